Context: an optimization exercise on an open-source flow, tuned for small area, a short achievable clock period and few clock cycles. The choices shown serve that exercise and are no tape-out recipe. RTL that was checked went through simulation tests only; none was proved equivalent to the original. Order is by start time. A run may have started before the one above it ended, and the first run may already hold edits. Not every run is shown, and edits may drop behaviour that the tests do not exercise. The RTL of runs 3 to 8 and 12 to 19 was laid out without a check of its function.

## design/flow/run.sh

```bash
#!/bin/bash
# synth_recipe.tcl (not shown) runs the flow's synth.tcl, then flattens the netlist and writes it again
# the make line also repeats each setting of config.mk as NAME=value (left out here)
make -C /OpenROAD-flow-scripts/flow DESIGN_CONFIG=/design/flow/config.mk WORK_HOME=/design/flow/orfs CLKGATE_MAP_FILE= SYNTH_SCRIPT=/design/flow/synth_recipe.tcl finish
```

## design/flow/config.mk

```make
export PLATFORM = sky130hd
export DESIGN_NAME = posit_top
export DESIGN_NICKNAME = posit_top
export VERILOG_FILES = /design/flow/design.v
export SDC_FILE = /design/flow/constraint.sdc
export NUM_CORES = 4
export LEC_CHECK = 0
export CAP_MARGIN = 20
export CORE_MARGIN = 2
export CORE_UTILIZATION = 40
export SLEW_MARGIN = 20
```

## design/flow/constraint.sdc

```tcl
create_clock -name core_clock -period 10.5 [get_ports {clk}]
set_input_delay 2.1000 -clock core_clock [delete_from_list [all_inputs] [get_ports {clk}]]
set_output_delay 2.1000 -clock core_clock [all_outputs]
set_load 0.01 [all_outputs]
```

## design/flow/design.v

```verilog
module CLZ #(
  parameter width = 8,
  localparam index_width = $clog2(width)
  )(  
  input [width - 1 : 0] in,
  output reg [index_width : 0] index
);
integer i;
always @* begin
  index = width;
  for (i = 0; i < width; i = i + 1) begin
    if (in[i] == 1'b1) begin
      index = i;
    end
  end
end
endmodule
module divider#(
  parameter width = 25
)(
  input clk,
  input reset,
  input en,
  input [width - 1 : 0] num, den,
  output reg [width - 1 : 0] q, r,
  output reg done
);
integer count;
reg [width - 1 : 0] d;
wire [width : 0] s;
assign s = {1'b0, r} - {1'b0, d};
always @(posedge clk or posedge reset) begin
  if(reset) begin
    d <= 0;
    q <= 0;
    r <= 0;
    done <= 0;
    count <= 0;
  end else if(!en) begin
    d <= 0;
    q <= 0;
    r <= 0;
    done <= 0;
    count <= 0;
  end else begin
    if (count == 0) begin
      r <= num;
      q <= 0;
      d <= den;
      count <= count + 1;
    end else if (count < width) begin
      if (r == 0) begin
        done <= 1;
        count <= width;
      end else if (s[width]) begin
        r <= {r[width - 2 : 0], q[width - 1]};
        q <= q << 1;
        count <= count + 1;
      end else begin
        r <= {s[width - 1 : 0], q[width - 1]};
        q <= {q[width - 2 : 0], 1'b1};
        count <= count + 1;
      end
    end else begin
      done <= 1;
    end
  end
end
endmodule
module posit_extraction #(
  parameter posit_width = 8,   
  parameter es = 1,            
  localparam frac_width = posit_width - es - 3,  
  localparam regime_width = $clog2(posit_width) + 1   
  )(
  input clk,
  input reset,
  input en,
  input [posit_width - 1 : 0] posit,
  output reg sign,
  output reg [regime_width - 1 : 0] regime,
  output reg [es - 1 : 0] exponent,
  output reg [frac_width - 1 : 0] fraction,
  output reg [posit_width - 1 : 0] abs_posit,
  output reg zero,
  output reg exception_flag
);
wire [posit_width - 2 : 0] twos_comp;  
wire [posit_width - 2 : 0] abs_regime;
wire [regime_width - 1: 0] index;
wire [regime_width - 2 : 0] zero_count;
wire [posit_width - 4 : 0] temp;
wire temp_sign, zero_temp, exception_temp;
assign zero_temp = ~|posit;
assign temp_sign = posit[posit_width - 1];
assign exception_temp = posit[posit_width - 1] & ~(|posit[posit_width - 2 : 0]);  
assign twos_comp = ({(posit_width){posit[posit_width - 1]}} ^ posit[posit_width - 1 : 0]) + posit[posit_width - 1];
assign abs_regime = {(posit_width - 1){twos_comp[posit_width - 2]}} ^ twos_comp[posit_width - 2 : 0];
assign zero_count = posit_width - index - 2;
assign temp = twos_comp[posit_width - 4 : 0] << (zero_count - 1);
CLZ #(posit_width - 1) count_leading_bit (
  .in(abs_regime),
  .index(index)
);
always @(posedge clk or posedge reset) begin
  if (reset) begin
    sign <= 0;
    regime <= 0;
    exponent <= 0;
    fraction <= 0;
    abs_posit <= 0;
    zero <= 0;
    exception_flag <= 0;
  end else if (!en) begin
    sign <= 0;
    regime <= 0;
    exponent <= 0;
    fraction <= 0;
    abs_posit <= 0;
    zero <= 0;
    exception_flag <= 0;
  end else if (en) begin
    sign <= temp_sign;
    regime <= (twos_comp[posit_width - 2]) ? zero_count - 1 : -zero_count;  
    exponent <= temp[posit_width - 4 : frac_width];
    fraction <= temp[frac_width - 1 : 0];
    abs_posit <= twos_comp;
    zero <= zero_temp;
    exception_flag <= exception_temp;
  end
end
endmodule
module posit_scalar #(
  parameter posit_width = 8,   
  parameter es = 1,            
  localparam regime_width = $clog2(posit_width) + 1,   
  localparam frac_width = posit_width - es - 3,  
  localparam scale_width = es + regime_width,  
  localparam signed [scale_width-1:0] max_sf = (1 << es) * (posit_width - 2)  
  )(
  input clk,
  input reset,   
  input en,     
  input [1:0] opcode,  
  input a_zero_in, b_zero_in,
  input a_sign, b_sign,
  input [regime_width - 1 : 0] a_regime, b_regime,
  input [es - 1 : 0] a_exponent, b_exponent,
  input [frac_width - 1 : 0] a_fraction, b_fraction,
  input [posit_width - 1 : 0] a_abs, b_abs,
  input a_exception, b_exception,
  output reg greater_sign, smaller_sign,
  output reg [frac_width - 1 : 0] greater_fraction, smaller_fraction,
  output reg [scale_width - 1 : 0] shift, greater_sf,
  output reg a_zero_out, b_zero_out,
  output reg greater_is_a,
  output reg exception_flag
);
wire a_greater_b;
wire a_b_sf_same;
wire a_b_frac_same;
wire a_b_sign_dif;
wire sum_zero;
wire signed [scale_width - 1 : 0] ZERO_SF;
wire [scale_width - 1 : 0] a_sf, b_sf, a_abs_sf, b_abs_sf;
wire [scale_width * 2 : 0] mul_result_sf, div_result_sf;
wire a_zero_temp, b_zero_temp;
function [scale_width - 1 : 0] MaxMin_sf (input [scale_width * 2 : 0] in); 
    begin
        MaxMin_sf = ($signed(in) >  max_sf) ? max_sf :
                  ($signed(in) < -max_sf) ? -max_sf : in;
    end 
endfunction
assign a_zero_temp = a_zero_in;
assign b_zero_temp = b_zero_in;
assign a_greater_b = (a_abs > b_abs) ? 1'b1 : 1'b0;  
assign a_sf = (a_regime << es) + a_exponent;  
assign b_sf = (b_regime << es) + b_exponent;
assign mul_result_sf = $signed(a_sf) + $signed(b_sf);
assign div_result_sf = $signed(a_sf) - $signed(b_sf);
assign a_b_sf_same = (a_sf == b_sf) ? 1'b1 : 1'b0;
assign a_b_frac_same = (a_fraction == b_fraction) ? 1'b1 : 1'b0;
assign a_b_sign_dif = (a_sign != b_sign) ? 1'b1 : 1'b0;
assign sum_zero = (a_b_sf_same & a_b_frac_same & a_b_sign_dif & (opcode != 2'b01) ) || 
                    (a_b_sf_same & a_b_frac_same & (opcode == 2'b01) & (a_sign == b_sign));
assign ZERO_SF = -(((posit_width - 1) << es) + 1);
assign a_abs_sf = ({(scale_width){a_sf[scale_width - 1]}} ^ a_sf[scale_width - 1: 0]) + a_sf[scale_width - 1];
assign b_abs_sf = ({(scale_width){b_sf[scale_width - 1]}} ^ b_sf[scale_width - 1: 0]) + b_sf[scale_width - 1];
always @(posedge clk or posedge reset) begin
  if (reset) begin
    greater_fraction <= 0;
    smaller_fraction <= 0;
    shift <= 0;
    greater_sf <= 0;
    greater_sign <= 0;
    smaller_sign <= 0;
    a_zero_out <= 0;
    b_zero_out <= 0;
    exception_flag <= 0;
    greater_is_a <= 0;
  end
  else if (en) begin
    a_zero_out <= a_zero_temp;
    b_zero_out <= b_zero_temp;
    exception_flag <= a_exception | b_exception; 
    greater_is_a <= a_greater_b;
      if (opcode[1]) begin
          if (opcode[0]) begin   
                greater_sf <= MaxMin_sf(div_result_sf);
          end
          else begin   
              greater_sf <= MaxMin_sf(mul_result_sf);
          end
          greater_sign <= a_sign;
          smaller_sign <= b_sign;
          greater_fraction <= a_fraction;
          smaller_fraction <= b_fraction;
      end
      else begin
          if (sum_zero) begin
              greater_fraction <= 0;
              smaller_fraction <= 0;
              greater_sign <= 0;
              smaller_sign <= 0;
              greater_sf <= ZERO_SF;
          end
          else if (a_greater_b) begin  
              greater_fraction <= a_fraction;
              smaller_fraction <= b_fraction;
              greater_sign <= a_sign;
              smaller_sign <= b_sign;
              greater_sf <= a_sf;
              if (!a_sf[scale_width - 1] & !b_sf[scale_width - 1]) begin     
                  shift <= a_sf - b_sf;   
              end
              else if (!a_sf[scale_width - 1] & b_sf[scale_width - 1]) begin   
                  shift <= a_abs_sf + b_abs_sf; 
              end
              else begin
                  shift <= b_abs_sf - a_abs_sf;  
              end
          end
          else begin   
              greater_sign <= b_sign;
              smaller_sign <= a_sign;
              greater_fraction <= b_fraction;
              smaller_fraction <= a_fraction;
              greater_sf <= b_sf;
              if(!a_sf[scale_width - 1] & !b_sf[scale_width - 1]) begin  
                shift <= b_sf - a_sf;
              end
              else if (a_sf[scale_width - 1] & !b_sf[scale_width - 1]) begin  
                shift <= a_abs_sf + b_abs_sf;
              end
              else begin
                shift <= a_abs_sf - b_abs_sf;  
              end          
          end
      end
    end
  end
endmodule
module posit_arithmetic_operator #(
  parameter posit_width = 8,   
  parameter es = 1,            
  localparam regime_width = $clog2(posit_width) + 1,   
  localparam frac_width = posit_width - es - 3,  
  localparam scale_width = es + regime_width,  
  localparam long_width = posit_width * 2,  
  localparam d_width = posit_width - es,  
  localparam index_width = $clog2(long_width+1)
  )(
  input clk,
  input reset,
  input en,    
  input [1:0] opcode,  
  input a_zero_in, b_zero_in,
  input greater_sign, smaller_sign,
  input [frac_width - 1 : 0] greater_fraction, smaller_fraction,
  input [scale_width - 1: 0] shift, greater_sf,
  input greater_is_a,
  input exception,
  output reg [posit_width - 1 : 0] result_frac,
  output reg result_sign,
  output reg [scale_width - 1 : 0] result_sf,
  output hold,
  output reg zero,
  output reg exception_flag
);
wire add_sign;
wire [long_width - 1 : 0] add_long_gr, add_long_sm, add_long_result, long_result;
wire [posit_width - 1 : 0] mul_a, mul_b;
wire [long_width - 1 : 0] mul_long_result;
wire [d_width - 1 : 0] div_n, div_d, div_q, div_r;
wire lt_flag, div_en, div_done;
wire [index_width - 1 : 0] index;
wire [scale_width - 1 : 0] temp_result_sf0, temp_result_sf1, temp_result_sf2;
wire a_zero_temp, b_zero_temp, smaller_frac_zero, greater_frac_zero;
assign a_zero_temp = a_zero_in;
assign b_zero_temp = b_zero_in;
assign smaller_frac_zero = ~|smaller_fraction;
assign greater_frac_zero = ~|greater_fraction;
assign add_sign = smaller_sign ^ opcode[0];  
assign add_long_gr = {2'b01, greater_fraction, {(long_width - frac_width - 2){1'b0}}};    
assign add_long_sm = {2'b01, smaller_fraction, {(long_width - frac_width - 2){1'b0}}} >> shift;  
assign add_long_result = (greater_sign == add_sign) ? add_long_gr + add_long_sm : add_long_gr - add_long_sm;
assign mul_a = {1'b1, greater_fraction, {(posit_width - frac_width - 1){1'b0}}};
assign mul_b = {1'b1, smaller_fraction, {(posit_width - frac_width - 1){1'b0}}};
assign mul_long_result = mul_a * mul_b;
assign lt_flag = greater_is_a ? (((greater_fraction < smaller_fraction) && (&opcode[1:0])) ? 1'b1 : 1'b0) : 1'b0;  
assign div_n = {1'b1, greater_fraction, 2'b0};
assign div_d = (lt_flag) ? {2'b01, smaller_fraction, 1'b0} : {1'b1, smaller_fraction, 2'b0};
assign div_en = en && opcode[1] && opcode[0] && !div_done;
assign hold = en && (opcode == 2'b11) && !div_done;
divider #(d_width) div (
  .clk(clk),
  .reset(reset),
  .en(div_en),
  .num(div_n),
  .den(div_d),
  .q(div_q),
  .r(div_r),
  .done(div_done)
);
assign long_result = (!opcode[1]) ? add_long_result : (!opcode[0]) ? mul_long_result : {div_q, {(long_width - d_width){1'b0}}};
CLZ #(long_width) count_leading_bit (
  .in(long_result),
  .index(index)  
);
assign temp_result_sf0 = greater_sf + 1 - lt_flag;
assign temp_result_sf1 = greater_sf - lt_flag;
assign temp_result_sf2 = (&opcode) ? greater_sf - lt_flag : greater_sf - (long_width - index - 2) - lt_flag;
always @(posedge clk or posedge reset) begin
  if (reset) begin
    result_frac <= 0;
    result_sign <= 0;
    result_sf <= 0;
    exception_flag <= 0;
    zero <= 0;
  end else if (en) begin
    exception_flag <= exception;
    zero <= 0; 
    result_sign <=
                    opcode[1] ? (greater_sign ^ smaller_sign):                                  
                   (opcode==2'b01 && greater_sign==smaller_sign) ? 
                        (greater_is_a ? greater_sign : ~greater_sign):                        
                   (opcode==2'b01 && greater_sign!=smaller_sign) ?
                        (greater_is_a ? greater_sign : smaller_sign):                        
                        greater_sign;                                                        
    if(a_zero_temp | b_zero_temp) begin
        if(opcode[1]) begin
            result_frac <= 0;
            result_sign <= 0;
            result_sf <= 0;
            zero <= a_zero_temp | b_zero_temp;
        end 
        else begin
            result_frac <= {1'b0, greater_fraction, {(posit_width - frac_width-1){1'b0}}};
            result_sign <= (a_zero_temp && opcode == 2'b01) ? ~greater_sign : greater_sign;
            result_sf <= greater_sf;
        end 
    end
    else if (index == (long_width - 1)) begin  
      result_frac[posit_width - 1 : 1] <= long_result[long_width - 1 : (long_width - posit_width + 1)];
      result_frac[0] <= |long_result[(long_width - posit_width) : 0];
      result_sf <= temp_result_sf0;  
    end
    else if (index == (long_width - 2)) begin  
      result_frac[posit_width - 1 : 1] <= long_result[long_width - 2 : (long_width - posit_width)];
      result_frac[0] <= |long_result[(long_width -  posit_width - 1) : 0];
      result_sf <= temp_result_sf1;
    end
    else begin  
      result_frac <= long_result[(index < posit_width - 1 ? (posit_width - 1) : index) -: posit_width];
      result_frac[0] <= |(long_result << (posit_width + (long_width - index)));
      result_sf <= temp_result_sf2;   
    end
  end
end
endmodule
module posit_encoder#(
  parameter posit_width = 8,
  parameter es = 1,
  localparam frac_width = posit_width - es - 3,  
  localparam regime_width = $clog2(posit_width) + 1,   
  localparam scale_width = es + regime_width,  
  localparam long_width = 2 * posit_width,  
  localparam signed [scale_width-1:0] max_sf = (1 << es) * (posit_width - 2),  
  localparam [posit_width-1:0] NaR = {1'b1, {(posit_width - 1){1'b0}}}  
)(
  input clk,
  input reset,
  input en,
  input sign,
  input [posit_width - 1 : 0] frac,
  input [scale_width - 1 : 0] sf,
  input exception,
  input zero_in,
  output reg [posit_width - 1 : 0] ans,
  output reg zero,
  output reg ready,
  output reg exception_flag
);
wire [scale_width - 1 : 0] abs_sf;
wire [es - 1 : 0] exp;
wire [regime_width - 1 : 0] regime, reg_shift;
wire [1:0] reg_pre;
wire [long_width - 1 : 0] temp_long_ans, temp_shift;
wire sticky, guard, round, nom;
wire [posit_width - 1 : 0] temp_ans;
assign abs_sf = ({(scale_width){sf[scale_width - 1]}} ^ sf[scale_width - 1 : 0]) + sf[scale_width - 1];
assign exp = (sf[scale_width - 1]) ? sf[es - 1 : 0] : abs_sf[es - 1 : 0];  
assign regime = (sf[scale_width - 1]) ? ~(sf >> es) + 1'b1 : abs_sf >> es; 
assign reg_pre = (sf[scale_width - 1]) ? 2'b01 : 2'b10; 
assign temp_long_ans[long_width - 1 : 0] = {reg_pre, exp, frac[posit_width - 2 : 0], {(posit_width-es-1){1'b0}}}; 
assign temp_shift = (sf[scale_width - 1]) ? $signed(temp_long_ans) >>> (regime - 1) : $signed(temp_long_ans) >>> regime;  
assign guard = temp_shift[posit_width];
assign round = temp_shift[posit_width - 1]; 
assign sticky = |temp_shift[posit_width - 2 : 0];
assign nom = guard & (round | sticky);
assign temp_ans = {1'b0, temp_shift[long_width-1:posit_width+1]};  
always @(posedge clk or posedge reset) begin
  if (reset) begin
    ans <= 0;
    zero <= 0;
    ready <= 0;
    exception_flag <= 0;
  end else if (en) begin
    ans <= ({(posit_width){sign}} ^ temp_ans) + sign;
    zero <= ~|temp_ans;
    ready <= 1'b1;
    if(exception) begin
      ans <= NaR;
    end else if (zero_in) begin
      ans <= 0;
    end
    exception_flag <= exception;
  end else begin
    ready <= 0;
  end
end
endmodule
module posit_top#(
  parameter posit_width = 16,  
  parameter es = 1,  
  localparam regime_width = $clog2(posit_width) + 1,  
  localparam frac_width = posit_width - es - 3,  
  localparam scale_width = es + regime_width  
)(
  input clk, 
  input reset,
  input start,
  input [1:0] opcode,  
  input [posit_width - 1 : 0] a, b,
  output done, zero,
  output [posit_width - 1 : 0] result
);
reg ctrl_extrac, ctrl_scalar, ctrl_op, ctrl_enc;
wire a_zero_extrac, b_zero_extrac, a_zero_scalar, b_zero_scalar, zero_arith;
wire a_sign, b_sign;
wire [regime_width - 1 : 0] a_regime, b_regime;
wire [es - 1 : 0] a_exponent, b_exponent;
wire [frac_width - 1 : 0] a_fraction, b_fraction;
wire [posit_width - 1 : 0] a_abs, b_abs;
wire a_exception, b_exception, exception_flag_s, exception_flag_arith, greater_is_a;
wire greater_sign, smaller_sign;
wire [frac_width - 1 : 0] greater_fraction, smaller_fraction;
wire [scale_width - 1 : 0] shift, greater_sf;
wire hold;
wire exception_flag;
wire [posit_width - 1 : 0] result_frac;
wire result_sign;
wire [scale_width - 1 : 0] result_sf;
posit_extraction #(.posit_width(posit_width), .es(es)) a_posit_extraction_inst (
  .clk(clk),
  .reset(reset),
  .en(ctrl_extrac),
  .posit(a),
  .sign(a_sign),
  .regime(a_regime),
  .exponent(a_exponent),
  .fraction(a_fraction),
  .abs_posit(a_abs),
  .zero(a_zero_extrac),
  .exception_flag(a_exception)
);
posit_extraction #(.posit_width(posit_width), .es(es)) b_posit_extraction_inst (
  .clk(clk),
  .reset(reset),
  .en(ctrl_extrac),
  .posit(b),
  .sign(b_sign),
  .regime(b_regime),
  .exponent(b_exponent),
  .fraction(b_fraction),
  .abs_posit(b_abs),
  .zero(b_zero_extrac),
  .exception_flag(b_exception)
);
posit_scalar #( .posit_width(posit_width), .es(es)) posit_scalar_inst (
  .clk(clk),
  .reset(reset),
  .en(ctrl_scalar),
  .opcode(opcode),
  .a_sign(a_sign),
  .b_sign(b_sign),
  .a_regime(a_regime),
  .b_regime(b_regime),
  .a_exponent(a_exponent),
  .b_exponent(b_exponent),
  .a_fraction(a_fraction),
  .b_fraction(b_fraction),
  .a_abs(a_abs),
  .b_abs(b_abs),
  .a_zero_in(a_zero_extrac),
  .b_zero_in(b_zero_extrac),
  .a_exception(a_exception),
  .b_exception(b_exception),
  .greater_sign(greater_sign),
  .smaller_sign(smaller_sign),
  .greater_fraction(greater_fraction),
  .smaller_fraction(smaller_fraction),
  .shift(shift),
  .greater_sf(greater_sf),
  .a_zero_out(a_zero_scalar),
  .b_zero_out(b_zero_scalar),
  .greater_is_a(greater_is_a),
  .exception_flag(exception_flag_s) 
);
posit_arithmetic_operator #(
  .posit_width(posit_width),
  .es(es)
) posit_arithmetic_operator_inst (
  .clk(clk),
  .reset(reset),
  .en(ctrl_op),
  .opcode(opcode),  
  .a_zero_in(a_zero_scalar),
  .b_zero_in(b_zero_scalar),
  .greater_sign(greater_sign),
  .smaller_sign(smaller_sign),
  .greater_fraction(greater_fraction),
  .smaller_fraction(smaller_fraction),
  .shift(shift),
  .greater_sf(greater_sf),
  .greater_is_a(greater_is_a),
  .exception(exception_flag_s),
  .result_frac(result_frac),
  .result_sign(result_sign),
  .result_sf(result_sf),
  .hold(hold),
  .zero(zero_arith),
  .exception_flag(exception_flag_arith)
);
posit_encoder #( .posit_width(posit_width), .es(es)) posit_encoder_inst (
  .clk(clk),
  .reset(reset),
  .en(ctrl_enc),
  .sign(result_sign),
  .frac(result_frac),
  .sf(result_sf),
  .exception(exception_flag_arith),
  .zero_in(zero_arith),
  .ans(result),
  .zero(zero),
  .ready(done),
  .exception_flag(exception_flag)
);
reg start_temp;
always @(posedge clk or posedge reset) begin
  if (reset) begin
    ctrl_extrac <= 0;
    ctrl_scalar <= 0;
    ctrl_op <= 0;
    ctrl_enc <= 0;
    start_temp <= 0;
  end else begin
  start_temp <= start;
    if (start) begin  
      ctrl_extrac <= start;
    end else begin
      ctrl_extrac <= 0;
    end
    if (ctrl_extrac) begin
        ctrl_scalar <= ctrl_extrac;
    end else begin
        ctrl_scalar <= 0;
    end
    if (opcode == 2'b11 && ctrl_op == 1 && hold) begin
      ctrl_enc <= 0;
    end else begin
      ctrl_op <= ctrl_scalar;
      ctrl_enc <= ctrl_op;
    end
  end
end
endmodule
```

==> results of run 1 <==
-- critical path: cells and delay by family (launching register included) --
| family | cells | cell delay [ns] |
|---|---|---|
| AO/OA/AOI/OAI | 14 | 2.91 |
| buffers and inverters | 7 | 1.17 |
| adder cells (fa/ha/maj) | 8 | 3.35 |
| AND/OR/NAND/NOR | 8 | 1.70 |
| flip-flops | 1 | 0.57 |
-- placed cells by master (no fill, tap or decap), types with 38 or more instances in the layout --
cell | netlist | layout
nor2_1 | 351 | 350
xnor2_1 | 142 | 140
ha_1 | 222 | 221
o21ai_0 | 186 | 184
a211oi_1 | 44 | 42
nor3_1 | 87 | 86
buf_4 | 4 | 89
clkdlybuf4s50_1 | 0 | 53
fa_1 | 132 | 132
a22oi_1 | 39 | 39
dfrtp_1 | 234 | 228
a31oi_1 | 46 | 46
nand4_1 | 40 | 40
mux2i_1 | 105 | 104
and2_1 | 113 | 113
nand3_1 | 92 | 92
inv_1 | 302 | 300
nand2b_1 | 48 | 48
a21o_1 | 53 | 53
xor2_1 | 80 | 80
nand2_1 | 340 | 340
nor2b_1 | 38 | 38
o211ai_1 | 42 | 42
a21oi_1 | 241 | 238
-- per-layer routing --
layer / vias up / track usage / part of all wire / wire length [µm]
li1: 13210 / - / - / -
met1: 13560 / 0.3543 / 0.45 / 44230
met2: 1031 / 0.4078 / 0.46 / 44840
met3: 165 / 0.02938 / 0.064 / 6252
met4: 0 / 0.06611 / 0.029 / 2799
met5: - / 0 / 0 / 0
-- cells by family after synthesis --
family,synth area share
mux,0.06483
compound gates,0.2153
xor+xnor,0.06542
fa+ha+maj,0.1816
buf+inv,0.06708
simple gates,0.2110
flops,0.1947
-- per-stage QoR --
step	hold slack, ns	setup slack [ns]	instance area, µm²	util	cells
after CTS	0.5285	0.2370	32720	0.4395	4709
after global routing	0.5549	0.001591	32780	0.4404	4709
after floorplan	0.3920	0.2398	30070	-	3746
after detailed placement	0.5191	0.3098	31720	0.4261	4658
final	0.5281	0.5703	32790	0.4404	4710
after global placement	0.5173	0.5439	31710	0.4259	4657
-- how the worst max path moves through the flow --
stage,startpoint,end,slack [ns],cells past startpoint
floorplan,posit_scalar_inst.smaller_fraction[6],posit_arithmetic_operator_inst.result_frac[4],0.24,40
global placement,posit_scalar_inst.smaller_fraction[1],posit_arithmetic_operator_inst.result_frac[8],0.54,37
detailed placement,posit_scalar_inst.smaller_fraction[1],posit_arithmetic_operator_inst.result_frac[5],0.31,37
CTS,posit_scalar_inst.smaller_fraction[1],posit_arithmetic_operator_inst.result_frac[8],0.24,37
global route,posit_scalar_inst.greater_fraction[1],posit_arithmetic_operator_inst.result_frac[14],0.002,39
finish,posit_scalar_inst.greater_fraction[6],posit_arithmetic_operator_inst.result_frac[14],0.57,37
-- final cells by class --
class	instances	area (µm²)	share of cell area
Multi-Input combinational cell	2997	22270	0.6793
Antenna cell	1	2.502	0.00007633
Tap cell	969	1212	0.03698
Clock buffer	33	749.5	0.02286
Inverter	310	1177	0.03591
Sequential cell	234	5863	0.1788
Timing Repair Buffer	148	1264	0.03855
Clock inverter	18	246.5	0.007518
==> metrics.csv, run 1 <==
stage;metric;value;unit
status;status;complete, no violations;
placement;RePlAce Congestion;1.014;
sta;worst slew pin tran;1.035;ns
logic_synthesis;post-synthesis sequential area ratio;0.1947;
logic_synthesis;dominant cell type by area after synthesis;dfrtp_1;
worst_setup_path;Worst path most repeated cell;fa_1;
global_routing;GRT Total Usage;0.2514;
sta;Setup TNS;0;ns
sta;# setup viols final;0;
logic_synthesis;Post-synth EDFFs;0;
worst_setup_path;slowest stage cell, crit path;dfrtp_1;
logic_synthesis;post-synthesis cell area;0.03007;mm²
job;max-cap viol count;0;
sta;Max Slew Vio Count;0;
sta;Worst Clk Skew;0.06135;ns
cells_and_area;Area growth syn-to-layout;9.038;%
worst_setup_path;CP Data Required Time;10.95;ns
routing;drt pass-1 iters;7;
floorplan;initial core utilization;0.4039;
logic_synthesis;synthesized netlist cell count;3746;
logic_synthesis;Async SR Flop Fraction;1.000;
worst_setup_path;reg2reg setup slack;0.57;ns
worst_setup_path;Reg2Reg Depth;37;
worst_setup_path;Critical Path Source Type;register;
hold_path;WHS Path Cells;2;
placement;dpl hpwl;75730;µm
global_routing;first-pass GRT wire length;156700;µm
logic_synthesis;Synth top cells by count;nor2_1 (351), nand2_1 (340), inv_1 (302), a21oi_1 (241), dfrtp_1 (234);
routing;Final ANT Viol Nets;0;
placement;port bufs;54;
routing;Routed WL per cell;20.83;µm
worst_setup_path;CP Max Fanout;25;
clocking;Max clock buf depth;3;
cells_and_area;max reg flops;32;
sta;relative slew slack;0.3049;
floorplan;core area;0.07445;mm²
global_routing;number of global-route vias before repair;26970;
routing;# DRC;0;
cells_and_area;share of layout cells above drive strength 1;0.07460;
clocking;H-tree Lvls;1;
worst_setup_path;crit path DAT;10.38;ns
logic_synthesis;Synth cell types;126;
worst_setup_path;r2r endpoint;posit_arithmetic_operator_inst.result_frac[14];
clocking;CTS tree;done;
worst_setup_path;CP Capture Type;register;
hold_path;Hold Path End;posit_encoder_inst.ans[2];
logic_synthesis;top-area cell type share of the netlist area;0.1947;
clocking;hold buffers post-CTS;0;
hold_path;worst hold path class;register to register;
logic_synthesis;most common cell in the netlist;nor2_1;
clocking;CTS resizes;0;
sta;final hold vios;0;
global_routing;antenna violations before repair;3;
routing;DR vias/cell;5.939;
sta;RSZ-0062 raised after global routing;false;
clocking;Clock Latency Late Sink;0.62;ns
floorplan;Die Y;278.2;µm
cells_and_area;nets;4110;
worst_setup_path;r2r startpoint;posit_scalar_inst.greater_fraction[6];
global_routing;largest net degree at the start of global routing;97;
clocking;root buffer cell;clkbuf_16;
sta;Tmin final;9.930;ns
sta;final critical-path share of the clock period;0.9457;
routing;DRT iter0 DRCs;2598;
hold_path;min-delay src;posit_encoder_inst.ans[2];
routing;final WL;98120;µm
logic_synthesis;Syn. warnings;8;
routing;Vias;27970;
sta;Fmax;100.7;MHz
clocking;number of setup buffers added after CTS;0;
floorplan;FP Rows;100;
cells_and_area;fillers;7483;
logic_synthesis;top cells by area, synth;dfrtp_1 (19%), ha_1 (9.2%), fa_1 (8.8%), nor2_1 (4.4%), nand2_1 (4.2%);
logic_synthesis;average size of a mapped cell;8.027;µm²
logic_synthesis;ys flop type;dfrtp_1;
logic_synthesis;register bit total from synthesis;234;
worst_setup_path;CP Class;register to register;
logic_synthesis;syn_nets;4137;
clocking;CTS buffer count;28;
worst_setup_path;Max stage delay on crit path;0.57;ns
clocking;clock sink total;234;
floorplan;die width;278.2;µm
clocking;Reg clk slew, reported paths;0.06;ns
floorplan;# IOs;55;
floorplan;Die ar.;0.07738;mm²
global_routing;gr ovfl total;0;
Testbench counts, summed over its fixed seeds: cycles 232,117.
Power of run 1 is not shown: default switching activity piles up to over one toggle a cycle in this logic, so the estimate is an artifact.
==> run 2: changes to the inputs <==
==> design/flow/design.v (replaced) <==
module CLZ #(
  parameter W = 14
)(
  input [W - 1 : 0] in,
  output [4:0] lz
);
wire [15:0] x = {in, {(16 - W){1'b0}}};
wire [7:0] v1;
wire [7:0] c1;
wire [3:0] v2;
wire [1:0] c2 [0:3];
wire [1:0] v3;
wire [2:0] c3 [0:1];
genvar g;
generate
  for (g = 0; g < 8; g = g + 1) begin : l1
    assign v1[g] = x[2 * g + 1] | x[2 * g];
    assign c1[g] = ~x[2 * g + 1];
  end
  for (g = 0; g < 4; g = g + 1) begin : l2
    assign v2[g] = v1[2 * g + 1] | v1[2 * g];
    assign c2[g] = v1[2 * g + 1] ? {1'b0, c1[2 * g + 1]} : {1'b1, c1[2 * g]};
  end
  for (g = 0; g < 2; g = g + 1) begin : l3
    assign v3[g] = v2[2 * g + 1] | v2[2 * g];
    assign c3[g] = v2[2 * g + 1] ? {1'b0, c2[2 * g + 1]} : {1'b1, c2[2 * g]};
  end
endgenerate
wire any = v3[1] | v3[0];
wire [3:0] c4 = v3[1] ? {1'b0, c3[1]} : {1'b1, c3[0]};
assign lz = any ? {1'b0, c4} : W;
endmodule
module CTZ12 (
  input [11:0] in,
  output [3:0] tz
);
wire [4:0] c;
CLZ #(12) z (.in({in[0], in[1], in[2], in[3], in[4], in[5], in[6], in[7], in[8], in[9], in[10], in[11]}), .lz(c));
assign tz = c[3:0];
endmodule
module pfx_or #(
  parameter W = 16
)(
  input [W - 1 : 0] in,
  output [W - 1 : 0] out
);
localparam L = $clog2(W);
wire [W - 1 : 0] O [0 : L];
assign O[0] = in;
genvar l, i;
generate
  for (l = 0; l < L; l = l + 1) begin : lev
    for (i = 0; i < W; i = i + 1) begin : bt
      if ((i >> l) & 1) begin
        localparam integer j = ((i >> l) << l) - 1;
        assign O[l + 1][i] = O[l][i] | O[l][j];
      end else begin
        assign O[l + 1][i] = O[l][i];
      end
    end
  end
endgenerate
assign out = O[L];
endmodule
module padd #(
  parameter W = 16
)(
  input [W - 1 : 0] a, b,
  input cin,
  output [W - 1 : 0] s,
  output cout
);
localparam L = $clog2(W + 1);
wire [W : 0] G [0 : L];
wire [W : 0] P [0 : L];
assign G[0] = {a & b, cin};
assign P[0] = {a ^ b, 1'b0};
genvar l, i;
generate
  for (l = 0; l < L; l = l + 1) begin : lev
    for (i = 0; i <= W; i = i + 1) begin : bt
      if ((i >> l) & 1) begin
        localparam integer j = ((i >> l) << l) - 1;
        assign G[l + 1][i] = G[l][i] | (P[l][i] & G[l][j]);
        assign P[l + 1][i] = P[l][i] & P[l][j];
      end else begin
        assign G[l + 1][i] = G[l][i];
        assign P[l + 1][i] = P[l][i];
      end
    end
  end
endgenerate
assign s = P[0][W : 1] ^ G[L][W - 1 : 0];
assign cout = G[L][W];
endmodule
module pgt #(
  parameter W = 15
)(
  input [W - 1 : 0] a, b,
  output gt
);
localparam L = $clog2(W);
wire [W - 1 : 0] G [0 : L];
wire [W - 1 : 0] E [0 : L];
assign G[0] = a & ~b;
assign E[0] = ~(a ^ b);
genvar l, i;
generate
  for (l = 0; l < L; l = l + 1) begin : lev
    for (i = 0; i < W; i = i + 1) begin : bt
      if ((i >> l) & 1) begin
        localparam integer j = ((i >> l) << l) - 1;
        assign G[l + 1][i] = G[l][i] | (E[l][i] & G[l][j]);
        assign E[l + 1][i] = E[l][i] & E[l][j];
      end else begin
        assign G[l + 1][i] = G[l][i];
        assign E[l + 1][i] = E[l][i];
      end
    end
  end
endgenerate
assign gt = G[L][W - 1];
endmodule
module dstep (
  input [14:0] r, d,
  output [14:0] r_out,
  output qb
);
wire [14:0] g0 = ~r & d;
wire [14:0] p0 = ~(r ^ d);
wire [14:0] G [0:4];
wire [14:0] P [0:4];
assign G[0] = g0;
assign P[0] = p0;
genvar l, i;
generate
  for (l = 0; l < 4; l = l + 1) begin : lev
    for (i = 0; i < 15; i = i + 1) begin : bt
      if ((i >> l) & 1) begin
        localparam integer j = ((i >> l) << l) - 1;
        assign G[l+1][i] = G[l][i] | (P[l][i] & G[l][j]);
        assign P[l+1][i] = P[l][i] & P[l][j];
      end else begin
        assign G[l+1][i] = G[l][i];
        assign P[l+1][i] = P[l][i];
      end
    end
  end
endgenerate
wire [14:0] bin = {G[4][13:0], 1'b0};
wire lt = G[4][14];         
assign qb = ~lt;
wire [14:0] t = (d ^ bin) & {15{~lt}};
wire [14:0] rn = r ^ t;
assign r_out = {rn[13:0], 1'b0};
endmodule
module divider #(
  parameter STEPS = 1
)(
  input [14:0] r_in,
  input [13:0] q_in,
  input [14:0] d,
  output [14:0] r_out,
  output [13:0] q_out
);
wire [14:0] r [0 : STEPS];
wire [13:0] q [0 : STEPS];
assign r[0] = r_in;
assign q[0] = q_in;
genvar i;
generate
  for (i = 0; i < STEPS; i = i + 1) begin : step
    wire qb;
    dstep st (.r(r[i]), .d(d), .r_out(r[i + 1]), .qb(qb));
    assign q[i + 1] = {q[i][12:0], qb};
  end
endgenerate
assign r_out = r[STEPS];
assign q_out = q[STEPS];
endmodule
module posit_extraction (
  input [15:0] x,
  output [14:0] t,
  output [5:0] sf,
  output [11:0] f,
  output [3:0] tz,
  output zero,
  output nar
);
wire s = x[15];
wire [14:0] any_le;
pfx_or #(15) po (.in(x[14:0]), .out(any_le));
wire [14:0] lower_any = {any_le[13:0], 1'b0};
assign t = x[14:0] ^ ({15{s}} & lower_any);
assign zero = ~|x;
assign nar = s & ~lower_any[14] & ~x[14];
wire r0 = t[14];
wire [4:0] lz;
CLZ #(14) clz (.in(t[13:0] ^ {14{r0}}), .lz(lz));
wire [12:0] tmp = t[12:0] << lz[3:0];
assign f = tmp[11:0];
assign sf = {r0 ? {1'b0, lz[3:0]} : ~{1'b0, lz[3:0]}, tmp[12]};
CTZ12 ctz (.in(f), .tz(tz));
endmodule
module posit_scalar (
  input [5:0] a_sf, b_sf,
  output [5:0] mul_sf, div_sf
);
wire signed [6:0] ms = $signed(a_sf) + $signed(b_sf);
wire signed [6:0] ds = $signed(a_sf) - $signed(b_sf);
assign mul_sf = (ms > 7'sd28) ? 6'd28 : (ms < -7'sd28) ? -6'sd28 : ms[5:0];
assign div_sf = (ds > 7'sd28) ? 6'd28 : (ds < -7'sd28) ? -6'sd28 : ds[5:0];
endmodule
module posit_arithmetic_operator (
  input [1:0] opcode,
  input [15:0] a, b,
  input [13:0] div_q,          
  output [14:0] div_n, div_d,  
  output [15:0] ans,
  output zero_flag
);
wire [14:0] ta, tb;
wire [5:0] sfa, sfb;
wire [11:0] fa, fb;
wire [3:0] tza, tzb;
wire za, zb, na, nb;
posit_extraction ea (.x(a), .t(ta), .sf(sfa), .f(fa), .tz(tza), .zero(za), .nar(na));
posit_extraction eb (.x(b), .t(tb), .sf(sfb), .f(fb), .tz(tzb), .zero(zb), .nar(nb));
wire sa = a[15];
wire sb = b[15];
wire a_gt_b;
pgt #(15) cmp (.a(ta), .b(tb), .gt(a_gt_b));
wire eff_sub = sa ^ sb ^ opcode[0];
wire sum_zero = (ta == tb) & eff_sub;
wire [5:0] sfg = a_gt_b ? sfa : sfb;
wire [11:0] fg = a_gt_b ? fa : fb;
wire [11:0] fs = a_gt_b ? fb : fa;
wire [3:0] tzs = a_gt_b ? tzb : tza;
wire [5:0] d_ab = sfa - sfb;
wire [5:0] d_ba = sfb - sfa;
wire [5:0] shift = a_gt_b ? d_ab : d_ba;
wire [14:0] sm_full = {2'b01, fs, 1'b0};
wire [14:0] S = (shift[5:4] != 2'b00) ? 15'd0 : (sm_full >> shift[3:0]);
wire sticky = (shift >= {2'b00, tzs} + 6'd2) & (shift <= 6'd30);
wire [14:0] G = {2'b01, fg, 1'b0};
wire [14:0] V;
padd #(15) addsub (.a(G), .b(S ^ {15{eff_sub}}), .cin(eff_sub & ~sticky), .s(V), .cout());
wire [4:0] lzv;
CLZ #(15) clzv (.in(V), .lz(lzv));
wire [14:0] Vn = V << lzv[3:0];
wire [11:0] f_as = Vn[13:2];
wire [5:0] sf_as = sfg + 6'd1 - {2'b0, lzv[3:0]};
wire [25:0] P;
mul13 mul (.a(fa), .b(fb), .p(P));
wire [5:0] mul_sf, div_sf;
posit_scalar scal (.a_sf(sfa), .b_sf(sfb), .mul_sf(mul_sf), .div_sf(div_sf));
wire [11:0] f_m = P[25] ? P[24:13] : P[23:12];
wire [5:0] sf_m = mul_sf + {5'b0, P[25]};
wire fb_gt_fa;
pgt #(12) cmpf (.a(fb), .b(fa), .gt(fb_gt_fa));
wire lt = a_gt_b & fb_gt_fa;
assign div_n = {1'b1, fa, 2'b0};
assign div_d = lt ? {2'b01, fb, 1'b0} : {1'b1, fb, 2'b0};
wire [4:0] lzq;
CLZ #(14) clzq (.in(div_q), .lz(lzq));
wire [13:0] qn = div_q << lzq[3:0];
wire [11:0] f_d = qn[12:1];
wire [5:0] sf_d = div_sf - {5'b0, lt};
reg [11:0] f_r;
reg [5:0] sf_r;
reg s_r;
always @* begin
  case (opcode)
    2'b10: begin f_r = f_m; sf_r = sf_m; s_r = sa ^ sb; end
    2'b11: begin f_r = f_d; sf_r = sf_d; s_r = sa ^ sb; end
    default: begin
      if (za | zb) begin f_r = fg; sf_r = sfg; end
      else begin f_r = f_as; sf_r = sf_as; end
      s_r = a_gt_b ? sa : (sb ^ opcode[0]);
    end
  endcase
end
wire [15:0] enc_ans;
wire enc_tz;
posit_encoder enc (.sign(s_r), .sf(sf_r), .f(f_r), .ans(enc_ans), .tz(enc_tz));
wire muldiv_zero = opcode[1] & (za | zb);
wire add_zero = ~opcode[1] & sum_zero;
assign ans = (na | nb) ? 16'h8000 : (muldiv_zero | add_zero) ? 16'h0000 : enc_ans;
assign zero_flag = add_zero | (~muldiv_zero & enc_tz);
endmodule
module mul13 (input [11:0] a, input [11:0] b, output [25:0] p);
wire s1;
wire c2;
assign s1 = (a[0]&b[9]) ^ (a[1]&b[8]);
assign c2 = (a[0]&b[9]) & (a[1]&b[8]);
wire s3;
wire c4;
assign s3 = (a[0]&b[10]) ^ (a[1]&b[9]) ^ (a[2]&b[8]);
assign c4 = ((a[0]&b[10]) & (a[1]&b[9])) | ((a[0]&b[10]) & (a[2]&b[8])) | ((a[1]&b[9]) & (a[2]&b[8]));
wire s5;
wire c6;
assign s5 = (a[3]&b[7]) ^ (a[4]&b[6]);
assign c6 = (a[3]&b[7]) & (a[4]&b[6]);
wire s7;
wire c8;
assign s7 = (a[0]&b[11]) ^ (a[1]&b[10]) ^ (a[2]&b[9]);
assign c8 = ((a[0]&b[11]) & (a[1]&b[10])) | ((a[0]&b[11]) & (a[2]&b[9])) | ((a[1]&b[10]) & (a[2]&b[9]));
wire s9;
wire c10;
assign s9 = (a[3]&b[8]) ^ (a[4]&b[7]) ^ (a[5]&b[6]);
assign c10 = ((a[3]&b[8]) & (a[4]&b[7])) | ((a[3]&b[8]) & (a[5]&b[6])) | ((a[4]&b[7]) & (a[5]&b[6]));
wire s11;
wire c12;
assign s11 = (a[6]&b[5]) ^ (a[7]&b[4]);
assign c12 = (a[6]&b[5]) & (a[7]&b[4]);
wire s13;
wire c14;
assign s13 = (a[1]&b[11]) ^ (a[2]&b[10]) ^ (a[3]&b[9]);
assign c14 = ((a[1]&b[11]) & (a[2]&b[10])) | ((a[1]&b[11]) & (a[3]&b[9])) | ((a[2]&b[10]) & (a[3]&b[9]));
wire s15;
wire c16;
assign s15 = (a[4]&b[8]) ^ (a[5]&b[7]) ^ (a[6]&b[6]);
assign c16 = ((a[4]&b[8]) & (a[5]&b[7])) | ((a[4]&b[8]) & (a[6]&b[6])) | ((a[5]&b[7]) & (a[6]&b[6]));
wire s17;
wire c18;
assign s17 = (a[7]&b[5]) ^ (a[8]&b[4]) ^ (a[9]&b[3]);
assign c18 = ((a[7]&b[5]) & (a[8]&b[4])) | ((a[7]&b[5]) & (a[9]&b[3])) | ((a[8]&b[4]) & (a[9]&b[3]));
wire s19;
wire c20;
assign s19 = (a[10]&b[2]) ^ (a[11]&b[1]);
assign c20 = (a[10]&b[2]) & (a[11]&b[1]);
wire s21;
wire c22;
assign s21 = (a[2]&b[11]) ^ (a[3]&b[10]) ^ (a[4]&b[9]);
assign c22 = ((a[2]&b[11]) & (a[3]&b[10])) | ((a[2]&b[11]) & (a[4]&b[9])) | ((a[3]&b[10]) & (a[4]&b[9]));
wire s23;
wire c24;
assign s23 = (a[5]&b[8]) ^ (a[6]&b[7]) ^ (a[7]&b[6]);
assign c24 = ((a[5]&b[8]) & (a[6]&b[7])) | ((a[5]&b[8]) & (a[7]&b[6])) | ((a[6]&b[7]) & (a[7]&b[6]));
wire s25;
wire c26;
assign s25 = (a[8]&b[5]) ^ (a[9]&b[4]) ^ (a[10]&b[3]);
assign c26 = ((a[8]&b[5]) & (a[9]&b[4])) | ((a[8]&b[5]) & (a[10]&b[3])) | ((a[9]&b[4]) & (a[10]&b[3]));
wire s27;
wire c28;
assign s27 = (a[11]&b[2]) ^ a[1];
assign c28 = (a[11]&b[2]) & a[1];
wire s29;
wire c30;
assign s29 = (a[3]&b[11]) ^ (a[4]&b[10]) ^ (a[5]&b[9]);
assign c30 = ((a[3]&b[11]) & (a[4]&b[10])) | ((a[3]&b[11]) & (a[5]&b[9])) | ((a[4]&b[10]) & (a[5]&b[9]));
wire s31;
wire c32;
assign s31 = (a[6]&b[8]) ^ (a[7]&b[7]) ^ (a[8]&b[6]);
assign c32 = ((a[6]&b[8]) & (a[7]&b[7])) | ((a[6]&b[8]) & (a[8]&b[6])) | ((a[7]&b[7]) & (a[8]&b[6]));
wire s33;
wire c34;
assign s33 = (a[9]&b[5]) ^ (a[10]&b[4]) ^ (a[11]&b[3]);
assign c34 = ((a[9]&b[5]) & (a[10]&b[4])) | ((a[9]&b[5]) & (a[11]&b[3])) | ((a[10]&b[4]) & (a[11]&b[3]));
wire s35;
wire c36;
assign s35 = (a[4]&b[11]) ^ (a[5]&b[10]) ^ (a[6]&b[9]);
assign c36 = ((a[4]&b[11]) & (a[5]&b[10])) | ((a[4]&b[11]) & (a[6]&b[9])) | ((a[5]&b[10]) & (a[6]&b[9]));
wire s37;
wire c38;
assign s37 = (a[7]&b[8]) ^ (a[8]&b[7]) ^ (a[9]&b[6]);
assign c38 = ((a[7]&b[8]) & (a[8]&b[7])) | ((a[7]&b[8]) & (a[9]&b[6])) | ((a[8]&b[7]) & (a[9]&b[6]));
wire s39;
wire c40;
assign s39 = (a[5]&b[11]) ^ (a[6]&b[10]) ^ (a[7]&b[9]);
assign c40 = ((a[5]&b[11]) & (a[6]&b[10])) | ((a[5]&b[11]) & (a[7]&b[9])) | ((a[6]&b[10]) & (a[7]&b[9]));
wire s41;
wire c42;
assign s41 = (a[0]&b[6]) ^ (a[1]&b[5]);
assign c42 = (a[0]&b[6]) & (a[1]&b[5]);
wire s43;
wire c44;
assign s43 = (a[0]&b[7]) ^ (a[1]&b[6]) ^ (a[2]&b[5]);
assign c44 = ((a[0]&b[7]) & (a[1]&b[6])) | ((a[0]&b[7]) & (a[2]&b[5])) | ((a[1]&b[6]) & (a[2]&b[5]));
wire s45;
wire c46;
assign s45 = (a[3]&b[4]) ^ (a[4]&b[3]);
assign c46 = (a[3]&b[4]) & (a[4]&b[3]);
wire s47;
wire c48;
assign s47 = (a[0]&b[8]) ^ (a[1]&b[7]) ^ (a[2]&b[6]);
assign c48 = ((a[0]&b[8]) & (a[1]&b[7])) | ((a[0]&b[8]) & (a[2]&b[6])) | ((a[1]&b[7]) & (a[2]&b[6]));
wire s49;
wire c50;
assign s49 = (a[3]&b[5]) ^ (a[4]&b[4]) ^ (a[5]&b[3]);
assign c50 = ((a[3]&b[5]) & (a[4]&b[4])) | ((a[3]&b[5]) & (a[5]&b[3])) | ((a[4]&b[4]) & (a[5]&b[3]));
wire s51;
wire c52;
assign s51 = (a[6]&b[2]) ^ (a[7]&b[1]);
assign c52 = (a[6]&b[2]) & (a[7]&b[1]);
wire s53;
wire c54;
assign s53 = (a[2]&b[7]) ^ (a[3]&b[6]) ^ (a[4]&b[5]);
assign c54 = ((a[2]&b[7]) & (a[3]&b[6])) | ((a[2]&b[7]) & (a[4]&b[5])) | ((a[3]&b[6]) & (a[4]&b[5]));
wire s55;
wire c56;
assign s55 = (a[5]&b[4]) ^ (a[6]&b[3]) ^ (a[7]&b[2]);
assign c56 = ((a[5]&b[4]) & (a[6]&b[3])) | ((a[5]&b[4]) & (a[7]&b[2])) | ((a[6]&b[3]) & (a[7]&b[2]));
wire s57;
wire c58;
assign s57 = (a[8]&b[1]) ^ (a[9]&b[0]) ^ s1;
assign c58 = ((a[8]&b[1]) & (a[9]&b[0])) | ((a[8]&b[1]) & s1) | ((a[9]&b[0]) & s1);
wire s59;
wire c60;
assign s59 = (a[5]&b[5]) ^ (a[6]&b[4]) ^ (a[7]&b[3]);
assign c60 = ((a[5]&b[5]) & (a[6]&b[4])) | ((a[5]&b[5]) & (a[7]&b[3])) | ((a[6]&b[4]) & (a[7]&b[3]));
wire s61;
wire c62;
assign s61 = (a[8]&b[2]) ^ (a[9]&b[1]) ^ (a[10]&b[0]);
assign c62 = ((a[8]&b[2]) & (a[9]&b[1])) | ((a[8]&b[2]) & (a[10]&b[0])) | ((a[9]&b[1]) & (a[10]&b[0]));
wire s63;
wire c64;
assign s63 = s3 ^ s5 ^ c2;
assign c64 = (s3 & s5) | (s3 & c2) | (s5 & c2);
wire s65;
wire c66;
assign s65 = (a[8]&b[3]) ^ (a[9]&b[2]) ^ (a[10]&b[1]);
assign c66 = ((a[8]&b[3]) & (a[9]&b[2])) | ((a[8]&b[3]) & (a[10]&b[1])) | ((a[9]&b[2]) & (a[10]&b[1]));
wire s67;
wire c68;
assign s67 = (a[11]&b[0]) ^ s7 ^ s9;
assign c68 = ((a[11]&b[0]) & s7) | ((a[11]&b[0]) & s9) | (s7 & s9);
wire s69;
wire c70;
assign s69 = s11 ^ c4 ^ c6;
assign c70 = (s11 & c4) | (s11 & c6) | (c4 & c6);
wire s71;
wire c72;
assign s71 = a[0] ^ b[0] ^ s13;
assign c72 = (a[0] & b[0]) | (a[0] & s13) | (b[0] & s13);
wire s73;
wire c74;
assign s73 = s15 ^ s17 ^ s19;
assign c74 = (s15 & s17) | (s15 & s19) | (s17 & s19);
wire s75;
wire c76;
assign s75 = c8 ^ c10 ^ c12;
assign c76 = (c8 & c10) | (c8 & c12) | (c10 & c12);
wire s77;
wire c78;
assign s77 = b[1] ^ s21 ^ s23;
assign c78 = (b[1] & s21) | (b[1] & s23) | (s21 & s23);
wire s79;
wire c80;
assign s79 = s25 ^ s27 ^ c14;
assign c80 = (s25 & s27) | (s25 & c14) | (s27 & c14);
wire s81;
wire c82;
assign s81 = c16 ^ c18 ^ c20;
assign c82 = (c16 & c18) | (c16 & c20) | (c18 & c20);
wire s83;
wire c84;
assign s83 = a[2] ^ b[2] ^ s29;
assign c84 = (a[2] & b[2]) | (a[2] & s29) | (b[2] & s29);
wire s85;
wire c86;
assign s85 = s31 ^ s33 ^ c22;
assign c86 = (s31 & s33) | (s31 & c22) | (s33 & c22);
wire s87;
wire c88;
assign s87 = c24 ^ c26 ^ c28;
assign c88 = (c24 & c26) | (c24 & c28) | (c26 & c28);
wire s89;
wire c90;
assign s89 = (a[10]&b[5]) ^ (a[11]&b[4]) ^ a[3];
assign c90 = ((a[10]&b[5]) & (a[11]&b[4])) | ((a[10]&b[5]) & a[3]) | ((a[11]&b[4]) & a[3]);
wire s91;
wire c92;
assign s91 = b[3] ^ s35 ^ s37;
assign c92 = (b[3] & s35) | (b[3] & s37) | (s35 & s37);
wire s93;
wire c94;
assign s93 = c30 ^ c32 ^ c34;
assign c94 = (c30 & c32) | (c30 & c34) | (c32 & c34);
wire s95;
wire c96;
assign s95 = (a[8]&b[8]) ^ (a[9]&b[7]) ^ (a[10]&b[6]);
assign c96 = ((a[8]&b[8]) & (a[9]&b[7])) | ((a[8]&b[8]) & (a[10]&b[6])) | ((a[9]&b[7]) & (a[10]&b[6]));
wire s97;
wire c98;
assign s97 = (a[11]&b[5]) ^ a[4] ^ b[4];
assign c98 = ((a[11]&b[5]) & a[4]) | ((a[11]&b[5]) & b[4]) | (a[4] & b[4]);
wire s99;
wire c100;
assign s99 = s39 ^ c36 ^ c38;
assign c100 = (s39 & c36) | (s39 & c38) | (c36 & c38);
wire s101;
wire c102;
assign s101 = (a[6]&b[11]) ^ (a[7]&b[10]) ^ (a[8]&b[9]);
assign c102 = ((a[6]&b[11]) & (a[7]&b[10])) | ((a[6]&b[11]) & (a[8]&b[9])) | ((a[7]&b[10]) & (a[8]&b[9]));
wire s103;
wire c104;
assign s103 = (a[9]&b[8]) ^ (a[10]&b[7]) ^ (a[11]&b[6]);
assign c104 = ((a[9]&b[8]) & (a[10]&b[7])) | ((a[9]&b[8]) & (a[11]&b[6])) | ((a[10]&b[7]) & (a[11]&b[6]));
wire s105;
wire c106;
assign s105 = a[5] ^ b[5] ^ c40;
assign c106 = (a[5] & b[5]) | (a[5] & c40) | (b[5] & c40);
wire s107;
wire c108;
assign s107 = (a[7]&b[11]) ^ (a[8]&b[10]) ^ (a[9]&b[9]);
assign c108 = ((a[7]&b[11]) & (a[8]&b[10])) | ((a[7]&b[11]) & (a[9]&b[9])) | ((a[8]&b[10]) & (a[9]&b[9]));
wire s109;
wire c110;
assign s109 = (a[10]&b[8]) ^ (a[11]&b[7]) ^ a[6];
assign c110 = ((a[10]&b[8]) & (a[11]&b[7])) | ((a[10]&b[8]) & a[6]) | ((a[11]&b[7]) & a[6]);
wire s111;
wire c112;
assign s111 = (a[8]&b[11]) ^ (a[9]&b[10]) ^ (a[10]&b[9]);
assign c112 = ((a[8]&b[11]) & (a[9]&b[10])) | ((a[8]&b[11]) & (a[10]&b[9])) | ((a[9]&b[10]) & (a[10]&b[9]));
wire s113;
wire c114;
assign s113 = (a[0]&b[4]) ^ (a[1]&b[3]);
assign c114 = (a[0]&b[4]) & (a[1]&b[3]);
wire s115;
wire c116;
assign s115 = (a[0]&b[5]) ^ (a[1]&b[4]) ^ (a[2]&b[3]);
assign c116 = ((a[0]&b[5]) & (a[1]&b[4])) | ((a[0]&b[5]) & (a[2]&b[3])) | ((a[1]&b[4]) & (a[2]&b[3]));
wire s117;
wire c118;
assign s117 = (a[3]&b[2]) ^ (a[4]&b[1]);
assign c118 = (a[3]&b[2]) & (a[4]&b[1]);
wire s119;
wire c120;
assign s119 = (a[2]&b[4]) ^ (a[3]&b[3]) ^ (a[4]&b[2]);
assign c120 = ((a[2]&b[4]) & (a[3]&b[3])) | ((a[2]&b[4]) & (a[4]&b[2])) | ((a[3]&b[3]) & (a[4]&b[2]));
wire s121;
wire c122;
assign s121 = (a[5]&b[1]) ^ (a[6]&b[0]) ^ s41;
assign c122 = ((a[5]&b[1]) & (a[6]&b[0])) | ((a[5]&b[1]) & s41) | ((a[6]&b[0]) & s41);
wire s123;
wire c124;
assign s123 = (a[5]&b[2]) ^ (a[6]&b[1]) ^ (a[7]&b[0]);
assign c124 = ((a[5]&b[2]) & (a[6]&b[1])) | ((a[5]&b[2]) & (a[7]&b[0])) | ((a[6]&b[1]) & (a[7]&b[0]));
wire s125;
wire c126;
assign s125 = s43 ^ s45 ^ c42;
assign c126 = (s43 & s45) | (s43 & c42) | (s45 & c42);
wire s127;
wire c128;
assign s127 = (a[8]&b[0]) ^ s47 ^ s49;
assign c128 = ((a[8]&b[0]) & s47) | ((a[8]&b[0]) & s49) | (s47 & s49);
wire s129;
wire c130;
assign s129 = s51 ^ c44 ^ c46;
assign c130 = (s51 & c44) | (s51 & c46) | (c44 & c46);
wire s131;
wire c132;
assign s131 = s53 ^ s55 ^ s57;
assign c132 = (s53 & s55) | (s53 & s57) | (s55 & s57);
wire s133;
wire c134;
assign s133 = c48 ^ c50 ^ c52;
assign c134 = (c48 & c50) | (c48 & c52) | (c50 & c52);
wire s135;
wire c136;
assign s135 = s59 ^ s61 ^ s63;
assign c136 = (s59 & s61) | (s59 & s63) | (s61 & s63);
wire s137;
wire c138;
assign s137 = c54 ^ c56 ^ c58;
assign c138 = (c54 & c56) | (c54 & c58) | (c56 & c58);
wire s139;
wire c140;
assign s139 = s65 ^ s67 ^ s69;
assign c140 = (s65 & s67) | (s65 & s69) | (s67 & s69);
wire s141;
wire c142;
assign s141 = c60 ^ c62 ^ c64;
assign c142 = (c60 & c62) | (c60 & c64) | (c62 & c64);
wire s143;
wire c144;
assign s143 = s71 ^ s73 ^ s75;
assign c144 = (s71 & s73) | (s71 & s75) | (s73 & s75);
wire s145;
wire c146;
assign s145 = c66 ^ c68 ^ c70;
assign c146 = (c66 & c68) | (c66 & c70) | (c68 & c70);
wire s147;
wire c148;
assign s147 = s77 ^ s79 ^ s81;
assign c148 = (s77 & s79) | (s77 & s81) | (s79 & s81);
wire s149;
wire c150;
assign s149 = c72 ^ c74 ^ c76;
assign c150 = (c72 & c74) | (c72 & c76) | (c74 & c76);
wire s151;
wire c152;
assign s151 = s83 ^ s85 ^ s87;
assign c152 = (s83 & s85) | (s83 & s87) | (s85 & s87);
wire s153;
wire c154;
assign s153 = c78 ^ c80 ^ c82;
assign c154 = (c78 & c80) | (c78 & c82) | (c80 & c82);
wire s155;
wire c156;
assign s155 = s89 ^ s91 ^ s93;
assign c156 = (s89 & s91) | (s89 & s93) | (s91 & s93);
wire s157;
wire c158;
assign s157 = c84 ^ c86 ^ c88;
assign c158 = (c84 & c86) | (c84 & c88) | (c86 & c88);
wire s159;
wire c160;
assign s159 = s95 ^ s97 ^ s99;
assign c160 = (s95 & s97) | (s95 & s99) | (s97 & s99);
wire s161;
wire c162;
assign s161 = c90 ^ c92 ^ c94;
assign c162 = (c90 & c92) | (c90 & c94) | (c92 & c94);
wire s163;
wire c164;
assign s163 = s101 ^ s103 ^ s105;
assign c164 = (s101 & s103) | (s101 & s105) | (s103 & s105);
wire s165;
wire c166;
assign s165 = c96 ^ c98 ^ c100;
assign c166 = (c96 & c98) | (c96 & c100) | (c98 & c100);
wire s167;
wire c168;
assign s167 = b[6] ^ s107 ^ s109;
assign c168 = (b[6] & s107) | (b[6] & s109) | (s107 & s109);
wire s169;
wire c170;
assign s169 = c102 ^ c104 ^ c106;
assign c170 = (c102 & c104) | (c102 & c106) | (c104 & c106);
wire s171;
wire c172;
assign s171 = (a[11]&b[8]) ^ a[7] ^ b[7];
assign c172 = ((a[11]&b[8]) & a[7]) | ((a[11]&b[8]) & b[7]) | (a[7] & b[7]);
wire s173;
wire c174;
assign s173 = s111 ^ c108 ^ c110;
assign c174 = (s111 & c108) | (s111 & c110) | (c108 & c110);
wire s175;
wire c176;
assign s175 = (a[9]&b[11]) ^ (a[10]&b[10]) ^ (a[11]&b[9]);
assign c176 = ((a[9]&b[11]) & (a[10]&b[10])) | ((a[9]&b[11]) & (a[11]&b[9])) | ((a[10]&b[10]) & (a[11]&b[9]));
wire s177;
wire c178;
assign s177 = a[8] ^ b[8] ^ c112;
assign c178 = (a[8] & b[8]) | (a[8] & c112) | (b[8] & c112);
wire s179;
wire c180;
assign s179 = (a[10]&b[11]) ^ (a[11]&b[10]) ^ a[9];
assign c180 = ((a[10]&b[11]) & (a[11]&b[10])) | ((a[10]&b[11]) & a[9]) | ((a[11]&b[10]) & a[9]);
wire s181;
wire c182;
assign s181 = (a[0]&b[3]) ^ (a[1]&b[2]);
assign c182 = (a[0]&b[3]) & (a[1]&b[2]);
wire s183;
wire c184;
assign s183 = (a[2]&b[2]) ^ (a[3]&b[1]) ^ (a[4]&b[0]);
assign c184 = ((a[2]&b[2]) & (a[3]&b[1])) | ((a[2]&b[2]) & (a[4]&b[0])) | ((a[3]&b[1]) & (a[4]&b[0]));
wire s185;
wire c186;
assign s185 = (a[5]&b[0]) ^ s115 ^ s117;
assign c186 = ((a[5]&b[0]) & s115) | ((a[5]&b[0]) & s117) | (s115 & s117);
wire s187;
wire c188;
assign s187 = s119 ^ s121 ^ c116;
assign c188 = (s119 & s121) | (s119 & c116) | (s121 & c116);
wire s189;
wire c190;
assign s189 = s123 ^ s125 ^ c120;
assign c190 = (s123 & s125) | (s123 & c120) | (s125 & c120);
wire s191;
wire c192;
assign s191 = s127 ^ s129 ^ c124;
assign c192 = (s127 & s129) | (s127 & c124) | (s129 & c124);
wire s193;
wire c194;
assign s193 = s131 ^ s133 ^ c128;
assign c194 = (s131 & s133) | (s131 & c128) | (s133 & c128);
wire s195;
wire c196;
assign s195 = s135 ^ s137 ^ c132;
assign c196 = (s135 & s137) | (s135 & c132) | (s137 & c132);
wire s197;
wire c198;
assign s197 = s139 ^ s141 ^ c136;
assign c198 = (s139 & s141) | (s139 & c136) | (s141 & c136);
wire s199;
wire c200;
assign s199 = s143 ^ s145 ^ c140;
assign c200 = (s143 & s145) | (s143 & c140) | (s145 & c140);
wire s201;
wire c202;
assign s201 = s147 ^ s149 ^ c144;
assign c202 = (s147 & s149) | (s147 & c144) | (s149 & c144);
wire s203;
wire c204;
assign s203 = s151 ^ s153 ^ c148;
assign c204 = (s151 & s153) | (s151 & c148) | (s153 & c148);
wire s205;
wire c206;
assign s205 = s155 ^ s157 ^ c152;
assign c206 = (s155 & s157) | (s155 & c152) | (s157 & c152);
wire s207;
wire c208;
assign s207 = s159 ^ s161 ^ c156;
assign c208 = (s159 & s161) | (s159 & c156) | (s161 & c156);
wire s209;
wire c210;
assign s209 = s163 ^ s165 ^ c160;
assign c210 = (s163 & s165) | (s163 & c160) | (s165 & c160);
wire s211;
wire c212;
assign s211 = s167 ^ s169 ^ c164;
assign c212 = (s167 & s169) | (s167 & c164) | (s169 & c164);
wire s213;
wire c214;
assign s213 = s171 ^ s173 ^ c168;
assign c214 = (s171 & s173) | (s171 & c168) | (s173 & c168);
wire s215;
wire c216;
assign s215 = s175 ^ s177 ^ c172;
assign c216 = (s175 & s177) | (s175 & c172) | (s177 & c172);
wire s217;
wire c218;
assign s217 = b[9] ^ s179 ^ c176;
assign c218 = (b[9] & s179) | (b[9] & c176) | (s179 & c176);
wire s219;
wire c220;
assign s219 = (a[11]&b[11]) ^ a[10] ^ b[10];
assign c220 = ((a[11]&b[11]) & a[10]) | ((a[11]&b[11]) & b[10]) | (a[10] & b[10]);
wire s221;
wire c222;
assign s221 = (a[0]&b[2]) ^ (a[1]&b[1]);
assign c222 = (a[0]&b[2]) & (a[1]&b[1]);
wire s223;
wire c224;
assign s223 = (a[2]&b[1]) ^ (a[3]&b[0]) ^ s181;
assign c224 = ((a[2]&b[1]) & (a[3]&b[0])) | ((a[2]&b[1]) & s181) | ((a[3]&b[0]) & s181);
wire s225;
wire c226;
assign s225 = s113 ^ s183 ^ c182;
assign c226 = (s113 & s183) | (s113 & c182) | (s183 & c182);
wire s227;
wire c228;
assign s227 = c114 ^ s185 ^ c184;
assign c228 = (c114 & s185) | (c114 & c184) | (s185 & c184);
wire s229;
wire c230;
assign s229 = c118 ^ s187 ^ c186;
assign c230 = (c118 & s187) | (c118 & c186) | (s187 & c186);
wire s231;
wire c232;
assign s231 = c122 ^ s189 ^ c188;
assign c232 = (c122 & s189) | (c122 & c188) | (s189 & c188);
wire s233;
wire c234;
assign s233 = c126 ^ s191 ^ c190;
assign c234 = (c126 & s191) | (c126 & c190) | (s191 & c190);
wire s235;
wire c236;
assign s235 = c130 ^ s193 ^ c192;
assign c236 = (c130 & s193) | (c130 & c192) | (s193 & c192);
wire s237;
wire c238;
assign s237 = c134 ^ s195 ^ c194;
assign c238 = (c134 & s195) | (c134 & c194) | (s195 & c194);
wire s239;
wire c240;
assign s239 = c138 ^ s197 ^ c196;
assign c240 = (c138 & s197) | (c138 & c196) | (s197 & c196);
wire s241;
wire c242;
assign s241 = c142 ^ s199 ^ c198;
assign c242 = (c142 & s199) | (c142 & c198) | (s199 & c198);
wire s243;
wire c244;
assign s243 = c146 ^ s201 ^ c200;
assign c244 = (c146 & s201) | (c146 & c200) | (s201 & c200);
wire s245;
wire c246;
assign s245 = c150 ^ s203 ^ c202;
assign c246 = (c150 & s203) | (c150 & c202) | (s203 & c202);
wire s247;
wire c248;
assign s247 = c154 ^ s205 ^ c204;
assign c248 = (c154 & s205) | (c154 & c204) | (s205 & c204);
wire s249;
wire c250;
assign s249 = c158 ^ s207 ^ c206;
assign c250 = (c158 & s207) | (c158 & c206) | (s207 & c206);
wire s251;
wire c252;
assign s251 = c162 ^ s209 ^ c208;
assign c252 = (c162 & s209) | (c162 & c208) | (s209 & c208);
wire s253;
wire c254;
assign s253 = c166 ^ s211 ^ c210;
assign c254 = (c166 & s211) | (c166 & c210) | (s211 & c210);
wire s255;
wire c256;
assign s255 = c170 ^ s213 ^ c212;
assign c256 = (c170 & s213) | (c170 & c212) | (s213 & c212);
wire s257;
wire c258;
assign s257 = c174 ^ s215 ^ c214;
assign c258 = (c174 & s215) | (c174 & c214) | (s215 & c214);
wire s259;
wire c260;
assign s259 = c178 ^ s217 ^ c216;
assign c260 = (c178 & s217) | (c178 & c216) | (s217 & c216);
wire s261;
wire c262;
assign s261 = c180 ^ s219 ^ c218;
assign c262 = (c180 & s219) | (c180 & c218) | (s219 & c218);
wire s263;
wire c264;
assign s263 = a[11] ^ b[11] ^ c220;
assign c264 = (a[11] & b[11]) | (a[11] & c220) | (b[11] & c220);
wire [25:0] r0 = {1'b0, 1'b1, s263, s261, s259, s257, s255, s253, s251, s249, s247, s245, s243, s241, s239, s237, s235, s233, s231, s229, s227, s225, s223, (a[2]&b[0]), (a[0]&b[1]), (a[0]&b[0])};
wire [25:0] r1 = {1'b0, c264, c262, c260, c258, c256, c254, c252, c250, c248, c246, c244, c242, c240, c238, c236, c234, c232, c230, c228, c226, c224, c222, s221, (a[1]&b[0]), 1'b0};
padd #(26) cpa (.a(r0), .b(r1), .cin(1'b0), .s(p), .cout());
endmodule
module posit_encoder (
  input sign,
  input [5:0] sf,
  input [11:0] f,
  output [15:0] ans,
  output tz
);
wire neg = sf[5];
wire [3:0] sh = sf[4:1] ^ {4{neg}};
wire [14:0] w = {~neg, neg, sf[0], f};
wire [29:0] wx = {{15{~neg}}, w} >> sh;
wire [15:0] t = {1'b0, wx[14:0]};
assign tz = ~|t;
wire [15:0] any_le;
pfx_or #(16) po (.in(t), .out(any_le));
wire [15:0] lower_any = {any_le[14:0], 1'b0};
assign ans = t ^ ({16{sign}} & lower_any);
endmodule
module posit_top#(
  parameter posit_width = 16,  
  parameter es = 1  
)(
  input clk,
  input reset,
  input start,
  input [1:0] opcode,  
  input [posit_width - 1 : 0] a, b,
  output reg done,
  output reg zero,
  output reg [posit_width - 1 : 0] result
);
wire [14:0] div_n, div_d;
wire [15:0] ans;
wire zero_flag;
reg busy1, busy2, busy3;
reg [14:0] r_reg, d_reg;
reg [13:0] q_reg;
wire [14:0] r4, r5;
wire [13:0] q4, q5;
divider #(.STEPS(4)) div_b4 (.r_in(r_reg), .q_in(q_reg), .d(d_reg), .r_out(r4), .q_out(q4));
divider #(.STEPS(1)) div_b1 (.r_in(r4), .q_in(q4), .d(d_reg), .r_out(r5), .q_out(q5));
posit_arithmetic_operator core (
  .opcode(opcode), .a(a), .b(b), .div_q(q4),
  .div_n(div_n), .div_d(div_d), .ans(ans), .zero_flag(zero_flag)
);
wire start_div = start & opcode[1] & opcode[0];
always @(posedge clk or posedge reset) begin
  if (reset) begin
    done <= 1'b0;
    busy1 <= 1'b0;
    busy2 <= 1'b0;
    busy3 <= 1'b0;
  end else begin
    done <= (start & ~start_div) | busy3;
    busy1 <= start_div;
    busy2 <= busy1;
    busy3 <= busy2;
  end
end
always @(posedge clk) begin
  result <= ans;
  zero <= zero_flag;
  r_reg <= (busy1 | busy2) ? r5 : div_n;
  q_reg <= (busy1 | busy2) ? q5 : 14'd0;
  d_reg <= div_d;
end
endmodule
--- a/design/flow/config.mk
+++ b/design/flow/config.mk
@@ -6,4 +6,5 @@
 export NUM_CORES = 4
 export LEC_CHECK = 0
+export ABC_AREA = 1
 export CAP_MARGIN = 20
 export CORE_MARGIN = 2
==> run 2 against run 1 <==
Compared with the run above:
- now fails the layout checks on negative setup slack
- clock-buffer cell count down 22
- highest routed layer is now met5
- hold slack worse by 0.13 ns
- routed wire length is 15% lower
- non-clock buffer count rose by 902
- clock skew shrank 0.043 ns
- design area down 6.4%
- setup slack got worse by 3.0 ns
- register-to-register slack lost 3.0 ns
- synthesized cell count decreased by 19%
- via count shrank 11%
- largest cell class unchanged
- global-route usage up 6.7 points
- critical path depth rose by 42
==> metrics.csv, run 2 <==
stage;metric;value;unit
status;status;finished with violations;
status;layout check faults;negative setup slack;
sta;final critical-path share of the clock period;1.235;
routing;DR vias/cell;5.365;
floorplan;# IOs;55;
routing;# DRC;0;
logic_synthesis;Synth top cells by count;nand2_1 (772), inv_1 (428), nor2_1 (311), nand3_1 (288), ha_1 (185);
sta;final hold vios;0;
routing;Vias;24840;
sta;worst slew pin tran;0.9974;ns
global_routing;number of global-route vias before repair;24440;
routing;drt pass-1 iters;7;
global_routing;GRT Total Usage;0.3181;
placement;placed cell areas;0.02497;mm²
placement;port bufs;54;
clocking;root buffer cell;clkbuf_16;
cells_and_area;commonest non-fill, non-tap cell in the layout;buf_4;
sta;relative slew slack;0.3334;
logic_synthesis;register bit total from synthesis;58;
sta;RSZ-0062 raised after global routing;true;
logic_synthesis;post-synthesis cell area;0.01866;mm²
worst_setup_path;CP Data Required Time;10.72;ns
logic_synthesis;top cells by area, synth;nand2_1 (16%), fa_1 (14%), ha_1 (12%), inv_1 (8.6%), nand3_1 (7.7%);
hold_path;worst hold path class;register to register;
floorplan;Die ar.;0.04840;mm²
logic_synthesis;most common cell in the netlist;nand2_1;
worst_setup_path;crit path DAT;13.19;ns
placement;DP Worst Slack;-2.299;ns
clocking;Reg clk slew, reported paths;0.07;ns
routing;DRT iter0 DRCs;2168;
floorplan;FP Rows;79;
worst_setup_path;CP Capture Type;register;
clocking;clock sink total;58;
worst_setup_path;Max stage delay on crit path;0.71;ns
sta;fin worst setup slack;-2.470;ns
cells_and_area;max reg flops;16;
logic_synthesis;top-area cell type share of the netlist area;0.1553;
cells_and_area;commonest non-fill, non-tap cells in the layout;buf_4 (923), nand2_1 (655), inv_1 (363);
sta;Tmin final;12.97;ns
worst_setup_path;slowest stage cell, crit path;xor2_1;
routing;Routed WL per cell;17.95;µm
cells_and_area;fillers;3761;
logic_synthesis;Async SR Flop Fraction;0.06897;
cells_and_area;fin area;0.03070;mm²
clocking;hold buffers post-CTS;0;
sta;# setup viols final;31;
clocking;CTS buffer count;9;
worst_setup_path;Critical Path Source Type;register;
sta;Setup TNS;-56.06;ns
clocking;H-tree Lvls;3;
floorplan;core area;0.04626;mm²
clocking;Max clock buf depth;2;
worst_setup_path;CP Max Fanout;4;
cells_and_area;share of layout cells above drive strength 1;0.4260;
logic_synthesis;average size of a mapped cell;6.139;µm²
routing;Final ANT Viol Nets;0;
routing;final WL;83090;µm
cells_and_area;Area growth syn-to-layout;64.51;%
global_routing;gr ovfl total;0;
logic_synthesis;synthesized netlist cell count;3040;
cells_and_area;nets;4366;
global_routing;first-pass GRT wire length;122800;µm
clocking;CTS tree;done;
sta;Max Slew Vio Count;0;
logic_synthesis;ys flop type;dfxtp_1;
logic_synthesis;Post-synth EDFFs;0;
placement;dpl hpwl;54280;µm
placement;RePlAce Congestion;0.9452;
floorplan;die width;220;µm
logic_synthesis;Syn. warnings;14;
logic_synthesis;Synth cell types;62;
clocking;Clock Latency Late Sink;0.36;ns
logic_synthesis;post-synthesis sequential area ratio;0.06329;
sta;Worst Clk Skew;0.01823;ns
global_routing;largest net degree at the start of global routing;34;
sta;Fmax;77.10;MHz
floorplan;initial core utilization;0.4034;
logic_synthesis;dominant cell type by area after synthesis;nand2_1;
logic_synthesis;syn_nets;3390;
global_routing;antenna violations before repair;3;
job;max-cap viol count;0;
floorplan;Die Y;220;µm
worst_setup_path;CP Class;register to register;
[run 2: repair_timing]
item / 4_1_cts / 5_1_grt
pin swaps: 262 / 186
setup endpoints to repair: 31 / 31
cloned: 11 / 2
setup buffers: 292 / 65
gates resized for setup: 590 / 240
[run 2: cell type report]
class	instances	area, µm²	area share
Inverter	453	1745	0.05685
Timing Repair Buffer	1050	8351	0.2720
Multi-Input combinational cell	2443	18340	0.5974
Clock buffer	11	264.0	0.008599
Tap cell	607	759.5	0.02474
Sequential cell	58	1185	0.03859
Timing Repair inverter	1	16.27	0.0005298
Clock inverter	5	36.28	0.001182
Antenna cell	2	5.005	0.0001630
[run 2: final timing paths]
kind / slack (ns) / startpoint / cells past startpoint / endpoint
max: -2.47 / r_reg[2] / 79 / r_reg[7]
min: 0.40 / busy2 / 0 / busy3
max reg2reg: -2.47 / r_reg[2] / 79 / r_reg[7]
min reg2reg: 0.40 / busy2 / 0 / busy3
max in group asynchronous: 8.41 / reset / 2 / busy1
min in group asynchronous: 1.93 / reset / 2 / busy2
[run 2: logic make-up (layout without fill, tap and decap cells)]
group           count (synthesis)  after routing  synth area share
simple gates                 1519           1528            0.3495
other cells                     1              3         0.0002009
buf+inv                       548           1520            0.1171
fa+ha+maj                     313            313            0.2613
compound gates                453            453            0.1366
mux                             4              4          0.002145
xor+xnor                      144            144           0.06979
flops                          58             58           0.06329
[run 2: critical path, delay by kind of cell, from the launching register on]
| kind | cells | cell delay (ns) |
|---|---|---|
| compound gates | 29 | 4.72 |
| xor+xnor | 4 | 1.51 |
| fa+ha+maj | 5 | 1.32 |
| buf+inv | 25 | 2.44 |
| flops | 1 | 0.32 |
| simple gates | 16 | 2.47 |
[run 2: metal layers]
layer  wire [µm]  share of wire  global-route usage  vias to the layer above
met5          69        0.00083                   0                        -
met4        5493          0.066              0.1644                        4
met3        6515          0.078             0.04596                      387
met2       38420           0.46              0.5468                     1134
met1       32600           0.39              0.3849                    11620
li1            -              -                   -                    11690
[run 2: metrics by stage]
stage,utilization,hold slack (ns),cells
finish,0.6637,0.3961,4630
global route,0.6636,0.4104,4629
CTS,0.6322,0.4018,4572
detailed placement,0.5398,0.3895,4256
global placement,0.5398,0.3809,4256
floorplan,-,0.3543,3040
Testbench counts for the RTL of run 2, summed over its fixed seeds: cycles 46,265.
Power of run 2 is left out for the same reason.
==> run 3: changes to the inputs <==
--- a/design/flow/design.v
+++ b/design/flow/design.v
@@ -236,19 +236,36 @@
 wire [11:0] fg = a_gt_b ? fa : fb;
 wire [11:0] fs = a_gt_b ? fb : fa;
-wire [3:0] tzs = a_gt_b ? tzb : tza;
-wire [5:0] d_ab = sfa - sfb;
-wire [5:0] d_ba = sfb - sfa;
+wire [5:0] d_ab, d_ba;
+padd #(6) sub_ab (.a(sfa), .b(~sfb), .cin(1'b1), .s(d_ab), .cout());
+padd #(6) sub_ba (.a(sfb), .b(~sfa), .cin(1'b1), .s(d_ba), .cout());
 wire [5:0] shift = a_gt_b ? d_ab : d_ba;
-wire [14:0] sm_full = {2'b01, fs, 1'b0};
-wire [14:0] S = (shift[5:4] != 2'b00) ? 15'd0 : (sm_full >> shift[3:0]);
-wire sticky = (shift >= {2'b00, tzs} + 6'd2) & (shift <= 6'd30);
 wire [14:0] G = {2'b01, fg, 1'b0};
+wire [14:0] S_full = {2'b01, fs, 1'b0};
+wire [5:0] sfg_p1, sfg_m1;
+padd #(6) inc_g (.a(sfg), .b(6'd1), .cin(1'b0), .s(sfg_p1), .cout());
+padd #(6) dec_g (.a(sfg), .b(6'h3f), .cin(1'b0), .s(sfg_m1), .cout());
+wire [14:0] S = (shift[5:4] != 2'b00) ? 15'd0 : (S_full >> shift[3:0]);
+wire [11:0] po_a, po_b;
+pfx_or #(12) poa (.in(fa), .out(po_a));
+pfx_or #(12) pob (.in(fb), .out(po_b));
+wire [11:0] po_s = a_gt_b ? po_b : po_a;
+wire [15:0] sticky_tab = {2'b11, po_s, 2'b00};
+wire sticky = shift[5] ? 1'b0 : shift[4] ? (shift[3:0] != 4'hf) : sticky_tab[shift[3:0]];
 wire [14:0] V;
 padd #(15) addsub (.a(G), .b(S ^ {15{eff_sub}}), .cin(eff_sub & ~sticky), .s(V), .cout());
-wire [4:0] lzv;
-CLZ #(15) clzv (.in(V), .lz(lzv));
-wire [14:0] Vn = V << lzv[3:0];
-wire [11:0] f_as = Vn[13:2];
-wire [5:0] sf_as = sfg + 6'd1 - {2'b0, lzv[3:0]};
+wire [11:0] f_far = V[14] ? V[13:2] : V[13] ? V[12:1] : V[11:0];
+wire [5:0] sf_far = V[14] ? sfg_p1 : V[13] ? sfg : sfg_m1;
+wire [14:0] Sn = shift[0] ? {1'b0, S_full[14:1]} : S_full;
+wire [14:0] Vn;
+padd #(15) subn (.a(G), .b(~Sn), .cin(1'b1), .s(Vn), .cout());
+wire [4:0] lzn;
+CLZ #(15) clzn (.in(Vn), .lz(lzn));
+wire [14:0] Vnn = Vn << lzn[3:0];
+wire [11:0] f_near = Vnn[13:2];
+wire [5:0] sf_near;
+padd #(6) sfn (.a(sfg_p1), .b(~{2'b0, lzn[3:0]}), .cin(1'b1), .s(sf_near), .cout());
+wire near = eff_sub & (shift[5:1] == 5'd0);
+wire [11:0] f_as = near ? f_near : f_far;
+wire [5:0] sf_as = near ? sf_near : sf_far;
 wire [25:0] P;
 mul13 mul (.a(fa), .b(fb), .p(P));
==> design/flow/flow/run.sh (new file) <==
#!/bin/bash
# Layout flow: the standard layout (standard.sh), with one synthesis
# setting changed: ADDER_MAP_FILE is left empty, so Yosys does not extract
# full/half adders into sky130 fa/ha cells and ABC maps the arithmetic into
# ordinary gates (faster carry paths). Everything else, including the
# registers the synthesis makes, is the standard flow's.
set -euo pipefail
cd "$(dirname "$0")/.."
sed 's/CLKGATE_MAP_FILE= /CLKGATE_MAP_FILE= ADDER_MAP_FILE= /' standard.sh > standard_noadder.sh
grep -q 'ADDER_MAP_FILE= ' standard_noadder.sh
bash standard_noadder.sh > flow_orfs.log 2>&1 || { tail -50 flow_orfs.log; exit 1; }
test -f out/final.def
==> design/flow/standard.sh (new file) <==
#!/bin/bash
# synth_recipe.tcl (not shown) runs the flow's synth.tcl, then flattens the netlist and writes it again
# the make line also repeats each setting of config.mk as NAME=value (left out here)
make -C /OpenROAD-flow-scripts/flow DESIGN_CONFIG=/design/flow/config.mk WORK_HOME=/design/flow/orfs CLKGATE_MAP_FILE= SYNTH_SCRIPT=/design/flow/synth_recipe.tcl "${@:-finish}"
removed: design/flow/run.sh
==> run 3 against run 2 <==
Compared with the run above:
- the run now finishes clean
- final cell count grew 31%
- die area grew 30%
- sequential share of layout area grew 0.44 points
- register-to-register slack gained 3.4 ns
- fmax grew 30%
- hold slack gained 0.0059 ns
- utilization shrank 21 points
- synthesized cell count grew 69%
==> metrics.csv, run 3 <==
stage;metric;value;unit
clocking;CTS buffer count;9;
logic_synthesis;post-synthesis sequential area ratio;0.04845;
worst_setup_path;Critical path buffers and inverters;10;
worst_setup_path;crit path DAT;10.21;ns
global_routing;first-pass GRT wire length;152700;µm
global_routing;GRT Total Usage;0.3002;
clocking;Max clock buf depth;2;
sta;Fmax;100.5;MHz
sta;worst slew pin tran;0.8967;ns
logic_synthesis;xor/xnor cell area share of the yosys netlist;0.04199;
logic_synthesis;mux cell area share after synthesis;0;
logic_synthesis;Post-synth EDFFs;0;
logic_synthesis;largest family of logic cells by synthesized area;simple AND/OR/NAND/NOR gates;
sta;final critical-path share of the clock period;0.9476;
cells_and_area;max reg flops;16;
clocking;clock sink total;58;
cells_and_area;Area growth syn-to-layout;12.66;%
sta;Tmin final;9.950;ns
worst_setup_path;reg2reg setup slack;0.88;ns
worst_setup_path;CP Data Required Time;10.76;ns
logic_synthesis;top-area cell type share of the netlist area;0.3395;
sta;Worst Clk Skew;0.01591;ns
logic_synthesis;post-synthesis cell area;0.02438;mm²
logic_synthesis;Async SR Flop Fraction;0.06897;
floorplan;core area;0.06036;mm²
hold_path;min-delay src;busy1;
cells_and_area;commonest non-fill, non-tap cell in the layout;nand2_1;
global_routing;gr ovfl total;0;
worst_setup_path;slowest stage cell, crit path;clkdlybuf4s50_1;
placement;dpl hpwl;80260;µm
global_routing;number of global-route vias before repair;28710;
floorplan;die width;250.9;µm
routing;Routed WL per cell;16.09;µm
hold_path;worst hold path class;register to register;
logic_synthesis;Syn. warnings;16;
status;status;complete, no violations;
placement;RePlAce Congestion;1.056;
sta;# setup viols final;0;
routing;Vias;32940;
floorplan;initial core utilization;0.4039;
sta;relative slew slack;0.3959;
cells_and_area;share of layout cells above drive strength 1;0.1071;
sta;RSZ-0062 raised after global routing;true;
worst_setup_path;CP delay by family, top;simple AND/OR/NAND/NOR gates;
clocking;Reg clk slew, reported paths;0.06;ns
worst_setup_path;CP Max Fanout;13;
logic_synthesis;ys flop type;dfxtp_1;
clocking;CTS tree;done;
logic_synthesis;synthesized netlist cell count;5147;
worst_setup_path;CP Capture Type;register;
cells_and_area;nets;5297;
logic_synthesis;Synth Area in Simple Gates;0.6816;
global_routing;largest net degree at the start of global routing;31;
placement;port bufs;54;
logic_synthesis;syn_nets;5184;
worst_setup_path;Max stage delay on crit path;0.47;ns
worst_setup_path;r2r startpoint;d_reg[4];
logic_synthesis;Synth Area in Adders;0.0008213;
logic_synthesis;top cells by area, synth;nand2_1 (34%), nand3_1 (20%), inv_1 (7.7%), nor2_1 (5.1%), dfxtp_1 (4.4%);
clocking;root buffer cell;clkbuf_16;
routing;Final ANT Viol Nets;0;
global_routing;antenna violations before repair;2;
logic_synthesis;register bit total from synthesis;58;
routing;# DRC;0;
floorplan;FP Rows;90;
cells_and_area;commonest non-fill, non-tap cells in the layout;nand2_1 (2188), nand3_1 (945), inv_1 (501);
worst_setup_path;Critical Path Source Type;input port;
routing;DR vias/cell;5.446;
job;max-cap viol count;0;
clocking;H-tree Lvls;3;
floorplan;Die Y;250.9;µm
routing;final WL;97310;µm
logic_synthesis;Synth top cells by count;nand2_1 (2205), nand3_1 (963), inv_1 (503), nor2_1 (331), o21ai_0 (136);
sta;Max Slew Vio Count;0;
logic_synthesis;most common cell in the netlist;nand2_1;
worst_setup_path;CP Class;input port to register;
logic_synthesis;compound-cell area share of the yosys netlist;0.09948;
logic_synthesis;average size of a mapped cell;4.736;µm²
cells_and_area;final core utilization;0.4550;
floorplan;Die ar.;0.06293;mm²
logic_synthesis;dominant cell type by area after synthesis;nand2_1;
floorplan;# IOs;55;
clocking;Clock Latency Late Sink;0.38;ns
routing;drt pass-1 iters;7;
routing;DRT iter0 DRCs;3613;
worst_setup_path;Crit. Startpoint;a[5];
sta;final hold vios;0;
logic_synthesis;Synth cell types;68;
-- run 3: changes by cell type in the layout (fill, tap and decap cells not counted), moves of 35 or more --
| cell | delta |
|---|---|
| nor2_1 | +54 |
| nand4_1 | +57 |
| fa_1 | -112 |
| ha_1 | -159 |
| inv_1 | +138 |
| buf_4 | -736 |
| nand2_2 | -35 |
| nand2_1 | +1533 |
| nand3_1 | +747 |
| nand3_2 | -49 |
| buf_6 | -52 |
-- run 3: stage by stage --
stage / TNS [ns] / std cells / hold slack, ns / setup WS [ns] / instance area, µm²
floorplan: 0 / 5147 / 0.3543 / 2.269 / 24380
global placement: -3.209 / 6008 / 0.3613 / -0.2970 / 26330
detailed placement: -2.222 / 6008 / 0.3866 / -0.2387 / 26330
CTS: 0 / 6024 / 0.3980 / 0.1164 / 26680
global route: -0.03270 / 6047 / 0.4080 / -0.02154 / 27460
finish: 0 / 6048 / 0.4020 / 0.5498 / 27460
-- run 3: routing by layer --
metal / track usage / share of wire / vias up
met5: 0 / 0.00013 / -
met4: 0.1194 / 0.042 / 2
met3: 0.03810 / 0.081 / 184
met2: 0.4834 / 0.43 / 1267
met1: 0.4056 / 0.44 / 14720
li1: - / - / 16760
-- run 3: final timing paths --
path	to	depth (start not counted)
setup / recovery	result[12]	59
hold / removal	busy2	0
setup reg to reg	result[12]	56
hold reg to reg	busy2	0
max in group asynchronous	busy2	2
min in group asynchronous	done	2
-- run 3: logic make-up after synthesis --
group | after synthesis
and+or+nand+nor | 3816
buffers and inverters | 729
DFF | 58
xor gates and xnor gates | 111
adders and majority gates | 2
AOI/OAI and AO/OA | 431
-- run 3: repair_timing --
item / CTS / global route
hold buffers: 0 / 0
endpoints found under the setup margin: 0 / 16
gates resized for setup: 0 / 146
setup buffers: 0 / 22
-- run 3: cell type report --
| type | instances | area, µm² |
|---|---|---|
| inverters | 577 | 2193 |
| diodes | 1 | 2.502 |
| fillers | 6814 | 32900 |
| repair buffers | 253 | 2132 |
| clock buffers | 9 | 225.2 |
| repair inverters | 1 | 7.507 |
| flip-flops and latches | 58 | 1181 |
| multi-input cells | 4360 | 20620 |
| clock inverters | 7 | 125.1 |
| well taps | 782 | 978.4 |
Power of run 3 is left out for the same reason.
==> run 4: changes to the inputs <==
--- a/design/flow/config.mk
+++ b/design/flow/config.mk
@@ -10,3 +10,4 @@
 export CORE_MARGIN = 2
 export CORE_UTILIZATION = 40
+export SETUP_SLACK_MARGIN = 2
 export SLEW_MARGIN = 20
==> run 4 against run 3 <==
Compared with the run above:
- clock skew is 0.0020 ns lower
- area after synthesis stayed put
- first-iteration DRC count is 7.2% higher
- largest cell class unchanged
==> metrics.csv, run 4 <==
stage;metric;value;unit
placement;port bufs;54;
clocking;Reg clk slew, reported paths;0.06;ns
logic_synthesis;Synth Area in Simple Gates;0.6816;
sta;worst slew pin tran;0.9158;ns
cells_and_area;diode count;0;
job;max-cap viol count;0;
worst_setup_path;CP Data Required Time;10.80;ns
logic_synthesis;Post-synth EDFFs;0;
logic_synthesis;dominant cell type by area after synthesis;nand2_1;
logic_synthesis;compound-cell area share of the yosys netlist;0.09948;
worst_setup_path;r2r startpoint;d_reg[1];
worst_setup_path;CP Capture Type;register;
clocking;CTS buffer count;9;
logic_synthesis;Synth top cells by count;nand2_1 (2205), nand3_1 (963), inv_1 (503), nor2_1 (331), o21ai_0 (136);
worst_setup_path;crit path DAT;9.43;ns
worst_setup_path;CP Max Fanout;8;
hold_path;min-delay src;busy1;
sta;final critical-path share of the clock period;0.8697;
global_routing;gr ovfl total;0;
sta;final hold vios;0;
worst_setup_path;CP Class;input port to register;
sta;# setup viols final;0;
floorplan;Die ar.;0.06293;mm²
logic_synthesis;ys flop type;dfxtp_1;
cells_and_area;commonest non-fill, non-tap cells in the layout;nand2_1 (1819), nand3_1 (720), inv_1 (473);
sta;Tmin final;9.132;ns
cells_and_area;non-filler cells, final;6343;
floorplan;core area;0.06036;mm²
worst_setup_path;CP delay by family, top;simple AND/OR/NAND/NOR gates;
logic_synthesis;xor/xnor cell area share of the yosys netlist;0.04199;
floorplan;die width;250.9;µm
routing;Routed WL per cell;17.54;µm
clocking;clock sink total;58;
logic_synthesis;mux cell area share after synthesis;0;
routing;# DRC;0;
sta;Hold Slack;0.4008;ns
logic_synthesis;largest family of logic cells by synthesized area;simple AND/OR/NAND/NOR gates;
global_routing;number of global-route vias before repair;31500;
sta;relative slew slack;0.3830;
placement;RePlAce Congestion;1.056;
floorplan;initial core utilization;0.4039;
floorplan;Die Y;250.9;µm
hold_path;worst hold path class;register to register;
routing;drt pass-1 iters;7;
worst_setup_path;Max stage delay on crit path;0.29;ns
cells_and_area;nets;5593;
worst_setup_path;Critical path buffers and inverters;11;
logic_synthesis;register bit total from synthesis;58;
worst_setup_path;Worst path most repeated cell;nand2_2;
cells_and_area;max reg flops;16;
logic_synthesis;Async SR Flop Fraction;0.06897;
routing;DRT iter0 DRCs;3874;
clocking;CTS tree;done;
sta;Worst Clk Skew;0.01395;ns
sta;Fmax;109.5;MHz
clocking;Clock Latency Late Sink;0.38;ns
logic_synthesis;most common cell in the netlist;nand2_1;
logic_synthesis;Synth cell types;68;
cells_and_area;Area growth syn-to-layout;44.24;%
logic_synthesis;post-synthesis cell area;0.02438;mm²
logic_synthesis;top cells by area, synth;nand2_1 (34%), nand3_1 (20%), inv_1 (7.7%), nor2_1 (5.1%), dfxtp_1 (4.4%);
floorplan;FP Rows;90;
global_routing;GRT Total Usage;0.3238;
cells_and_area;commonest non-fill, non-tap cell in the layout;nand2_1;
global_routing;first-pass GRT wire length;165000;µm
floorplan;# IOs;55;
worst_setup_path;Critical Path Source Type;input port;
global_routing;antenna violations before repair;0;
logic_synthesis;post-synthesis sequential area ratio;0.04845;
logic_synthesis;average size of a mapped cell;4.736;µm²
sta;Setup TNS;0;ns
clocking;root buffer cell;clkbuf_16;
global_routing;largest net degree at the start of global routing;30;
logic_synthesis;synthesized netlist cell count;5147;
cells_and_area;share of layout cells above drive strength 1;0.3039;
clocking;hold buffers post-CTS;0;
worst_setup_path;reg2reg setup slack;2.51;ns
status;status;complete, no violations;
worst_setup_path;Crit. Startpoint;a[9];
logic_synthesis;Synth Area in Adders;0.0008213;
routing;Final ANT Viol Nets;0;
routing;final WL;111300;µm
logic_synthesis;top-area cell type share of the netlist area;0.3395;
logic_synthesis;syn_nets;5184;
logic_synthesis;Syn. warnings;16;
placement;dpl hpwl;80260;µm
placement;cell total after placement;6008;
worst_setup_path;slowest stage cell, crit path;dlygate4sd2_1;
sta;RSZ-0062 raised after global routing;true;
routing;Vias;36100;
sta;Max Slew Vio Count;0;
routing;DR vias/cell;5.691;
clocking;H-tree Lvls;3;
clocking;Max clock buf depth;2;
[run 4: changes by cell type in the layout (fill, tap and decap cells not counted), sizes merged, moves of 2 or more]
cell,change
clkdlybuf4s50,-32
buf,+277
bufbuf,+3
clkinvlp,+4
clkinv,-2
dlymetal6s2s,+2
nand2,+12
clkbuf,+11
clkdlybuf4s15,+5
dlygate4sd2,+15
[run 4: kinds of logic (layout without fill, tap and decap cells)]
family | Yosys count | in the layout
AOI/OAI and AO/OA | 431 | 431
and+or+nand+nor | 3816 | 3830
DFF | 58 | 58
xor gates and xnor gates | 111 | 111
buffers and inverters | 729 | 1129
adders and majority gates | 2 | 2
[run 4: layout make-up]
class                      instances  area [µm²]
sequential                        58        1196
clock inverter                     7       125.1
clock buffer                       9       225.2
tap                              782       978.4
timing repair inverter             2       11.26
timing repair buffer             534        5070
fill                            5852       25200
multi-input combinational       4374       25260
inverter                         577        2296
[run 4: worst paths after layout]
check                        end  depth (start not counted)
max in group asynchronous  busy2                          2
min                        busy2                          0
min in group asynchronous   done                          2
max                         zero                         63
min reg2reg                busy2                          0
max reg2reg                 zero                         60
[run 4: per-layer routing]
metal | vias to the layer above | part of all wire | global-route usage
li1 | 17410 | - | -
met1 | 16330 | 0.40 | 0.4164
met2 | 1894 | 0.44 | 0.5213
met3 | 457 | 0.10 | 0.05467
met4 | 0 | 0.062 | 0.1638
met5 | - | 0 | 0
[run 4: what timing repair did]
action	CTS	global route
gates resized for setup	843	639
setup buffers	187	104
setup endpoints to repair	30	30
gates cloned	22	6
pin swaps	203	239
[run 4: per-stage QoR]
stage	area, µm²	worst slack, ns	util
floorplan	24380	2.269	-
global placement	26330	-0.2970	0.4362
detailed placement	26330	-0.2387	0.4362
CTS	31790	1.680	0.5267
global route	35160	0.8920	0.5825
finish	35160	1.368	0.5825
[run 4: worst reg2reg max path: cells and delay by family (launching register included)]
kind / cells / cell delay [ns]
flip-flops: 1 / 0.41
buffers and inverters: 7 / 1.01
AO/OA/AOI/OAI: 6 / 1.14
AND/OR/NAND/NOR: 47 / 5.36
Power of run 4 is left out for the same reason.
==> run 5: changes to the inputs <==
--- a/design/flow/config.mk
+++ b/design/flow/config.mk
@@ -10,4 +10,4 @@
 export CORE_MARGIN = 2
 export CORE_UTILIZATION = 40
-export SETUP_SLACK_MARGIN = 2
+export SETUP_SLACK_MARGIN = 3
 export SLEW_MARGIN = 20
==> run 5 against run 4 <==
Compared with the run above:
- critical path type unchanged
- routed wire length rose by 5.0%
- final cell count rose by 1.7%
- critical endpoint is now result[14]
- highest routed layer unchanged
- die area did not move
- design area rose by 6.7%
- global-route usage rose by 0.71 points
==> metrics.csv, run 5 <==
stage;metric;value;unit
sta;Setup TNS;0;ns
worst_setup_path;reg2reg setup slack;2.67;ns
sta;Max Slew Vio Count;0;
logic_synthesis;Syn. warnings;16;
logic_synthesis;synthesized netlist cell count;5147;
clocking;root buffer cell;clkbuf_16;
cells_and_area;max reg flops;16;
floorplan;Die ar.;0.06293;mm²
routing;Routed WL per cell;18.13;µm
logic_synthesis;post-synthesis cell area;0.02438;mm²
cells_and_area;commonest non-fill, non-tap cell in the layout;nand2_1;
logic_synthesis;Synth top cells by count;nand2_1 (2205), nand3_1 (963), inv_1 (503), nor2_1 (331), o21ai_0 (136);
worst_setup_path;r2r startpoint;d_reg[10];
routing;drt pass-1 iters;8;
floorplan;die width;250.9;µm
logic_synthesis;top cells by area, synth;nand2_1 (34%), nand3_1 (20%), inv_1 (7.7%), nor2_1 (5.1%), dfxtp_1 (4.4%);
job;max-cap viol count;0;
clocking;CTS buffer count;9;
logic_synthesis;syn_nets;5184;
placement;port bufs;54;
logic_synthesis;register bit total from synthesis;58;
global_routing;largest net degree at the start of global routing;29;
cells_and_area;share of layout cells above drive strength 1;0.3644;
placement;DP Worst Slack;-0.07261;ns
clocking;Max clock buf depth;2;
sta;relative slew slack;0.3686;
worst_setup_path;CP Capture Type;register;
global_routing;GRT Total Usage;0.3309;
routing;Final ANT Viol Nets;0;
routing;DRT iter0 DRCs;3637;
logic_synthesis;Post-synth EDFFs;0;
clocking;hold buffers post-CTS;0;
logic_synthesis;Synth cell types;68;
sta;final critical-path share of the clock period;0.8656;
sta;RSZ-0062 raised after global routing;true;
sta;fin worst setup slack;1.411;ns
global_routing;number of global-route vias before repair;31620;
sta;worst slew pin tran;0.9460;ns
worst_setup_path;slowest stage cell, crit path;nand3b_1;
floorplan;FP Rows;90;
worst_setup_path;crit path DAT;9.31;ns
placement;RePlAce Congestion;1.029;
cells_and_area;nets;5700;
logic_synthesis;top-area cell type share of the netlist area;0.3395;
cells_and_area;diode count;0;
logic_synthesis;most common cell in the netlist;nand2_1;
sta;Fmax;110.0;MHz
worst_setup_path;CP Max Fanout;8;
global_routing;first-pass GRT wire length;169000;µm
placement;dpl hpwl;82570;µm
cells_and_area;commonest non-fill, non-tap cells in the layout;nand2_1 (1696), nand3_1 (651), inv_1 (461);
clocking;clock sink total;58;
worst_setup_path;CP Data Required Time;10.72;ns
routing;Vias;36660;
sta;# setup viols final;0;
floorplan;core area;0.06036;mm²
floorplan;# IOs;55;
worst_setup_path;Reg2Reg Depth;56;
worst_setup_path;r2r endpoint;result[14];
clocking;CTS tree;done;
routing;# DRC;0;
logic_synthesis;ys flop type;dfxtp_1;
cells_and_area;Area growth syn-to-layout;53.85;%
global_routing;antenna violations before repair;0;
sta;Hold Slack;0.3717;ns
floorplan;Die Y;250.9;µm
worst_setup_path;Max stage delay on crit path;0.22;ns
worst_setup_path;CP Class;input port to register;
hold_path;worst hold path class;register to register;
routing;final WL;116900;µm
clocking;Clock Latency Late Sink;0.33;ns
logic_synthesis;average size of a mapped cell;4.736;µm²
logic_synthesis;post-synthesis sequential area ratio;0.04845;
sta;Tmin final;9.089;ns
sta;Worst Clk Skew;0.007933;ns
hold_path;WHS Path Cells;0;
routing;DR vias/cell;5.684;
worst_setup_path;Critical Path Source Type;input port;
logic_synthesis;dominant cell type by area after synthesis;nand2_1;
logic_synthesis;Async SR Flop Fraction;0.06897;
cells_and_area;final core utilization;0.6213;
global_routing;gr ovfl total;0;
floorplan;initial core utilization;0.4039;
clocking;Reg clk slew, reported paths;0.05;ns
status;status;complete, no violations;
clocking;H-tree Lvls;3;
hold_path;Hold Path End;busy2;
hold_path;min-delay src;busy1;
sta;final hold vios;0;
## run 5: cell count changes in the layout (fill, tap and decap cells not counted), moves of 14 or more
cell	change
nand3_4	+31
nor2_4	+17
nand2_1	-123
o21ai_0	-15
buf_6	+26
nand3_2	+37
buf_4	+78
nand3_1	-69
nand2_4	+42
nand2_2	+82
buf_2	+14
## run 5: logic make-up after synthesis
| logic type | count (synthesis) | synth area share |
|---|---|---|
| xor gates and xnor gates | 111 | 0.04199 |
| AOI/OAI and AO/OA | 431 | 0.09948 |
| DFF | 58 | 0.04846 |
| adders and majority gates | 2 | 0.0008213 |
| and+or+nand+nor | 3816 | 0.6816 |
| buffers and inverters | 729 | 0.1277 |
## run 5: cell type report
| class | instances | area, µm² |
|---|---|---|
| sequential | 58 | 1241 |
| timing repair buffer | 641 | 6035 |
| clock inverter | 5 | 78.83 |
| clock buffer | 10 | 239.0 |
| multi-input combinational | 4373 | 26600 |
| tap | 782 | 978.4 |
| fill | 5601 | 22860 |
| timing repair inverter | 3 | 20.02 |
| inverter | 577 | 2313 |
## run 5: worst max path at each step
stage,from,end,slack [ns]
5_1_grt,a[9],result[9],1.05
6_report,a[5],result[14],1.41
3_5_place_dp,b[15],zero,-0.07
2_1_floorplan,a[0],result[14],2.33
4_1_cts,a[1],result[14],1.86
3_3_place_gp,b[15],zero,-0.01
## run 5: critical path, delay by kind of cell
family          cells  cell delay, ns
compound gates      2            0.27
buf+inv            12            1.58
simple gates       49            5.33
## run 5: repair_timing
item	4_1_cts	5_1_grt
gates cloned	23	15
buffers inserted	196	176
pin swaps	257	324
endpoints found under the hold margin	0	0
endpoints found under the setup margin	30	30
resized for setup	949	993
## run 5: layer usage
| metal | wire length (µm) | up-vias | global-route usage |
|---|---|---|---|
| li1 | - | 17610 | - |
| met1 | 47790 | 16820 | 0.4451 |
| met2 | 52310 | 1767 | 0.5317 |
| met3 | 10610 | 456 | 0.04773 |
| met4 | 6181 | 0 | 0.1304 |
| met5 | 0 | - | 0 |
## run 5: per-stage QoR
stage | cell area [µm²] | std cells
after global placement | 26600 | 6024
final | 37500 | 6449
after global routing | 37500 | 6449
after detailed placement | 26600 | 6024
after CTS | 31990 | 6258
after floorplan | 24550 | 5147
Power of run 5 is left out for the same reason.
==> run 6: changes to the inputs <==
==> design/flow/design.v (replaced) <==
module CLZ #(
  parameter W = 14
)(
  input [W - 1 : 0] in,
  output [4:0] lz
);
wire [15:0] x = {in, {(16 - W){1'b0}}};
wire [7:0] v1;
wire [7:0] c1;
wire [3:0] v2;
wire [1:0] c2 [0:3];
wire [1:0] v3;
wire [2:0] c3 [0:1];
genvar g;
generate
  for (g = 0; g < 8; g = g + 1) begin : l1
    assign v1[g] = x[2 * g + 1] | x[2 * g];
    assign c1[g] = ~x[2 * g + 1];
  end
  for (g = 0; g < 4; g = g + 1) begin : l2
    assign v2[g] = v1[2 * g + 1] | v1[2 * g];
    assign c2[g] = v1[2 * g + 1] ? {1'b0, c1[2 * g + 1]} : {1'b1, c1[2 * g]};
  end
  for (g = 0; g < 2; g = g + 1) begin : l3
    assign v3[g] = v2[2 * g + 1] | v2[2 * g];
    assign c3[g] = v2[2 * g + 1] ? {1'b0, c2[2 * g + 1]} : {1'b1, c2[2 * g]};
  end
endgenerate
wire any = v3[1] | v3[0];
wire [3:0] c4 = v3[1] ? {1'b0, c3[1]} : {1'b1, c3[0]};
assign lz = any ? {1'b0, c4} : W;
endmodule
module pfx_or #(
  parameter W = 16
)(
  input [W - 1 : 0] in,
  output [W - 1 : 0] out
);
localparam L = $clog2(W);
wire [W - 1 : 0] O [0 : L];
assign O[0] = in;
genvar l, i;
generate
  for (l = 0; l < L; l = l + 1) begin : lev
    for (i = 0; i < W; i = i + 1) begin : bt
      if ((i >> l) & 1) begin
        localparam integer j = ((i >> l) << l) - 1;
        assign O[l + 1][i] = O[l][i] | O[l][j];
      end else begin
        assign O[l + 1][i] = O[l][i];
      end
    end
  end
endgenerate
assign out = O[L];
endmodule
module padd #(
  parameter W = 16
)(
  input [W - 1 : 0] a, b,
  input cin,
  output [W - 1 : 0] s,
  output cout
);
localparam L = $clog2(W + 1);
wire [W : 0] G [0 : L];
wire [W : 0] P [0 : L];
assign G[0] = {a & b, cin};
assign P[0] = {a ^ b, 1'b0};
genvar l, i;
generate
  for (l = 0; l < L; l = l + 1) begin : lev
    for (i = 0; i <= W; i = i + 1) begin : bt
      if ((i >> l) & 1) begin
        localparam integer j = ((i >> l) << l) - 1;
        assign G[l + 1][i] = G[l][i] | (P[l][i] & G[l][j]);
        assign P[l + 1][i] = P[l][i] & P[l][j];
      end else begin
        assign G[l + 1][i] = G[l][i];
        assign P[l + 1][i] = P[l][i];
      end
    end
  end
endgenerate
assign s = P[0][W : 1] ^ G[L][W - 1 : 0];
assign cout = G[L][W];
endmodule
module pgt #(
  parameter W = 15
)(
  input [W - 1 : 0] a, b,
  output gt,
  output eq
);
localparam L = $clog2(W);
wire [W - 1 : 0] G [0 : L];
wire [W - 1 : 0] E [0 : L];
assign G[0] = a & ~b;
assign E[0] = ~(a ^ b);
genvar l, i;
generate
  for (l = 0; l < L; l = l + 1) begin : lev
    for (i = 0; i < W; i = i + 1) begin : bt
      if ((i >> l) & 1) begin
        localparam integer j = ((i >> l) << l) - 1;
        assign G[l + 1][i] = G[l][i] | (E[l][i] & G[l][j]);
        assign E[l + 1][i] = E[l][i] & E[l][j];
      end else begin
        assign G[l + 1][i] = G[l][i];
        assign E[l + 1][i] = E[l][i];
      end
    end
  end
endgenerate
assign gt = G[L][W - 1];
assign eq = E[L][W - 1];
endmodule
module dstep (
  input [14:0] r, d,
  output [14:0] r_out,
  output qb
);
wire [14:0] g0 = ~r & d;
wire [14:0] p0 = ~(r ^ d);
wire [14:0] G [0:4];
wire [14:0] P [0:4];
assign G[0] = g0;
assign P[0] = p0;
genvar l, i;
generate
  for (l = 0; l < 4; l = l + 1) begin : lev
    for (i = 0; i < 15; i = i + 1) begin : bt
      if ((i >> l) & 1) begin
        localparam integer j = ((i >> l) << l) - 1;
        assign G[l+1][i] = G[l][i] | (P[l][i] & G[l][j]);
        assign P[l+1][i] = P[l][i] & P[l][j];
      end else begin
        assign G[l+1][i] = G[l][i];
        assign P[l+1][i] = P[l][i];
      end
    end
  end
endgenerate
wire [14:0] bin = {G[4][13:0], 1'b0};
wire lt = G[4][14];         
assign qb = ~lt;
wire [14:0] t = (d ^ bin) & {15{~lt}};
wire [14:0] rn = r ^ t;
assign r_out = {rn[13:0], 1'b0};
endmodule
module divider #(
  parameter STEPS = 1
)(
  input [14:0] r_in,
  input [13:0] q_in,
  input [14:0] d,
  output [14:0] r_out,
  output [13:0] q_out
);
wire [14:0] r [0 : STEPS];
wire [13:0] q [0 : STEPS];
assign r[0] = r_in;
assign q[0] = q_in;
genvar i;
generate
  for (i = 0; i < STEPS; i = i + 1) begin : step
    wire qb;
    dstep st (.r(r[i]), .d(d), .r_out(r[i + 1]), .qb(qb));
    assign q[i + 1] = {q[i][12:0], qb};
  end
endgenerate
assign r_out = r[STEPS];
assign q_out = q[STEPS];
endmodule
module posit_extraction (
  input [15:0] x,
  output [14:0] t,
  output [5:0] sf,
  output [11:0] f,
  output zero,
  output nar
);
wire s = x[15];
wire [14:0] any_le;
pfx_or #(15) po (.in(x[14:0]), .out(any_le));
wire [14:0] lower_any = {any_le[13:0], 1'b0};
assign t = x[14:0] ^ ({15{s}} & lower_any);
assign zero = ~|x;
assign nar = s & ~lower_any[14] & ~x[14];
wire r0 = t[14];
wire [4:0] lz;
CLZ #(14) clz (.in(t[13:0] ^ {14{r0}}), .lz(lz));
wire [12:0] tmp = t[12:0] << lz[3:0];
assign f = tmp[11:0];
assign sf = {r0 ? {1'b0, lz[3:0]} : ~{1'b0, lz[3:0]}, tmp[12]};
endmodule
module posit_scalar (
  input div,
  input [5:0] a_sf, b_sf,
  output [5:0] md_sf
);
wire [5:0] bx = div ? ~b_sf : b_sf;
wire [6:0] msu = {a_sf[5], a_sf} + {bx[5], bx} + {6'd0, div};
wire signed [6:0] ms = msu;
assign md_sf = (ms > 7'sd28) ? 6'd28 : (ms < -7'sd28) ? -6'sd28 : ms[5:0];
endmodule
module posit_arithmetic_operator (
  input [1:0] opcode,
  input [15:0] a, b,
  input [13:0] div_q,          
  output [14:0] div_n, div_d,  
  output enc_sign,             
  output [5:0] enc_sf,
  output [11:0] enc_f,
  output nar,                  
  output force_zero,           
  output zero_flag
);
wire [14:0] ta, tb;
wire [5:0] sfa, sfb;
wire [11:0] fa, fb;
wire za, zb, na, nb;
posit_extraction ea (.x(a), .t(ta), .sf(sfa), .f(fa), .zero(za), .nar(na));
posit_extraction eb (.x(b), .t(tb), .sf(sfb), .f(fb), .zero(zb), .nar(nb));
wire sa = a[15];
wire sb = b[15];
wire a_gt_b, a_eq_b;
pgt #(15) cmp (.a(ta), .b(tb), .gt(a_gt_b), .eq(a_eq_b));
wire eff_sub = sa ^ sb ^ opcode[0];
wire sum_zero = a_eq_b & eff_sub;
wire [5:0] sfg = a_gt_b ? sfa : sfb;
wire [11:0] fg = a_gt_b ? fa : fb;
wire [11:0] fs = a_gt_b ? fb : fa;
wire [5:0] d_ab = sfa - sfb;
wire [5:0] d_ba = sfb - sfa;
wire [5:0] shift = a_gt_b ? d_ab : d_ba;
wire [14:0] G = {2'b01, fg, 1'b0};
wire [14:0] S_full = {2'b01, fs, 1'b0};
wire [5:0] sfg_p1 = sfg + 6'd1;
wire [5:0] sfg_m1 = sfg - 6'd1;
wire [14:0] S = (shift[5:4] != 2'b00) ? 15'd0 : (S_full >> shift[3:0]);
wire [11:0] po_a, po_b;
pfx_or #(12) poa (.in(fa), .out(po_a));
pfx_or #(12) pob (.in(fb), .out(po_b));
wire [11:0] po_s = a_gt_b ? po_b : po_a;
wire [15:0] sticky_tab = {2'b11, po_s, 2'b00};
wire sticky = shift[5] ? 1'b0 : shift[4] ? (shift[3:0] != 4'hf) : sticky_tab[shift[3:0]];
wire [14:0] V;
padd #(15) addsub (.a(G), .b(S ^ {15{eff_sub}}), .cin(eff_sub & ~sticky), .s(V), .cout());
wire [11:0] f_far = V[14] ? V[13:2] : V[13] ? V[12:1] : V[11:0];
wire [5:0] sf_far = V[14] ? sfg_p1 : V[13] ? sfg : sfg_m1;
wire [4:0] lzn;
CLZ #(15) clzn (.in(V), .lz(lzn));
wire [14:0] Vnn = V << lzn[3:0];
wire [11:0] f_near = Vnn[13:2];
wire [5:0] sf_near = sfg_p1 - {2'b0, lzn[3:0]};
wire near = eff_sub & (shift[5:1] == 5'd0);
wire [11:0] f_as = near ? f_near : f_far;
wire [5:0] sf_as = near ? sf_near : sf_far;
wire [25:0] P;
mul13 mul (.a(fa), .b(fb), .p(P));
wire [5:0] md_sf;
posit_scalar scal (.div(opcode[0]), .a_sf(sfa), .b_sf(sfb), .md_sf(md_sf));
wire [11:0] f_m = P[25] ? P[24:13] : P[23:12];
wire [5:0] sf_m = md_sf + {5'b0, P[25]};
wire fb_gt_fa;
pgt #(12) cmpf (.a(fb), .b(fa), .gt(fb_gt_fa), .eq());
wire lt = a_gt_b & fb_gt_fa;
assign div_n = {1'b1, fa, 2'b0};
assign div_d = lt ? {2'b01, fb, 1'b0} : {1'b1, fb, 2'b0};
wire [4:0] lzh;
CLZ #(10) clzq (.in(div_q[13:4]), .lz(lzh));
wire [13:0] qn_h = div_q << lzh[3:0];
wire [2:0] qn_l = div_q[3] ? div_q[2:0] : div_q[2] ? {div_q[1:0], 1'b0} : div_q[1] ? {div_q[0], 2'b0} : 3'b0;
wire [11:0] f_d = (div_q[13:4] != 10'd0) ? qn_h[12:1] : {qn_l, 9'b0};
wire [5:0] sf_d = md_sf - {5'b0, lt};
reg [11:0] f_r;
reg [5:0] sf_r;
reg s_r;
always @* begin
  case (opcode)
    2'b10: begin f_r = f_m; sf_r = sf_m; s_r = sa ^ sb; end
    2'b11: begin f_r = f_d; sf_r = sf_d; s_r = sa ^ sb; end
    default: begin
      if (za | zb) begin f_r = fg; sf_r = sfg; end
      else begin f_r = f_as; sf_r = sf_as; end
      s_r = a_gt_b ? sa : (sb ^ opcode[0]);
    end
  endcase
end
wire enc_tz = sf_r[5] & (sf_r[4:2] == 3'b000);
wire muldiv_zero = opcode[1] & (za | zb);
wire add_zero = ~opcode[1] & sum_zero;
assign enc_sign = s_r;
assign enc_sf = sf_r;
assign enc_f = f_r;
assign nar = na | nb;
assign force_zero = muldiv_zero | add_zero;
assign zero_flag = add_zero | (~muldiv_zero & enc_tz);
endmodule
module mul13 (input [11:0] a, input [11:0] b, output [25:0] p);
wire neg0 = b[1] & ~(b[0] & 1'b0);
wire one0 = b[0] ^ 1'b0;
wire two0 = (b[1] & ~b[0] & ~1'b0) | (~b[1] & b[0] & 1'b0);
wire pp0_0 = ((one0 & a[0]) | (two0 & 1'b0)) ^ neg0;
wire pp0_1 = ((one0 & a[1]) | (two0 & a[0])) ^ neg0;
wire pp0_2 = ((one0 & a[2]) | (two0 & a[1])) ^ neg0;
wire pp0_3 = ((one0 & a[3]) | (two0 & a[2])) ^ neg0;
wire pp0_4 = ((one0 & a[4]) | (two0 & a[3])) ^ neg0;
wire pp0_5 = ((one0 & a[5]) | (two0 & a[4])) ^ neg0;
wire pp0_6 = ((one0 & a[6]) | (two0 & a[5])) ^ neg0;
wire pp0_7 = ((one0 & a[7]) | (two0 & a[6])) ^ neg0;
wire pp0_8 = ((one0 & a[8]) | (two0 & a[7])) ^ neg0;
wire pp0_9 = ((one0 & a[9]) | (two0 & a[8])) ^ neg0;
wire pp0_10 = ((one0 & a[10]) | (two0 & a[9])) ^ neg0;
wire pp0_11 = ((one0 & a[11]) | (two0 & a[10])) ^ neg0;
wire pp0_12 = ((one0 & 1'b1) | (two0 & a[11])) ^ neg0;
wire pp0_13 = ((one0 & 1'b0) | (two0 & 1'b1)) ^ neg0;
wire neg1 = b[3] & ~(b[2] & b[1]);
wire one1 = b[2] ^ b[1];
wire two1 = (b[3] & ~b[2] & ~b[1]) | (~b[3] & b[2] & b[1]);
wire pp1_0 = ((one1 & a[0]) | (two1 & 1'b0)) ^ neg1;
wire pp1_1 = ((one1 & a[1]) | (two1 & a[0])) ^ neg1;
wire pp1_2 = ((one1 & a[2]) | (two1 & a[1])) ^ neg1;
wire pp1_3 = ((one1 & a[3]) | (two1 & a[2])) ^ neg1;
wire pp1_4 = ((one1 & a[4]) | (two1 & a[3])) ^ neg1;
wire pp1_5 = ((one1 & a[5]) | (two1 & a[4])) ^ neg1;
wire pp1_6 = ((one1 & a[6]) | (two1 & a[5])) ^ neg1;
wire pp1_7 = ((one1 & a[7]) | (two1 & a[6])) ^ neg1;
wire pp1_8 = ((one1 & a[8]) | (two1 & a[7])) ^ neg1;
wire pp1_9 = ((one1 & a[9]) | (two1 & a[8])) ^ neg1;
wire pp1_10 = ((one1 & a[10]) | (two1 & a[9])) ^ neg1;
wire pp1_11 = ((one1 & a[11]) | (two1 & a[10])) ^ neg1;
wire pp1_12 = ((one1 & 1'b1) | (two1 & a[11])) ^ neg1;
wire pp1_13 = ((one1 & 1'b0) | (two1 & 1'b1)) ^ neg1;
wire neg2 = b[5] & ~(b[4] & b[3]);
wire one2 = b[4] ^ b[3];
wire two2 = (b[5] & ~b[4] & ~b[3]) | (~b[5] & b[4] & b[3]);
wire pp2_0 = ((one2 & a[0]) | (two2 & 1'b0)) ^ neg2;
wire pp2_1 = ((one2 & a[1]) | (two2 & a[0])) ^ neg2;
wire pp2_2 = ((one2 & a[2]) | (two2 & a[1])) ^ neg2;
wire pp2_3 = ((one2 & a[3]) | (two2 & a[2])) ^ neg2;
wire pp2_4 = ((one2 & a[4]) | (two2 & a[3])) ^ neg2;
wire pp2_5 = ((one2 & a[5]) | (two2 & a[4])) ^ neg2;
wire pp2_6 = ((one2 & a[6]) | (two2 & a[5])) ^ neg2;
wire pp2_7 = ((one2 & a[7]) | (two2 & a[6])) ^ neg2;
wire pp2_8 = ((one2 & a[8]) | (two2 & a[7])) ^ neg2;
wire pp2_9 = ((one2 & a[9]) | (two2 & a[8])) ^ neg2;
wire pp2_10 = ((one2 & a[10]) | (two2 & a[9])) ^ neg2;
wire pp2_11 = ((one2 & a[11]) | (two2 & a[10])) ^ neg2;
wire pp2_12 = ((one2 & 1'b1) | (two2 & a[11])) ^ neg2;
wire pp2_13 = ((one2 & 1'b0) | (two2 & 1'b1)) ^ neg2;
wire neg3 = b[7] & ~(b[6] & b[5]);
wire one3 = b[6] ^ b[5];
wire two3 = (b[7] & ~b[6] & ~b[5]) | (~b[7] & b[6] & b[5]);
wire pp3_0 = ((one3 & a[0]) | (two3 & 1'b0)) ^ neg3;
wire pp3_1 = ((one3 & a[1]) | (two3 & a[0])) ^ neg3;
wire pp3_2 = ((one3 & a[2]) | (two3 & a[1])) ^ neg3;
wire pp3_3 = ((one3 & a[3]) | (two3 & a[2])) ^ neg3;
wire pp3_4 = ((one3 & a[4]) | (two3 & a[3])) ^ neg3;
wire pp3_5 = ((one3 & a[5]) | (two3 & a[4])) ^ neg3;
wire pp3_6 = ((one3 & a[6]) | (two3 & a[5])) ^ neg3;
wire pp3_7 = ((one3 & a[7]) | (two3 & a[6])) ^ neg3;
wire pp3_8 = ((one3 & a[8]) | (two3 & a[7])) ^ neg3;
wire pp3_9 = ((one3 & a[9]) | (two3 & a[8])) ^ neg3;
wire pp3_10 = ((one3 & a[10]) | (two3 & a[9])) ^ neg3;
wire pp3_11 = ((one3 & a[11]) | (two3 & a[10])) ^ neg3;
wire pp3_12 = ((one3 & 1'b1) | (two3 & a[11])) ^ neg3;
wire pp3_13 = ((one3 & 1'b0) | (two3 & 1'b1)) ^ neg3;
wire neg4 = b[9] & ~(b[8] & b[7]);
wire one4 = b[8] ^ b[7];
wire two4 = (b[9] & ~b[8] & ~b[7]) | (~b[9] & b[8] & b[7]);
wire pp4_0 = ((one4 & a[0]) | (two4 & 1'b0)) ^ neg4;
wire pp4_1 = ((one4 & a[1]) | (two4 & a[0])) ^ neg4;
wire pp4_2 = ((one4 & a[2]) | (two4 & a[1])) ^ neg4;
wire pp4_3 = ((one4 & a[3]) | (two4 & a[2])) ^ neg4;
wire pp4_4 = ((one4 & a[4]) | (two4 & a[3])) ^ neg4;
wire pp4_5 = ((one4 & a[5]) | (two4 & a[4])) ^ neg4;
wire pp4_6 = ((one4 & a[6]) | (two4 & a[5])) ^ neg4;
wire pp4_7 = ((one4 & a[7]) | (two4 & a[6])) ^ neg4;
wire pp4_8 = ((one4 & a[8]) | (two4 & a[7])) ^ neg4;
wire pp4_9 = ((one4 & a[9]) | (two4 & a[8])) ^ neg4;
wire pp4_10 = ((one4 & a[10]) | (two4 & a[9])) ^ neg4;
wire pp4_11 = ((one4 & a[11]) | (two4 & a[10])) ^ neg4;
wire pp4_12 = ((one4 & 1'b1) | (two4 & a[11])) ^ neg4;
wire pp4_13 = ((one4 & 1'b0) | (two4 & 1'b1)) ^ neg4;
wire neg5 = b[11] & ~(b[10] & b[9]);
wire one5 = b[10] ^ b[9];
wire two5 = (b[11] & ~b[10] & ~b[9]) | (~b[11] & b[10] & b[9]);
wire pp5_0 = ((one5 & a[0]) | (two5 & 1'b0)) ^ neg5;
wire pp5_1 = ((one5 & a[1]) | (two5 & a[0])) ^ neg5;
wire pp5_2 = ((one5 & a[2]) | (two5 & a[1])) ^ neg5;
wire pp5_3 = ((one5 & a[3]) | (two5 & a[2])) ^ neg5;
wire pp5_4 = ((one5 & a[4]) | (two5 & a[3])) ^ neg5;
wire pp5_5 = ((one5 & a[5]) | (two5 & a[4])) ^ neg5;
wire pp5_6 = ((one5 & a[6]) | (two5 & a[5])) ^ neg5;
wire pp5_7 = ((one5 & a[7]) | (two5 & a[6])) ^ neg5;
wire pp5_8 = ((one5 & a[8]) | (two5 & a[7])) ^ neg5;
wire pp5_9 = ((one5 & a[9]) | (two5 & a[8])) ^ neg5;
wire pp5_10 = ((one5 & a[10]) | (two5 & a[9])) ^ neg5;
wire pp5_11 = ((one5 & a[11]) | (two5 & a[10])) ^ neg5;
wire pp5_12 = ((one5 & 1'b1) | (two5 & a[11])) ^ neg5;
wire pp5_13 = ((one5 & 1'b0) | (two5 & 1'b1)) ^ neg5;
wire neg6 = 1'b0 & ~(1'b1 & b[11]);
wire one6 = 1'b1 ^ b[11];
wire two6 = (1'b0 & ~1'b1 & ~b[11]) | (~1'b0 & 1'b1 & b[11]);
wire pp6_0 = ((one6 & a[0]) | (two6 & 1'b0)) ^ neg6;
wire pp6_1 = ((one6 & a[1]) | (two6 & a[0])) ^ neg6;
wire pp6_2 = ((one6 & a[2]) | (two6 & a[1])) ^ neg6;
wire pp6_3 = ((one6 & a[3]) | (two6 & a[2])) ^ neg6;
wire pp6_4 = ((one6 & a[4]) | (two6 & a[3])) ^ neg6;
wire pp6_5 = ((one6 & a[5]) | (two6 & a[4])) ^ neg6;
wire pp6_6 = ((one6 & a[6]) | (two6 & a[5])) ^ neg6;
wire pp6_7 = ((one6 & a[7]) | (two6 & a[6])) ^ neg6;
wire pp6_8 = ((one6 & a[8]) | (two6 & a[7])) ^ neg6;
wire pp6_9 = ((one6 & a[9]) | (two6 & a[8])) ^ neg6;
wire pp6_10 = ((one6 & a[10]) | (two6 & a[9])) ^ neg6;
wire pp6_11 = ((one6 & a[11]) | (two6 & a[10])) ^ neg6;
wire pp6_12 = ((one6 & 1'b1) | (two6 & a[11])) ^ neg6;
wire pp6_13 = ((one6 & 1'b0) | (two6 & 1'b1)) ^ neg6;
wire s1;
wire c2;
assign s1 = pp0_10 ^ pp1_8;
assign c2 = pp0_10 & pp1_8;
wire s3;
wire c4;
assign s3 = pp0_11 ^ pp1_9;
assign c4 = pp0_11 & pp1_9;
wire s5;
wire c6;
assign s5 = pp0_12 ^ pp1_10 ^ pp2_8;
assign c6 = (pp0_12 & pp1_10) | (pp0_12 & pp2_8) | (pp1_10 & pp2_8);
wire s7;
wire c8;
assign s7 = pp3_6 ^ pp4_4;
assign c8 = pp3_6 & pp4_4;
wire s9;
wire c10;
assign s9 = pp0_13 ^ pp1_11 ^ pp2_9;
assign c10 = (pp0_13 & pp1_11) | (pp0_13 & pp2_9) | (pp1_11 & pp2_9);
wire s11;
wire c12;
assign s11 = pp3_7 ^ pp4_5;
assign c12 = pp3_7 & pp4_5;
wire s13;
wire c14;
assign s13 = ~neg0 ^ pp1_12 ^ pp2_10;
assign c14 = (~neg0 & pp1_12) | (~neg0 & pp2_10) | (pp1_12 & pp2_10);
wire s15;
wire c16;
assign s15 = pp3_8 ^ pp4_6 ^ pp5_4;
assign c16 = (pp3_8 & pp4_6) | (pp3_8 & pp5_4) | (pp4_6 & pp5_4);
wire s17;
wire c18;
assign s17 = pp1_13 ^ pp2_11 ^ pp3_9;
assign c18 = (pp1_13 & pp2_11) | (pp1_13 & pp3_9) | (pp2_11 & pp3_9);
wire s19;
wire c20;
assign s19 = pp4_7 ^ pp5_5;
assign c20 = pp4_7 & pp5_5;
wire s21;
wire c22;
assign s21 = ~neg1 ^ pp2_12 ^ pp3_10;
assign c22 = (~neg1 & pp2_12) | (~neg1 & pp3_10) | (pp2_12 & pp3_10);
wire s23;
wire c24;
assign s23 = pp2_13 ^ pp3_11;
assign c24 = pp2_13 & pp3_11;
wire s25;
wire c26;
assign s25 = pp0_6 ^ pp1_4;
assign c26 = pp0_6 & pp1_4;
wire s27;
wire c28;
assign s27 = pp0_7 ^ pp1_5;
assign c28 = pp0_7 & pp1_5;
wire s29;
wire c30;
assign s29 = pp0_8 ^ pp1_6 ^ pp2_4;
assign c30 = (pp0_8 & pp1_6) | (pp0_8 & pp2_4) | (pp1_6 & pp2_4);
wire s31;
wire c32;
assign s31 = pp3_2 ^ pp4_0;
assign c32 = pp3_2 & pp4_0;
wire s33;
wire c34;
assign s33 = pp0_9 ^ pp1_7 ^ pp2_5;
assign c34 = (pp0_9 & pp1_7) | (pp0_9 & pp2_5) | (pp1_7 & pp2_5);
wire s35;
wire c36;
assign s35 = pp3_3 ^ pp4_1;
assign c36 = pp3_3 & pp4_1;
wire s37;
wire c38;
assign s37 = pp2_6 ^ pp3_4 ^ pp4_2;
assign c38 = (pp2_6 & pp3_4) | (pp2_6 & pp4_2) | (pp3_4 & pp4_2);
wire s39;
wire c40;
assign s39 = pp5_0 ^ neg5 ^ s1;
assign c40 = (pp5_0 & neg5) | (pp5_0 & s1) | (neg5 & s1);
wire s41;
wire c42;
assign s41 = pp2_7 ^ pp3_5 ^ pp4_3;
assign c42 = (pp2_7 & pp3_5) | (pp2_7 & pp4_3) | (pp3_5 & pp4_3);
wire s43;
wire c44;
assign s43 = pp5_1 ^ s3 ^ c2;
assign c44 = (pp5_1 & s3) | (pp5_1 & c2) | (s3 & c2);
wire s45;
wire c46;
assign s45 = pp5_2 ^ pp6_0 ^ neg6;
assign c46 = (pp5_2 & pp6_0) | (pp5_2 & neg6) | (pp6_0 & neg6);
wire s47;
wire c48;
assign s47 = s5 ^ s7 ^ c4;
assign c48 = (s5 & s7) | (s5 & c4) | (s7 & c4);
wire s49;
wire c50;
assign s49 = pp5_3 ^ pp6_1 ^ s9;
assign c50 = (pp5_3 & pp6_1) | (pp5_3 & s9) | (pp6_1 & s9);
wire s51;
wire c52;
assign s51 = s11 ^ c6 ^ c8;
assign c52 = (s11 & c6) | (s11 & c8) | (c6 & c8);
wire s53;
wire c54;
assign s53 = pp6_2 ^ 1'b1 ^ s13;
assign c54 = (pp6_2 & 1'b1) | (pp6_2 & s13) | (1'b1 & s13);
wire s55;
wire c56;
assign s55 = s15 ^ c10 ^ c12;
assign c56 = (s15 & c10) | (s15 & c12) | (c10 & c12);
wire s57;
wire c58;
assign s57 = pp6_3 ^ 1'b1 ^ s17;
assign c58 = (pp6_3 & 1'b1) | (pp6_3 & s17) | (1'b1 & s17);
wire s59;
wire c60;
assign s59 = s19 ^ c14 ^ c16;
assign c60 = (s19 & c14) | (s19 & c16) | (c14 & c16);
wire s61;
wire c62;
assign s61 = pp4_8 ^ pp5_6 ^ pp6_4;
assign c62 = (pp4_8 & pp5_6) | (pp4_8 & pp6_4) | (pp5_6 & pp6_4);
wire s63;
wire c64;
assign s63 = s21 ^ c18 ^ c20;
assign c64 = (s21 & c18) | (s21 & c20) | (c18 & c20);
wire s65;
wire c66;
assign s65 = pp4_9 ^ pp5_7 ^ pp6_5;
assign c66 = (pp4_9 & pp5_7) | (pp4_9 & pp6_5) | (pp5_7 & pp6_5);
wire s67;
wire c68;
assign s67 = 1'b1 ^ s23 ^ c22;
assign c68 = (1'b1 & s23) | (1'b1 & c22) | (s23 & c22);
wire s69;
wire c70;
assign s69 = ~neg2 ^ pp3_12 ^ pp4_10;
assign c70 = (~neg2 & pp3_12) | (~neg2 & pp4_10) | (pp3_12 & pp4_10);
wire s71;
wire c72;
assign s71 = pp5_8 ^ pp6_6 ^ c24;
assign c72 = (pp5_8 & pp6_6) | (pp5_8 & c24) | (pp6_6 & c24);
wire s73;
wire c74;
assign s73 = pp3_13 ^ pp4_11 ^ pp5_9;
assign c74 = (pp3_13 & pp4_11) | (pp3_13 & pp5_9) | (pp4_11 & pp5_9);
wire s75;
wire c76;
assign s75 = pp6_7 ^ 1'b1;
assign c76 = pp6_7 & 1'b1;
wire s77;
wire c78;
assign s77 = ~neg3 ^ pp4_12 ^ pp5_10;
assign c78 = (~neg3 & pp4_12) | (~neg3 & pp5_10) | (pp4_12 & pp5_10);
wire s79;
wire c80;
assign s79 = pp4_13 ^ pp5_11;
assign c80 = pp4_13 & pp5_11;
wire s81;
wire c82;
assign s81 = pp0_4 ^ pp1_2;
assign c82 = pp0_4 & pp1_2;
wire s83;
wire c84;
assign s83 = pp0_5 ^ pp1_3;
assign c84 = pp0_5 & pp1_3;
wire s85;
wire c86;
assign s85 = pp2_2 ^ pp3_0 ^ neg3;
assign c86 = (pp2_2 & pp3_0) | (pp2_2 & neg3) | (pp3_0 & neg3);
wire s87;
wire c88;
assign s87 = pp2_3 ^ pp3_1 ^ s27;
assign c88 = (pp2_3 & pp3_1) | (pp2_3 & s27) | (pp3_1 & s27);
wire s89;
wire c90;
assign s89 = neg4 ^ s29 ^ s31;
assign c90 = (neg4 & s29) | (neg4 & s31) | (s29 & s31);
wire s91;
wire c92;
assign s91 = s33 ^ s35 ^ c30;
assign c92 = (s33 & s35) | (s33 & c30) | (s35 & c30);
wire s93;
wire c94;
assign s93 = s37 ^ s39 ^ c34;
assign c94 = (s37 & s39) | (s37 & c34) | (s39 & c34);
wire s95;
wire c96;
assign s95 = s41 ^ s43 ^ c38;
assign c96 = (s41 & s43) | (s41 & c38) | (s43 & c38);
wire s97;
wire c98;
assign s97 = s45 ^ s47 ^ c42;
assign c98 = (s45 & s47) | (s45 & c42) | (s47 & c42);
wire s99;
wire c100;
assign s99 = s49 ^ s51 ^ c46;
assign c100 = (s49 & s51) | (s49 & c46) | (s51 & c46);
wire s101;
wire c102;
assign s101 = s53 ^ s55 ^ c50;
assign c102 = (s53 & s55) | (s53 & c50) | (s55 & c50);
wire s103;
wire c104;
assign s103 = s57 ^ s59 ^ c54;
assign c104 = (s57 & s59) | (s57 & c54) | (s59 & c54);
wire s105;
wire c106;
assign s105 = s61 ^ s63 ^ c58;
assign c106 = (s61 & s63) | (s61 & c58) | (s63 & c58);
wire s107;
wire c108;
assign s107 = s65 ^ s67 ^ c62;
assign c108 = (s65 & s67) | (s65 & c62) | (s67 & c62);
wire s109;
wire c110;
assign s109 = s69 ^ s71 ^ c66;
assign c110 = (s69 & s71) | (s69 & c66) | (s71 & c66);
wire s111;
wire c112;
assign s111 = s73 ^ s75 ^ c70;
assign c112 = (s73 & s75) | (s73 & c70) | (s75 & c70);
wire s113;
wire c114;
assign s113 = pp6_8 ^ s77 ^ c74;
assign c114 = (pp6_8 & s77) | (pp6_8 & c74) | (s77 & c74);
wire s115;
wire c116;
assign s115 = pp6_9 ^ 1'b1 ^ s79;
assign c116 = (pp6_9 & 1'b1) | (pp6_9 & s79) | (1'b1 & s79);
wire s117;
wire c118;
assign s117 = ~neg4 ^ pp5_12 ^ pp6_10;
assign c118 = (~neg4 & pp5_12) | (~neg4 & pp6_10) | (pp5_12 & pp6_10);
wire s119;
wire c120;
assign s119 = pp5_13 ^ pp6_11;
assign c120 = pp5_13 & pp6_11;
wire s121;
wire c122;
assign s121 = pp0_2 ^ pp1_0;
assign c122 = pp0_2 & pp1_0;
wire s123;
wire c124;
assign s123 = pp0_3 ^ pp1_1;
assign c124 = pp0_3 & pp1_1;
wire s125;
wire c126;
assign s125 = pp2_0 ^ neg2 ^ s81;
assign c126 = (pp2_0 & neg2) | (pp2_0 & s81) | (neg2 & s81);
wire s127;
wire c128;
assign s127 = pp2_1 ^ s83 ^ c82;
assign c128 = (pp2_1 & s83) | (pp2_1 & c82) | (s83 & c82);
wire s129;
wire c130;
assign s129 = s25 ^ s85 ^ c84;
assign c130 = (s25 & s85) | (s25 & c84) | (s85 & c84);
wire s131;
wire c132;
assign s131 = c26 ^ s87 ^ c86;
assign c132 = (c26 & s87) | (c26 & c86) | (s87 & c86);
wire s133;
wire c134;
assign s133 = c28 ^ s89 ^ c88;
assign c134 = (c28 & s89) | (c28 & c88) | (s89 & c88);
wire s135;
wire c136;
assign s135 = c32 ^ s91 ^ c90;
assign c136 = (c32 & s91) | (c32 & c90) | (s91 & c90);
wire s137;
wire c138;
assign s137 = c36 ^ s93 ^ c92;
assign c138 = (c36 & s93) | (c36 & c92) | (s93 & c92);
wire s139;
wire c140;
assign s139 = c40 ^ s95 ^ c94;
assign c140 = (c40 & s95) | (c40 & c94) | (s95 & c94);
wire s141;
wire c142;
assign s141 = c44 ^ s97 ^ c96;
assign c142 = (c44 & s97) | (c44 & c96) | (s97 & c96);
wire s143;
wire c144;
assign s143 = c48 ^ s99 ^ c98;
assign c144 = (c48 & s99) | (c48 & c98) | (s99 & c98);
wire s145;
wire c146;
assign s145 = c52 ^ s101 ^ c100;
assign c146 = (c52 & s101) | (c52 & c100) | (s101 & c100);
wire s147;
wire c148;
assign s147 = c56 ^ s103 ^ c102;
assign c148 = (c56 & s103) | (c56 & c102) | (s103 & c102);
wire s149;
wire c150;
assign s149 = c60 ^ s105 ^ c104;
assign c150 = (c60 & s105) | (c60 & c104) | (s105 & c104);
wire s151;
wire c152;
assign s151 = c64 ^ s107 ^ c106;
assign c152 = (c64 & s107) | (c64 & c106) | (s107 & c106);
wire s153;
wire c154;
assign s153 = c68 ^ s109 ^ c108;
assign c154 = (c68 & s109) | (c68 & c108) | (s109 & c108);
wire s155;
wire c156;
assign s155 = c72 ^ s111 ^ c110;
assign c156 = (c72 & s111) | (c72 & c110) | (s111 & c110);
wire s157;
wire c158;
assign s157 = c76 ^ s113 ^ c112;
assign c158 = (c76 & s113) | (c76 & c112) | (s113 & c112);
wire s159;
wire c160;
assign s159 = c78 ^ s115 ^ c114;
assign c160 = (c78 & s115) | (c78 & c114) | (s115 & c114);
wire s161;
wire c162;
assign s161 = c80 ^ s117 ^ c116;
assign c162 = (c80 & s117) | (c80 & c116) | (s117 & c116);
wire s163;
wire c164;
assign s163 = 1'b1 ^ s119 ^ c118;
assign c164 = (1'b1 & s119) | (1'b1 & c118) | (s119 & c118);
wire s165;
wire c166;
assign s165 = ~neg5 ^ pp6_12 ^ c120;
assign c166 = (~neg5 & pp6_12) | (~neg5 & c120) | (pp6_12 & c120);
wire s167;
wire c168;
assign s167 = pp6_13 ^ 1'b1;
assign c168 = pp6_13 & 1'b1;
wire [25:0] r0 = {s167, s165, s163, s161, s159, s157, s155, s153, s151, s149, s147, s145, s143, s141, s139, s137, s135, s133, s131, s129, s127, s125, s123, neg1, pp0_1, pp0_0};
wire [25:0] r1 = {c166, c164, c162, c160, c158, c156, c154, c152, c150, c148, c146, c144, c142, c140, c138, c136, c134, c132, c130, c128, c126, c124, c122, s121, 1'b0, neg0};
padd #(26) cpa (.a(r0), .b(r1), .cin(1'b0), .s(p), .cout());
endmodule
module posit_encoder (
  input sign,
  input [5:0] sf,
  input [11:0] f,
  output [15:0] ans
);
wire neg = sf[5];
wire [3:0] sh = sf[4:1] ^ {4{neg}};
wire [14:0] w = {~neg, neg, sf[0], f};
wire [29:0] wx = {{15{~neg}}, w} >> sh;
wire [15:0] t = {1'b0, wx[14:0]};
wire [15:0] any_le;
pfx_or #(16) po (.in(t), .out(any_le));
wire [15:0] lower_any = {any_le[14:0], 1'b0};
assign ans = t ^ ({16{sign}} & lower_any);
endmodule
module posit_top#(
  parameter posit_width = 16,  
  parameter es = 1  
)(
  input clk,
  input reset,
  input start,
  input [1:0] opcode,  
  input [posit_width - 1 : 0] a, b,
  output reg done,
  output reg zero,
  output [posit_width - 1 : 0] result
);
wire [14:0] div_n, div_d;
wire enc_sign, nar, force_zero, zero_flag;
wire [5:0] enc_sf;
wire [11:0] enc_f;
reg busy1, busy2, busy3;
reg sign_reg, nar_reg, fz_reg;
reg [5:0] sf_reg;
reg [11:0] f_reg;
wire [15:0] enc_ans;
posit_encoder enc (.sign(sign_reg), .sf(sf_reg), .f(f_reg), .ans(enc_ans));
assign result = nar_reg ? 16'h8000 : fz_reg ? 16'h0000 : enc_ans;
reg [14:0] r_reg, d_reg;
reg [13:0] q_reg;
wire [14:0] r4, r5;
wire [13:0] q4, q5;
divider #(.STEPS(4)) div_b4 (.r_in(r_reg), .q_in(q_reg), .d(d_reg), .r_out(r4), .q_out(q4));
divider #(.STEPS(1)) div_b1 (.r_in(r4), .q_in(q4), .d(d_reg), .r_out(r5), .q_out(q5));
posit_arithmetic_operator core (
  .opcode(opcode), .a(a), .b(b), .div_q(q4),
  .div_n(div_n), .div_d(div_d),
  .enc_sign(enc_sign), .enc_sf(enc_sf), .enc_f(enc_f),
  .nar(nar), .force_zero(force_zero), .zero_flag(zero_flag)
);
wire start_div = start & opcode[1] & opcode[0];
always @(posedge clk or posedge reset) begin
  if (reset) begin
    done <= 1'b0;
    busy1 <= 1'b0;
    busy2 <= 1'b0;
    busy3 <= 1'b0;
  end else begin
    done <= (start & ~start_div) | busy3;
    busy1 <= start_div;
    busy2 <= busy1;
    busy3 <= busy2;
  end
end
always @(posedge clk) begin
  sign_reg <= enc_sign;
  sf_reg <= enc_sf;
  f_reg <= enc_f;
  nar_reg <= nar;
  fz_reg <= force_zero;
  zero <= zero_flag;
  r_reg <= (busy1 | busy2) ? r5 : div_n;
  q_reg <= (busy1 | busy2) ? q5 : 14'd0;
  d_reg <= div_d;
end
endmodule
--- a/design/flow/config.mk
+++ b/design/flow/config.mk
@@ -10,4 +10,3 @@
 export CORE_MARGIN = 2
 export CORE_UTILIZATION = 40
-export SETUP_SLACK_MARGIN = 3
 export SLEW_MARGIN = 20
==> run 6 against run 5 <==
Compared with the run above:
- routed wire length is 32% lower
- sequential share of layout area increased by 2.1 points
- synthesized cell count shrank 11%
- critical path depth down 8
- final cell count fell by 17%
- flip-flop and latch count rose by 5
- design area down 36%
- first-iteration DRC count decreased by 24%
- still clean
- global-route usage shrank 6.0 points
- die area shrank 8.3%
==> metrics.csv, run 6 <==
stage;metric;value;unit
global_routing;gr ovfl total;0;
routing;DR vias/cell;5.327;
worst_setup_path;CP Class;input port to register;
placement;dpl hpwl;64650;µm
floorplan;Die Y;240.2;µm
sta;RSZ-0062 raised after global routing;false;
logic_synthesis;most common cell in the netlist;nand2_1;
logic_synthesis;Syn. warnings;15;
routing;Final ANT Viol Nets;0;
job;max-cap viol count;0;
sta;final hold vios;0;
routing;final WL;79010;µm
hold_path;worst hold path class;register to register;
logic_synthesis;syn_nets;4632;
clocking;clock sink total;63;
sta;# setup viols final;0;
clocking;CTS tree;done;
logic_synthesis;register bit total from synthesis;63;
logic_synthesis;dominant cell type by area after synthesis;nand2_1;
routing;Routed WL per cell;14.76;µm
cells_and_area;commonest non-fill, non-tap cells in the layout;nand2_1 (1888), nand3_1 (787), inv_1 (481);
floorplan;initial core utilization;0.4051;
cells_and_area;FF+latch area;0.001281;mm²
clocking;number of setup buffers added after CTS;0;
clocking;Reg clk slew, reported paths;0.06;ns
routing;Vias;28510;
status;status;complete, no violations;
cells_and_area;commonest non-fill, non-tap cell in the layout;nand2_1;
clocking;Max clock buf depth;2;
worst_setup_path;CP Capture Type;register;
worst_setup_path;Max stage delay on crit path;0.61;ns
global_routing;antenna violations before repair;5;
cells_and_area;fillers;6347;
sta;Fmax;103.7;MHz
logic_synthesis;post-synthesis sequential area ratio;0.05741;
floorplan;core area;0.05509;mm²
logic_synthesis;top-area cell type share of the netlist area;0.3175;
logic_synthesis;post-synthesis cell area;0.02232;mm²
sta;fin worst setup slack;0.8593;ns
global_routing;first-pass GRT wire length;127800;µm
routing;# DRC;0;
cells_and_area;Area growth syn-to-layout;6.806;%
placement;DP Worst Slack;0.6663;ns
logic_synthesis;average size of a mapped cell;4.857;µm²
placement;RePlAce Congestion;0.9842;
logic_synthesis;synthesized netlist cell count;4595;
floorplan;FP Rows;86;
floorplan;# IOs;55;
logic_synthesis;Post-synth EDFFs;0;
cells_and_area;nets;4635;
sta;Tmin final;9.641;ns
cells_and_area;area of the multi-input gates;0.01818;mm²
sta;Max Slew Vio Count;0;
worst_setup_path;Worst path most repeated cell;nand2_1;
sta;relative slew slack;0.2923;
placement;port bufs;54;
cells_and_area;max reg flops;14;
global_routing;largest net degree at the start of global routing;49;
logic_synthesis;ys flop type;dfxtp_1;
clocking;root buffer cell;clkbuf_16;
logic_synthesis;Synth top cells by count;nand2_1 (1888), nand3_1 (787), inv_1 (481), nor2_1 (265), o21ai_0 (174);
logic_synthesis;Synth cell types;73;
global_routing;GRT Total Usage;0.2709;
clocking;H-tree Lvls;3;
worst_setup_path;crit path DAT;9.85;ns
global_routing;number of global-route vias before repair;25520;
clocking;hold buffers post-CTS;0;
sta;Worst Clk Skew;0.01064;ns
sta;Setup TNS;0;ns
worst_setup_path;CP Data Required Time;10.71;ns
clocking;CTS resizes;0;
sta;final critical-path share of the clock period;0.9182;
clocking;Clock Latency Late Sink;0.34;ns
routing;DRT iter0 DRCs;2750;
routing;drt pass-1 iters;7;
clocking;CTS buffer count;9;
sta;worst slew pin tran;1.051;ns
worst_setup_path;CP Max Fanout;21;
floorplan;die width;240.2;µm
worst_setup_path;slowest stage cell, crit path;clkinv_1;
worst_setup_path;reg2reg setup slack;1.28;ns
floorplan;Die ar.;0.05770;mm²
logic_synthesis;Async SR Flop Fraction;0.06349;
logic_synthesis;top cells by area, synth;nand2_1 (32%), nand3_1 (18%), inv_1 (8.1%), dfxtp_1 (5.3%), nor2_1 (4.5%);
cells_and_area;share of layout cells above drive strength 1;0.07148;
worst_setup_path;Critical Path Source Type;input port;
## run 6: final cells by class
cell class              instances  share of cell area
diodes                          1           0.0001050
clock buffers                  12             0.01034
clock inverters                 4           0.0009448
inverters                     547             0.08650
multi-input cells            3848              0.7628
flip-flops and latches         63             0.05375
well taps                     748             0.03926
repair buffers                129             0.04630
## run 6: cell families after synthesis
kind of cell | Yosys count | synth area share
adder cells (fa/ha/maj) | 1 | 0.0005045
AND/OR/NAND/NOR | 3249 | 0.6397
flip-flops | 63 | 0.05741
buffers and inverters | 684 | 0.1279
AO/OA/AOI/OAI | 476 | 0.1246
XOR/XNOR | 120 | 0.04905
multiplexers | 2 | 0.0008970
## run 6: path summary, 6_finish.rpt
path                            from        to  cells past startpoint
setup / recovery                a[0]      zero                     55
hold / removal                 busy1     busy2                      0
setup reg to reg           d_reg[10]  r_reg[7]                     53
hold reg to reg                busy1     busy2                      0
max in group asynchronous      reset      done                      2
min in group asynchronous      reset     busy1                      2
## run 6: routing by layer
metal	wire, µm	track usage	share of wire
met5	25	0	0.00032
met4	4242	0.1355	0.054
met3	5065	0.02388	0.064
met2	35520	0.4623	0.45
met1	34150	0.3404	0.43
## run 6: stage by stage
stage / hold WS [ns] / std cells / cell area [µm²] / utilization
2_1_floorplan: 0.3543 / 4595 / 22320 / -
3_5_place_dp: 0.3640 / 5335 / 23570 / 0.4277
6_report: 0.3814 / 5352 / 23840 / 0.4327
5_1_grt: 0.3887 / 5351 / 23830 / 0.4326
4_1_cts: 0.3816 / 5351 / 23830 / 0.4326
3_3_place_gp: 0.3593 / 5335 / 23570 / 0.4277
## run 6: critical path: cells and delay by family
kind	cells	cell delay, ns
compound gates	2	0.56
buf+inv	6	1.55
simple gates	47	5.58
Power of run 6 is left out for the same reason.
==> run 7: changes to the inputs <==
--- a/design/flow/config.mk
+++ b/design/flow/config.mk
@@ -10,3 +10,5 @@
 export CORE_MARGIN = 2
 export CORE_UTILIZATION = 40
+export SETUP_SLACK_MARGIN = 1.5
 export SLEW_MARGIN = 20
+export TNS_END_PERCENT = 5
==> run 7 against run 6 <==
Compared with the run above:
- critical path type unchanged
- sequential share of layout area shrank 0.45 points
- synthesized cell count stayed put
- via count increased by 2.6%
- area after synthesis stayed put
- largest cell class unchanged
- highest routed layer unchanged
==> metrics.csv, run 7 <==
stage;metric;value;unit
sta;Hold Slack;0.3813;ns
clocking;Reg clk slew, reported paths;0.06;ns
clocking;Max clock buf depth;2;
job;max-cap viol count;0;
sta;Worst Clk Skew;0.01170;ns
cells_and_area;diode count;0;
cells_and_area;share of layout cells above drive strength 1;0.1321;
logic_synthesis;Synth cell types;73;
sta;worst slew pin tran;1.100;ns
routing;DR vias/cell;5.352;
worst_setup_path;CP Data Required Time;10.72;ns
logic_synthesis;post-synthesis sequential area ratio;0.05741;
logic_synthesis;synthesized netlist cell count;4595;
clocking;Clock Latency Late Sink;0.34;ns
logic_synthesis;top-area cell type share of the netlist area;0.3175;
logic_synthesis;average size of a mapped cell;4.857;µm²
logic_synthesis;register bit total from synthesis;63;
routing;# DRC;0;
routing;drt pass-1 iters;6;
cells_and_area;nets;4748;
clocking;root buffer cell;clkbuf_16;
placement;RePlAce Congestion;0.9842;
routing;Routed WL per cell;15.01;µm
worst_setup_path;Reg2Reg Depth;51;
worst_setup_path;slowest stage cell, crit path;clkdlybuf4s50_1;
cells_and_area;final core utilization;0.4728;
sta;Tmin final;8.613;ns
sta;Setup TNS;0;ns
worst_setup_path;CP Max Fanout;13;
global_routing;GRT Total Usage;0.2726;
global_routing;antenna violations before repair;4;
floorplan;Die Y;240.2;µm
floorplan;core area;0.05509;mm²
routing;DRT iter0 DRCs;2608;
cells_and_area;max reg flops;14;
logic_synthesis;syn_nets;4632;
cells_and_area;commonest non-fill, non-tap cell in the layout;nand2_1;
logic_synthesis;top cells by area, synth;nand2_1 (32%), nand3_1 (18%), inv_1 (8.1%), dfxtp_1 (5.3%), nor2_1 (4.5%);
floorplan;# IOs;55;
sta;Max Slew Vio Count;0;
routing;Vias;29240;
worst_setup_path;Max stage delay on crit path;0.45;ns
placement;DP Worst Slack;0.6663;ns
logic_synthesis;dominant cell type by area after synthesis;nand2_1;
cells_and_area;fillers;6147;
logic_synthesis;Synth top cells by count;nand2_1 (1888), nand3_1 (787), inv_1 (481), nor2_1 (265), o21ai_0 (174);
global_routing;number of global-route vias before repair;25680;
floorplan;die width;240.2;µm
sta;Fmax;116.1;MHz
clocking;H-tree Lvls;3;
routing;Final ANT Viol Nets;0;
worst_setup_path;Critical Path Source Type;input port;
cells_and_area;commonest non-fill, non-tap cells in the layout;nand2_1 (1822), nand3_1 (750), inv_1 (480);
floorplan;initial core utilization;0.4051;
worst_setup_path;CP Capture Type;register;
sta;# setup viols final;0;
worst_setup_path;crit path DAT;8.83;ns
cells_and_area;Area growth syn-to-layout;16.72;%
clocking;CTS buffer count;9;
logic_synthesis;Async SR Flop Fraction;0.06349;
logic_synthesis;Syn. warnings;15;
logic_synthesis;ys flop type;dfxtp_1;
clocking;CTS tree;done;
hold_path;worst hold path class;register to register;
global_routing;first-pass GRT wire length;128600;µm
placement;dpl hpwl;64650;µm
logic_synthesis;post-synthesis cell area;0.02232;mm²
global_routing;largest net degree at the start of global routing;49;
sta;fin worst setup slack;1.887;ns
clocking;clock sink total;63;
sta;relative slew slack;0.2589;
logic_synthesis;most common cell in the netlist;nand2_1;
worst_setup_path;CP Class;input port to register;
sta;RSZ-0062 raised after global routing;true;
floorplan;Die ar.;0.05770;mm²
hold_path;WHS Path Cells;0;
sta;final hold vios;0;
floorplan;FP Rows;86;
worst_setup_path;Worst path most repeated cell;nand2_1;
placement;port bufs;54;
global_routing;gr ovfl total;0;
routing;final WL;82040;µm
logic_synthesis;Post-synth EDFFs;0;
sta;final critical-path share of the clock period;0.8202;
status;status;complete, no violations;
## run 7: changes by cell type in the layout (fill, tap and decap cells not counted), sizes merged
cell,change
clkinvlp,+1
clkdlybuf4s50,-20
clkbuf,+3
dlygate4sd2,+1
diode,-1
nand2,+6
inv,+3
nor2,+1
buf,+104
clkinv,-4
dlymetal6s2s,+18
## run 7: final cells by class
type / instances / area, µm² / area share
clock inverters: 4 / 22.52 / 0.0008646
multi-input cells: 3855 / 19340 / 0.7425
well taps: 748 / 935.9 / 0.03593
clock buffers: 12 / 246.5 / 0.009463
repair buffers: 235 / 2122 / 0.08146
inverters: 547 / 2096 / 0.08046
flip-flops and latches: 63 / 1284 / 0.04928
## run 7: per-layer routing
layer,up-vias,share of wire,GRT usage
met3,250,0.062,0.02377
met1,12940,0.43,0.3418
met4,2,0.057,0.1372
met5,-,0.00012,0
met2,996,0.45,0.4660
li1,15060,-,-
## run 7: timing repair
item / CTS / global route
gates resized for setup: 29 / 297
setup buffers: 20 / 85
setup endpoints to repair: 29 / 33
pin swaps: 8 / 75
hold buffers: 0 / 0
cloned: 1 / 7
## run 7: cells by family (layout without fill, tap and decap cells)
logic type,after synthesis,in the layout,synth area share
xor gates and xnor gates,120,120,0.04905
buffers and inverters,684,798,0.1279
and+or+nand+nor,3249,3256,0.6397
muxes,2,2,0.0008970
AOI/OAI and AO/OA,476,476,0.1246
DFF,63,63,0.05741
adders and majority gates,1,1,0.0005045
## run 7: critical path: cells and delay by family
family / cells / cell delay, ns
buf+inv: 6 / 1.09
simple gates: 42 / 4.30
compound gates: 7 / 1.29
## run 7: path summary, 6_finish.rpt
kind | start | endpoint | slack [ns]
max | b[6] | f_reg[8] | 1.89
min | busy1 | busy2 | 0.38
max reg2reg | d_reg[10] | r_reg[10] | 2.33
min reg2reg | busy1 | busy2 | 0.38
max in group asynchronous | reset | done | 8.41
min in group asynchronous | reset | busy1 | 1.94
## run 7: stage by stage
step	instances	cell area, µm²
detailed placement	5335	23570
floorplan	4595	22320
global placement	5335	23570
global route	5464	26050
CTS	5372	24110
finish	5464	26050
Power of run 7 is left out for the same reason.
==> run 8: changes to the inputs <==
--- a/design/flow/config.mk
+++ b/design/flow/config.mk
@@ -10,5 +10,5 @@
 export CORE_MARGIN = 2
 export CORE_UTILIZATION = 40
-export SETUP_SLACK_MARGIN = 1.5
+export SETUP_SLACK_MARGIN = 2.5
 export SLEW_MARGIN = 20
 export TNS_END_PERCENT = 5
==> run 8 against run 7 <==
Compared with the run above:
- final cell count up 2.7%
- clock-buffer cell count did not move
- routed wire length rose by 8.7%
- setup slack gained 0.42 ns
- register-to-register slack improved by 0.56 ns
- first-iteration DRC count rose by 18%
- flip-flop and latch count did not move
- via count is 6.3% higher
- critical endpoint unchanged
- die area did not move
==> metrics.csv, run 8 <==
stage;metric;value;unit
cells_and_area;non-filler cells, final;5613;
logic_synthesis;post-synthesis cell area;0.02232;mm²
routing;final WL;89170;µm
placement;cell total after placement;5335;
worst_setup_path;slowest stage cell, crit path;a21oi_4;
logic_synthesis;register bit total from synthesis;63;
sta;fin worst setup slack;2.306;ns
logic_synthesis;dominant cell type by area after synthesis;nand2_1;
cells_and_area;share of layout cells above drive strength 1;0.2333;
global_routing;number of global-route vias before repair;26600;
cells_and_area;max reg flops;14;
floorplan;initial core utilization;0.4051;
worst_setup_path;CP Class;input port to register;
routing;Final ANT Viol Nets;0;
clocking;root buffer cell;clkbuf_16;
routing;Routed WL per cell;15.89;µm
clocking;CTS tree;done;
logic_synthesis;top cells by area, synth;nand2_1 (32%), nand3_1 (18%), inv_1 (8.1%), dfxtp_1 (5.3%), nor2_1 (4.5%);
floorplan;die width;240.2;µm
job;max-cap viol count;0;
logic_synthesis;synthesized netlist cell count;4595;
worst_setup_path;Worst path most repeated cell;nand2_2;
logic_synthesis;Post-synth EDFFs;0;
placement;dpl hpwl;64650;µm
worst_setup_path;Critical Path Source Type;input port;
clocking;Max clock buf depth;2;
cells_and_area;area of the multi-input gates;0.02139;mm²
clocking;Reg clk slew, reported paths;0.06;ns
sta;# setup viols final;0;
cells_and_area;fillers;5638;
routing;drt pass-1 iters;6;
logic_synthesis;top-area cell type share of the netlist area;0.3175;
floorplan;core area;0.05509;mm²
sta;Worst Clk Skew;0.01038;ns
worst_setup_path;crit path DAT;8.41;ns
logic_synthesis;Syn. warnings;15;
clocking;Clock Latency Late Sink;0.34;ns
floorplan;Die ar.;0.05770;mm²
routing;# DRC;0;
cells_and_area;commonest non-fill, non-tap cells in the layout;nand2_1 (1678), nand3_1 (642), inv_1 (459);
logic_synthesis;ys flop type;dfxtp_1;
global_routing;largest net degree at the start of global routing;49;
routing;DRT iter0 DRCs;3084;
logic_synthesis;post-synthesis sequential area ratio;0.05741;
hold_path;worst hold path class;register to register;
worst_setup_path;CP Data Required Time;10.72;ns
sta;Max Slew Vio Count;0;
clocking;H-tree Lvls;3;
worst_setup_path;reg2reg setup slack;2.89;ns
placement;port bufs;54;
cells_and_area;nets;4896;
sta;worst slew pin tran;1.059;ns
status;status;complete, no violations;
global_routing;GRT Total Usage;0.2795;
routing;Vias;31100;
global_routing;gr ovfl total;0;
cells_and_area;commonest non-fill, non-tap cell in the layout;nand2_1;
sta;Tmin final;8.194;ns
placement;DP Worst Slack;0.6663;ns
clocking;CTS buffer count;9;
sta;Fmax;122.0;MHz
sta;Setup TNS;0;ns
global_routing;first-pass GRT wire length;132100;µm
logic_synthesis;Synth top cells by count;nand2_1 (1888), nand3_1 (787), inv_1 (481), nor2_1 (265), o21ai_0 (174);
sta;final critical-path share of the clock period;0.7804;
worst_setup_path;CP Max Fanout;7;
logic_synthesis;syn_nets;4632;
global_routing;antenna violations before repair;3;
clocking;clock sink total;63;
cells_and_area;Area growth syn-to-layout;32.07;%
cells_and_area;FF+latch area;0.001291;mm²
logic_synthesis;average size of a mapped cell;4.857;µm²
sta;relative slew slack;0.2867;
routing;DR vias/cell;5.540;
worst_setup_path;CP Capture Type;register;
worst_setup_path;Max stage delay on crit path;0.23;ns
logic_synthesis;Synth cell types;73;
sta;final hold vios;0;
logic_synthesis;most common cell in the netlist;nand2_1;
floorplan;# IOs;55;
floorplan;Die Y;240.2;µm
floorplan;FP Rows;86;
placement;RePlAce Congestion;0.9842;
sta;RSZ-0062 raised after global routing;true;
logic_synthesis;Async SR Flop Fraction;0.06349;
run 8: cell counts after synthesis:
No cell type changed its count.
run 8: layer usage:
metal  vias up  GRT usage  part of all wire
met5         -          0                 0
met4         0     0.1496             0.067
met3       406    0.02181             0.074
met2      1458     0.4784              0.46
met1     13830     0.3484              0.40
li1      15400          -                 -
run 8: final timing paths:
path | to | depth (start not counted) | start
setup / recovery | f_reg[8] | 54 | a[1]
hold / removal | busy2 | 0 | busy1
setup reg to reg | r_reg[10] | 54 | d_reg[1]
hold reg to reg | busy2 | 0 | busy1
max in group asynchronous | done | 2 | reset
min in group asynchronous | busy1 | 2 | reset
run 8: what timing repair did:
item | CTS | global route
setup buffers | 90 | 156
setup endpoints to repair | 33 | 36
gates cloned | 5 | 10
gates resized for setup | 274 | 666
pin swaps | 73 | 231
hold buffers | 0 | 0
run 8: worst max-delay path, delay by kind of cell:
kind | cells | cell delay [ns]
and+or+nand+nor | 39 | 4.13
buffers and inverters | 7 | 0.90
AOI/OAI and AO/OA | 8 | 1.20
run 8: area by class of cell:
cell class	instances	share of cell area
Antenna cell	1	0.00008490
Sequential cell	63	0.04381
Tap cell	748	0.03175
Clock inverter	4	0.0007641
Inverter	547	0.07301
Timing Repair Buffer	380	0.1166
Multi-Input combinational cell	3858	0.7256
Clock buffer	12	0.008363
run 8: logic make-up (layout without fill, tap and decap cells):
group,count (synthesis),count (layout),share of synthesized area
adder cells (fa/ha/maj),1,1,0.0005045
AND/OR/NAND/NOR,3249,3259,0.6397
buffers and inverters,684,943,0.1279
multiplexers,2,2,0.0008970
XOR/XNOR,120,120,0.04905
flip-flops,63,63,0.05741
other,0,1,0
AO/OA/AOI/OAI,476,476,0.1246
run 8: stage by stage:
step                hold slack (ns)  instance area [µm²]    util
floorplan                    0.3543                22320       -
global placement             0.3593                23570  0.4277
detailed placement           0.3640                23570  0.4277
CTS                          0.3816                25670  0.4660
global route                 0.3887                29470  0.5350
finish                       0.3813                29470  0.5350
Power of run 8 is left out for the same reason.
==> run 9: changes to the inputs <==
--- a/design/flow/design.v
+++ b/design/flow/design.v
@@ -212,8 +212,8 @@
   output enc_sign,             
   output [5:0] enc_sf,
-  output [11:0] enc_f,
+  output [13:0] enc_m,
   output nar,                  
-  output force_zero,           
-  output zero_flag
+  output muldiv_zero,          
+  output add_zero              
 );
 wire [14:0] ta, tb;
@@ -237,6 +237,6 @@
 wire [14:0] G = {2'b01, fg, 1'b0};
 wire [14:0] S_full = {2'b01, fs, 1'b0};
-wire [5:0] sfg_p1 = sfg + 6'd1;
 wire [5:0] sfg_m1 = sfg - 6'd1;
+wire [5:0] sfg_m2 = sfg - 6'd2;
 wire [14:0] S = (shift[5:4] != 2'b00) ? 15'd0 : (S_full >> shift[3:0]);
 wire [11:0] po_a, po_b;
@@ -249,10 +249,10 @@
 padd #(15) addsub (.a(G), .b(S ^ {15{eff_sub}}), .cin(eff_sub & ~sticky), .s(V), .cout());
 wire [11:0] f_far = V[14] ? V[13:2] : V[13] ? V[12:1] : V[11:0];
-wire [5:0] sf_far = V[14] ? sfg_p1 : V[13] ? sfg : sfg_m1;
+wire [5:0] sf_far = V[14] ? sfg : V[13] ? sfg_m1 : sfg_m2;
 wire [4:0] lzn;
 CLZ #(15) clzn (.in(V), .lz(lzn));
 wire [14:0] Vnn = V << lzn[3:0];
 wire [11:0] f_near = Vnn[13:2];
-wire [5:0] sf_near = sfg_p1 - {2'b0, lzn[3:0]};
+wire [5:0] sf_near = sfg - {2'b0, lzn[3:0]};
 wire near = eff_sub & (shift[5:1] == 5'd0);
 wire [11:0] f_as = near ? f_near : f_far;
@@ -262,6 +262,4 @@
 wire [5:0] md_sf;
 posit_scalar scal (.div(opcode[0]), .a_sf(sfa), .b_sf(sfb), .md_sf(md_sf));
-wire [11:0] f_m = P[25] ? P[24:13] : P[23:12];
-wire [5:0] sf_m = md_sf + {5'b0, P[25]};
 wire fb_gt_fa;
 pgt #(12) cmpf (.a(fb), .b(fa), .gt(fb_gt_fa), .eq());
@@ -274,28 +272,25 @@
 wire [2:0] qn_l = div_q[3] ? div_q[2:0] : div_q[2] ? {div_q[1:0], 1'b0} : div_q[1] ? {div_q[0], 2'b0} : 3'b0;
 wire [11:0] f_d = (div_q[13:4] != 10'd0) ? qn_h[12:1] : {qn_l, 9'b0};
-wire [5:0] sf_d = md_sf - {5'b0, lt};
-reg [11:0] f_r;
+wire [5:0] sf_d = md_sf - {5'b0, lt} - 6'd1;
+reg [13:0] m_r;
 reg [5:0] sf_r;
 reg s_r;
 always @* begin
   case (opcode)
-    2'b10: begin f_r = f_m; sf_r = sf_m; s_r = sa ^ sb; end
-    2'b11: begin f_r = f_d; sf_r = sf_d; s_r = sa ^ sb; end
+    2'b10: begin m_r = P[25:12]; sf_r = md_sf; s_r = sa ^ sb; end
+    2'b11: begin m_r = {1'b1, f_d, 1'b0}; sf_r = sf_d; s_r = sa ^ sb; end
     default: begin
-      if (za | zb) begin f_r = fg; sf_r = sfg; end
-      else begin f_r = f_as; sf_r = sf_as; end
+      if (za | zb) begin m_r = {1'b1, fg, 1'b0}; sf_r = sfg_m1; end
+      else begin m_r = {1'b1, f_as, 1'b0}; sf_r = sf_as; end
       s_r = a_gt_b ? sa : (sb ^ opcode[0]);
     end
   endcase
 end
-wire enc_tz = sf_r[5] & (sf_r[4:2] == 3'b000);
-wire muldiv_zero = opcode[1] & (za | zb);
-wire add_zero = ~opcode[1] & sum_zero;
 assign enc_sign = s_r;
 assign enc_sf = sf_r;
-assign enc_f = f_r;
+assign enc_m = m_r;
 assign nar = na | nb;
-assign force_zero = muldiv_zero | add_zero;
-assign zero_flag = add_zero | (~muldiv_zero & enc_tz);
+assign muldiv_zero = opcode[1] & (za | zb);
+assign add_zero = ~opcode[1] & sum_zero;
 endmodule
 module mul13 (input [11:0] a, input [11:0] b, output [25:0] p);
@@ -785,20 +780,23 @@
   input [posit_width - 1 : 0] a, b,
   output reg done,
-  output reg zero,
+  output zero,
   output [posit_width - 1 : 0] result
 );
 wire [14:0] div_n, div_d;
-wire enc_sign, nar, force_zero, zero_flag;
+wire enc_sign, nar, muldiv_zero, add_zero;
 wire [5:0] enc_sf;
-wire [11:0] enc_f;
+wire [13:0] enc_m;
 reg busy1, busy2, busy3;
-reg sign_reg, nar_reg, fz_reg;
-reg [5:0] sf_reg;
-reg [11:0] f_reg;
-wire [15:0] enc_ans;
-posit_encoder enc (.sign(sign_reg), .sf(sf_reg), .f(f_reg), .ans(enc_ans));
-assign result = nar_reg ? 16'h8000 : fz_reg ? 16'h0000 : enc_ans;
 reg [14:0] r_reg, d_reg;
 reg [13:0] q_reg;
+reg sign_reg, nar_reg, mdz_reg, addz_reg;
+reg [5:0] sf_reg;
+reg [13:0] m_reg;
+wire [5:0] sf_out = sf_reg + {5'd0, m_reg[13]};
+wire [11:0] f_out = m_reg[13] ? m_reg[12:1] : m_reg[11:0];
+wire [15:0] enc_ans;
+posit_encoder enc (.sign(sign_reg), .sf(sf_out), .f(f_out), .ans(enc_ans));
+assign result = nar_reg ? 16'h8000 : (mdz_reg | addz_reg) ? 16'h0000 : enc_ans;
+assign zero = addz_reg | (~mdz_reg & sf_out[5] & (sf_out[4:2] == 3'b000));
 wire [14:0] r4, r5;
 wire [13:0] q4, q5;
@@ -808,6 +806,6 @@
   .opcode(opcode), .a(a), .b(b), .div_q(q4),
   .div_n(div_n), .div_d(div_d),
-  .enc_sign(enc_sign), .enc_sf(enc_sf), .enc_f(enc_f),
-  .nar(nar), .force_zero(force_zero), .zero_flag(zero_flag)
+  .enc_sign(enc_sign), .enc_sf(enc_sf), .enc_m(enc_m),
+  .nar(nar), .muldiv_zero(muldiv_zero), .add_zero(add_zero)
 );
 wire start_div = start & opcode[1] & opcode[0];
@@ -828,8 +826,8 @@
   sign_reg <= enc_sign;
   sf_reg <= enc_sf;
-  f_reg <= enc_f;
+  m_reg <= enc_m;
   nar_reg <= nar;
-  fz_reg <= force_zero;
-  zero <= zero_flag;
+  mdz_reg <= muldiv_zero;
+  addz_reg <= add_zero;
   r_reg <= (busy1 | busy2) ? r5 : div_n;
   q_reg <= (busy1 | busy2) ? q5 : 14'd0;
--- a/design/flow/config.mk
+++ b/design/flow/config.mk
@@ -10,5 +10,5 @@
 export CORE_MARGIN = 2
 export CORE_UTILIZATION = 40
-export SETUP_SLACK_MARGIN = 2.5
+export SETUP_SLACK_MARGIN = 1.5
 export SLEW_MARGIN = 20
 export TNS_END_PERCENT = 5
==> run 9 against run 8 <==
Compared with the run above:
- sequential share of layout area grew 1.0 points
- non-clock buffer count shrank 224
- critical path type unchanged
- clock-buffer cell count up 1
- hold slack lost 0.0067 ns
- final cell count fell by 6.1%
- flip-flop and latch count up 2
- highest routed layer is now met5
- first-iteration DRC count is 21% lower
- critical path depth is 14 lower
- largest cell class unchanged
==> metrics.csv, run 9 <==
stage;metric;value;unit
cells_and_area;fin area;0.02452;mm²
sta;Max Slew Vio Count;0;
routing;# DRC;0;
routing;wl on met1;34610;µm
logic_synthesis;Post-synth EDFFs;0;
cells_and_area;nets;4556;
floorplan;initial core utilization;0.4060;
logic_synthesis;most common cell in the netlist;nand2_1;
floorplan;Die ar.;0.05794;mm²
routing;wire length on met2;36480;µm
global_routing;gr ovfl total;0;
placement;placed cell areas;0.02335;mm²
placement;dpl hpwl;63650;µm
routing;DRT iter0 DRCs;2439;
sta;final hold vios;0;
hold_path;worst hold path class;register to register;
logic_synthesis;Async SR Flop Fraction;0.06154;
logic_synthesis;dominant cell type by area after synthesis;nand2_1;
cells_and_area;Area growth syn-to-layout;9.424;%
sta;Fmax;115.0;MHz
clocking;CTS tree;done;
status;status;complete, no violations;
routing;DR vias/cell;5.324;
placement;port bufs;54;
routing;Final ANT Viol Nets;0;
routing;highest routed metal layer;met5;
logic_synthesis;Synth top cells by count;nand2_1 (1805), nand3_1 (656), inv_1 (463), nor2_1 (270), o21ai_0 (182);
sta;Worst Clk Skew;0.007419;ns
sta;relative slew slack;0.2659;
logic_synthesis;top cells by area, synth;nand2_1 (30%), nand3_1 (15%), inv_1 (7.8%), dfxtp_1 (5.4%), nor2_1 (4.5%);
logic_synthesis;synthesized netlist cell count;4482;
sta;# setup viols final;0;
worst_setup_path;CP Class;input port to register;
floorplan;Die Y;240.7;µm
logic_synthesis;syn_nets;4519;
worst_setup_path;CP Max Fanout;15;
global_routing;number of global-route vias before repair;24710;
floorplan;# IOs;55;
logic_synthesis;Syn. warnings;15;
sta;worst slew pin tran;1.090;ns
global_routing;largest net degree at the start of global routing;44;
worst_setup_path;crit path DAT;8.91;ns
global_routing;antenna violations before repair;3;
worst_setup_path;CP Capture Type;register;
cells_and_area;commonest non-fill, non-tap cells in the layout;nand2_1 (1789), nand3_1 (653), inv_1 (458);
cells_and_area;final core utilization;0.4443;
worst_setup_path;Max stage delay on crit path;0.60;ns
global_routing;GRT Total Usage;0.2640;
clocking;H-tree Lvls;3;
routing;drt pass-1 iters;8;
cells_and_area;share of layout cells above drive strength 1;0.1054;
routing;final WL;79120;µm
floorplan;die width;240.7;µm
clocking;clock sink total;65;
floorplan;FP Rows;86;
routing;Vias;28070;
clocking;Clock Latency Late Sink;0.33;ns
logic_synthesis;ys flop type;dfxtp_1;
logic_synthesis;post-synthesis cell area;0.02241;mm²
clocking;Reg clk slew, reported paths;0.06;ns
clocking;Max clock buf depth;2;
job;max-cap viol count;0;
sta;Hold Slack;0.3745;ns
routing;met3 wire length;4497;µm
clocking;hold buffers post-CTS;0;
sta;RSZ-0062 raised after global routing;true;
worst_setup_path;CP Data Required Time;10.72;ns
logic_synthesis;average size of a mapped cell;5.000;µm²
global_routing;first-pass GRT wire length;125200;µm
clocking;CTS buffer count;9;
logic_synthesis;register bit total from synthesis;65;
logic_synthesis;Synth cell types;70;
cells_and_area;commonest non-fill, non-tap cell in the layout;nand2_1;
floorplan;core area;0.05520;mm²
sta;final critical-path share of the clock period;0.8284;
sta;Tmin final;8.698;ns
worst_setup_path;Critical Path Source Type;input port;
worst_setup_path;slowest stage cell, crit path;o21ai_0;
worst_setup_path;CP delay by family, top;simple AND/OR/NAND/NOR gates;
worst_setup_path;Critical path buffers and inverters;7;
placement;RePlAce Congestion;0.9989;
clocking;root buffer cell;clkbuf_16;
worst_setup_path;reg2reg setup slack;2.40;ns
sta;Setup TNS;0;ns
worst_setup_path;Worst path most repeated cell;nand2_1;
logic_synthesis;post-synthesis sequential area ratio;0.05895;
logic_synthesis;top-area cell type share of the netlist area;0.3023;
routing;Routed WL per cell;15.01;µm
[run 9: path summary, 6_finish.rpt]
check,from,end,cells after the start
min in group asynchronous,reset,done,2
max in group asynchronous,reset,busy2,2
setup / recovery,a[3],m_reg[10],40
hold reg to reg,busy2,busy3,0
hold / removal,busy2,busy3,0
setup reg to reg,d_reg[5],r_reg[7],45
[run 9: cell type report]
class	instances	area, µm²
clock inverter	3	40.04
tap	748	935.9
inverter	539	2054
multi-input combinational	3748	18560
antenna	1	2.502
sequential	65	1321
timing repair buffer	156	1348
fill	6258	30680
clock buffer	13	260.3
[run 9: timing repair]
action,4_1_cts,5_1_grt
setup buffers,4,55
cloned,0,4
hold endpoints to repair,0,0
setup endpoints to repair,19,35
resized for setup,12,81
pin swaps,1,20
[run 9: stage by stage]
stage / instances / worst slack, ns
floorplan: 4482 / 3.286
global placement: 5193 / 0.6114
detailed placement: 5193 / 0.5022
CTS: 5213 / 1.502
global route: 5272 / 1.263
finish: 5273 / 1.802
[run 9: metal layers]
| metal | GRT usage | vias to the layer above |
|---|---|---|
| li1 | - | 14520 |
| met1 | 0.3357 | 12460 |
| met2 | 0.4570 | 886 |
| met3 | 0.02173 | 203 |
| met4 | 0.1116 | 2 |
| met5 | 0 | - |
[run 9: worst reg2reg max path, delay by kind of cell, from the launching register on]
family                    cells  cell delay [ns]
and+or+nand+nor              34             5.27
AOI/OAI and AO/OA             8             1.69
DFF                           1             0.51
buffers and inverters         2             0.36
xor gates and xnor gates      1             0.20
[run 9: kinds of logic (layout without fill, tap and decap cells)]
family          after synthesis  count (layout)  synth area share
compound gates              499             500            0.1315
xor+xnor                    140             140           0.05985
buf+inv                     673             711            0.1294
flops                        65              65           0.05896
mux                           7               7          0.003182
other cells                   0               1                 0
simple gates               3098            3101            0.6171
Testbench counts for the RTL of run 9, summed over its fixed seeds: cycles 46,265.
Power of run 9 is left out for the same reason.
==> run 10: changes to the inputs <==
--- a/design/flow/config.mk
+++ b/design/flow/config.mk
@@ -10,5 +10,5 @@
 export CORE_MARGIN = 2
 export CORE_UTILIZATION = 40
-export SETUP_SLACK_MARGIN = 1.5
+export SETUP_SLACK_MARGIN = 1
 export SLEW_MARGIN = 20
 export TNS_END_PERCENT = 5
==> run 10 against run 9 <==
Compared with the run above:
- still clean on timing, DRC and antenna
- via count shrank 1.2%
- area after synthesis is the same
- clock-buffer cell count is the same
- clock skew is essentially flat
- flip-flop and latch count is the same
- fmax shrank 2.4%
- setup slack lost 0.22 ns
- highest routed layer unchanged
==> metrics.csv, run 10 <==
stage;metric;value;unit
status;status;complete, no violations;
logic_synthesis;Post-synth EDFFs;0;
worst_setup_path;CP Data Required Time;10.72;ns
worst_setup_path;crit path DAT;9.13;ns
placement;cell total after placement;5193;
worst_setup_path;Worst path most repeated cell;nand2_1;
logic_synthesis;post-synthesis cell area;0.02241;mm²
cells_and_area;area of the multi-input gates;0.01837;mm²
global_routing;first-pass GRT wire length;125100;µm
worst_setup_path;CP Capture Type;register;
sta;Fmax;112.2;MHz
worst_setup_path;reg2reg setup slack;2.18;ns
sta;Tmin final;8.916;ns
cells_and_area;non-filler cells, final;5225;
cells_and_area;commonest non-fill, non-tap cell in the layout;nand2_1;
placement;RePlAce Congestion;0.9989;
sta;Hold Slack;0.3746;ns
logic_synthesis;Synth cell types;70;
logic_synthesis;top cells by area, synth;nand2_1 (30%), nand3_1 (15%), inv_1 (7.8%), dfxtp_1 (5.4%), nor2_1 (4.5%);
worst_setup_path;Critical Path Source Type;input port;
logic_synthesis;synthesized netlist cell count;4482;
logic_synthesis;post-synthesis sequential area ratio;0.05895;
logic_synthesis;average size of a mapped cell;5.000;µm²
sta;Max Slew Vio Count;0;
clocking;CTS buffer count;9;
logic_synthesis;dominant cell type by area after synthesis;nand2_1;
worst_setup_path;CP Class;input port to register;
worst_setup_path;Reg2Reg Depth;45;
cells_and_area;fillers;6306;
clocking;Max clock buf depth;2;
sta;# setup viols final;0;
placement;dpl hpwl;63650;µm
routing;Routed WL per cell;14.97;µm
sta;Worst Clk Skew;0.007400;ns
floorplan;FP Rows;86;
sta;relative slew slack;0.2765;
worst_setup_path;CP Max Fanout;15;
sta;worst slew pin tran;1.085;ns
routing;Final ANT Viol Nets;0;
sta;Setup TNS;0;ns
placement;port bufs;54;
logic_synthesis;top-area cell type share of the netlist area;0.3023;
routing;DRT iter0 DRCs;2431;
job;max-cap viol count;0;
sta;final critical-path share of the clock period;0.8491;
global_routing;antenna violations before repair;3;
logic_synthesis;Synth top cells by count;nand2_1 (1805), nand3_1 (656), inv_1 (463), nor2_1 (270), o21ai_0 (182);
routing;final WL;78210;µm
sta;RSZ-0062 raised after global routing;true;
cells_and_area;share of layout cells above drive strength 1;0.08914;
global_routing;GRT Total Usage;0.2638;
logic_synthesis;syn_nets;4519;
sta;final hold vios;0;
floorplan;Die Y;240.7;µm
routing;DR vias/cell;5.307;
global_routing;number of global-route vias before repair;24690;
floorplan;Die ar.;0.05794;mm²
clocking;clock sink total;65;
worst_setup_path;r2r startpoint;d_reg[10];
worst_setup_path;Crit. Startpoint;a[3];
hold_path;min-delay src;busy2;
routing;# DRC;0;
hold_path;WHS Path Cells;0;
clocking;CTS tree;done;
worst_setup_path;Max stage delay on crit path;0.58;ns
logic_synthesis;most common cell in the netlist;nand2_1;
clocking;Reg clk slew, reported paths;0.06;ns
hold_path;Hold Path End;busy3;
cells_and_area;Area growth syn-to-layout;6.928;%
logic_synthesis;register bit total from synthesis;65;
routing;Vias;27730;
hold_path;worst hold path class;register to register;
logic_synthesis;Async SR Flop Fraction;0.06154;
logic_synthesis;Syn. warnings;15;
floorplan;# IOs;55;
clocking;Clock Latency Late Sink;0.33;ns
cells_and_area;nets;4508;
routing;drt pass-1 iters;6;
worst_setup_path;slowest stage cell, crit path;o21ai_0;
cells_and_area;commonest non-fill, non-tap cells in the layout;nand2_1 (1798), nand3_1 (654), inv_1 (463);
worst_setup_path;r2r endpoint;r_reg[7];
global_routing;gr ovfl total;0;
floorplan;die width;240.7;µm
floorplan;core area;0.05520;mm²
floorplan;initial core utilization;0.4060;
clocking;hold buffers post-CTS;0;
cells_and_area;FF+latch area;0.001321;mm²
clocking;root buffer cell;clkbuf_16;
clocking;H-tree Lvls;3;
logic_synthesis;ys flop type;dfxtp_1;
global_routing;largest net degree at the start of global routing;44;
## run 10: cell count changes in the layout (fill, tap and decap cells not counted), moves of 5 or more
cell     delta
buf_4      -43
nand2_2     -5
nor2_2      -5
inv_1       +5
nor2_1      +7
nand2_1     +9
## run 10: cells by family (layout without fill, tap and decap cells)
logic type	count (synthesis)	count (layout)	synth area share
other	0	1	0
muxes	7	7	0.003182
and+or+nand+nor	3098	3100	0.6171
xor gates and xnor gates	140	140	0.05985
AOI/OAI and AO/OA	499	499	0.1315
DFF	65	65	0.05896
buffers and inverters	673	665	0.1294
## run 10: critical path: cells and delay by family
kind	cells	cell delay, ns
AND/OR/NAND/NOR	27	3.69
AO/OA/AOI/OAI	7	1.76
buffers and inverters	8	1.57
## run 10: repair_timing
item	in CTS	in global routing
pin swaps	1	7
buffers inserted	4	9
endpoints found under the setup margin	17	19
cloned	0	2
resized for setup	4	34
## run 10: metrics by stage
stage	area [µm²]	worst slack (ns)	utilization
2_1_floorplan	22410	3.286	-
3_3_place_gp	23350	0.6114	0.4229
3_5_place_dp	23350	0.5022	0.4229
4_1_cts	23690	1.149	0.4292
5_1_grt	23960	0.9658	0.4341
6_report	23960	1.584	0.4341
## run 10: final cells by class
type / count / area share
flip-flops and latches: 65 / 0.05514
well taps: 748 / 0.03905
multi-input cells: 3746 / 0.7665
repair buffers: 110 / 0.04161
clock buffers: 13 / 0.01086
clock inverters: 3 / 0.001671
diodes: 1 / 0.0001044
inverters: 539 / 0.08505
## run 10: worst max path at each step
stage / endpoint / cells past startpoint / slack [ns]
finish: m_reg[10] / 42 / 1.58
global route: sf_reg[5] / 55 / 0.97
CTS: m_reg[7] / 52 / 1.15
detailed placement: m_reg[7] / 46 / 0.50
global placement: m_reg[3] / 50 / 0.61
floorplan: m_reg[11] / 57 / 3.29
## run 10: routing by layer
layer  track usage  part of all wire  vias to the layer above
li1              -                 -                    14420
met2        0.4573              0.46                      801
met4        0.1097             0.041                        2
met3       0.02127             0.054                      169
met5             0           0.00017                        -
met1        0.3358              0.44                    12340
Power of run 10 is left out for the same reason.
==> run 11: changes to the inputs <==
--- a/design/flow/config.mk
+++ b/design/flow/config.mk
@@ -10,5 +10,6 @@
 export CORE_MARGIN = 2
 export CORE_UTILIZATION = 40
-export SETUP_SLACK_MARGIN = 1
+export GPL_TIMING_DRIVEN = 0
+export SETUP_SLACK_MARGIN = 1.5
 export SLEW_MARGIN = 20
 export TNS_END_PERCENT = 5
==> run 11 against run 10 <==
Compared with the run above:
- sequential share of layout area fell by 0.21 points
- setup slack better by 0.33 ns
- register-to-register slack improved by 1.1 ns
- clock skew decreased by 0.00097 ns
- fmax rose by 3.9%
- via count up 1.7%
- critical endpoint is now m_reg[6]
==> metrics.csv, run 11 <==
stage;metric;value;unit
cells_and_area;share of layout cells above drive strength 1;0.1153;
clocking;CTS buffer count;9;
worst_setup_path;slowest stage cell, crit path;clkdlybuf4s50_1;
logic_synthesis;top cells by area, synth;nand2_1 (30%), nand3_1 (15%), inv_1 (7.8%), dfxtp_1 (5.4%), nor2_1 (4.5%);
clocking;H-tree Lvls;3;
routing;DR vias/cell;5.291;
cells_and_area;Area growth syn-to-layout;11.11;%
status;status;complete, no violations;
cells_and_area;commonest non-fill, non-tap cell in the layout;nand2_1;
logic_synthesis;Post-synth EDFFs;0;
global_routing;first-pass GRT wire length;129100;µm
sta;Tmin final;8.581;ns
routing;Vias;28190;
logic_synthesis;ys flop type;dfxtp_1;
worst_setup_path;r2r startpoint;d_reg[14];
job;max-cap viol count;0;
floorplan;# IOs;55;
global_routing;largest net degree at the start of global routing;12;
logic_synthesis;Synth cell types;70;
floorplan;die width;240.7;µm
hold_path;Hold Path End;busy2;
worst_setup_path;reg2reg setup slack;3.27;ns
clocking;CTS tree;done;
logic_synthesis;xor/xnor cell area share of the yosys netlist;0.05985;
floorplan;Die Y;240.7;µm
clocking;clock sink total;65;
sta;fin worst setup slack;1.919;ns
worst_setup_path;CP delay by family, top;simple AND/OR/NAND/NOR gates;
placement;dpl hpwl;66750;µm
sta;worst slew pin tran;1.009;ns
placement;RePlAce Congestion;1.006;
worst_setup_path;Max stage delay on crit path;0.54;ns
sta;Hold Slack;0.3740;ns
logic_synthesis;Synth Area in Simple Gates;0.6171;
routing;DRT iter0 DRCs;2265;
logic_synthesis;mux cell area share after synthesis;0.003182;
logic_synthesis;register bit total from synthesis;65;
logic_synthesis;synthesized netlist cell count;4482;
sta;RSZ-0062 raised after global routing;true;
logic_synthesis;syn_nets;4519;
worst_setup_path;r2r endpoint;r_reg[10];
worst_setup_path;Worst path most repeated cell;nand3_1;
worst_setup_path;crit path DAT;8.86;ns
floorplan;FP Rows;86;
logic_synthesis;average size of a mapped cell;5.000;µm²
sta;Max Slew Vio Count;0;
sta;final critical-path share of the clock period;0.8172;
logic_synthesis;compound-cell area share of the yosys netlist;0.1315;
sta;Worst Clk Skew;0.006435;ns
placement;DP Worst Slack;1.029;ns
clocking;root buffer cell;clkbuf_16;
hold_path;WHS Path Cells;0;
routing;final WL;80530;µm
logic_synthesis;largest family of logic cells by synthesized area;simple AND/OR/NAND/NOR gates;
sta;final hold vios;0;
logic_synthesis;dominant cell type by area after synthesis;nand2_1;
placement;port bufs;51;
sta;relative slew slack;0.3205;
routing;drt pass-1 iters;7;
sta;Setup TNS;0;ns
cells_and_area;commonest non-fill, non-tap cells in the layout;nand2_1 (1778), nand3_1 (648), inv_1 (458);
floorplan;initial core utilization;0.4060;
routing;Routed WL per cell;15.11;µm
hold_path;worst hold path class;register to register;
logic_synthesis;most common cell in the netlist;nand2_1;
logic_synthesis;Syn. warnings;15;
global_routing;number of global-route vias before repair;25280;
worst_setup_path;CP Class;input port to register;
logic_synthesis;top-area cell type share of the netlist area;0.3023;
global_routing;GRT Total Usage;0.2739;
logic_synthesis;Async SR Flop Fraction;0.06154;
logic_synthesis;post-synthesis cell area;0.02241;mm²
clocking;Clock Latency Late Sink;0.34;ns
worst_setup_path;CP Data Required Time;10.78;ns
worst_setup_path;Critical Path Source Type;input port;
logic_synthesis;post-synthesis sequential area ratio;0.05895;
worst_setup_path;Critical path buffers and inverters;7;
cells_and_area;nets;4612;
routing;# DRC;0;
sta;# setup viols final;0;
clocking;Max clock buf depth;2;
global_routing;gr ovfl total;0;
floorplan;core area;0.05520;mm²
hold_path;min-delay src;busy1;
worst_setup_path;Reg2Reg Depth;51;
routing;Final ANT Viol Nets;0;
global_routing;antenna violations before repair;3;
worst_setup_path;CP Max Fanout;10;
logic_synthesis;Synth Area in Adders;0;
worst_setup_path;CP Capture Type;register;
floorplan;Die ar.;0.05794;mm²
logic_synthesis;Synth top cells by count;nand2_1 (1805), nand3_1 (656), inv_1 (463), nor2_1 (270), o21ai_0 (182);
clocking;hold buffers post-CTS;0;
clocking;Reg clk slew, reported paths;0.06;ns
sta;Fmax;116.5;MHz
[run 11: repair_timing]
| item | CTS | global route |
|---|---|---|
| endpoints found under the setup margin | 5 | 23 |
| resized for setup | 4 | 145 |
| pin swaps | 0 | 24 |
| setup buffers | 0 | 31 |
| gates cloned | 0 | 0 |
[run 11: layout make-up]
cell class	count	area (µm²)
Sequential cell	65	1321
Buffer	134	907.1
Tap cell	748	935.9
Multi-Input combinational cell	3744	18640
Inverter	539	2054
Antenna cell	1	2.502
Clock inverter	4	27.53
Clock buffer	11	252.7
Timing Repair Buffer	82	759.5
Fill cell	6207	30300
[run 11: cell families (layout without fill, tap and decap cells)]
logic type	after synthesis	in the layout
and+or+nand+nor	3098	3098
buffers and inverters	673	770
AOI/OAI and AO/OA	499	499
xor gates and xnor gates	140	140
DFF	65	65
muxes	7	7
other	0	1
[run 11: worst max-delay path by stage]
stage	startpoint	to	cells past startpoint
after global placement	b[0]	m_reg[5]	50
after CTS	a[3]	m_reg[6]	49
after floorplan	a[0]	m_reg[11]	57
after detailed placement	b[0]	m_reg[5]	40
after global routing	b[8]	m_reg[7]	57
final	a[15]	m_reg[6]	44
[run 11: stage by stage]
step	utilization	area, µm²	std cells
detailed placement	0.4322	23860	5281
CTS	0.4374	24150	5296
global route	0.4511	24900	5327
floorplan	-	22410	4482
finish	0.4511	24900	5328
global placement	0.4322	23860	5281
[run 11: per-layer routing]
metal  vias to the layer above  track usage  share of wire
li1                      14610            -              -
met2                       910       0.4671           0.45
met4                         4       0.1414          0.057
met5                         -            0        0.00032
met1                     12450       0.3456           0.43
met3                       222      0.02059          0.059
Power of run 11 is left out for the same reason.
==> run 12: changes to the inputs <==
--- a/design/flow/design.v
+++ b/design/flow/design.v
@@ -250,8 +250,13 @@
 wire [11:0] f_far = V[14] ? V[13:2] : V[13] ? V[12:1] : V[11:0];
 wire [5:0] sf_far = V[14] ? sfg : V[13] ? sfg_m1 : sfg_m2;
+wire [14:0] Sn = (sfa[0] ^ sfb[0]) ? {1'b0, S_full[14:1]} : S_full;
+wire [14:0] Vn;
+padd #(15) subn (.a(G), .b(~Sn), .cin(1'b1), .s(Vn), .cout());
+wire [14:0] nx = opcode[1] ? {div_q, 1'b0} : Vn;
 wire [4:0] lzn;
-CLZ #(15) clzn (.in(V), .lz(lzn));
-wire [14:0] Vnn = V << lzn[3:0];
-wire [11:0] f_near = Vnn[13:2];
+CLZ #(15) clzn (.in(nx), .lz(lzn));
+wire [14:0] nxn = nx << lzn[3:0];
+wire [11:0] f_norm = nxn[13:2];
+wire [11:0] f_near = f_norm;
 wire [5:0] sf_near = sfg - {2'b0, lzn[3:0]};
 wire near = eff_sub & (shift[5:1] == 5'd0);
@@ -267,9 +272,5 @@
 assign div_n = {1'b1, fa, 2'b0};
 assign div_d = lt ? {2'b01, fb, 1'b0} : {1'b1, fb, 2'b0};
-wire [4:0] lzh;
-CLZ #(10) clzq (.in(div_q[13:4]), .lz(lzh));
-wire [13:0] qn_h = div_q << lzh[3:0];
-wire [2:0] qn_l = div_q[3] ? div_q[2:0] : div_q[2] ? {div_q[1:0], 1'b0} : div_q[1] ? {div_q[0], 2'b0} : 3'b0;
-wire [11:0] f_d = (div_q[13:4] != 10'd0) ? qn_h[12:1] : {qn_l, 9'b0};
+wire [11:0] f_d = f_norm;
 wire [5:0] sf_d = md_sf - {5'b0, lt} - 6'd1;
 reg [13:0] m_r;
@@ -765,7 +766,12 @@
 wire [29:0] wx = {{15{~neg}}, w} >> sh;
 wire [15:0] t = {1'b0, wx[14:0]};
-wire [15:0] any_le;
-pfx_or #(16) po (.in(t), .out(any_le));
-wire [15:0] lower_any = {any_le[14:0], 1'b0};
+wire [15:0] lower_any;
+genvar i;
+generate
+  for (i = 0; i < 16; i = i + 1) begin : neg_b
+    if (i == 0) assign lower_any[i] = 1'b0;
+    else assign lower_any[i] = lower_any[i - 1] | t[i - 1];
+  end
+endgenerate
 assign ans = t ^ ({16{sign}} & lower_any);
 endmodule
--- a/design/flow/config.mk
+++ b/design/flow/config.mk
@@ -10,5 +10,4 @@
 export CORE_MARGIN = 2
 export CORE_UTILIZATION = 40
-export GPL_TIMING_DRIVEN = 0
 export SETUP_SLACK_MARGIN = 1.5
 export SLEW_MARGIN = 20
==> run 12 against run 11 <==
Compared with the run above:
- still clean on timing, DRC and antenna
- critical path depth up 8
- register-to-register slack worse by 1.2 ns
- die area up 0.65%
- first-iteration DRC count up 15%
- flip-flop and latch count unchanged
- area after synthesis up 0.66%
- largest cell class unchanged
==> metrics.csv, run 12 <==
stage;metric;value;unit
status;status;complete, no violations;
sta;RSZ-0062 raised after global routing;true;
clocking;Reg clk slew, reported paths;0.06;ns
hold_path;WHS Path Cells;0;
clocking;Clock Latency Late Sink;0.35;ns
cells_and_area;area of the multi-input gates;0.01895;mm²
logic_synthesis;Synth top cells by count;nand2_1 (1970), nand3_1 (653), inv_1 (488), nor2_1 (266), o21ai_0 (155);
clocking;CTS buffer count;9;
hold_path;Hold Path End;busy2;
sta;Setup TNS;0;ns
logic_synthesis;synthesized netlist cell count;4609;
cells_and_area;fillers;6261;
global_routing;largest net degree at the start of global routing;42;
routing;DR vias/cell;5.321;
global_routing;antenna violations before repair;3;
placement;port bufs;54;
global_routing;first-pass GRT wire length;128700;µm
worst_setup_path;CP Max Fanout;15;
floorplan;die width;241.5;µm
routing;Routed WL per cell;15.00;µm
logic_synthesis;post-synthesis sequential area ratio;0.05857;
cells_and_area;commonest non-fill, non-tap cell in the layout;nand2_1;
global_routing;GRT Total Usage;0.2705;
sta;final hold vios;0;
worst_setup_path;reg2reg setup slack;2.09;ns
placement;cell total after placement;5339;
worst_setup_path;r2r endpoint;r_reg[2];
logic_synthesis;Post-synth EDFFs;0;
cells_and_area;nets;4704;
floorplan;# IOs;55;
hold_path;min-delay src;busy1;
sta;# setup viols final;0;
logic_synthesis;ys flop type;dfxtp_1;
sta;Max Slew Vio Count;0;
global_routing;number of global-route vias before repair;25520;
routing;# DRC;0;
routing;Final ANT Viol Nets;0;
clocking;H-tree Lvls;3;
global_routing;met1 usage;0.3684;
placement;dpl hpwl;64830;µm
placement;placed cell areas;0.02369;mm²
worst_setup_path;crit path DAT;8.83;ns
floorplan;FP Rows;87;
sta;relative slew slack;0.2461;
cells_and_area;final core utilization;0.4505;
floorplan;initial core utilization;0.4024;
floorplan;Die Y;241.5;µm
sta;Tmin final;8.537;ns
clocking;root buffer cell;clkbuf_16;
logic_synthesis;Syn. warnings;13;
logic_synthesis;average size of a mapped cell;4.895;µm²
worst_setup_path;Worst path most repeated cell;nand2_1;
logic_synthesis;post-synthesis cell area;0.02256;mm²
worst_setup_path;r2r startpoint;d_reg[12];
placement;RePlAce Congestion;1.007;
worst_setup_path;CP Class;input port to register;
worst_setup_path;CP Data Required Time;10.79;ns
worst_setup_path;Critical Path Source Type;input port;
logic_synthesis;top cells by area, synth;nand2_1 (33%), nand3_1 (14%), inv_1 (8.1%), dfxtp_1 (5.4%), nor2_1 (4.4%);
hold_path;worst hold path class;register to register;
routing;drt pass-1 iters;7;
global_routing;met2 usage;0.4412;
global_routing;met3 Use GR;0.03441;
job;max-cap viol count;0;
sta;final critical-path share of the clock period;0.8130;
clocking;CTS tree;done;
logic_synthesis;register bit total from synthesis;65;
clocking;Max clock buf depth;2;
cells_and_area;non-filler cells, final;5429;
floorplan;Die ar.;0.05832;mm²
worst_setup_path;CP Capture Type;register;
routing;DRT iter0 DRCs;2597;
sta;Fmax;117.1;MHz
logic_synthesis;Synth cell types;68;
logic_synthesis;dominant cell type by area after synthesis;nand2_1;
worst_setup_path;slowest stage cell, crit path;clkdlybuf4s50_1;
sta;worst slew pin tran;1.122;ns
routing;Vias;28890;
cells_and_area;FF+latch area;0.001326;mm²
worst_setup_path;Crit. Startpoint;a[1];
cells_and_area;Area growth syn-to-layout;11.94;%
routing;final WL;81410;µm
cells_and_area;commonest non-fill, non-tap cells in the layout;nand2_1 (1940), nand3_1 (645), inv_1 (487);
cells_and_area;fin area;0.02525;mm²
global_routing;gr ovfl total;0;
logic_synthesis;most common cell in the netlist;nand2_1;
global_routing;busiest grt layer;met2;
cells_and_area;share of layout cells above drive strength 1;0.1124;
logic_synthesis;Async SR Flop Fraction;0.06154;
logic_synthesis;top-area cell type share of the netlist area;0.3278;
worst_setup_path;Reg2Reg Depth;49;
floorplan;core area;0.05606;mm²
sta;Worst Clk Skew;0.006747;ns
worst_setup_path;Max stage delay on crit path;0.46;ns
logic_synthesis;syn_nets;4646;
clocking;clock sink total;65;
[run 12: logic make-up (layout without fill, tap and decap cells)]
group / Yosys count / in the layout / synth area share
AOI/OAI and AO/OA: 470 / 471 / 0.1215
buffers and inverters: 711 / 767 / 0.1308
xor gates and xnor gates: 133 / 133 / 0.05851
and+or+nand+nor: 3214 / 3220 / 0.6235
other: 0 / 1 / 0
muxes: 15 / 15 / 0.006655
adders and majority gates: 1 / 1 / 0.0004437
DFF: 65 / 65 / 0.05857
[run 12: worst max-delay path, delay by kind of cell]
family	cells	cell delay, ns
xor gates and xnor gates	3	0.66
buffers and inverters	10	1.57
and+or+nand+nor	39	4.47
[run 12: how the worst max path moves through the flow]
stage | endpoint | slack [ns]
after floorplan | m_reg[10] | 3.30
after global placement | m_reg[6] | 0.52
after detailed placement | m_reg[6] | 0.41
after CTS | m_reg[6] | 1.31
after global routing | m_reg[4] | 1.33
final | m_reg[9] | 1.96
[run 12: layout make-up]
cell class / instances / area share
multi-input combinational: 3840 / 0.7504
inverter: 578 / 0.08779
timing repair buffer: 173 / 0.05871
sequential: 65 / 0.05252
tap: 756 / 0.03746
clock buffer: 10 / 0.009463
clock inverter: 6 / 0.003567
antenna: 1 / 0.00009909
[run 12: stage by stage]
step                worst slack [ns]  hold WS, ns
floorplan                      3.301       0.3543
global placement              0.5210       0.3605
detailed placement            0.4127       0.3649
CTS                            1.309       0.3768
global route                   1.327       0.3828
finish                         1.963       0.3739
[run 12: layer usage]
layer,vias to the layer above,routed length (µm)
met5,-,11
met4,2,2511
met3,154,6295
met2,1052,35820
met1,12810,36780
li1,14870,-
[run 12: repair_timing]
| item | in CTS | in global routing |
|---|---|---|
| endpoints found under the setup margin | 22 | 40 |
| setup buffers | 2 | 64 |
| resized for setup | 19 | 155 |
| pin swaps | 2 | 33 |
| hold buffers | 0 | 0 |
| gates cloned | 0 | 7 |
Power of run 12 is left out for the same reason.
==> run 13: changes to the inputs <==
--- a/design/flow/config.mk
+++ b/design/flow/config.mk
@@ -9,5 +9,5 @@
 export CAP_MARGIN = 20
 export CORE_MARGIN = 2
-export CORE_UTILIZATION = 40
+export CORE_UTILIZATION = 55
 export SETUP_SLACK_MARGIN = 1.5
 export SLEW_MARGIN = 20
==> run 13 against run 12 <==
Compared with the run above:
- area after synthesis unchanged
- non-clock buffer count shrank 17
- clock-buffer cell count fell by 1
- setup slack got worse by 0.11 ns
- global-route usage rose by 8.9 points
- via count about the same
- first-iteration DRC count up 1.2%
- design area is 2.8% lower
- flip-flop and latch count stayed put
- highest routed layer is now met4
==> metrics.csv, run 13 <==
stage;metric;value;unit
worst_setup_path;crit path DAT;8.88;ns
floorplan;Die Y;206.5;µm
clocking;CTS buffer count;9;
floorplan;Die ar.;0.04265;mm²
sta;worst slew pin tran;1.078;ns
logic_synthesis;ys flop type;dfxtp_1;
routing;DR vias/cell;5.574;
worst_setup_path;Critical path buffers and inverters;9;
cells_and_area;Area growth syn-to-layout;8.835;%
worst_setup_path;Critical Path Source Type;input port;
routing;Vias;28890;
sta;Worst Clk Skew;0.01079;ns
global_routing;gr ovfl total;0;
sta;final hold vios;0;
logic_synthesis;dominant cell type by area after synthesis;nand2_1;
clocking;root buffer cell;clkbuf_16;
floorplan;# IOs;55;
logic_synthesis;Synth cell types;68;
worst_setup_path;CP Capture Type;register;
logic_synthesis;Syn. warnings;13;
logic_synthesis;top-area cell type share of the netlist area;0.3278;
hold_path;min-delay src;busy1;
logic_synthesis;post-synthesis cell area;0.02256;mm²
hold_path;worst hold path class;register to register;
sta;Max Slew Vio Count;0;
logic_synthesis;most common cell in the netlist;nand2_1;
routing;Final ANT Viol Nets;0;
logic_synthesis;average size of a mapped cell;4.895;µm²
logic_synthesis;post-synthesis sequential area ratio;0.05857;
global_routing;largest net degree at the start of global routing;42;
routing;met3 wire length;6611;µm
placement;cell total after placement;5114;
cells_and_area;commonest non-fill, non-tap cells in the layout;nand2_1 (1946), nand3_1 (647), inv_1 (482);
floorplan;core area;0.04065;mm²
worst_setup_path;r2r endpoint;r_reg[13];
placement;dpl hpwl;62320;µm
logic_synthesis;register bit total from synthesis;65;
sta;RSZ-0062 raised after global routing;true;
routing;DRT iter0 DRCs;2628;
logic_synthesis;Post-synth EDFFs;0;
cells_and_area;nets;4683;
placement;RePlAce Congestion;1.032;
hold_path;WHS Path Cells;0;
cells_and_area;diode count;0;
sta;Fmax;115.7;MHz
routing;drt pass-1 iters;6;
clocking;clock sink total;65;
logic_synthesis;syn_nets;4646;
sta;final critical-path share of the clock period;0.8232;
worst_setup_path;CP Class;input port to register;
clocking;H-tree Lvls;3;
sta;Hold Slack;0.3819;ns
clocking;Clock Latency Late Sink;0.36;ns
global_routing;number of global-route vias before repair;24870;
logic_synthesis;Async SR Flop Fraction;0.06154;
floorplan;die width;206.5;µm
cells_and_area;non-filler cells, final;5183;
routing;wl on met1;34680;µm
sta;Tmin final;8.643;ns
job;max-cap viol count;0;
status;status;complete, no violations;
routing;highest routed metal layer;met4;
clocking;CTS tree;done;
routing;final WL;78440;µm
placement;port bufs;54;
worst_setup_path;slowest stage cell, crit path;clkdlybuf4s50_1;
clocking;Max clock buf depth;2;
worst_setup_path;CP delay by family, top;simple AND/OR/NAND/NOR gates;
logic_synthesis;top cells by area, synth;nand2_1 (33%), nand3_1 (14%), inv_1 (8.1%), dfxtp_1 (5.4%), nor2_1 (4.4%);
logic_synthesis;Synth top cells by count;nand2_1 (1970), nand3_1 (653), inv_1 (488), nor2_1 (266), o21ai_0 (155);
worst_setup_path;Max stage delay on crit path;0.46;ns
global_routing;GRT Total Usage;0.3596;
worst_setup_path;r2r startpoint;d_reg[7];
logic_synthesis;synthesized netlist cell count;4609;
routing;wire length on met2;34390;µm
floorplan;FP Rows;74;
global_routing;antenna violations before repair;3;
worst_setup_path;CP Max Fanout;17;
worst_setup_path;Reg2Reg Depth;49;
sta;relative slew slack;0.2736;
sta;Setup TNS;0;ns
floorplan;initial core utilization;0.5550;
worst_setup_path;Worst path most repeated cell;nand2_1;
worst_setup_path;CP Data Required Time;10.74;ns
routing;Routed WL per cell;15.13;µm
global_routing;first-pass GRT wire length;125000;µm
worst_setup_path;reg2reg setup slack;2.14;ns
sta;# setup viols final;0;
cells_and_area;share of layout cells above drive strength 1;0.1004;
cells_and_area;commonest non-fill, non-tap cell in the layout;nand2_1;
routing;# DRC;0;
clocking;Reg clk slew, reported paths;0.06;ns
hold_path;Hold Path End;busy2;
-- run 13: kinds of logic after synthesis --
logic type	Yosys count	share of synthesized area
AND/OR/NAND/NOR	3214	0.6235
buffers and inverters	711	0.1308
AO/OA/AOI/OAI	470	0.1215
XOR/XNOR	133	0.05851
flip-flops	65	0.05857
multiplexers	15	0.006655
adder cells (fa/ha/maj)	1	0.0004437
-- run 13: worst max path at each step --
| stage | endpoint | depth (start not counted) | from |
|---|---|---|---|
| after floorplan | m_reg[10] | 53 | a[9] |
| after global placement | sf_reg[5] | 49 | b[0] |
| after detailed placement | m_reg[6] | 51 | b[0] |
| after CTS | m_reg[9] | 53 | b[0] |
| after global routing | m_reg[11] | 54 | b[1] |
| final | sf_reg[0] | 47 | a[1] |
-- run 13: what timing repair did --
action	in CTS	in global routing
gates cloned	0	3
hold buffers	0	0
setup endpoints to repair	24	40
buffers inserted	0	50
gates resized for setup	13	102
pin swaps	0	21
-- run 13: area by class of cell --
| class | instances | area, µm² |
|---|---|---|
| tap | 532 | 665.6 |
| inverter | 578 | 2215 |
| fill | 4486 | 16090 |
| clock inverter | 7 | 101.3 |
| sequential | 65 | 1325 |
| clock buffer | 9 | 225.2 |
| multi-input combinational | 3836 | 18700 |
| timing repair buffer | 156 | 1326 |
-- run 13: worst register-to-register path, delay by kind of cell (launching register included) --
family | cells | cell delay, ns
AND/OR/NAND/NOR | 43 | 6.20
AO/OA/AOI/OAI | 4 | 1.02
flip-flops | 1 | 0.60
buffers and inverters | 2 | 0.43
-- run 13: per-layer routing --
metal,global-route usage,up-vias
met5,0,-
met4,0.1283,0
met3,0.04207,207
met2,0.5902,1145
met1,0.4847,12740
li1,-,14800
-- run 13: through the flow --
step	utilization	cell area [µm²]	setup slack, ns
floorplan	-	22560	3.301
detailed placement	0.5755	23390	0.6077
global placement	0.5755	23390	0.6059
finish	0.6041	24550	1.857
global route	0.6041	24550	1.287
CTS	0.5846	23760	1.412
Power of run 13 is left out for the same reason.
==> run 14: changes to the inputs <==
==> design/flow/flow/run.sh (replaced) <==
#!/bin/bash
# Layout flow: the standard layout (standard.sh) with two settings
# changed on its make command line:
#  - ADDER_MAP_FILE is left empty, so Yosys does not extract full/half adders
#    into sky130 fa/ha cells and ABC maps the arithmetic into ordinary gates
#    (faster carry paths);
#  - BUFFER_PORTS_ARGS makes the port buffers (every input and output port
#    still gets one) sky130_fd_sc_hd__buf_4 cells instead of the default
#    delay cells.
# Everything else, including the registers the synthesis makes, is the
# standard flow's. The ORFS output goes to flow_orfs.log.
set -euo pipefail
cd "$(dirname "$0")/.."
sed "s/CLKGATE_MAP_FILE= /CLKGATE_MAP_FILE= ADDER_MAP_FILE= 'BUFFER_PORTS_ARGS=-buffer_cell sky130_fd_sc_hd__buf_4' /" standard.sh > standard_own.sh
grep -q 'ADDER_MAP_FILE= ' standard_own.sh
bash standard_own.sh > flow_orfs.log 2>&1 || { tail -50 flow_orfs.log; exit 1; }
test -f out/final.def
--- a/design/flow/config.mk
+++ b/design/flow/config.mk
@@ -10,5 +10,5 @@
 export CORE_MARGIN = 2
 export CORE_UTILIZATION = 55
-export SETUP_SLACK_MARGIN = 1.5
+export SETUP_SLACK_MARGIN = 2.5
 export SLEW_MARGIN = 20
 export TNS_END_PERCENT = 5
==> run 14 against run 13 <==
Compared with the run above:
- design area grew 17%
- via count grew 7.6%
- still clean on timing, DRC and antenna
- area after synthesis stayed put
- largest cell class unchanged
- final cell count is 3.7% higher
- flip-flop and latch count did not move
- fmax up 8.7%
- clock-buffer cell count unchanged
- utilization grew 10 points
- hold slack gained 0.00099 ns
- non-clock buffer count increased by 171
- critical path type unchanged
- global-route usage grew 0.94 points
- die area unchanged
==> metrics.csv, run 14 <==
stage;metric;value;unit
cells_and_area;commonest non-fill, non-tap cell in the layout;nand2_1;
floorplan;Die Y;206.5;µm
clocking;H-tree Lvls;3;
logic_synthesis;syn_nets;4646;
worst_setup_path;slowest stage cell, crit path;xor2_2;
cells_and_area;nets;4876;
logic_synthesis;post-synthesis sequential area ratio;0.05857;
routing;drt pass-1 iters;9;
sta;Hold Slack;0.3829;ns
cells_and_area;Area growth syn-to-layout;27.43;%
worst_setup_path;r2r startpoint;d_reg[7];
sta;Max Slew Vio Count;0;
logic_synthesis;synthesized netlist cell count;4609;
floorplan;# IOs;55;
logic_synthesis;most common cell in the netlist;nand2_1;
sta;RSZ-0062 raised after global routing;true;
placement;RePlAce Congestion;1.050;
routing;Final ANT Viol Nets;0;
routing;Vias;31090;
floorplan;Die ar.;0.04265;mm²
floorplan;FP Rows;74;
clocking;Max clock buf depth;2;
logic_synthesis;dominant cell type by area after synthesis;nand2_1;
status;status;complete, no violations;
clocking;CTS buffer count;9;
worst_setup_path;crit path DAT;8.20;ns
sta;Tmin final;7.954;ns
worst_setup_path;CP Data Required Time;10.75;ns
logic_synthesis;top cells by area, synth;nand2_1 (33%), nand3_1 (14%), inv_1 (8.1%), dfxtp_1 (5.4%), nor2_1 (4.4%);
sta;final hold vios;0;
worst_setup_path;Critical Path Source Type;input port;
logic_synthesis;top-area cell type share of the netlist area;0.3278;
logic_synthesis;register bit total from synthesis;65;
worst_setup_path;CP Capture Type;register;
logic_synthesis;Async SR Flop Fraction;0.06154;
global_routing;largest net degree at the start of global routing;42;
global_routing;gr ovfl total;0;
logic_synthesis;Synth top cells by count;nand2_1 (1970), nand3_1 (653), inv_1 (488), nor2_1 (266), o21ai_0 (155);
global_routing;GRT Total Usage;0.3690;
sta;# setup viols final;0;
placement;port bufs;54;
worst_setup_path;CP Max Fanout;12;
worst_setup_path;Critical path buffers and inverters;6;
global_routing;antenna violations before repair;4;
routing;Routed WL per cell;16.56;µm
logic_synthesis;Syn. warnings;13;
logic_synthesis;Synth cell types;68;
routing;# DRC;0;
placement;dpl hpwl;62450;µm
clocking;CTS tree;done;
worst_setup_path;CP Class;input port to register;
sta;Worst Clk Skew;0.006368;ns
clocking;Reg clk slew, reported paths;0.06;ns
worst_setup_path;CP delay by family, top;simple AND/OR/NAND/NOR gates;
routing;DR vias/cell;5.784;
logic_synthesis;Post-synth EDFFs;0;
cells_and_area;commonest non-fill, non-tap cells in the layout;nand2_1 (1783), nand3_1 (574), inv_1 (462);
sta;final critical-path share of the clock period;0.7576;
logic_synthesis;ys flop type;dfxtp_1;
logic_synthesis;post-synthesis cell area;0.02256;mm²
worst_setup_path;Max stage delay on crit path;0.35;ns
global_routing;number of global-route vias before repair;25180;
worst_setup_path;Worst path most repeated cell;nand2_1;
sta;relative slew slack;0.4178;
clocking;root buffer cell;clkbuf_16;
floorplan;die width;206.5;µm
routing;final WL;89030;µm
hold_path;min-delay src;busy1;
floorplan;initial core utilization;0.5550;
clocking;clock sink total;65;
routing;DRT iter0 DRCs;3403;
worst_setup_path;Crit. Startpoint;a[0];
logic_synthesis;average size of a mapped cell;4.895;µm²
global_routing;first-pass GRT wire length;127500;µm
sta;Setup TNS;0;ns
cells_and_area;diode count;0;
floorplan;core area;0.04065;mm²
sta;Fmax;125.7;MHz
job;max-cap viol count;0;
clocking;Clock Latency Late Sink;0.36;ns
sta;worst slew pin tran;0.8641;ns
cells_and_area;share of layout cells above drive strength 1;0.2287;
hold_path;worst hold path class;register to register;
==> run 14: worst register-to-register path, delay by kind of cell (launching register included) <==
family          cells  cell delay (ns)
simple gates       43             5.54
buf+inv             8             0.99
flops               1             0.45
compound gates      3             0.40
==> run 14: layout make-up <==
class	instances	area (µm²)
clock buffers	9	225.2
clock inverters	7	100.1
fillers	3759	11900
inverters	578	2370
multi-input cells	3858	21200
flip-flops and latches	65	1348
well taps	532	665.6
repair buffers	327	2835
==> run 14: path summary, 6_finish.rpt <==
kind                            end  slack [ns]  cells past startpoint
hold reg to reg               busy2        0.38                      0
setup reg to reg           r_reg[4]        3.02                     54
max in group asynchronous     busy1        8.73                      2
min in group asynchronous     busy2        1.62                      2
setup / recovery           m_reg[7]        2.55                     51
hold / removal                busy2        0.38                      0
==> run 14: routing by layer <==
layer / vias up / global-route usage / wire length, µm
li1: 15250 / - / -
met5: - / 0 / 37
met2: 1690 / 0.5926 / 38910
met4: 6 / 0.1263 / 4323
met3: 353 / 0.05510 / 9580
met1: 13790 / 0.5024 / 36180
==> run 14: kinds of logic (layout without fill, tap and decap cells) <==
family / Yosys count / after routing / share of synthesized area
AO/OA/AOI/OAI: 470 / 471 / 0.1215
XOR/XNOR: 133 / 133 / 0.05851
adder cells (fa/ha/maj): 1 / 1 / 0.0004437
buffers and inverters: 711 / 921 / 0.1308
flip-flops: 65 / 65 / 0.05857
multiplexers: 15 / 15 / 0.006655
AND/OR/NAND/NOR: 3214 / 3238 / 0.6235
==> run 14: timing repair <==
action / in CTS / in global routing
hold buffers: 0 / 0
cloned: 6 / 24
resized for setup: 140 / 646
setup buffers: 39 / 198
pin swaps: 23 / 204
endpoints found under the setup margin: 42 / 40
==> run 14: through the flow <==
| step | util | instance area, µm² | setup slack [ns] | instances |
|---|---|---|---|---|
| final | 0.7073 | 28750 | 2.546 | 5376 |
| after global routing | 0.7073 | 28750 | 2.122 | 5376 |
| after CTS | 0.5998 | 24380 | 2.443 | 5154 |
| after detailed placement | 0.5683 | 23100 | 0.7457 | 5093 |
| after global placement | 0.5683 | 23100 | 0.7490 | 5093 |
| after floorplan | - | 22560 | 3.301 | 4609 |
Power of run 14 is left out for the same reason.
==> run 15: changes to the inputs <==
==> design/flow/flow/run.sh (replaced) <==
#!/bin/bash
# Layout flow: the standard layout (standard.sh), with one synthesis
# setting changed: ADDER_MAP_FILE is left empty, so Yosys does not extract
# full/half adders into sky130 fa/ha cells and ABC maps the arithmetic into
# ordinary gates (faster carry paths). Everything else, including the
# registers the synthesis makes, is the standard flow's.
set -euo pipefail
cd "$(dirname "$0")/.."
sed 's/CLKGATE_MAP_FILE= /CLKGATE_MAP_FILE= ADDER_MAP_FILE= /' standard.sh > standard_noadder.sh
grep -q 'ADDER_MAP_FILE= ' standard_noadder.sh
bash standard_noadder.sh > flow_orfs.log 2>&1 || { tail -50 flow_orfs.log; exit 1; }
test -f out/final.def
==> run 15 against run 14 <==
Compared with the run above:
- register-to-register slack is essentially flat
- clock skew rose by 0.0034 ns
- die area stayed put
- via count fell by 2.1%
- largest cell class unchanged
- highest routed layer is now met4
==> metrics.csv, run 15 <==
stage;metric;value;unit
status;status;complete, no violations;
worst_setup_path;CP Class;input port to register;
cells_and_area;nets;4843;
sta;relative slew slack;0.2929;
worst_setup_path;CP Max Fanout;18;
cells_and_area;Area growth syn-to-layout;22.33;%
logic_synthesis;most common cell in the netlist;nand2_1;
floorplan;# IOs;55;
sta;final hold vios;0;
logic_synthesis;top-area cell type share of the netlist area;0.3278;
worst_setup_path;CP Capture Type;register;
clocking;Max clock buf depth;2;
logic_synthesis;ys flop type;dfxtp_1;
cells_and_area;commonest non-fill, non-tap cells in the layout;nand2_1 (1840), nand3_1 (591), inv_1 (470);
sta;worst slew pin tran;1.057;ns
sta;Tmin final;8.218;ns
sta;Max Slew Vio Count;0;
worst_setup_path;CP Data Required Time;10.74;ns
clocking;CTS buffer count;9;
routing;Routed WL per cell;15.80;µm
clocking;clock sink total;65;
routing;Final ANT Viol Nets;0;
cells_and_area;FF+latch area;0.001354;mm²
global_routing;antenna violations before repair;4;
floorplan;Die ar.;0.04265;mm²
sta;Worst Clk Skew;0.009813;ns
sta;Fmax;121.7;MHz
logic_synthesis;dominant cell type by area after synthesis;nand2_1;
logic_synthesis;register bit total from synthesis;65;
clocking;CTS tree;done;
global_routing;GRT Total Usage;0.3677;
logic_synthesis;post-synthesis cell area;0.02256;mm²
job;max-cap viol count;0;
logic_synthesis;synthesized netlist cell count;4609;
sta;final critical-path share of the clock period;0.7827;
clocking;Reg clk slew, reported paths;0.06;ns
worst_setup_path;slowest stage cell, crit path;clkdlybuf4s50_1;
clocking;H-tree Lvls;3;
routing;DR vias/cell;5.694;
logic_synthesis;Synth cell types;68;
routing;DRT iter0 DRCs;3147;
placement;cell total after placement;5114;
floorplan;initial core utilization;0.5550;
logic_synthesis;average size of a mapped cell;4.895;µm²
routing;final WL;84470;µm
sta;# setup viols final;0;
cells_and_area;share of layout cells above drive strength 1;0.1879;
global_routing;gr ovfl total;0;
worst_setup_path;crit path DAT;8.46;ns
logic_synthesis;Synth top cells by count;nand2_1 (1970), nand3_1 (653), inv_1 (488), nor2_1 (266), o21ai_0 (155);
cells_and_area;commonest non-fill, non-tap cell in the layout;nand2_1;
routing;Vias;30440;
logic_synthesis;syn_nets;4646;
worst_setup_path;Worst path most repeated cell;nand2_1;
clocking;root buffer cell;clkbuf_16;
placement;dpl hpwl;62320;µm
logic_synthesis;top cells by area, synth;nand2_1 (33%), nand3_1 (14%), inv_1 (8.1%), dfxtp_1 (5.4%), nor2_1 (4.4%);
cells_and_area;fillers;4012;
floorplan;die width;206.5;µm
sta;RSZ-0062 raised after global routing;true;
clocking;Clock Latency Late Sink;0.36;ns
worst_setup_path;Max stage delay on crit path;0.41;ns
floorplan;FP Rows;74;
worst_setup_path;Critical path buffers and inverters;8;
routing;# DRC;0;
logic_synthesis;post-synthesis sequential area ratio;0.05857;
floorplan;Die Y;206.5;µm
hold_path;worst hold path class;register to register;
floorplan;core area;0.04065;mm²
placement;port bufs;54;
global_routing;largest net degree at the start of global routing;42;
logic_synthesis;Async SR Flop Fraction;0.06154;
routing;drt pass-1 iters;9;
worst_setup_path;CP delay by family, top;simple AND/OR/NAND/NOR gates;
cells_and_area;area of the multi-input gates;0.02022;mm²
logic_synthesis;Syn. warnings;13;
placement;RePlAce Congestion;1.032;
sta;Setup TNS;0;ns
global_routing;number of global-route vias before repair;25460;
worst_setup_path;Critical Path Source Type;input port;
cells_and_area;non-filler cells, final;5345;
global_routing;first-pass GRT wire length;127700;µm
logic_synthesis;Post-synth EDFFs;0;
worst_setup_path;reg2reg setup slack;3.02;ns
[run 15: changes by cell type in the layout (fill, tap and decap cells not counted), sizes merged, moves of 4 or more]
cell	change
dlymetal6s2s	+7
nand2	-5
buf	-79
inv	+8
clkinv	-7
dlygate4sd2	+4
clkdlybuf4s50	+42
[run 15: worst reg2reg max path, delay by kind of cell (launching register included)]
| kind | cells | cell delay (ns) |
|---|---|---|
| compound gates | 3 | 0.27 |
| flops | 1 | 0.46 |
| buf+inv | 9 | 1.20 |
| simple gates | 46 | 5.49 |
[run 15: repair_timing]
action	4_1_cts	5_1_grt
gates cloned	5	15
hold buffers	0	0
resized for setup	156	417
endpoints found under the setup margin	51	41
buffers inserted	55	138
pin swaps	33	130
[run 15: routing by layer]
metal  GRT usage  vias up  part of all wire
met1      0.4892    13610              0.42
met2      0.6030     1369              0.44
met4      0.1337        0             0.044
met3     0.05275      298             0.095
met5           0        -                 0
li1            -    15160                 -
[run 15: cell families after synthesis]
logic type | synth area share
buf+inv | 0.1308
xor+xnor | 0.05851
simple gates | 0.6235
compound gates | 0.1215
fa+ha+maj | 0.0004437
flops | 0.05857
mux | 0.006655
[run 15: cell type report]
type                    count  share of cell area
inverters                 578             0.08369
diodes                      2           0.0001813
repair buffers            300             0.09834
flip-flops and latches     65             0.04905
well taps                 532             0.02412
clock inverters             7            0.003672
multi-input cells        3851              0.7325
clock buffers               9            0.008161
repair inverters            1           0.0002720
[run 15: worst paths after layout]
check                           from   endpoint  cells past startpoint
max                             a[9]  sf_reg[1]                     52
min                            busy1      busy2                      0
max reg2reg                d_reg[10]   r_reg[5]                     58
min reg2reg                    busy1      busy2                      0
max in group asynchronous      reset      busy3                      2
min in group asynchronous      reset      busy2                      2
[run 15: metrics by stage]
stage               setup WS, ns  hold slack [ns]  instance area, µm²    util
floorplan                  3.301           0.3543               22560       -
global placement          0.6059           0.3727               23390  0.5755
detailed placement        0.6077           0.3768               23390  0.5755
CTS                        2.341           0.3897               24770  0.6093
global route               1.803           0.3936               27590  0.6788
finish                     2.282           0.3827               27600  0.6790
Power of run 15 is left out for the same reason.
==> run 16: changes to the inputs <==
--- a/design/flow/design.v
+++ b/design/flow/design.v
@@ -250,8 +250,5 @@
 wire [11:0] f_far = V[14] ? V[13:2] : V[13] ? V[12:1] : V[11:0];
 wire [5:0] sf_far = V[14] ? sfg : V[13] ? sfg_m1 : sfg_m2;
-wire [14:0] Sn = (sfa[0] ^ sfb[0]) ? {1'b0, S_full[14:1]} : S_full;
-wire [14:0] Vn;
-padd #(15) subn (.a(G), .b(~Sn), .cin(1'b1), .s(Vn), .cout());
-wire [14:0] nx = opcode[1] ? {div_q, 1'b0} : Vn;
+wire [14:0] nx = opcode[1] ? {div_q, 1'b0} : V;
 wire [4:0] lzn;
 CLZ #(15) clzn (.in(nx), .lz(lzn));
--- a/design/flow/config.mk
+++ b/design/flow/config.mk
@@ -10,5 +10,5 @@
 export CORE_MARGIN = 2
 export CORE_UTILIZATION = 55
-export SETUP_SLACK_MARGIN = 2.5
+export SETUP_SLACK_MARGIN = 1.5
 export SLEW_MARGIN = 20
 export TNS_END_PERCENT = 5
==> run 16 against run 15 <==
Compared with the run above:
- still clean
- synthesized cell count decreased by 5.0%
- first-iteration DRC count decreased by 2.8%
- area after synthesis decreased by 4.6%
- fmax decreased by 5.8%
- largest cell class unchanged
==> metrics.csv, run 16 <==
stage;metric;value;unit
worst_setup_path;CP Class;input port to register;
sta;relative slew slack;0.2745;
floorplan;Die ar.;0.04073;mm²
logic_synthesis;post-synthesis sequential area ratio;0.06140;
cells_and_area;Area growth syn-to-layout;13.72;%
cells_and_area;commonest non-fill, non-tap cells in the layout;nand2_1 (1724), nand3_1 (639), inv_1 (467);
logic_synthesis;Synth top cells by count;nand2_1 (1782), nand3_1 (647), inv_1 (477), nor2_1 (293), o21ai_0 (146);
logic_synthesis;Post-synth EDFFs;0;
routing;DRT iter0 DRCs;3059;
logic_synthesis;synthesized netlist cell count;4377;
worst_setup_path;Critical path buffers and inverters;5;
clocking;Max clock buf depth;2;
sta;RSZ-0062 raised after global routing;true;
logic_synthesis;syn_nets;4414;
logic_synthesis;most common cell in the netlist;nand2_1;
sta;# setup viols final;0;
clocking;hold buffers post-CTS;0;
worst_setup_path;Worst path most repeated cell;nand2_1;
placement;dpl hpwl;59730;µm
floorplan;FP Rows;72;
hold_path;worst hold path class;register to register;
placement;cell total after placement;4880;
global_routing;busiest grt layer;met2;
worst_setup_path;Critical Path Source Type;input port;
global_routing;number of global-route vias before repair;23920;
worst_setup_path;CP Capture Type;register;
worst_setup_path;CP Max Fanout;12;
clocking;root buffer cell;clkbuf_16;
logic_synthesis;average size of a mapped cell;4.917;µm²
cells_and_area;nets;4521;
worst_setup_path;slowest stage cell, crit path;o21ai_0;
logic_synthesis;register bit total from synthesis;65;
clocking;Clock Latency Late Sink;0.35;ns
worst_setup_path;CP delay by family, top;simple AND/OR/NAND/NOR gates;
status;status;complete, no violations;
floorplan;core area;0.03865;mm²
clocking;clock sink total;65;
hold_path;min-delay src;busy2;
global_routing;largest net degree at the start of global routing;45;
hold_path;WHS Path Cells;0;
sta;Setup TNS;0;ns
worst_setup_path;r2r endpoint;r_reg[3];
logic_synthesis;Synth cell types;66;
logic_synthesis;post-synthesis cell area;0.02152;mm²
routing;final WL;77380;µm
logic_synthesis;top-area cell type share of the netlist area;0.3108;
sta;final hold vios;0;
routing;Vias;28330;
global_routing;GRT Total Usage;0.3581;
clocking;CTS tree;done;
global_routing;first-pass GRT wire length;120800;µm
job;max-cap viol count;0;
sta;final critical-path share of the clock period;0.8311;
clocking;Reg clk slew, reported paths;0.06;ns
placement;port bufs;54;
clocking;CTS buffer count;9;
worst_setup_path;r2r startpoint;d_reg[10];
cells_and_area;non-filler cells, final;5011;
cells_and_area;fillers;4095;
logic_synthesis;Syn. warnings;13;
worst_setup_path;Reg2Reg Depth;53;
global_routing;gr ovfl total;0;
logic_synthesis;dominant cell type by area after synthesis;nand2_1;
global_routing;met1 usage;0.4896;
routing;Routed WL per cell;15.44;µm
logic_synthesis;Async SR Flop Fraction;0.06154;
cells_and_area;commonest non-fill, non-tap cell in the layout;nand2_1;
floorplan;die width;201.8;µm
worst_setup_path;CP Data Required Time;10.70;ns
logic_synthesis;top cells by area, synth;nand2_1 (31%), nand3_1 (15%), inv_1 (8.3%), dfxtp_1 (5.7%), nor2_1 (5.1%);
sta;Tmin final;8.727;ns
floorplan;initial core utilization;0.5569;
global_routing;antenna violations before repair;5;
routing;# DRC;0;
sta;Fmax;114.6;MHz
sta;Worst Clk Skew;0.008623;ns
cells_and_area;fin area;0.02447;mm²
placement;RePlAce Congestion;1.018;
routing;drt pass-1 iters;6;
placement;placed cell areas;0.02243;mm²
floorplan;# IOs;55;
global_routing;met2 usage;0.5770;
floorplan;Die Y;201.8;µm
worst_setup_path;reg2reg setup slack;2.44;ns
routing;Final ANT Viol Nets;0;
global_routing;met3 Use GR;0.04886;
worst_setup_path;crit path DAT;8.93;ns
clocking;H-tree Lvls;3;
routing;DR vias/cell;5.653;
hold_path;Hold Path End;busy3;
logic_synthesis;ys flop type;dfxtp_1;
worst_setup_path;Max stage delay on crit path;0.51;ns
cells_and_area;share of layout cells above drive strength 1;0.1227;
sta;worst slew pin tran;1.077;ns
sta;Max Slew Vio Count;0;
cells_and_area;final core utilization;0.6332;
[run 16: cell types whose count changed in the layout (fill, tap and decap cells not counted), sizes merged, moves of 22 or more]
cell   change
nand2    -205
buf       -72
inv       -55
o21ai     -52
or2       +23
o22ai     +22
[run 16: worst max path at each step]
| stage | slack, ns | start | cells after the start | to |
|---|---|---|---|---|
| 2_1_floorplan | 3.02 | b[4] | 49 | m_reg[12] |
| 3_3_place_gp | 0.72 | a[0] | 59 | m_reg[2] |
| 3_5_place_dp | 0.62 | a[0] | 59 | m_reg[2] |
| 4_1_cts | 1.28 | b[5] | 61 | sf_reg[4] |
| 5_1_grt | 1.23 | b[4] | 60 | m_reg[6] |
| 6_report | 1.77 | b[4] | 52 | sf_reg[5] |
[run 16: through the flow]
stage	setup slack, ns	hold slack [ns]
final	1.773	0.3723
after global routing	1.227	0.3927
after CTS	1.280	0.3752
after floorplan	3.018	0.3543
after detailed placement	0.6241	0.3631
after global placement	0.7217	0.3580
[run 16: per-layer routing]
metal	wire length [µm]	part of all wire
met2	33960	0.44
met5	0	0
met3	7313	0.095
met1	33340	0.43
met4	2764	0.036
[run 16: worst register-to-register path, delay by kind of cell (launching register included)]
family	cells	cell delay, ns
buffers and inverters	7	0.96
flip-flops	1	0.31
AO/OA/AOI/OAI	3	0.28
AND/OR/NAND/NOR	43	6.39
[run 16: what timing repair did]
| item | CTS | global route |
|---|---|---|
| cloned | 0 | 12 |
| setup endpoints to repair | 29 | 40 |
| resized for setup | 10 | 229 |
| pin swaps | 0 | 52 |
| buffers inserted | 0 | 99 |
[run 16: layout make-up]
cell class | instances | area (µm²) | share of cell area
clock inverters | 7 | 75.07 | 0.003068
multi-input cells | 3660 | 18170 | 0.7424
repair buffers | 229 | 2019 | 0.08252
diodes | 4 | 10.01 | 0.0004090
inverters | 518 | 1988 | 0.08124
clock buffers | 9 | 225.2 | 0.009203
repair inverters | 1 | 7.507 | 0.0003068
well taps | 518 | 648.1 | 0.02648
flip-flops and latches | 65 | 1330 | 0.05435
[run 16: cell families after synthesis]
group                    Yosys count  share of synthesized area
AND/OR/NAND/NOR                 3023                     0.6112
multiplexers                      14                   0.006511
adder cells (fa/ha/maj)            1                  0.0004651
XOR/XNOR                         154                    0.06517
buffers and inverters            662                     0.1303
AO/OA/AOI/OAI                    458                     0.1250
flip-flops                        65                    0.06140
Power of run 16 is left out for the same reason.
==> run 17: changes to the inputs <==
--- a/design/flow/config.mk
+++ b/design/flow/config.mk
@@ -10,5 +10,5 @@
 export CORE_MARGIN = 2
 export CORE_UTILIZATION = 55
-export SETUP_SLACK_MARGIN = 1.5
+export SETUP_SLACK_MARGIN = 1.0
 export SLEW_MARGIN = 20
 export TNS_END_PERCENT = 5
==> run 17 against run 16 <==
Compared with the run above:
- still clean on timing, DRC and antenna
- die area did not move
- sequential share of layout area rose by 0.28 points
- flip-flop and latch count did not move
- fmax fell by 3.1%
- via count fell by 2.7%
- non-clock buffer count fell by 79
- synthesized cell count did not move
- routed wire length fell by 3.4%
- critical path type unchanged
- critical endpoint unchanged
==> metrics.csv, run 17 <==
stage;metric;value;unit
status;status;complete, no violations;
logic_synthesis;post-synthesis cell area;0.02152;mm²
routing;DR vias/cell;5.598;
cells_and_area;Area growth syn-to-layout;7.808;%
sta;# setup viols final;0;
logic_synthesis;top cells by area, synth;nand2_1 (31%), nand3_1 (15%), inv_1 (8.3%), dfxtp_1 (5.7%), nor2_1 (5.1%);
sta;Setup TNS;0;ns
logic_synthesis;Async SR Flop Fraction;0.06154;
logic_synthesis;average size of a mapped cell;4.917;µm²
sta;Max Slew Vio Count;0;
logic_synthesis;top-area cell type share of the netlist area;0.3108;
routing;drt pass-1 iters;8;
logic_synthesis;register bit total from synthesis;65;
cells_and_area;commonest non-fill, non-tap cell in the layout;nand2_1;
sta;Worst Clk Skew;0.008703;ns
placement;dpl hpwl;59730;µm
sta;relative slew slack;0.2362;
global_routing;first-pass GRT wire length;120800;µm
floorplan;# IOs;55;
sta;Fmax;111.0;MHz
worst_setup_path;CP Data Required Time;10.70;ns
logic_synthesis;Synth cell types;66;
floorplan;Die Y;201.8;µm
cells_and_area;share of layout cells above drive strength 1;0.08360;
clocking;H-tree Lvls;3;
clocking;Clock Latency Late Sink;0.35;ns
routing;Final ANT Viol Nets;0;
floorplan;Die ar.;0.04073;mm²
sta;RSZ-0062 raised after global routing;true;
clocking;CTS tree;done;
sta;Tmin final;9.009;ns
logic_synthesis;ys flop type;dfxtp_1;
logic_synthesis;most common cell in the netlist;nand2_1;
routing;Vias;27560;
cells_and_area;commonest non-fill, non-tap cells in the layout;nand2_1 (1771), nand3_1 (647), inv_1 (473);
global_routing;gr ovfl total;0;
floorplan;FP Rows;72;
routing;DRT iter0 DRCs;2740;
cells_and_area;nets;4434;
routing;Routed WL per cell;15.18;µm
logic_synthesis;Syn. warnings;13;
clocking;hold buffers post-CTS;0;
logic_synthesis;dominant cell type by area after synthesis;nand2_1;
placement;port bufs;54;
clocking;Max clock buf depth;2;
sta;final hold vios;0;
logic_synthesis;Post-synth EDFFs;0;
placement;RePlAce Congestion;1.018;
worst_setup_path;CP Capture Type;register;
hold_path;WHS Path Cells;0;
routing;final WL;74720;µm
global_routing;largest net degree at the start of global routing;45;
sta;final critical-path share of the clock period;0.8580;
worst_setup_path;CP Class;input port to register;
hold_path;worst hold path class;register to register;
worst_setup_path;Reg2Reg Depth;50;
global_routing;antenna violations before repair;5;
logic_synthesis;synthesized netlist cell count;4377;
clocking;CTS buffer count;9;
job;max-cap viol count;0;
logic_synthesis;Synth top cells by count;nand2_1 (1782), nand3_1 (647), inv_1 (477), nor2_1 (293), o21ai_0 (146);
clocking;root buffer cell;clkbuf_16;
floorplan;initial core utilization;0.5569;
global_routing;number of global-route vias before repair;23910;
logic_synthesis;syn_nets;4414;
floorplan;die width;201.8;µm
routing;# DRC;0;
worst_setup_path;slowest stage cell, crit path;clkdlybuf4s50_1;
worst_setup_path;Worst path most repeated cell;nand2_1;
worst_setup_path;Max stage delay on crit path;0.49;ns
floorplan;core area;0.03865;mm²
worst_setup_path;crit path DAT;9.21;ns
worst_setup_path;CP Max Fanout;17;
sta;worst slew pin tran;1.134;ns
clocking;clock sink total;65;
worst_setup_path;Critical Path Source Type;input port;
global_routing;GRT Total Usage;0.3580;
logic_synthesis;post-synthesis sequential area ratio;0.06140;
clocking;Reg clk slew, reported paths;0.06;ns
run 17: cell type report:
class / instances / area, µm²
Tap cell: 518 / 648.1
Inverter: 518 / 1964
Sequential cell: 65 / 1325
Timing Repair inverter: 1 / 7.507
Multi-Input combinational cell: 3652 / 17640
Timing Repair Buffer: 150 / 1306
Clock buffer: 9 / 225.2
Clock inverter: 7 / 75.07
Fill cell: 4262 / 15450
Antenna cell: 2 / 5.005
run 17: kinds of logic (layout without fill, tap and decap cells):
kind of cell | count (synthesis) | count (layout) | share of synthesized area
adders and majority gates | 1 | 1 | 0.0004651
other | 0 | 2 | 0
AOI/OAI and AO/OA | 458 | 458 | 0.1250
xor gates and xnor gates | 154 | 154 | 0.06517
and+or+nand+nor | 3023 | 3025 | 0.6112
DFF | 65 | 65 | 0.06140
muxes | 14 | 14 | 0.006511
buffers and inverters | 662 | 685 | 0.1303
run 17: through the flow:
step	util	instances	hold WS, ns	worst slack, ns	area [µm²]
after floorplan	-	4377	0.3543	3.018	21520
after global placement	0.5805	4880	0.3580	0.7217	22430
after detailed placement	0.5805	4880	0.3631	0.6241	22430
after CTS	0.5883	4896	0.3752	1.004	22740
after global routing	0.6002	4920	0.3927	0.8378	23200
final	0.6003	4922	0.3730	1.491	23200
run 17: timing repair:
item | CTS | global route
pin swaps | 0 | 5
gates cloned | 0 | 3
gates resized for setup | 1 | 70
buffers inserted | 0 | 21
setup endpoints to repair | 1 | 39
run 17: worst max-delay path, delay by kind of cell:
| kind | cells | cell delay (ns) |
|---|---|---|
| simple gates | 54 | 5.78 |
| buf+inv | 5 | 1.01 |
| compound gates | 1 | 0.28 |
run 17: final timing paths:
check / from / slack [ns] / endpoint
setup / recovery: a[2] / 1.49 / sf_reg[5]
hold / removal: busy2 / 0.37 / busy3
setup reg to reg: d_reg[9] / 1.93 / r_reg[3]
hold reg to reg: busy2 / 0.37 / busy3
max in group asynchronous: reset / 8.42 / done
min in group asynchronous: reset / 1.93 / busy3
run 17: layer usage:
metal / vias up / part of all wire / track usage
met5: - / 0.00012 / 0
met4: 2 / 0.034 / 0.1218
met3: 181 / 0.086 / 0.04918
met2: 1107 / 0.43 / 0.5765
met1: 12170 / 0.45 / 0.4895
li1: 14100 / - / -
Power of run 17 is left out for the same reason.
==> run 18: changes to the inputs <==
--- a/design/flow/design.v
+++ b/design/flow/design.v
@@ -239,11 +239,11 @@
 wire [5:0] sfg_m1 = sfg - 6'd1;
 wire [5:0] sfg_m2 = sfg - 6'd2;
-wire [14:0] S = (shift[5:4] != 2'b00) ? 15'd0 : (S_full >> shift[3:0]);
-wire [11:0] po_a, po_b;
-pfx_or #(12) poa (.in(fa), .out(po_a));
-pfx_or #(12) pob (.in(fb), .out(po_b));
-wire [11:0] po_s = a_gt_b ? po_b : po_a;
-wire [15:0] sticky_tab = {2'b11, po_s, 2'b00};
-wire sticky = shift[5] ? 1'b0 : shift[4] ? (shift[3:0] != 4'hf) : sticky_tab[shift[3:0]];
+wire [14:0] s1 = shift[0] ? {1'b0, S_full[14:1]} : S_full;
+wire [14:0] s2 = shift[1] ? {2'b0, s1[14:2]} : s1;
+wire [14:0] s4 = shift[2] ? {4'b0, s2[14:4]} : s2;
+wire [14:0] s8 = shift[3] ? {8'b0, s4[14:8]} : s4;
+wire out_any = (shift[1] & |s1[1:0]) | (shift[2] & |s2[3:0]) | (shift[3] & |s4[7:0]);
+wire [14:0] S = (shift[5:4] != 2'b00) ? 15'd0 : s8;
+wire sticky = shift[5] ? 1'b0 : shift[4] ? (shift[3:0] != 4'hf) : out_any;
 wire [14:0] V;
 padd #(15) addsub (.a(G), .b(S ^ {15{eff_sub}}), .cin(eff_sub & ~sticky), .s(V), .cout());
--- a/design/flow/config.mk
+++ b/design/flow/config.mk
@@ -10,5 +10,5 @@
 export CORE_MARGIN = 2
 export CORE_UTILIZATION = 55
-export SETUP_SLACK_MARGIN = 1.0
+export SETUP_SLACK_MARGIN = 1.25
 export SLEW_MARGIN = 20
 export TNS_END_PERCENT = 5
==> run 18 against run 17 <==
Compared with the run above:
- still clean on timing, DRC and antenna
- die area fell by 1.6%
- clock-buffer cell count unchanged
- global-route usage decreased by 0.73 points
- clock skew increased by 0.0043 ns
- hold slack improved by 0.0049 ns
- design area increased by 1.7%
- utilization grew 2.5 points
- routed wire length decreased by 2.6%
- register-to-register slack worse by 0.07 ns
- flip-flop and latch count did not move
- via count fell by 1.2%
- synthesized cell count fell by 2.5%
==> metrics.csv, run 18 <==
stage;metric;value;unit
logic_synthesis;largest family of logic cells by synthesized area;simple AND/OR/NAND/NOR gates;
clocking;clock sink total;65;
worst_setup_path;Worst path most repeated cell;nand2_1;
logic_synthesis;most common cell in the netlist;nand2_1;
worst_setup_path;slowest stage cell, crit path;clkdlybuf4s50_1;
placement;port bufs;54;
worst_setup_path;crit path DAT;9.07;ns
placement;dpl hpwl;57790;µm
logic_synthesis;top-area cell type share of the netlist area;0.2962;
logic_synthesis;Synth top cells by count;nand2_1 (1670), nand3_1 (633), inv_1 (455), nor2_1 (271), o21ai_0 (168);
placement;RePlAce Congestion;1.026;
hold_path;worst hold path class;register to register;
sta;Hold Slack;0.3778;ns
sta;relative slew slack;0.3938;
worst_setup_path;reg2reg setup slack;1.86;ns
sta;Setup TNS;0;ns
cells_and_area;fin area;0.02361;mm²
global_routing;number of global-route vias before repair;23870;
worst_setup_path;Reg2Reg Depth;52;
global_routing;largest net degree at the start of global routing;46;
floorplan;initial core utilization;0.5606;
floorplan;Die Y;200.2;µm
clocking;Clock Latency Late Sink;0.35;ns
routing;drt pass-1 iters;8;
sta;Tmin final;8.835;ns
logic_synthesis;Async SR Flop Fraction;0.06154;
clocking;CTS tree;done;
cells_and_area;nets;4375;
job;max-cap viol count;0;
routing;Vias;27220;
placement;placed cell areas;0.02210;mm²
logic_synthesis;syn_nets;4303;
logic_synthesis;Syn. warnings;12;
worst_setup_path;CP delay by family, top;simple AND/OR/NAND/NOR gates;
cells_and_area;commonest non-fill, non-tap cell in the layout;nand2_1;
floorplan;# IOs;55;
cells_and_area;Area growth syn-to-layout;11.52;%
cells_and_area;commonest non-fill, non-tap cells in the layout;nand2_1 (1639), nand3_1 (631), inv_1 (452);
clocking;H-tree Lvls;3;
floorplan;Die ar.;0.04007;mm²
sta;final critical-path share of the clock period;0.8414;
logic_synthesis;Post-synth EDFFs;0;
logic_synthesis;synthesized netlist cell count;4266;
worst_setup_path;CP Data Required Time;10.74;ns
sta;final hold vios;0;
sta;worst slew pin tran;0.8999;ns
worst_setup_path;CP Capture Type;register;
cells_and_area;share of layout cells above drive strength 1;0.1152;
routing;DRT iter0 DRCs;2692;
logic_synthesis;xor/xnor cell area share of the yosys netlist;0.06561;
worst_setup_path;Critical path buffers and inverters;6;
global_routing;antenna violations before repair;1;
worst_setup_path;Critical Path Source Type;input port;
clocking;Max clock buf depth;2;
sta;Fmax;113.2;MHz
floorplan;die width;200.2;µm
sta;# setup viols final;0;
worst_setup_path;Max stage delay on crit path;0.48;ns
logic_synthesis;top cells by area, synth;nand2_1 (30%), nand3_1 (15%), inv_1 (8.1%), dfxtp_1 (5.8%), xor2_1 (5.5%);
clocking;Reg clk slew, reported paths;0.06;ns
global_routing;gr ovfl total;0;
logic_synthesis;Synth Area in Simple Gates;0.6093;
sta;RSZ-0062 raised after global routing;true;
routing;DR vias/cell;5.609;
worst_setup_path;CP Max Fanout;16;
sta;Worst Clk Skew;0.01298;ns
global_routing;first-pass GRT wire length;118800;µm
worst_setup_path;r2r endpoint;r_reg[2];
cells_and_area;diode count;0;
logic_synthesis;register bit total from synthesis;65;
logic_synthesis;post-synthesis cell area;0.02117;mm²
logic_synthesis;Synth cell types;66;
clocking;CTS buffer count;9;
worst_setup_path;CP Class;input port to register;
logic_synthesis;Synth Area in Adders;0;
logic_synthesis;mux cell area share after synthesis;0.007093;
logic_synthesis;dominant cell type by area after synthesis;nand2_1;
floorplan;core area;0.03776;mm²
logic_synthesis;post-synthesis sequential area ratio;0.06242;
clocking;root buffer cell;clkbuf_16;
routing;final WL;72740;µm
hold_path;Hold Path End;busy3;
routing;Final ANT Viol Nets;0;
logic_synthesis;compound-cell area share of the yosys netlist;0.1288;
hold_path;WHS Path Cells;0;
logic_synthesis;average size of a mapped cell;4.962;µm²
floorplan;FP Rows;71;
routing;# DRC;0;
hold_path;min-delay src;busy2;
worst_setup_path;r2r startpoint;d_reg[10];
status;status;complete, no violations;
logic_synthesis;ys flop type;dfxtp_1;
sta;Max Slew Vio Count;0;
global_routing;GRT Total Usage;0.3507;
routing;Routed WL per cell;14.99;µm
==> run 18: changes by cell type in the layout (fill, tap and decap cells not counted), moves of 9 or more <==
| cell | delta |
|---|---|
| nand2_1 | -132 |
| nand2_2 | +32 |
| buf_4 | +32 |
| nor2_1 | -31 |
| nand2_4 | +9 |
| nor2_2 | +16 |
| o21ai_0 | +19 |
| o21ai_2 | +9 |
| nand3_1 | -16 |
| o211ai_1 | -9 |
| inv_1 | -21 |
==> run 18: per-stage QoR <==
step / setup WS [ns] / utilization / std cells
floorplan: 3.030 / - / 4266
global placement: 0.6600 / 0.5854 / 4764
detailed placement: 0.6655 / 0.5854 / 4764
CTS: 1.273 / 0.5935 / 4782
global route: 1.160 / 0.6252 / 4853
finish: 1.665 / 0.6252 / 4853
==> run 18: logic make-up after synthesis <==
group,count (synthesis)
AOI/OAI and AO/OA,469
xor gates and xnor gates,156
buffers and inverters,645
DFF,65
muxes,15
and+or+nand+nor,2916
==> run 18: how the worst max path moves through the flow <==
stage	slack [ns]	cells after the start	end	start
CTS	1.27	56	m_reg[9]	b[5]
floorplan	3.03	55	m_reg[10]	b[4]
finish	1.67	52	m_reg[9]	b[4]
global placement	0.66	51	m_reg[4]	b[4]
detailed placement	0.67	47	m_reg[12]	b[5]
global route	1.16	56	m_reg[12]	b[4]
==> run 18: worst reg2reg max path, delay by kind of cell, from the launching register on <==
family | cells | cell delay [ns]
AND/OR/NAND/NOR | 40 | 5.63
AO/OA/AOI/OAI | 6 | 1.35
buffers and inverters | 6 | 1.04
flip-flops | 1 | 0.57
==> run 18: area by class of cell <==
class,instances,area (µm²)
Fill cell,4079,14150
Timing Repair Buffer,186,1630
Clock buffer,9,225.2
Sequential cell,65,1329
Clock inverter,6,45.04
Timing Repair inverter,2,10.01
Multi-Input combinational cell,3560,17740
Inverter,514,1987
Tap cell,511,639.4
==> run 18: per-layer routing <==
metal	track usage	vias up	wire, µm
li1	-	13880	-
met1	0.4819	11990	32660
met2	0.5699	1154	31680
met3	0.03498	194	5731
met4	0.1213	2	2657
met5	0	-	10
==> run 18: repair_timing <==
item | 4_1_cts | 5_1_grt
pin swaps | 1 | 32
setup endpoints to repair | 16 | 38
buffers inserted | 3 | 65
gates resized for setup | 7 | 162
cloned | 0 | 6
hold buffers | 0 | 0
Power of run 18 is left out for the same reason.
==> run 19: changes to the inputs <==
--- a/design/flow/config.mk
+++ b/design/flow/config.mk
@@ -9,6 +9,6 @@
 export CAP_MARGIN = 20
 export CORE_MARGIN = 2
-export CORE_UTILIZATION = 55
-export SETUP_SLACK_MARGIN = 1.25
+export CORE_UTILIZATION = 65
+export SETUP_SLACK_MARGIN = 1.0
 export SLEW_MARGIN = 20
 export TNS_END_PERCENT = 5
==> run 19 against run 18 <==
Compared with the run above:
- still clean on timing, DRC and antenna
- via count grew 0.34%
- clock skew is essentially flat
- clock-buffer cell count is the same
- register-to-register slack lost 0.09 ns
- sequential share of layout area grew 0.16 points
- synthesized cell count is the same
- routed wire length shrank 3.5%
- critical path type unchanged
- critical endpoint is now sf_reg[2]
- largest cell class unchanged
- highest routed layer unchanged
==> metrics.csv, run 19 <==
stage;metric;value;unit
global_routing;largest net degree at the start of global routing;43;
sta;Fmax;109.9;MHz
global_routing;GRT Total Usage;0.4037;
floorplan;die width;184.5;µm
global_routing;first-pass GRT wire length;113300;µm
logic_synthesis;Syn. warnings;12;
placement;port bufs;54;
sta;Hold Slack;0.3789;ns
logic_synthesis;synthesized netlist cell count;4266;
logic_synthesis;post-synthesis cell area;0.02117;mm²
routing;final WL;70220;µm
logic_synthesis;Synth Area in Simple Gates;0.6093;
cells_and_area;final core utilization;0.7072;
logic_synthesis;Synth Area in Adders;0;
routing;Routed WL per cell;14.85;µm
cells_and_area;area of the multi-input gates;0.01750;mm²
logic_synthesis;ys flop type;dfxtp_1;
clocking;clock sink total;65;
logic_synthesis;Synth top cells by count;nand2_1 (1670), nand3_1 (633), inv_1 (455), nor2_1 (271), o21ai_0 (168);
clocking;Reg clk slew, reported paths;0.06;ns
routing;Vias;27310;
logic_synthesis;compound-cell area share of the yosys netlist;0.1288;
global_routing;gr ovfl total;0;
routing;DRT iter0 DRCs;3125;
worst_setup_path;Critical Path Source Type;input port;
logic_synthesis;most common cell in the netlist;nand2_1;
cells_and_area;diode count;0;
sta;# setup viols final;0;
routing;Final ANT Viol Nets;0;
worst_setup_path;Worst path most repeated cell;nand2_1;
routing;DR vias/cell;5.774;
logic_synthesis;Post-synth EDFFs;0;
floorplan;initial core utilization;0.6555;
logic_synthesis;mux cell area share after synthesis;0.007093;
worst_setup_path;CP Capture Type;register;
routing;# DRC;0;
floorplan;# IOs;55;
floorplan;Die ar.;0.03402;mm²
sta;relative slew slack;0.1986;
logic_synthesis;largest family of logic cells by synthesized area;simple AND/OR/NAND/NOR gates;
routing;drt pass-1 iters;8;
job;max-cap viol count;0;
sta;final critical-path share of the clock period;0.8666;
cells_and_area;commonest non-fill, non-tap cells in the layout;nand2_1 (1659), nand3_1 (631), inv_1 (451);
logic_synthesis;top-area cell type share of the netlist area;0.2962;
clocking;H-tree Lvls;3;
placement;dpl hpwl;55580;µm
sta;RSZ-0062 raised after global routing;true;
sta;final hold vios;0;
clocking;Clock Latency Late Sink;0.35;ns
global_routing;number of global-route vias before repair;23570;
sta;Tmin final;9.100;ns
logic_synthesis;post-synthesis sequential area ratio;0.06242;
worst_setup_path;crit path DAT;9.31;ns
sta;Setup TNS;0;ns
floorplan;core area;0.03229;mm²
floorplan;FP Rows;66;
clocking;hold buffers post-CTS;0;
clocking;root buffer cell;clkbuf_16;
sta;Worst Clk Skew;0.01319;ns
clocking;Max clock buf depth;2;
logic_synthesis;register bit total from synthesis;65;
worst_setup_path;CP Data Required Time;10.71;ns
sta;Max Slew Vio Count;0;
worst_setup_path;CP Max Fanout;19;
cells_and_area;fillers;3184;
logic_synthesis;syn_nets;4303;
cells_and_area;commonest non-fill, non-tap cell in the layout;nand2_1;
cells_and_area;FF+latch area;0.001323;mm²
cells_and_area;share of layout cells above drive strength 1;0.09258;
placement;RePlAce Congestion;1.040;
cells_and_area;nets;4321;
global_routing;antenna violations before repair;1;
clocking;CTS tree;done;
logic_synthesis;dominant cell type by area after synthesis;nand2_1;
logic_synthesis;top cells by area, synth;nand2_1 (30%), nand3_1 (15%), inv_1 (8.1%), dfxtp_1 (5.8%), xor2_1 (5.5%);
status;status;complete, no violations;
cells_and_area;Area growth syn-to-layout;7.874;%
clocking;CTS buffer count;9;
logic_synthesis;Synth cell types;66;
floorplan;Die Y;184.5;µm
logic_synthesis;Async SR Flop Fraction;0.06154;
logic_synthesis;xor/xnor cell area share of the yosys netlist;0.06561;
worst_setup_path;Max stage delay on crit path;0.52;ns
hold_path;worst hold path class;register to register;
logic_synthesis;average size of a mapped cell;4.962;µm²
worst_setup_path;CP Class;input port to register;
sta;worst slew pin tran;1.190;ns
worst_setup_path;slowest stage cell, crit path;clkdlybuf4s50_1;
-- run 19: cell counts after synthesis --
Identical to the previous run, type by type.
-- run 19: final cells by class --
class	count	area share
flip-flops and latches	65	0.05792
repair buffers	137	0.05293
multi-input cells	3556	0.7665
inverters	514	0.08642
repair inverters	1	0.0002192
well taps	442	0.02422
clock buffers	9	0.009864
clock inverters	6	0.001973
-- run 19: logic make-up (layout without fill, tap and decap cells) --
logic type / after synthesis / in the layout
simple gates: 2916 / 2916
buf+inv: 645 / 667
compound gates: 469 / 469
xor+xnor: 156 / 156
flops: 65 / 65
mux: 15 / 15
-- run 19: what timing repair did --
action                                  4_1_cts  5_1_grt
pin swaps                                     1       13
gates cloned                                  0        1
endpoints found under the setup margin       10       37
setup buffers                                 1       28
gates resized for setup                       4       77
-- run 19: worst max-delay path, delay by kind of cell --
| kind | cells | cell delay [ns] |
|---|---|---|
| xor gates and xnor gates | 1 | 0.38 |
| AOI/OAI and AO/OA | 9 | 1.51 |
| and+or+nand+nor | 36 | 4.38 |
| buffers and inverters | 4 | 0.93 |
-- run 19: metal layers --
layer | wire length (µm) | vias to the layer above | global-route usage | share of wire
met3 | 6849 | 269 | 0.04900 | 0.098
met4 | 3210 | 2 | 0.1728 | 0.046
li1 | - | 13760 | - | -
met2 | 30020 | 1406 | 0.6531 | 0.43
met1 | 30130 | 11880 | 0.5396 | 0.43
met5 | 16 | - | 0 | 0.00023
-- run 19: path summary, 6_finish.rpt --
path / end / from / cells after the start / slack (ns)
max: sf_reg[2] / a[0] / 50 / 1.40
min in group asynchronous: done / reset / 2 / 1.93
min: busy3 / busy2 / 0 / 0.38
max reg2reg: r_reg[6] / d_reg[10] / 50 / 1.77
max in group asynchronous: busy1 / reset / 2 / 8.41
min reg2reg: busy3 / busy2 / 0 / 0.38
-- run 19: through the flow --
step	cells	worst slack, ns	cell area (µm²)
after global placement	4685	0.5874	21940
after detailed placement	4685	0.5235	21940
final	4730	1.400	22830
after floorplan	4266	3.030	21170
after CTS	4701	1.062	22220
after global routing	4730	0.7688	22830
Power of run 19 is left out for the same reason.
==> run 20: changes to the inputs <==
==> design/flow/design.v: back to that of run 9 <==
--- a/design/flow/config.mk
+++ b/design/flow/config.mk
@@ -9,6 +9,6 @@
 export CAP_MARGIN = 20
 export CORE_MARGIN = 2
-export CORE_UTILIZATION = 65
-export SETUP_SLACK_MARGIN = 1.0
+export CORE_UTILIZATION = 55
+export SETUP_SLACK_MARGIN = 1.5
 export SLEW_MARGIN = 20
 export TNS_END_PERCENT = 5
==> run 20 against run 19 <==
Compared with the run above:
- still clean on timing, DRC and antenna
- clock skew decreased by 0.0025 ns
- routed wire length increased by 10%
- via count increased by 4.1%
- design area increased by 6.4%
- hold slack improved by 0.0011 ns
- fmax increased by 6.9%
==> metrics.csv, run 20 <==
stage;metric;value;unit
status;status;complete, no violations;
logic_synthesis;top cells by area, synth;nand2_1 (30%), nand3_1 (15%), inv_1 (7.8%), dfxtp_1 (5.4%), nor2_1 (4.5%);
cells_and_area;fillers;4403;
global_routing;largest net degree at the start of global routing;33;
sta;Tmin final;8.509;ns
placement;port bufs;54;
cells_and_area;commonest non-fill, non-tap cell in the layout;nand2_1;
routing;DRT iter0 DRCs;2926;
sta;fin worst setup slack;1.991;ns
clocking;root buffer cell;clkbuf_16;
worst_setup_path;CP Max Fanout;29;
clocking;CTS buffer count;9;
worst_setup_path;Reg2Reg Depth;47;
worst_setup_path;reg2reg setup slack;2.22;ns
hold_path;min-delay src;busy2;
routing;DR vias/cell;5.633;
logic_synthesis;post-synthesis sequential area ratio;0.05895;
logic_synthesis;Synth top cells by count;nand2_1 (1805), nand3_1 (656), inv_1 (463), nor2_1 (270), o21ai_0 (182);
logic_synthesis;average size of a mapped cell;5.000;µm²
logic_synthesis;top-area cell type share of the netlist area;0.3023;
cells_and_area;area of the multi-input gates;0.01864;mm²
logic_synthesis;post-synthesis cell area;0.02241;mm²
logic_synthesis;register bit total from synthesis;65;
routing;Vias;28440;
job;max-cap viol count;0;
logic_synthesis;Synth cell types;70;
sta;Fmax;117.5;MHz
hold_path;Hold Path End;busy3;
cells_and_area;nets;4554;
worst_setup_path;CP Class;input port to register;
sta;Setup TNS;0;ns
routing;drt pass-1 iters;9;
sta;final hold vios;0;
global_routing;number of global-route vias before repair;24550;
worst_setup_path;r2r endpoint;r_reg[5];
clocking;Max clock buf depth;2;
floorplan;Die ar.;0.04238;mm²
sta;Worst Clk Skew;0.01072;ns
clocking;Reg clk slew, reported paths;0.06;ns
cells_and_area;commonest non-fill, non-tap cells in the layout;nand2_1 (1782), nand3_1 (648), inv_1 (460);
hold_path;WHS Path Cells;0;
worst_setup_path;CP Capture Type;register;
placement;RePlAce Congestion;1.009;
worst_setup_path;Critical Path Source Type;input port;
logic_synthesis;Post-synth EDFFs;0;
clocking;H-tree Lvls;3;
floorplan;die width;205.9;µm
logic_synthesis;syn_nets;4519;
floorplan;FP Rows;73;
global_routing;met1 usage;0.4728;
routing;# DRC;0;
logic_synthesis;Syn. warnings;15;
worst_setup_path;r2r startpoint;d_reg[10];
sta;worst slew pin tran;1.163;ns
floorplan;core area;0.04001;mm²
global_routing;first-pass GRT wire length;123300;µm
global_routing;gr ovfl total;0;
clocking;CTS tree;done;
global_routing;antenna violations before repair;4;
sta;Max Slew Vio Count;0;
floorplan;initial core utilization;0.5602;
sta;relative slew slack;0.2163;
routing;Final ANT Viol Nets;0;
clocking;hold buffers post-CTS;0;
clocking;clock sink total;65;
worst_setup_path;CP Data Required Time;10.74;ns
logic_synthesis;Async SR Flop Fraction;0.06154;
sta;# setup viols final;0;
cells_and_area;FF+latch area;0.001326;mm²
worst_setup_path;crit path DAT;8.75;ns
floorplan;# IOs;55;
cells_and_area;Area growth syn-to-layout;8.452;%
cells_and_area;share of layout cells above drive strength 1;0.1081;
floorplan;Die Y;205.9;µm
hold_path;worst hold path class;register to register;
placement;DP Worst Slack;0.7404;ns
global_routing;busiest grt layer;met2;
worst_setup_path;Worst path most repeated cell;nand2_1;
sta;RSZ-0062 raised after global routing;true;
logic_synthesis;dominant cell type by area after synthesis;nand2_1;
logic_synthesis;ys flop type;dfxtp_1;
global_routing;GRT Total Usage;0.3562;
logic_synthesis;most common cell in the netlist;nand2_1;
worst_setup_path;slowest stage cell, crit path;clkdlybuf4s50_1;
sta;final critical-path share of the clock period;0.8104;
logic_synthesis;synthesized netlist cell count;4482;
global_routing;met3 Use GR;0.04115;
placement;dpl hpwl;61470;µm
routing;final WL;77390;µm
clocking;Clock Latency Late Sink;0.35;ns
worst_setup_path;Max stage delay on crit path;0.48;ns
routing;Routed WL per cell;15.33;µm
global_routing;met2 usage;0.6020;
## run 20: cell types whose count changed in the layout (fill, tap and decap cells not counted), moves of 10 or more
cell	change
or2_2	-14
nand2_1	+123
nand3_1	+17
inv_2	+30
nand2_2	+21
buf_4	+15
xor2_1	-15
nand3_2	+19
o21ai_1	+10
o21ai_0	+13
nand2_4	+11
## run 20: logic make-up after synthesis
kind of cell           after synthesis  synth area share
flip-flops                          65           0.05896
buffers and inverters              673            0.1294
XOR/XNOR                           140           0.05985
AND/OR/NAND/NOR                   3098            0.6171
multiplexers                         7          0.003182
AO/OA/AOI/OAI                      499            0.1315
## run 20: worst max-delay path by stage
stage               slack (ns)  startpoint         to  cells past startpoint
detailed placement        0.74        b[0]   m_reg[3]                     44
CTS                       1.51        a[0]  sf_reg[1]                     50
floorplan                 3.29        a[0]  m_reg[11]                     57
global route              1.40        b[1]  m_reg[11]                     51
global placement          0.75       b[15]   m_reg[3]                     39
finish                    1.99        b[1]  m_reg[10]                     51
## run 20: critical path: cells and delay by family
kind            cells  cell delay, ns
simple gates       42            4.54
buf+inv             6            1.53
compound gates      3            0.53
## run 20: area by class of cell
| type | instances | area share |
|---|---|---|
| Multi-Input combinational cell | 3752 | 0.7669 |
| Inverter | 539 | 0.08432 |
| Sequential cell | 65 | 0.05457 |
| Timing Repair Buffer | 150 | 0.05374 |
| Tap cell | 525 | 0.02703 |
| Clock buffer | 11 | 0.009987 |
| Clock inverter | 5 | 0.003243 |
| Antenna cell | 2 | 0.0002059 |
## run 20: metal layers
metal	part of all wire	up-vias	routed length, µm
met1	0.44	12670	34280
met4	0.031	4	2416
met3	0.074	180	5756
li1	-	14510	-
met5	0.00034	-	26
met2	0.45	1080	34910
## run 20: through the flow
stage               cell area (µm²)    util  hold WS [ns]  cells
finish                        24310  0.6076        0.3800   5049
global route                  24300  0.6074        0.3834   5047
CTS                           23430  0.5858        0.3808   4985
detailed placement            23040  0.5758        0.3682   4966
global placement              23040  0.5758        0.3584   4966
floorplan                     22410       -        0.3543   4482
## run 20: what timing repair did
action,CTS,global route
endpoints found under the setup margin,18,39
hold endpoints to repair,0,0
setup buffers,3,54
pin swaps,1,28
gates cloned,0,8
resized for setup,10,90
Testbench counts for the RTL of run 20, summed over its fixed seeds: cycles 46,265.
Power of run 20 is left out for the same reason.
==> run 21: changes to the inputs <==
--- a/design/flow/config.mk
+++ b/design/flow/config.mk
@@ -10,5 +10,5 @@
 export CORE_MARGIN = 2
 export CORE_UTILIZATION = 55
-export SETUP_SLACK_MARGIN = 1.5
+export SETUP_SLACK_MARGIN = 1.25
 export SLEW_MARGIN = 20
-export TNS_END_PERCENT = 5
+export TNS_END_PERCENT = 0
==> run 21 against run 20 <==
Compared with the run above:
- via count down 1.6%
- routed wire length down 1.7%
- sequential share of layout area up 0.13 points
- clock skew down 0.0021 ns
- register-to-register slack worse by 0.21 ns
- die area unchanged
- final cell count down 0.89%
- still clean on timing, DRC and antenna
- fmax down 2.6%
- non-clock buffer count down 36
- flip-flop and latch count unchanged
- setup slack worse by 0.23 ns
- global-route usage about the same
==> metrics.csv, run 21 <==
stage;metric;value;unit
cells_and_area;fillers;4475;
logic_synthesis;Synth top cells by count;nand2_1 (1805), nand3_1 (656), inv_1 (463), nor2_1 (270), o21ai_0 (182);
routing;DRT iter0 DRCs;2856;
sta;Max Slew Vio Count;0;
routing;# DRC;0;
placement;dpl hpwl;61470;µm
logic_synthesis;top-area cell type share of the netlist area;0.3023;
worst_setup_path;slowest stage cell, crit path;clkdlybuf4s50_1;
global_routing;gr ovfl total;0;
cells_and_area;commonest non-fill, non-tap cells in the layout;nand2_1 (1797), nand3_1 (654), inv_1 (462);
clocking;CTS tree;done;
worst_setup_path;crit path DAT;8.97;ns
cells_and_area;commonest non-fill, non-tap cell in the layout;nand2_1;
job;max-cap viol count;0;
sta;Tmin final;8.738;ns
sta;RSZ-0062 raised after global routing;true;
worst_setup_path;CP Class;input port to register;
clocking;Max clock buf depth;2;
routing;DR vias/cell;5.592;
routing;Final ANT Viol Nets;0;
routing;drt pass-1 iters;6;
clocking;Reg clk slew, reported paths;0.06;ns
worst_setup_path;CP delay by family, top;simple AND/OR/NAND/NOR gates;
placement;RePlAce Congestion;1.009;
worst_setup_path;Critical Path Source Type;input port;
logic_synthesis;most common cell in the netlist;nand2_1;
sta;Fmax;114.4;MHz
logic_synthesis;top cells by area, synth;nand2_1 (30%), nand3_1 (15%), inv_1 (7.8%), dfxtp_1 (5.4%), nor2_1 (4.5%);
logic_synthesis;Async SR Flop Fraction;0.06154;
clocking;hold buffers post-CTS;0;
status;status;complete, no violations;
clocking;root buffer cell;clkbuf_16;
routing;final WL;76090;µm
logic_synthesis;post-synthesis cell area;0.02241;mm²
global_routing;antenna violations before repair;0;
cells_and_area;share of layout cells above drive strength 1;0.09176;
logic_synthesis;average size of a mapped cell;5.000;µm²
cells_and_area;nets;4511;
worst_setup_path;Worst path most repeated cell;nand2_1;
hold_path;worst hold path class;register to register;
clocking;H-tree Lvls;3;
worst_setup_path;CP Max Fanout;19;
clocking;clock sink total;65;
clocking;CTS buffer count;9;
logic_synthesis;synthesized netlist cell count;4482;
worst_setup_path;Critical path buffers and inverters;5;
floorplan;Die Y;205.9;µm
floorplan;FP Rows;73;
cells_and_area;diode count;0;
logic_synthesis;ys flop type;dfxtp_1;
worst_setup_path;CP Data Required Time;10.74;ns
clocking;Clock Latency Late Sink;0.35;ns
floorplan;core area;0.04001;mm²
sta;final critical-path share of the clock period;0.8322;
sta;# setup viols final;0;
routing;Vias;27980;
placement;port bufs;54;
logic_synthesis;register bit total from synthesis;65;
sta;worst slew pin tran;1.091;ns
floorplan;# IOs;55;
floorplan;Die ar.;0.04238;mm²
logic_synthesis;dominant cell type by area after synthesis;nand2_1;
global_routing;first-pass GRT wire length;123200;µm
logic_synthesis;Synth cell types;70;
floorplan;initial core utilization;0.5602;
routing;Routed WL per cell;15.21;µm
worst_setup_path;CP Capture Type;register;
worst_setup_path;reg2reg setup slack;2.01;ns
hold_path;min-delay src;busy2;
worst_setup_path;Crit. Startpoint;a[2];
cells_and_area;Area growth syn-to-layout;5.923;%
logic_synthesis;post-synthesis sequential area ratio;0.05895;
worst_setup_path;r2r startpoint;d_reg[10];
logic_synthesis;syn_nets;4519;
sta;relative slew slack;0.2647;
sta;Worst Clk Skew;0.008619;ns
placement;DP Worst Slack;0.7404;ns
sta;fin worst setup slack;1.762;ns
global_routing;GRT Total Usage;0.3559;
global_routing;number of global-route vias before repair;24510;
logic_synthesis;Syn. warnings;15;
logic_synthesis;Post-synth EDFFs;0;
floorplan;die width;205.9;µm
worst_setup_path;Max stage delay on crit path;0.47;ns
sta;final hold vios;0;
sta;Setup TNS;0;ns
global_routing;largest net degree at the start of global routing;33;
==> run 21: final timing paths <==
| path | cells past startpoint | endpoint |
|---|---|---|
| worst min register to register | 0 | busy3 |
| worst max-delay path | 54 | sf_reg[5] |
| worst max register to register | 47 | r_reg[5] |
| max in group asynchronous | 2 | busy2 |
| min in group asynchronous | 2 | done |
| worst min-delay path | 0 | busy3 |
==> run 21: area by class of cell <==
type / instances / area [µm²] / area share
multi-input combinational: 3745 / 18380 / 0.7742
inverter: 539 / 2043 / 0.08607
sequential: 65 / 1325 / 0.05582
timing repair buffer: 114 / 1013 / 0.04269
tap: 525 / 656.9 / 0.02767
clock buffer: 11 / 242.7 / 0.01023
clock inverter: 5 / 78.83 / 0.003321
==> run 21: logic make-up after synthesis <==
group,synth area share
AO/OA/AOI/OAI,0.1315
XOR/XNOR,0.05985
flip-flops,0.05896
buffers and inverters,0.1294
AND/OR/NAND/NOR,0.6171
multiplexers,0.003182
==> run 21: metal layers <==
metal	vias up	routed length [µm]	GRT usage	share of wire
met5	-	0	0	0
met4	0	2235	0.1087	0.029
met3	148	5980	0.03847	0.079
met2	1005	34190	0.6027	0.45
met1	12420	33680	0.4738	0.44
li1	14410	-	-	-
==> run 21: stage by stage <==
stage	hold slack, ns	std cells	utilization	instance area (µm²)
floorplan	0.3543	4482	-	22410
global placement	0.3584	4966	0.5758	23040
detailed placement	0.3682	4966	0.5758	23040
CTS	0.3808	4982	0.5839	23360
global route	0.3831	5004	0.5934	23740
finish	0.3794	5004	0.5934	23740
==> run 21: worst reg2reg max path, delay by kind of cell, from the launching register on <==
| kind | cells | cell delay, ns |
|---|---|---|
| flip-flops | 1 | 0.48 |
| buffers and inverters | 1 | 0.45 |
| XOR/XNOR | 1 | 0.20 |
| AO/OA/AOI/OAI | 7 | 1.44 |
| AND/OR/NAND/NOR | 38 | 5.79 |
==> run 21: repair_timing <==
item,4_1_cts,5_1_grt
pin swaps,0,11
endpoints found under the hold margin,0,0
endpoints found under the setup margin,11,37
setup buffers,0,21
gates cloned,0,1
gates resized for setup,2,46
Power of run 21 is left out for the same reason.
==> run 22: changes to the inputs <==
==> design/flow/flow/run.sh (replaced) <==
#!/bin/bash
# Layout flow: the standard layout (standard.sh) with two settings
# changed on its make command line:
#  - ADDER_MAP_FILE is left empty, so Yosys does not extract full/half adders
#    into sky130 fa/ha cells and ABC maps the arithmetic into ordinary gates
#    (faster carry paths);
#  - BUFFER_PORTS_ARGS makes the port buffers (every input and output port
#    still gets one) sky130_fd_sc_hd__buf_4 cells instead of the default
#    delay cells.
# Everything else, including the registers the synthesis makes, is the
# standard flow's. The ORFS output goes to flow_orfs.log.
set -euo pipefail
cd "$(dirname "$0")/.."
sed "s/CLKGATE_MAP_FILE= /CLKGATE_MAP_FILE= ADDER_MAP_FILE= 'BUFFER_PORTS_ARGS=-buffer_cell sky130_fd_sc_hd__buf_4' /" standard.sh > standard_own.sh
grep -q 'ADDER_MAP_FILE= ' standard_own.sh
bash standard_own.sh > flow_orfs.log 2>&1 || { tail -50 flow_orfs.log; exit 1; }
test -f out/final.def
==> run 22 against run 21 <==
Compared with the run above:
- utilization decreased by 1.1 points
- still clean on timing, DRC and antenna
- global-route usage decreased by 0.42 points
- register-to-register slack improved by 0.09 ns
==> metrics.csv, run 22 <==
stage;metric;value;unit
status;status;complete, no violations;
logic_synthesis;top-area cell type share of the netlist area;0.3023;
cells_and_area;commonest non-fill, non-tap cell in the layout;nand2_1;
sta;final critical-path share of the clock period;0.8189;
logic_synthesis;Post-synth EDFFs;0;
placement;placed cell areas;0.02280;mm²
sta;final hold vios;0;
clocking;Max clock buf depth;2;
clocking;CTS tree;done;
cells_and_area;Area growth syn-to-layout;3.880;%
floorplan;# IOs;55;
logic_synthesis;register bit total from synthesis;65;
sta;RSZ-0062 raised after global routing;true;
worst_setup_path;CP Class;input port to register;
logic_synthesis;Async SR Flop Fraction;0.06154;
placement;RePlAce Congestion;1.033;
worst_setup_path;slowest stage cell, crit path;o21ai_4;
global_routing;antenna violations before repair;2;
routing;# DRC;0;
logic_synthesis;synthesized netlist cell count;4482;
global_routing;number of global-route vias before repair;24850;
logic_synthesis;syn_nets;4519;
floorplan;Die ar.;0.04238;mm²
logic_synthesis;average size of a mapped cell;5.000;µm²
sta;Setup TNS;0;ns
logic_synthesis;dominant cell type by area after synthesis;nand2_1;
floorplan;FP Rows;73;
floorplan;initial core utilization;0.5602;
worst_setup_path;Critical path buffers and inverters;1;
sta;Worst Clk Skew;0.005646;ns
clocking;root buffer cell;clkbuf_16;
logic_synthesis;post-synthesis cell area;0.02241;mm²
cells_and_area;fin area;0.02328;mm²
sta;relative slew slack;0.3004;
floorplan;core area;0.04001;mm²
worst_setup_path;Worst path most repeated cell;nand2_1;
sta;worst slew pin tran;1.038;ns
job;max-cap viol count;0;
sta;# setup viols final;0;
routing;Final ANT Viol Nets;0;
clocking;Reg clk slew, reported paths;0.06;ns
worst_setup_path;CP Capture Type;register;
global_routing;gr ovfl total;0;
routing;drt pass-1 iters;9;
cells_and_area;nets;4483;
placement;dpl hpwl;60710;µm
sta;Tmin final;8.598;ns
routing;Routed WL per cell;15.05;µm
logic_synthesis;ys flop type;dfxtp_1;
logic_synthesis;top cells by area, synth;nand2_1 (30%), nand3_1 (15%), inv_1 (7.8%), dfxtp_1 (5.4%), nor2_1 (4.5%);
placement;port bufs;54;
placement;DP Worst Slack;0.8458;ns
floorplan;Die Y;205.9;µm
global_routing;largest net degree at the start of global routing;44;
logic_synthesis;post-synthesis sequential area ratio;0.05895;
floorplan;die width;205.9;µm
worst_setup_path;crit path DAT;8.88;ns
cells_and_area;commonest non-fill, non-tap cells in the layout;nand2_1 (1795), nand3_1 (655), inv_1 (462);
worst_setup_path;Max stage delay on crit path;0.48;ns
clocking;H-tree Lvls;3;
clocking;Clock Latency Late Sink;0.34;ns
clocking;clock sink total;65;
logic_synthesis;Syn. warnings;15;
sta;Fmax;116.3;MHz
sta;Max Slew Vio Count;0;
worst_setup_path;CP Max Fanout;20;
worst_setup_path;CP Data Required Time;10.78;ns
global_routing;first-pass GRT wire length;121800;µm
sta;fin worst setup slack;1.902;ns
hold_path;worst hold path class;register to register;
routing;Vias;27710;
routing;final WL;74900;µm
cells_and_area;share of layout cells above drive strength 1;0.09728;
worst_setup_path;Critical Path Source Type;input port;
logic_synthesis;Synth top cells by count;nand2_1 (1805), nand3_1 (656), inv_1 (463), nor2_1 (270), o21ai_0 (182);
worst_setup_path;CP delay by family, top;simple AND/OR/NAND/NOR gates;
routing;DRT iter0 DRCs;2703;
clocking;CTS buffer count;9;
global_routing;GRT Total Usage;0.3517;
logic_synthesis;most common cell in the netlist;nand2_1;
logic_synthesis;Synth cell types;70;
routing;DR vias/cell;5.567;
==> run 22: cell counts after synthesis <==
Identical to the previous run, type by type.
==> run 22: cell type report <==
| type | count | area, µm² |
|---|---|---|
| antenna | 2 | 5.005 |
| inverter | 539 | 2047 |
| timing repair buffer | 86 | 645.6 |
| clock inverter | 5 | 55.05 |
| multi-input combinational | 3745 | 18310 |
| clock buffer | 11 | 242.7 |
| fill | 4525 | 16720 |
| sequential | 65 | 1323 |
| tap | 525 | 656.9 |
==> run 22: path summary, 6_finish.rpt <==
check | startpoint | to | slack [ns] | depth (start not counted)
worst max-delay path | a[2] | m_reg[2] | 1.90 | 52
worst min-delay path | busy1 | busy2 | 0.38 | 0
worst max register to register | d_reg[10] | r_reg[7] | 2.10 | 48
worst min register to register | busy1 | busy2 | 0.38 | 0
max in group asynchronous | reset | busy3 | 8.71 | 2
min in group asynchronous | reset | busy1 | 1.64 | 2
==> run 22: timing repair <==
action | CTS | global route
setup endpoints to repair | 8 | 34
hold buffers | 0 | 0
setup buffers | 0 | 7
cloned | 0 | 1
pin swaps | 0 | 3
resized for setup | 1 | 27
==> run 22: cell families (layout without fill, tap and decap cells) <==
logic type | after synthesis | in the layout | share of synthesized area
and+or+nand+nor | 3098 | 3098 | 0.6171
buffers and inverters | 673 | 641 | 0.1294
AOI/OAI and AO/OA | 499 | 500 | 0.1315
xor gates and xnor gates | 140 | 140 | 0.05985
DFF | 65 | 65 | 0.05896
muxes | 7 | 7 | 0.003182
other | 0 | 2 | 0
==> run 22: layer usage <==
metal  track usage  vias to the layer above  wire (µm)
met5             0                        -         11
met2        0.6083                      985      33760
met1        0.4532                    12180      32750
li1              -                    14370          -
met3       0.02870                      177       5347
met4        0.1357                        2       3024
==> run 22: worst reg2reg max path, delay by kind of cell, from the launching register on <==
family | cells | cell delay, ns
AOI/OAI and AO/OA | 7 | 1.48
buffers and inverters | 3 | 0.48
DFF | 1 | 0.45
and+or+nand+nor | 38 | 5.85
==> run 22: stage by stage <==
stage               utilization  hold slack [ns]  std cells
global route             0.5818           0.3822       4976
floorplan                     -           0.3543       4482
global placement         0.5698           0.3605       4952
CTS                      0.5773           0.3769       4968
finish                   0.5819           0.3760       4978
detailed placement       0.5698           0.3643       4952
Power of run 22 is left out for the same reason.
==> run 23: changes to the inputs <==
--- a/design/flow/design.v
+++ b/design/flow/design.v
@@ -212,5 +212,5 @@
   output enc_sign,             
   output [5:0] enc_sf,
-  output [13:0] enc_m,
+  output [14:0] enc_x,
   output nar,                  
   output muldiv_zero,          
@@ -237,25 +237,13 @@
 wire [14:0] G = {2'b01, fg, 1'b0};
 wire [14:0] S_full = {2'b01, fs, 1'b0};
-wire [5:0] sfg_m1 = sfg - 6'd1;
-wire [5:0] sfg_m2 = sfg - 6'd2;
-wire [14:0] S = (shift[5:4] != 2'b00) ? 15'd0 : (S_full >> shift[3:0]);
-wire [11:0] po_a, po_b;
-pfx_or #(12) poa (.in(fa), .out(po_a));
-pfx_or #(12) pob (.in(fb), .out(po_b));
-wire [11:0] po_s = a_gt_b ? po_b : po_a;
-wire [15:0] sticky_tab = {2'b11, po_s, 2'b00};
-wire sticky = shift[5] ? 1'b0 : shift[4] ? (shift[3:0] != 4'hf) : sticky_tab[shift[3:0]];
+wire [14:0] s1 = shift[0] ? {1'b0, S_full[14:1]} : S_full;
+wire [14:0] s2 = shift[1] ? {2'b0, s1[14:2]} : s1;
+wire [14:0] s4 = shift[2] ? {4'b0, s2[14:4]} : s2;
+wire [14:0] s8 = shift[3] ? {8'b0, s4[14:8]} : s4;
+wire out_any = (shift[1] & |s1[1:0]) | (shift[2] & |s2[3:0]) | (shift[3] & |s4[7:0]);
+wire [14:0] S = (shift[5:4] != 2'b00) ? 15'd0 : s8;
+wire sticky = shift[5] ? 1'b0 : shift[4] ? (shift[3:0] != 4'hf) : out_any;
 wire [14:0] V;
 padd #(15) addsub (.a(G), .b(S ^ {15{eff_sub}}), .cin(eff_sub & ~sticky), .s(V), .cout());
-wire [11:0] f_far = V[14] ? V[13:2] : V[13] ? V[12:1] : V[11:0];
-wire [5:0] sf_far = V[14] ? sfg : V[13] ? sfg_m1 : sfg_m2;
-wire [4:0] lzn;
-CLZ #(15) clzn (.in(V), .lz(lzn));
-wire [14:0] Vnn = V << lzn[3:0];
-wire [11:0] f_near = Vnn[13:2];
-wire [5:0] sf_near = sfg - {2'b0, lzn[3:0]};
-wire near = eff_sub & (shift[5:1] == 5'd0);
-wire [11:0] f_as = near ? f_near : f_far;
-wire [5:0] sf_as = near ? sf_near : sf_far;
 wire [25:0] P;
 mul13 mul (.a(fa), .b(fb), .p(P));
@@ -267,20 +255,15 @@
 assign div_n = {1'b1, fa, 2'b0};
 assign div_d = lt ? {2'b01, fb, 1'b0} : {1'b1, fb, 2'b0};
-wire [4:0] lzh;
-CLZ #(10) clzq (.in(div_q[13:4]), .lz(lzh));
-wire [13:0] qn_h = div_q << lzh[3:0];
-wire [2:0] qn_l = div_q[3] ? div_q[2:0] : div_q[2] ? {div_q[1:0], 1'b0} : div_q[1] ? {div_q[0], 2'b0} : 3'b0;
-wire [11:0] f_d = (div_q[13:4] != 10'd0) ? qn_h[12:1] : {qn_l, 9'b0};
-wire [5:0] sf_d = md_sf - {5'b0, lt} - 6'd1;
-reg [13:0] m_r;
+wire [5:0] sf_d = md_sf - {5'b0, lt};
+reg [14:0] x_r;
 reg [5:0] sf_r;
 reg s_r;
 always @* begin
   case (opcode)
-    2'b10: begin m_r = P[25:12]; sf_r = md_sf; s_r = sa ^ sb; end
-    2'b11: begin m_r = {1'b1, f_d, 1'b0}; sf_r = sf_d; s_r = sa ^ sb; end
+    2'b10: begin x_r = P[25:11]; sf_r = md_sf; s_r = sa ^ sb; end
+    2'b11: begin x_r = {div_q, 1'b0}; sf_r = sf_d; s_r = sa ^ sb; end
     default: begin
-      if (za | zb) begin m_r = {1'b1, fg, 1'b0}; sf_r = sfg_m1; end
-      else begin m_r = {1'b1, f_as, 1'b0}; sf_r = sf_as; end
+      x_r = (za | zb) ? G : V;
+      sf_r = sfg;
       s_r = a_gt_b ? sa : (sb ^ opcode[0]);
     end
@@ -289,5 +272,5 @@
 assign enc_sign = s_r;
 assign enc_sf = sf_r;
-assign enc_m = m_r;
+assign enc_x = x_r;
 assign nar = na | nb;
 assign muldiv_zero = opcode[1] & (za | zb);
@@ -786,13 +769,16 @@
 wire enc_sign, nar, muldiv_zero, add_zero;
 wire [5:0] enc_sf;
-wire [13:0] enc_m;
+wire [14:0] enc_x;
 reg busy1, busy2, busy3;
 reg [14:0] r_reg, d_reg;
 reg [13:0] q_reg;
-reg sign_reg, nar_reg, mdz_reg, addz_reg;
+reg sign_reg, nar_reg, mdz_reg, addz_reg, div_reg;
 reg [5:0] sf_reg;
-reg [13:0] m_reg;
-wire [5:0] sf_out = sf_reg + {5'd0, m_reg[13]};
-wire [11:0] f_out = m_reg[13] ? m_reg[12:1] : m_reg[11:0];
+reg [14:0] x_reg;
+wire [4:0] lz_out;
+CLZ #(15) clz_out (.in(x_reg), .lz(lz_out));
+wire [14:0] xn = x_reg << lz_out[3:0];
+wire [11:0] f_out = xn[13:2];
+wire [5:0] sf_out = div_reg ? sf_reg : sf_reg + 6'd1 - {2'b0, lz_out[3:0]};
 wire [15:0] enc_ans;
 posit_encoder enc (.sign(sign_reg), .sf(sf_out), .f(f_out), .ans(enc_ans));
@@ -806,5 +792,5 @@
   .opcode(opcode), .a(a), .b(b), .div_q(q4),
   .div_n(div_n), .div_d(div_d),
-  .enc_sign(enc_sign), .enc_sf(enc_sf), .enc_m(enc_m),
+  .enc_sign(enc_sign), .enc_sf(enc_sf), .enc_x(enc_x),
   .nar(nar), .muldiv_zero(muldiv_zero), .add_zero(add_zero)
 );
@@ -826,5 +812,6 @@
   sign_reg <= enc_sign;
   sf_reg <= enc_sf;
-  m_reg <= enc_m;
+  x_reg <= enc_x;
+  div_reg <= opcode[1] & opcode[0];
   nar_reg <= nar;
   mdz_reg <= muldiv_zero;
==> design/flow/flow/run.sh (replaced) <==
#!/bin/bash
# Layout flow: the standard layout (standard.sh), with one synthesis
# setting changed: ADDER_MAP_FILE is left empty, so Yosys does not extract
# full/half adders into sky130 fa/ha cells and ABC maps the arithmetic into
# ordinary gates (faster carry paths). Everything else, including the
# registers the synthesis makes, is the standard flow's.
set -euo pipefail
cd "$(dirname "$0")/.."
sed 's/CLKGATE_MAP_FILE= /CLKGATE_MAP_FILE= ADDER_MAP_FILE= /' standard.sh > standard_noadder.sh
grep -q 'ADDER_MAP_FILE= ' standard_noadder.sh
bash standard_noadder.sh > flow_orfs.log 2>&1 || { tail -50 flow_orfs.log; exit 1; }
test -f out/final.def
==> run 23 against run 22 <==
Compared with the run above:
- fmax is 2.9% lower
- via count decreased by 6.9%
- clock-buffer cell count fell by 2
- still clean on timing, DRC and antenna
- die area decreased by 9.6%
- critical endpoint is now x_reg[4]
- final cell count decreased by 6.1%
- first-iteration DRC count decreased by 17%
- routed wire length is 8.9% lower
- hold slack lost 0.0031 ns
- non-clock buffer count is 33 higher
==> metrics.csv, run 23 <==
stage;metric;value;unit
routing;DR vias/cell;5.525;
logic_synthesis;syn_nets;4222;
cells_and_area;diode count;0;
logic_synthesis;Async SR Flop Fraction;0.05970;
logic_synthesis;synthesized netlist cell count;4185;
sta;Fmax;112.9;MHz
sta;RSZ-0062 raised after global routing;true;
placement;port bufs;54;
placement;placed cell areas;0.02101;mm²
cells_and_area;area of the multi-input gates;0.01648;mm²
global_routing;number of global-route vias before repair;22420;
routing;Vias;25810;
worst_setup_path;Worst path most repeated cell;nand2_1;
clocking;hold buffers post-CTS;0;
logic_synthesis;register bit total from synthesis;67;
logic_synthesis;most common cell in the netlist;nand2_1;
routing;DRT iter0 DRCs;2241;
sta;Setup TNS;0;ns
sta;final critical-path share of the clock period;0.8433;
global_routing;antenna violations before repair;0;
hold_path;worst hold path class;register to register;
logic_synthesis;dominant cell type by area after synthesis;nand2_1;
logic_synthesis;ys flop type;dfxtp_1;
logic_synthesis;post-synthesis sequential area ratio;0.06732;
clocking;H-tree Lvls;3;
logic_synthesis;Synth top cells by count;nand2_1 (1789), nand3_1 (579), inv_1 (471), nor2_1 (246), o21ai_0 (227);
global_routing;largest net degree at the start of global routing;52;
global_routing;first-pass GRT wire length;110800;µm
floorplan;core area;0.03643;mm²
logic_synthesis;average size of a mapped cell;4.832;µm²
routing;# DRC;0;
cells_and_area;commonest non-fill, non-tap cell in the layout;nand2_1;
logic_synthesis;post-synthesis cell area;0.02022;mm²
logic_synthesis;top-area cell type share of the netlist area;0.3321;
logic_synthesis;Synth cell types;73;
job;max-cap viol count;0;
cells_and_area;fin area;0.02178;mm²
global_routing;GRT Total Usage;0.3492;
worst_setup_path;CP Class;input port to register;
floorplan;FP Rows;70;
clocking;Clock Latency Late Sink;0.35;ns
clocking;CTS buffer count;9;
placement;RePlAce Congestion;1.035;
placement;DP Worst Slack;0.6980;ns
worst_setup_path;CP Max Fanout;51;
sta;Max Slew Vio Count;0;
logic_synthesis;Post-synth EDFFs;0;
floorplan;die width;195.7;µm
placement;dpl hpwl;54380;µm
sta;# setup viols final;0;
cells_and_area;fillers;4023;
sta;relative slew slack;0.4862;
clocking;Max clock buf depth;2;
clocking;CTS tree;done;
status;status;complete, no violations;
sta;final hold vios;0;
routing;Final ANT Viol Nets;0;
worst_setup_path;CP Capture Type;register;
cells_and_area;Area growth syn-to-layout;7.691;%
logic_synthesis;Syn. warnings;13;
sta;fin worst setup slack;1.646;ns
clocking;clock sink total;67;
clocking;root buffer cell;clkbuf_16;
sta;Worst Clk Skew;0.01192;ns
floorplan;Die Y;195.7;µm
worst_setup_path;crit path DAT;9.05;ns
sta;worst slew pin tran;0.7626;ns
floorplan;# IOs;55;
cells_and_area;share of layout cells above drive strength 1;0.07303;
worst_setup_path;Critical Path Source Type;input port;
routing;Routed WL per cell;14.60;µm
logic_synthesis;top cells by area, synth;nand2_1 (33%), nand3_1 (14%), inv_1 (8.7%), dfxtp_1 (6.2%), o21ai_0 (5.6%);
cells_and_area;final core utilization;0.5977;
floorplan;Die ar.;0.03832;mm²
routing;drt pass-1 iters;7;
worst_setup_path;Max stage delay on crit path;0.60;ns
routing;final WL;68220;µm
global_routing;gr ovfl total;0;
cells_and_area;max reg flops;15;
worst_setup_path;slowest stage cell, crit path;or4_1;
worst_setup_path;CP Data Required Time;10.70;ns
cells_and_area;nets;4236;
floorplan;initial core utilization;0.5550;
cells_and_area;FF+latch area;0.001363;mm²
clocking;Reg clk slew, reported paths;0.05;ns
cells_and_area;commonest non-fill, non-tap cells in the layout;nand2_1 (1773), nand3_1 (577), inv_1 (463);
sta;Tmin final;8.854;ns
run 23: changes by cell type after synthesis, sizes merged, moves of 12 or more:
cell,before,now
a21oi,117,91
buf,85,73
nand2,1904,1829
nand3,701,594
nor2,319,276
o21ai,233,278
o22ai,62,19
or2,38,26
xor2,121,87
run 23: timing repair:
action | in CTS | in global routing
pin swaps | 1 | 7
setup endpoints to repair | 18 | 41
setup buffers | 1 | 23
gates resized for setup | 8 | 73
gates cloned | 0 | 2
run 23: worst paths after layout:
kind	end	startpoint	slack, ns	cells after the start
max in group asynchronous	busy1	reset	8.40	2
hold reg to reg	busy3	busy2	0.37	0
setup reg to reg	r_reg[8]	d_reg[10]	1.83	49
min in group asynchronous	done	reset	1.95	2
setup / recovery	x_reg[4]	a[0]	1.65	38
hold / removal	busy3	busy2	0.37	0
run 23: critical path: cells and delay by family:
family,cells,cell delay [ns]
buffers and inverters,6,1.46
and+or+nand+nor,23,3.64
AOI/OAI and AO/OA,9,1.84
run 23: metal layers:
layer  global-route usage  vias up  share of wire
met3              0.04985      130          0.079
met4               0.1091        0          0.030
li1                     -    13460              -
met2               0.5874      922           0.45
met5                    0        -              0
met1               0.4614    11300           0.45
run 23: stage by stage:
stage | instances | hold WS [ns]
after floorplan | 4185 | 0.3543
after global placement | 4630 | 0.3598
after detailed placement | 4630 | 0.3630
after CTS | 4647 | 0.3754
after global routing | 4672 | 0.3975
final | 4672 | 0.3729
run 23: cell type report:
type	count	area share
Multi-Input combinational cell	3476	0.7566
Inverter	525	0.09250
Sequential cell	67	0.06257
Timing Repair Buffer	119	0.04734
Tap cell	468	0.02689
Clock buffer	9	0.01034
Clock inverter	7	0.003505
Timing Repair inverter	1	0.0002298
run 23: logic make-up (layout without fill, tap and decap cells):
kind of cell | count (synthesis) | count (layout) | synth area share
DFF | 67 | 67 | 0.06732
xor gates and xnor gates | 106 | 106 | 0.04907
and+or+nand+nor | 2880 | 2881 | 0.6126
buffers and inverters | 643 | 661 | 0.1298
muxes | 1 | 1 | 0.0004950
AOI/OAI and AO/OA | 488 | 488 | 0.1407
Testbench counts for the RTL of run 23, summed over its fixed seeds: cycles 46,265.
Power of run 23 is left out for the same reason.
==> run 24: changes to the inputs <==
--- a/design/flow/config.mk
+++ b/design/flow/config.mk
@@ -10,5 +10,5 @@
 export CORE_MARGIN = 2
 export CORE_UTILIZATION = 55
-export SETUP_SLACK_MARGIN = 1.25
+export SETUP_SLACK_MARGIN = 1.5
 export SLEW_MARGIN = 20
-export TNS_END_PERCENT = 0
+export TNS_END_PERCENT = 5
==> run 24 against run 23 <==
Compared with the run above:
- still clean on timing, DRC and antenna
- setup slack improved by 0.34 ns
- non-clock buffer count rose by 30
- global-route usage about the same
- routed wire length increased by 2.0%
- clock skew barely moved
- utilization is 1.3 points higher
- critical endpoint unchanged
- largest cell class unchanged
==> metrics.csv, run 24 <==
stage;metric;value;unit
status;status;complete, no violations;
floorplan;# IOs;55;
routing;DR vias/cell;5.546;
global_routing;largest net degree at the start of global routing;52;
global_routing;gr ovfl total;0;
placement;dpl hpwl;54380;µm
cells_and_area;Area growth syn-to-layout;10.08;%
clocking;H-tree Lvls;3;
global_routing;GRT Total Usage;0.3496;
worst_setup_path;Max stage delay on crit path;0.59;ns
cells_and_area;nets;4272;
worst_setup_path;crit path DAT;8.72;ns
hold_path;worst hold path class;register to register;
routing;Final ANT Viol Nets;0;
logic_synthesis;synthesized netlist cell count;4185;
logic_synthesis;top cells by area, synth;nand2_1 (33%), nand3_1 (14%), inv_1 (8.7%), dfxtp_1 (6.2%), o21ai_0 (5.6%);
worst_setup_path;CP Max Fanout;51;
floorplan;initial core utilization;0.5550;
logic_synthesis;dominant cell type by area after synthesis;nand2_1;
routing;Vias;26110;
worst_setup_path;CP Data Required Time;10.70;ns
sta;Worst Clk Skew;0.01195;ns
clocking;Max clock buf depth;2;
worst_setup_path;slowest stage cell, crit path;or4_1;
routing;drt pass-1 iters;7;
logic_synthesis;Async SR Flop Fraction;0.05970;
clocking;Reg clk slew, reported paths;0.06;ns
sta;Setup TNS;0;ns
sta;final critical-path share of the clock period;0.8113;
global_routing;number of global-route vias before repair;22450;
floorplan;Die ar.;0.03832;mm²
logic_synthesis;Syn. warnings;13;
floorplan;core area;0.03643;mm²
logic_synthesis;register bit total from synthesis;67;
global_routing;antenna violations before repair;0;
cells_and_area;commonest non-fill, non-tap cell in the layout;nand2_1;
routing;DRT iter0 DRCs;2360;
sta;relative slew slack;0.4834;
routing;highest routed metal layer;met4;
logic_synthesis;syn_nets;4222;
floorplan;Die Y;195.7;µm
routing;# DRC;0;
sta;# setup viols final;0;
sta;worst slew pin tran;0.7669;ns
sta;Fmax;117.4;MHz
cells_and_area;diode count;0;
logic_synthesis;post-synthesis cell area;0.02022;mm²
cells_and_area;share of layout cells above drive strength 1;0.08750;
routing;Routed WL per cell;14.78;µm
clocking;hold buffers post-CTS;0;
logic_synthesis;top-area cell type share of the netlist area;0.3321;
placement;port bufs;54;
floorplan;FP Rows;70;
worst_setup_path;CP Class;input port to register;
floorplan;die width;195.7;µm
logic_synthesis;Post-synth EDFFs;0;
worst_setup_path;Worst path most repeated cell;nand2_1;
worst_setup_path;CP Capture Type;register;
routing;wire length on met2;31050;µm
logic_synthesis;most common cell in the netlist;nand2_1;
clocking;clock sink total;67;
clocking;root buffer cell;clkbuf_16;
routing;wl on met1;30640;µm
routing;met3 wire length;5713;µm
logic_synthesis;average size of a mapped cell;4.832;µm²
worst_setup_path;CP delay by family, top;simple AND/OR/NAND/NOR gates;
cells_and_area;commonest non-fill, non-tap cells in the layout;nand2_1 (1770), nand3_1 (574), inv_1 (459);
logic_synthesis;Synth top cells by count;nand2_1 (1789), nand3_1 (579), inv_1 (471), nor2_1 (246), o21ai_0 (227);
routing;final WL;69560;µm
logic_synthesis;Synth cell types;73;
sta;RSZ-0062 raised after global routing;true;
global_routing;first-pass GRT wire length;111000;µm
clocking;Clock Latency Late Sink;0.35;ns
clocking;CTS buffer count;9;
worst_setup_path;Critical path buffers and inverters;7;
clocking;CTS tree;done;
cells_and_area;max reg flops;15;
logic_synthesis;post-synthesis sequential area ratio;0.06732;
placement;RePlAce Congestion;1.035;
sta;Tmin final;8.518;ns
sta;Max Slew Vio Count;0;
worst_setup_path;Critical Path Source Type;input port;
job;max-cap viol count;0;
cells_and_area;fillers;3961;
sta;final hold vios;0;
logic_synthesis;ys flop type;dfxtp_1;
## run 24: cell counts after synthesis
Identical to the previous run, type by type.
## run 24: final cells by class
| type | count | area (µm²) | area share |
|---|---|---|---|
| Tap cell | 468 | 585.6 | 0.02631 |
| Clock inverter | 7 | 76.32 | 0.003429 |
| Multi-Input combinational cell | 3479 | 16700 | 0.7504 |
| Timing Repair Buffer | 149 | 1259 | 0.05655 |
| Sequential cell | 67 | 1364 | 0.06127 |
| Clock buffer | 9 | 225.2 | 0.01012 |
| Timing Repair inverter | 4 | 20.02 | 0.0008993 |
| Inverter | 525 | 2027 | 0.09106 |
## run 24: routing by layer
layer / track usage / vias up
met5: 0 / -
met4: 0.1100 / 0
met3: 0.04470 / 148
met2: 0.5889 / 1019
met1: 0.4641 / 11430
li1: - / 13520
## run 24: cell families (layout without fill, tap and decap cells)
family | after synthesis | in the layout | synth area share
muxes | 1 | 1 | 0.0004950
AOI/OAI and AO/OA | 488 | 489 | 0.1407
and+or+nand+nor | 2880 | 2883 | 0.6126
DFF | 67 | 67 | 0.06732
xor gates and xnor gates | 106 | 106 | 0.04907
buffers and inverters | 643 | 694 | 0.1298
## run 24: stage by stage
stage	util	worst slack (ns)	instance area (µm²)	std cells	hold WS, ns
floorplan	-	3.031	20220	4185	0.3543
global placement	0.5765	0.8024	21010	4630	0.3598
detailed placement	0.5765	0.6980	21010	4630	0.3630
CTS	0.5871	1.454	21390	4650	0.3754
global route	0.6110	1.256	22260	4708	0.3975
finish	0.6110	1.982	22260	4708	0.3730
## run 24: path summary, 6_finish.rpt
path	from	slack [ns]	endpoint	cells past startpoint
worst max-delay path	a[0]	1.98	x_reg[4]	39
worst min-delay path	busy2	0.37	busy3	0
worst max register to register	d_reg[8]	1.99	r_reg[8]	46
worst min register to register	busy2	0.37	busy3	0
max in group asynchronous	reset	8.40	busy1	2
min in group asynchronous	reset	1.95	done	2
## run 24: what timing repair did
action | 4_1_cts | 5_1_grt
gates resized for setup | 18 | 121
buffers inserted | 4 | 50
pin swaps | 1 | 18
cloned | 0 | 8
endpoints found under the setup margin | 22 | 42
Power of run 24 is left out for the same reason.
==> run 25: changes to the inputs <==
==> design/flow/flow/run.sh (replaced) <==
#!/bin/bash
# Layout flow: the standard layout (standard.sh) with two settings
# changed on its make command line:
#  - ADDER_MAP_FILE is left empty, so Yosys does not extract full/half adders
#    into sky130 fa/ha cells and ABC maps the arithmetic into ordinary gates
#    (faster carry paths);
#  - BUFFER_PORTS_ARGS makes the port buffers (every input and output port
#    still gets one) sky130_fd_sc_hd__buf_4 cells instead of the default
#    delay cells.
# Everything else, including the registers the synthesis makes, is the
# standard flow's. The ORFS output goes to flow_orfs.log.
set -euo pipefail
cd "$(dirname "$0")/.."
sed "s/CLKGATE_MAP_FILE= /CLKGATE_MAP_FILE= ADDER_MAP_FILE= 'BUFFER_PORTS_ARGS=-buffer_cell sky130_fd_sc_hd__buf_4' /" standard.sh > standard_own.sh
grep -q 'ADDER_MAP_FILE= ' standard_own.sh
bash standard_own.sh > flow_orfs.log 2>&1 || { tail -50 flow_orfs.log; exit 1; }
test -f out/final.def
==> run 25 against run 24 <==
Compared with the run above:
- sequential share of layout area rose by 0.15 points
- area after synthesis unchanged
- first-iteration DRC count is 0.51% lower
- register-to-register slack got worse by 0.09 ns
- routed wire length decreased by 1.5%
- hold slack improved by 0.0031 ns
- critical endpoint is now r_reg[8]
- global-route usage about the same
- utilization shrank 1.6 points
- die area did not move
- clock skew hardly changed
- still clean
- non-clock buffer count is 37 lower
- design area shrank 2.6%
==> metrics.csv, run 25 <==
stage;metric;value;unit
sta;Max Slew Vio Count;0;
clocking;root buffer cell;clkbuf_16;
global_routing;largest net degree at the start of global routing;52;
routing;Vias;25750;
routing;DRT iter0 DRCs;2348;
global_routing;number of global-route vias before repair;22260;
worst_setup_path;CP Data Required Time;10.68;ns
sta;Fmax;116.3;MHz
floorplan;die width;195.7;µm
worst_setup_path;r2r endpoint;r_reg[8];
cells_and_area;nets;4233;
cells_and_area;commonest non-fill, non-tap cells in the layout;nand2_1 (1767), nand3_1 (577), inv_1 (460);
placement;placed cell areas;0.02076;mm²
floorplan;# IOs;55;
clocking;Max clock buf depth;2;
worst_setup_path;Max stage delay on crit path;0.60;ns
global_routing;gr ovfl total;0;
sta;worst slew pin tran;1.167;ns
floorplan;initial core utilization;0.5550;
hold_path;worst hold path class;register to register;
job;max-cap viol count;0;
logic_synthesis;top-area cell type share of the netlist area;0.3321;
sta;final hold vios;0;
clocking;hold buffers post-CTS;0;
logic_synthesis;top cells by area, synth;nand2_1 (33%), nand3_1 (14%), inv_1 (8.7%), dfxtp_1 (6.2%), o21ai_0 (5.6%);
worst_setup_path;Critical Path Source Type;register;
clocking;CTS buffer count;9;
clocking;clock sink total;67;
sta;relative slew slack;0.2139;
logic_synthesis;post-synthesis cell area;0.02022;mm²
routing;Final ANT Viol Nets;0;
floorplan;core area;0.03643;mm²
routing;Routed WL per cell;14.67;µm
logic_synthesis;post-synthesis sequential area ratio;0.06732;
logic_synthesis;Post-synth EDFFs;0;
cells_and_area;FF+latch area;0.001361;mm²
logic_synthesis;average size of a mapped cell;4.832;µm²
global_routing;antenna violations before repair;4;
sta;Hold Slack;0.3761;ns
hold_path;Hold Path End;busy2;
worst_setup_path;CP Class;register to register;
hold_path;WHS Path Cells;0;
worst_setup_path;slowest stage cell, crit path;dfxtp_1;
logic_synthesis;Synth cell types;73;
sta;Tmin final;8.596;ns
logic_synthesis;most common cell in the netlist;nand2_1;
sta;final critical-path share of the clock period;0.8187;
routing;final WL;68510;µm
clocking;H-tree Lvls;3;
floorplan;Die Y;195.7;µm
logic_synthesis;register bit total from synthesis;67;
placement;DP Worst Slack;0.8356;ns
logic_synthesis;syn_nets;4222;
cells_and_area;Area growth syn-to-layout;7.252;%
cells_and_area;share of layout cells above drive strength 1;0.08641;
routing;drt pass-1 iters;7;
worst_setup_path;crit path DAT;8.77;ns
worst_setup_path;reg2reg setup slack;1.90;ns
cells_and_area;fillers;4016;
routing;# DRC;0;
logic_synthesis;ys flop type;dfxtp_1;
worst_setup_path;Worst path most repeated cell;nand2_1;
logic_synthesis;Async SR Flop Fraction;0.05970;
sta;RSZ-0062 raised after global routing;true;
sta;fin worst setup slack;1.904;ns
floorplan;Die ar.;0.03832;mm²
cells_and_area;fin area;0.02169;mm²
global_routing;first-pass GRT wire length;111400;µm
worst_setup_path;CP Capture Type;register;
routing;DR vias/cell;5.512;
cells_and_area;area of the multi-input gates;0.01653;mm²
placement;port bufs;54;
clocking;CTS tree;done;
worst_setup_path;Reg2Reg Depth;46;
cells_and_area;commonest non-fill, non-tap cell in the layout;nand2_1;
cells_and_area;max reg flops;15;
sta;Setup TNS;0;ns
global_routing;GRT Total Usage;0.3491;
logic_synthesis;dominant cell type by area after synthesis;nand2_1;
status;status;complete, no violations;
sta;Worst Clk Skew;0.01151;ns
worst_setup_path;r2r startpoint;d_reg[9];
clocking;Reg clk slew, reported paths;0.06;ns
hold_path;min-delay src;busy1;
worst_setup_path;CP Max Fanout;16;
logic_synthesis;Syn. warnings;13;
logic_synthesis;Synth top cells by count;nand2_1 (1789), nand3_1 (579), inv_1 (471), nor2_1 (246), o21ai_0 (227);
floorplan;FP Rows;70;
sta;# setup viols final;0;
logic_synthesis;synthesized netlist cell count;4185;
clocking;Clock Latency Late Sink;0.35;ns
placement;RePlAce Congestion;0.9798;
placement;dpl hpwl;54260;µm
-- run 25: cell types whose count changed in the layout (fill, tap and decap cells not counted), moves of 4 or more --
| cell | delta |
|---|---|
| xor2_1 | +6 |
| nor2_1 | +6 |
| o21ai_1 | -6 |
| o21ai_0 | +8 |
| a21oi_1 | +5 |
| buf_4 | +16 |
| xor2_2 | -6 |
| nand2_2 | +4 |
| nor2_2 | -4 |
| clkdlybuf4s50_1 | -51 |
-- run 25: per-stage QoR --
step,instances,util
global placement,4615,0.5697
detailed placement,4615,0.5697
finish,4671,0.5953
floorplan,4185,-
global route,4669,0.5951
CTS,4632,0.5791
-- run 25: how the worst max path moves through the flow --
stage                    from    endpoint  slack [ns]
CTS                 x_reg[13]  result[14]        1.46
finish               d_reg[9]    r_reg[8]        1.90
floorplan           x_reg[14]  result[14]        3.03
detailed placement       b[0]    x_reg[4]        0.84
global placement         b[0]   x_reg[12]        0.97
global route             b[0]   x_reg[12]        1.45
-- run 25: routing by layer --
metal / vias up / wire length, µm / global-route usage
met4: 0 / 2115 / 0.1083
met5: - / 0 / 0
met1: 11240 / 31140 / 0.4731
met2: 917 / 30090 / 0.5833
met3: 139 / 5157 / 0.03610
li1: 13450 / - / -
-- run 25: area by class of cell --
cell class / instances / share of cell area
repair inverters: 3 / 0.0009230
multi-input cells: 3478 / 0.7623
clock buffers: 11 / 0.01119
flip-flops and latches: 67 / 0.06277
clock inverters: 5 / 0.002827
diodes: 2 / 0.0002308
repair buffers: 112 / 0.03952
inverters: 525 / 0.09328
well taps: 468 / 0.02700
-- run 25: cells by family after synthesis --
logic type	share of synthesized area
AND/OR/NAND/NOR	0.6126
buffers and inverters	0.1298
AO/OA/AOI/OAI	0.1407
XOR/XNOR	0.04907
flip-flops	0.06732
multiplexers	0.0004950
-- run 25: worst max-delay path, delay by kind of cell, from the launching register on --
kind / cells / cell delay [ns]
flip-flops: 1 / 0.60
buffers and inverters: 2 / 0.40
XOR/XNOR: 1 / 0.18
AND/OR/NAND/NOR: 41 / 6.90
AO/OA/AOI/OAI: 2 / 0.27
-- run 25: timing repair --
action / in CTS / in global routing
setup endpoints to repair: 18 / 39
gates cloned: 1 / 5
gates resized for setup: 10 / 82
pin swaps: 0 / 6
setup buffers: 0 / 32
Power of run 25 is left out for the same reason.
==> run 26: changes to the inputs <==
--- a/design/flow/config.mk
+++ b/design/flow/config.mk
@@ -10,5 +10,5 @@
 export CORE_MARGIN = 2
 export CORE_UTILIZATION = 55
-export SETUP_SLACK_MARGIN = 1.5
+export SETUP_SLACK_MARGIN = 2.0
 export SLEW_MARGIN = 20
 export TNS_END_PERCENT = 5
==> run 26 against run 25 <==
Compared with the run above:
- flip-flop and latch count unchanged
- still clean
- fmax increased by 6.8%
- clock-buffer cell count unchanged
- critical endpoint is now r_reg[13]
- sequential share of layout area decreased by 0.28 points
- via count increased by 2.3%
- utilization increased by 3.1 points
==> metrics.csv, run 26 <==
stage;metric;value;unit
status;status;complete, no violations;
hold_path;WHS Path Cells;0;
hold_path;Hold Path End;busy2;
routing;DRT iter0 DRCs;2577;
sta;Tmin final;8.049;ns
floorplan;initial core utilization;0.5550;
worst_setup_path;Max stage delay on crit path;0.37;ns
global_routing;first-pass GRT wire length;111900;µm
sta;Fmax;124.2;MHz
logic_synthesis;xor/xnor cell area share of the yosys netlist;0.04907;
floorplan;core area;0.03643;mm²
placement;RePlAce Congestion;0.9798;
logic_synthesis;ys flop type;dfxtp_1;
logic_synthesis;largest family of logic cells by synthesized area;simple AND/OR/NAND/NOR gates;
floorplan;# IOs;55;
floorplan;Die ar.;0.03832;mm²
clocking;Reg clk slew, reported paths;0.06;ns
logic_synthesis;mux cell area share after synthesis;0.0004950;
clocking;CTS tree;done;
placement;placed cell areas;0.02076;mm²
worst_setup_path;CP Data Required Time;10.73;ns
global_routing;number of global-route vias before repair;22330;
worst_setup_path;CP Class;register to register;
cells_and_area;share of layout cells above drive strength 1;0.1204;
routing;# DRC;0;
logic_synthesis;Syn. warnings;13;
logic_synthesis;post-synthesis sequential area ratio;0.06732;
clocking;CTS buffer count;9;
logic_synthesis;most common cell in the netlist;nand2_1;
routing;Routed WL per cell;14.93;µm
job;max-cap viol count;0;
routing;final WL;71010;µm
global_routing;largest net degree at the start of global routing;52;
logic_synthesis;syn_nets;4222;
sta;# setup viols final;0;
floorplan;die width;195.7;µm
logic_synthesis;dominant cell type by area after synthesis;nand2_1;
cells_and_area;commonest non-fill, non-tap cells in the layout;nand2_1 (1750), nand3_1 (568), inv_1 (454);
routing;Vias;26330;
clocking;Clock Latency Late Sink;0.35;ns
sta;relative slew slack;0.2953;
sta;final critical-path share of the clock period;0.7666;
logic_synthesis;Synth Area in Adders;0;
worst_setup_path;crit path DAT;8.28;ns
routing;drt pass-1 iters;7;
floorplan;FP Rows;70;
logic_synthesis;Async SR Flop Fraction;0.05970;
logic_synthesis;Post-synth EDFFs;0;
placement;cell total after placement;4615;
worst_setup_path;r2r endpoint;r_reg[13];
sta;final hold vios;0;
cells_and_area;fin area;0.02284;mm²
routing;Final ANT Viol Nets;0;
hold_path;min-delay src;busy1;
worst_setup_path;CP Capture Type;register;
routing;DR vias/cell;5.538;
hold_path;worst hold path class;register to register;
worst_setup_path;reg2reg setup slack;2.45;ns
worst_setup_path;Worst path most repeated cell;nand2_1;
floorplan;Die Y;195.7;µm
clocking;root buffer cell;clkbuf_16;
clocking;hold buffers post-CTS;0;
sta;Max Slew Vio Count;0;
cells_and_area;commonest non-fill, non-tap cell in the layout;nand2_1;
global_routing;antenna violations before repair;4;
logic_synthesis;register bit total from synthesis;67;
worst_setup_path;slowest stage cell, crit path;nor2_2;
logic_synthesis;Synth top cells by count;nand2_1 (1789), nand3_1 (579), inv_1 (471), nor2_1 (246), o21ai_0 (227);
worst_setup_path;Reg2Reg Depth;46;
clocking;H-tree Lvls;3;
logic_synthesis;top-area cell type share of the netlist area;0.3321;
sta;RSZ-0062 raised after global routing;true;
placement;port bufs;54;
logic_synthesis;top cells by area, synth;nand2_1 (33%), nand3_1 (14%), inv_1 (8.7%), dfxtp_1 (6.2%), o21ai_0 (5.6%);
worst_setup_path;r2r startpoint;d_reg[10];
logic_synthesis;Synth cell types;73;
clocking;Max clock buf depth;2;
sta;Worst Clk Skew;0.01207;ns
worst_setup_path;Critical Path Source Type;register;
placement;dpl hpwl;54260;µm
logic_synthesis;post-synthesis cell area;0.02022;mm²
global_routing;GRT Total Usage;0.3512;
logic_synthesis;average size of a mapped cell;4.832;µm²
cells_and_area;max reg flops;15;
cells_and_area;non-filler cells, final;4755;
global_routing;gr ovfl total;0;
sta;Setup TNS;0;ns
logic_synthesis;compound-cell area share of the yosys netlist;0.1407;
sta;Hold Slack;0.3761;ns
cells_and_area;Area growth syn-to-layout;12.93;%
logic_synthesis;synthesized netlist cell count;4185;
logic_synthesis;Synth Area in Simple Gates;0.6126;
sta;worst slew pin tran;1.046;ns
clocking;clock sink total;67;
cells_and_area;nets;4318;
worst_setup_path;CP Max Fanout;14;
## run 26: worst max path at each step
stage / start / to / slack, ns / cells past startpoint
2_1_floorplan: x_reg[14] / result[14] / 3.03 / 41
3_3_place_gp: b[0] / x_reg[12] / 0.97 / 49
3_5_place_dp: b[0] / x_reg[4] / 0.84 / 49
4_1_cts: d_reg[5] / r_reg[8] / 1.96 / 46
5_1_grt: b[0] / x_reg[4] / 1.93 / 52
6_report: d_reg[10] / r_reg[13] / 2.45 / 46
## run 26: layer usage
layer	global-route usage	up-vias	wire length (µm)
met1	0.4788	11550	31780
met2	0.5899	989	31300
met4	0.1030	0	2458
li1	-	13620	-
met3	0.03129	181	5474
met5	0	-	0
## run 26: metrics by stage
| step | setup WS [ns] | util |
|---|---|---|
| after global placement | 0.9691 | 0.5697 |
| after detailed placement | 0.8356 | 0.5697 |
| after global routing | 1.927 | 0.6267 |
| after floorplan | 3.031 | - |
| after CTS | 1.961 | 0.5842 |
| final | 2.451 | 0.6268 |
## run 26: what timing repair did
action | CTS | global route
pin swaps | 4 | 32
resized for setup | 34 | 176
cloned | 2 | 14
buffers inserted | 13 | 94
setup endpoints to repair | 36 | 42
## run 26: layout make-up
cell class | instances | area (µm²)
clock buffer | 11 | 242.7
timing repair inverter | 6 | 35.03
sequential | 67 | 1370
timing repair buffer | 188 | 1508
tap | 468 | 585.6
fill | 3919 | 13600
antenna | 1 | 2.502
clock inverter | 5 | 61.31
inverter | 525 | 2059
multi-input combinational | 3484 | 16970
## run 26: worst max-delay path, delay by kind of cell, from the launching register on
kind	cells	cell delay, ns
AO/OA/AOI/OAI	2	0.24
XOR/XNOR	1	0.17
buffers and inverters	4	0.70
flip-flops	1	0.31
AND/OR/NAND/NOR	39	6.49
## run 26: cell families (layout without fill, tap and decap cells)
logic type | after synthesis | count (layout)
AO/OA/AOI/OAI | 488 | 490
XOR/XNOR | 106 | 106
buffers and inverters | 643 | 735
flip-flops | 67 | 67
multiplexers | 1 | 1
other | 0 | 1
AND/OR/NAND/NOR | 2880 | 2887
Power of run 26 is left out for the same reason.
==> run 27: changes to the inputs <==
--- a/design/flow/config.mk
+++ b/design/flow/config.mk
@@ -10,5 +10,5 @@
 export CORE_MARGIN = 2
 export CORE_UTILIZATION = 55
-export SETUP_SLACK_MARGIN = 2.0
+export SETUP_SLACK_MARGIN = 2.5
 export SLEW_MARGIN = 20
 export TNS_END_PERCENT = 5
==> run 27 against run 26 <==
Compared with the run above:
- register-to-register slack better by 0.56 ns
- utilization is 6.3 points higher
- first-iteration DRC count increased by 8.0%
- sequential share of layout area decreased by 0.54 points
- largest cell class unchanged
- highest routed layer unchanged
==> metrics.csv, run 27 <==
stage;metric;value;unit
status;status;complete, no violations;
routing;Vias;27550;
global_routing;number of global-route vias before repair;22780;
global_routing;largest net degree at the start of global routing;52;
routing;final WL;75950;µm
worst_setup_path;Critical Path Source Type;input port;
clocking;root buffer cell;clkbuf_16;
sta;Fmax;127.9;MHz
cells_and_area;share of layout cells above drive strength 1;0.1985;
sta;worst slew pin tran;1.214;ns
floorplan;Die Y;195.7;µm
routing;DR vias/cell;5.647;
floorplan;core area;0.03643;mm²
logic_synthesis;Syn. warnings;13;
placement;dpl hpwl;54260;µm
floorplan;FP Rows;70;
cells_and_area;final core utilization;0.6898;
sta;final critical-path share of the clock period;0.7445;
job;max-cap viol count;0;
logic_synthesis;average size of a mapped cell;4.832;µm²
logic_synthesis;Post-synth EDFFs;0;
logic_synthesis;top-area cell type share of the netlist area;0.3321;
logic_synthesis;Synth top cells by count;nand2_1 (1789), nand3_1 (579), inv_1 (471), nor2_1 (246), o21ai_0 (227);
routing;DRT iter0 DRCs;2782;
routing;drt pass-1 iters;7;
worst_setup_path;CP Class;input port to register;
clocking;Clock Latency Late Sink;0.35;ns
sta;relative slew slack;0.1823;
sta;Worst Clk Skew;0.01111;ns
worst_setup_path;Reg2Reg Depth;50;
hold_path;worst hold path class;register to register;
clocking;CTS buffer count;9;
global_routing;antenna violations before repair;3;
hold_path;WHS Path Cells;0;
global_routing;first-pass GRT wire length;114400;µm
logic_synthesis;post-synthesis cell area;0.02022;mm²
sta;# setup viols final;0;
logic_synthesis;ys flop type;dfxtp_1;
routing;Final ANT Viol Nets;0;
worst_setup_path;crit path DAT;7.99;ns
cells_and_area;Area growth syn-to-layout;24.28;%
worst_setup_path;CP Capture Type;register;
worst_setup_path;slowest stage cell, crit path;a21oi_1;
logic_synthesis;post-synthesis sequential area ratio;0.06732;
routing;# DRC;0;
clocking;Max clock buf depth;2;
sta;RSZ-0062 raised after global routing;true;
placement;RePlAce Congestion;0.9798;
clocking;Reg clk slew, reported paths;0.05;ns
routing;Routed WL per cell;15.57;µm
cells_and_area;nets;4439;
cells_and_area;commonest non-fill, non-tap cells in the layout;nand2_1 (1650), nand3_1 (520), inv_1 (431);
global_routing;gr ovfl total;0;
floorplan;initial core utilization;0.5550;
worst_setup_path;Worst path most repeated cell;nand2_1;
cells_and_area;commonest non-fill, non-tap cell in the layout;nand2_1;
worst_setup_path;Max stage delay on crit path;0.29;ns
logic_synthesis;Async SR Flop Fraction;0.05970;
sta;Tmin final;7.818;ns
floorplan;die width;195.7;µm
logic_synthesis;syn_nets;4222;
worst_setup_path;CP Data Required Time;10.67;ns
logic_synthesis;register bit total from synthesis;67;
sta;final hold vios;0;
sta;Max Slew Vio Count;0;
clocking;hold buffers post-CTS;0;
logic_synthesis;top cells by area, synth;nand2_1 (33%), nand3_1 (14%), inv_1 (8.7%), dfxtp_1 (6.2%), o21ai_0 (5.6%);
worst_setup_path;reg2reg setup slack;3.01;ns
sta;Setup TNS;0;ns
global_routing;GRT Total Usage;0.3601;
logic_synthesis;most common cell in the netlist;nand2_1;
logic_synthesis;Synth cell types;73;
floorplan;# IOs;55;
clocking;clock sink total;67;
placement;port bufs;54;
cells_and_area;max reg flops;15;
logic_synthesis;synthesized netlist cell count;4185;
clocking;CTS tree;done;
logic_synthesis;dominant cell type by area after synthesis;nand2_1;
worst_setup_path;CP Max Fanout;8;
floorplan;Die ar.;0.03832;mm²
clocking;H-tree Lvls;3;
## run 27: layer usage
layer | up-vias | part of all wire | global-route usage
met3 | 250 | 0.093 | 0.04813
met1 | 12120 | 0.42 | 0.4819
met5 | - | 0 | 0
met2 | 1306 | 0.44 | 0.5999
li1 | 13880 | - | -
met4 | 0 | 0.040 | 0.1142
## run 27: kinds of logic after synthesis
kind of cell,Yosys count,synth area share
compound gates,488,0.1407
xor+xnor,106,0.04907
buf+inv,643,0.1298
flops,67,0.06732
mux,1,0.0004950
simple gates,2880,0.6126
## run 27: layout make-up
class	instances	area, µm²
multi-input cells	3489	18200
fillers	3546	11300
repair buffers	304	2510
inverters	525	2111
flip-flops and latches	67	1373
well taps	468	585.6
clock buffers	11	242.7
clock inverters	5	61.31
repair inverters	6	37.54
diodes	4	10.01
## run 27: metrics by stage
| stage | setup slack [ns] | instance area (µm²) | hold WS, ns | std cells |
|---|---|---|---|---|
| 2_1_floorplan | 3.031 | 20220 | 0.3543 | 4185 |
| 3_3_place_gp | 0.9691 | 20760 | 0.3561 | 4615 |
| 3_5_place_dp | 0.8356 | 20760 | 0.3625 | 4615 |
| 4_1_cts | 2.467 | 21820 | 0.3751 | 4680 |
| 5_1_grt | 2.255 | 25120 | 0.3908 | 4875 |
| 6_report | 2.682 | 25130 | 0.3760 | 4879 |
## run 27: repair_timing
item / in CTS / in global routing
gates cloned: 10 / 11
gates resized for setup: 116 / 488
pin swaps: 13 / 137
hold endpoints to repair: 0 / 0
setup buffers: 39 / 184
setup endpoints to repair: 46 / 42
## run 27: path summary, 6_finish.rpt
kind,endpoint,from
worst max-delay path,x_reg[1],b[0]
max in group asynchronous,busy1,reset
min in group asynchronous,busy2,reset
worst min register to register,busy2,busy1
worst min-delay path,busy2,busy1
worst max register to register,r_reg[8],d_reg[11]
## run 27: critical path: cells and delay by family
kind / cells / cell delay (ns)
AOI/OAI and AO/OA: 4 / 0.82
and+or+nand+nor: 34 / 3.64
buffers and inverters: 11 / 1.41
Power of run 27 is left out for the same reason.
==> run 28: changes to the inputs <==
--- a/design/flow/config.mk
+++ b/design/flow/config.mk
@@ -10,5 +10,5 @@
 export CORE_MARGIN = 2
 export CORE_UTILIZATION = 55
-export SETUP_SLACK_MARGIN = 2.5
+export SETUP_SLACK_MARGIN = 2.0
 export SLEW_MARGIN = 20
-export TNS_END_PERCENT = 5
+export TNS_END_PERCENT = 0
==> run 28 against run 27 <==
Compared with the run above:
- critical path depth is 3 lower
- global-route usage is 0.89 points lower
- die area stayed put
==> metrics.csv, run 28 <==
stage;metric;value;unit
logic_synthesis;synthesized netlist cell count;4185;
logic_synthesis;Post-synth EDFFs;0;
logic_synthesis;top cells by area, synth;nand2_1 (33%), nand3_1 (14%), inv_1 (8.7%), dfxtp_1 (6.2%), o21ai_0 (5.6%);
logic_synthesis;Async SR Flop Fraction;0.05970;
sta;Max Slew Vio Count;0;
worst_setup_path;Critical Path Source Type;register;
routing;DR vias/cell;5.544;
sta;Setup TNS;0;ns
logic_synthesis;top-area cell type share of the netlist area;0.3321;
routing;final WL;70970;µm
clocking;H-tree Lvls;3;
worst_setup_path;Max stage delay on crit path;0.37;ns
routing;# DRC;0;
worst_setup_path;Reg2Reg Depth;46;
worst_setup_path;CP Capture Type;register;
global_routing;number of global-route vias before repair;22330;
worst_setup_path;Worst path most repeated cell;nand2_1;
sta;# setup viols final;0;
placement;placed cell areas;0.02076;mm²
cells_and_area;commonest non-fill, non-tap cells in the layout;nand2_1 (1750), nand3_1 (568), inv_1 (454);
floorplan;core area;0.03643;mm²
logic_synthesis;syn_nets;4222;
worst_setup_path;CP Max Fanout;14;
global_routing;first-pass GRT wire length;111900;µm
clocking;Reg clk slew, reported paths;0.06;ns
sta;Hold Slack;0.3762;ns
routing;Routed WL per cell;14.93;µm
placement;dpl hpwl;54260;µm
sta;Tmin final;8.064;ns
clocking;Clock Latency Late Sink;0.35;ns
worst_setup_path;CP endpoint;r_reg[13];
clocking;CTS tree;done;
logic_synthesis;average size of a mapped cell;4.832;µm²
logic_synthesis;most common cell in the netlist;nand2_1;
placement;port bufs;54;
cells_and_area;max reg flops;15;
logic_synthesis;register bit total from synthesis;67;
cells_and_area;Area growth syn-to-layout;12.85;%
sta;final critical-path share of the clock period;0.7680;
logic_synthesis;post-synthesis sequential area ratio;0.06732;
global_routing;antenna violations before repair;4;
cells_and_area;nets;4316;
logic_synthesis;Synth top cells by count;nand2_1 (1789), nand3_1 (579), inv_1 (471), nor2_1 (246), o21ai_0 (227);
floorplan;Die ar.;0.03832;mm²
sta;Worst Clk Skew;0.01189;ns
logic_synthesis;post-synthesis cell area;0.02022;mm²
sta;worst slew pin tran;1.085;ns
routing;DRT iter0 DRCs;2536;
status;status;complete, no violations;
clocking;hold buffers post-CTS;0;
global_routing;largest net degree at the start of global routing;52;
logic_synthesis;Syn. warnings;13;
logic_synthesis;ys flop type;dfxtp_1;
cells_and_area;share of layout cells above drive strength 1;0.1197;
sta;RSZ-0062 raised after global routing;true;
global_routing;GRT Total Usage;0.3512;
sta;Fmax;124.0;MHz
sta;final hold vios;0;
cells_and_area;commonest non-fill, non-tap cell in the layout;nand2_1;
floorplan;Die Y;195.7;µm
floorplan;initial core utilization;0.5550;
routing;Vias;26350;
worst_setup_path;CP Data Required Time;10.73;ns
hold_path;worst hold path class;register to register;
floorplan;die width;195.7;µm
global_routing;gr ovfl total;0;
worst_setup_path;CP Class;register to register;
sta;fin worst setup slack;2.436;ns
clocking;Max clock buf depth;2;
worst_setup_path;r2r startpoint;d_reg[10];
clocking;CTS buffer count;9;
routing;drt pass-1 iters;6;
worst_setup_path;reg2reg setup slack;2.44;ns
clocking;clock sink total;67;
placement;RePlAce Congestion;0.9798;
sta;relative slew slack;0.2690;
worst_setup_path;crit path DAT;8.30;ns
floorplan;# IOs;55;
logic_synthesis;dominant cell type by area after synthesis;nand2_1;
worst_setup_path;r2r endpoint;r_reg[13];
clocking;root buffer cell;clkbuf_16;
placement;DP Worst Slack;0.8356;ns
logic_synthesis;Synth cell types;73;
job;max-cap viol count;0;
worst_setup_path;slowest stage cell, crit path;nor2_2;
cells_and_area;fin area;0.02282;mm²
floorplan;FP Rows;70;
worst_setup_path;Crit. Startpoint;d_reg[10];
routing;Final ANT Viol Nets;0;
==> run 28: changes by cell type in the layout (fill, tap and decap cells not counted), sizes merged <==
cell	change
buf	-117
inv	+11
clkinv	-6
clkinvlp	-6
nand2	-5
diode	-3
nor2	-1
o21ai	+1
==> run 28: metal layers <==
metal | GRT usage | up-vias | part of all wire
met5 | 0 | - | 0
met4 | 0.1030 | 0 | 0.032
met3 | 0.03129 | 165 | 0.079
met2 | 0.5899 | 1008 | 0.44
met1 | 0.4788 | 11560 | 0.45
li1 | - | 13620 | -
==> run 28: worst max-delay path, delay by kind of cell (launching register included) <==
family | cells | cell delay, ns
AOI/OAI and AO/OA | 2 | 0.24
xor gates and xnor gates | 1 | 0.17
buffers and inverters | 4 | 0.69
DFF | 1 | 0.31
and+or+nand+nor | 39 | 6.47
==> run 28: how the worst min path moves through the flow <==
stage	depth (start not counted)	startpoint	endpoint
6_report	0	busy1	busy2
3_3_place_gp	0	busy1	busy2
5_1_grt	0	busy1	busy2
2_1_floorplan	0	busy2	busy3
3_5_place_dp	0	busy1	busy2
4_1_cts	0	busy1	busy2
==> run 28: what timing repair did <==
| action | in CTS | in global routing |
|---|---|---|
| gates resized for setup | 34 | 175 |
| gates cloned | 2 | 13 |
| buffers inserted | 13 | 93 |
| pin swaps | 4 | 31 |
| setup endpoints to repair | 36 | 42 |
==> run 28: area by class of cell <==
class,instances,area [µm²]
Inverter,525,2059
Antenna cell,1,2.502
Clock buffer,11,242.7
Sequential cell,67,1370
Timing Repair Buffer,187,1500
Timing Repair inverter,5,30.03
Tap cell,468,585.6
Clock inverter,5,61.31
Multi-Input combinational cell,3484,16970
Fill cell,3925,13620
==> run 28: kinds of logic (layout without fill, tap and decap cells) <==
| family | Yosys count | after routing | share of synthesized area |
|---|---|---|---|
| other | 0 | 1 | 0 |
| xor gates and xnor gates | 106 | 106 | 0.04907 |
| AOI/OAI and AO/OA | 488 | 490 | 0.1407 |
| buffers and inverters | 643 | 733 | 0.1298 |
| muxes | 1 | 1 | 0.0004950 |
| and+or+nand+nor | 2880 | 2887 | 0.6126 |
| DFF | 67 | 67 | 0.06732 |
==> run 28: metrics by stage <==
stage / instances / util
2_1_floorplan: 4185 / -
5_1_grt: 4752 / 0.6262
6_report: 4753 / 0.6263
3_3_place_gp: 4615 / 0.5697
4_1_cts: 4646 / 0.5842
3_5_place_dp: 4615 / 0.5697
Power of run 28 is left out for the same reason.
==> run 29: changes to the inputs <==
--- a/design/flow/config.mk
+++ b/design/flow/config.mk
@@ -9,6 +9,6 @@
 export CAP_MARGIN = 20
 export CORE_MARGIN = 2
-export CORE_UTILIZATION = 55
+export CORE_UTILIZATION = 62
 export SETUP_SLACK_MARGIN = 2.0
 export SLEW_MARGIN = 20
-export TNS_END_PERCENT = 0
+export TNS_END_PERCENT = 5
==> run 29 against run 28 <==
Compared with the run above:
- setup slack worse by 0.015 ns
- hold slack better by 0.0033 ns
- sequential share of layout area is essentially flat
- die area shrank 11%
- flip-flop and latch count unchanged
- area after synthesis unchanged
- final cell count fell by 0.53%
- first-iteration DRC count rose by 31%
- critical endpoint is now x_reg[4]
- highest routed layer is now met5
==> metrics.csv, run 29 <==
stage;metric;value;unit
clocking;clock sink total;67;
cells_and_area;final core utilization;0.7069;
logic_synthesis;ys flop type;dfxtp_1;
clocking;root buffer cell;clkbuf_16;
routing;DRT iter0 DRCs;3316;
routing;drt pass-1 iters;6;
floorplan;FP Rows;66;
routing;highest routed metal layer;met5;
placement;RePlAce Congestion;1.043;
sta;worst slew pin tran;0.9610;ns
cells_and_area;share of layout cells above drive strength 1;0.1200;
worst_setup_path;Critical Path Source Type;input port;
routing;met3 wire length;8225;µm
logic_synthesis;Async SR Flop Fraction;0.05970;
worst_setup_path;CP Max Fanout;51;
worst_setup_path;crit path DAT;8.27;ns
sta;relative slew slack;0.3526;
placement;placed cell areas;0.02073;mm²
worst_setup_path;Worst path most repeated cell;nand2_1;
cells_and_area;nets;4316;
logic_synthesis;post-synthesis sequential area ratio;0.06732;
floorplan;die width;184.6;µm
logic_synthesis;Syn. warnings;13;
logic_synthesis;dominant cell type by area after synthesis;nand2_1;
routing;final WL;71520;µm
routing;Routed WL per cell;15.13;µm
routing;wl on met1;29360;µm
logic_synthesis;Synth cell types;73;
floorplan;Die Y;184.6;µm
clocking;CTS buffer count;9;
worst_setup_path;CP Data Required Time;10.69;ns
routing;Vias;27140;
logic_synthesis;syn_nets;4222;
placement;port bufs;54;
global_routing;gr ovfl total;0;
cells_and_area;commonest non-fill, non-tap cells in the layout;nand2_1 (1752), nand3_1 (574), inv_1 (452);
clocking;hold buffers post-CTS;0;
floorplan;# IOs;55;
logic_synthesis;top cells by area, synth;nand2_1 (33%), nand3_1 (14%), inv_1 (8.7%), dfxtp_1 (6.2%), o21ai_0 (5.6%);
job;max-cap viol count;0;
global_routing;first-pass GRT wire length;108900;µm
clocking;Max clock buf depth;2;
sta;Tmin final;8.079;ns
clocking;H-tree Lvls;3;
logic_synthesis;top-area cell type share of the netlist area;0.3321;
worst_setup_path;Max stage delay on crit path;0.58;ns
routing;DR vias/cell;5.740;
cells_and_area;fin area;0.02283;mm²
global_routing;number of global-route vias before repair;22340;
logic_synthesis;Post-synth EDFFs;0;
logic_synthesis;synthesized netlist cell count;4185;
routing;Final ANT Viol Nets;0;
global_routing;antenna violations before repair;5;
placement;dpl hpwl;53380;µm
global_routing;largest net degree at the start of global routing;52;
routing;wire length on met2;30270;µm
cells_and_area;Area growth syn-to-layout;12.88;%
sta;final hold vios;0;
clocking;CTS tree;done;
global_routing;GRT Total Usage;0.3913;
clocking;Clock Latency Late Sink;0.35;ns
sta;Fmax;123.8;MHz
sta;Max Slew Vio Count;0;
routing;# DRC;0;
sta;final critical-path share of the clock period;0.7694;
sta;Worst Clk Skew;0.01567;ns
logic_synthesis;post-synthesis cell area;0.02022;mm²
clocking;Reg clk slew, reported paths;0.06;ns
sta;Setup TNS;0;ns
sta;RSZ-0062 raised after global routing;true;
cells_and_area;commonest non-fill, non-tap cell in the layout;nand2_1;
logic_synthesis;most common cell in the netlist;nand2_1;
logic_synthesis;Synth top cells by count;nand2_1 (1789), nand3_1 (579), inv_1 (471), nor2_1 (246), o21ai_0 (227);
logic_synthesis;average size of a mapped cell;4.832;µm²
sta;# setup viols final;0;
floorplan;core area;0.03229;mm²
hold_path;worst hold path class;register to register;
floorplan;initial core utilization;0.6263;
logic_synthesis;register bit total from synthesis;67;
worst_setup_path;slowest stage cell, crit path;or4_1;
worst_setup_path;CP Class;input port to register;
floorplan;Die ar.;0.03408;mm²
worst_setup_path;CP Capture Type;register;
worst_setup_path;reg2reg setup slack;2.49;ns
sta;Hold Slack;0.3795;ns
status;status;complete, no violations;
cells_and_area;max reg flops;15;
[run 29: metal layers]
metal  GRT usage  vias to the layer above
met3     0.07133                      297
met4      0.1667                        4
li1            -                    13640
met2      0.6227                     1470
met1      0.5168                    11730
met5           0                        -
[run 29: through the flow]
step                setup WS (ns)  cells
floorplan                   3.031   4185
global placement           0.9218   4590
detailed placement         0.8280   4590
CTS                         1.974   4610
global route                1.812   4726
finish                      2.421   4728
[run 29: worst paths after layout]
| kind | start | end | cells after the start |
|---|---|---|---|
| max | b[0] | x_reg[4] | 39 |
| min | busy1 | busy2 | 0 |
| max reg2reg | d_reg[10] | r_reg[12] | 49 |
| min reg2reg | busy1 | busy2 | 0 |
| max in group asynchronous | reset | busy1 | 2 |
| min in group asynchronous | reset | busy2 | 2 |
[run 29: kinds of logic after synthesis]
family | synth area share
multiplexers | 0.0004950
XOR/XNOR | 0.04907
flip-flops | 0.06732
AO/OA/AOI/OAI | 0.1407
AND/OR/NAND/NOR | 0.6126
buffers and inverters | 0.1298
[run 29: layout make-up]
| cell class | instances | area (µm²) |
|---|---|---|
| antenna | 2 | 5.005 |
| clock buffer | 11 | 232.7 |
| clock inverter | 5 | 78.83 |
| fill | 3189 | 9463 |
| inverter | 525 | 2066 |
| multi-input combinational | 3488 | 17050 |
| sequential | 67 | 1366 |
| tap | 442 | 553.0 |
| timing repair buffer | 182 | 1440 |
| timing repair inverter | 6 | 35.03 |
[run 29: critical path: cells and delay by family]
| kind | cells | cell delay, ns |
|---|---|---|
| buf+inv | 4 | 0.88 |
| simple gates | 26 | 3.36 |
| compound gates | 9 | 1.92 |
[run 29: what timing repair did]
action                     4_1_cts  5_1_grt
gates cloned                     2       17
gates resized for setup         31      185
setup buffers                    2       99
setup endpoints to repair       35       43
pin swaps                        1       41
Power of run 29 is left out for the same reason.
==> run 30: changes to the inputs <==
--- a/design/flow/config.mk
+++ b/design/flow/config.mk
@@ -9,6 +9,6 @@
 export CAP_MARGIN = 20
 export CORE_MARGIN = 2
-export CORE_UTILIZATION = 62
-export SETUP_SLACK_MARGIN = 2.0
+export CORE_UTILIZATION = 55
+export SETUP_SLACK_MARGIN = 2.25
 export SLEW_MARGIN = 20
 export TNS_END_PERCENT = 5
==> run 30 against run 29 <==
Compared with the run above:
- fmax up 2.3%
- first-iteration DRC count shrank 26%
- area after synthesis is the same
- critical endpoint is now result[14]
- highest routed layer unchanged
==> metrics.csv, run 30 <==
stage;metric;value;unit
logic_synthesis;Async SR Flop Fraction;0.05970;
cells_and_area;nets;4354;
job;max-cap viol count;0;
floorplan;initial core utilization;0.5550;
logic_synthesis;top cells by area, synth;nand2_1 (33%), nand3_1 (14%), inv_1 (8.7%), dfxtp_1 (6.2%), o21ai_0 (5.6%);
routing;DR vias/cell;5.608;
sta;worst slew pin tran;1.129;ns
placement;RePlAce Congestion;0.9798;
logic_synthesis;top-area cell type share of the netlist area;0.3321;
sta;# setup viols final;0;
worst_setup_path;CP Capture Type;primary output;
floorplan;Die Y;195.7;µm
floorplan;Die ar.;0.03832;mm²
status;status;complete, no violations;
logic_synthesis;syn_nets;4222;
routing;met3 wire length;6522;µm
global_routing;antenna violations before repair;4;
worst_setup_path;crit path DAT;5.80;ns
worst_setup_path;Worst path most repeated cell;inv_1;
worst_setup_path;Critical path buffers and inverters;9;
routing;Routed WL per cell;15.20;µm
worst_setup_path;CP Max Fanout;10;
routing;# DRC;0;
sta;relative slew slack;0.2397;
worst_setup_path;CP delay by family, top;simple AND/OR/NAND/NOR gates;
sta;Tmin final;7.896;ns
logic_synthesis;Synth cell types;73;
clocking;Reg clk slew, reported paths;0.05;ns
cells_and_area;commonest non-fill, non-tap cells in the layout;nand2_1 (1719), nand3_1 (556), inv_1 (449);
logic_synthesis;Synth top cells by count;nand2_1 (1789), nand3_1 (579), inv_1 (471), nor2_1 (246), o21ai_0 (227);
logic_synthesis;post-synthesis cell area;0.02022;mm²
placement;dpl hpwl;54260;µm
sta;Max Slew Vio Count;0;
floorplan;core area;0.03643;mm²
logic_synthesis;post-synthesis sequential area ratio;0.06732;
worst_setup_path;Critical Path Source Type;register;
clocking;CTS tree;done;
floorplan;FP Rows;70;
global_routing;largest net degree at the start of global routing;52;
sta;Setup TNS;0;ns
logic_synthesis;Syn. warnings;13;
routing;Final ANT Viol Nets;0;
clocking;CTS buffer count;9;
routing;wl on met1;31450;µm
routing;drt pass-1 iters;6;
worst_setup_path;Max stage delay on crit path;0.33;ns
logic_synthesis;most common cell in the netlist;nand2_1;
sta;Fmax;126.6;MHz
logic_synthesis;synthesized netlist cell count;4185;
worst_setup_path;slowest stage cell, crit path;dfxtp_1;
routing;final WL;72820;µm
routing;DRT iter0 DRCs;2470;
worst_setup_path;CP Class;register to primary output;
global_routing;first-pass GRT wire length;113900;µm
sta;final critical-path share of the clock period;0.7520;
hold_path;worst hold path class;register to register;
floorplan;# IOs;55;
logic_synthesis;dominant cell type by area after synthesis;nand2_1;
routing;wire length on met2;32130;µm
worst_setup_path;CP Data Required Time;8.40;ns
logic_synthesis;Post-synth EDFFs;0;
clocking;root buffer cell;clkbuf_16;
routing;Vias;26870;
logic_synthesis;register bit total from synthesis;67;
global_routing;gr ovfl total;0;
sta;final hold vios;0;
cells_and_area;share of layout cells above drive strength 1;0.1439;
clocking;clock sink total;67;
global_routing;number of global-route vias before repair;22650;
cells_and_area;fillers;3782;
cells_and_area;Area growth syn-to-layout;16.53;%
placement;port bufs;54;
clocking;H-tree Lvls;3;
clocking;Max clock buf depth;2;
routing;highest routed metal layer;met5;
global_routing;GRT Total Usage;0.3577;
cells_and_area;commonest non-fill, non-tap cell in the layout;nand2_1;
logic_synthesis;average size of a mapped cell;4.832;µm²
sta;RSZ-0062 raised after global routing;true;
logic_synthesis;ys flop type;dfxtp_1;
cells_and_area;max reg flops;15;
clocking;Clock Latency Late Sink;0.35;ns
floorplan;die width;195.7;µm
clocking;hold buffers post-CTS;0;
sta;Worst Clk Skew;0.01262;ns
[run 30: cells by family (layout without fill, tap and decap cells)]
logic type / count (synthesis) / in the layout / share of synthesized area
AND/OR/NAND/NOR: 2880 / 2893 / 0.6126
buffers and inverters: 643 / 763 / 0.1298
AO/OA/AOI/OAI: 488 / 492 / 0.1407
multiplexers: 1 / 1 / 0.0004950
XOR/XNOR: 106 / 106 / 0.04907
other: 0 / 1 / 0
flip-flops: 67 / 67 / 0.06732
[run 30: metrics by stage]
stage | std cells | hold WS, ns | setup slack [ns] | utilization | cell area, µm²
6_report | 4791 | 0.3744 | 2.604 | 0.6468 | 23570
5_1_grt | 4790 | 0.3908 | 2.067 | 0.6467 | 23560
4_1_cts | 4661 | 0.3751 | 2.242 | 0.5901 | 21500
3_5_place_dp | 4615 | 0.3625 | 0.8356 | 0.5697 | 20760
3_3_place_gp | 4615 | 0.3561 | 0.9691 | 0.5697 | 20760
2_1_floorplan | 4185 | 0.3543 | 3.031 | - | 20220
[run 30: what timing repair did]
item / in CTS / in global routing
endpoints found under the setup margin: 41 / 41
gates cloned: 8 / 16
gates resized for setup: 65 / 269
buffers inserted: 22 / 113
pin swaps: 7 / 66
[run 30: per-layer routing]
| metal | up-vias | global-route usage |
|---|---|---|
| met5 | - | 0 |
| met4 | 2 | 0.1089 |
| met3 | 215 | 0.04538 |
| met2 | 1176 | 0.5978 |
| met1 | 11770 | 0.4802 |
| li1 | 13700 | - |
[run 30: area by class of cell]
cell class | instances | area, µm² | area share
repair buffers | 216 | 1768 | 0.07502
well taps | 468 | 585.6 | 0.02485
multi-input cells | 3492 | 17420 | 0.7392
repair inverters | 6 | 40.04 | 0.001699
clock inverters | 5 | 61.31 | 0.002602
clock buffers | 11 | 242.7 | 0.01030
flip-flops and latches | 67 | 1370 | 0.05814
diodes | 1 | 2.502 | 0.0001062
inverters | 525 | 2074 | 0.08803
[run 30: worst paths after layout]
path,slack [ns],depth (start not counted),startpoint,to
min in group asynchronous,1.64,2,reset,done
worst max register to register,2.74,50,d_reg[10],r_reg[13]
worst min-delay path,0.37,0,busy1,busy2
worst max-delay path,2.60,44,x_reg[6],result[14]
max in group asynchronous,8.71,2,reset,busy1
worst min register to register,0.37,0,busy1,busy2
Power of run 30 is left out for the same reason.
==> run 31: changes to the inputs <==
--- a/design/flow/config.mk
+++ b/design/flow/config.mk
@@ -10,5 +10,5 @@
 export CORE_MARGIN = 2
 export CORE_UTILIZATION = 55
-export SETUP_SLACK_MARGIN = 2.25
+export SETUP_SLACK_MARGIN = 1.75
 export SLEW_MARGIN = 20
 export TNS_END_PERCENT = 5
==> run 31 against run 30 <==
Compared with the run above:
- global-route usage shrank 0.84 points
- register-to-register slack got worse by 0.44 ns
- still clean on timing, DRC and antenna
- critical endpoint unchanged
- flip-flop and latch count is the same
- highest routed layer is now met4
- critical path type unchanged
==> metrics.csv, run 31 <==
stage;metric;value;unit
global_routing;gr ovfl total;0;
routing;drt pass-1 iters;6;
logic_synthesis;post-synthesis cell area;0.02022;mm²
worst_setup_path;r2r endpoint;r_reg[8];
sta;final critical-path share of the clock period;0.7860;
logic_synthesis;synthesized netlist cell count;4185;
routing;# DRC;0;
logic_synthesis;syn_nets;4222;
job;max-cap viol count;0;
clocking;hold buffers post-CTS;0;
cells_and_area;max reg flops;15;
logic_synthesis;Async SR Flop Fraction;0.05970;
logic_synthesis;most common cell in the netlist;nand2_1;
global_routing;GRT Total Usage;0.3493;
hold_path;min-delay src;busy1;
status;status;complete, no violations;
logic_synthesis;top-area cell type share of the netlist area;0.3321;
sta;# setup viols final;0;
sta;final hold vios;0;
worst_setup_path;CP Data Required Time;8.40;ns
floorplan;Die ar.;0.03832;mm²
logic_synthesis;Synth cell types;73;
logic_synthesis;post-synthesis sequential area ratio;0.06732;
clocking;Reg clk slew, reported paths;0.05;ns
cells_and_area;commonest non-fill, non-tap cells in the layout;nand2_1 (1763), nand3_1 (575), inv_1 (455);
floorplan;die width;195.7;µm
floorplan;initial core utilization;0.5550;
worst_setup_path;Critical path buffers and inverters;10;
routing;DR vias/cell;5.532;
sta;Setup TNS;0;ns
worst_setup_path;CP Max Fanout;12;
placement;RePlAce Congestion;0.9798;
logic_synthesis;Synth top cells by count;nand2_1 (1789), nand3_1 (579), inv_1 (471), nor2_1 (246), o21ai_0 (227);
sta;Fmax;121.2;MHz
sta;worst slew pin tran;1.160;ns
clocking;CTS buffer count;9;
sta;Max Slew Vio Count;0;
hold_path;Hold Path End;busy2;
sta;relative slew slack;0.2184;
logic_synthesis;dominant cell type by area after synthesis;nand2_1;
sta;RSZ-0062 raised after global routing;true;
cells_and_area;Area growth syn-to-layout;9.906;%
global_routing;number of global-route vias before repair;22270;
worst_setup_path;crit path DAT;6.15;ns
routing;Routed WL per cell;14.83;µm
routing;final WL;69870;µm
floorplan;Die Y;195.7;µm
clocking;CTS tree;done;
clocking;H-tree Lvls;3;
cells_and_area;area of the multi-input gates;0.01673;mm²
logic_synthesis;top cells by area, synth;nand2_1 (33%), nand3_1 (14%), inv_1 (8.7%), dfxtp_1 (6.2%), o21ai_0 (5.6%);
worst_setup_path;Critical Path Source Type;register;
hold_path;WHS Path Cells;0;
worst_setup_path;CP Capture Type;primary output;
global_routing;antenna violations before repair;3;
worst_setup_path;CP delay by family, top;simple AND/OR/NAND/NOR gates;
floorplan;# IOs;55;
sta;Tmin final;8.253;ns
placement;dpl hpwl;54260;µm
floorplan;core area;0.03643;mm²
global_routing;first-pass GRT wire length;111400;µm
worst_setup_path;r2r startpoint;d_reg[11];
clocking;clock sink total;67;
clocking;Clock Latency Late Sink;0.35;ns
worst_setup_path;slowest stage cell, crit path;dfxtp_1;
placement;port bufs;54;
routing;Vias;26070;
worst_setup_path;reg2reg setup slack;2.30;ns
routing;Final ANT Viol Nets;0;
worst_setup_path;CP Class;register to primary output;
cells_and_area;nets;4274;
global_routing;largest net degree at the start of global routing;52;
cells_and_area;FF+latch area;0.001366;mm²
cells_and_area;fillers;3979;
cells_and_area;commonest non-fill, non-tap cell in the layout;nand2_1;
hold_path;worst hold path class;register to register;
logic_synthesis;register bit total from synthesis;67;
sta;Worst Clk Skew;0.01308;ns
logic_synthesis;average size of a mapped cell;4.832;µm²
worst_setup_path;Reg2Reg Depth;44;
clocking;Max clock buf depth;2;
logic_synthesis;Syn. warnings;13;
routing;DRT iter0 DRCs;2379;
cells_and_area;share of layout cells above drive strength 1;0.1018;
clocking;root buffer cell;clkbuf_16;
worst_setup_path;WP depth;43;
worst_setup_path;Max stage delay on crit path;0.33;ns
logic_synthesis;Post-synth EDFFs;0;
floorplan;FP Rows;70;
logic_synthesis;ys flop type;dfxtp_1;
run 31: cell counts after synthesis:
No cell type changed its count.
run 31: how the worst max path moves through the flow:
stage,from,endpoint
2_1_floorplan,x_reg[14],result[14]
3_3_place_gp,b[0],x_reg[12]
3_5_place_dp,b[0],x_reg[4]
4_1_cts,x_reg[13],result[14]
5_1_grt,x_reg[13],result[14]
6_report,x_reg[13],result[14]
run 31: layer usage:
metal  vias to the layer above  track usage  part of all wire
li1                      13540            -                 -
met1                     11430       0.4730              0.45
met2                       955       0.5840              0.44
met3                       149      0.03610             0.078
met4                         0       0.1083             0.032
met5                         -            0                 0
run 31: cell families after synthesis:
logic type | Yosys count | share of synthesized area
XOR/XNOR | 106 | 0.04907
flip-flops | 67 | 0.06732
AND/OR/NAND/NOR | 2880 | 0.6126
multiplexers | 1 | 0.0004950
AO/OA/AOI/OAI | 488 | 0.1407
buffers and inverters | 643 | 0.1298
run 31: worst register-to-register path: cells and delay by family (launching register included):
kind	cells	cell delay, ns
compound gates	4	0.71
xor+xnor	1	0.17
buf+inv	4	0.62
flops	1	0.65
simple gates	35	5.89
run 31: stage by stage:
step / cell area, µm² / hold WS, ns / utilization / setup WS, ns / std cells
global placement: 20760 / 0.3561 / 0.5697 / 0.9691 / 4615
CTS: 21120 / 0.3751 / 0.5797 / 1.728 / 4632
finish: 22230 / 0.3761 / 0.6100 / 2.247 / 4712
global route: 22220 / 0.3908 / 0.6099 / 1.630 / 4710
detailed placement: 20760 / 0.3625 / 0.5697 / 0.8356 / 4615
floorplan: 20220 / 0.3543 / - / 3.031 / 4185
run 31: area by class of cell:
cell class / instances / share of cell area
repair buffers: 146 / 0.05196
flip-flops and latches: 67 / 0.06148
clock inverters: 5 / 0.002759
inverters: 525 / 0.09199
multi-input cells: 3483 / 0.7530
clock buffers: 11 / 0.01092
diodes: 2 / 0.0002252
well taps: 468 / 0.02635
repair inverters: 5 / 0.001351
run 31: repair_timing:
item,in CTS,in global routing
setup buffers,0,65
endpoints found under the setup margin,33,39
gates resized for setup,17,123
pin swaps,0,19
gates cloned,1,13
Power of run 31 is left out for the same reason.

-- separate check: timing with driven ports --
Ports are ideal in the flow. The routed layouts listed here were re-timed in OpenROAD.
Step 1 assumes that a clkbuf_16 drives the clock port and a buf_2 every other input.
Step 2, shift: input delay + t, output delay - t, t = (earliest + latest rising clock arrival at the registers) / 2. This alone moves slack from input paths to output paths.
Three values: ideal, step 1, step 2; two values: the first two.
run	shift t [ns]	setup slack, ns	worst setup path after step 2
run 1	0.651	0.570 / 0.570 / 0.570	register to register
run 2	0.404	-2.470 / -2.470 / -2.470	register to register
run 3	0.424	0.550 / 0.579 / 0.155	input to register
run 4	0.424	1.368 / 1.398 / 0.974	input to register
run 5	0.380	1.411 / 1.441 / 1.061	input to register
run 6	0.378	0.859 / 0.884 / 0.506	input to register
run 7	0.381	1.887 / 1.913 / 1.532	input to register
run 8	0.378	2.306 / 2.310 / 1.932	input to register
run 9	0.364	1.802 / 1.822 / 1.457	input to register
run 10	0.366	1.584 / 1.606 / 1.240	input to register
run 11	0.379	1.919 / 1.940 / 1.561	input to register
run 12	0.403	1.963 / 1.997 / 1.595	input to register
run 13	0.402	1.857 / 1.887 / 1.484	input to register
run 14	0.407	2.546 / 2.579 / 2.172	input to register
run 15	0.396	2.282 / 2.303 / 1.907	input to register
run 16	0.398	1.773 / 1.801 / 1.403	input to register
run 17	0.398	1.491 / 1.521 / 1.123	input to register
run 18	0.396	1.665 / 1.694 / 1.298	input to register
run 19	0.394	1.400 / 1.428 / 1.034	input to register
run 20	0.389	1.991 / 2.014 / 1.625	input to register
run 21	0.392	1.762 / 1.788 / 1.396	input to register
run 22	0.383	1.902 / 1.922 / 1.540	input to register
run 23	0.396	1.646 / 1.680 / 1.284	input to register
run 24	0.390	1.982 / 1.993 / 1.622	input to register
run 25	0.392	1.904 / 1.904 / 1.783	input to register
run 26	0.394	2.451 / 2.451 / 2.114	input to register
run 27	0.390	2.682 / 2.704 / 2.317	input to register
run 28	0.393	2.436 / 2.436 / 2.153	input to register
run 29	0.389	2.421 / 2.391 / 2.059	input to register
run 30	0.394	2.604 / 2.555 / 2.281	input to register
run 31	0.395	2.247 / 2.197 / 2.050	input to register
The setup slack of run 3, which loses most, moves by +0.029 ns with the drivers and by -0.395 ns with both steps.
